Source: an optimization exercise on an open RTL-to-GDS flow (aim: small area and a short achievable clock period). Production flows keep margins and buffers that such runs may drop. Where RTL was checked, it was by simulation tests only, not by an equivalence proof against the original. Runs are listed by start time; runs that overlapped did not see each other's results, and the first one shown may already differ from the original design. Not every run is shown, and edits may drop behaviour that the tests do not exercise. Function not checked in runs 5 to 13, 16, 17, 24 to 27, 30, 31, 33, 34, 37, 44, 45, 48 to 50, 52 and 54: the RTL went through the layout flow alone. The clock cells of runs 11, 14, 16, 18 and 20 to 58 come from the design's own scripts or RTL, not from TritonCTS. The flow treats the clock pin as an ideal source. Dropping or thinning the clock tree relies on that and would not hold on a real chip. Power is estimated from default activity; no workload was simulated.

## run.sh

```bash
#!/bin/bash
# synth_recipe.tcl (not shown) runs the flow's synth.tcl, then flattens the netlist and writes it again
# the make line also repeats each setting of config.mk as NAME=value (left out here)
make -C /OpenROAD-flow-scripts/flow DESIGN_CONFIG=/design/flow/config.mk WORK_HOME=/design/flow/orfs CLKGATE_MAP_FILE= SYNTH_SCRIPT=/design/flow/synth_recipe.tcl finish
```

## config.mk

```make
export PLATFORM = sky130hd
export DESIGN_NAME = apb_top
export DESIGN_NICKNAME = apb_top
export VERILOG_FILES = /design/flow/design.v
export SDC_FILE = /design/flow/constraint.sdc
export NUM_CORES = 8
export LEC_CHECK = 0
export CAP_MARGIN = 40
export CORE_MARGIN = 2
export CORE_UTILIZATION = 30
export SETUP_SLACK_MARGIN = 0.5
export SLEW_MARGIN = 40
```

## constraint.sdc

```tcl
create_clock -name core_clock -period 7.0 [get_ports {PCLK}]
set_input_delay 1.4000 -clock core_clock [delete_from_list [all_inputs] [get_ports {PCLK}]]
set_output_delay 1.4000 -clock core_clock [all_outputs]
set_load 0.01 [all_outputs]
```

## design.v

```verilog
module apb_master (
  input PCLK,
  input PRESETn,
  input transfer,        
  input read_write,    
  input  [7:0] write_addr,
  input  [7:0] write_data,
  input  [7:0] read_addr,
  input  [7:0] PRDATA,
  input  PREADY,
  output reg PWRITE,
  output reg PSEL,
  output reg PENABLE,
  output reg [7:0] PADDR,
  output reg [7:0] PWDATA,
  output reg [7:0] read_data_out
);
   reg [1:0] state;
   parameter IDLE = 2'b00,
              SETUP = 2'b01,
              ENABLE = 2'b10;
    always @(posedge PCLK or negedge PRESETn) begin
        if (!PRESETn) begin
            state <= IDLE;
            PSEL <= 0;
            PENABLE <= 0;
        end
        else begin
        case (state)
      IDLE: begin
        if (transfer) begin
         PSEL <= 1;
         PENABLE <= 0;
         state <= SETUP;
        if (read_write) begin
         PWRITE <= 1;
         PADDR  <= write_addr;
         PWDATA <= write_data;
        end
        else begin
         PWRITE <= 0;
         PADDR  <= read_addr;
        end
        end
        end
      SETUP: begin
         PENABLE <= 1;
         state <= ENABLE;
         end
      ENABLE: begin
       if (PREADY) begin
       if (!PWRITE)
        read_data_out <= PRDATA;
        PSEL <= 0;
        PENABLE <= 0;
        state <= IDLE;
     end
     end
       endcase
     end
     end
endmodule
module apb_slave (
  input PCLK,
  input PRESETn,
  input [7:0] PADDR,
  input [7:0] PWDATA,
  input PWRITE,
  input PSEL,
  input PENABLE,
  output reg [7:0] PRDATA,
  output reg PREADY
);
  reg [7:0] mem [0:255];
  always @(posedge PCLK or negedge PRESETn) begin
   if (!PRESETn) begin
    PREADY <= 0;
   end
   else begin
   if (PSEL && PENABLE) begin
    PREADY <= 1;
   if (PWRITE)
    mem[PADDR] <= PWDATA;      
   else
    PRDATA <= mem[PADDR];     
   end
   else begin
    PREADY <= 0;
  end
  end
  end
endmodule
module apb_top (
 input PCLK,
 input PRESETn,
 input transfer,
 input read_write,
 input  [7:0] write_addr,
 input  [7:0] write_data,
 input  [7:0] read_addr,
 output [7:0] read_data_out
);
 wire [7:0] PADDR;
 wire [7:0] PWDATA;
 wire [7:0] PRDATA;
 wire PWRITE, PSEL, PENABLE, PREADY;
    apb_master master (
     PCLK, PRESETn, transfer, read_write,write_addr, write_data, read_addr,PRDATA, PREADY,PWRITE,PSEL, PENABLE,PADDR, PWDATA, read_data_out
    );
    apb_slave slave (
     PCLK, PRESETn,PADDR, PWDATA, PWRITE,PSEL, PENABLE,PRDATA, PREADY
    );
endmodule
```

==> results of run 1 <==
-- cell usage after synthesis (9+ instances only) --
library cell	number
a2111oi_0	17
a21oi_1	58
a221oi_1	50
a222oi_1	81
a22o_1	74
a22oi_1	544
a32o_1	11
a32oi_1	157
and3_1	60
buf_1	77
buf_2	81
buf_4	11
buf_6	20
clkbuf_1	147
edfxtp_1	2081
mux2_2	16
nand2_1	91
nand3_1	101
nand4_1	83
nand4bb_1	9
nor2_1	308
nor3_1	133
nor4_1	71
nor4bb_1	11
o211ai_1	14
o21ai_0	29
o22ai_1	154
or4_1	23
-- cells by family (layout without fill, tap and decap cells) --
family / count (synthesis) / after routing / share of synthesized area
flops: 2085 / 2085 / 0.792
compound gates: 1229 / 1229 / 0.120
simple gates: 967 / 967 / 0.0647
buf+inv: 341 / 949 / 0.0199
mux: 19 / 19 / 0.00268
fa+ha+maj: 3 / 3 / 0.000475
xor+xnor: 3 / 3 / 0.000333
other cells: 0 / 24 / 0
-- state kept, by name, summed over array words and instances (netlist names) --
name,cells
slave.PREADY,1
master.read_data_out,8
master.state,2
master.PWDATA,8
slave.mem,2048
slave.PRDATA,8
master.PADDR,8
master.PSEL,1
master.PWRITE,1
-- stage by stage --
stage	utilization	std cells	instance area, um^2	setup WS (ns)	hold slack (ns)
3_3_place_gp	0.333	8296	87300	0.587	0.411
2_1_floorplan	-	4647	79000	2.95	0.400
3_5_place_dp	0.337	8347	88500	1.16	0.411
5_1_grt	0.367	8772	96200	1.02	0.429
6_report	0.367	8794	96200	0.808	0.425
4_1_cts	0.365	8752	95800	1.09	0.427
-- critical path, stage by stage (launching register included) --
cell and delay [ns]:
edfxtp_1 0.74, buf_8 0.24, or4b_4 0.68, nor2_2 0.39, nor4_1 0.83, buf_4 0.25
nand4_1 0.28, or4_1 0.73, nor4_1 0.43, and4_1 0.85, mux2_2 0.42
-- area by class of cell --
type / instances / area share
Inverter: 5 / 0.000195
Tap cell: 3515 / 0.0457
Sequential cell: 2085 / 0.650
Multi-Input combinational cell: 2221 / 0.175
Clock inverter: 150 / 0.0182
Timing Repair Buffer: 539 / 0.0524
Clock buffer: 255 / 0.0577
Antenna cell: 24 / 0.000624
-- layer usage --
| layer | vias to the layer above | GRT usage | routed length [um] |
|---|---|---|---|
| met2 | 6485 | 0.458 | 182000 |
| li1 | 20600 | - | - |
| met3 | 1368 | 0.157 | 76200 |
| met5 | - | 0.00415 | 210 |
| met1 | 30300 | 0.416 | 160000 |
| met4 | 30 | 0.231 | 39500 |
-- path summary, 6_finish.rpt --
check                      slack (ns)                                 to
setup / recovery                 0.81          slave.PRDATA[0]$_DFFE_PP_
hold / removal                   0.42  master.read_data_out[6]$_DFFE_PP_
setup reg to reg                 0.81          slave.PRDATA[0]$_DFFE_PP_
hold reg to reg                  0.42  master.read_data_out[6]$_DFFE_PP_
max in group asynchronous        5.95             slave.PREADY$_DFF_PN0_
min in group asynchronous        0.76        master.state[0]$_DFFE_PN0P_
==> qor.yml, run 1 <==
finish:
  multi_input_area_um2: 16800
  seq_area_um2: 62600
  nNetsFinal: 5099
  final_cell_mix: "2,081 x edfxtp_1, 542 x a22oi_1, 406 x buf_4, 216 x clkbuf_16, 160 x nor2_1"
  fillers: 24300
  final_common_cell: "edfxtp_1"
  drive_above_1_share: 0.221
  area_growth_pct: 21.8
grt:
  grt_pass1_wl_um: 574000
  grt_max_degree: 160
  grt_pass1_vias: 52200
  antenna_found_initial: 56
  track_usage: 0.335
  grt_overflow: 0
routing:
  ant_nets: 0
  vias_per_cell: 6.68
  routed-via-count: 58800
  wl_um: 458000
  route.detailed.drc: 0
  wl_per_cell_um: 52.1
  drt_iter0_drc: 14100
  drtPass1Iterations: 8
flow_run:
  max-cap-violations: 0
logic_synthesis:
  yosysTopAreaCell: "edfxtp_1"
  async_reset_ff_frac: 0.00192
  synth_top_area_frac: 0.791
  synth_edf_count: 2081
  ys_types: 70
  synthTopCellsByArea: "edfxtp_1 79%, a22oi_1 5.2%, a32oi_1 1.7%"
  ys_seq_elements: 2085
  syn_area_per_cell_um2: 17.0
  ys_warn_count: 3
  synthCells: 4647
  ys_seq_area_frac: 0.792
  syn_area_um2: 79000
  ys.flop_type: "edfxtp_1"
clock_network:
  post_cts_buffers: 0
  cts_made_buffers: 216
  htree_levels: 4
  cts_root_buf: "clkbuf_16"
  cts.sink_count: 2085
  clk_latency_ns: 0.94
  clk_pin_slew_ns: 0.07
  cts-resized-gates: 0
  clockBufferDepth: 3
  cts_tree: "yes"
  hold_buffers: 0
critical_path:
  cp_max_fo: 28
  cp.required_ns: 7.64
  path_class: "register to register"
  r2r-start: "master.PADDR[1]$_DFFE_PP_"
  crit_path_start: "master.PADDR[1]$_DFFE_PP_"
  cp.arrival_ns: 6.83
  worst-r2r-cell-count: 10
  cp-start-kind: "register"
  endpoint_kind: "register"
timing:
  setup_tns_ns: 0
  slew_viol_final: 0
  rsz0062_at_grt: "no"
  max_freq_mhz: 161
  max_slew_margin: 0.312
  finalCritPeriodShare: 0.885
  fin_skew_ns: 0.105
  setup_viol: 0
  period_needed_ns: 6.19
  hold_viol: 0
  worstMarginPinSlew_ns: 1.03
worst_hold_path:
  whs_path_depth: 0
  hp-start: "slave.PRDATA[6]$_DFFE_PP_"
  hold_class: "register to register"
die:
  pin_count: 36
  die_w_um: 517
  die_area_um2: 268000
  rows: 188
  start_util: 0.301
  die_h_um: 517
  core_area_um2: 262000
place:
  gp_congestion: 1.09
  port_buffers: 35
  dp_hpwl_um: 313000
outcome:
  status: "timing/DRC/antenna clean"
Power of run 1 is not shown: the default activity estimate is doubtful for this run.
==> run 2, diff against run 1 <==
==> design.v (replaced) <==
module apb_master (
  input PCLK,
  input PRESETn,
  input transfer,
  input read_write,
  input  [7:0] write_addr,
  input  [7:0] write_data,
  input  [7:0] read_addr,
  output reg [15:0] lo_n,    
  output reg [15:0] hi_n,    
  output reg [15:0] hw_n,    
  output reg [7:0]  wdata,
  input  [7:0] rdata,
  output reg [7:0] read_data_out
);
  reg st1, st2, st3;         
  reg rd1, rd2, rd3;         
  reg [7:0] m1, m2;          
  wire idle  = ~(st1 | st2 | st3);
  wire start = idle & transfer;
  wire [7:0] addr = read_write ? write_addr : read_addr;
  integer i;
  always @(posedge PCLK or negedge PRESETn) begin
    if (!PRESETn) begin
      st1 <= 1'b0; st2 <= 1'b0; st3 <= 1'b0;
      rd1 <= 1'b0; rd2 <= 1'b0; rd3 <= 1'b0;
      hw_n <= 16'hffff;
    end else begin
      st1 <= start;
      st2 <= st1;
      st3 <= st2;
      rd1 <= start & ~read_write;
      rd2 <= rd1;
      rd3 <= rd2;
      for (i = 0; i < 16; i = i + 1)
        hw_n[i] <= ~(start & read_write & (addr[7:4] == i));
    end
  end
  always @(posedge PCLK) begin
    for (i = 0; i < 16; i = i + 1) begin
      lo_n[i] <= ~(addr[3:0] == i);
      hi_n[i] <= ~(addr[7:4] == i);
    end
    wdata <= write_data;
    m1 <= rdata;
    m2 <= m1;
    if (rd3)
      read_data_out <= m2;
  end
endmodule
module apb_slave (
  input PCLK,
  input [15:0] lo_n,
  input [15:0] hi_n,
  input [15:0] hw_n,
  input [7:0]  wdata,
  output [7:0] rdata
);
  reg [2047:0] mem;
  genvar h, l;
  generate
    for (h = 0; h < 16; h = h + 1) begin : g_h
      for (l = 0; l < 16; l = l + 1) begin : g_l
        wire we = ~(hw_n[h] | lo_n[l]);
        always @(posedge PCLK)
          if (we)
            mem[(h*16+l)*8 +: 8] <= wdata;
      end
    end
  endgenerate
  reg [7:0] grp [0:15];
  reg [7:0] acc;
  integer gi, li;
  always @* begin
    for (gi = 0; gi < 16; gi = gi + 1) begin
      acc = 8'hff;
      for (li = 0; li < 16; li = li + 1)
        acc = acc & (mem[(gi*16+li)*8 +: 8] | {8{lo_n[li]}});
      grp[gi] = acc;
    end
  end
  reg [7:0] r;
  always @* begin
    r = 8'hff;
    for (gi = 0; gi < 16; gi = gi + 1)
      r = r & (grp[gi] | {8{hi_n[gi]}});
  end
  assign rdata = r;
endmodule
module apb_top (
 input PCLK,
 input PRESETn,
 input transfer,
 input read_write,
 input  [7:0] write_addr,
 input  [7:0] write_data,
 input  [7:0] read_addr,
 output [7:0] read_data_out
);
 wire [15:0] lo_n;
 wire [15:0] hi_n;
 wire [15:0] hw_n;
 wire [7:0]  wdata;
 wire [7:0]  rdata;
 wire        rd3;
    apb_master master (
     .PCLK(PCLK), .PRESETn(PRESETn), .transfer(transfer), .read_write(read_write),
     .write_addr(write_addr), .write_data(write_data), .read_addr(read_addr),
     .lo_n(lo_n), .hi_n(hi_n), .hw_n(hw_n), .wdata(wdata),
     .rdata(rdata), .read_data_out(read_data_out)
    );
    apb_slave slave (
     .PCLK(PCLK), .lo_n(lo_n), .hi_n(hi_n), .hw_n(hw_n), .wdata(wdata), .rdata(rdata)
    );
endmodule
==> run 2 against run 1 <==
Effect of this change: still clean on timing, DRC and antenna; register-to-register slack improved by 2.5 ns; fmax rose by 66%; setup slack improved by 2.5 ns; cell area fell by 10%; clock skew decreased by 0.029 ns; synthesized cell count down 6.1%; critical path depth fell by 4; worst hold slack got worse by 0.072 ns; core utilization fell by 2.3 points; area after synthesis is 4.4% lower; first-iteration DRC count is 69% lower; critical path type unchanged.
==> qor.yml, run 2 <==
routing:
  wl_met1_um: 76600  # was 160,000 um
  wl_met3_um: 12100  # was 76,200 um
  route.detailed.drc: 0  # unchanged
  ant_nets: 0  # unchanged
  drt_iter0_drc: 4387  # was 14.1k
  top_layer: "met4"  # was met5
  routed-via-count: 40600  # was 58.8k
  vias_per_cell: 5.14  # was 6.68
  drtPass1Iterations: 5  # was 8
  wl_met2_um: 90200  # was 182,000 um
critical_path:
  path_class: "register to register"  # unchanged
  critPathSlowestCell: "nor4_1"  # was and4_1
  worst-r2r-cell-count: 6  # was 10
  cp_cell_sequence: "buf_12 -> o22ai_1 -> nor4_1 -> a31oi_1 -> nor4_2 -> and4_1"  # was buf_8 -> or4b_4 -> nor2_2 -> nor4_1 -> buf_4 -> nand4_1 -> or4_1 -> nor4_1 -> and4_1 -> mux2_2
  cp_max_fo: 108  # was 28
  r2r-end: "master.m1[7]$_DFF_P_"  # was slave.PRDATA[0]$_DFFE_PP_
  r2r-start: "master.lo_n[3]$_DFF_P_"  # was master.PADDR[1]$_DFFE_PP_
  cp.required_ns: 7.78  # was 7.64 ns
worst_hold_path:
  hp-start: "master.m1[5]$_DFF_P_"  # was slave.PRDATA[6]$_DFFE_PP_
  whs_path_depth: 0  # unchanged
timing:
  rsz0062_at_grt: "no"  # unchanged
  hold_viol: 0  # unchanged
  finalCritPeriodShare: 0.533  # was 0.885
  worst_hold_slack_ns: 0.353  # was 0.425 ns
  setup_viol: 0  # unchanged
  worstMarginPinSlew_ns: 1.03  # about the same
  max_freq_mhz: 268  # was 161 MHz
  max_slew_margin: 0.313  # was 0.312
  setup_tns_ns: 0  # unchanged
  slew_viol_final: 0  # unchanged
clock_network:
  clockBufferDepth: 3  # unchanged
  cts-resized-gates: 0  # unchanged
  htree_levels: 4  # unchanged
  post_cts_buffers: 0  # unchanged
  cts.sink_count: 2134  # was 2,085
  clk_pin_slew_ns: 0.06  # was 0.07 ns
  cts_made_buffers: 201  # was 216
  hold_buffers: 0  # unchanged
  cts_tree: "yes"  # unchanged
die:
  core_area_um2: 251000  # was 262,000 um^2
  die_area_um2: 256000  # was 268,000 um^2
  die_h_um: 506  # was 517 um
  rows: 184  # was 188
  die_w_um: 506  # was 517 um
logic_synthesis:
  ys.flop_type: "edfxtp_1"  # unchanged
  ys_seq_area_frac: 0.840  # was 0.792
  synth_top_area_frac: 0.818  # was 0.791
  ys_seq_elements: 2134  # was 2,085
  synth_edf_count: 2056  # was 2,081
  syn_area_um2: 75500  # was 79,000 um^2
  synthTopCellsByArea: "edfxtp_1 82%, o22ai_1 8.5%, nor2_1 2.5%"  # was edfxtp_1 79%, a22oi_1 5.2%, a32oi_1 1.7%
  syn_area_per_cell_um2: 17.3  # was 17.0 um^2
  ys_types: 20  # was 70
  async_reset_ff_frac: 0.0103  # was 0.00192
grt:
  use_met2: 0.230  # was 0.458
  track_usage: 0.139  # was 0.335
  use_met3: 0.0215  # was 0.157
  grt_pass1_vias: 39600  # was 52.2k
  grt_busiest_layer: "met2"  # unchanged
  grt_overflow: 0  # unchanged
  grt_max_degree: 191  # was 160
finish:
  nNetsFinal: 4394  # was 5,099
  regMostFlops: "slave.mem"  # unchanged
  fillers: 23600  # was 24.3k
  area_growth_pct: 14.4  # was 21.8%
  multi_input_area_um2: 10800  # was 16,800 um^2
place:
  gp_congestion: 0.804  # was 1.09
  dp_hpwl_um: 106000  # was 313,000 um
  port_buffers: 35  # unchanged
outcome:
  status: "timing/DRC/antenna clean"  # unchanged
flow_run:
  max-cap-violations: 0  # unchanged
## run 2: cell count changes after synthesis, sizes merged, moves of 101 or more
| cell | delta |
|---|---|
| nor2 | +203 |
| nand3 | -101 |
| a22oi | -544 |
| a31oi | +120 |
| nor3 | -133 |
| a32oi | -157 |
| o22ai | +878 |
## run 2: worst max-delay path by stage
stage | startpoint | slack [ns] | endpoint
after floorplan | master.wdata[0]$_DFF_P_ | 2.77 | slave.mem[0]$_DFFE_PN_
after detailed placement | master.lo_n[9]$_DFF_P_ | 3.23 | master.m1[1]$_DFF_P_
after global placement | master.lo_n[9]$_DFF_P_ | 2.60 | master.m1[0]$_DFF_P_
after global routing | master.lo_n[9]$_DFF_P_ | 3.23 | master.m1[1]$_DFF_P_
final | master.lo_n[3]$_DFF_P_ | 3.27 | master.m1[7]$_DFF_P_
after CTS | master.lo_n[9]$_DFF_P_ | 3.20 | master.m1[1]$_DFF_P_
## run 2: cells by family after synthesis
logic type / count (synthesis) / synth area share
flip-flops: 2134 / 0.840
AND/OR/NAND/NOR: 747 / 0.0435
buffers and inverters: 314 / 0.0195
AO/OA/AOI/OAI: 1168 / 0.0970
## run 2: report_power, final
part | switching (mW) | internal [mW] | leakage, nW
clock network | 4.75 | 5.83 | 3.14
registers | 0.129 | 14.0 | 19.2
logic | 0.565 | 0.218 | 3.04
## run 2: layout make-up
type	instances	share of cell area
Timing Repair Buffer	106	0.0155
Tap cell	3348	0.0485
Inverter	8	0.000348
Clock inverter	115	0.0127
Multi-Input combinational cell	1915	0.125
Antenna cell	12	0.000348
Sequential cell	2134	0.735
Clock buffer	257	0.0620
## run 2: through the flow
step           instance area [um^2]   util  setup slack (ns)  instances
2_1_floorplan                 75500      -              2.77       4363
3_3_place_gp                  79300  0.316              2.60       7490
3_5_place_dp                  79600  0.317              3.23       7501
4_1_cts                       86000  0.343              3.20       7873
5_1_grt                       86400  0.344              3.23       7892
6_report                      86400  0.344              3.27       7895
## run 2: critical path: cells and delay by family (launching register included)
family                 cells  cell delay (ns)
flip-flops                 1             0.67
buffers and inverters      1             0.43
AO/OA/AOI/OAI              2             0.51
AND/OR/NAND/NOR            3             1.68
==> run 3, diff against run 2 <==
--- a/config.mk
+++ b/config.mk
@@ -8,5 +8,7 @@
 export CAP_MARGIN = 40
 export CORE_MARGIN = 2
-export CORE_UTILIZATION = 30
-export SETUP_SLACK_MARGIN = 0.5
+export CORE_UTILIZATION = 60
+export CTS_BUF_LIST = sky130_fd_sc_hd__clkbuf_4 sky130_fd_sc_hd__clkbuf_8
+export PLACE_DENSITY = 0.7
+export SETUP_SLACK_MARGIN = 4.5
 export SLEW_MARGIN = 40
==> run 3 against run 2 <==
Effect of this change: still clean on timing, DRC and antenna; flip-flop and latch count unchanged; worst hold slack gained 0.013 ns; final cell count shrank 18%; register-to-register slack improved by 1.1 ns; non-clock buffer count up 92; combinational power rose by about 30%; core utilization increased by 35 points; highest routed layer is now met5.
==> qor.yml, run 3 <==
outcome:
  status: "timing/DRC/antenna clean"  # unchanged
critical_path:
  slowest_delay_ns: 0.45  # was 0.71 ns
  cp.required_ns: 5.60  # was 7.78 ns
  cp_cell_sequence: "buf_2"  # was buf_12 -> o22ai_1 -> nor4_1 -> a31oi_1 -> nor4_2 -> and4_1
  cp.arrival_ns: 1.62  # was 4.52 ns
  r2r_slack_ns: 4.36  # was 3.27 ns
  r2r-end: "master.m1[7]$_DFF_P_"  # unchanged
  critPathSlowestCell: "edfxtp_1"  # was nor4_1
  worst-r2r-cell-count: 7  # was 6
  cp-start-kind: "register"  # unchanged
  path_buf_inv: 1  # unchanged
  path_class: "register to primary output"  # was register to register
  cp_max_fo: 1  # was 108
  r2r-start: "master.lo_n[2]$_DFF_P_"  # was master.lo_n[3]$_DFF_P_
timing:
  setup_viol: 0  # unchanged
  finalCritPeriodShare: 0.432  # was 0.533
  setup_tns_ns: 0  # unchanged
  rsz0062_at_grt: "yes"  # was no
  slew_viol_final: 0  # unchanged
  hold_viol: 0  # unchanged
  worst_hold_slack_ns: 0.366  # was 0.353 ns
  fin_skew_ns: 0.0622  # was 0.0759 ns
  worstMarginPinSlew_ns: 0.867  # was 1.03 ns
  max_slew_margin: 0.420  # was 0.313
  max_freq_mhz: 331  # was 268 MHz
routing:
  drt_iter0_drc: 7527  # was 4,387
  drtPass1Iterations: 6  # was 5
  wl_um: 213000  # was 184,000 um
  ant_nets: 0  # unchanged
  route.detailed.drc: 0  # unchanged
  vias_per_cell: 6.93  # was 5.14
die:
  die_w_um: 359  # was 506 um
  start_util: 0.603  # was 0.301
  die_h_um: 359  # was 506 um
  die_area_um2: 129000  # was 256,000 um^2
  pin_count: 36  # unchanged
  core_area_um2: 125000  # was 251,000 um^2
finish:
  final_cell_mix: "2,056 x edfxtp_1, 1,032 x o22ai_1, 486 x nor2_1, 355 x clkbuf_8, 112 x a31oi_1"  # was 2,056 x edfxtp_1, 1,032 x o22ai_1, 481 x nor2_1, 204 x clkbuf_16, 143 x nor4_1
  drive_above_1_share: 0.178  # was 0.0990
  nNetsFinal: 4625  # was 4,394
  regMostFlops: "slave.mem"  # unchanged
  largest_reg_flops: 2048  # unchanged
  final_common_cell: "edfxtp_1"  # unchanged
grt:
  grt_max_degree: 180  # was 191
  antenna_found_initial: 13  # was 7
  grt_pass1_wl_um: 290000  # was 269,000 um
  grt_overflow: 0  # unchanged
  grt_pass1_vias: 42200  # was 39.6k
worst_hold_path:
  holdPathEnd: "master.m2[3]$_DFF_P_"  # was master.m2[5]$_DFF_P_
  whs_path_depth: 0  # unchanged
  hold_class: "register to register"  # unchanged
logic_synthesis:
  synthTopCellsByArea: "edfxtp_1 82%, o22ai_1 8.5%, nor2_1 2.5%"  # unchanged
  ys_types: 20  # unchanged
  yosysTopAreaCell: "edfxtp_1"  # unchanged
  syn_area_um2: 75500  # unchanged
  ys.flop_type: "edfxtp_1"  # unchanged
  synthTopCellsByCount: "2,056 x edfxtp_1, 1,032 x o22ai_1, 512 x nor2_1"  # unchanged
  ys_warn_count: 3  # unchanged
  synth_edf_count: 2056  # unchanged
place:
  placed_area_um2: 77500  # was 79,600 um^2
  dp_slack_ns: 3.17  # was 3.23 ns
  post-place-cells: 5806  # was 7,501
  dp_hpwl_um: 102000  # was 106,000 um
clock_network:
  htree_levels: 5  # was 4
  cts_root_buf: "clkbuf_8"  # was clkbuf_16
  cts.sink_count: 2134  # unchanged
  clk_pin_slew_ns: 0.07  # was 0.06 ns
  cts_made_buffers: 340  # was 201
  cts_tree: "yes"  # unchanged
  hold_buffers: 0  # unchanged
flow_run:
  max-cap-violations: 0  # unchanged
==> run 3: cell counts after synthesis <==
Identical to the previous run, type by type.
==> run 3: layout make-up <==
cell class | count | area (um^2)
antenna | 5 | 12.5
clock buffer | 453 | 5620
clock inverter | 105 | 707
fill | 7641 | 38600
inverter | 8 | 30.0
multi-input combinational | 1915 | 11700
sequential | 2134 | 63500
tap | 1650 | 2060
timing repair buffer | 198 | 3050
==> run 3: report_power, final <==
part           switching [mW]  leakage [nW]  internal, mW
Combinational           0.714          4.24         0.301
Clock                    4.66          3.35          5.54
Sequential              0.101          19.2          14.0
Total                    5.47          26.8          19.9
==> run 3: kinds of logic (layout without fill, tap and decap cells) <==
| group | after synthesis | count (layout) | share of synthesized area |
|---|---|---|---|
| flip-flops | 2134 | 2134 | 0.840 |
| AO/OA/AOI/OAI | 1168 | 1168 | 0.0970 |
| buffers and inverters | 314 | 764 | 0.0195 |
| AND/OR/NAND/NOR | 747 | 747 | 0.0435 |
| other | 0 | 5 | 0 |
==> run 3: routing by layer <==
layer / up-vias / global-route usage / share of wire
li1: 18300 / - / -
met5: - / 0 / 0.00031
met4: 10 / 0.122 / 0.038
met2: 3575 / 0.473 / 0.46
met1: 22400 / 0.450 / 0.36
met3: 490 / 0.0852 / 0.14
==> run 3: repair_timing <==
action,4_1_cts,5_1_grt
pin swaps,15,23
setup buffers,53,19
resized for setup,169,71
setup endpoints to repair,56,148
gates cloned,14,11
==> run 3: how the worst max path moves through the flow <==
| stage | startpoint | endpoint | cells past startpoint |
|---|---|---|---|
| finish | master.read_data_out[3]$_DFFE_PP_ | read_data_out[3] | 1 |
| global route | master.read_data_out[3]$_DFFE_PP_ | read_data_out[3] | 1 |
| CTS | master.read_data_out[3]$_DFFE_PP_ | read_data_out[3] | 1 |
| detailed placement | master.lo_n[0]$_DFF_P_ | master.m1[2]$_DFF_P_ | 7 |
| global placement | master.lo_n[9]$_DFF_P_ | master.m1[4]$_DFF_P_ | 7 |
| floorplan | master.wdata[0]$_DFF_P_ | slave.mem[0]$_DFFE_PN_ | 0 |
==> run 4, diff against run 3 <==
--- a/config.mk
+++ b/config.mk
@@ -8,7 +8,5 @@
 export CAP_MARGIN = 40
 export CORE_MARGIN = 2
-export CORE_UTILIZATION = 60
-export CTS_BUF_LIST = sky130_fd_sc_hd__clkbuf_4 sky130_fd_sc_hd__clkbuf_8
-export PLACE_DENSITY = 0.7
+export CORE_UTILIZATION = 30
 export SETUP_SLACK_MARGIN = 4.5
 export SLEW_MARGIN = 40
==> run 4 against run 3 <==
Effect of this change: clock skew grew 0.012 ns; sequential share of layout area shrank 3.0 points; critical path depth is the same; cell area grew 4.3%; clock power grew 6%; routed wire length grew 3.1%; final cell count grew 24%; critical endpoint is now read_data_out[5]; non-clock buffer count grew 58; first-iteration DRC count shrank 18%; still clean on timing, DRC and antenna.
==> qor.yml, run 4 <==
timing:
  setup_tns_ns: 0  # unchanged
  rsz0062_at_grt: "yes"  # unchanged
  fin_skew_ns: 0.0742  # was 0.0622 ns
  finalCritPeriodShare: 0.429  # was 0.432
  slew_viol_final: 0  # unchanged
  hold_viol: 0  # unchanged
  worstMarginPinSlew_ns: 0.895  # was 0.867 ns
  setup_viol: 0  # unchanged
  period_needed_ns: 3.01  # was 3.02 ns
  max_slew_margin: 0.401  # was 0.420
routing:
  route.detailed.drc: 0  # unchanged
  ant_nets: 0  # unchanged
  drtPass1Iterations: 6  # unchanged
  vias_per_cell: 5.44  # was 6.93
  wl_per_cell_um: 27.3  # was 33.0 um
logic_synthesis:
  synth_top_area_frac: 0.818  # unchanged
  yosysMostFrequentCell: "edfxtp_1"  # unchanged
  synthTopCellsByArea: "edfxtp_1 82%, o22ai_1 8.5%, nor2_1 2.5%"  # unchanged
  synth_edf_count: 2056  # unchanged
  synth.area.mux_share: 0  # unchanged
  syn_area_um2: 75500  # unchanged
  synth_compound_area_frac: 0.0970  # unchanged
  ys_warn_count: 3  # unchanged
  ys.flop_type: "edfxtp_1"  # unchanged
  synth_xor_area_frac: 0  # unchanged
  yosys.area_share.simple: 0.0435  # unchanged
  syn_area_per_cell_um2: 17.3  # unchanged
  synth_fa_ha_area_frac: 0  # unchanged
  yosysTopAreaCell: "edfxtp_1"  # unchanged
  ys_seq_elements: 2134  # unchanged
  async_reset_ff_frac: 0.0103  # unchanged
die:
  die_w_um: 506  # was 359 um
  die_area_um2: 256000  # was 129,000 um^2
  die_h_um: 506  # was 359 um
  rows: 184  # was 130
  start_util: 0.301  # was 0.603
  pin_count: 36  # unchanged
critical_path:
  cp.required_ns: 5.60  # about the same
  cp-start-kind: "register"  # unchanged
  critPathSlowestCell: "edfxtp_1"  # unchanged
  path_buf_inv: 1  # unchanged
  crit_path_start: "master.read_data_out[5]$_DFFE_PP_"  # was master.read_data_out[3]$_DFFE_PP_
  r2r-end: "master.m1[1]$_DFF_P_"  # was master.m1[7]$_DFF_P_
  cp_cell_sequence: "buf_2"  # unchanged
  worst-r2r-cell-count: 8  # was 7
  endpoint_kind: "primary output"  # unchanged
  slowest_delay_ns: 0.54  # was 0.45 ns
  r2r-start: "master.lo_n[9]$_DFF_P_"  # was master.lo_n[2]$_DFF_P_
  r2r_slack_ns: 4.45  # was 4.36 ns
place:
  port_buffers: 35  # unchanged
clock_network:
  cts.sink_count: 2134  # unchanged
  cts_tree: "yes"  # unchanged
  clk_latency_ns: 0.88  # was 1.04 ns
  cts_root_buf: "clkbuf_16"  # was clkbuf_8
  cts_made_buffers: 202  # was 340
  clockBufferDepth: 3  # was 4
worst_hold_path:
  hp-start: "master.m1[1]$_DFF_P_"  # was master.m1[3]$_DFF_P_
  whs_path_depth: 0  # unchanged
finish:
  seq_area_um2: 63500  # about the same
  stdcell_area_um2: 90400  # was 86,700 um^2
  largest_reg_flops: 2048  # unchanged
  fillers: 23100  # was 7,641
  nNetsFinal: 4545  # was 4,625
  drive_above_1_share: 0.159  # was 0.178
grt:
  use_met3: 0.0272  # was 0.0852
  met1_usage: 0.219  # was 0.450
  use_met2: 0.255  # was 0.473
  grt_pass1_wl_um: 299000  # was 290,000 um
  antenna_found_initial: 9  # was 13
  grt_pass1_vias: 41000  # was 42.2k
outcome:
  status: "timing/DRC/antenna clean"  # unchanged
[run 4: cell counts after synthesis]
No cell type changed its count.
[run 4: routing by layer]
layer,share of wire,vias up
met5,0.000050,-
met4,0.029,2
met3,0.095,355
met2,0.48,2511
met1,0.40,22700
li1,-,18200
[run 4: cell families (layout without fill, tap and decap cells)]
logic type	after synthesis	in the layout
and+or+nand+nor	747	747
buffers and inverters	314	637
other	0	9
DFF	2134	2134
AOI/OAI and AO/OA	1168	1168
[run 4: worst max-delay path by stage]
stage	endpoint	slack [ns]	cells after the start
2_1_floorplan	slave.mem[0]$_DFFE_PN_	4.52	0
3_3_place_gp	master.m1[4]$_DFF_P_	2.63	6
3_5_place_dp	master.m1[6]$_DFF_P_	3.08	7
4_1_cts	read_data_out[5]	3.95	1
5_1_grt	read_data_out[5]	3.99	1
6_report	read_data_out[5]	3.99	1
[run 4: power breakdown]
part	leakage (nW)	total, mW	internal, mW	switching, mW
logic	4.92	1.08	0.345	0.736
clock network	3.17	10.8	6.00	4.76
registers	19.2	14.1	14.0	0.0977
[run 4: stage by stage]
step	instances	setup WS (ns)	utilization	hold slack, ns
6_report	8043	3.99	0.360	0.342
5_1_grt	8040	3.99	0.360	0.351
4_1_cts	7966	3.95	0.353	0.347
3_5_place_dp	7515	3.08	0.317	0.340
3_3_place_gp	7508	2.63	0.316	0.337
2_1_floorplan	4363	4.52	-	0.310
[run 4: area by class of cell]
class / count / area share
clock buffers: 256 / 0.0593
diodes: 9 / 0.000249
well taps: 3348 / 0.0463
clock inverters: 117 / 0.0126
multi-input cells: 1915 / 0.133
repair buffers: 256 / 0.0453
inverters: 8 / 0.000332
flip-flops and latches: 2134 / 0.703
[run 4: repair_timing]
item	in CTS	in global routing
endpoints found under the setup margin	277	19
buffers inserted	65	40
cloned	13	20
resized for setup	233	132
pin swaps	33	60
==> run 5, diff against run 4 <==
==> design.v (replaced) <==
module apb_master (
  input PCLK,
  input PRESETn,
  input transfer,
  input read_write,
  input  [7:0] write_addr,
  input  [7:0] write_data,
  input  [7:0] read_addr,
  output [15:0] wlo_n,       
  output [15:0] whi_n,       
  output reg [7:0] wdata,
  output reg [15:0] lo_n,    
  output reg [15:0] hi_n,    
  input  [7:0] rdata,
  output reg [7:0] read_data_out
);
  reg st1, st2, st3;         
  reg wr1;                   
  reg rd1, rd2;              
  reg [7:0] addr;
  reg [7:0] rhold;
  wire idle  = ~(st1 | st2 | st3);
  wire start = idle & transfer;
  always @(posedge PCLK or negedge PRESETn) begin
    if (!PRESETn) begin
      st1 <= 1'b0; st2 <= 1'b0; st3 <= 1'b0;
      wr1 <= 1'b0; rd1 <= 1'b0; rd2 <= 1'b0;
    end else begin
      st1 <= start;
      st2 <= st1;
      st3 <= st2;
      wr1 <= start & read_write;
      rd1 <= start & ~read_write;
      rd2 <= rd1;
    end
  end
  genvar i;
  generate
    for (i = 0; i < 16; i = i + 1) begin : g_dec
      assign wlo_n[i] = ~(addr[3:0] == i);
      assign whi_n[i] = ~(wr1 & (addr[7:4] == i));
    end
  endgenerate
  always @(posedge PCLK) begin
    addr  <= read_write ? write_addr : read_addr;
    wdata <= write_data;
    lo_n  <= wlo_n;
    hi_n  <= ~(16'h1 << addr[7:4]);
    if (rd2)
      rhold <= rdata;
    read_data_out <= rhold;
  end
endmodule
module apb_slave (
  input PCLK,
  input [15:0] wlo_n,
  input [15:0] whi_n,
  input [7:0]  wdata,
  input [15:0] lo_n,
  input [15:0] hi_n,
  output [7:0] rdata
);
  reg [2047:0] mem;
  genvar h, l;
  generate
    for (h = 0; h < 16; h = h + 1) begin : g_h
      for (l = 0; l < 16; l = l + 1) begin : g_l
        wire we = ~(whi_n[h] | wlo_n[l]);
        always @(posedge PCLK)
          if (we)
            mem[(h*16+l)*8 +: 8] <= wdata;
      end
    end
  endgenerate
  reg [7:0] grp [0:15];
  reg [7:0] acc;
  integer gi, li;
  always @* begin
    for (gi = 0; gi < 16; gi = gi + 1) begin
      acc = 8'hff;
      for (li = 0; li < 16; li = li + 1)
        acc = acc & (mem[(gi*16+li)*8 +: 8] | {8{lo_n[li]}});
      grp[gi] = acc;
    end
  end
  reg [7:0] r;
  always @* begin
    r = 8'hff;
    for (gi = 0; gi < 16; gi = gi + 1)
      r = r & (grp[gi] | {8{hi_n[gi]}});
  end
  assign rdata = r;
endmodule
module apb_top (
 input PCLK,
 input PRESETn,
 input transfer,
 input read_write,
 input  [7:0] write_addr,
 input  [7:0] write_data,
 input  [7:0] read_addr,
 output [7:0] read_data_out
);
 wire [15:0] lo_n;
 wire [15:0] hi_n;
 wire [15:0] wlo_n;
 wire [15:0] whi_n;
 wire [7:0]  wdata;
 wire [7:0]  rdata;
    apb_master master (
     .PCLK(PCLK), .PRESETn(PRESETn), .transfer(transfer), .read_write(read_write),
     .write_addr(write_addr), .write_data(write_data), .read_addr(read_addr),
     .wlo_n(wlo_n), .whi_n(whi_n), .wdata(wdata), .lo_n(lo_n), .hi_n(hi_n),
     .rdata(rdata), .read_data_out(read_data_out)
    );
    apb_slave slave (
     .PCLK(PCLK), .wlo_n(wlo_n), .whi_n(whi_n), .wdata(wdata),
     .lo_n(lo_n), .hi_n(hi_n), .rdata(rdata)
    );
endmodule
--- a/config.mk
+++ b/config.mk
@@ -8,5 +8,9 @@
 export CAP_MARGIN = 40
 export CORE_MARGIN = 2
-export CORE_UTILIZATION = 30
+export CORE_UTILIZATION = 60
+export CTS_BUF_LIST = sky130_fd_sc_hd__clkbuf_16
+export CTS_CLUSTER_DIAMETER = 100
+export CTS_CLUSTER_SIZE = 30
+export PLACE_DENSITY = 0.7
 export SETUP_SLACK_MARGIN = 4.5
 export SLEW_MARGIN = 40
==> run 5 against run 4 <==
Effect of this change: core utilization increased by 33 points; sequential power about the same; final cell count decreased by 24%; critical path type is now register to register; largest cell class unchanged.
==> qor.yml, run 5 <==
outcome:
  status: "timing/DRC/antenna clean"  # unchanged
critical_path:
  cp.required_ns: 7.38  # was 5.60 ns
  r2r_slack_ns: 4.29  # was 4.45 ns
  cp-endpoint: "slave.mem[907]$_DFFE_PN_"  # was read_data_out[5]
  r2r-end: "slave.mem[907]$_DFFE_PN_"  # was master.m1[1]$_DFF_P_
  cp_max_fo: 17  # was 2
  cp.arrival_ns: 3.09  # was 1.61 ns
  worst-r2r-cell-count: 3  # was 8
  crit_path_start: "master.addr[0]$_DFF_P_"  # was master.read_data_out[5]$_DFFE_PP_
finish:
  largest_reg_flops: 2048  # unchanged
  fillers: 7461  # was 23.1k
  regMostFlops: "slave.mem"  # unchanged
  reg_top3: "slave.mem: 2048 flops, master.hi_n: 16 flops, master.lo_n: 16 flops"
  multi_input_area_um2: 13600  # was 12,000 um^2
  nNetsFinal: 4444  # was 4,545
  final_common_cell: "edfxtp_1"  # unchanged
  seq_area_um2: 63100  # was 63,500 um^2
routing:
  ant_nets: 0  # unchanged
  route.detailed.drc: 0  # unchanged
  wl_per_cell_um: 38.3  # was 27.3 um
  wl_met3_um: 38200  # was 20,900 um
  drtPass1Iterations: 13  # was 6
  wl_um: 234000  # was 220,000 um
  drt_iter0_drc: 8592  # was 6,173
  wl_met2_um: 104000  # was 105,000 um
  routed-via-count: 45300  # was 43.8k
  top_layer: "met5"  # unchanged
grt:
  grt_pass1_vias: 40700  # was 41.0k
  antenna_found_initial: 9  # unchanged
  grt_max_degree: 141  # was 181
  grt_pass1_wl_um: 301000  # was 299,000 um
  grt_overflow: 0  # unchanged
clock_network:
  clk_latency_ns: 0.74  # was 0.88 ns
  cts_tree: "yes"  # unchanged
  hold_buffers: 0  # unchanged
  cts_made_buffers: 80  # was 202
  clk_pin_slew_ns: 0.11  # was 0.07 ns
  cts_root_buf: "clkbuf_16"  # unchanged
  htree_levels: 3  # was 4
logic_synthesis:
  ys_warn_count: 3  # unchanged
  syn_area_um2: 75000  # was 75,500 um^2
  ys_seq_area_frac: 0.840  # about the same
  yosysTopAreaCell: "edfxtp_1"  # unchanged
  ys.flop_type: "edfxtp_1"  # unchanged
  synthTopCellsByCount: "2,056 x edfxtp_1, 1,024 x o22ai_1, 516 x nor2_1"  # was 2,056 x edfxtp_1, 1,032 x o22ai_1, 512 x nor2_1
  synth_edf_count: 2056  # unchanged
  ys_types: 21  # was 20
  synth_top_area_frac: 0.823  # was 0.818
  syn_area_per_cell_um2: 17.4  # was 17.3 um^2
worst_hold_path:
  hold_class: "register to register"  # unchanged
  whs_path_depth: 0  # unchanged
die:
  die_w_um: 358  # was 506 um
  start_util: 0.606  # was 0.301
  die_area_um2: 128000  # was 256,000 um^2
  pin_count: 36  # unchanged
  die_h_um: 358  # was 506 um
  rows: 129  # was 184
  core_area_um2: 124000  # was 251,000 um^2
place:
  dp_slack_ns: 2.85  # was 3.08 ns
  dp_hpwl_um: 115000  # was 112,000 um
  port_buffers: 35  # unchanged
timing:
  max_freq_mhz: 369  # was 333 MHz
  fin_skew_ns: 0.0459  # was 0.0742 ns
  max_slew_margin: 0.370  # was 0.401
  setup_tns_ns: 0  # unchanged
  hold_viol: 0  # unchanged
  final.setup.worst_slack_ns: 4.29  # was 3.99 ns
  worstMarginPinSlew_ns: 0.944  # was 0.895 ns
  setup_viol: 0  # unchanged
  period_needed_ns: 2.71  # was 3.01 ns
flow_run:
  max-cap-violations: 0  # unchanged
## run 5: layer usage
metal / vias up / track usage
met4: 10 / 0.130
met3: 712 / 0.0835
met5: - / 0
met1: 22600 / 0.481
met2: 4193 / 0.510
li1: 17800 / -
## run 5: worst min-delay path by stage
stage / start / to / slack [ns]
final: master.rd1$_DFF_PN0_ / master.rd2$_DFF_PN0_ / 0.37
after global routing: master.rd1$_DFF_PN0_ / master.rd2$_DFF_PN0_ / 0.39
after CTS: master.rd1$_DFF_PN0_ / master.rd2$_DFF_PN0_ / 0.36
after detailed placement: master.rd1$_DFF_PN0_ / master.rd2$_DFF_PN0_ / 0.34
after global placement: master.rd1$_DFF_PN0_ / master.rd2$_DFF_PN0_ / 0.33
after floorplan: master.rhold[0]$_DFFE_PP_ / master.read_data_out[0]$_DFF_P_ / 0.32
## run 5: through the flow
step / hold slack [ns] / instances / power (mW)
finish: 0.367 / 6123 / 21.3
global route: 0.386 / 6114 / 21.7
CTS: 0.362 / 6011 / 21.0
detailed placement: 0.336 / 5766 / 15.2
global placement: 0.333 / 5758 / 15.2
floorplan: 0.323 / 4310 / 14.8
## run 5: area by class of cell
cell class / count / area share
antenna: 10 / 0.000292
clock buffer: 86 / 0.0251
clock inverter: 56 / 0.00268
multi-input combinational: 1908 / 0.158
sequential: 2118 / 0.736
tap: 1637 / 0.0239
timing repair buffer: 308 / 0.0538
## run 5: repair_timing
| action | 4_1_cts | 5_1_grt |
|---|---|---|
| setup buffers | 88 | 74 |
| gates resized for setup | 425 | 335 |
| cloned | 15 | 28 |
| pin swaps | 33 | 79 |
| endpoints found under the setup margin | 2082 | 1770 |
## run 5: kinds of logic (layout without fill, tap and decap cells)
group	Yosys count	after routing	synth area share
buf+inv	284	450	0.0186
other cells	0	10	0
mux	8	8	0.00120
flops	2118	2118	0.840
simple gates	748	748	0.0441
compound gates	1152	1152	0.0961
## run 5: worst max-delay path, cell delays in order (launching register included)
cell     delay, ns
dfxtp_1       0.58
nor2b_2       0.50
nand2_4       0.61
nor2_2        0.65
## run 5: where the power goes
group	switching, mW	internal (mW)
Sequential	0.0889	13.9
Combinational	0.974	0.428
Clock	3.66	2.26
Total	4.72	16.6
==> run 6, diff against run 5 <==
--- a/config.mk
+++ b/config.mk
@@ -6,4 +6,5 @@
 export NUM_CORES = 8
 export LEC_CHECK = 0
+export ABC_CLOCK_PERIOD_IN_PS = 2000
 export CAP_MARGIN = 40
 export CORE_MARGIN = 2
==> run 6 against run 5 <==
Effect of this change: still clean on timing, DRC and antenna; total power unchanged; first-iteration DRC count stayed put; routed wire length unchanged; combinational power barely moved; clock skew unchanged; worst hold slack did not move; synthesized cell count stayed put; critical path type unchanged; critical endpoint unchanged; largest power group unchanged.
==> qor.yml, run 6 <==
place:
  port_buffers: 35  # unchanged
  dp_hpwl_um: 115000  # unchanged
  post-place-cells: 5766  # unchanged
  dp_slack_ns: 2.85  # unchanged
  gp_congestion: 0.894  # unchanged
  placed_area_um2: 77100  # unchanged
die:
  die_w_um: 358  # unchanged
  rows: 129  # unchanged
  start_util: 0.606  # unchanged
  pin_count: 36  # unchanged
  core_area_um2: 124000  # unchanged
  die_area_um2: 128000  # unchanged
  die_h_um: 358  # unchanged
critical_path:
  cp_cell_sequence: "nor2b_2 -> nand2_4 -> nor2_2"  # unchanged
  r2r-start: "master.addr[0]$_DFF_P_"  # unchanged
  slowest_delay_ns: 0.65  # about the same
  cp.arrival_ns: 3.09  # about the same
  cp_top_family: "simple AND/OR/NAND/NOR gates"  # unchanged
  cp_max_fo: 17  # unchanged
  r2r_slack_ns: 4.29  # about the same
  critPathSlowestCell: "nor2_2"  # unchanged
  path_buf_inv: 0  # unchanged
  cp.required_ns: 7.38  # about the same
  r2r-end: "slave.mem[907]$_DFFE_PN_"  # unchanged
  path_class: "register to register"  # unchanged
  crit_path_start: "master.addr[0]$_DFF_P_"  # unchanged
  cp-start-kind: "register"  # unchanged
  worst-r2r-cell-count: 3  # unchanged
  endpoint_kind: "register"  # unchanged
pwr:
  p_per_area_nw_per_um2: 249  # unchanged
  power.total_mw: 21.3  # unchanged
  p_leak_nw: 25.7  # unchanged
  ir_drop_uv: 224  # unchanged
routing:
  routed-via-count: 45300  # unchanged
  wl_um: 234000  # unchanged
  ant_nets: 0  # unchanged
  wl_per_cell_um: 38.3  # unchanged
  drtPass1Iterations: 13  # unchanged
  route.detailed.drc: 0  # unchanged
  vias_per_cell: 7.40  # unchanged
  drt_iter0_drc: 8592  # unchanged
logic_synthesis:
  synth_edf_count: 2056  # unchanged
  ys.flop_type: "edfxtp_1"  # unchanged
  synthTopCellsByCount: "2,056 x edfxtp_1, 1,024 x o22ai_1, 516 x nor2_1"  # unchanged
  synthTopCellsByArea: "edfxtp_1 82%, o22ai_1 8.5%, nor2_1 2.6%"  # unchanged
  ys_warn_count: 3  # unchanged
  syn_area_per_cell_um2: 17.4  # unchanged
  synthCells: 4310  # unchanged
  yosysMostFrequentCell: "edfxtp_1"  # unchanged
  synth_top_area_frac: 0.823  # unchanged
  ys_types: 21  # unchanged
  yosysTopAreaCell: "edfxtp_1"  # unchanged
  ys_seq_elements: 2118  # unchanged
  ys_seq_area_frac: 0.840  # unchanged
  async_reset_ff_frac: 0.00283  # unchanged
  syn_area_um2: 75000  # unchanged
finish:
  largest_reg_flops: 2048  # unchanged
  reg_top3: "slave.mem: 2048 flops, master.hi_n: 16 flops, master.lo_n: 16 flops"  # unchanged
  drive_above_1_share: 0.189  # unchanged
  regMostFlops: "slave.mem"  # unchanged
  area_growth_pct: 14.3  # unchanged
  final_common_cell: "edfxtp_1"  # unchanged
  fillers: 7461  # unchanged
  stdcell_area_um2: 85800  # unchanged
  finalNonFillerCells: 6123  # unchanged
  multi_input_area_um2: 13600  # unchanged
  seq_area_um2: 63100  # unchanged
  final_core_util: 0.693  # unchanged
  nNetsFinal: 4444  # unchanged
  final_cell_mix: "2,056 x edfxtp_1, 1,011 x o22ai_1, 261 x nor2_1, 169 x nor2_4, 110 x clkbuf_16"  # unchanged
grt:
  grt_pass1_wl_um: 301000  # unchanged
  grt_overflow: 0  # unchanged
  track_usage: 0.337  # unchanged
  grt_pass1_vias: 40700  # unchanged
  antenna_found_initial: 9  # unchanged
  grt_max_degree: 141  # unchanged
clock_network:
  cts_root_buf: "clkbuf_16"  # unchanged
  clk_latency_ns: 0.74  # about the same
  cts_tree: "yes"  # unchanged
  clockBufferDepth: 3  # unchanged
  clk_pin_slew_ns: 0.11  # about the same
  cts_made_buffers: 80  # unchanged
  htree_levels: 3  # unchanged
  cts.sink_count: 2118  # unchanged
worst_hold_path:
  whs_path_depth: 0  # unchanged
  holdPathEnd: "master.rd2$_DFF_PN0_"  # unchanged
  hold_class: "register to register"  # unchanged
  hp-start: "master.rd1$_DFF_PN0_"  # unchanged
timing:
  rsz0062_at_grt: "yes"  # unchanged
  setup_viol: 0  # unchanged
  hold_viol: 0  # unchanged
  finalCritPeriodShare: 0.387  # unchanged
  max_slew_margin: 0.370  # unchanged
  worst_hold_slack_ns: 0.367  # unchanged
  worstMarginPinSlew_ns: 0.944  # unchanged
  setup_tns_ns: 0  # unchanged
  slew_viol_final: 0  # unchanged
  max_freq_mhz: 369  # unchanged
  period_needed_ns: 2.71  # unchanged
  fin_skew_ns: 0.0459  # unchanged
  final.setup.worst_slack_ns: 4.29  # unchanged
outcome:
  status: "timing/DRC/antenna clean"  # unchanged
flow_run:
  max-cap-violations: 0  # unchanged
## run 6: cell counts after synthesis
No cell type changed its count.
## run 6: timing repair
action	in CTS	in global routing
buffers inserted	88	74
hold buffers	0	0
gates cloned	15	28
setup endpoints to repair	2082	1770
pin swaps	33	79
gates resized for setup	425	335
## run 6: per-layer routing
layer	global-route usage	vias to the layer above	wire (um)
met5	0	-	210
met4	0.130	10	12800
met3	0.0835	712	38200
met2	0.510	4193	104000
met1	0.481	22600	78700
li1	-	17800	-
## run 6: how the worst max path moves through the flow
stage	endpoint	cells after the start
finish	slave.mem[907]$_DFFE_PN_	3
global route	slave.mem[927]$_DFFE_PN_	3
CTS	slave.mem[23]$_DFFE_PN_	4
detailed placement	master.rhold[4]$_DFFE_PP_	7
global placement	master.rhold[0]$_DFFE_PP_	7
floorplan	slave.mem[0]$_DFFE_PN_	0
## run 6: logic make-up after synthesis
kind of cell / after synthesis / synth area share
flops: 2118 / 0.840
mux: 8 / 0.00120
simple gates: 748 / 0.0441
compound gates: 1152 / 0.0961
buf+inv: 284 / 0.0186
## run 6: power breakdown
part	switching, mW	leakage [nW]	total [mW]	internal, mW
sequential	0.0889	19.0	14.0	13.9
clock	3.66	1.36	5.92	2.26
combinational	0.974	5.32	1.40	0.428
## run 6: area by class of cell
| type | count | share of cell area |
|---|---|---|
| Clock inverter | 56 | 0.00268 |
| Multi-Input combinational cell | 1908 | 0.158 |
| Sequential cell | 2118 | 0.736 |
| Clock buffer | 86 | 0.0251 |
| Tap cell | 1637 | 0.0239 |
| Timing Repair Buffer | 308 | 0.0538 |
| Antenna cell | 10 | 0.000292 |
==> run 7, diff against run 6 <==
--- a/design.v
+++ b/design.v
@@ -7,6 +7,5 @@
   input  [7:0] write_data,
   input  [7:0] read_addr,
-  output [15:0] wlo_n,       
-  output [15:0] whi_n,       
+  output reg [15:0] whi_n,   
   output reg [7:0] wdata,
   output reg [15:0] lo_n,    
@@ -19,4 +18,5 @@
   reg rd1, rd2;              
   reg [7:0] addr;
+  reg [7:0] wdata0;
   reg [7:0] rhold;
   wire idle  = ~(st1 | st2 | st3);
@@ -35,16 +35,11 @@
     end
   end
-  genvar i;
-  generate
-    for (i = 0; i < 16; i = i + 1) begin : g_dec
-      assign wlo_n[i] = ~(addr[3:0] == i);
-      assign whi_n[i] = ~(wr1 & (addr[7:4] == i));
-    end
-  endgenerate
   always @(posedge PCLK) begin
     addr  <= read_write ? write_addr : read_addr;
-    wdata <= write_data;
-    lo_n  <= wlo_n;
+    wdata0 <= write_data;
+    wdata <= wdata0;
+    lo_n  <= ~(16'h1 << addr[3:0]);
     hi_n  <= ~(16'h1 << addr[7:4]);
+    whi_n <= ~({15'h0, wr1} << addr[7:4]);
     if (rd2)
       rhold <= rdata;
@@ -54,5 +49,4 @@
 module apb_slave (
   input PCLK,
-  input [15:0] wlo_n,
   input [15:0] whi_n,
   input [7:0]  wdata,
@@ -66,5 +60,5 @@
     for (h = 0; h < 16; h = h + 1) begin : g_h
       for (l = 0; l < 16; l = l + 1) begin : g_l
-        wire we = ~(whi_n[h] | wlo_n[l]);
+        wire we = ~(whi_n[h] | lo_n[l]);
         always @(posedge PCLK)
           if (we)
@@ -104,5 +98,4 @@
  wire [15:0] lo_n;
  wire [15:0] hi_n;
- wire [15:0] wlo_n;
  wire [15:0] whi_n;
  wire [7:0]  wdata;
@@ -111,9 +104,9 @@
      .PCLK(PCLK), .PRESETn(PRESETn), .transfer(transfer), .read_write(read_write),
      .write_addr(write_addr), .write_data(write_data), .read_addr(read_addr),
-     .wlo_n(wlo_n), .whi_n(whi_n), .wdata(wdata), .lo_n(lo_n), .hi_n(hi_n),
+     .whi_n(whi_n), .wdata(wdata), .lo_n(lo_n), .hi_n(hi_n),
      .rdata(rdata), .read_data_out(read_data_out)
     );
     apb_slave slave (
-     .PCLK(PCLK), .wlo_n(wlo_n), .whi_n(whi_n), .wdata(wdata),
+     .PCLK(PCLK), .whi_n(whi_n), .wdata(wdata),
      .lo_n(lo_n), .hi_n(hi_n), .rdata(rdata)
     );
--- a/config.mk
+++ b/config.mk
@@ -6,5 +6,4 @@
 export NUM_CORES = 8
 export LEC_CHECK = 0
-export ABC_CLOCK_PERIOD_IN_PS = 2000
 export CAP_MARGIN = 40
 export CORE_MARGIN = 2
==> run 7 against run 6 <==
Effect of this change: total power shrank 0.40%; still clean on timing, DRC and antenna; critical endpoint is now master.rhold[5]$_DFFE_PP_; highest routed layer unchanged; global-route usage fell by 3.6 points; clock-buffer cell count fell by 1.
==> qor.yml, run 7 <==
routing:
  wl_met3_um: 24200  # was 38,200 um
  ant_nets: 0  # unchanged
  drt_iter0_drc: 7716  # was 8,592
  top_layer: "met5"  # unchanged
  route.detailed.drc: 0  # unchanged
  wl_met2_um: 93500  # was 104,000 um
  drtPass1Iterations: 6  # was 13
  routed-via-count: 42500  # was 45.3k
  wl_per_cell_um: 33.1  # was 38.3 um
logic_synthesis:
  ys_warn_count: 3  # unchanged
  synth_top_area_frac: 0.817  # was 0.823
  synthTopCellsByArea: "edfxtp_1 82%, o22ai_1 8.5%, nor2_1 2.6%"  # unchanged
  synthTopCellsByCount: "2,056 x edfxtp_1, 1,024 x o22ai_1, 516 x nor2_1"  # unchanged
  ys_seq_elements: 2142  # was 2,118
  synth_edf_count: 2056  # unchanged
  ys_types: 21  # unchanged
  yosysTopAreaCell: "edfxtp_1"  # unchanged
  synthCells: 4358  # was 4,310
critical_path:
  cp-start-kind: "register"  # unchanged
  cp_cell_sequence: "buf_4 -> o22ai_1 -> nor4_2 -> a31oi_1 -> nor4_1 -> buf_4 -> and4_1"  # was nor2b_2 -> nand2_4 -> nor2_2
  r2r-start: "master.lo_n[2]$_DFF_P_"  # was master.addr[0]$_DFF_P_
  r2r-end: "master.rhold[5]$_DFFE_PP_"  # was slave.mem[907]$_DFFE_PN_
  cp.required_ns: 7.62  # was 7.38 ns
  slowest_delay_ns: 0.55  # was 0.65 ns
  endpoint_kind: "register"  # unchanged
  cp.arrival_ns: 3.29  # was 3.09 ns
  critPathSlowestCell: "nor4_2"  # was nor2_2
  r2r_slack_ns: 4.33  # was 4.29 ns
place:
  dp_hpwl_um: 104000  # was 115,000 um
  port_buffers: 35  # unchanged
clock_network:
  cts_root_buf: "clkbuf_16"  # unchanged
  cts_tree: "yes"  # unchanged
  clockBufferDepth: 3  # unchanged
  clk_pin_slew_ns: 0.12  # was 0.11 ns
  clk_latency_ns: 0.75  # was 0.74 ns
  cts_made_buffers: 83  # was 80
  cts.sink_count: 2142  # was 2,118
worst_hold_path:
  whs_path_depth: 0  # unchanged
  holdPathEnd: "master.wdata[2]$_DFF_P_"  # was master.rd2$_DFF_PN0_
  hold_class: "register to register"  # unchanged
  hp-start: "master.wdata0[2]$_DFF_P_"  # was master.rd1$_DFF_PN0_
pwr:
  p_seq_frac: 0.666  # was 0.657
  p_per_area_nw_per_um2: 258  # was 249 nW/um^2
  p_leak_nw: 24.5  # was 25.7 nW
  powerComb_mw: 1.11  # was 1.40 mW
  combinationalPowerShare: 0.052  # was 0.066
  p_clk_mw: 5.98  # was 5.92 mW
  p_sw_frac: 0.216  # was 0.222
  power-top-group: "sequential cells"  # unchanged
die:
  die_w_um: 359  # was 358 um
  core_area_um2: 125000  # was 124,000 um^2
  start_util: 0.603  # was 0.606
  die_area_um2: 129000  # was 128,000 um^2
grt:
  grt_max_degree: 189  # was 141
  track_usage: 0.301  # was 0.337
  use_met3: 0.0502  # was 0.0835
  antenna_found_initial: 7  # was 9
  grt_busiest_layer: "met2"  # unchanged
timing:
  worst_hold_slack_ns: 0.327  # was 0.367 ns
  finalCritPeriodShare: 0.381  # was 0.387
  max_freq_mhz: 375  # was 369 MHz
  rsz0062_at_grt: "yes"  # unchanged
  setup_tns_ns: 0  # unchanged
  worstMarginPinSlew_ns: 0.888  # was 0.944 ns
outcome:
  status: "timing/DRC/antenna clean"  # unchanged
finish:
  drive_above_1_share: 0.0909  # was 0.189
  regMostFlops: "slave.mem"  # unchanged
  final_cell_mix: "2,056 x edfxtp_1, 1,024 x o22ai_1, 486 x nor2_1, 116 x a31oi_1, 88 x clkbuf_16"  # was 2,056 x edfxtp_1, 1,011 x o22ai_1, 261 x nor2_1, 169 x nor2_4, 110 x clkbuf_16
  nNetsFinal: 4331  # was 4,444
  area_growth_pct: 8.73  # was 14.3%
flow_run:
  max-cap-violations: 0  # unchanged
==> run 7: cell count changes in the layout (fill, tap and decap cells not counted), sizes merged <==
cell	before	now
dfxtp	56	80
diode	10	1
bufbuf	2	7
clkinv	2	4
clkbuf	110	88
inv	54	49
buf	255	131
==> run 7: layout make-up <==
type	count	area, um^2
diodes	1	2.50
clock buffers	85	2130
clock inverters	53	310
fillers	8243	43100
multi-input cells	1908	11400
flip-flops and latches	2142	63600
well taps	1650	2060
repair buffers	168	2640
==> run 7: per-stage QoR <==
step / cells / util / cell area, um^2 / setup WS, ns / power [mW]
after global placement: 5783 / 0.615 / 77100 / 2.98 / 15.3
final: 6007 / 0.656 / 82200 / 4.33 / 21.2
after global routing: 6006 / 0.656 / 82200 / 4.32 / 21.7
after detailed placement: 5789 / 0.617 / 77300 / 3.33 / 15.3
after floorplan: 4358 / - / 75600 / 4.52 / 14.9
after CTS: 5990 / 0.650 / 81500 / 4.32 / 21.2
==> run 7: cell families (layout without fill, tap and decap cells) <==
kind of cell | Yosys count | in the layout | synth area share
AOI/OAI and AO/OA | 1152 | 1152 | 0.0954
buffers and inverters | 308 | 306 | 0.0196
DFF | 2142 | 2142 | 0.840
muxes | 8 | 8 | 0.00119
other | 0 | 1 | 0
and+or+nand+nor | 748 | 748 | 0.0437
==> run 7: worst max path at each step <==
stage	start	end	slack [ns]	cells after the start
6_report	master.lo_n[2]$_DFF_P_	master.rhold[5]$_DFFE_PP_	4.33	7
5_1_grt	master.read_data_out[1]$_DFF_P_	read_data_out[1]	4.32	1
4_1_cts	master.read_data_out[1]$_DFF_P_	read_data_out[1]	4.32	1
3_5_place_dp	master.lo_n[3]$_DFF_P_	master.rhold[1]$_DFFE_PP_	3.33	6
3_3_place_gp	master.lo_n[2]$_DFF_P_	master.rhold[7]$_DFFE_PP_	2.98	6
2_1_floorplan	master.wdata[0]$_DFF_P_	slave.mem[0]$_DFFE_PN_	4.52	0
==> run 7: what timing repair did <==
action                     in CTS  in global routing
pin swaps                      14                 18
cloned                          9                  3
gates resized for setup       170                 59
setup endpoints to repair      58                 30
setup buffers                  54                  9
==> run 8, diff against run 7 <==
--- a/config.mk
+++ b/config.mk
@@ -10,6 +10,6 @@
 export CORE_UTILIZATION = 60
 export CTS_BUF_LIST = sky130_fd_sc_hd__clkbuf_16
-export CTS_CLUSTER_DIAMETER = 100
-export CTS_CLUSTER_SIZE = 30
+export CTS_CLUSTER_DIAMETER = 80
+export CTS_CLUSTER_SIZE = 25
 export PLACE_DENSITY = 0.7
 export SETUP_SLACK_MARGIN = 4.5
==> run 8 against run 7 <==
Effect of this change: setup slack worse by 0.050 ns; combinational power grew 5%; clock-buffer cell count rose by 19; clock power up 12%; fmax decreased by 1.9%; sequential share of layout area decreased by 1.1 points; worst hold slack worse by 0.0022 ns; core utilization is 0.97 points higher.
==> qor.yml, run 8 <==
pwr:
  ir_drop_uv: 280  # was 188 uV
  p_per_area_nw_per_um2: 263  # was 258 nW/um^2
worst_hold_path:
  hold_class: "register to register"  # unchanged
  hp-start: "master.wdata0[5]$_DFF_P_"  # was master.wdata0[2]$_DFF_P_
clock_network:
  cts_made_buffers: 100  # was 83
  cts_root_buf: "clkbuf_16"  # unchanged
  clk_latency_ns: 0.78  # was 0.75 ns
  post_cts_buffers: 64  # was 54
  cts-resized-gates: 178  # was 170
  cts_tree: "yes"  # unchanged
  clockBufferDepth: 3  # unchanged
grt:
  grt_pass1_vias: 40200  # was 39.6k
  use_met2: 0.465  # was 0.470
  grt_busiest_layer: "met2"  # unchanged
  grt_max_degree: 189  # unchanged
  grt_pass1_wl_um: 285000  # was 281,000 um
  antenna_found_initial: 4  # was 7
  grt_overflow: 0  # unchanged
die:
  core_area_um2: 125000  # unchanged
  die_area_um2: 129000  # unchanged
  die_h_um: 359  # unchanged
  die_w_um: 359  # unchanged
  start_util: 0.603  # unchanged
routing:
  routed-via-count: 43000  # was 42.5k
  route.detailed.drc: 0  # unchanged
  vias_per_cell: 7.08  # about the same
  ant_nets: 0  # unchanged
  drtPass1Iterations: 6  # unchanged
  wl_per_cell_um: 33.5  # was 33.1 um
logic_synthesis:
  synth_top_area_frac: 0.817  # unchanged
  synth.area.mux_share: 0.00119  # unchanged
  syn_area_per_cell_um2: 17.3  # unchanged
  synth_compound_area_frac: 0.0954  # unchanged
  syn_area_um2: 75600  # unchanged
  synth_edf_count: 2056  # unchanged
  yosysMostFrequentCell: "edfxtp_1"  # unchanged
  yosys.area_share.simple: 0.0437  # unchanged
  synth_fa_ha_area_frac: 0  # unchanged
  synthTopCellsByCount: "2,056 x edfxtp_1, 1,024 x o22ai_1, 516 x nor2_1"  # unchanged
  async_reset_ff_frac: 0.00280  # unchanged
  synthCells: 4358  # unchanged
  synth_top_family_by_area: "compound AO/OA/AOI/OAI gates"  # unchanged
  synth_xor_area_frac: 0  # unchanged
  ys_seq_elements: 2142  # unchanged
timing:
  finalCritPeriodShare: 0.388  # was 0.381
  max_slew_margin: 0.401  # was 0.406
  worstMarginPinSlew_ns: 0.895  # was 0.888 ns
  fin_skew_ns: 0.0524  # was 0.0527 ns
outcome:
  status: "timing/DRC/antenna clean"  # unchanged
finish:
  multi_input_area_um2: 11500  # was 11,400 um^2
  largest_reg_flops: 2048  # unchanged
  final_common_cell: "edfxtp_1"  # unchanged
  regMostFlops: "slave.mem"  # unchanged
  drive_above_1_share: 0.102  # was 0.0909
  final_cell_mix: "2,056 x edfxtp_1, 1,024 x o22ai_1, 488 x nor2_1, 114 x a31oi_1, 110 x clkbuf_16"  # was 2,056 x edfxtp_1, 1,024 x o22ai_1, 486 x nor2_1, 116 x a31oi_1, 88 x clkbuf_16
  area_growth_pct: 10.3  # was 8.73%
flow_run:
  max-cap-violations: 0  # unchanged
critical_path:
  path_class: "register to register"  # unchanged
  critPathMostFrequentCell: "buf_12"  # was buf_4
  cp-endpoint: "master.rhold[1]$_DFFE_PP_"  # was master.rhold[5]$_DFFE_PP_
  crit_path_start: "master.lo_n[3]$_DFF_P_"  # was master.lo_n[2]$_DFF_P_
  cp.required_ns: 7.65  # was 7.62 ns
  cp.arrival_ns: 3.36  # was 3.29 ns
  cp_cell_sequence: "buf_12 -> buf_12 -> clkbuf_16 -> o22ai_1 -> nor4_2 -> a31oi_2 -> nor4_4 -> and4_1"  # was buf_4 -> o22ai_1 -> nor4_2 -> a31oi_1 -> nor4_1 -> buf_4 -> and4_1
  r2r-end: "master.rhold[1]$_DFFE_PP_"  # was master.rhold[5]$_DFFE_PP_
  cp-start-kind: "register"  # unchanged
  critPathSlowestCell: "nor4_4"  # was nor4_2
  cp_max_fo: 27  # was 12
  r2r_slack_ns: 4.28  # was 4.33 ns
  endpoint_kind: "register"  # unchanged
place:
  gp_congestion: 0.870  # unchanged
run 8: cell count changes in the layout (fill, tap and decap cells not counted), sizes merged:
cell,previous run,this run
buf,131,152
bufbuf,7,6
clkbuf,88,110
clkinv,4,12
diode,1,5
inv,49,64
run 8: worst min path at each step:
| stage | endpoint | slack, ns | cells after the start |
|---|---|---|---|
| after floorplan | master.wdata[0]$_DFF_P_ | 0.31 | 0 |
| after global placement | master.wdata[1]$_DFF_P_ | 0.31 | 0 |
| after detailed placement | master.wdata[1]$_DFF_P_ | 0.31 | 0 |
| after CTS | master.wdata[3]$_DFF_P_ | 0.33 | 0 |
| after global routing | master.wdata[1]$_DFF_P_ | 0.33 | 0 |
| final | master.wdata[5]$_DFF_P_ | 0.32 | 0 |
run 8: per-layer routing:
| layer | share of wire | vias to the layer above |
|---|---|---|
| met1 | 0.37 | 21700 |
| met4 | 0.037 | 2 |
| li1 | - | 17700 |
| met5 | 0.000064 | - |
| met2 | 0.47 | 3202 |
| met3 | 0.12 | 406 |
run 8: metrics by stage:
| step | hold WS [ns] | instance area (um^2) | power (mW) | worst slack, ns | cells |
|---|---|---|---|---|---|
| after detailed placement | 0.312 | 77300 | 15.3 | 3.33 | 5789 |
| after global placement | 0.310 | 77100 | 15.3 | 2.98 | 5783 |
| final | 0.325 | 83400 | 22.0 | 4.28 | 6076 |
| after global routing | 0.330 | 83400 | 22.4 | 4.26 | 6071 |
| after CTS | 0.327 | 82400 | 21.9 | 4.27 | 6043 |
| after floorplan | 0.310 | 75600 | 14.9 | 4.52 | 4358 |
run 8: cell type report:
cell class	count	share of cell area
clock inverter	76	0.00521
multi-input combinational	1908	0.138
tap	1650	0.0248
antenna	5	0.000150
sequential	2142	0.763
timing repair buffer	191	0.0376
clock buffer	104	0.0312
run 8: report_power, final:
part | internal, mW | switching, mW
clock network | 2.76 | 3.91
logic | 0.360 | 0.795
registers | 14.0 | 0.0965
run 8: critical path, delay by kind of cell (launching register included):
kind            cells  cell delay [ns]
simple gates        3             1.21
compound gates      2             0.40
flops               1             0.45
buf+inv             3             0.50
==> run 9, diff against run 8 <==
--- a/design.v
+++ b/design.v
@@ -10,5 +10,5 @@
   output reg [7:0] wdata,
   output reg [15:0] lo_n,    
-  output reg [15:0] hi_n,    
+  output reg [15:0] hi,      
   input  [7:0] rdata,
   output reg [7:0] read_data_out
@@ -40,5 +40,5 @@
     wdata <= wdata0;
     lo_n  <= ~(16'h1 << addr[3:0]);
-    hi_n  <= ~(16'h1 << addr[7:4]);
+    hi    <= 16'h1 << addr[7:4];
     whi_n <= ~({15'h0, wr1} << addr[7:4]);
     if (rd2)
@@ -52,13 +52,14 @@
   input [7:0]  wdata,
   input [15:0] lo_n,
-  input [15:0] hi_n,
+  input [15:0] hi,
   output [7:0] rdata
 );
   reg [2047:0] mem;
-  genvar h, l;
+  genvar h, l, b, k;
   generate
     for (h = 0; h < 16; h = h + 1) begin : g_h
       for (l = 0; l < 16; l = l + 1) begin : g_l
-        wire we = ~(whi_n[h] | lo_n[l]);
+        wire we;
+        rd_nor2 u_we (.a(whi_n[h]), .b(lo_n[l]), .y(we));
         always @(posedge PCLK)
           if (we)
@@ -66,23 +67,41 @@
       end
     end
+    for (b = 0; b < 8; b = b + 1) begin : g_b
+      wire [15:0] z;
+      for (h = 0; h < 16; h = h + 1) begin : g_grp
+        wire [7:0] t;
+        wire [3:0] u;
+        for (k = 0; k < 8; k = k + 1) begin : g_t
+          rd_oai22 u_t (.a1(mem[(h*16+2*k)*8+b]), .a2(lo_n[2*k]),
+                        .b1(mem[(h*16+2*k+1)*8+b]), .b2(lo_n[2*k+1]), .y(t[k]));
+        end
+        for (k = 0; k < 4; k = k + 1) begin : g_u
+          rd_nor2 u_u (.a(t[2*k]), .b(t[2*k+1]), .y(u[k]));
+        end
+        rd_nand4 u_z (.a(u[0]), .b(u[1]), .c(u[2]), .d(u[3]), .y(z[h]));
+      end
+      wire [7:0] v;
+      wire [1:0] w;
+      for (k = 0; k < 8; k = k + 1) begin : g_v
+        rd_aoi22 u_v (.a1(z[2*k]), .a2(hi[2*k]), .b1(z[2*k+1]), .b2(hi[2*k+1]), .y(v[k]));
+      end
+      for (k = 0; k < 2; k = k + 1) begin : g_w
+        rd_nand4 u_w (.a(v[4*k]), .b(v[4*k+1]), .c(v[4*k+2]), .d(v[4*k+3]), .y(w[k]));
+      end
+      rd_nor2 u_r (.a(w[0]), .b(w[1]), .y(rdata[b]));
+    end
   endgenerate
-  reg [7:0] grp [0:15];
-  reg [7:0] acc;
-  integer gi, li;
-  always @* begin
-    for (gi = 0; gi < 16; gi = gi + 1) begin
-      acc = 8'hff;
-      for (li = 0; li < 16; li = li + 1)
-        acc = acc & (mem[(gi*16+li)*8 +: 8] | {8{lo_n[li]}});
-      grp[gi] = acc;
-    end
-  end
-  reg [7:0] r;
-  always @* begin
-    r = 8'hff;
-    for (gi = 0; gi < 16; gi = gi + 1)
-      r = r & (grp[gi] | {8{hi_n[gi]}});
-  end
-  assign rdata = r;
+endmodule
+module rd_nor2 (input a, input b, output y);
+  assign y = ~(a | b);
+endmodule
+module rd_nand4 (input a, input b, input c, input d, output y);
+  assign y = ~(a & b & c & d);
+endmodule
+module rd_oai22 (input a1, input a2, input b1, input b2, output y);
+  assign y = ~((a1 | a2) & (b1 | b2));
+endmodule
+module rd_aoi22 (input a1, input a2, input b1, input b2, output y);
+  assign y = ~((a1 & a2) | (b1 & b2));
 endmodule
 module apb_top (
@@ -97,5 +116,5 @@
 );
  wire [15:0] lo_n;
- wire [15:0] hi_n;
+ wire [15:0] hi;
  wire [15:0] whi_n;
  wire [7:0]  wdata;
@@ -104,10 +123,10 @@
      .PCLK(PCLK), .PRESETn(PRESETn), .transfer(transfer), .read_write(read_write),
      .write_addr(write_addr), .write_data(write_data), .read_addr(read_addr),
-     .whi_n(whi_n), .wdata(wdata), .lo_n(lo_n), .hi_n(hi_n),
+     .whi_n(whi_n), .wdata(wdata), .lo_n(lo_n), .hi(hi),
      .rdata(rdata), .read_data_out(read_data_out)
     );
     apb_slave slave (
      .PCLK(PCLK), .whi_n(whi_n), .wdata(wdata),
-     .lo_n(lo_n), .hi_n(hi_n), .rdata(rdata)
+     .lo_n(lo_n), .hi(hi), .rdata(rdata)
     );
 endmodule
--- a/config.mk
+++ b/config.mk
@@ -10,7 +10,8 @@
 export CORE_UTILIZATION = 60
 export CTS_BUF_LIST = sky130_fd_sc_hd__clkbuf_16
-export CTS_CLUSTER_DIAMETER = 80
-export CTS_CLUSTER_SIZE = 25
+export CTS_CLUSTER_DIAMETER = 100
+export CTS_CLUSTER_SIZE = 30
 export PLACE_DENSITY = 0.7
-export SETUP_SLACK_MARGIN = 4.5
+export SETUP_SLACK_MARGIN = 4.7
 export SLEW_MARGIN = 40
+export SYNTH_HIERARCHICAL = 1
==> run 9 against run 8 <==
Effect of this change: still clean; die area down 0.75%; setup slack worse by 0.0079 ns; worst hold slack improved by 0.0050 ns; critical endpoint is now master.rhold[6]$_DFFE_PP_; largest power group unchanged.
==> qor.yml, run 9 <==
critical_path:
  r2r-start: "master.lo_n[1]$_DFF_P_"  # was master.lo_n[3]$_DFF_P_
  cp_max_fo: 6  # was 27
  worst-r2r-cell-count: 11  # was 8
  cp.arrival_ns: 3.30  # was 3.36 ns
  endpoint_kind: "register"  # unchanged
  path_class: "register to register"  # unchanged
  crit_path_start: "master.lo_n[1]$_DFF_P_"  # was master.lo_n[3]$_DFF_P_
  r2r-end: "master.rhold[6]$_DFFE_PP_"  # was master.rhold[1]$_DFFE_PP_
  cp.required_ns: 7.57  # was 7.65 ns
  cp-endpoint: "master.rhold[6]$_DFFE_PP_"  # was master.rhold[1]$_DFFE_PP_
  cp-start-kind: "register"  # unchanged
pwr:
  p_leak_nw: 26.7  # was 25.2 nW
  ir_drop_uv: 200  # was 280 uV
  power.total_mw: 21.7  # was 22.0 mW
finish:
  finalNonFillerCells: 6322  # was 6,076
  largest_reg_flops: 2048  # unchanged
  final_cell_mix: "2,056 x edfxtp_1, 989 x o22ai_1, 707 x nor2_1, 145 x nand4_1, 108 x clkbuf_16"  # was 2,056 x edfxtp_1, 1,024 x o22ai_1, 488 x nor2_1, 114 x a31oi_1, 110 x clkbuf_16
  final_core_util: 0.691  # was 0.666
  fillers: 7609  # was 8,028
  final_common_cell: "edfxtp_1"  # unchanged
  seq_area_um2: 63600  # about the same
place:
  dp_slack_ns: 3.57  # was 3.33 ns
  placed_area_um2: 78100  # was 77,300 um^2
  dp_hpwl_um: 105000  # was 104,000 um
clock_network:
  clk_latency_ns: 0.73  # was 0.78 ns
  clockBufferDepth: 3  # unchanged
  cts_tree: "yes"  # unchanged
  cts_made_buffers: 81  # was 100
  cts.sink_count: 2142  # unchanged
  htree_levels: 3  # unchanged
grt:
  grt_overflow: 0  # unchanged
  track_usage: 0.341  # was 0.304
timing:
  period_needed_ns: 2.73  # was 2.72 ns
  max_slew_margin: 0.372  # was 0.401
  setup_viol: 0  # unchanged
  finalCritPeriodShare: 0.389  # was 0.388
  slew_viol_final: 0  # unchanged
  hold_viol: 0  # unchanged
  rsz0062_at_grt: "yes"  # unchanged
  max_freq_mhz: 367  # was 368 MHz
  final.setup.worst_slack_ns: 4.27  # was 4.28 ns
logic_synthesis:
  synth_compound_area_frac: 0.0961  # was 0.0954
  yosys.area_share.simple: 0.0557  # was 0.0437
  syn_area_um2: 75000  # was 75,600 um^2
  synth_xor_area_frac: 0  # unchanged
  ys_types: 22  # was 21
  ys_warn_count: 8  # was 3
  synth.area.mux_share: 0.00120  # was 0.00119
  synthTopCellsByCount: "2,056 x edfxtp_1, 1,024 x o22ai_1, 788 x nor2_1"  # was 2,056 x edfxtp_1, 1,024 x o22ai_1, 516 x nor2_1
  yosysMostFrequentCell: "edfxtp_1"  # unchanged
  synthCells: 4233  # was 4,358
  ys_seq_elements: 2142  # unchanged
  syn_area_per_cell_um2: 17.7  # was 17.3 um^2
  synth_edf_count: 2056  # unchanged
die:
  core_area_um2: 124000  # was 125,000 um^2
  pin_count: 36  # unchanged
  start_util: 0.606  # was 0.603
  die_area_um2: 128000  # was 129,000 um^2
routing:
  routed-via-count: 46100  # was 43.0k
  drtPass1Iterations: 6  # unchanged
  drt_iter0_drc: 9336  # was 7,586
  ant_nets: 0  # unchanged
  route.detailed.drc: 0  # unchanged
  wl_per_cell_um: 36.3  # was 33.5 um
  vias_per_cell: 7.29  # was 7.08
worst_hold_path:
  holdPathEnd: "master.wdata[0]$_DFF_P_"  # was master.wdata[5]$_DFF_P_
  whs_path_depth: 0  # unchanged
  hp-start: "master.wdata0[0]$_DFF_P_"  # was master.wdata0[5]$_DFF_P_
  hold_class: "register to register"  # unchanged
flow_run:
  max-cap-violations: 0  # unchanged
outcome:
  status: "timing/DRC/antenna clean"  # unchanged
[run 9: changes by cell type after synthesis, moves of 8 or more]
| cell | delta |
|---|---|
| a22oi_2 | +64 |
| nand2_1 | -14 |
| buf_2 | -144 |
| nor4_1 | -159 |
| buf_4 | -17 |
| clkbuf_1 | -107 |
| nand4_1 | +144 |
| buf_6 | -9 |
| nor2_1 | +272 |
| and4_1 | -8 |
| buf_1 | -26 |
| a31oi_1 | -128 |
[run 9: where the power goes]
| part | switching (mW) | internal [mW] | leakage [nW] |
|---|---|---|---|
| combinational | 1.02 | 0.486 | 6.12 |
| sequential | 0.101 | 14.1 | 19.2 |
| clock | 3.71 | 2.29 | 1.41 |
[run 9: worst max-delay path, stage by stage (launching register included)]
cell	delay (ns)
dfxtp_4	0.41
buf_12	0.11
buf_16	0.16
buf_16	0.20
buf_12	0.13
buf_6	0.09
o22ai_4	0.06
nor2_4	0.17
nand4_1	0.16
a22oi_2	0.52
nand4_1	0.33
nor2_1	0.21
[run 9: cells by family after synthesis]
| logic type | after synthesis |
|---|---|
| compound gates | 1088 |
| buf+inv | 5 |
| flops | 2142 |
| mux | 8 |
| simple gates | 990 |
[run 9: modules after synthesis (local to each module, per instance), a selection]
module      flip-flops and latches  cells  area, um^2  copies in the design
rd_nand4                         0      1        6.26                   144
rd_nor2                          0      1        3.75                   776
rd_aoi22                         0      1        12.5                    64
rd_oai22                         0      1        6.26                  1024
apb_master                      94    177        2480                     1
apb_slave                     2048   2048       61500                     1
[run 9: layout make-up]
| class | count | area share |
|---|---|---|
| Antenna cell | 1 | 0.0000292 |
| Multi-Input combinational cell | 2086 | 0.141 |
| Clock inverter | 63 | 0.00303 |
| Sequential cell | 2142 | 0.743 |
| Tap cell | 1637 | 0.0239 |
| Clock buffer | 87 | 0.0254 |
| Timing Repair Buffer | 306 | 0.0636 |
[run 9: layer usage]
layer  part of all wire  wire length, um  track usage
met1               0.34            79000        0.499
met2               0.45           103000        0.506
met3               0.16            36100       0.0810
met4              0.048            10900        0.131
met5            0.00019               43            0
[run 9: timing repair]
item | in CTS | in global routing
pin swaps | 122 | 97
resized for setup | 251 | 81
setup endpoints to repair | 138 | 16
buffers inserted | 105 | 38
gates cloned | 53 | 22
==> run 10, diff against run 9 <==
--- a/config.mk
+++ b/config.mk
@@ -13,5 +13,5 @@
 export CTS_CLUSTER_SIZE = 30
 export PLACE_DENSITY = 0.7
-export SETUP_SLACK_MARGIN = 4.7
+export SETUP_SLACK_MARGIN = 4.5
 export SLEW_MARGIN = 40
 export SYNTH_HIERARCHICAL = 1
==> run 10 against run 9 <==
Effect of this change: sequential share of layout area is 3.3 points higher; critical path depth is 4 lower; register-to-register slack better by 0.15 ns; die area stayed put; global-route usage down 4.9 points; fmax up 5.8%; combinational power decreased by 21%; clock-buffer cell count fell by 3; critical path type unchanged; critical endpoint is now master.rhold[7]$_DFFE_PP_.
==> qor.yml, run 10 <==
timing:
  worstMarginPinSlew_ns: 0.874  # was 0.938 ns
  setup_tns_ns: 0  # unchanged
  finalCritPeriodShare: 0.368  # was 0.389
  hold_viol: 0  # unchanged
  setup_viol: 0  # unchanged
  period_needed_ns: 2.58  # was 2.73 ns
  max_slew_margin: 0.415  # was 0.372
  max_freq_mhz: 388  # was 367 MHz
  fin_skew_ns: 0.0479  # was 0.0394 ns
grt:
  grt_pass1_vias: 39600  # was 41.8k
  grt_max_degree: 193  # unchanged
  grt_pass1_wl_um: 270000  # was 307,000 um
finish:
  multi_input_area_um2: 11500  # was 12,100 um^2
  final-nonclk-buf-share: 0.0295  # was 0.0636
  nNetsFinal: 4493  # was 4,645
  fillers: 8079  # was 7,609
  seq_area_um2: 63600  # about the same
  largest_reg_flops: 2048  # unchanged
  clkCellAreaFrac: 0.0288  # was 0.0285
  final_common_cell: "edfxtp_1"  # unchanged
  area_growth_pct: 9.27  # was 14.1%
  regMostFlops: "slave.mem"  # unchanged
  stdcell_area_um2: 82000  # was 85,600 um^2
  final_cell_mix: "2,056 x edfxtp_1, 1,024 x o22ai_1, 765 x nor2_1, 145 x nand4_1, 88 x clkbuf_16"  # was 2,056 x edfxtp_1, 989 x o22ai_1, 707 x nor2_1, 145 x nand4_1, 108 x clkbuf_16
  seq_area_frac: 0.776  # was 0.743
  seq_cells: 2142  # unchanged
  buffers: 154  # was 306
  multi_input_area_share: 0.141  # about the same
  layout.comb_gates.multi_input: 2086  # unchanged
  largest_class: "flip-flops and latches"  # unchanged
logic_synthesis:
  synth_top_area_frac: 0.823  # unchanged
  syn_area_per_cell_um2: 17.7  # unchanged
  synthTopCellsByArea: "edfxtp_1 82%, o22ai_1 8.5%, nor2_1 3.9%"  # unchanged
  async_reset_ff_frac: 0.00280  # unchanged
  ys_seq_elements: 2142  # unchanged
  ys_seq_area_frac: 0.847  # unchanged
  yosysMostFrequentCell: "edfxtp_1"  # unchanged
  ys_types: 22  # unchanged
  ys.flop_type: "edfxtp_1"  # unchanged
  synthCells: 4233  # unchanged
  synthTopCellsByCount: "2,056 x edfxtp_1, 1,024 x o22ai_1, 788 x nor2_1"  # unchanged
  synth_edf_count: 2056  # unchanged
  ys_warn_count: 8  # unchanged
die:
  die_w_um: 358  # unchanged
  die_area_um2: 128000  # unchanged
  die_h_um: 358  # unchanged
  start_util: 0.606  # unchanged
  rows: 129  # unchanged
clock_network:
  clk_latency_ns: 0.73  # about the same
  cts_made_buffers: 81  # unchanged
  cts_tree: "yes"  # unchanged
  cts_root_buf: "clkbuf_16"  # unchanged
  cts.sink_count: 2142  # unchanged
critical_path:
  cp_cell_sequence: "buf_12 -> o22ai_1 -> nor2_1 -> nand4_1 -> a22oi_2 -> nand4_1 -> nor2_1"  # was buf_12 -> buf_16 -> buf_16 -> buf_12 -> buf_6 -> o22ai_4 -> nor2_4 -> nand4_1 -> a22oi_2 -> nand4_1 -> nor2_1
  cp.required_ns: 7.57  # about the same
  critPathSlowestCell: "dfxtp_4"  # was a22oi_2
  cp_max_fo: 74  # was 6
  endpoint_kind: "register"  # unchanged
  path_buf_inv: 1  # was 5
routing:
  routed-via-count: 42500  # was 46.1k
  drtPass1Iterations: 5  # was 6
  ant_nets: 0  # unchanged
  vias_per_cell: 6.89  # was 7.29
place:
  port_buffers: 35  # unchanged
  placed_area_um2: 78200  # was 78,100 um^2
  dp_hpwl_um: 105000  # about the same
pwr:
  p_per_area_nw_per_um2: 258  # was 253 nW/um^2
  ir_drop_uv: 226  # was 200 uV
worst_hold_path:
  hold_class: "register to register"  # unchanged
flow_run:
  max-cap-violations: 0  # unchanged
outcome:
  status: "timing/DRC/antenna clean"  # unchanged
## run 10: stage by stage
| step | setup slack, ns | utilization | hold WS (ns) | cells | total power [mW] |
|---|---|---|---|---|---|
| after floorplan | 4.50 | - | 0.310 | 4233 | 15.0 |
| after global placement | 3.64 | 0.629 | 0.312 | 5941 | 15.4 |
| after detailed placement | 3.80 | 0.631 | 0.312 | 5953 | 15.5 |
| after CTS | 4.38 | 0.659 | 0.331 | 6145 | 21.1 |
| after global routing | 4.41 | 0.662 | 0.337 | 6162 | 21.7 |
| final | 4.42 | 0.662 | 0.331 | 6162 | 21.2 |
## run 10: path summary, 6_finish.rpt
kind,start,end,cells after the start
hold reg to reg,master.wdata0[4]$_DFF_P_,master.wdata[4]$_DFF_P_,0
max in group asynchronous,PRESETn,master.st2$_DFF_PN0_,1
min in group asynchronous,PRESETn,master.st3$_DFF_PN0_,1
setup / recovery,master.lo_n[1]$_DFF_P_,master.rhold[7]$_DFFE_PP_,7
hold / removal,master.wdata0[4]$_DFF_P_,master.wdata[4]$_DFF_P_,0
setup reg to reg,master.lo_n[1]$_DFF_P_,master.rhold[7]$_DFFE_PP_,7
## run 10: what timing repair did
item	in CTS	in global routing
endpoints found under the setup margin	16	15
hold buffers	0	0
gates resized for setup	98	19
gates cloned	4	4
pin swaps	3	5
setup buffers	45	8
## run 10: power by group
part           internal [mW]  switching [mW]  total [mW]
clock network           2.22            3.61        5.83
logic                  0.344           0.838        1.18
registers               14.0          0.0920        14.1
## run 10: per-layer routing
metal / global-route usage / wire length, um / share of wire / up-vias
li1: - / - / - / 17900
met5: 0 / 25 / 0.00013 / -
met4: 0.0695 / 4250 / 0.022 / 4
met2: 0.452 / 89400 / 0.47 / 2495
met3: 0.0639 / 22300 / 0.12 / 233
met1: 0.434 / 74100 / 0.39 / 21800
## run 10: cells by family (layout without fill, tap and decap cells)
family,count (synthesis),in the layout,synth area share
DFF,2142,2142,0.847
AOI/OAI and AO/OA,1088,1088,0.0961
and+or+nand+nor,990,990,0.0557
muxes,8,8,0.00120
buffers and inverters,5,297,0.000400
==> run 11, diff against run 10 <==
==> flow/run.sh (new file) <==
#!/bin/bash
# The standard layout (standard.sh), with the clock tree built by
# flow/clock_tree.tcl in place of TritonCTS: the CTS step sources it as its
# PRE_CTS_TCL hook. The make output goes to standard.log here; ORFS keeps
# each step's own log under orfs/logs/.
set -euo pipefail
export PRE_CTS_TCL="$PWD/flow/clock_tree.tcl"
bash standard.sh > standard.log 2>&1
==> flow/clock_tree.tcl (new file) <==
# Builds a two-level clock tree in place of TritonCTS: the clock port drives
# four root buffers, each root drives the leaf buffers of one quadrant, and
# each leaf buffer drives one cluster of about CLK_LEAF_SIZE flip-flops.
# Sourced as PRE_CTS_TCL; it then turns clock_tree_synthesis into a no-op so
# the rest of the standard CTS step (legalisation, repair) runs unchanged.

set ::ctree_leaf_cell [expr {[info exists ::env(CLK_LEAF_CELL)] ? $::env(CLK_LEAF_CELL) : "sky130_fd_sc_hd__clkbuf_16"}]
set ::ctree_root_cell [expr {[info exists ::env(CLK_ROOT_CELL)] ? $::env(CLK_ROOT_CELL) : "sky130_fd_sc_hd__clkbuf_16"}]
set ::ctree_leaf_size [expr {[info exists ::env(CLK_LEAF_SIZE)] ? $::env(CLK_LEAF_SIZE) : 30}]

proc ctree_build {} {
  global ctree_leaf_cell ctree_root_cell ctree_leaf_size
  set block [ord::get_db_block]
  set clk_port_net [$block findNet PCLK]
  set db [ord::get_db]
  set rmaster [$db findMaster $ctree_root_cell]
  set lmaster [$db findMaster $ctree_leaf_cell]
  set sinks {}
  foreach it [$clk_port_net getITerms] {
    set inst [$it getInst]
    set bb [$inst getBBox]
    set x [expr {([$bb xMin] + [$bb xMax]) / 2}]
    set y [expr {([$bb yMin] + [$bb yMax]) / 2}]
    lappend sinks [list [$inst getName] [[$it getMTerm] getName] $x $y]
  }
  set n [llength $sinks]
  set nleaf [expr {max(4, int(round(double($n) / $ctree_leaf_size)))}]
  # columns x rows close to square, with an even number of each
  set cols [expr {max(2, 2 * int(round(sqrt($nleaf) / 2.0)))}]
  set rows [expr {max(2, 2 * int(round(double($nleaf) / $cols / 2.0)))}]
  puts "ctree: $n sinks, $cols x $rows leaf clusters"

  # split into columns of equal count by x, then each column into rows by y
  set byx [lsort -integer -index 2 $sinks]
  set leaves {}
  for {set c 0} {$c < $cols} {incr c} {
    set lo [expr {$c * $n / $cols}]
    set hi [expr {($c + 1) * $n / $cols - 1}]
    set col [lsort -integer -index 3 [lrange $byx $lo $hi]]
    set m [llength $col]
    for {set r 0} {$r < $rows} {incr r} {
      set l2 [expr {$r * $m / $rows}]
      set h2 [expr {($r + 1) * $m / $rows - 1}]
      lappend leaves [list $c $r [lrange $col $l2 $h2]]
    }
  }

  # quadrants: left/right half of the columns, lower/upper half of the rows
  set leaf_idx 0
  foreach q {0 1 2 3} {
    set qc [expr {$q % 2}]
    set qr [expr {$q / 2}]
    set rname "ctree_root_$q"
    set rnet "ctree_rnet_$q"
    set rinst [odb::dbInst_create $block $rmaster $rname]
    set rn [odb::dbNet_create $block $rnet]
    $rn setSigType CLOCK
    [$rinst findITerm X] connect $rn
    [$rinst findITerm A] connect $clk_port_net
    set sx 0; set sy 0; set k 0
    foreach leaf $leaves {
      lassign $leaf c r members
      if {($c >= $cols / 2) != $qc || ($r >= $rows / 2) != $qr} { continue }
      set lname "ctree_leaf_$leaf_idx"
      set lnet "ctree_lnet_$leaf_idx"
      incr leaf_idx
      set linst [odb::dbInst_create $block $lmaster $lname]
      set ln [odb::dbNet_create $block $lnet]
      $ln setSigType CLOCK
      [$linst findITerm X] connect $ln
      [$linst findITerm A] connect $rn
      set lx 0; set ly 0
      foreach s $members {
        lassign $s iname pname x y
        set it [[$block findInst $iname] findITerm $pname]
        $it disconnect
        $it connect $ln
        incr lx $x; incr ly $y
      }
      set lx [expr {$lx / [llength $members]}]
      set ly [expr {$ly / [llength $members]}]
      ctree_place $lname $lx $ly
      incr sx $lx; incr sy $ly; incr k
    }
    ctree_place $rname [expr {$sx / $k}] [expr {$sy / $k}]
  }
  puts "ctree: $leaf_idx leaf buffers, 4 root buffers"
}

proc ctree_place {name x y} {
  set block [ord::get_db_block]
  set inst [$block findInst $name]
  set m [$inst getMaster]
  set x [expr {$x - [$m getWidth] / 2}]
  set y [expr {$y - [$m getHeight] / 2}]
  $inst setLocation $x $y
  $inst setPlacementStatus PLACED
}

ctree_build
set_propagated_clock [all_clocks]
rename ::clock_tree_synthesis ctree_unused_cts
proc ::clock_tree_synthesis {args} { puts "ctree: clock tree already built" }
==> standard.sh (new file) <==
#!/bin/bash
# synth_recipe.tcl (not shown) runs the flow's synth.tcl, then flattens the netlist and writes it again
# the make line also repeats each setting of config.mk as NAME=value (left out here)
make -C /OpenROAD-flow-scripts/flow DESIGN_CONFIG=/design/flow/config.mk WORK_HOME=/design/flow/orfs CLKGATE_MAP_FILE= SYNTH_SCRIPT=/design/flow/synth_recipe.tcl "${@:-finish}"
--- a/config.mk
+++ b/config.mk
@@ -9,7 +9,4 @@
 export CORE_MARGIN = 2
 export CORE_UTILIZATION = 60
-export CTS_BUF_LIST = sky130_fd_sc_hd__clkbuf_16
-export CTS_CLUSTER_DIAMETER = 100
-export CTS_CLUSTER_SIZE = 30
 export PLACE_DENSITY = 0.7
 export SETUP_SLACK_MARGIN = 4.5
removed: run.sh
==> run 11 against run 10 <==
Effect of this change: critical endpoint unchanged; synthesized cell count did not move; fmax fell by 1.6%; flip-flop and latch count did not move; global-route usage is 0.54 points lower; combinational power hardly changed; cell area down 0.88%; still clean; clock skew fell by 0.014 ns; final cell count down 1.2%.
==> qor.yml, run 11 <==
outcome:
  status: "timing/DRC/antenna clean"  # unchanged
routing:
  wl_um: 188000  # was 190,000 um
  wl_per_cell_um: 30.9  # was 30.8 um
  route.detailed.drc: 0  # unchanged
  drtPass1Iterations: 5  # unchanged
  drt_iter0_drc: 6361  # was 6,458
  routed-via-count: 42300  # was 42.5k
  ant_nets: 0  # unchanged
finish:
  largest_reg_flops: 2048  # unchanged
  finalNonFillerCells: 6087  # was 6,162
  drive_above_1_share: 0.0730  # was 0.0760
  stdcell_area_um2: 81200  # was 82,000 um^2
  final_cell_mix: "2,056 x edfxtp_1, 1,024 x o22ai_1, 764 x nor2_1, 145 x nand4_1, 71 x clkbuf_16"  # was 2,056 x edfxtp_1, 1,024 x o22ai_1, 765 x nor2_1, 145 x nand4_1, 88 x clkbuf_16
  regMostFlops: "slave.mem"  # unchanged
  area_growth_pct: 8.31  # was 9.27%
  final_core_util: 0.656  # was 0.662
timing:
  worst_hold_slack_ns: 0.333  # was 0.331 ns
  max_freq_mhz: 382  # was 388 MHz
  max_slew_margin: 0.371  # was 0.415
  worstMarginPinSlew_ns: 0.940  # was 0.874 ns
  final.setup.worst_slack_ns: 4.38  # was 4.42 ns
  rsz0062_at_grt: "yes"  # unchanged
  setup_viol: 0  # unchanged
  finalCritPeriodShare: 0.374  # was 0.368
  period_needed_ns: 2.62  # was 2.58 ns
  fin_skew_ns: 0.0336  # was 0.0479 ns
  slew_viol_final: 0  # unchanged
  setup_tns_ns: 0  # unchanged
place:
  gp_congestion: 0.894  # unchanged
  dp_slack_ns: 3.80  # unchanged
  port_buffers: 35  # unchanged
  dp_hpwl_um: 105000  # unchanged
  placed_area_um2: 78200  # unchanged
pwr:
  clockPowerShare: 0.250  # was 0.276
  p_sw_frac: 0.209  # was 0.214
  p_leak_nw: 24.4  # was 25.0 nW
  p_per_area_nw_per_um2: 251  # was 258 nW/um^2
  p_seq_frac: 0.693  # was 0.668
  switchingPower_mw: 4.26  # was 4.54 mW
grt:
  grt_pass1_vias: 39400  # was 39.6k
  grt_overflow: 0  # unchanged
  track_usage: 0.287  # was 0.292
  antenna_found_initial: 4  # was 6
logic_synthesis:
  ys_types: 22  # unchanged
  yosysTopAreaCell: "edfxtp_1"  # unchanged
  async_reset_ff_frac: 0.00280  # unchanged
  syn_area_um2: 75000  # unchanged
  ys_seq_area_frac: 0.847  # unchanged
  synthCells: 4233  # unchanged
  ys_warn_count: 8  # unchanged
  yosysMostFrequentCell: "edfxtp_1"  # unchanged
  synth_edf_count: 2056  # unchanged
  syn_area_per_cell_um2: 17.7  # unchanged
  synthTopCellsByArea: "edfxtp_1 82%, o22ai_1 8.5%, nor2_1 3.9%"  # unchanged
  ys_seq_elements: 2142  # unchanged
flow_run:
  max-cap-violations: 0  # unchanged
critical_path:
  cp_max_fo: 74  # unchanged
  cp.arrival_ns: 2.99  # was 3.15 ns
  cp_cell_sequence: "buf_12 -> o22ai_1 -> nor2_1 -> nand4_1 -> a22oi_2 -> nand4_1 -> nor2_1"  # unchanged
  endpoint_kind: "register"  # unchanged
  cp.required_ns: 7.37  # was 7.57 ns
  slowest_delay_ns: 0.46  # was 0.47 ns
  cp-start-kind: "register"  # unchanged
clock_network:
  clk_latency_ns: 0.54  # was 0.73 ns
die:
  rows: 129  # unchanged
  die_w_um: 358  # unchanged
  start_util: 0.606  # unchanged
  pin_count: 36  # unchanged
  die_h_um: 358  # unchanged
  core_area_um2: 124000  # unchanged
worst_hold_path:
  hold_class: "register to register"  # unchanged
run 11: cell families after synthesis:
group,synth area share
DFF,0.847
AOI/OAI and AO/OA,0.0961
and+or+nand+nor,0.0557
muxes,0.00120
buffers and inverters,0.000400
run 11: power by group through the flow:
stage / sequential, mW / clock, mW / combinational [mW]
after floorplan: 14.6 / 0 / 0.396
after global placement: 14.5 / 0 / 0.936
after detailed placement: 14.5 / 0 / 1.01
after CTS: 14.1 / 5.10 / 1.13
after global routing: 14.1 / 5.48 / 1.23
final: 14.1 / 5.09 / 1.17
run 11: critical path, delay by kind of cell (launching register included):
| family | cells | cell delay, ns |
|---|---|---|
| and+or+nand+nor | 4 | 0.95 |
| AOI/OAI and AO/OA | 2 | 0.58 |
| buffers and inverters | 1 | 0.30 |
| DFF | 1 | 0.46 |
run 11: final timing paths:
kind	start	end	slack, ns	depth (start not counted)
setup / recovery	master.lo_n[1]$_DFF_P_	master.rhold[7]$_DFFE_PP_	4.38	7
hold / removal	master.wdata0[4]$_DFF_P_	master.wdata[4]$_DFF_P_	0.33	0
setup reg to reg	master.lo_n[1]$_DFF_P_	master.rhold[7]$_DFFE_PP_	4.38	7
hold reg to reg	master.wdata0[4]$_DFF_P_	master.wdata[4]$_DFF_P_	0.33	0
max in group asynchronous	PRESETn	master.wr1$_DFF_PN0_	5.55	1
min in group asynchronous	PRESETn	master.st3$_DFF_PN0_	1.15	1
run 11: routing by layer:
metal,global-route usage,wire length [um],vias to the layer above
li1,-,-,17800
met1,0.431,73900,21700
met2,0.456,88700,2537
met3,0.0515,21600,224
met4,0.0482,3900,4
met5,0,22,-
run 11: final cells by class:
| class | count | area (um^2) |
|---|---|---|
| Sequential cell | 2142 | 63600 |
| Fill cell | 8183 | 42600 |
| Multi-Input combinational cell | 2086 | 11500 |
| Timing Repair Buffer | 154 | 2350 |
| Tap cell | 1637 | 2050 |
| Buffer | 68 | 1700 |
run 11: repair_timing:
action                                  4_1_cts  5_1_grt
gates resized for setup                      85       25
gates cloned                                  4        3
endpoints found under the setup margin       16       13
pin swaps                                     3        6
buffers inserted                             44        9
==> run 12, diff against run 11 <==
--- a/design.v
+++ b/design.v
@@ -9,5 +9,5 @@
   output reg [15:0] whi_n,   
   output reg [7:0] wdata,
-  output reg [15:0] lo_n,    
+  output [63:0] lo_n,        
   output reg [15:0] hi,      
   input  [7:0] rdata,
@@ -35,9 +35,15 @@
     end
   end
+  wire [15:0] lo_dec_n = ~(16'h1 << addr[3:0]);
+  genvar c;
+  generate
+    for (c = 0; c < 4; c = c + 1) begin : g_lo
+      apb_lo_reg u_lo (.PCLK(PCLK), .d(lo_dec_n), .q_n(lo_n[16*c +: 16]));
+    end
+  endgenerate
   always @(posedge PCLK) begin
     addr  <= read_write ? write_addr : read_addr;
     wdata0 <= write_data;
     wdata <= wdata0;
-    lo_n  <= ~(16'h1 << addr[3:0]);
     hi    <= 16'h1 << addr[7:4];
     whi_n <= ~({15'h0, wr1} << addr[7:4]);
@@ -47,9 +53,17 @@
   end
 endmodule
+module apb_lo_reg (
+  input PCLK,
+  input [15:0] d,
+  output reg [15:0] q_n
+);
+  always @(posedge PCLK)
+    q_n <= d;
+endmodule
 module apb_slave (
   input PCLK,
   input [15:0] whi_n,
   input [7:0]  wdata,
-  input [15:0] lo_n,
+  input [63:0] lo_n,        
   input [15:0] hi,
   output [7:0] rdata
@@ -61,5 +75,5 @@
       for (l = 0; l < 16; l = l + 1) begin : g_l
         wire we;
-        rd_nor2 u_we (.a(whi_n[h]), .b(lo_n[l]), .y(we));
+        rd_nor2 u_we (.a(whi_n[h]), .b(lo_n[16*(h/4)+l]), .y(we));
         always @(posedge PCLK)
           if (we)
@@ -73,6 +87,6 @@
         wire [3:0] u;
         for (k = 0; k < 8; k = k + 1) begin : g_t
-          rd_oai22 u_t (.a1(mem[(h*16+2*k)*8+b]), .a2(lo_n[2*k]),
-                        .b1(mem[(h*16+2*k+1)*8+b]), .b2(lo_n[2*k+1]), .y(t[k]));
+          rd_oai22 u_t (.a1(mem[(h*16+2*k)*8+b]), .a2(lo_n[16*(h/4)+2*k]),
+                        .b1(mem[(h*16+2*k+1)*8+b]), .b2(lo_n[16*(h/4)+2*k+1]), .y(t[k]));
         end
         for (k = 0; k < 4; k = k + 1) begin : g_u
@@ -115,5 +129,5 @@
  output [7:0] read_data_out
 );
- wire [15:0] lo_n;
+ wire [63:0] lo_n;
  wire [15:0] hi;
  wire [15:0] whi_n;
==> run.sh (new file) <==
#!/bin/bash
# synth_recipe.tcl (not shown) runs the flow's synth.tcl, then flattens the netlist and writes it again
# the make line also repeats each setting of config.mk as NAME=value (left out here)
make -C /OpenROAD-flow-scripts/flow DESIGN_CONFIG=/design/flow/config.mk WORK_HOME=/design/flow/orfs CLKGATE_MAP_FILE= SYNTH_SCRIPT=/design/flow/synth_recipe.tcl finish
--- a/config.mk
+++ b/config.mk
@@ -9,4 +9,7 @@
 export CORE_MARGIN = 2
 export CORE_UTILIZATION = 60
+export CTS_BUF_LIST = sky130_fd_sc_hd__clkbuf_16
+export CTS_CLUSTER_DIAMETER = 100
+export CTS_CLUSTER_SIZE = 30
 export PLACE_DENSITY = 0.7
 export SETUP_SLACK_MARGIN = 4.5
removed: flow/run.sh
removed: flow/clock_tree.tcl
removed: standard.sh
==> run 12 against run 11 <==
Effect of this change: routed wire length down 7.4%; global-route usage shrank 2.3 points; clock power up 18%; final cell count up 1.9%; flip-flop and latch count is 48 higher; die area increased by 1.3%; combinational power is 9% lower; critical path type is now register to primary output.
==> qor.yml, run 12 <==
logic_synthesis:
  synthTopCellsByArea: "edfxtp_1 81%, o22ai_1 8.4%, nor2_1 3.9%"  # was edfxtp_1 82%, o22ai_1 8.5%, nor2_1 3.9%
  ys_types: 22  # unchanged
  syn_area_per_cell_um2: 17.7  # about the same
  synth_edf_count: 2056  # unchanged
  syn_area_um2: 76000  # was 75,000 um^2
  yosysTopAreaCell: "edfxtp_1"  # unchanged
  ys_seq_elements: 2190  # was 2,142
  ys_seq_area_frac: 0.849  # was 0.847
  async_reset_ff_frac: 0.00274  # was 0.00280
  ys_warn_count: 9  # was 8
  synthCells: 4281  # was 4,233
  synthTopCellsByCount: "2,056 x edfxtp_1, 1,024 x o22ai_1, 788 x nor2_1"  # unchanged
  synth_top_area_frac: 0.813  # was 0.823
critical_path:
  cp-start-kind: "register"  # unchanged
  cp.arrival_ns: 1.16  # was 2.99 ns
  cp_top_family: "flip-flops"  # was simple AND/OR/NAND/NOR gates
  critPathSlowestCell: "dfxtp_2"  # was dfxtp_4
  path_class: "register to primary output"  # was register to register
  cp.required_ns: 5.60  # was 7.37 ns
  cp_cell_sequence: "buf_6"  # was buf_12 -> o22ai_1 -> nor2_1 -> nand4_1 -> a22oi_2 -> nand4_1 -> nor2_1
finish:
  multi_input_area_um2: 11500  # about the same
  finalNonFillerCells: 6203  # was 6,087
  regMostFlops: "slave.mem"  # unchanged
  nNetsFinal: 4512  # was 4,480
  fillers: 8519  # was 8,183
  reg_top3: "slave.mem: 2048 flops, master.g_lo.u_lo.q_n: 64 flops"
  area_growth_pct: 7.71  # was 8.31%
  stdcell_area_um2: 81800  # was 81,200 um^2
  seq_area_um2: 64500  # was 63,600 um^2
  drive_above_1_share: 0.0628  # was 0.0730
pwr:
  p_int_mw: 17.0  # was 16.1 mW
  powerSeq_mw: 14.4  # was 14.1 mW
  switchingPower_mw: 4.54  # was 4.26 mW
  p_clk_mw: 6.00  # was 5.09 mW
  clockPowerShare: 0.279  # was 0.250
  p_leak_nw: 24.8  # was 24.4 nW
  power-top-group: "sequential cells"  # unchanged
  ir_drop_uv: 232  # was 227 uV
  powerComb_mw: 1.07  # was 1.17 mW
  combinationalPowerShare: 0.050  # was 0.057
routing:
  vias_per_cell: 6.65  # was 6.95
  routed-via-count: 41200  # was 42.3k
  drt_iter0_drc: 5862  # was 6,361
  route.detailed.drc: 0  # unchanged
  drtPass1Iterations: 5  # unchanged
place:
  placed_area_um2: 79100  # was 78,200 um^2
  post-place-cells: 6045  # was 5,953
  dp_slack_ns: 3.97  # was 3.80 ns
grt:
  antenna_found_initial: 6  # was 4
  grt_max_degree: 183  # was 193
  grt_overflow: 0  # unchanged
  track_usage: 0.264  # was 0.287
die:
  rows: 130  # was 129
  die_area_um2: 129000  # was 128,000 um^2
  start_util: 0.605  # was 0.606
  die_w_um: 360  # was 358 um
  die_h_um: 360  # was 358 um
timing:
  setup_viol: 0  # unchanged
  setup_tns_ns: 0  # unchanged
  fin_skew_ns: 0.0392  # was 0.0336 ns
  finalCritPeriodShare: 0.366  # was 0.374
  period_needed_ns: 2.56  # was 2.62 ns
  final.setup.worst_slack_ns: 4.44  # was 4.38 ns
  slew_viol_final: 0  # unchanged
  hold_viol: 0  # unchanged
clock_network:
  cts_root_buf: "clkbuf_16"
  cts_tree: "yes"
  post_cts_buffers: 0  # was 44
  clk_latency_ns: 0.71  # was 0.54 ns
flow_run:
  max-cap-violations: 0  # unchanged
outcome:
  status: "timing/DRC/antenna clean"  # unchanged
[run 12: metal layers]
| layer | global-route usage | part of all wire |
|---|---|---|
| met5 | 0 | 0.000063 |
| met1 | 0.400 | 0.41 |
| met3 | 0.0408 | 0.090 |
| met4 | 0.0551 | 0.018 |
| met2 | 0.415 | 0.48 |
[run 12: cells by family (layout without fill, tap and decap cells)]
family / count (synthesis) / count (layout) / synth area share
flip-flops: 2190 / 2190 / 0.849
buffers and inverters: 5 / 275 / 0.000395
AND/OR/NAND/NOR: 990 / 990 / 0.0550
multiplexers: 8 / 8 / 0.00119
AO/OA/AOI/OAI: 1088 / 1088 / 0.0949
other: 0 / 2 / 0
[run 12: path summary, 6_finish.rpt]
check / from / to / slack (ns) / depth (start not counted)
setup / recovery: master.read_data_out[6]$_DFF_P_ / read_data_out[6] / 4.44 / 1
hold / removal: master.wdata0[0]$_DFF_P_ / master.wdata[0]$_DFF_P_ / 0.33 / 0
setup reg to reg: master.g_lo[0].u_lo.q_n[0]$_DFF_P_ / master.rhold[6]$_DFFE_PP_ / 4.52 / 7
hold reg to reg: master.wdata0[0]$_DFF_P_ / master.wdata[0]$_DFF_P_ / 0.33 / 0
max in group asynchronous: PRESETn / master.st3$_DFF_PN0_ / 5.86 / 1
min in group asynchronous: PRESETn / master.st1$_DFF_PN0_ / 0.92 / 1
[run 12: per-module statistics from Yosys, one instance, submodules excluded, excerpt]
| module | flops+latches | cells | times used |
|---|---|---|---|
| rd_aoi22 | 0 | 1 | 64 |
| apb_lo_reg | 16 | 16 | 4 |
| rd_oai22 | 0 | 1 | 1024 |
| apb_master | 78 | 161 | 1 |
| apb_slave | 2048 | 2048 | 1 |
| rd_nand4 | 0 | 1 | 144 |
| rd_nor2 | 0 | 1 | 776 |
[run 12: cell type report]
class	instances	area share
timing repair buffer	123	0.0155
antenna	2	0.0000612
clock inverter	63	0.00326
multi-input combinational	2086	0.140
sequential	2190	0.788
tap	1650	0.0252
clock buffer	89	0.0272
[run 12: worst register-to-register path, stage by stage, from the launching register on]
cell and delay [ns]:
dfxtp_1 0.34, buf_6 0.28, o22ai_1 0.21, nor2_1 0.27, nand4_1 0.27, a22oi_2 0.51
nand4_1 0.30, nor2_1 0.17
==> run 13, diff against run 12 <==
--- a/design.v
+++ b/design.v
@@ -7,5 +7,5 @@
   input  [7:0] write_data,
   input  [7:0] read_addr,
-  output reg [15:0] whi_n,   
+  output [63:0] ins,         
   output reg [7:0] wdata,
   output [63:0] lo_n,        
@@ -15,8 +15,9 @@
 );
   reg st1, st2, st3;         
-  reg wr1;                   
+  reg wr1, wr2, wr3;         
+  reg wr4;                   
   reg rd1, rd2;              
+  reg [1:0] phase;           
   reg [7:0] addr;
-  reg [7:0] wdata0;
   reg [7:0] rhold;
   wire idle  = ~(st1 | st2 | st3);
@@ -25,5 +26,6 @@
     if (!PRESETn) begin
       st1 <= 1'b0; st2 <= 1'b0; st3 <= 1'b0;
-      wr1 <= 1'b0; rd1 <= 1'b0; rd2 <= 1'b0;
+      wr1 <= 1'b0; wr2 <= 1'b0; wr3 <= 1'b0;
+      rd1 <= 1'b0; rd2 <= 1'b0;
     end else begin
       st1 <= start;
@@ -31,10 +33,21 @@
       st3 <= st2;
       wr1 <= start & read_write;
+      wr2 <= wr1;
+      wr3 <= wr2;
       rd1 <= start & ~read_write;
       rd2 <= rd1;
     end
   end
-  wire [15:0] lo_dec_n = ~(16'h1 << addr[3:0]);
-  genvar c;
+  wire wnow = (wr1 | wr2 | wr3 | wr4) & (addr[1:0] == ~phase);
+  wire [15:0] ins_hi = {15'h0, wnow} << addr[7:4];
+  wire [3:0]  ins_lo = 4'h1 << addr[3:2];
+  genvar c, g;
+  generate
+    for (g = 0; g < 64; g = g + 1) begin : g_ins
+      assign ins[g] = ins_hi[g / 4] & ins_lo[g % 4];
+    end
+  endgenerate
+  wire [1:0]  place    = addr[1:0] + phase + 2'd1;
+  wire [15:0] lo_dec_n = ~(16'h1 << {addr[3:2], place});
   generate
     for (c = 0; c < 4; c = c + 1) begin : g_lo
@@ -43,9 +56,11 @@
   endgenerate
   always @(posedge PCLK) begin
-    addr  <= read_write ? write_addr : read_addr;
-    wdata0 <= write_data;
-    wdata <= wdata0;
+    phase <= phase + 2'd1;
+    wr4   <= wr3;
+    if (idle) begin
+      addr  <= read_write ? write_addr : read_addr;
+      wdata <= write_data;
+    end
     hi    <= 16'h1 << addr[7:4];
-    whi_n <= ~({15'h0, wr1} << addr[7:4]);
     if (rd2)
       rhold <= rdata;
@@ -63,20 +78,19 @@
 module apb_slave (
   input PCLK,
-  input [15:0] whi_n,
+  input [63:0] ins,
   input [7:0]  wdata,
-  input [63:0] lo_n,        
+  input [63:0] lo_n,         
   input [15:0] hi,
   output [7:0] rdata
 );
   reg [2047:0] mem;
-  genvar h, l, b, k;
+  genvar h, b, k, p;
   generate
-    for (h = 0; h < 16; h = h + 1) begin : g_h
-      for (l = 0; l < 16; l = l + 1) begin : g_l
-        wire we;
-        rd_nor2 u_we (.a(whi_n[h]), .b(lo_n[16*(h/4)+l]), .y(we));
-        always @(posedge PCLK)
-          if (we)
-            mem[(h*16+l)*8 +: 8] <= wdata;
+    for (k = 0; k < 64; k = k + 1) begin : g_ring
+      always @(posedge PCLK) begin
+        mem[(4*k+0)*8 +: 8] <= ins[k] ? wdata : mem[(4*k+3)*8 +: 8];
+        mem[(4*k+1)*8 +: 8] <= mem[(4*k+0)*8 +: 8];
+        mem[(4*k+2)*8 +: 8] <= mem[(4*k+1)*8 +: 8];
+        mem[(4*k+3)*8 +: 8] <= mem[(4*k+2)*8 +: 8];
       end
     end
@@ -129,18 +143,17 @@
  output [7:0] read_data_out
 );
+ wire [63:0] ins;
+ wire [7:0]  wdata;
  wire [63:0] lo_n;
  wire [15:0] hi;
- wire [15:0] whi_n;
- wire [7:0]  wdata;
  wire [7:0]  rdata;
     apb_master master (
      .PCLK(PCLK), .PRESETn(PRESETn), .transfer(transfer), .read_write(read_write),
      .write_addr(write_addr), .write_data(write_data), .read_addr(read_addr),
-     .whi_n(whi_n), .wdata(wdata), .lo_n(lo_n), .hi(hi),
+     .ins(ins), .wdata(wdata), .lo_n(lo_n), .hi(hi),
      .rdata(rdata), .read_data_out(read_data_out)
     );
     apb_slave slave (
-     .PCLK(PCLK), .whi_n(whi_n), .wdata(wdata),
-     .lo_n(lo_n), .hi(hi), .rdata(rdata)
+     .PCLK(PCLK), .ins(ins), .wdata(wdata), .lo_n(lo_n), .hi(hi), .rdata(rdata)
     );
 endmodule
==> run 13 against run 12 <==
Effect of this change: routed wire length decreased by 8.5%; via count down 5.2%; clock-buffer cell count is the same; register-to-register slack worse by 0.03 ns; die area is 16% lower; cell area shrank 16%; first-iteration DRC count fell by 31%; area after synthesis fell by 16%; worst hold slack improved by 0.0068 ns; largest cell class unchanged.
==> qor.yml, run 13 <==
flow_run:
  max-cap-violations: 0  # unchanged
logic_synthesis:
  synth_fa_ha_area_frac: 0.000197  # was 0
  yosysTopAreaCell: "dfxtp_1"  # was edfxtp_1
  ys.flop_type: "dfxtp_1"  # was edfxtp_1
  ys_warn_count: 9  # unchanged
  yosys.area_share.simple: 0.0581  # was 0.0550
  ys_types: 39  # was 22
  syn_area_per_cell_um2: 13.5  # was 17.7 um^2
  yosysMostFrequentCell: "dfxtp_1"  # was edfxtp_1
  synth_edf_count: 24  # was 2,056
  synth_top_family_by_area: "multiplexers"  # was compound AO/OA/AOI/OAI gates
  ys_seq_area_frac: 0.687  # was 0.849
  syn_area_um2: 63700  # was 76,000 um^2
pwr:
  p_per_area_nw_per_um2: 330  # was 263 nW/um^2
  combinationalPowerShare: 0.151  # was 0.050
  switchingPower_mw: 6.33  # was 4.54 mW
  p_leak_nw: 27.4  # was 24.8 nW
  p_int_mw: 16.4  # was 17.0 mW
  p_seq_frac: 0.590  # was 0.671
  ir_drop_uv: 302  # was 232 uV
clock_network:
  clockBufferDepth: 3  # unchanged
  cts.sink_count: 2171  # was 2,190
  clk_pin_slew_ns: 0.11  # about the same
  cts_made_buffers: 82  # was 83
  cts_root_buf: "clkbuf_16"  # unchanged
finish:
  finalNonFillerCells: 6271  # was 6,203
  fillers: 7672  # was 8,519
  largest_reg_flops: 2048  # unchanged
  stdcell_area_um2: 69000  # was 81,800 um^2
  final_core_util: 0.655  # was 0.652
  final_common_cell: "dfxtp_1"  # was edfxtp_1
  regMostFlops: "slave.mem"  # unchanged
  drive_above_1_share: 0.198  # was 0.0628
critical_path:
  cp_top_family: "flip-flops"  # unchanged
  slowest_delay_ns: 0.37  # was 0.34 ns
  r2r-start: "master.g_lo[0].u_lo.q_n[13]$_DFF_P_"  # was master.g_lo[0].u_lo.q_n[0]$_DFF_P_
  cp_cell_sequence: "buf_6"  # unchanged
  worst-r2r-cell-count: 7  # unchanged
  cp.arrival_ns: 1.17  # was 1.16 ns
  r2r_slack_ns: 4.49  # was 4.52 ns
  cp_max_fo: 1  # unchanged
  crit_cells: 1  # unchanged
  path_buf_inv: 1  # unchanged
  critPathSlowestCell: "dfxtp_2"  # unchanged
timing:
  worst_hold_slack_ns: 0.339  # was 0.332 ns
  max_freq_mhz: 389  # was 390 MHz
  final.setup.worst_slack_ns: 4.43  # was 4.44 ns
  setup_tns_ns: 0  # unchanged
  period_needed_ns: 2.57  # was 2.56 ns
  setup_viol: 0  # unchanged
  rsz0062_at_grt: "yes"  # unchanged
worst_hold_path:
  hp-start: "slave.mem[1204]$_DFF_P_"  # was master.wdata0[0]$_DFF_P_
  whs_path_depth: 0  # unchanged
place:
  dp_slack_ns: 3.89  # was 3.97 ns
  placed_area_um2: 66000  # was 79,100 um^2
routing:
  routed-via-count: 39100  # was 41.2k
  wl_per_cell_um: 25.4  # was 28.1 um
  ant_nets: 0  # unchanged
grt:
  antenna_found_initial: 6  # unchanged
  use_met2: 0.438  # was 0.415
  grt_overflow: 0  # unchanged
  grt_pass1_wl_um: 238000  # was 254,000 um
  grt_max_degree: 51  # was 183
  grt_busiest_layer: "met2"  # unchanged
  met1_usage: 0.423  # was 0.400
  track_usage: 0.287  # was 0.264
outcome:
  status: "timing/DRC/antenna clean"  # unchanged
die:
  pin_count: 36  # unchanged
  core_area_um2: 105000  # was 126,000 um^2
  start_util: 0.605  # about the same
  die_w_um: 330  # was 360 um
## run 13: changes by cell type after synthesis, sizes merged, moves of 6 or more
cell     change
buf        +119
clkbuf      +23
dfxtp     +2011
edfxtp    -2032
inv         +10
mux2       +512
nand2       -22
nand3        -6
nand3b       +6
nand4b       +6
nand4bb      +6
nor2       -264
nor4        +65
or4b         +8
## run 13: timing repair
item / in CTS / in global routing
hold buffers: 0 / 0
pin swaps: 12 / 10
buffers inserted: 31 / 10
setup endpoints to repair: 517 / 131
resized for setup: 80 / 19
## run 13: Yosys stat by module (local to each module, per instance), a selection
module	flops+latches	cells inside	copies in the design
rd_nand4	0	1	144
apb_slave	2048	2680	1
rd_nor2	0	1	520
rd_oai22	0	1	1024
rd_aoi22	0	1	64
apb_master	59	231	1
apb_lo_reg	16	16	4
## run 13: worst max path at each step
stage	from	end	slack, ns
after floorplan	master.phase[0]$_DFF_P_	slave.mem[1280]$_DFF_P_	4.69
after global placement	master.phase[0]$_DFF_P_	slave.mem[37]$_DFF_P_	3.80
after detailed placement	read_write	master.addr[2]$_DFFE_PN_	3.89
after CTS	master.read_data_out[5]$_DFF_P_	read_data_out[5]	4.40
after global routing	master.read_data_out[5]$_DFF_P_	read_data_out[5]	4.40
final	master.read_data_out[5]$_DFF_P_	read_data_out[5]	4.43
## run 13: final cells by class
class | count | area [um^2] | area share
multi-input combinational | 2399 | 19300 | 0.279
clock inverter | 17 | 81.3 | 0.00118
inverter | 10 | 37.5 | 0.000544
tap | 1391 | 1740 | 0.0252
antenna | 2 | 5.00 | 0.0000725
timing repair buffer | 192 | 1760 | 0.0256
clock buffer | 89 | 2230 | 0.0323
sequential | 2171 | 43900 | 0.636
## run 13: layer usage
layer / part of all wire / up-vias
met5: 0.00029 / -
met4: 0.030 / 8
met3: 0.070 / 247
met2: 0.44 / 1487
met1: 0.46 / 19600
li1: - / 17700
## run 13: power by group through the flow
stage	Clock, mW	Sequential (mW)	Combinational (mW)
floorplan	0	13.5	2.07
global placement	0	13.7	3.15
detailed placement	0	13.7	3.22
CTS	5.98	13.4	3.35
global route	6.39	13.5	3.61
finish	5.89	13.4	3.45
--- run 14: outline of the changes from run 13 ---
design.v: 159 -> 163 lines; modules unchanged: 5
  apb_master: edited, 69 -> 74 lines, shown in part
  apb_slave: edited, 45 -> 41 lines, not shown
  rd_and4: new, 3 lines
  apb_top: edited, 25 -> 25 lines, not shown
==> module apb_master, changes in run 14, first 12 of 60 lines <==
@@ -9,6 +9,6 @@
   output [63:0] ins,         
   output reg [7:0] wdata,
-  output [63:0] lo_n,        
-  output reg [15:0] hi,      
+  output [31:0] lo_n,        
+  output reg [7:0] hi,       
   input  [7:0] rdata,
   output reg [7:0] read_data_out
@@ -17,7 +17,8 @@
   reg wr1, wr2, wr3;         
   reg wr4;                   
==> module rd_and4 as of run 14 <==
module rd_and4 (input a, input b, input c, input d, output y);
  assign y = a & b & c & d;
endmodule
removed: run.sh
==> flow/run.sh (new file) <==
#!/bin/bash
# The standard layout (standard.sh), with the clock tree built by
# flow/clock_tree.tcl in place of TritonCTS: the CTS step sources it as its
# PRE_CTS_TCL hook. The make output goes to standard.log here; ORFS keeps
# each step's own log under orfs/logs/.
set -euo pipefail
export PRE_CTS_TCL="$PWD/flow/clock_tree.tcl"
bash standard.sh > standard.log 2>&1
==> flow/clock_tree.tcl: back to that of run 11 <==
==> standard.sh (new file) <==
#!/bin/bash
# synth_recipe.tcl (not shown) runs the flow's synth.tcl, then flattens the netlist and writes it again
# the make line also repeats each setting of config.mk as NAME=value (left out here)
make -C /OpenROAD-flow-scripts/flow DESIGN_CONFIG=/design/flow/config.mk WORK_HOME=/design/flow/orfs CLKGATE_MAP_FILE= SYNTH_SCRIPT=/design/flow/synth_recipe.tcl "${@:-finish}"
--- a/config.mk
+++ b/config.mk
@@ -9,7 +9,4 @@
 export CORE_MARGIN = 2
 export CORE_UTILIZATION = 60
-export CTS_BUF_LIST = sky130_fd_sc_hd__clkbuf_16
-export CTS_CLUSTER_DIAMETER = 100
-export CTS_CLUSTER_SIZE = 30
 export PLACE_DENSITY = 0.7
 export SETUP_SLACK_MARGIN = 4.5
==> run 14 against run 13 <==
Effect of this change: synthesized cell count fell by 20%; first-iteration DRC count shrank 46%; critical path depth grew 6; global-route usage decreased by 4.6 points; clock skew is 0.012 ns lower; core utilization shrank 0.57 points; sequential power down 4%; cell area fell by 10%; largest cell class unchanged; largest power group unchanged.
==> qor.yml, run 14 <==
critical_path:
  slowest_delay_ns: 0.42  # was 0.37 ns
  cp_cell_sequence: "buf_6 -> o22ai_1 -> nor2_1 -> nand4_1 -> a22oi_2 -> and4_1 -> mux2_2"  # was buf_6
  crit_cells: 7  # was 1
  r2r-start: "master.g_lo[0].u_lo.q_n[7]$_DFF_P_"  # was master.g_lo[0].u_lo.q_n[13]$_DFF_P_
  endpoint_kind: "register"  # was primary output
  path_class: "register to register"  # was register to primary output
  cp.arrival_ns: 2.96  # was 1.17 ns
  cp.required_ns: 7.43  # was 5.60 ns
routing:
  wl_um: 123000  # was 159,000 um
  drt_iter0_drc: 2207  # was 4,065
  top_layer: "met5"  # unchanged
  wl_met2_um: 51100  # was 70,800 um
  wl_met3_um: 7080  # was 11,100 um
  wl_per_cell_um: 24.1  # was 25.4 um
grt:
  use_met3: 0.0429  # was 0.0414
  grt_busiest_layer: "met1"  # was met2
  met1_usage: 0.375  # was 0.423
  use_met2: 0.349  # was 0.438
  antenna_found_initial: 6  # unchanged
  track_usage: 0.241  # was 0.287
  grt_pass1_wl_um: 181000  # was 238,000 um
  grt_overflow: 0  # unchanged
  grt_max_degree: 58  # was 51
  grt_pass1_vias: 28200  # was 37.4k
pwr:
  p_leak_nw: 24.4  # was 27.4 nW
  p_clk_mw: 5.01  # was 5.89 mW
  power-top-group: "sequential cells"  # unchanged
  p_per_area_nw_per_um2: 328  # was 330 nW/um^2
  combinationalPowerShare: 0.117  # was 0.151
  p_sw_frac: 0.254  # was 0.278
  ir_drop_uv: 212  # was 302 uV
finish:
  final_cell_mix: "2,092 x dfxtp_1, 512 x o22ai_1, 480 x mux2_4, 253 x nor2_1, 68 x clkbuf_16"  # was 2,096 x dfxtp_1, 1,024 x o22ai_1, 524 x nor2_1, 480 x mux2_4, 145 x nand4_1
  regMostFlops: "slave.mem"  # unchanged
  reg_top3: "slave.mem: 2048 flops, master.g_lo.u_lo.q_n: 32 flops"  # was slave.mem: 2048 flops, master.g_lo.u_lo.q_n: 64 flops, master.hi: 16 flops
  finalNonFillerCells: 5122  # was 6,271
  drive_above_1_share: 0.213  # was 0.198
  final_core_util: 0.650  # was 0.655
  nNetsFinal: 3888  # was 4,885
outcome:
  status: "timing/DRC/antenna clean"  # unchanged
worst_hold_path:
  hp-start: "slave.mem[2030]$_DFF_P_"  # was slave.mem[1204]$_DFF_P_
  whs_path_depth: 0  # unchanged
logic_synthesis:
  ys_warn_count: 9  # unchanged
  ys_types: 35  # was 39
  synthCells: 3793  # was 4,727
  synth_xor_area_frac: 0.000867  # was 0.00102
  synth_top_area_frac: 0.728  # was 0.673
  ys.flop_type: "dfxtp_1"  # unchanged
  yosysMostFrequentCell: "dfxtp_1"  # unchanged
  ys_seq_area_frac: 0.745  # was 0.687
  synth_top_family_by_area: "multiplexers"  # unchanged
  ys_seq_elements: 2133  # was 2,171
  synthTopCellsByArea: "dfxtp_1 73%, mux2_4 12%, o22ai_1 5.5%"  # was dfxtp_1 67%, mux2_4 11%, o22ai_1 10%
  synth.area.mux_share: 0.134  # was 0.120
  syn_area_per_cell_um2: 15.2  # was 13.5 um^2
  yosys.area_share.simple: 0.0369  # was 0.0581
  synth_compound_area_frac: 0.0625  # was 0.113
timing:
  max_freq_mhz: 395  # was 389 MHz
  fin_skew_ns: 0.0212  # was 0.0337 ns
  setup_tns_ns: 0  # unchanged
  slew_viol_final: 0  # unchanged
  worstMarginPinSlew_ns: 0.902  # was 0.890 ns
  hold_viol: 0  # unchanged
die:
  core_area_um2: 95200  # was 105,000 um^2
  die_w_um: 314  # was 330 um
  die_h_um: 314  # was 330 um
clock_network:
  hold_buffers: 0  # unchanged
  post_cts_buffers: 4  # was 31
  clk_pin_slew_ns: 0.12  # was 0.11 ns
  clk_latency_ns: 0.51  # was 0.71 ns
place:
  gp_congestion: 0.819  # was 0.830
  post-place-cells: 5010  # was 6,122
==> run 14: cell count changes in the layout (fill, tap and decap cells not counted), moves of 14 or more <==
cell / before / now
nor4_4: 19 / 0
dfxtp_4: 31 / 7
nor2_1: 524 / 253
clkbuf_16: 89 / 68
buf_12: 7 / 30
inv_1: 25 / 2
buf_6: 22 / 8
nor4_2: 46 / 0
nand4_1: 145 / 64
a22oi_2: 64 / 32
nor2_4: 0 / 59
buf_4: 126 / 49
o22ai_1: 1024 / 512
==> run 14: final cells by class <==
cell class,instances,area share
buffer,68,0.0275
inverter,2,0.000121
sequential,2133,0.696
timing repair buffer,123,0.0228
tap,1265,0.0256
multi-input combinational,1531,0.228
==> run 14: per-module statistics from Yosys (local to each module, per instance), excerpt <==
| module | times used | cells | flops+latches | area (um^2) |
|---|---|---|---|---|
| rd_nor2 | 256 | 1 | 0 | 3.75 |
| apb_lo_reg | 2 | 16 | 16 | 320 |
| rd_oai22 | 512 | 1 | 0 | 6.26 |
| rd_nand4 | 64 | 1 | 0 | 6.26 |
| rd_aoi22 | 32 | 1 | 0 | 12.5 |
| apb_slave | 1 | 2680 | 2048 | 49700 |
| rd_and4 | 8 | 1 | 0 | 8.76 |
| apb_master | 1 | 209 | 53 | 2350 |
==> run 14: final timing paths <==
kind / end / slack [ns]
max: master.read_data_out[0]$_DFF_P_ / 4.47
min: slave.mem[2038]$_DFF_P_ / 0.33
max reg2reg: master.read_data_out[0]$_DFF_P_ / 4.47
min reg2reg: slave.mem[2038]$_DFF_P_ / 0.33
max in group asynchronous: master.wr1$_DFF_PN0_ / 5.46
min in group asynchronous: master.wr2$_DFF_PN0_ / 1.21
==> run 14: stage by stage <==
| stage | area [um^2] | power [mW] | setup WS (ns) | hold slack [ns] |
|---|---|---|---|---|
| 6_report | 61800 | 20.3 | 4.47 | 0.330 |
| 5_1_grt | 61800 | 20.9 | 4.44 | 0.334 |
| 4_1_cts | 61100 | 20.2 | 4.31 | 0.333 |
| 3_5_place_dp | 59000 | 15.4 | 3.92 | 0.312 |
| 3_3_place_gp | 58800 | 15.4 | 3.86 | 0.310 |
| 2_1_floorplan | 57700 | 14.5 | 4.68 | 0.310 |
==> run 15, diff against run 14 <==
==> run.sh (new file) <==
#!/bin/bash
# synth_recipe.tcl (not shown) runs the flow's synth.tcl, then flattens the netlist and writes it again
# the make line also repeats each setting of config.mk as NAME=value (left out here)
make -C /OpenROAD-flow-scripts/flow DESIGN_CONFIG=/design/flow/config.mk WORK_HOME=/design/flow/orfs CLKGATE_MAP_FILE= SYNTH_SCRIPT=/design/flow/synth_recipe.tcl finish
--- a/config.mk
+++ b/config.mk
@@ -9,4 +9,7 @@
 export CORE_MARGIN = 2
 export CORE_UTILIZATION = 60
+export CTS_BUF_LIST = sky130_fd_sc_hd__clkbuf_16
+export CTS_CLUSTER_DIAMETER = 100
+export CTS_CLUSTER_SIZE = 30
 export PLACE_DENSITY = 0.7
 export SETUP_SLACK_MARGIN = 4.5
removed: flow/run.sh
removed: flow/clock_tree.tcl
removed: standard.sh
==> run 15 against run 14 <==
Effect of this change: sequential share of layout area decreased by 0.67 points; largest cell class unchanged; flip-flop and latch count unchanged; highest routed layer unchanged; die area unchanged; via count increased by 1.2%; critical endpoint is now read_data_out[2]; global-route usage increased by 0.75 points.
==> qor.yml, run 15 <==
critical_path:
  cp.required_ns: 5.60  # was 7.43 ns
  cp-start-kind: "register"  # unchanged
  path_buf_inv: 1  # unchanged
  cp.arrival_ns: 1.13  # was 2.96 ns
  slowest_delay_ns: 0.34  # was 0.42 ns
  endpoint_kind: "primary output"  # was register
  cp_cell_sequence: "buf_6"  # was buf_6 -> o22ai_1 -> nor2_1 -> nand4_1 -> a22oi_2 -> and4_1 -> mux2_2
  critPathSlowestCell: "dfxtp_2"  # was nor2_1
  cp_max_fo: 1  # was 32
timing:
  rsz0062_at_grt: "yes"  # unchanged
  hold_viol: 0  # unchanged
  max_freq_mhz: 396  # was 395 MHz
  finalCritPeriodShare: 0.361  # was 0.362
  setup_viol: 0  # unchanged
  max_slew_margin: 0.405  # was 0.399
  slew_viol_final: 0  # unchanged
  final.setup.worst_slack_ns: 4.47  # about the same
  fin_skew_ns: 0.0314  # was 0.0212 ns
  period_needed_ns: 2.53  # about the same
  setup_tns_ns: 0  # unchanged
  worstMarginPinSlew_ns: 0.893  # was 0.902 ns
finish:
  final_cell_mix: "2,090 x dfxtp_1, 512 x o22ai_1, 480 x mux2_4, 252 x nor2_1, 85 x clkbuf_16"  # was 2,092 x dfxtp_1, 512 x o22ai_1, 480 x mux2_4, 253 x nor2_1, 68 x clkbuf_16
  finalNonFillerCells: 5152  # was 5,122
  drive_above_1_share: 0.217  # was 0.213
  stdcell_area_um2: 62400  # was 61,800 um^2
  largest_reg_flops: 2048  # unchanged
  nNetsFinal: 3900  # was 3,888
  final_common_cell: "dfxtp_1"  # unchanged
  regMostFlops: "slave.mem"  # unchanged
  reg_top3: "slave.mem: 2048 flops, master.g_lo.u_lo.q_n: 32 flops"  # unchanged
  final_core_util: 0.656  # was 0.650
  antenna_cells: 0  # unchanged
clock_network:
  hold_buffers: 0  # unchanged
  clk_pin_slew_ns: 0.11  # was 0.12 ns
  cts-resized-gates: 109  # was 92
  htree_levels: 3
  cts_tree: "yes"
  clk_latency_ns: 0.68  # was 0.51 ns
logic_synthesis:
  syn_area_per_cell_um2: 15.2  # unchanged
  ys_seq_elements: 2133  # unchanged
  async_reset_ff_frac: 0.00422  # unchanged
  synth_top_area_frac: 0.728  # unchanged
  ys_warn_count: 9  # unchanged
  yosysMostFrequentCell: "dfxtp_1"  # unchanged
  syn_area_um2: 57700  # unchanged
  ys_types: 35  # unchanged
  ys.flop_type: "dfxtp_1"  # unchanged
  ys_seq_area_frac: 0.745  # unchanged
die:
  pin_count: 36  # unchanged
  die_h_um: 314  # unchanged
  start_util: 0.607  # unchanged
  die_w_um: 314  # unchanged
  core_area_um2: 95200  # unchanged
routing:
  drtPass1Iterations: 5  # unchanged
  route.detailed.drc: 0  # unchanged
  vias_per_cell: 5.60  # was 5.56
  wl_per_cell_um: 24.2  # was 24.1 um
  ant_nets: 0  # unchanged
pwr:
  p_leak_nw: 24.7  # was 24.4 nW
  ir_drop_uv: 268  # was 212 uV
  power.total_mw: 21.0  # was 20.3 mW
grt:
  grt_pass1_wl_um: 184000  # was 181,000 um
  grt_overflow: 0  # unchanged
  track_usage: 0.249  # was 0.241
worst_hold_path:
  hold_class: "register to register"  # unchanged
place:
  placed_area_um2: 59000  # unchanged
  dp_slack_ns: 3.92  # unchanged
  post-place-cells: 5010  # unchanged
  dp_hpwl_um: 74300  # unchanged
flow_run:
  max-cap-violations: 0  # unchanged
outcome:
  status: "timing/DRC/antenna clean"  # unchanged
[run 15: modules after synthesis (local to each module, per instance), a selection]
| module | flip-flops and latches | copies in the design |
|---|---|---|
| apb_lo_reg | 16 | 2 |
| rd_oai22 | 0 | 512 |
| apb_master | 53 | 1 |
| rd_nand4 | 0 | 64 |
| apb_slave | 2048 | 1 |
| rd_nor2 | 0 | 256 |
| rd_aoi22 | 0 | 32 |
| rd_and4 | 0 | 8 |
[run 15: path summary, 6_finish.rpt]
kind	slack (ns)	end	depth (start not counted)	startpoint
max	4.47	read_data_out[2]	1	master.read_data_out[2]$_DFF_P_
min	0.30	slave.mem[1680]$_DFF_P_	0	slave.mem[1672]$_DFF_P_
max reg2reg	4.48	master.read_data_out[6]$_DFF_P_	6	master.g_lo[0].u_lo.q_n[6]$_DFF_P_
min reg2reg	0.30	slave.mem[1680]$_DFF_P_	0	slave.mem[1672]$_DFF_P_
max in group asynchronous	5.62	master.wr1$_DFF_PN0_	1	PRESETn
min in group asynchronous	1.04	master.rd2$_DFF_PN0_	1	PRESETn
[run 15: cell type report]
cell class / instances / area (um^2)
multi-input cells: 1531 / 14100
repair buffers: 122 / 1490
clock buffers: 85 / 2130
clock inverters: 14 / 88.8
well taps: 1265 / 1580
flip-flops and latches: 2133 / 43000
inverters: 2 / 7.51
fillers: 6712 / 32700
[run 15: power breakdown]
part	internal (mW)	total (mW)	switching [mW]
Combinational	0.759	2.38	1.62
Clock	2.21	5.68	3.47
Sequential	12.6	12.9	0.282
[run 15: cells by family (layout without fill, tap and decap cells)]
group	after synthesis	after routing	synth area share
AO/OA/AOI/OAI	545	545	0.0625
XOR/XNOR	4	4	0.000867
adder cells (fa/ha/maj)	1	1	0.000217
buffers and inverters	129	223	0.0207
flip-flops	2133	2133	0.745
multiplexers	528	528	0.134
AND/OR/NAND/NOR	453	453	0.0369
[run 15: routing by layer]
layer	vias up	track usage	routed length [um]
met1	14600	0.377	61700
met5	-	0	109
met2	725	0.359	51900
met3	154	0.0538	8140
li1	13400	-	-
met4	8	0.0663	2830
==> run 16: too many edits to list; what changed since run 15 <==
design.v: 163 -> 170 lines; modules unchanged: 6
  apb_master: edited, 74 -> 81 lines, shown in part
  apb_slave: edited, 41 -> 41 lines, not shown
  apb_top: edited, 25 -> 25 lines
==> module apb_master, changes in run 16, first 12 of 81 lines <==
@@ -9,5 +9,5 @@
   output [63:0] ins,         
   output reg [7:0] wdata,
-  output [31:0] lo_n,        
+  output [63:0] lo_n,        
   output reg [7:0] hi,       
   input  [7:0] rdata,
@@ -16,5 +16,6 @@
   reg st1, st2, st3;         
   reg wr1, wr2, wr3;         
-  reg wr4;                   
+  reg wm;                    
==> module apb_top, changes in run 16 <==
@@ -11,5 +11,5 @@
  wire [63:0] ins;
  wire [7:0]  wdata;
- wire [31:0] lo_n;
+ wire [63:0] lo_n;
  wire [7:0]  hi;
  wire [7:0]  rdata;
new, not shown: flow/clock_tree.tcl
removed: run.sh
==> flow/run.sh (new file) <==
#!/bin/bash
# The standard layout (standard.sh), with the clock tree built by
# flow/clock_tree.tcl in place of TritonCTS: the CTS step sources it as its
# PRE_CTS_TCL hook. The make output goes to standard.log here; ORFS keeps
# each step's own log under orfs/logs/.
set -euo pipefail
export PRE_CTS_TCL="$PWD/flow/clock_tree.tcl"
bash standard.sh > standard.log 2>&1
==> standard.sh (new file) <==
#!/bin/bash
# synth_recipe.tcl (not shown) runs the flow's synth.tcl, then flattens the netlist and writes it again
# the make line also repeats each setting of config.mk as NAME=value (left out here)
make -C /OpenROAD-flow-scripts/flow DESIGN_CONFIG=/design/flow/config.mk WORK_HOME=/design/flow/orfs CLKGATE_MAP_FILE= SYNTH_SCRIPT=/design/flow/synth_recipe.tcl "${@:-finish}"
--- a/config.mk
+++ b/config.mk
@@ -9,7 +9,4 @@
 export CORE_MARGIN = 2
 export CORE_UTILIZATION = 60
-export CTS_BUF_LIST = sky130_fd_sc_hd__clkbuf_16
-export CTS_CLUSTER_DIAMETER = 100
-export CTS_CLUSTER_SIZE = 30
 export PLACE_DENSITY = 0.7
 export SETUP_SLACK_MARGIN = 4.5
==> run 16 against run 15 <==
Effect of this change: sequential share of layout area grew 1.3 points; die area rose by 1.2%; global-route usage is 0.27 points lower; synthesized cell count is 1.7% higher; setup slack got worse by 0.12 ns; clock skew decreased by 0.020 ns; flip-flop and latch count up 33; core utilization shrank 1.1 points; area after synthesis up 1.2%; combinational power rose by 66%; worst hold slack better by 0.031 ns.
==> qor.yml, run 16 <==
routing:
  wl_per_cell_um: 24.5  # was 24.2 um
  routed-via-count: 28900  # was 28.8k
  drt_iter0_drc: 2268  # was 1,984
  ant_nets: 0  # unchanged
  vias_per_cell: 5.59  # was 5.60
pwr:
  power-top-group: "sequential cells"  # unchanged
  ir_drop_uv: 280  # was 268 uV
  p_int_mw: 16.9  # was 15.6 mW
  p_sw_frac: 0.288  # was 0.256
  combinationalPowerShare: 0.166  # was 0.113
  p_clk_mw: 5.48  # was 5.68 mW
  powerSeq_mw: 14.3  # was 12.9 mW
  p_per_area_nw_per_um2: 381  # was 336 nW/um^2
  switchingPower_mw: 6.83  # was 5.37 mW
  p_leak_nw: 24.5  # was 24.7 nW
critical_path:
  path_class: "register to register"  # was register to primary output
  critPathSlowestCell: "nor2_2"  # was dfxtp_2
  slowest_delay_ns: 0.62  # was 0.34 ns
  cp.required_ns: 7.43  # was 5.60 ns
  cp_max_fo: 8  # was 1
  cp_cell_sequence: "inv_1 -> nor3_2 -> nand3_1 -> nor2_2 -> mux2_4"  # was buf_6
place:
  gp_congestion: 0.801  # was 0.819
  dp_hpwl_um: 78600  # was 74,300 um
  placed_area_um2: 59600  # was 59,000 um^2
  post-place-cells: 5065  # was 5,010
  dp_slack_ns: 3.07  # was 3.92 ns
finish:
  final_core_util: 0.645  # was 0.656
  final_common_cell: "dfxtp_1"  # unchanged
  finalNonFillerCells: 5162  # was 5,152
  multi_input_area_um2: 14100  # unchanged
  nNetsFinal: 3916  # was 3,900
  drive_above_1_share: 0.213  # was 0.217
  fillers: 6893  # was 6,712
  reg_top3: "slave.mem: 2048 flops, master.g_lo.u_lo.q_n: 64 flops"  # was slave.mem: 2048 flops, master.g_lo.u_lo.q_n: 32 flops
  stdcell_area_um2: 62200  # was 62,400 um^2
grt:
  track_usage: 0.246  # was 0.249
  antenna_found_initial: 3  # was 5
  grt_overflow: 0  # unchanged
  grt_pass1_wl_um: 186000  # was 184,000 um
logic_synthesis:
  ys_types: 36  # was 35
  yosysTopAreaCell: "dfxtp_1"  # unchanged
  syn_area_per_cell_um2: 15.1  # was 15.2 um^2
  ys_seq_elements: 2166  # was 2,133
  ys_warn_count: 9  # unchanged
  synth_top_area_frac: 0.731  # was 0.728
  synth_compound_area_frac: 0.0633  # was 0.0625
  ys.flop_type: "dfxtp_1"  # unchanged
  synthTopCellsByArea: "dfxtp_1 73%, mux2_4 12%, o22ai_1 5.5%"  # unchanged
  synth.area.mux_share: 0.133  # was 0.134
  ys_seq_area_frac: 0.747  # was 0.745
  synthTopCellsByCount: "2,132 x dfxtp_1, 512 x o22ai_1, 480 x mux2_4"  # was 2,100 x dfxtp_1, 512 x o22ai_1, 480 x mux2_4
  synthCells: 3859  # was 3,793
  synth_top_family_by_area: "multiplexers"  # unchanged
timing:
  hold_viol: 0  # unchanged
  max_slew_margin: 0.406  # was 0.405
  fin_skew_ns: 0.0118  # was 0.0314 ns
  final.setup.worst_slack_ns: 4.36  # was 4.47 ns
  finalCritPeriodShare: 0.378  # was 0.361
  setup_viol: 0  # unchanged
  worstMarginPinSlew_ns: 0.890  # was 0.893 ns
  slew_viol_final: 0  # unchanged
  worst_hold_slack_ns: 0.327  # was 0.296 ns
  period_needed_ns: 2.64  # was 2.53 ns
die:
  die_w_um: 316  # was 314 um
  core_area_um2: 96600  # was 95,200 um^2
  die_h_um: 316  # was 314 um
clock_network:
  clk_latency_ns: 0.54  # was 0.68 ns
  clk_pin_slew_ns: 0.10  # was 0.11 ns
outcome:
  status: "timing/DRC/antenna clean"  # unchanged
worst_hold_path:
  hold_class: "register to register"  # unchanged
flow_run:
  max-cap-violations: 0  # unchanged
## run 16: cell types whose count changed in the layout (fill, tap and decap cells not counted), moves of 11 or more
cell     before  now
dfxtp_2       3   45
buf_12       38    4
nor2_4       59   40
nor2_1      252  270
buf_4        40   26
nor2_2       11   23
mux2_2       48   37
## run 16: final cells by class
cell class | instances | share of cell area
antenna | 1 | 0.0000402
tap | 1276 | 0.0256
inverter | 7 | 0.000422
buffer | 84 | 0.0338
multi-input combinational | 1556 | 0.227
timing repair buffer | 72 | 0.0112
sequential | 2166 | 0.702
## run 16: per-module statistics from Yosys, one instance, submodules excluded, a selection
module / cells inside / flip-flops and latches / cell area (um^2)
apb_lo_reg: 16 / 16 / 320
apb_slave: 2680 / 2048 / 49700
rd_nor2: 1 / 0 / 3.75
rd_nand4: 1 / 0 / 6.26
rd_aoi22: 1 / 0 / 12.5
rd_oai22: 1 / 0 / 6.26
rd_and4: 1 / 0 / 8.76
apb_master: 243 / 54 / 2390
## run 16: path summary, 6_finish.rpt
kind | end | from | cells past startpoint
setup / recovery | slave.mem[1701]$_DFF_P_ | master.addr[6]$_DFF_P_ | 5
hold / removal | slave.mem[592]$_DFF_P_ | slave.mem[584]$_DFF_P_ | 0
setup reg to reg | slave.mem[1701]$_DFF_P_ | master.addr[6]$_DFF_P_ | 5
hold reg to reg | slave.mem[592]$_DFF_P_ | slave.mem[584]$_DFF_P_ | 0
max in group asynchronous | master.st2$_DFF_PN0_ | PRESETn | 1
min in group asynchronous | master.rd1$_DFF_PN0_ | PRESETn | 1
## run 16: layer usage
layer,track usage,wire (um),up-vias,part of all wire
met3,0.0223,5390,142,0.043
met4,0.0434,2240,4,0.018
met1,0.382,63500,14600,0.50
met5,0,32,-,0.00025
met2,0.379,55400,645,0.44
li1,-,-,13500,-
## run 16: critical path: cells and delay by family (launching register included)
| family | cells | cell delay, ns |
|---|---|---|
| buf+inv | 1 | 0.10 |
| flops | 1 | 0.39 |
| simple gates | 3 | 1.69 |
| mux | 1 | 0.35 |
## run 16: repair_timing
item	in CTS	in global routing
pin swaps	4	3
setup endpoints to repair	399	446
gates resized for setup	84	68
buffers inserted	7	4
hold buffers	0	0
cloned	0	1
==> run 17, diff against run 16 <==
==> run.sh (new file) <==
#!/bin/bash
# synth_recipe.tcl (not shown) runs the flow's synth.tcl, then flattens the netlist and writes it again
# the make line also repeats each setting of config.mk as NAME=value (left out here)
make -C /OpenROAD-flow-scripts/flow DESIGN_CONFIG=/design/flow/config.mk WORK_HOME=/design/flow/orfs CLKGATE_MAP_FILE= SYNTH_SCRIPT=/design/flow/synth_recipe.tcl finish
--- a/config.mk
+++ b/config.mk
@@ -9,4 +9,7 @@
 export CORE_MARGIN = 2
 export CORE_UTILIZATION = 60
+export CTS_BUF_LIST = sky130_fd_sc_hd__clkbuf_16
+export CTS_CLUSTER_DIAMETER = 100
+export CTS_CLUSTER_SIZE = 30
 export PLACE_DENSITY = 0.7
 export SETUP_SLACK_MARGIN = 4.5
removed: flow/run.sh
removed: flow/clock_tree.tcl
removed: standard.sh
==> run 17 against run 16 <==
Effect of this change: global-route usage increased by 0.46 points; die area did not move; core utilization fell by 0.078 points; still clean; largest power group unchanged; highest routed layer unchanged; critical endpoint is now read_data_out[1]; routed wire length grew 0.55%.
==> qor.yml, run 17 <==
timing:
  slew_viol_final: 0  # unchanged
  rsz0062_at_grt: "yes"  # unchanged
  worstMarginPinSlew_ns: 0.889  # was 0.890 ns
  period_needed_ns: 2.79  # was 2.64 ns
  setup_viol: 0  # unchanged
  fin_skew_ns: 0.0413  # was 0.0118 ns
  finalCritPeriodShare: 0.399  # was 0.378
  max_slew_margin: 0.407  # was 0.406
  setup_tns_ns: 0  # unchanged
logic_synthesis:
  synth_edf_count: 24  # unchanged
  syn_area_um2: 58400  # unchanged
  ys_warn_count: 9  # unchanged
  syn_area_per_cell_um2: 15.1  # unchanged
  yosysTopAreaCell: "dfxtp_1"  # unchanged
  synthTopCellsByArea: "dfxtp_1 73%, mux2_4 12%, o22ai_1 5.5%"  # unchanged
  synth_top_area_frac: 0.731  # unchanged
  ys.flop_type: "dfxtp_1"  # unchanged
  synthCells: 3859  # unchanged
  yosysMostFrequentCell: "dfxtp_1"  # unchanged
  async_reset_ff_frac: 0.00462  # unchanged
  ys_seq_elements: 2166  # unchanged
  ys_seq_area_frac: 0.747  # unchanged
  synthTopCellsByCount: "2,132 x dfxtp_1, 512 x o22ai_1, 480 x mux2_4"  # unchanged
finish:
  finalNonFillerCells: 5176  # was 5,162
  final_cell_mix: "2,084 x dfxtp_1, 512 x o22ai_1, 480 x mux2_4, 272 x nor2_1, 83 x clkbuf_16"  # was 2,087 x dfxtp_1, 512 x o22ai_1, 481 x mux2_4, 270 x nor2_1, 85 x clkbuf_16
  drive_above_1_share: 0.211  # was 0.213
  reg_top3: "slave.mem: 2048 flops, master.g_lo.u_lo.q_n: 64 flops"  # unchanged
  largest_reg_flops: 2048  # unchanged
  area_growth_pct: 6.43  # was 6.55%
  nNetsFinal: 3912  # was 3,916
  regMostFlops: "slave.mem"  # unchanged
  fillers: 6920  # was 6,893
critical_path:
  cp.arrival_ns: 1.39  # was 3.07 ns
  critPathSlowestCell: "edfxtp_1"  # was nor2_2
  cp_top_family: "flip-flops"  # was simple AND/OR/NAND/NOR gates
  endpoint_kind: "primary output"  # was register
  cp_max_fo: 1  # was 8
  cp-start-kind: "register"  # unchanged
  path_class: "register to primary output"  # was register to register
  slowest_delay_ns: 0.51  # was 0.62 ns
  cp_cell_sequence: "buf_6"  # was inv_1 -> nor3_2 -> nand3_1 -> nor2_2 -> mux2_4
grt:
  track_usage: 0.250  # was 0.246
  grt_pass1_wl_um: 187000  # was 186,000 um
  antenna_found_initial: 2  # was 3
  grt_pass1_vias: 28500  # about the same
place:
  port_buffers: 35  # unchanged
  placed_area_um2: 59600  # unchanged
  post-place-cells: 5065  # unchanged
  gp_congestion: 0.801  # unchanged
  dp_hpwl_um: 78600  # unchanged
routing:
  ant_nets: 0  # unchanged
  wl_um: 127000  # about the same
  drt_iter0_drc: 2366  # was 2,268
  vias_per_cell: 5.59  # about the same
  routed-via-count: 28900  # about the same
  route.detailed.drc: 0  # unchanged
die:
  die_area_um2: 99900  # unchanged
  start_util: 0.605  # unchanged
  pin_count: 36  # unchanged
  die_h_um: 316  # unchanged
  rows: 114  # unchanged
  core_area_um2: 96600  # unchanged
pwr:
  ir_drop_uv: 241  # was 280 uV
  p_per_area_nw_per_um2: 385  # was 381 nW/um^2
clock_network:
  clockBufferDepth: 3
  clk_pin_slew_ns: 0.11  # was 0.10 ns
  cts_root_buf: "clkbuf_16"
  cts_made_buffers: 82
  hold_buffers: 0  # unchanged
outcome:
  status: "timing/DRC/antenna clean"  # unchanged
worst_hold_path:
  hold_class: "register to register"  # unchanged
-- run 17: worst paths after layout --
check                                       startpoint                      to  slack (ns)  cells past startpoint
max                        master.rshadow[1]$_DFFE_PP_        read_data_out[1]        4.21                      1
min                              slave.mem[75]$_DFF_P_   slave.mem[83]$_DFF_P_        0.32                      0
max reg2reg                     master.addr[3]$_DFF_P_  slave.mem[320]$_DFF_P_        4.54                      4
min reg2reg                      slave.mem[75]$_DFF_P_   slave.mem[83]$_DFF_P_        0.32                      0
max in group asynchronous                      PRESETn    master.st2$_DFF_PN0_        5.66                      1
min in group asynchronous                      PRESETn    master.rd2$_DFF_PN0_        1.01                      1
-- run 17: logic make-up after synthesis --
family,count (synthesis),share of synthesized area
xor+xnor,6,0.00141
mux,527,0.133
flops,2166,0.747
simple gates,463,0.0343
compound gates,559,0.0633
buf+inv,137,0.0209
fa+ha+maj,1,0.000214
-- run 17: modules after synthesis (local to each module, per instance), excerpt --
module,copies in the design,flops+latches,cells inside,cell area (um^2)
rd_nand4,64,0,1,6.26
apb_lo_reg,4,16,16,320
rd_nor2,256,0,1,3.75
rd_aoi22,32,0,1,12.5
rd_oai22,512,0,1,6.26
apb_master,1,54,243,2390
apb_slave,1,2048,2680,49700
rd_and4,8,0,1,8.76
-- run 17: power breakdown --
group	switching [mW]	total, mW	internal [mW]
logic	2.47	3.87	1.40
clock network	3.54	5.72	2.18
registers	0.975	14.3	13.3
-- run 17: what timing repair did --
action,CTS,global route
pin swaps,0,4
setup buffers,0,10
gates resized for setup,66,49
setup endpoints to repair,397,386
-- run 17: layout make-up --
cell class,instances,area [um^2],area share
clock buffers,83,2080,0.0334
flip-flops and latches,2166,43700,0.703
repair buffers,70,644,0.0104
well taps,1276,1600,0.0257
multi-input cells,1556,14000,0.225
diodes,1,2.50,0.0000403
clock inverters,17,130,0.00209
inverters,7,26.3,0.000423
-- run 17: layer usage --
layer / global-route usage / vias to the layer above / wire length [um]
li1: - / 13500 / -
met1: 0.385 / 14600 / 63500
met2: 0.375 / 672 / 54800
met3: 0.0332 / 163 / 5800
met4: 0.0618 / 4 / 3050
met5: 0 / - / 27
==> run 18, diff against run 17 <==
==> design.v: back to that of run 14 <==
==> flow/run.sh (new file) <==
#!/bin/bash
# The standard layout (standard.sh) with two hooks into its steps:
#   flow/downsize.tcl (POST_FLOORPLAN_TCL) sets logic cells to their
#     smallest size before placement; the repair steps size up what timing
#     needs.
#   flow/clock_tree.tcl (PRE_CTS_TCL) builds a two-level clock tree in place
#     of TritonCTS.
# The make output goes to standard.log here; ORFS keeps each step's own log
# under orfs/logs/.
set -euo pipefail
export POST_FLOORPLAN_TCL="$PWD/flow/downsize.tcl"
export PRE_CTS_TCL="$PWD/flow/clock_tree.tcl"
bash standard.sh > standard.log 2>&1
==> flow/clock_tree.tcl: back to that of run 16 <==
==> flow/downsize.tcl (new file) <==
# Sourced as POST_FLOORPLAN_TCL. Synthesis maps some cells at a larger drive
# than their loads need; this sets every logic cell (not buffers, clock
# cells, taps or ties) to the smallest size of its family, and leaves the
# later repair steps to size up the cells that timing needs.
proc ds_run {} {
  set db [ord::get_db]
  set block [ord::get_db_block]
  array set best {}
  array set best_area {}
  foreach lib [$db getLibs] {
    foreach m [$lib getMasters] {
      set n [$m getName]
      if {![regexp {^(sky130_fd_sc_hd__[a-z0-9]+)_([0-9]+)$} $n -> base drive]} { continue }
      set a [expr {[$m getWidth] * [$m getHeight]}]
      if {![info exists best($base)] || $a < $best_area($base)} {
        set best($base) $n
        set best_area($base) $a
      }
    }
  }
  set skip {^sky130_fd_sc_hd__(buf|bufbuf|bufinv|clkbuf|clkdlybuf4s[0-9]+|clkinv|clkinvlp|dlygate4sd[0-9]+|dlymetal6s[0-9]+s|dlyb|tapvpwrvgnd|tap|fill|decap|diode|conb)$}
  set count 0
  foreach inst [$block getInsts] {
    set n [[$inst getMaster] getName]
    if {![regexp {^(sky130_fd_sc_hd__[a-z0-9]+)_([0-9]+)$} $n -> base drive]} { continue }
    if {[regexp $skip $base]} { continue }
    if {![info exists best($base)] || $best($base) eq $n} { continue }
    replace_cell [$inst getName] $best($base)
    incr count
  }
  puts "downsize: $count cells set to their smallest size"
}
ds_run
==> standard.sh (new file) <==
#!/bin/bash
# synth_recipe.tcl (not shown) runs the flow's synth.tcl, then flattens the netlist and writes it again
# the make line also repeats each setting of config.mk as NAME=value (left out here)
make -C /OpenROAD-flow-scripts/flow DESIGN_CONFIG=/design/flow/config.mk WORK_HOME=/design/flow/orfs CLKGATE_MAP_FILE= SYNTH_SCRIPT=/design/flow/synth_recipe.tcl "${@:-finish}"
--- a/config.mk
+++ b/config.mk
@@ -9,7 +9,4 @@
 export CORE_MARGIN = 2
 export CORE_UTILIZATION = 60
-export CTS_BUF_LIST = sky130_fd_sc_hd__clkbuf_16
-export CTS_CLUSTER_DIAMETER = 100
-export CTS_CLUSTER_SIZE = 30
 export PLACE_DENSITY = 0.7
 export SETUP_SLACK_MARGIN = 4.5
removed: run.sh
==> run 18 against run 17 <==
Effect of this change: still clean on timing, DRC and antenna; fmax up 6.8%; first-iteration DRC count grew 3.8%; setup slack improved by 0.18 ns; cell area down 4.0%; via count down 0.15%; routed wire length fell by 3.7%; clock power shrank 5.1%; critical path depth up 5; final cell count decreased by 1.1%; register-to-register slack worse by 0.16 ns; flip-flop and latch count is 33 lower; synthesized cell count shrank 1.7%; critical endpoint is now master.read_data_out[4]$_DFF_P_; highest routed layer is now met4.
==> qor.yml, run 18 <==
logic_synthesis:
  synth_top_family_by_area: "multiplexers"  # unchanged
  synth_xor_area_frac: 0.000867  # was 0.00141
  yosys.area_share.simple: 0.0369  # was 0.0343
  synth.area.mux_share: 0.134  # was 0.133
  ys_types: 35  # was 36
  synth_top_area_frac: 0.728  # was 0.731
  synthTopCellsByCount: "2,100 x dfxtp_1, 512 x o22ai_1, 480 x mux2_4"  # was 2,132 x dfxtp_1, 512 x o22ai_1, 480 x mux2_4
  yosysMostFrequentCell: "dfxtp_1"  # unchanged
  async_reset_ff_frac: 0.00422  # was 0.00462
  synth_fa_ha_area_frac: 0.000217  # was 0.000214
  ys.flop_type: "dfxtp_1"  # unchanged
  ys_seq_area_frac: 0.745  # was 0.747
  syn_area_um2: 57700  # was 58,400 um^2
finish:
  final_common_cell: "dfxtp_1"  # unchanged
  reg_top3: "slave.mem: 2048 flops, master.g_lo.u_lo.q_n: 32 flops"  # was slave.mem: 2048 flops, master.g_lo.u_lo.q_n: 64 flops
  largest_reg_flops: 2048  # unchanged
  final_core_util: 0.627  # was 0.644
  seq_area_um2: 43000  # was 43,700 um^2
  stdcell_area_um2: 59700  # was 62,200 um^2
  area_growth_pct: 3.35  # was 6.43%
  nNetsFinal: 3876  # was 3,912
routing:
  wl_um: 122000  # was 127,000 um
  drtPass1Iterations: 5  # unchanged
  routed-via-count: 28900  # about the same
  wl_met1_um: 59900  # was 63,500 um
  wl_per_cell_um: 23.9  # was 24.6 um
  wl_met3_um: 7640  # was 5800 um
  route.detailed.drc: 0  # unchanged
  wl_met2_um: 52400  # was 54,800 um
timing:
  rsz0062_at_grt: "yes"  # unchanged
  period_needed_ns: 2.62  # was 2.79 ns
  worstMarginPinSlew_ns: 0.847  # was 0.889 ns
  setup_viol: 0  # unchanged
  worst_hold_slack_ns: 0.323  # was 0.321 ns
  finalCritPeriodShare: 0.374  # was 0.399
  slew_viol_final: 0  # unchanged
  setup_tns_ns: 0  # unchanged
  final.setup.worst_slack_ns: 4.38  # was 4.21 ns
  fin_skew_ns: 0.0177  # was 0.0413 ns
die:
  start_util: 0.607  # was 0.605
  core_area_um2: 95200  # was 96,600 um^2
  die_area_um2: 98700  # was 99,900 um^2
  die_w_um: 314  # was 316 um
  rows: 113  # was 114
critical_path:
  path_class: "register to register"  # was register to primary output
  r2r_slack_ns: 4.38  # was 4.54 ns
  cp.arrival_ns: 3.05  # was 1.39 ns
  cp-start-kind: "register"  # unchanged
  r2r-start: "master.g_lo[1].u_lo.q_n[8]$_DFF_P_"  # was master.addr[3]$_DFF_P_
  cp_cell_sequence: "o22ai_1 -> nor2_1 -> nand4_1 -> a22oi_1 -> and4_1 -> mux2_1"  # was buf_6
  slowest_delay_ns: 0.70  # was 0.51 ns
  r2r-end: "master.read_data_out[4]$_DFF_P_"  # was slave.mem[320]$_DFF_P_
clock_network:
  clk_pin_slew_ns: 0.10  # was 0.11 ns
  clk_latency_ns: 0.54  # was 0.70 ns
  hold_buffers: 0  # unchanged
grt:
  use_met3: 0.0236  # was 0.0332
  met1_usage: 0.382  # was 0.385
  grt_overflow: 0  # unchanged
  track_usage: 0.243  # was 0.250
  use_met2: 0.369  # was 0.375
  grt_pass1_vias: 28000  # was 28.5k
  grt_max_degree: 65  # was 54
  grt_pass1_wl_um: 182000  # was 187,000 um
place:
  gp_congestion: 0.818  # was 0.801
  post-place-cells: 5003  # was 5,065
  dp_slack_ns: 3.84  # was 3.07 ns
pwr:
  p_per_area_nw_per_um2: 345  # was 385 nW/um^2
  ir_drop_uv: 262  # was 241 uV
worst_hold_path:
  whs_path_depth: 0  # unchanged
  hold_class: "register to register"  # unchanged
outcome:
  status: "timing/DRC/antenna clean"  # unchanged
[run 18: final cells by class]
class,instances,share of cell area
Timing Repair Buffer,95,0.0162
Multi-Input combinational cell,1531,0.201
Inverter,2,0.000126
Antenna cell,7,0.000294
Buffer,84,0.0352
Sequential cell,2133,0.721
Tap cell,1265,0.0265
[run 18: repair_timing]
item	CTS	global route
endpoints found under the setup margin	514	374
cloned	0	0
gates resized for setup	141	33
pin swaps	8	2
buffers inserted	18	4
[run 18: worst max path at each step]
stage	start	end	slack [ns]	cells past startpoint
finish	master.g_lo[1].u_lo.q_n[8]$_DFF_P_	master.read_data_out[4]$_DFF_P_	4.38	6
global route	master.addr[4]$_DFFE_PN_	slave.mem[1090]$_DFF_P_	4.39	4
CTS	master.addr[1]$_DFFE_PN_	slave.mem[1250]$_DFF_P_	4.35	4
detailed placement	master.addr[1]$_DFFE_PN_	slave.mem[130]$_DFF_P_	3.84	4
global placement	master.addr[1]$_DFFE_PN_	slave.mem[1382]$_DFF_P_	3.55	4
floorplan	read_write	master.addr[0]$_DFFE_PN_	4.68	2
[run 18: report_power, final]
part           total, mW  switching [mW]  internal, mW
sequential          12.9           0.292          12.6
combinational       2.21            1.56         0.652
clock               5.43            3.31          2.12
total               20.6            5.16          15.4
[run 18: critical path, delay by kind of cell (launching register included)]
kind	cells	cell delay, ns
muxes	1	0.29
DFF	1	0.70
AOI/OAI and AO/OA	2	0.65
and+or+nand+nor	3	0.84
[run 18: kinds of logic (layout without fill, tap and decap cells)]
group | count (synthesis) | in the layout
XOR/XNOR | 4 | 4
buffers and inverters | 129 | 181
AND/OR/NAND/NOR | 453 | 453
adder cells (fa/ha/maj) | 1 | 1
flip-flops | 2133 | 2133
multiplexers | 528 | 528
AO/OA/AOI/OAI | 545 | 545
other | 0 | 7
[run 18: modules after synthesis (local to each module, per instance), excerpt]
module / flip-flops and latches / cells
rd_and4: 0 / 1
rd_oai22: 0 / 1
rd_nor2: 0 / 1
apb_slave: 2048 / 2680
apb_master: 53 / 209
rd_nand4: 0 / 1
rd_aoi22: 0 / 1
apb_lo_reg: 16 / 16
==> run 19, diff against run 18 <==
--- a/design.v
+++ b/design.v
@@ -9,5 +9,5 @@
   output [63:0] ins,         
   output reg [7:0] wdata,
-  output [31:0] lo_n,        
+  output [63:0] lo_n,        
   output reg [7:0] hi,       
   input  [7:0] rdata,
@@ -16,5 +16,8 @@
   reg st1, st2, st3;         
   reg wr1, wr2, wr3;         
-  reg wr4;                   
+  reg wm;                    
+  reg wm4;                   
+  reg [15:0] ins_h;          
+  reg [3:0]  ins_l_n;        
   reg rd1, rd2, rd3;         
   reg [1:0] phase;           
@@ -24,8 +27,11 @@
   wire idle  = ~(st1 | st2 | st3);
   wire start = idle & transfer;
+  wire [7:0] addr_d  = idle ? (read_write ? write_addr : read_addr) : addr;
+  wire [1:0] phase_d = phase + 2'd1;
   always @(posedge PCLK or negedge PRESETn) begin
     if (!PRESETn) begin
       st1 <= 1'b0; st2 <= 1'b0; st3 <= 1'b0;
       wr1 <= 1'b0; wr2 <= 1'b0; wr3 <= 1'b0;
+      wm  <= 1'b0;
       rd1 <= 1'b0; rd2 <= 1'b0; rd3 <= 1'b0;
     end else begin
@@ -36,4 +42,5 @@
       wr2 <= wr1;
       wr3 <= wr2;
+      wm  <= ((start & read_write) | wr1 | wr2) & (addr_d[1:0] == ~phase_d);
       rd1 <= start & ~read_write;
       rd2 <= rd1;
@@ -41,11 +48,10 @@
     end
   end
-  wire wnow = (wr1 | wr2 | wr3 | wr4) & (addr[1:0] == ~phase);
-  wire [15:0] ins_hi = {15'h0, wnow} << addr[7:4];
-  wire [3:0]  ins_lo = 4'h1 << addr[3:2];
+  wire wnow = wm | wm4;
+  wire [15:0] ins_h_n = ~({16{wnow}} & ins_h);
   genvar c, g;
   generate
     for (g = 0; g < 64; g = g + 1) begin : g_ins
-      assign ins[g] = ins_hi[g / 4] & ins_lo[g % 4];
+      assign ins[g] = ~(ins_h_n[g / 4] | ins_l_n[g % 4]);
     end
   endgenerate
@@ -53,5 +59,5 @@
   wire [15:0] lo_dec_n = ~(16'h1 << {addr[4:2], place[1]});
   generate
-    for (c = 0; c < 2; c = c + 1) begin : g_lo
+    for (c = 0; c < 4; c = c + 1) begin : g_lo
       apb_lo_reg u_lo (.PCLK(PCLK), .d(lo_dec_n), .q_n(lo_n[16*c +: 16]));
     end
@@ -61,9 +67,10 @@
   always @(posedge PCLK) begin
     phase <= phase + 2'd1;
-    wr4   <= wr3;
-    if (idle) begin
-      addr  <= read_write ? write_addr : read_addr;
+    wm4   <= wr3 & (addr[1:0] == ~phase_d);
+    ins_h <= 16'h1 << addr_d[7:4];
+    ins_l_n <= ~(4'h1 << addr_d[3:2]);
+    addr  <= addr_d;
+    if (idle)
       wdata <= write_data;
-    end
     hi    <= 8'h1 << addr[7:5];
     vis   <= ~place[0];
@@ -85,5 +92,5 @@
   input [63:0] ins,
   input [7:0]  wdata,
-  input [31:0] lo_n,         
+  input [63:0] lo_n,         
   input [7:0]  hi,
   output [7:0] rdata
@@ -106,6 +113,6 @@
         wire [3:0] u;
         for (i = 0; i < 8; i = i + 1) begin : g_t
-          rd_oai22 u_t (.a1(mem[(4*(8*h+i)+0)*8+b]), .a2(lo_n[16*(h/4)+2*i]),
-                        .b1(mem[(4*(8*h+i)+2)*8+b]), .b2(lo_n[16*(h/4)+2*i+1]), .y(t[i]));
+          rd_oai22 u_t (.a1(mem[(4*(8*h+i)+0)*8+b]), .a2(lo_n[16*(h/2)+2*i]),
+                        .b1(mem[(4*(8*h+i)+2)*8+b]), .b2(lo_n[16*(h/2)+2*i+1]), .y(t[i]));
         end
         for (i = 0; i < 4; i = i + 1) begin : g_u
@@ -149,5 +156,5 @@
  wire [63:0] ins;
  wire [7:0]  wdata;
- wire [31:0] lo_n;
+ wire [63:0] lo_n;
  wire [7:0]  hi;
  wire [7:0]  rdata;
==> run.sh (new file) <==
#!/bin/bash
# synth_recipe.tcl (not shown) runs the flow's synth.tcl, then flattens the netlist and writes it again
# the make line also repeats each setting of config.mk as NAME=value (left out here)
make -C /OpenROAD-flow-scripts/flow DESIGN_CONFIG=/design/flow/config.mk WORK_HOME=/design/flow/orfs CLKGATE_MAP_FILE= SYNTH_SCRIPT=/design/flow/synth_recipe.tcl finish
--- a/config.mk
+++ b/config.mk
@@ -9,4 +9,7 @@
 export CORE_MARGIN = 2
 export CORE_UTILIZATION = 60
+export CTS_BUF_LIST = sky130_fd_sc_hd__clkbuf_16
+export CTS_CLUSTER_DIAMETER = 100
+export CTS_CLUSTER_SIZE = 30
 export PLACE_DENSITY = 0.7
 export SETUP_SLACK_MARGIN = 4.5
removed: flow/run.sh
removed: flow/clock_tree.tcl
removed: flow/downsize.tcl
removed: standard.sh
==> run 19 against run 18 <==
Effect of this change: still clean; worst hold slack worse by 0.010 ns; final cell count up 1.7%; register-to-register slack improved by 0.13 ns; total power up 12%; setup slack better by 0.090 ns; highest routed layer is now met5; sequential power is 5% higher; sequential share of layout area is 1.4 points lower; cell area grew 4.4%; clock skew up 0.015 ns; first-iteration DRC count rose by 4.2%; flip-flop and latch count up 53; largest power group unchanged.
==> qor.yml, run 19 <==
routing:
  route.detailed.drc: 0  # unchanged
  ant_nets: 0  # unchanged
  routed-via-count: 28800  # was 28.9k
  drtPass1Iterations: 6  # was 5
  wl_met2_um: 53800  # was 52,400 um
  wl_um: 126000  # was 122,000 um
  top_layer: "met5"  # was met4
  wl_met3_um: 6720  # was 7640 um
logic_synthesis:
  synthTopCellsByCount: "2,160 x dfxtp_1, 512 x o22ai_1, 481 x mux2_4"  # was 2,100 x dfxtp_1, 512 x o22ai_1, 480 x mux2_4
  synth_fa_ha_area_frac: 0.000212  # was 0.000217
  yosysMostFrequentCell: "dfxtp_1"  # unchanged
  ys_warn_count: 9  # unchanged
  ys.flop_type: "dfxtp_1"  # unchanged
  synth_compound_area_frac: 0.0635  # was 0.0625
  synthTopCellsByArea: "dfxtp_1 73%, mux2_4 12%, o22ai_1 5.4%"  # was dfxtp_1 73%, mux2_4 12%, o22ai_1 5.5%
  syn_area_um2: 59100  # was 57,700 um^2
  ys_seq_elements: 2186  # was 2,133
  ys_types: 50  # was 35
  yosysTopAreaCell: "dfxtp_1"  # unchanged
grt:
  grt_overflow: 0  # unchanged
  grt_pass1_vias: 28900  # was 28.0k
  antenna_found_initial: 13  # was 4
clock_network:
  clockBufferDepth: 3
  clk_latency_ns: 0.71  # was 0.54 ns
  cts_root_buf: "clkbuf_16"
  cts_made_buffers: 82
die:
  core_area_um2: 98000  # was 95,200 um^2
  die_area_um2: 101000  # was 98,700 um^2
  start_util: 0.603  # was 0.607
  die_h_um: 318  # was 314 um
  rows: 115  # was 113
timing:
  finalCritPeriodShare: 0.361  # was 0.374
  hold_viol: 0  # unchanged
  max_freq_mhz: 396  # was 382 MHz
  worstMarginPinSlew_ns: 0.829  # was 0.847 ns
  period_needed_ns: 2.53  # was 2.62 ns
  setup_viol: 0  # unchanged
  rsz0062_at_grt: "yes"  # unchanged
  worst_hold_slack_ns: 0.313  # was 0.323 ns
  max_slew_margin: 0.447  # was 0.435
  final.setup.worst_slack_ns: 4.47  # was 4.38 ns
  setup_tns_ns: 0  # unchanged
critical_path:
  cp-start-kind: "register"  # unchanged
  cp.arrival_ns: 1.13  # was 3.05 ns
  path_buf_inv: 1  # was 0
  endpoint_kind: "primary output"  # was register
  path_class: "register to primary output"  # was register to register
  cp.required_ns: 5.60  # was 7.44 ns
  critPathSlowestCell: "dfxtp_2"  # was dfxtp_4
  cp_top_family: "flip-flops"  # was simple AND/OR/NAND/NOR gates
  crit_cells: 1  # was 6
worst_hold_path:
  hold_class: "register to register"  # unchanged
  whs_path_depth: 0  # unchanged
place:
  dp_slack_ns: 4.20  # was 3.84 ns
  gp_congestion: 0.804  # was 0.818
  placed_area_um2: 60000  # was 56,800 um^2
  post-place-cells: 5105  # was 5,003
finish:
  largest_reg_flops: 2048  # unchanged
  final_common_cell: "dfxtp_1"  # unchanged
  fillers: 7168  # was 7,091
  reg_top3: "slave.mem: 2048 flops, master.g_lo.u_lo.q_n: 64 flops, master.ins_h: 16 flops"  # was slave.mem: 2048 flops, master.g_lo.u_lo.q_n: 32 flops
  stdcell_area_um2: 62300  # was 59,700 um^2
  nNetsFinal: 3931  # was 3,876
  final_core_util: 0.636  # was 0.627
  area_growth_pct: 5.40  # was 3.35%
  finalNonFillerCells: 5204  # was 5,117
pwr:
  ir_drop_uv: 258  # was 262 uV
  p_leak_nw: 24.8  # was 24.5 nW
  p_per_area_nw_per_um2: 371  # was 345 nW/um^2
flow_run:
  max-cap-violations: 0  # unchanged
outcome:
  status: "timing/DRC/antenna clean"  # unchanged
==> run 19: cell count changes in the layout (fill, tap and decap cells not counted), sizes merged, moves of 6 or more <==
cell    previous run  this run
inv                2        17
diode              7         1
edfxtp            24        16
buf               66        31
mux2i              0        10
nor2             322       286
and2               5        68
dfxtp           2100      2160
==> run 19: worst paths after layout <==
path                                                       from                 endpoint  slack, ns
worst max register to register              master.wm$_DFF_PN0_  slave.mem[1254]$_DFF_P_       4.51
worst max-delay path            master.read_data_out[4]$_DFF_P_         read_data_out[4]       4.47
max in group asynchronous                               PRESETn      master.wm$_DFF_PN0_       5.66
worst min register to register           slave.mem[463]$_DFF_P_   slave.mem[471]$_DFF_P_       0.31
worst min-delay path                     slave.mem[463]$_DFF_P_   slave.mem[471]$_DFF_P_       0.31
min in group asynchronous                               PRESETn     master.rd3$_DFF_PN0_       1.01
==> run 19: area by class of cell <==
cell class	instances	area, um^2	area share
diodes	1	2.50	0.0000402
clock buffers	83	2080	0.0334
clock inverters	15	128	0.00205
inverters	6	35.0	0.000563
multi-input cells	1569	13900	0.223
flip-flops and latches	2186	44000	0.707
well taps	1287	1610	0.0259
repair buffers	57	539	0.00866
==> run 19: per-module statistics from Yosys (local to each module, per instance), excerpt <==
module | cells | cell area, um^2 | flops+latches
apb_master | 278 | 3060 | 74
apb_lo_reg | 16 | 320 | 16
rd_and4 | 1 | 8.76 | 0
rd_nand4 | 1 | 6.26 | 0
rd_oai22 | 1 | 6.26 | 0
rd_nor2 | 1 | 3.75 | 0
==> run 19: logic make-up (layout without fill, tap and decap cells) <==
family / Yosys count / count (layout)
buffers and inverters: 139 / 161
and+or+nand+nor: 470 / 470
xor gates and xnor gates: 6 / 6
DFF: 2186 / 2186
adders and majority gates: 1 / 1
AOI/OAI and AO/OA: 559 / 559
other: 0 / 1
muxes: 533 / 533
==> run 19: metal layers <==
layer / global-route usage / vias up
met3: 0.0366 / 148
li1: - / 13500
met4: 0.0592 / 4
met1: 0.380 / 14500
met2: 0.363 / 687
met5: 0 / -
==> run 19: report_power, final <==
group,internal (mW),leakage (nW),switching (mW)
combinational,1.24,6.00,2.50
clock,2.21,1.11,3.54
sequential,12.9,17.7,0.768
==> run 20, diff against run 19 <==
==> flow/run.sh (new file) <==
#!/bin/bash
# The standard layout (standard.sh) with hooks into its steps:
#   flow/downsize.tcl (POST_FLOORPLAN_TCL) sets logic cells to their
#     smallest size before placement; the repair steps size up what timing
#     needs.
#   flow/clock_tree.tcl (PRE_CTS_TCL) builds a two-level clock tree in place
#     of TritonCTS.
#   The port buffers are buf_2 cells (BUFFER_PORTS_ARGS).
# The make output goes to standard.log here; ORFS keeps each step's own log
# under orfs/logs/.
set -euo pipefail
export POST_FLOORPLAN_TCL="$PWD/flow/downsize.tcl"
export PRE_CTS_TCL="$PWD/flow/clock_tree.tcl"
export BUFFER_PORTS_ARGS="-buffer_cell sky130_fd_sc_hd__buf_2"
bash standard.sh > standard.log 2>&1
==> flow/clock_tree.tcl: back to that of run 16 <==
==> flow/downsize.tcl (new file) <==
# Sourced as POST_FLOORPLAN_TCL. Synthesis maps some cells at a larger drive
# than their loads need; this sets every logic cell (not buffers, clock
# cells, taps or ties) to the smallest size of its family, and leaves the
# later repair steps to size up the cells that timing needs.
proc ds_run {} {
  set db [ord::get_db]
  set block [ord::get_db_block]
  array set best {}
  array set best_area {}
  foreach lib [$db getLibs] {
    foreach m [$lib getMasters] {
      set n [$m getName]
      if {![regexp {^(sky130_fd_sc_hd__[a-z0-9]+)_([0-9]+)$} $n -> base drive]} { continue }
      set a [expr {[$m getWidth] * [$m getHeight]}]
      if {![info exists best($base)] || $a < $best_area($base)} {
        set best($base) $n
        set best_area($base) $a
      }
    }
  }
  set skip {^sky130_fd_sc_hd__(buf|bufbuf|bufinv|clkbuf|clkdlybuf4s[0-9]+|clkinv|clkinvlp|dlygate4sd[0-9]+|dlymetal6s[0-9]+s|dlyb|tapvpwrvgnd|tap|fill|decap|diode|conb)$}
  set count 0
  foreach inst [$block getInsts] {
    set n [[$inst getMaster] getName]
    if {![regexp {^(sky130_fd_sc_hd__[a-z0-9]+)_([0-9]+)$} $n -> base drive]} { continue }
    if {[regexp $skip $base]} { continue }
    if {![info exists best($base)] || $best($base) eq $n} { continue }
    replace_cell [$inst getName] $best($base)
    incr count
  }
  puts "downsize: $count cells set to their smallest size"
}
ds_run
==> standard.sh (new file) <==
#!/bin/bash
# synth_recipe.tcl (not shown) runs the flow's synth.tcl, then flattens the netlist and writes it again
# the make line also repeats each setting of config.mk as NAME=value (left out here)
make -C /OpenROAD-flow-scripts/flow DESIGN_CONFIG=/design/flow/config.mk WORK_HOME=/design/flow/orfs CLKGATE_MAP_FILE= SYNTH_SCRIPT=/design/flow/synth_recipe.tcl "${@:-finish}"
--- a/config.mk
+++ b/config.mk
@@ -9,7 +9,4 @@
 export CORE_MARGIN = 2
 export CORE_UTILIZATION = 60
-export CTS_BUF_LIST = sky130_fd_sc_hd__clkbuf_16
-export CTS_CLUSTER_DIAMETER = 100
-export CTS_CLUSTER_SIZE = 30
 export PLACE_DENSITY = 0.7
 export SETUP_SLACK_MARGIN = 4.5
removed: run.sh
==> run 20 against run 19 <==
Effect of this change: sequential power hardly changed; largest cell class unchanged; still clean; area after synthesis stayed put; total power is 2.3% lower; sequential share of layout area is 2.7 points higher.
==> qor.yml, run 20 <==
place:
  gp_congestion: 0.837  # was 0.804
  dp_slack_ns: 4.22  # was 4.20 ns
  port_buffers: 35  # unchanged
  dp_hpwl_um: 78200  # was 79,600 um
logic_synthesis:
  ys_seq_area_frac: 0.744  # unchanged
  synth_top_family_by_area: "multiplexers"  # unchanged
  synthTopCellsByArea: "dfxtp_1 73%, mux2_4 12%, o22ai_1 5.4%"  # unchanged
  synth_top_area_frac: 0.732  # unchanged
  ys_types: 50  # unchanged
  synth_compound_area_frac: 0.0635  # unchanged
  ys_seq_elements: 2186  # unchanged
  syn_area_um2: 59100  # unchanged
  syn_area_per_cell_um2: 15.2  # unchanged
  async_reset_ff_frac: 0.00457  # unchanged
  ys_warn_count: 9  # unchanged
  synthTopCellsByCount: "2,160 x dfxtp_1, 512 x o22ai_1, 481 x mux2_4"  # unchanged
  synth.area.mux_share: 0.132  # unchanged
  yosysTopAreaCell: "dfxtp_1"  # unchanged
  synthCells: 3894  # unchanged
critical_path:
  cp.arrival_ns: 3.08  # was 1.13 ns
  slowest_delay_ns: 0.77  # was 0.33 ns
  cp_max_fo: 16  # was 1
  path_class: "register to register"  # was register to primary output
  cp_cell_sequence: "o22ai_1 -> nor2_1 -> nand4_1 -> a22oi_1 -> and4_1 -> mux2_1"  # was buf_6
  cp-start-kind: "register"  # unchanged
  endpoint_kind: "register"  # was primary output
  cp_top_family: "simple AND/OR/NAND/NOR gates"  # was flip-flops
timing:
  max_slew_margin: 0.428  # was 0.447
  max_freq_mhz: 385  # was 396 MHz
  final.setup.worst_slack_ns: 4.40  # was 4.47 ns
  period_needed_ns: 2.60  # was 2.53 ns
  setup_viol: 0  # unchanged
  slew_viol_final: 0  # unchanged
  fin_skew_ns: 0.0162  # was 0.0327 ns
  hold_viol: 0  # unchanged
  rsz0062_at_grt: "yes"  # unchanged
  setup_tns_ns: 0  # unchanged
clock_network:
  clk_pin_slew_ns: 0.10  # about the same
  clk_latency_ns: 0.54  # was 0.71 ns
  post_cts_buffers: 0  # unchanged
  hold_buffers: 0  # unchanged
finish:
  final_cell_mix: "2,134 x dfxtp_1, 523 x mux2_1, 512 x o22ai_1, 281 x nor2_1, 84 x clkbuf_16"  # was 2,137 x dfxtp_1, 512 x o22ai_1, 481 x mux2_4, 280 x nor2_1, 83 x clkbuf_16
  area_growth_pct: 1.62  # was 5.40%
  nNetsFinal: 3931  # unchanged
  drive_above_1_share: 0.0449  # was 0.185
  fillers: 7470  # was 7,168
  multi_input_area_um2: 11900  # was 13,900 um^2
  seq_area_um2: 44000  # about the same
  regMostFlops: "slave.mem"  # unchanged
  largest_reg_flops: 2048  # unchanged
  reg_top3: "slave.mem: 2048 flops, master.g_lo.u_lo.q_n: 64 flops, master.ins_h: 16 flops"  # unchanged
die:
  core_area_um2: 98000  # unchanged
  pin_count: 36  # unchanged
  rows: 115  # unchanged
  die_h_um: 318  # unchanged
  die_area_um2: 101000  # unchanged
grt:
  grt_pass1_wl_um: 180000  # was 188,000 um
  grt_overflow: 0  # unchanged
  grt_max_degree: 65  # was 40
  grt_pass1_vias: 28200  # was 28.9k
  track_usage: 0.233  # was 0.246
pwr:
  p_per_area_nw_per_um2: 376  # was 371 nW/um^2
routing:
  drtPass1Iterations: 6  # unchanged
  wl_per_cell_um: 23.5  # was 24.2 um
  drt_iter0_drc: 2303  # was 2,560
  vias_per_cell: 5.54  # about the same
  wl_um: 122000  # was 126,000 um
  route.detailed.drc: 0  # unchanged
outcome:
  status: "timing/DRC/antenna clean"  # unchanged
worst_hold_path:
  hold_class: "register to register"  # unchanged
flow_run:
  max-cap-violations: 0  # unchanged
-- run 20: final timing paths --
| kind | start | to | slack, ns | cells past startpoint |
|---|---|---|---|---|
| worst max-delay path | master.g_lo[1].u_lo.q_n[7]$_DFF_P_ | master.read_data_out[5]$_DFF_P_ | 4.40 | 6 |
| worst min-delay path | slave.mem[202]$_DFF_P_ | slave.mem[210]$_DFF_P_ | 0.32 | 0 |
| worst max register to register | master.g_lo[1].u_lo.q_n[7]$_DFF_P_ | master.read_data_out[5]$_DFF_P_ | 4.40 | 6 |
| worst min register to register | slave.mem[202]$_DFF_P_ | slave.mem[210]$_DFF_P_ | 0.32 | 0 |
| max in group asynchronous | PRESETn | master.rd3$_DFF_PN0_ | 6.12 | 1 |
| min in group asynchronous | PRESETn | master.wm$_DFF_PN0_ | 0.69 | 1 |
-- run 20: repair_timing --
action / 4_1_cts / 5_1_grt
endpoints found under the setup margin: 9 / 144
gates resized for setup: 15 / 21
pin swaps: 0 / 0
-- run 20: power breakdown --
part           leakage (nW)  internal (mW)  switching (mW)
combinational          6.11           1.12            2.40
sequential             17.7           12.9           0.701
clock                  1.04           2.13            3.36
-- run 20: per-stage QoR --
step / hold WS, ns / utilization / instance area, um^2 / std cells / power [mW]
floorplan: 0.310 / - / 59100 / 3894 / 15.7
global placement: 0.310 / 0.589 / 57700 / 5096 / 17.2
detailed placement: 0.312 / 0.590 / 57800 / 5103 / 17.2
CTS: 0.320 / 0.612 / 60000 / 5187 / 22.5
global route: 0.331 / 0.613 / 60000 / 5188 / 23.3
finish: 0.324 / 0.613 / 60000 / 5197 / 22.6
-- run 20: area by class of cell --
type	count	share of cell area
Multi-Input combinational cell	1569	0.198
Sequential cell	2186	0.733
Tap cell	1287	0.0268
Antenna cell	10	0.000417
Buffer	84	0.0350
Timing Repair Buffer	55	0.00661
Inverter	6	0.000583
-- run 20: cell families after synthesis --
kind of cell | Yosys count
compound gates | 559
xor+xnor | 6
fa+ha+maj | 1
buf+inv | 139
flops | 2186
mux | 533
simple gates | 470
-- run 20: per-layer routing --
metal  vias up  routed length, um  track usage
li1      13600                  -            -
met4         8               3380       0.0598
met1     14300              59600        0.354
met2       748              50700        0.343
met5         -                 50            0
met3       188               8240       0.0444
==> run 21, diff against run 20 <==
==> flow/run.sh (replaced) <==
#!/bin/bash
# The standard layout (standard.sh) with hooks into its steps:
#   flow/downsize.tcl (PRE_FLOORPLAN_TCL) sets logic cells to their
#     smallest size; the floorplan's repair_timing and the later repair
#     steps size up what timing needs.
#   flow/clock_tree.tcl (PRE_CTS_TCL) builds a two-level clock tree in place
#     of TritonCTS.
#   The port buffers are buf_2 cells (BUFFER_PORTS_ARGS).
# The make output goes to standard.log here; ORFS keeps each step's own log
# under orfs/logs/.
set -euo pipefail
export PRE_FLOORPLAN_TCL="$PWD/flow/downsize.tcl"
export PRE_CTS_TCL="$PWD/flow/clock_tree.tcl"
export BUFFER_PORTS_ARGS="-buffer_cell sky130_fd_sc_hd__buf_2"
bash standard.sh > standard.log 2>&1
--- a/flow/downsize.tcl
+++ b/flow/downsize.tcl
@@ -1,3 +1,3 @@
-# Sourced as POST_FLOORPLAN_TCL. Synthesis maps some cells at a larger drive
+# Sourced as PRE_FLOORPLAN_TCL. Synthesis maps some cells at a larger drive
 # than their loads need; this sets every logic cell (not buffers, clock
 # cells, taps or ties) to the smallest size of its family, and leaves the
@@ -8,4 +8,5 @@
   array set best {}
   array set best_area {}
+  array set best_drive {}
   foreach lib [$db getLibs] {
     foreach m [$lib getMasters] {
@@ -13,7 +14,9 @@
       if {![regexp {^(sky130_fd_sc_hd__[a-z0-9]+)_([0-9]+)$} $n -> base drive]} { continue }
       set a [expr {[$m getWidth] * [$m getHeight]}]
-      if {![info exists best($base)] || $a < $best_area($base)} {
+      if {![info exists best($base)] || $a < $best_area($base)
+          || ($a == $best_area($base) && $drive > $best_drive($base))} {
         set best($base) $n
         set best_area($base) $a
+        set best_drive($base) $drive
       }
     }
==> run 21 against run 20 <==
Effect of this change: core utilization up 2.1 points; setup slack better by 0.13 ns; die area down 3.4%; critical path type unchanged; highest routed layer unchanged.
==> qor.yml, run 21 <==
die:
  die_h_um: 312  # was 318 um
  die_area_um2: 97600  # was 101,000 um^2
  pin_count: 36  # unchanged
  rows: 113  # was 115
  die_w_um: 312  # was 318 um
  start_util: 0.603  # about the same
  core_area_um2: 94600  # was 98,000 um^2
grt:
  grt_max_degree: 57  # was 65
  grt_pass1_vias: 27800  # was 28.2k
  track_usage: 0.245  # was 0.233
  antenna_found_initial: 15  # was 16
  grt_overflow: 0  # unchanged
  grt_pass1_wl_um: 181000  # was 180,000 um
critical_path:
  worst-r2r-cell-count: 6  # unchanged
  slowest_delay_ns: 0.78  # was 0.77 ns
  cp-start-kind: "register"  # unchanged
  cp.arrival_ns: 2.94  # was 3.08 ns
  cp.required_ns: 7.47  # was 7.49 ns
  path_buf_inv: 0  # unchanged
  cp_cell_sequence: "o22ai_1 -> nor2_1 -> nand4_1 -> a22oi_1 -> and4_1 -> mux2_2"  # was o22ai_1 -> nor2_1 -> nand4_1 -> a22oi_1 -> and4_1 -> mux2_1
  endpoint_kind: "register"  # unchanged
  critPathSlowestCell: "dfxtp_1"  # unchanged
  r2r-end: "master.read_data_out[1]$_DFF_P_"  # was master.read_data_out[5]$_DFF_P_
  r2r_slack_ns: 4.53  # was 4.40 ns
  path_class: "register to register"  # unchanged
  r2r-start: "master.g_lo[2].u_lo.q_n[12]$_DFF_P_"  # was master.g_lo[1].u_lo.q_n[7]$_DFF_P_
  cp_max_fo: 16  # unchanged
  cp_top_family: "flip-flops"  # was simple AND/OR/NAND/NOR gates
place:
  post-place-cells: 5077  # was 5,103
  dp_hpwl_um: 77400  # was 78,200 um
  port_buffers: 35  # unchanged
  gp_congestion: 0.822  # was 0.837
  placed_area_um2: 57800  # about the same
routing:
  vias_per_cell: 5.56  # was 5.54
  drtPass1Iterations: 7  # was 6
  wl_um: 124000  # was 122,000 um
  drt_iter0_drc: 2228  # was 2,303
  route.detailed.drc: 0  # unchanged
  wl_per_cell_um: 24.0  # was 23.5 um
  routed-via-count: 28700  # was 28.8k
  ant_nets: 0  # unchanged
worst_hold_path:
  hp-start: "slave.mem[970]$_DFF_P_"  # was slave.mem[202]$_DFF_P_
  whs_path_depth: 0  # unchanged
  hold_class: "register to register"  # unchanged
  holdPathEnd: "slave.mem[978]$_DFF_P_"  # was slave.mem[210]$_DFF_P_
timing:
  hold_viol: 0  # unchanged
  rsz0062_at_grt: "yes"  # unchanged
  fin_skew_ns: 0.0159  # was 0.0162 ns
  setup_tns_ns: 0  # unchanged
  worstMarginPinSlew_ns: 0.940  # was 0.858 ns
  finalCritPeriodShare: 0.352  # was 0.371
  max_freq_mhz: 405  # was 385 MHz
  slew_viol_final: 0  # unchanged
  period_needed_ns: 2.47  # was 2.60 ns
  max_slew_margin: 0.372  # was 0.428
  setup_viol: 0  # unchanged
outcome:
  status: "timing/DRC/antenna clean"  # unchanged
clock_network:
  clk_latency_ns: 0.55  # was 0.54 ns
  clk_pin_slew_ns: 0.10  # about the same
  hold_buffers: 0  # unchanged
finish:
  regMostFlops: "slave.mem"  # unchanged
  final_common_cell: "dfxtp_1"  # unchanged
  drive_above_1_share: 0.182  # was 0.0449
  largest_reg_flops: 2048  # unchanged
  final_cell_mix: "2,124 x dfxtp_1, 523 x mux2_2, 512 x o22ai_1, 281 x nor2_1, 84 x clkbuf_16"  # was 2,134 x dfxtp_1, 523 x mux2_1, 512 x o22ai_1, 281 x nor2_1, 84 x clkbuf_16
  finalNonFillerCells: 5162  # was 5,197
  reg_top3: "slave.mem: 2048 flops, master.g_lo.u_lo.q_n: 64 flops, master.ins_h: 16 flops"  # unchanged
  nNetsFinal: 3927  # was 3,931
  stdcell_area_um2: 60000  # about the same
logic_synthesis:
  ys_warn_count: 9  # unchanged
  synthCells: 3894  # unchanged
pwr:
  p_per_area_nw_per_um2: 377  # was 376 nW/um^2
  ir_drop_uv: 265  # was 246 uV
  p_leak_nw: 24.2  # was 24.8 nW
flow_run:
  max-cap-violations: 0  # unchanged
run 21: final cells by class:
| cell class | count | area [um^2] |
|---|---|---|
| antenna | 1 | 2.50 |
| sequential | 2186 | 44000 |
| fill | 6994 | 34600 |
| buffer | 84 | 2100 |
| inverter | 6 | 35.0 |
| timing repair buffer | 51 | 358 |
| multi-input combinational | 1569 | 11900 |
| tap | 1265 | 1580 |
run 21: worst max-delay path by stage:
stage	slack, ns	from	depth (start not counted)	endpoint
3_3_place_gp	3.98	read_write	5	master.wm$_DFF_PN0_
6_report	4.53	master.g_lo[2].u_lo.q_n[12]$_DFF_P_	6	master.read_data_out[1]$_DFF_P_
2_1_floorplan	4.57	read_write	5	master.ins_h[13]$_SDFF_PN0_
4_1_cts	4.50	master.g_lo[0].u_lo.q_n[13]$_DFF_P_	6	master.read_data_out[2]$_DFF_P_
3_5_place_dp	3.98	read_write	5	master.wm$_DFF_PN0_
5_1_grt	4.48	master.g_lo[1].u_lo.q_n[6]$_DFF_P_	6	master.read_data_out[7]$_DFF_P_
run 21: power breakdown:
group | internal, mW | leakage, nW | total [mW] | switching (mW)
logic | 1.13 | 5.48 | 3.51 | 2.38
clock network | 2.13 | 1.04 | 5.50 | 3.37
registers | 12.9 | 17.7 | 13.6 | 0.725
run 21: what timing repair did:
action	4_1_cts	5_1_grt
setup buffers	0	0
endpoints found under the hold margin	0	0
resized for setup	14	28
endpoints found under the setup margin	10	13
run 21: metrics by stage:
step	hold slack (ns)	utilization	total power, mW	setup slack [ns]
2_1_floorplan	0.310	-	15.5	4.57
3_3_place_gp	0.310	0.610	17.2	3.98
3_5_place_dp	0.312	0.611	17.3	3.98
4_1_cts	0.329	0.633	22.6	4.50
5_1_grt	0.333	0.634	23.3	4.48
6_report	0.325	0.634	22.6	4.53
run 21: metal layers:
metal	vias up	part of all wire	GRT usage	routed length [um]
met1	14200	0.48	0.375	59800
met5	-	0.00046	0	57
li1	13500	-	-	-
met4	8	0.026	0.0549	3250
met2	776	0.43	0.368	52900
met3	171	0.062	0.0371	7640
==> run 22, diff against run 21 <==
--- a/flow/run.sh
+++ b/flow/run.sh
@@ -12,4 +12,5 @@
 export PRE_FLOORPLAN_TCL="$PWD/flow/downsize.tcl"
 export PRE_CTS_TCL="$PWD/flow/clock_tree.tcl"
+export POST_CTS_TCL="$PWD/flow/post_cts.tcl"
 export BUFFER_PORTS_ARGS="-buffer_cell sky130_fd_sc_hd__buf_2"
 bash standard.sh > standard.log 2>&1
==> flow/post_cts.tcl (new file) <==
# Sourced as POST_CTS_TCL: one more setup repair pass after the CTS step's
# own, then legalise again.
repair_timing -setup -setup_margin [expr {$::env(SETUP_SLACK_MARGIN) + 0.1}] -verbose
detailed_placement
check_placement -verbose
==> run 22 against run 21 <==
Effect of this change: cell area is essentially flat; flip-flop and latch count stayed put; via count down 0.39%; combinational power barely moved; first-iteration DRC count is 2.6% lower; critical path depth is 5 lower; global-route usage is essentially flat; sequential power is essentially flat; still clean; clock power barely moved; sequential share of layout area is essentially flat; clock skew about the same.
==> qor.yml, run 22 <==
finish:
  reg_top3: "slave.mem: 2048 flops, master.g_lo.u_lo.q_n: 64 flops, master.ins_h: 16 flops"  # unchanged
  final_common_cell: "dfxtp_1"  # unchanged
  nNetsFinal: 3927  # unchanged
  final_core_util: 0.634  # about the same
  regMostFlops: "slave.mem"  # unchanged
  fillers: 6983  # was 6,994
  largest_reg_flops: 2048  # unchanged
  final_cell_mix: "2,116 x dfxtp_1, 523 x mux2_2, 512 x o22ai_1, 281 x nor2_1, 84 x clkbuf_16"  # was 2,124 x dfxtp_1, 523 x mux2_2, 512 x o22ai_1, 281 x nor2_1, 84 x clkbuf_16
  finalNonFillerCells: 5163  # was 5,162
  drive_above_1_share: 0.184  # was 0.182
critical_path:
  path_class: "register to primary output"  # was register to register
  cp_top_family: "flip-flops"  # unchanged
  slowest_delay_ns: 0.40  # was 0.78 ns
  critPathSlowestCell: "dfxtp_4"  # was dfxtp_1
  endpoint_kind: "primary output"  # was register
  cp.arrival_ns: 1.04  # was 2.94 ns
  path_buf_inv: 1  # was 0
  cp-start-kind: "register"  # unchanged
  cp_max_fo: 1  # was 16
  cp.required_ns: 5.60  # was 7.47 ns
  cp_cell_sequence: "buf_6"  # was o22ai_1 -> nor2_1 -> nand4_1 -> a22oi_1 -> and4_1 -> mux2_2
clock_network:
  clk_latency_ns: 0.54  # was 0.55 ns
  clk_pin_slew_ns: 0.10  # about the same
place:
  port_buffers: 35  # unchanged
  post-place-cells: 5077  # unchanged
  gp_congestion: 0.822  # unchanged
  dp_hpwl_um: 77400  # unchanged
routing:
  wl_per_cell_um: 23.9  # was 24.0 um
  drt_iter0_drc: 2170  # was 2,228
  ant_nets: 0  # unchanged
  routed-via-count: 28600  # was 28.7k
  route.detailed.drc: 0  # unchanged
  wl_um: 123000  # was 124,000 um
  vias_per_cell: 5.54  # was 5.56
  drtPass1Iterations: 5  # was 7
outcome:
  status: "timing/DRC/antenna clean"  # unchanged
timing:
  setup_viol: 0  # unchanged
  slew_viol_final: 0  # unchanged
  max_slew_margin: 0.379  # was 0.372
  period_needed_ns: 2.44  # was 2.47 ns
  finalCritPeriodShare: 0.349  # was 0.352
  worstMarginPinSlew_ns: 0.932  # was 0.940 ns
  rsz0062_at_grt: "no"  # was yes
  max_freq_mhz: 409  # was 405 MHz
  setup_tns_ns: 0  # unchanged
  hold_viol: 0  # unchanged
  fin_skew_ns: 0.0159  # about the same
grt:
  use_met3: 0.0372  # was 0.0371
  grt_pass1_wl_um: 181000  # about the same
  antenna_found_initial: 16  # was 15
  grt_max_degree: 57  # unchanged
  met1_usage: 0.375  # about the same
  grt_busiest_layer: "met1"  # unchanged
  use_met2: 0.368  # about the same
  grt_pass1_vias: 27800  # unchanged
  grt_overflow: 0  # unchanged
  track_usage: 0.245  # about the same
flow_run:
  max-cap-violations: 0  # unchanged
pwr:
  p_per_area_nw_per_um2: 377  # about the same
  ir_drop_uv: 268  # was 265 uV
  p_leak_nw: 24.2  # about the same
die:
  start_util: 0.603  # unchanged
  rows: 113  # unchanged
  core_area_um2: 94600  # unchanged
  die_area_um2: 97600  # unchanged
  die_h_um: 312  # unchanged
  die_w_um: 312  # unchanged
  pin_count: 36  # unchanged
logic_synthesis:
  synthCells: 3894  # unchanged
  ys_warn_count: 9  # unchanged
worst_hold_path:
  hold_class: "register to register"  # unchanged
-- run 22: final timing paths --
| kind | start | to | depth (start not counted) | slack [ns] |
|---|---|---|---|---|
| worst max-delay path | master.read_data_out[3]$_DFF_P_ | read_data_out[3] | 1 | 4.56 |
| worst min-delay path | slave.mem[1673]$_DFF_P_ | slave.mem[1681]$_DFF_P_ | 0 | 0.32 |
| worst max register to register | master.g_lo[3].u_lo.q_n[9]$_DFF_P_ | master.read_data_out[3]$_DFF_P_ | 6 | 4.59 |
| worst min register to register | slave.mem[1673]$_DFF_P_ | slave.mem[1681]$_DFF_P_ | 0 | 0.32 |
| max in group asynchronous | PRESETn | master.wm$_DFF_PN0_ | 1 | 6.09 |
| min in group asynchronous | PRESETn | master.rd1$_DFF_PN0_ | 1 | 0.71 |
-- run 22: report_power, final --
group | total (mW) | switching (mW) | internal, mW
logic | 3.52 | 2.37 | 1.15
registers | 13.6 | 0.726 | 12.9
clock network | 5.49 | 3.36 | 2.13
-- run 22: final cells by class --
type,instances,area (um^2),area share
flip-flops and latches,2186,44000,0.734
multi-input cells,1569,11900,0.198
diodes,2,5.00,0.0000834
repair buffers,51,389,0.00648
well taps,1265,1580,0.0264
inverters,6,35.0,0.000584
plain buffers,84,2100,0.0350
-- run 22: layer usage --
layer / routed length, um / up-vias
li1: - / 13500
met2: 52800 / 732
met1: 59300 / 14100
met5: 57 / -
met3: 7870 / 180
met4: 3320 / 8
-- run 22: metrics by stage --
step	total power [mW]	setup WS, ns	instance area, um^2	hold WS, ns
after floorplan	15.5	4.57	57000	0.310
after global placement	17.2	3.98	57700	0.310
after detailed placement	17.3	3.98	57800	0.312
after global routing	23.3	4.51	60000	0.333
final	22.6	4.56	60000	0.323
-- run 22: worst register-to-register path, stage by stage, from the launching register on --
cell and delay, ns:
dfxtp_1 0.75, o22ai_1 0.24, nor2_1 0.32, nand4_1 0.18
a22oi_1 0.39, and4_1 0.27, mux2_2 0.19
==> run 23, diff against run 22 <==
--- a/flow/run.sh
+++ b/flow/run.sh
@@ -12,5 +12,4 @@
 export PRE_FLOORPLAN_TCL="$PWD/flow/downsize.tcl"
 export PRE_CTS_TCL="$PWD/flow/clock_tree.tcl"
-export POST_CTS_TCL="$PWD/flow/post_cts.tcl"
 export BUFFER_PORTS_ARGS="-buffer_cell sky130_fd_sc_hd__buf_2"
 bash standard.sh > standard.log 2>&1
--- a/config.mk
+++ b/config.mk
@@ -10,5 +10,5 @@
 export CORE_UTILIZATION = 60
 export PLACE_DENSITY = 0.7
-export SETUP_SLACK_MARGIN = 4.5
+export SETUP_SLACK_MARGIN = 4.6
 export SLEW_MARGIN = 40
 export SYNTH_HIERARCHICAL = 1
removed: flow/post_cts.tcl
==> run 23 against run 22 <==
Effect of this change: still clean; first-iteration DRC count is 6.4% higher; combinational power is 2% lower; fmax is 1.2% lower; cell area is 0.13% higher; critical path depth stayed put; sequential power hardly changed; critical path type unchanged; setup slack worse by 0.029 ns; total power hardly changed; flip-flop and latch count stayed put; clock power hardly changed; core utilization is 0.085 points higher.
==> qor.yml, run 23 <==
grt:
  grt_pass1_wl_um: 183000  # was 181,000 um
  track_usage: 0.245  # about the same
  grt_max_degree: 65  # was 57
  antenna_found_initial: 14  # was 16
  grt_pass1_vias: 28000  # was 27.8k
  grt_overflow: 0  # unchanged
finish:
  fillers: 6971  # was 6,983
  final_common_cell: "dfxtp_1"  # unchanged
  final_core_util: 0.635  # was 0.634
  largest_reg_flops: 2048  # unchanged
  drive_above_1_share: 0.187  # was 0.184
  reg_top3: "slave.mem: 2048 flops, master.g_lo.u_lo.q_n: 64 flops, master.ins_h: 16 flops"  # unchanged
  final_cell_mix: "2,102 x dfxtp_1, 523 x mux2_2, 512 x o22ai_1, 282 x nor2_1, 84 x clkbuf_16"  # was 2,116 x dfxtp_1, 523 x mux2_2, 512 x o22ai_1, 281 x nor2_1, 84 x clkbuf_16
  regMostFlops: "slave.mem"  # unchanged
  nNetsFinal: 3926  # was 3,927
  stdcell_area_um2: 60100  # was 60,000 um^2
clock_network:
  post_cts_buffers: 0
  clk_pin_slew_ns: 0.10  # about the same
  clk_latency_ns: 0.54  # about the same
timing:
  period_needed_ns: 2.47  # was 2.44 ns
  setup_tns_ns: 0  # unchanged
  finalCritPeriodShare: 0.353  # was 0.349
  max_slew_margin: 0.389  # was 0.379
  slew_viol_final: 0  # unchanged
  rsz0062_at_grt: "yes"  # was no
  max_freq_mhz: 404  # was 409 MHz
  setup_viol: 0  # unchanged
  worstMarginPinSlew_ns: 0.916  # was 0.932 ns
  fin_skew_ns: 0.0186  # was 0.0159 ns
  hold_viol: 0  # unchanged
critical_path:
  path_buf_inv: 1  # unchanged
  crit_path_start: "master.read_data_out[2]$_DFF_P_"  # was master.read_data_out[3]$_DFF_P_
  cp-start-kind: "register"  # unchanged
  cp_max_fo: 1  # unchanged
  endpoint_kind: "primary output"  # unchanged
  path_class: "register to primary output"  # unchanged
  slowest_delay_ns: 0.42  # was 0.40 ns
  cp_cell_sequence: "buf_6"  # unchanged
  cp.required_ns: 5.60  # about the same
  r2r-start: "master.g_lo[0].u_lo.q_n[3]$_DFF_P_"  # was master.g_lo[3].u_lo.q_n[9]$_DFF_P_
  critPathSlowestCell: "dfxtp_4"  # unchanged
  worst-r2r-cell-count: 6  # unchanged
  crit_cells: 1  # unchanged
  cp.arrival_ns: 1.07  # was 1.04 ns
  cp_top_family: "flip-flops"  # unchanged
routing:
  wl_um: 123000  # about the same
  route.detailed.drc: 0  # unchanged
  drtPass1Iterations: 6  # was 5
  vias_per_cell: 5.60  # was 5.54
  drt_iter0_drc: 2308  # was 2,170
  wl_per_cell_um: 23.9  # about the same
  routed-via-count: 28900  # was 28.6k
  ant_nets: 0  # unchanged
place:
  gp_congestion: 0.840  # was 0.822
  placed_area_um2: 57800  # about the same
  port_buffers: 35  # unchanged
  dp_hpwl_um: 77900  # was 77,400 um
logic_synthesis:
  ys_warn_count: 9  # unchanged
  synthCells: 3894  # unchanged
worst_hold_path:
  hold_class: "register to register"  # unchanged
  whs_path_depth: 0  # unchanged
  hp-start: "slave.mem[1579]$_DFF_P_"  # was slave.mem[1673]$_DFF_P_
die:
  die_w_um: 312  # unchanged
  die_h_um: 312  # unchanged
  start_util: 0.603  # unchanged
  pin_count: 36  # unchanged
  core_area_um2: 94600  # unchanged
  rows: 113  # unchanged
  die_area_um2: 97600  # unchanged
outcome:
  status: "timing/DRC/antenna clean"  # unchanged
pwr:
  p_per_area_nw_per_um2: 376  # was 377 nW/um^2
  ir_drop_uv: 268  # about the same
  p_leak_nw: 24.2  # about the same
flow_run:
  max-cap-violations: 0  # unchanged
[run 23: power by group]
part / switching [mW] / internal [mW]
sequential: 0.725 / 12.9
clock: 3.39 / 2.13
combinational: 2.31 / 1.15
total: 6.42 / 16.2
[run 23: final cells by class]
cell class                 count  area [um^2]  area share
antenna                        6         15.0    0.000250
sequential                  2186        44100       0.733
inverter                       6         35.0    0.000583
timing repair buffer          50          435     0.00725
multi-input combinational   1569        11900       0.197
tap                         1265         1580      0.0263
buffer                        84         2100      0.0350
[run 23: repair_timing]
action | in CTS | in global routing
hold buffers | 0 | 0
resized for setup | 49 | 27
setup endpoints to repair | 12 | 19
[run 23: worst paths after layout]
check / end / slack [ns]
max: read_data_out[2] / 4.53
max reg2reg: master.read_data_out[4]$_DFF_P_ / 4.60
min: slave.mem[1587]$_DFF_P_ / 0.32
min in group asynchronous: master.st3$_DFF_PN0_ / 0.70
max in group asynchronous: master.wr3$_DFF_PN0_ / 6.10
min reg2reg: slave.mem[1587]$_DFF_P_ / 0.32
[run 23: per-layer routing]
| layer | GRT usage | vias up | part of all wire | routed length (um) |
|---|---|---|---|---|
| met5 | 0 | - | 0.00026 | 32 |
| met3 | 0.0295 | 125 | 0.057 | 7030 |
| met1 | 0.382 | 14500 | 0.49 | 60200 |
| li1 | - | 13600 | - | - |
| met2 | 0.376 | 724 | 0.44 | 54000 |
| met4 | 0.0327 | 6 | 0.016 | 1990 |
[run 23: metrics by stage]
step | setup slack (ns) | std cells | hold slack, ns | total power [mW]
5_1_grt | 4.50 | 5160 | 0.327 | 23.3
3_3_place_gp | 4.33 | 5071 | 0.310 | 17.1
4_1_cts | 4.52 | 5160 | 0.327 | 22.5
6_report | 4.53 | 5166 | 0.322 | 22.6
2_1_floorplan | 4.60 | 3894 | 0.310 | 15.5
3_5_place_dp | 4.25 | 5076 | 0.312 | 17.2
==> run 24, diff against run 23 <==
--- a/design.v
+++ b/design.v
@@ -20,9 +20,10 @@
   reg [15:0] ins_h;          
   reg [3:0]  ins_l_n;        
-  reg rd1, rd2, rd3;         
+  reg rd1, rd2;              
   reg [1:0] phase;           
   reg [7:0] addr;
   reg vis;                   
   reg [7:0] rhold;
+  reg [7:0] rshadow;
   wire idle  = ~(st1 | st2 | st3);
   wire start = idle & transfer;
@@ -34,5 +35,5 @@
       wr1 <= 1'b0; wr2 <= 1'b0; wr3 <= 1'b0;
       wm  <= 1'b0;
-      rd1 <= 1'b0; rd2 <= 1'b0; rd3 <= 1'b0;
+      rd1 <= 1'b0; rd2 <= 1'b0;
     end else begin
       st1 <= start;
@@ -45,5 +46,4 @@
       rd1 <= start & ~read_write;
       rd2 <= rd1;
-      rd3 <= rd2;
     end
   end
@@ -56,6 +56,7 @@
     end
   endgenerate
-  wire [1:0]  place    = addr[1:0] + phase + 2'd1;
-  wire [15:0] lo_dec_n = ~(16'h1 << {addr[4:2], place[1]});
+  wire [7:0]  raddr_d  = idle ? read_addr : addr;
+  wire [1:0]  place    = raddr_d[1:0] + phase_d;
+  wire [15:0] lo_dec_n = ~(16'h1 << {raddr_d[4:2], place[1]});
   generate
     for (c = 0; c < 4; c = c + 1) begin : g_lo
@@ -63,6 +64,6 @@
     end
   endgenerate
+  wire take1 = rd1 & vis;    
   wire take2 = rd2 & vis;    
-  wire take3 = rd3 & vis;    
   always @(posedge PCLK) begin
     phase <= phase + 2'd1;
@@ -73,9 +74,10 @@
     if (idle)
       wdata <= write_data;
-    hi    <= 8'h1 << addr[7:5];
+    hi    <= 8'h1 << raddr_d[7:5];
     vis   <= ~place[0];
-    if (take2 | take3)
+    if (take1 | take2)
       rhold <= rdata;
-    read_data_out <= take3 ? rdata : rhold;
+    rshadow <= rhold;
+    read_data_out <= rd2 ? rshadow : rhold;
   end
 endmodule
==> run 24 against run 23 <==
Effect of this change: core utilization rose by 0.45 points; sequential power barely moved; first-iteration DRC count fell by 1.1%; synthesized cell count rose by 0.85%; final cell count rose by 1.1%; flip-flop and latch count rose by 7; critical path depth rose by 8; largest cell class unchanged; register-to-register slack got worse by 0.06 ns; combinational power fell by about 10%; critical path type is now input port to register; clock skew rose by 0.0016 ns; critical endpoint is now master.g_lo[3].u_lo.q_n[2]$_DFF_P_; cell area rose by 1.0%; worst hold slack barely moved.
==> qor.yml, run 24 <==
pwr:
  p_seq_frac: 0.611  # was 0.602
  combinationalPowerShare: 0.140  # was 0.153
  p_int_mw: 16.1  # was 16.2 mW
  p_sw_frac: 0.273  # was 0.284
  clockPowerShare: 0.249  # was 0.244
  p_leak_nw: 24.5  # was 24.2 nW
  power.total_mw: 22.2  # was 22.6 mW
  switchingPower_mw: 6.06  # was 6.42 mW
  p_per_area_nw_per_um2: 365  # was 376 nW/um^2
  ir_drop_uv: 253  # was 268 uV
timing:
  slew_viol_final: 0  # unchanged
  period_needed_ns: 2.48  # was 2.47 ns
  hold_viol: 0  # unchanged
  fin_skew_ns: 0.0202  # was 0.0186 ns
  setup_viol: 0  # unchanged
  max_slew_margin: 0.388  # was 0.389
  max_freq_mhz: 403  # was 404 MHz
  final.setup.worst_slack_ns: 4.52  # was 4.53 ns
  setup_tns_ns: 0  # unchanged
  finalCritPeriodShare: 0.355  # was 0.353
  rsz0062_at_grt: "yes"  # unchanged
  worstMarginPinSlew_ns: 0.910  # was 0.916 ns
critical_path:
  critPathMostFrequentCell: "nand2_2"
  cp.required_ns: 7.38  # was 5.60 ns
  slowest_delay_ns: 0.33  # was 0.42 ns
  endpoint_kind: "register"  # was primary output
  cp_max_fo: 4  # was 1
  cp.arrival_ns: 2.86  # was 1.07 ns
  cp_cell_sequence: "buf_12 -> nand2_4 -> nand2_2 -> ha_2 -> xnor3_2 -> buf_6 -> xnor2_4 -> o32ai_4 -> nand2_2"  # was buf_6
  critPathSlowestCell: "xnor3_2"  # was dfxtp_4
  cp-start-kind: "input port"  # was register
  path_class: "input port to register"  # was register to primary output
routing:
  route.detailed.drc: 0  # unchanged
  vias_per_cell: 5.60  # about the same
  ant_nets: 0  # unchanged
  wl_um: 126000  # was 123,000 um
  drtPass1Iterations: 6  # unchanged
  drt_iter0_drc: 2283  # was 2,308
  routed-via-count: 29300  # was 28.9k
  wl_per_cell_um: 24.1  # was 23.9 um
grt:
  track_usage: 0.251  # was 0.245
  grt_pass1_wl_um: 188000  # was 183,000 um
  antenna_found_initial: 24  # was 14
  grt_pass1_vias: 29100  # was 28.0k
  grt_max_degree: 65  # unchanged
  grt_overflow: 0  # unchanged
die:
  die_w_um: 313  # was 312 um
  die_area_um2: 98000  # was 97,600 um^2
  rows: 113  # unchanged
  die_h_um: 313  # was 312 um
  core_area_um2: 94900  # was 94,600 um^2
  start_util: 0.604  # was 0.603
  pin_count: 36  # unchanged
clock_network:
  clk_latency_ns: 0.54  # about the same
  clk_pin_slew_ns: 0.10  # about the same
  hold_buffers: 0  # unchanged
logic_synthesis:
  ys_warn_count: 9  # unchanged
  synthCells: 3927  # was 3,894
finish:
  drive_above_1_share: 0.198  # was 0.187
  finalNonFillerCells: 5225  # was 5,166
  seq_area_um2: 44200  # was 44,100 um^2
  regMostFlops: "slave.mem"  # unchanged
  largest_reg_flops: 2048  # unchanged
  final_cell_mix: "2,121 x dfxtp_1, 523 x mux2_2, 512 x o22ai_1, 283 x nor2_1, 84 x clkbuf_16"  # was 2,102 x dfxtp_1, 523 x mux2_2, 512 x o22ai_1, 282 x nor2_1, 84 x clkbuf_16
  reg_top3: "slave.mem: 2048 flops, master.g_lo.u_lo.q_n: 64 flops, master.ins_h: 16 flops"  # unchanged
  multi_input_area_um2: 12200  # was 11,900 um^2
  nNetsFinal: 3985  # was 3,926
  fillers: 7112  # was 6,971
  final_common_cell: "dfxtp_1"  # unchanged
place:
  post-place-cells: 5123  # was 5,076
  dp_slack_ns: 3.60  # was 4.25 ns
  dp_hpwl_um: 80200  # was 77,900 um
  port_buffers: 35  # unchanged
  gp_congestion: 0.823  # was 0.840
worst_hold_path:
  hold_class: "register to register"  # unchanged
flow_run:
  max-cap-violations: 0  # unchanged
outcome:
  status: "timing/DRC/antenna clean"  # unchanged
==> run 24: final timing paths <==
check                                        startpoint  cells past startpoint                                 end  slack, ns
worst max-delay path                       read_addr[0]                      9  master.g_lo[3].u_lo.q_n[2]$_DFF_P_       4.52
worst min-delay path            slave.mem[1449]$_DFF_P_                      0             slave.mem[1457]$_DFF_P_       0.32
worst max register to register     master.st2$_DFF_PN0_                      9  master.g_lo[3].u_lo.q_n[2]$_DFF_P_       4.54
worst min register to register  slave.mem[1449]$_DFF_P_                      0             slave.mem[1457]$_DFF_P_       0.32
max in group asynchronous                       PRESETn                      1                master.st2$_DFF_PN0_       6.10
min in group asynchronous                       PRESETn                      1                master.wr2$_DFF_PN0_       0.69
==> run 24: repair_timing <==
item | in CTS | in global routing
resized for setup | 60 | 22
buffers inserted | 6 | 4
setup endpoints to repair | 135 | 77
gates cloned | 2 | 0
pin swaps | 4 | 7
==> run 24: power by group through the flow <==
stage               clock (mW)  sequential, mW  combinational, mW
finish                    5.51            13.5               3.11
global route              6.02            13.6               3.28
CTS                       5.57            13.5               3.02
detailed placement           0            13.8               2.95
global placement             0            13.8               2.92
floorplan                    0            13.5               1.79
==> run 24: per-layer routing <==
metal	vias up	track usage	wire (um)
met1	14700	0.371	60300
met4	22	0.0440	2410
li1	13700	-	-
met5	-	0	139
met3	178	0.0341	6280
met2	601	0.401	56900
==> run 24: through the flow <==
step | utilization | hold WS [ns] | instance area [um^2]
final | 0.640 | 0.322 | 60700
after global routing | 0.640 | 0.328 | 60700
after CTS | 0.638 | 0.322 | 60500
after detailed placement | 0.614 | 0.312 | 58200
after global placement | 0.613 | 0.310 | 58100
after floorplan | - | 0.310 | 57400
==> run 24: critical path, delay by kind of cell <==
family,cells,cell delay [ns]
xor gates and xnor gates,2,0.49
buffers and inverters,2,0.30
and+or+nand+nor,3,0.24
AOI/OAI and AO/OA,1,0.23
adders and majority gates,1,0.19
==> run 24: area by class of cell <==
cell class,count,area share
flip-flops and latches,2193,0.728
multi-input cells,1591,0.201
plain buffers,84,0.0346
well taps,1265,0.0261
repair buffers,76,0.00919
inverters,9,0.000763
diodes,6,0.000247
repair inverters,1,0.000144
==> run 25, diff against run 24 <==
--- a/config.mk
+++ b/config.mk
@@ -8,6 +8,6 @@
 export CAP_MARGIN = 40
 export CORE_MARGIN = 2
-export CORE_UTILIZATION = 60
-export PLACE_DENSITY = 0.7
+export CORE_UTILIZATION = 75
+export PLACE_DENSITY = 0.8
 export SETUP_SLACK_MARGIN = 4.6
 export SLEW_MARGIN = 40
==> run 25 against run 24 <==
Effect of this change: still clean on timing, DRC and antenna; combinational power is essentially flat; final cell count shrank 5.8%; register-to-register slack lost 0.13 ns; global-route usage grew 7.6 points; sequential share of layout area grew 0.55 points; flip-flop and latch count is the same; worst hold slack lost 0.0011 ns; die area shrank 20%; sequential power is essentially flat; cell area shrank 0.74%; clock power shrank 0.9%.
==> qor.yml, run 25 <==
clock_network:
  hold_buffers: 0  # unchanged
  cts-resized-gates: 34  # was 60
  clk_pin_slew_ns: 0.10  # about the same
  post_cts_buffers: 4  # was 6
  clk_latency_ns: 0.54  # about the same
critical_path:
  cp_max_fo: 4  # unchanged
  slowest_delay_ns: 0.41  # was 0.33 ns
  critPathSlowestCell: "o32ai_4"  # was xnor3_2
  cp.required_ns: 7.36  # was 7.38 ns
  cp_top_family: "XOR/XNOR gates"  # unchanged
  critPathMostFrequentCell: "nand2_4"  # was nand2_2
  cp-start-kind: "input port"  # unchanged
  endpoint_kind: "register"  # unchanged
  cp.arrival_ns: 2.96  # was 2.86 ns
  cp_cell_sequence: "buf_2 -> nand2_4 -> nand2_4 -> ha_4 -> xnor3_2 -> xor2_4 -> o32ai_4 -> nand2_2"  # was buf_12 -> nand2_4 -> nand2_2 -> ha_2 -> xnor3_2 -> buf_6 -> xnor2_4 -> o32ai_4 -> nand2_2
  path_class: "input port to register"  # unchanged
  path_buf_inv: 1  # was 2
die:
  core_area_um2: 75800  # was 94,900 um^2
  pin_count: 36  # unchanged
  start_util: 0.756  # was 0.604
  die_h_um: 280  # was 313 um
  die_w_um: 280  # was 313 um
  rows: 101  # was 113
  die_area_um2: 78600  # was 98,000 um^2
finish:
  regMostFlops: "slave.mem"  # unchanged
  nNetsFinal: 3970  # was 3,985
  drive_above_1_share: 0.194  # was 0.198
  final_cell_mix: "2,118 x dfxtp_1, 523 x mux2_2, 512 x o22ai_1, 285 x nor2_1, 84 x clkbuf_16"  # was 2,121 x dfxtp_1, 523 x mux2_2, 512 x o22ai_1, 283 x nor2_1, 84 x clkbuf_16
  multi_input_area_um2: 12200  # about the same
  largest_reg_flops: 2048  # unchanged
  reg_top3: "slave.mem: 2048 flops, master.g_lo.u_lo.q_n: 64 flops, master.ins_h: 16 flops"  # unchanged
  seq_area_um2: 44200  # about the same
  final_core_util: 0.795  # was 0.640
  final_common_cell: "dfxtp_1"  # unchanged
  fillers: 4248  # was 7,112
routing:
  route.detailed.drc: 0  # unchanged
  wl_um: 131000  # was 126,000 um
  ant_nets: 0  # unchanged
  routed-via-count: 30300  # was 29.3k
  wl_per_cell_um: 26.6  # was 24.1 um
  drt_iter0_drc: 2294  # was 2,283
  drtPass1Iterations: 5  # was 6
  vias_per_cell: 6.16  # was 5.60
worst_hold_path:
  hold_class: "register to register"  # unchanged
place:
  dp_hpwl_um: 84000  # was 80,200 um
  gp_congestion: 0.897  # was 0.823
  port_buffers: 35  # unchanged
flow_run:
  max-cap-violations: 0  # unchanged
pwr:
  switchingPower_mw: 6.09  # was 6.06 mW
  ir_drop_uv: 292  # was 253 uV
  p_seq_frac: 0.613  # was 0.611
  p_per_area_nw_per_um2: 368  # was 365 nW/um^2
  p_leak_nw: 24.4  # was 24.5 nW
  combinationalPowerShare: 0.141  # was 0.140
  clockPowerShare: 0.246  # was 0.249
  p_sw_frac: 0.274  # was 0.273
  power.total_mw: 22.2  # about the same
  p_int_mw: 16.1  # about the same
timing:
  max_freq_mhz: 385  # was 403 MHz
  period_needed_ns: 2.60  # was 2.48 ns
  hold_viol: 0  # unchanged
  setup_viol: 0  # unchanged
  setup_tns_ns: 0  # unchanged
  max_slew_margin: 0.302  # was 0.388
  finalCritPeriodShare: 0.371  # was 0.355
  slew_viol_final: 0  # unchanged
  rsz0062_at_grt: "yes"  # unchanged
  worstMarginPinSlew_ns: 1.04  # was 0.910 ns
  fin_skew_ns: 0.0226  # was 0.0202 ns
grt:
  track_usage: 0.327  # was 0.251
  grt_overflow: 0  # unchanged
  grt_max_degree: 65  # unchanged
  grt_pass1_wl_um: 193000  # was 188,000 um
  antenna_found_initial: 18  # was 24
  grt_pass1_vias: 30800  # was 29.1k
logic_synthesis:
  ys_warn_count: 9  # unchanged
  synthCells: 3927  # unchanged
outcome:
  status: "timing/DRC/antenna clean"  # unchanged
-- run 25: power groups by stage --
stage	Clock (mW)	Combinational (mW)	Sequential (mW)
floorplan	0	1.79	13.5
global placement	0	2.85	13.8
detailed placement	0	2.92	13.9
CTS	5.47	3.01	13.6
global route	5.90	3.21	13.6
finish	5.46	3.12	13.6
-- run 25: routing by layer --
metal | global-route usage | routed length, um | vias up | part of all wire
met5 | 0 | 87 | - | 0.00067
met4 | 0.135 | 6330 | 14 | 0.048
met3 | 0.0386 | 8500 | 285 | 0.065
met2 | 0.545 | 61800 | 1018 | 0.47
met1 | 0.439 | 54100 | 15300 | 0.41
li1 | - | - | 13700 | -
-- run 25: path summary, 6_finish.rpt --
check	startpoint	to	slack, ns	cells after the start
max	read_addr[0]	master.g_lo[2].u_lo.q_n[1]$_DFF_P_	4.40	8
min	slave.mem[73]$_DFF_P_	slave.mem[81]$_DFF_P_	0.32	0
max reg2reg	master.st2$_DFF_PN0_	master.g_lo[2].u_lo.q_n[1]$_DFF_P_	4.41	10
min reg2reg	slave.mem[73]$_DFF_P_	slave.mem[81]$_DFF_P_	0.32	0
max in group asynchronous	PRESETn	master.wm$_DFF_PN0_	6.12	1
min in group asynchronous	PRESETn	master.rd1$_DFF_PN0_	0.70	1
-- run 25: final cells by class --
class                      instances  area share
sequential                      2193       0.733
multi-input combinational       1590       0.202
buffer                            84      0.0349
tap                              978      0.0203
timing repair buffer              62     0.00837
inverter                           9    0.000831
antenna                            7    0.000291
timing repair inverter             1    0.000145
-- run 25: per-stage QoR --
| stage | setup slack [ns] | cell area, um^2 | instances | hold WS, ns |
|---|---|---|---|---|
| 2_1_floorplan | 4.34 | 57400 | 3927 | 0.310 |
| 3_3_place_gp | 3.84 | 57600 | 4819 | 0.310 |
| 3_5_place_dp | 3.76 | 57800 | 4823 | 0.312 |
| 4_1_cts | 4.45 | 60100 | 4913 | 0.333 |
| 5_1_grt | 4.36 | 60200 | 4917 | 0.333 |
| 6_report | 4.40 | 60200 | 4924 | 0.321 |
==> run 26, diff against run 25 <==
--- a/design.v
+++ b/design.v
@@ -21,5 +21,5 @@
   reg [3:0]  ins_l_n;        
   reg rd1, rd2;              
-  reg [1:0] phase;           
+  reg [1:0] cnt;             
   reg [7:0] addr;
   reg vis;                   
@@ -29,5 +29,4 @@
   wire start = idle & transfer;
   wire [7:0] addr_d  = idle ? (read_write ? write_addr : read_addr) : addr;
-  wire [1:0] phase_d = phase + 2'd1;
   always @(posedge PCLK or negedge PRESETn) begin
     if (!PRESETn) begin
@@ -43,5 +42,5 @@
       wr2 <= wr1;
       wr3 <= wr2;
-      wm  <= ((start & read_write) | wr1 | wr2) & (addr_d[1:0] == ~phase_d);
+      wm  <= ((start & read_write) | wr1 | wr2) & (addr_d[1:0] == ~cnt);
       rd1 <= start & ~read_write;
       rd2 <= rd1;
@@ -56,7 +55,8 @@
     end
   endgenerate
-  wire [7:0]  raddr_d  = idle ? read_addr : addr;
-  wire [1:0]  place    = raddr_d[1:0] + phase_d;
-  wire [15:0] lo_dec_n = ~(16'h1 << {raddr_d[4:2], place[1]});
+  wire [7:0]  raddr_d = idle ? read_addr : addr;
+  wire [15:0] lo_dec_n;
+  wire        vis_d;
+  apb_rdec u_rdec (.a(raddr_d[4:0]), .cnt(cnt), .lo_n(lo_dec_n), .vis(vis_d));
   generate
     for (c = 0; c < 4; c = c + 1) begin : g_lo
@@ -67,6 +67,6 @@
   wire take2 = rd2 & vis;    
   always @(posedge PCLK) begin
-    phase <= phase + 2'd1;
-    wm4   <= wr3 & (addr[1:0] == ~phase_d);
+    cnt   <= cnt + 2'd1;
+    wm4   <= wr3 & (addr[1:0] == ~cnt);
     ins_h <= 16'h1 << addr_d[7:4];
     ins_l_n <= ~(4'h1 << addr_d[3:2]);
@@ -75,5 +75,5 @@
       wdata <= write_data;
     hi    <= 8'h1 << raddr_d[7:5];
-    vis   <= ~place[0];
+    vis   <= vis_d;
     if (take1 | take2)
       rhold <= rdata;
@@ -89,4 +89,14 @@
   always @(posedge PCLK)
     q_n <= d;
+endmodule
+module apb_rdec (
+  input  [4:0]  a,
+  input  [1:0]  cnt,
+  output [15:0] lo_n,
+  output        vis
+);
+  wire p1 = a[1] ^ cnt[1] ^ (a[0] & cnt[0]);
+  assign vis  = ~(a[0] ^ cnt[0]);
+  assign lo_n = ~(16'h1 << {a[4:2], p1});
 endmodule
 module apb_slave (
--- a/flow/clock_tree.tcl
+++ b/flow/clock_tree.tcl
@@ -6,5 +6,5 @@
 
 set ::ctree_leaf_cell [expr {[info exists ::env(CLK_LEAF_CELL)] ? $::env(CLK_LEAF_CELL) : "sky130_fd_sc_hd__clkbuf_16"}]
-set ::ctree_root_cell [expr {[info exists ::env(CLK_ROOT_CELL)] ? $::env(CLK_ROOT_CELL) : "sky130_fd_sc_hd__clkbuf_16"}]
+set ::ctree_root_cell [expr {[info exists ::env(CLK_ROOT_CELL)] ? $::env(CLK_ROOT_CELL) : "sky130_fd_sc_hd__buf_16"}]
 set ::ctree_leaf_size [expr {[info exists ::env(CLK_LEAF_SIZE)] ? $::env(CLK_LEAF_SIZE) : 26}]
 
--- a/config.mk
+++ b/config.mk
@@ -8,7 +8,7 @@
 export CAP_MARGIN = 40
 export CORE_MARGIN = 2
-export CORE_UTILIZATION = 75
-export PLACE_DENSITY = 0.8
-export SETUP_SLACK_MARGIN = 4.6
+export CORE_UTILIZATION = 60
+export PLACE_DENSITY = 0.7
+export SETUP_SLACK_MARGIN = 4.5
 export SLEW_MARGIN = 40
 export SYNTH_HIERARCHICAL = 1
==> run 26 against run 25 <==
Effect of this change: still clean; global-route usage decreased by 8.2 points; flip-flop and latch count unchanged; worst hold slack improved by 0.0080 ns; via count decreased by 5.1%; combinational power increased by 14%; final cell count increased by 5.6%; highest routed layer unchanged.
==> qor.yml, run 26 <==
timing:
  setup_viol: 0  # unchanged
  setup_tns_ns: 0  # unchanged
  period_needed_ns: 2.48  # was 2.60 ns
  hold_viol: 0  # unchanged
  finalCritPeriodShare: 0.354  # was 0.371
  worstMarginPinSlew_ns: 0.878  # was 1.04 ns
  rsz0062_at_grt: "yes"  # unchanged
  max_freq_mhz: 403  # was 385 MHz
  max_slew_margin: 0.414  # was 0.302
  fin_skew_ns: 0.0147  # was 0.0226 ns
  slew_viol_final: 0  # unchanged
routing:
  routed-via-count: 28800  # was 30.3k
  wl_per_cell_um: 23.7  # was 26.6 um
  wl_um: 123000  # was 131,000 um
  vias_per_cell: 5.54  # was 6.16
  drt_iter0_drc: 2151  # was 2,294
  route.detailed.drc: 0  # unchanged
  ant_nets: 0  # unchanged
  drtPass1Iterations: 5  # unchanged
die:
  rows: 113  # was 101
  die_w_um: 313  # was 280 um
  core_area_um2: 94900  # was 75,800 um^2
  pin_count: 36  # unchanged
  start_util: 0.604  # was 0.756
  die_area_um2: 98000  # was 78,600 um^2
  die_h_um: 313  # was 280 um
pwr:
  power.total_mw: 23.4  # was 22.2 mW
  clockPowerShare: 0.236  # was 0.246
  p_sw_frac: 0.283  # was 0.274
  p_seq_frac: 0.611  # was 0.613
  p_per_area_nw_per_um2: 388  # was 368 nW/um^2
  p_int_mw: 16.8  # was 16.1 mW
  combinationalPowerShare: 0.153  # was 0.141
  switchingPower_mw: 6.62  # was 6.09 mW
  ir_drop_uv: 263  # was 292 uV
  p_leak_nw: 24.4  # about the same
critical_path:
  crit_path_start: "master.g_lo[2].u_lo.q_n[0]$_DFF_P_"  # was read_addr[0]
  cp.arrival_ns: 2.86  # was 2.96 ns
  path_buf_inv: 0  # was 1
  r2r-start: "master.g_lo[2].u_lo.q_n[0]$_DFF_P_"  # was master.st2$_DFF_PN0_
  cp-start-kind: "register"  # was input port
  critPathSlowestCell: "dfxtp_1"  # was o32ai_4
  slowest_delay_ns: 0.82  # was 0.41 ns
  path_class: "register to register"  # was input port to register
  cp_max_fo: 16  # was 4
  cp.required_ns: 7.38  # was 7.36 ns
  cp_top_family: "flip-flops"  # was XOR/XNOR gates
  endpoint_kind: "register"  # unchanged
  cp_cell_sequence: "o22ai_1 -> nor2_1 -> nand4_1 -> a22oi_1 -> and4_1"  # was buf_2 -> nand2_4 -> nand2_4 -> ha_4 -> xnor3_2 -> xor2_4 -> o32ai_4 -> nand2_2
place:
  port_buffers: 35  # unchanged
  dp_hpwl_um: 77400  # was 84,000 um
  gp_congestion: 0.803  # was 0.897
logic_synthesis:
  ys_warn_count: 9  # unchanged
  synthCells: 3925  # was 3,927
grt:
  track_usage: 0.245  # was 0.327
  grt_max_degree: 65  # unchanged
  antenna_found_initial: 12  # was 18
  grt_pass1_vias: 28400  # was 30.8k
  grt_overflow: 0  # unchanged
  grt_pass1_wl_um: 182000  # was 193,000 um
clock_network:
  clk_latency_ns: 0.52  # was 0.54 ns
  hold_buffers: 0  # unchanged
  clk_pin_slew_ns: 0.11  # was 0.10 ns
finish:
  final_common_cell: "dfxtp_1"  # unchanged
  final_cell_mix: "2,122 x dfxtp_1, 523 x mux2_2, 512 x o22ai_1, 283 x nor2_1, 80 x clkbuf_16"  # was 2,118 x dfxtp_1, 523 x mux2_2, 512 x o22ai_1, 285 x nor2_1, 84 x clkbuf_16
  nNetsFinal: 3965  # was 3,970
  regMostFlops: "slave.mem"  # unchanged
  largest_reg_flops: 2048  # unchanged
  reg_top3: "slave.mem: 2048 flops, master.g_lo.u_lo.q_n: 64 flops, master.ins_h: 16 flops"  # unchanged
  drive_above_1_share: 0.187  # was 0.194
outcome:
  status: "timing/DRC/antenna clean"  # unchanged
worst_hold_path:
  hold_class: "register to register"  # unchanged
  hp-start: "slave.mem[335]$_DFF_P_"  # was slave.mem[73]$_DFF_P_
flow_run:
  max-cap-violations: 0  # unchanged
-- run 26: final timing paths --
check,end,slack [ns],depth (start not counted)
max in group asynchronous,master.rd1$_DFF_PN0_,6.12,1
hold / removal,slave.mem[343]$_DFF_P_,0.33,0
setup reg to reg,master.rhold[7]$_DFFE_PP_,4.52,5
min in group asynchronous,master.wr2$_DFF_PN0_,0.71,1
hold reg to reg,slave.mem[343]$_DFF_P_,0.33,0
setup / recovery,master.rhold[7]$_DFFE_PP_,4.52,5
-- run 26: metrics by stage --
| step | util | instances | hold slack [ns] | instance area (um^2) | setup WS [ns] |
|---|---|---|---|---|---|
| floorplan | - | 3925 | 0.310 | 57300 | 4.50 |
| global placement | 0.611 | 5104 | 0.310 | 58000 | 3.85 |
| detailed placement | 0.612 | 5110 | 0.312 | 58100 | 3.83 |
| CTS | 0.635 | 5194 | 0.330 | 60200 | 4.50 |
| global route | 0.636 | 5199 | 0.326 | 60300 | 4.48 |
| finish | 0.636 | 5202 | 0.329 | 60300 | 4.52 |
-- run 26: what timing repair did --
| action | 4_1_cts | 5_1_grt |
|---|---|---|
| gates resized for setup | 12 | 26 |
| pin swaps | 0 | 2 |
| buffers inserted | 0 | 4 |
| setup endpoints to repair | 45 | 44 |
| cloned | 0 | 0 |
-- run 26: power groups by stage --
| stage | registers (mW) | logic [mW] | clock network [mW] |
|---|---|---|---|
| after global placement | 14.5 | 3.42 | 0 |
| final | 14.3 | 3.57 | 5.54 |
| after floorplan | 14.1 | 2.17 | 0 |
| after detailed placement | 14.6 | 3.48 | 0 |
| after global routing | 14.4 | 3.77 | 6.05 |
| after CTS | 14.3 | 3.50 | 5.61 |
-- run 26: layout make-up --
cell class	instances	area, um^2
plain buffers	84	2110
well taps	1265	1580
inverters	9	46.3
fillers	7006	34500
flip-flops and latches	2193	44200
repair buffers	60	455
multi-input cells	1588	12000
diodes	3	7.51
-- run 26: layer usage --
layer | up-vias | part of all wire | track usage
li1 | 13700 | - | -
met1 | 14300 | 0.48 | 0.367
met2 | 607 | 0.43 | 0.372
met3 | 192 | 0.057 | 0.0369
met4 | 10 | 0.031 | 0.0669
met5 | - | 0.00051 | 0
==> run 27, diff against run 26 <==
--- a/config.mk
+++ b/config.mk
@@ -10,5 +10,5 @@
 export CORE_UTILIZATION = 60
 export PLACE_DENSITY = 0.7
-export SETUP_SLACK_MARGIN = 4.5
+export SETUP_SLACK_MARGIN = 4.6
 export SLEW_MARGIN = 40
 export SYNTH_HIERARCHICAL = 1
==> run 27 against run 26 <==
Effect of this change: setup slack better by 0.032 ns; total power is 0.13% lower; combinational power is essentially flat; worst hold slack lost 0.0035 ns; flip-flop and latch count unchanged; die area stayed put; first-iteration DRC count rose by 8.2%; synthesized cell count stayed put; global-route usage rose by 0.35 points; clock skew up 0.0047 ns; critical path type unchanged; critical endpoint unchanged; largest cell class unchanged; largest power group unchanged.
==> qor.yml, run 27 <==
outcome:
  status: "timing/DRC/antenna clean"  # unchanged
routing:
  wl_um: 125000  # was 123,000 um
  vias_per_cell: 5.60  # was 5.54
  top_layer: "met5"  # unchanged
  routed-via-count: 29100  # was 28.8k
  route.detailed.drc: 0  # unchanged
  wl_per_cell_um: 24.1  # was 23.7 um
  ant_nets: 0  # unchanged
  drtPass1Iterations: 5  # unchanged
  drt_iter0_drc: 2327  # was 2,151
  wl_met3_um: 5860  # was 7070 um
  wl_met1_um: 60500  # was 58,900 um
  wl_met2_um: 55000  # was 53,500 um
critical_path:
  cp_cell_sequence: "o22ai_1 -> nor2_1 -> nand4_1 -> a22oi_1 -> and4_1"  # unchanged
  cp_max_fo: 16  # unchanged
  r2r-end: "master.rhold[7]$_DFFE_PP_"  # unchanged
  r2r_slack_ns: 4.55  # was 4.52 ns
  slowest_delay_ns: 0.65  # was 0.82 ns
  endpoint_kind: "register"  # unchanged
  cp.arrival_ns: 2.83  # was 2.86 ns
  r2r-start: "master.g_lo[1].u_lo.q_n[12]$_DFF_P_"  # was master.g_lo[2].u_lo.q_n[0]$_DFF_P_
  cp.required_ns: 7.38  # about the same
  path_class: "register to register"  # unchanged
  crit_path_start: "master.g_lo[1].u_lo.q_n[12]$_DFF_P_"  # was master.g_lo[2].u_lo.q_n[0]$_DFF_P_
  critPathSlowestCell: "a22oi_1"  # was dfxtp_1
  cp-start-kind: "register"  # unchanged
  worst-r2r-cell-count: 5  # unchanged
finish:
  drive_above_1_share: 0.190  # was 0.187
  final_cell_mix: "2,122 x dfxtp_1, 523 x mux2_2, 512 x o22ai_1, 283 x nor2_1, 80 x clkbuf_16"  # unchanged
  regMostFlops: "slave.mem"  # unchanged
  nNetsFinal: 3967  # was 3,965
  finalNonFillerCells: 5205  # was 5,202
  largest_reg_flops: 2048  # unchanged
  final_common_cell: "dfxtp_1"  # unchanged
  reg_top3: "slave.mem: 2048 flops, master.g_lo.u_lo.q_n: 64 flops, master.ins_h: 16 flops"  # unchanged
grt:
  grt_busiest_layer: "met2"  # unchanged
  met1_usage: 0.377  # was 0.367
  grt_pass1_wl_um: 185000  # was 182,000 um
  grt_max_degree: 65  # unchanged
  antenna_found_initial: 18  # was 12
  grt_pass1_vias: 28300  # was 28.4k
  grt_overflow: 0  # unchanged
  use_met3: 0.0228  # was 0.0369
  use_met2: 0.385  # was 0.372
  track_usage: 0.248  # was 0.245
timing:
  hold_viol: 0  # unchanged
  slew_viol_final: 0  # unchanged
  setup_viol: 0  # unchanged
  worstMarginPinSlew_ns: 0.846  # was 0.878 ns
  setup_tns_ns: 0  # unchanged
  period_needed_ns: 2.45  # was 2.48 ns
  rsz0062_at_grt: "yes"  # unchanged
  max_slew_margin: 0.435  # was 0.414
  max_freq_mhz: 409  # was 403 MHz
  fin_skew_ns: 0.0194  # was 0.0147 ns
  finalCritPeriodShare: 0.350  # was 0.354
logic_synthesis:
  synthCells: 3925  # unchanged
  ys_warn_count: 9  # unchanged
die:
  rows: 113  # unchanged
  die_area_um2: 98000  # unchanged
  die_h_um: 313  # unchanged
  core_area_um2: 94900  # unchanged
  die_w_um: 313  # unchanged
  start_util: 0.604  # unchanged
  pin_count: 36  # unchanged
worst_hold_path:
  whs_path_depth: 0  # unchanged
  holdPathEnd: "slave.mem[1526]$_DFF_P_"  # was slave.mem[343]$_DFF_P_
  hp-start: "slave.mem[1518]$_DFF_P_"  # was slave.mem[335]$_DFF_P_
  hold_class: "register to register"  # unchanged
place:
  port_buffers: 35  # unchanged
  dp_hpwl_um: 79600  # was 77,400 um
  post-place-cells: 5110  # unchanged
  gp_congestion: 0.836  # was 0.803
pwr:
  p_per_area_nw_per_um2: 387  # was 388 nW/um^2
  power.total_mw: 23.4  # about the same
  p_leak_nw: 24.4  # about the same
  ir_drop_uv: 258  # was 263 uV
flow_run:
  max-cap-violations: 0  # unchanged
clock_network:
  clk_latency_ns: 0.52  # about the same
  clk_pin_slew_ns: 0.10  # was 0.11 ns
## run 27: repair_timing
action	4_1_cts	5_1_grt
setup buffers	4	0
pin swaps	0	1
hold buffers	0	0
resized for setup	34	10
gates cloned	0	2
endpoints found under the setup margin	71	28
## run 27: worst max path at each step
| stage | end | slack [ns] | depth (start not counted) |
|---|---|---|---|
| finish | master.rhold[7]$_DFFE_PP_ | 4.55 | 5 |
| global route | read_data_out[6] | 4.59 | 1 |
| CTS | read_data_out[5] | 4.60 | 1 |
| detailed placement | master.g_lo[2].u_lo.q_n[14]$_DFF_P_ | 3.98 | 6 |
| global placement | master.g_lo[2].u_lo.q_n[15]$_DFF_P_ | 3.93 | 6 |
| floorplan | master.g_lo[0].u_lo.q_n[10]$_DFF_P_ | 4.55 | 5 |
## run 27: metrics by stage
| step | util | hold WS, ns | area, um^2 | setup slack [ns] |
|---|---|---|---|---|
| 2_1_floorplan | - | 0.310 | 57400 | 4.55 |
| 4_1_cts | 0.636 | 0.328 | 60300 | 4.60 |
| 3_3_place_gp | 0.612 | 0.310 | 58000 | 3.93 |
| 3_5_place_dp | 0.613 | 0.312 | 58100 | 3.98 |
| 5_1_grt | 0.637 | 0.332 | 60400 | 4.59 |
| 6_report | 0.637 | 0.325 | 60400 | 4.55 |
## run 27: area by class of cell
class | count | area, um^2
fillers | 7007 | 34400
inverters | 9 | 46.3
repair inverters | 1 | 8.76
plain buffers | 84 | 2110
flip-flops and latches | 2193 | 44200
diodes | 4 | 10.0
well taps | 1265 | 1580
repair buffers | 60 | 430
multi-input cells | 1589 | 12100
## run 27: critical path, delay by kind of cell (launching register included)
kind | cells | cell delay, ns
AO/OA/AOI/OAI | 2 | 0.83
flip-flops | 1 | 0.63
AND/OR/NAND/NOR | 3 | 0.85
## run 27: report_power, final
group	internal, mW	switching, mW	total [mW]
sequential	13.4	0.896	14.3
combinational	1.28	2.31	3.59
clock	2.15	3.38	5.53
total	16.8	6.59	23.4
==> run 28, diff against run 27 <==
--- a/design.v
+++ b/design.v
@@ -8,5 +8,5 @@
   input  [7:0] read_addr,
   output [63:0] ins,         
-  output reg [7:0] wdata,
+  output [7:0] wdata,        
   output [63:0] lo_n,        
   output reg [7:0] hi,       
@@ -21,8 +21,11 @@
   reg [3:0]  ins_l_n;        
   reg rd1, rd2;              
-  reg [1:0] cnt;             
+  reg [2:0] cnt;             
   reg [7:0] addr;
   reg vis;                   
-  reg [7:0] rhold;
+  reg [7:0] wbyte;
+  reg wpol;                  
+  reg [7:0] rhold;           
+  reg rpol;                  
   reg [7:0] rshadow;
   wire idle  = ~(st1 | st2 | st3);
@@ -42,5 +45,5 @@
       wr2 <= wr1;
       wr3 <= wr2;
-      wm  <= ((start & read_write) | wr1 | wr2) & (addr_d[1:0] == ~cnt);
+      wm  <= ((start & read_write) | wr1 | wr2) & (addr_d[1:0] == ~cnt[1:0]);
       rd1 <= start & ~read_write;
       rd2 <= rd1;
@@ -58,5 +61,9 @@
   wire [15:0] lo_dec_n;
   wire        vis_d;
-  apb_rdec u_rdec (.a(raddr_d[4:0]), .cnt(cnt), .lo_n(lo_dec_n), .vis(vis_d));
+  apb_rdec u_rdec (.a(raddr_d[4:0]), .cnt(cnt[1:0]), .lo_n(lo_dec_n), .vis(vis_d));
+  wire [2:0] x_now  = {1'b0, addr[1:0]} + cnt + 3'd7;
+  wire [2:0] x_next = {1'b0, addr_d[1:0]} + cnt;
+  assign wdata = wbyte ^ {8{wpol}};
+  wire [7:0] rbyte = rhold ^ {8{rpol}};
   generate
     for (c = 0; c < 4; c = c + 1) begin : g_lo
@@ -67,17 +74,20 @@
   wire take2 = rd2 & vis;    
   always @(posedge PCLK) begin
-    cnt   <= cnt + 2'd1;
-    wm4   <= wr3 & (addr[1:0] == ~cnt);
+    cnt   <= cnt + 3'd1;
+    wm4   <= wr3 & (addr[1:0] == ~cnt[1:0]);
+    wpol  <= x_next[2];
     ins_h <= 16'h1 << addr_d[7:4];
     ins_l_n <= ~(4'h1 << addr_d[3:2]);
     addr  <= addr_d;
     if (idle)
-      wdata <= write_data;
+      wbyte <= write_data;
     hi    <= 8'h1 << raddr_d[7:5];
     vis   <= vis_d;
-    if (take1 | take2)
+    if (take1 | take2) begin
       rhold <= rdata;
-    rshadow <= rhold;
-    read_data_out <= rd2 ? rshadow : rhold;
+      rpol  <= x_now[2];
+    end
+    rshadow <= rbyte;
+    read_data_out <= rd2 ? rshadow : rbyte;
   end
 endmodule
@@ -112,6 +122,10 @@
   generate
     for (k = 0; k < 64; k = k + 1) begin : g_ring
+      wire [7:0] d0;
+      for (b = 0; b < 8; b = b + 1) begin : g_in
+        rd_mux2i u_in (.a0(mem[(4*k+3)*8+b]), .a1(wdata[b]), .s(ins[k]), .y(d0[b]));
+      end
       always @(posedge PCLK) begin
-        mem[(4*k+0)*8 +: 8] <= ins[k] ? wdata : mem[(4*k+3)*8 +: 8];
+        mem[(4*k+0)*8 +: 8] <= d0;
         mem[(4*k+1)*8 +: 8] <= mem[(4*k+0)*8 +: 8];
         mem[(4*k+2)*8 +: 8] <= mem[(4*k+1)*8 +: 8];
@@ -140,4 +154,7 @@
     end
   endgenerate
+endmodule
+module rd_mux2i (input a0, input a1, input s, output y);
+  assign y = ~(s ? a1 : a0);
 endmodule
 module rd_nor2 (input a, input b, output y);
==> run 28 against run 27 <==
Effect of this change: worst hold slack worse by 0.0048 ns; total power down 5.3%; synthesized cell count down 1.6%; via count up 2.3%; critical path depth unchanged; routed wire length up 2.1%; final cell count up 0.79%; clock power about the same; clock skew up 0.00064 ns; cell area about the same; global-route usage up 1.3 points; setup slack better by 0.024 ns.
==> qor.yml, run 28 <==
outcome:
  status: "timing/DRC/antenna clean"  # unchanged
critical_path:
  critPathSlowestCell: "dfxtp_1"  # was a22oi_1
  r2r-end: "master.rhold[4]$_DFFE_PP_"  # was master.rhold[7]$_DFFE_PP_
  worst-r2r-cell-count: 5  # unchanged
  path_buf_inv: 0  # unchanged
  slowest_delay_ns: 0.89  # was 0.65 ns
  r2r_slack_ns: 4.58  # was 4.55 ns
  cp.required_ns: 7.39  # was 7.38 ns
  cp_top_family: "flip-flops"  # was simple AND/OR/NAND/NOR gates
  cp_max_fo: 16  # unchanged
  cp.arrival_ns: 2.82  # was 2.83 ns
  endpoint_kind: "register"  # unchanged
logic_synthesis:
  synthTopCellsByArea: "dfxtp_1 77%, mux2i_1 9.3%, o22ai_1 5.7%"
  ys.flop_type: "dfxtp_1"
  ys_warn_count: 9  # unchanged
  synthTopCellsByCount: "2,170 x dfxtp_1, 521 x mux2i_1, 512 x o22ai_1"
  synth_top_family_by_area: "multiplexers"
  async_reset_ff_frac: 0.00410
  synth.area.mux_share: 0.0951
  yosysTopAreaCell: "dfxtp_1"
  yosysMostFrequentCell: "dfxtp_1"
  synth_edf_count: 17
  ys_seq_elements: 2196
  synth_fa_ha_area_frac: 0.00156
  yosys.area_share.simple: 0.0412
  ys_types: 43
die:
  die_area_um2: 95800  # was 98,000 um^2
  pin_count: 36  # unchanged
  rows: 112  # was 113
routing:
  routed-via-count: 29800  # was 29.1k
  ant_nets: 0  # unchanged
  wl_per_cell_um: 24.4  # was 24.1 um
  drt_iter0_drc: 2825  # was 2,327
  wl_met2_um: 56000  # was 55,000 um
  wl_met3_um: 7000  # was 5860 um
  vias_per_cell: 5.68  # was 5.60
place:
  port_buffers: 35  # unchanged
  placed_area_um2: 58100  # about the same
  dp_hpwl_um: 81100  # was 79,600 um
grt:
  track_usage: 0.261  # was 0.248
  antenna_found_initial: 16  # was 18
  grt_max_degree: 51  # was 65
  grt_pass1_vias: 28300  # about the same
timing:
  fin_skew_ns: 0.0200  # was 0.0194 ns
  setup_viol: 0  # unchanged
  setup_tns_ns: 0  # unchanged
  slew_viol_final: 0  # unchanged
  finalCritPeriodShare: 0.346  # was 0.350
  hold_viol: 0  # unchanged
  worstMarginPinSlew_ns: 0.909  # was 0.846 ns
  rsz0062_at_grt: "no"  # was yes
  period_needed_ns: 2.42  # was 2.45 ns
  max_slew_margin: 0.392  # was 0.435
  max_freq_mhz: 413  # was 409 MHz
flow_run:
  max-cap-violations: 0  # unchanged
worst_hold_path:
  holdPathEnd: "slave.mem[791]$_DFF_P_"  # was slave.mem[1526]$_DFF_P_
  hp-start: "slave.mem[783]$_DFF_P_"  # was slave.mem[1518]$_DFF_P_
finish:
  regMostFlops: "slave.mem"  # unchanged
  nNetsFinal: 4024  # was 3,967
  largest_reg_flops: 2048  # unchanged
  seq_area_um2: 44300  # was 44,200 um^2
  final_core_util: 0.650  # was 0.637
  drive_above_1_share: 0.0647  # was 0.190
  stdcell_area_um2: 60400  # about the same
  final_cell_mix: "2,108 x dfxtp_1, 521 x mux2i_1, 512 x o22ai_1, 274 x nor2_1, 80 x clkbuf_16"  # was 2,122 x dfxtp_1, 523 x mux2_2, 512 x o22ai_1, 283 x nor2_1, 80 x clkbuf_16
  multi_input_area_um2: 12000  # was 12,100 um^2
  reg_top3: "slave.mem: 2048 flops, master.g_lo.u_lo.q_n: 64 flops, master.ins_h: 16 flops"  # unchanged
clock_network:
  clk_pin_slew_ns: 0.10  # about the same
  hold_buffers: 0  # unchanged
  clk_latency_ns: 0.52  # about the same
pwr:
  ir_drop_uv: 251  # was 258 uV
[run 28: area by class of cell]
| cell class | count | area share |
|---|---|---|
| flip-flops and latches | 2196 | 0.733 |
| multi-input cells | 1639 | 0.198 |
| plain buffers | 84 | 0.0350 |
| well taps | 1254 | 0.0260 |
| repair buffers | 58 | 0.00704 |
| inverters | 10 | 0.000746 |
| diodes | 5 | 0.000207 |
[run 28: what timing repair did]
| item | in CTS | in global routing |
|---|---|---|
| buffers inserted | 0 | 3 |
| pin swaps | 1 | 1 |
| endpoints found under the setup margin | 172 | 22 |
| cloned | 2 | 0 |
| endpoints found under the hold margin | 0 | 0 |
| gates resized for setup | 37 | 12 |
[run 28: stage by stage]
stage | setup WS [ns] | total power, mW | std cells | hold slack (ns)
finish | 4.58 | 22.2 | 5246 | 0.321
CTS | 4.61 | 22.1 | 5238 | 0.328
floorplan | 3.78 | 15.3 | 3863 | 0.310
global placement | 4.00 | 16.7 | 5146 | 0.310
global route | 4.60 | 22.8 | 5243 | 0.334
detailed placement | 3.99 | 16.8 | 5152 | 0.312
[run 28: worst max path at each step]
stage               depth (start not counted)                            endpoint                           startpoint
floorplan                                   3                slave.mem[0]$_DFF_P_                  master.wpol$_DFF_P_
global placement                            5  master.g_lo[0].u_lo.q_n[0]$_DFF_P_                         read_addr[4]
detailed placement                          4  master.g_lo[3].u_lo.q_n[8]$_DFF_P_                         read_addr[4]
CTS                                         5           master.rhold[5]$_DFFE_PP_   master.g_lo[1].u_lo.q_n[2]$_DFF_P_
global route                                1                    read_data_out[2]      master.read_data_out[2]$_DFF_P_
finish                                      5           master.rhold[4]$_DFFE_PP_  master.g_lo[2].u_lo.q_n[13]$_DFF_P_
[run 28: report_power, final]
part / internal, mW / total (mW) / switching (mW)
registers: 13.3 / 14.2 / 0.890
logic: 0.793 / 2.44 / 1.65
clock network: 2.15 / 5.55 / 3.39
[run 28: routing by layer]
| metal | GRT usage | vias to the layer above |
|---|---|---|
| met5 | 0 | - |
| met4 | 0.0496 | 18 |
| met3 | 0.0275 | 172 |
| met2 | 0.403 | 764 |
| met1 | 0.401 | 14900 |
| li1 | - | 13900 |
==> run 29, diff against run 28 <==
--- a/config.mk
+++ b/config.mk
@@ -11,4 +11,4 @@
 export PLACE_DENSITY = 0.7
 export SETUP_SLACK_MARGIN = 4.6
-export SLEW_MARGIN = 40
+export SLEW_MARGIN = 85
 export SYNTH_HIERARCHICAL = 1
==> run 29 against run 28 <==
Effect of this change: still clean on timing, DRC and antenna; critical path depth grew 3; clock power is essentially flat; global-route usage grew 1.1 points; die area is the same; routed wire length grew 4.5%; fmax grew 2.5%; sequential share of layout area shrank 4.8 points; synthesized cell count is the same; core utilization grew 4.9 points; clock skew shrank 0.0024 ns; flip-flop and latch count is the same; worst hold slack gained 0.00074 ns; critical path type unchanged; critical endpoint is now master.rhold[7]$_DFFE_PP_.
==> qor.yml, run 29 <==
critical_path:
  endpoint_kind: "register"  # unchanged
  slowest_delay_ns: 0.52  # was 0.89 ns
  critPathMostFrequentCell: "buf_4"
  cp.arrival_ns: 2.75  # was 2.82 ns
  cp-start-kind: "register"  # unchanged
  cp_cell_sequence: "buf_4 -> buf_4 -> o22ai_1 -> nor2_1 -> nand4_1 -> a22oi_2 -> clkdlybuf4s50_1 -> and4_1"  # was o22ai_1 -> nor2_1 -> nand4_1 -> a22oi_1 -> and4_1
  path_class: "register to register"  # unchanged
  cp_max_fo: 7  # was 16
  critPathSlowestCell: "clkdlybuf4s50_1"  # was dfxtp_1
routing:
  drt_iter0_drc: 2878  # was 2,825
  wl_met2_um: 59900  # was 56,000 um
  vias_per_cell: 5.62  # was 5.68
  wl_um: 134000  # was 128,000 um
  routed-via-count: 30900  # was 29.8k
  wl_met1_um: 62500  # was 61,900 um
  top_layer: "met5"  # unchanged
  ant_nets: 0  # unchanged
  drtPass1Iterations: 7  # was 8
timing:
  finalCritPeriodShare: 0.338  # was 0.346
  setup_viol: 0  # unchanged
  final.setup.worst_slack_ns: 4.64  # was 4.58 ns
  max_slew_margin: 0.810  # was 0.392
  setup_tns_ns: 0  # unchanged
  max_freq_mhz: 423  # was 413 MHz
  period_needed_ns: 2.36  # was 2.42 ns
  worstMarginPinSlew_ns: 0.285  # was 0.909 ns
  hold_viol: 0  # unchanged
  rsz0062_at_grt: "no"  # unchanged
clock_network:
  clk_latency_ns: 0.52  # about the same
finish:
  nNetsFinal: 4281  # was 4,024
  seq_area_um2: 44500  # was 44,300 um^2
  drive_above_1_share: 0.215  # was 0.0647
  multi_input_area_share: 0.216  # was 0.198
  antenna_cells: 7  # was 5
  largest_class: "flip-flops and latches"  # unchanged
  regMostFlops: "slave.mem"  # unchanged
  reg_top3: "slave.mem: 2048 flops, master.g_lo.u_lo.q_n: 64 flops, master.ins_h: 16 flops"  # unchanged
  largest_reg_flops: 2048  # unchanged
  final_common_cell: "dfxtp_1"  # unchanged
grt:
  track_usage: 0.272  # was 0.261
die:
  core_area_um2: 92900  # unchanged
  die_area_um2: 95800  # unchanged
  n_tap_cell: 1254  # unchanged
  die_h_um: 310  # unchanged
place:
  dp_hpwl_um: 94300  # was 81,100 um
  gp_congestion: 0.835  # unchanged
  port_buffers: 35  # unchanged
logic_synthesis:
  ys_types: 43  # unchanged
  synth.area.mux_share: 0.0951  # unchanged
  yosys.area_share.simple: 0.0412  # unchanged
  ys.flop_type: "dfxtp_1"  # unchanged
  synth_fa_ha_area_frac: 0.00156  # unchanged
  synth_edf_count: 17  # unchanged
  ys_seq_area_frac: 0.786  # unchanged
  synthTopCellsByCount: "2,170 x dfxtp_1, 521 x mux2i_1, 512 x o22ai_1"  # unchanged
  yosysMostFrequentCell: "dfxtp_1"  # unchanged
  yosysTopAreaCell: "dfxtp_1"  # unchanged
  synthTopCellsByArea: "dfxtp_1 77%, mux2i_1 9.3%, o22ai_1 5.7%"  # unchanged
  ys_warn_count: 9  # unchanged
  ys_seq_elements: 2196  # unchanged
pwr:
  combinationalPowerShare: 0.166  # was 0.110
  power.total_mw: 23.3  # was 22.2 mW
  clockPowerShare: 0.239  # was 0.250
  p_sw_frac: 0.275  # was 0.268
  p_seq_frac: 0.595  # was 0.639
  p_per_area_nw_per_um2: 359  # was 367 nW/um^2
  p_int_mw: 16.9  # was 16.2 mW
  switchingPower_mw: 6.43  # was 5.93 mW
  p_clk_mw: 5.58  # was 5.55 mW
outcome:
  status: "timing/DRC/antenna clean"  # unchanged
worst_hold_path:
  hold_class: "register to register"  # unchanged
## run 29: timing repair
action / 4_1_cts / 5_1_grt
hold buffers: 0 / 0
buffers inserted: 2 / 3
pin swaps: 3 / 2
gates resized for setup: 6 / 13
gates cloned: 0 / 1
setup endpoints to repair: 32 / 49
## run 29: through the flow
step                      utilization  cells  cell area, um^2  hold WS [ns]
after global placement          0.624   5146            58000         0.310
final                           0.699   5505            64900         0.321
after floorplan                     -   3863            56100         0.310
after CTS                       0.694   5481            64500         0.328
after global routing            0.699   5500            64900         0.334
after detailed placement        0.671   5395            62300         0.312
## run 29: worst paths after layout
path | startpoint | to | slack, ns
worst max-delay path | master.g_lo[1].u_lo.q_n[11]$_DFF_P_ | master.rhold[7]$_DFFE_PP_ | 4.64
worst min-delay path | slave.mem[783]$_DFF_P_ | slave.mem[791]$_DFF_P_ | 0.32
worst max register to register | master.g_lo[1].u_lo.q_n[11]$_DFF_P_ | master.rhold[7]$_DFFE_PP_ | 4.64
worst min register to register | slave.mem[783]$_DFF_P_ | slave.mem[791]$_DFF_P_ | 0.32
max in group asynchronous | PRESETn | master.rd2$_DFF_PN0_ | 6.13
min in group asynchronous | PRESETn | master.rd1$_DFF_PN0_ | 0.70
## run 29: critical path, delay by kind of cell (launching register included)
family | cells | cell delay (ns)
buffers and inverters | 3 | 0.89
AND/OR/NAND/NOR | 3 | 0.60
AO/OA/AOI/OAI | 2 | 0.31
flip-flops | 1 | 0.43
## run 29: Yosys stat by module (local to each module, per instance), excerpt
module	flops+latches	cells	times used	area, um^2
rd_nor2	0	1	256	3.75
apb_master	84	337	1	3540
rd_nand4	0	1	64	6.26
apb_lo_reg	16	16	4	320
apb_slave	2048	2048	1	41000
rd_aoi22	0	1	32	12.5
apb_rdec	0	30	1	201
rd_oai22	0	1	512	6.26
rd_and4	0	1	8	8.76
## run 29: per-layer routing
metal / up-vias / GRT usage
met3: 205 / 0.0250
li1: 14400 / -
met1: 15400 / 0.407
met5: - / 0
met4: 10 / 0.0611
met2: 884 / 0.431
==> run 30, diff against run 29 <==
--- a/design.v
+++ b/design.v
@@ -15,4 +15,5 @@
 );
   reg st1, st2, st3;         
+  reg idle;                  
   reg wr1, wr2, wr3;         
   reg wm;                    
@@ -29,5 +30,4 @@
   reg rpol;                  
   reg [7:0] rshadow;
-  wire idle  = ~(st1 | st2 | st3);
   wire start = idle & transfer;
   wire [7:0] addr_d  = idle ? (read_write ? write_addr : read_addr) : addr;
@@ -35,4 +35,5 @@
     if (!PRESETn) begin
       st1 <= 1'b0; st2 <= 1'b0; st3 <= 1'b0;
+      idle <= 1'b1;
       wr1 <= 1'b0; wr2 <= 1'b0; wr3 <= 1'b0;
       wm  <= 1'b0;
@@ -42,4 +43,5 @@
       st2 <= st1;
       st3 <= st2;
+      idle <= ~(start | st1 | st2);
       wr1 <= start & read_write;
       wr2 <= wr1;
@@ -58,8 +60,11 @@
     end
   endgenerate
-  wire [7:0]  raddr_d = idle ? read_addr : addr;
-  wire [15:0] lo_dec_n;
-  wire        vis_d;
-  apb_rdec u_rdec (.a(raddr_d[4:0]), .cnt(cnt[1:0]), .lo_n(lo_dec_n), .vis(vis_d));
+  wire [15:0] lo_in_n, lo_held_n;
+  wire        vis_in, vis_held;
+  apb_rdec u_rdec_in (.a(read_addr[4:0]), .cnt(cnt[1:0]), .lo_n(lo_in_n), .vis(vis_in));
+  apb_rdec u_rdec_held (.a(addr[4:0]), .cnt(cnt[1:0]), .lo_n(lo_held_n), .vis(vis_held));
+  wire [15:0] lo_dec_n = idle ? lo_in_n : lo_held_n;
+  wire        vis_d    = idle ? vis_in : vis_held;
+  wire [2:0]  hi_a     = idle ? read_addr[7:5] : addr[7:5];
   wire [2:0] x_now  = {1'b0, addr[1:0]} + cnt + 3'd7;
   wire [2:0] x_next = {1'b0, addr_d[1:0]} + cnt;
@@ -82,5 +87,5 @@
     if (idle)
       wbyte <= write_data;
-    hi    <= 8'h1 << raddr_d[7:5];
+    hi    <= 8'h1 << hi_a;
     vis   <= vis_d;
     if (take1 | take2) begin
--- a/config.mk
+++ b/config.mk
@@ -11,4 +11,4 @@
 export PLACE_DENSITY = 0.7
 export SETUP_SLACK_MARGIN = 4.6
-export SLEW_MARGIN = 85
+export SLEW_MARGIN = 60
 export SYNTH_HIERARCHICAL = 1
==> run 30 against run 29 <==
Effect of this change: register-to-register slack is essentially flat; sequential power grew 5%; die area is 0.15% higher; largest cell class unchanged; first-iteration DRC count shrank 18%; largest power group unchanged; fmax is 0.13% lower; total power fell by 2.7%; combinational power shrank 34%; worst hold slack got worse by 0.0067 ns; core utilization down 4.8 points.
==> qor.yml, run 30 <==
pwr:
  switchingPower_mw: 6.02  # was 6.43 mW
  p_seq_frac: 0.642  # was 0.595
  clockPowerShare: 0.245  # was 0.239
  p_clk_mw: 5.56  # was 5.58 mW
  combinationalPowerShare: 0.113  # was 0.166
  ir_drop_uv: 263  # was 285 uV
  powerComb_mw: 2.57  # was 3.88 mW
  p_int_mw: 16.7  # was 16.9 mW
  power.total_mw: 22.7  # was 23.3 mW
  power-top-group: "sequential cells"  # unchanged
  p_per_area_nw_per_um2: 375  # was 359 nW/um^2
grt:
  use_met3: 0.0286  # was 0.0250
  met1_usage: 0.392  # was 0.407
  grt_pass1_vias: 28800  # was 30.5k
  grt_busiest_layer: "met2"  # unchanged
  use_met2: 0.402  # was 0.431
timing:
  setup_viol: 0  # unchanged
  rsz0062_at_grt: "no"  # unchanged
  hold_viol: 0  # unchanged
  max_freq_mhz: 422  # was 423 MHz
  slew_viol_final: 0  # unchanged
  worstMarginPinSlew_ns: 0.591  # was 0.285 ns
  final.setup.worst_slack_ns: 4.63  # was 4.64 ns
  worst_hold_slack_ns: 0.315  # was 0.321 ns
routing:
  drt_iter0_drc: 2374  # was 2,878
  wl_met3_um: 6480  # was 7550 um
  drtPass1Iterations: 5  # was 7
  routed-via-count: 29500  # was 30.9k
  wl_met2_um: 56000  # was 59,900 um
  wl_met1_um: 62000  # was 62,500 um
  vias_per_cell: 5.63  # was 5.62
  top_layer: "met5"  # unchanged
  wl_um: 127000  # was 134,000 um
  wl_per_cell_um: 24.2  # was 24.3 um
logic_synthesis:
  ys_seq_area_frac: 0.785  # was 0.786
  ys.flop_type: "dfxtp_1"  # unchanged
  synthCells: 3857  # was 3,863
  async_reset_ff_frac: 0.00410  # unchanged
  synth_top_area_frac: 0.772  # was 0.773
  synthTopCellsByArea: "dfxtp_1 77%, mux2i_1 9.2%, o22ai_1 5.7%"  # was dfxtp_1 77%, mux2i_1 9.3%, o22ai_1 5.7%
  synthTopCellsByCount: "2,170 x dfxtp_1, 520 x mux2i_1, 512 x o22ai_1"  # was 2,170 x dfxtp_1, 521 x mux2i_1, 512 x o22ai_1
critical_path:
  slowest_delay_ns: 0.38  # was 0.52 ns
  cp_max_fo: 8  # was 7
  critPathSlowestCell: "or3_1"  # was clkdlybuf4s50_1
  path_buf_inv: 1  # was 3
  endpoint_kind: "register"  # unchanged
  cp.arrival_ns: 2.77  # was 2.75 ns
  cp-start-kind: "input port"  # was register
  cp.required_ns: 7.40  # was 7.39 ns
  cp_top_family: "simple AND/OR/NAND/NOR gates"  # was buffers and inverters
die:
  die_w_um: 310  # about the same
  core_area_um2: 93000  # was 92,900 um^2
  die_area_um2: 96000  # was 95,800 um^2
  die_h_um: 310  # about the same
  pin_count: 36  # unchanged
clock_network:
  hold_buffers: 0  # unchanged
  post_cts_buffers: 0  # was 2
place:
  post-place-cells: 5160  # was 5,395
  port_buffers: 35  # unchanged
  gp_congestion: 0.816  # was 0.835
  dp_slack_ns: 4.13  # was 3.75 ns
  dp_hpwl_um: 80800  # was 94,300 um
finish:
  regMostFlops: "slave.mem"  # unchanged
  multi_input_area_um2: 12000  # was 14,000 um^2
  reg_top3: "slave.mem: 2048 flops, master.g_lo.u_lo.q_n: 64 flops, master.ins_h: 16 flops"  # unchanged
  final_cell_mix: "2,104 x dfxtp_1, 520 x mux2i_1, 512 x o22ai_1, 276 x nor2_1, 80 x clkbuf_16"  # was 2,079 x dfxtp_1, 514 x mux2i_1, 422 x o22ai_1, 139 x nor2_1, 113 x nor2_2
  final_core_util: 0.651  # was 0.699
  fillers: 6851  # was 6,174
  final_common_cell: "dfxtp_1"  # unchanged
worst_hold_path:
  hold_class: "register to register"  # unchanged
outcome:
  status: "timing/DRC/antenna clean"  # unchanged
-- run 30: cell families after synthesis --
logic type | Yosys count | share of synthesized area
flip-flops | 2196 | 0.785
AO/OA/AOI/OAI | 561 | 0.0661
multiplexers | 545 | 0.0975
AND/OR/NAND/NOR | 489 | 0.0417
buffers and inverters | 35 | 0.00325
XOR/XNOR | 24 | 0.00485
adder cells (fa/ha/maj) | 7 | 0.00156
-- run 30: what timing repair did --
action,in CTS,in global routing
cloned,0,0
setup endpoints to repair,1,14
resized for setup,3,13
-- run 30: cell type report --
cell class | count | area share
Sequential cell | 2196 | 0.730
Tap cell | 1254 | 0.0259
Inverter | 12 | 0.000743
Multi-Input combinational cell | 1626 | 0.198
Antenna cell | 3 | 0.000124
Timing Repair Buffer | 76 | 0.00974
Buffer | 84 | 0.0348
-- run 30: path summary, 6_finish.rpt --
kind | startpoint | to | cells past startpoint
worst min register to register | slave.mem[1615]$_DFF_P_ | slave.mem[1623]$_DFF_P_ | 0
max in group asynchronous | PRESETn | master.idle$_DFF_PN1_ | 1
worst max-delay path | read_addr[0] | master.g_lo[3].u_lo.q_n[4]$_DFF_P_ | 5
worst min-delay path | slave.mem[1615]$_DFF_P_ | slave.mem[1623]$_DFF_P_ | 0
min in group asynchronous | PRESETn | master.wr1$_DFF_PN0_ | 1
worst max register to register | master.g_lo[2].u_lo.q_n[10]$_DFF_P_ | master.rhold[4]$_DFFE_PP_ | 5
-- run 30: per-module statistics from Yosys, one instance, submodules excluded, excerpt --
| module | flip-flops and latches | cells | times used | cell area [um^2] |
|---|---|---|---|---|
| apb_rdec | 0 | 30 | 2 | 201 |
| rd_mux2i | 0 | 1 | 512 | 10.0 |
| rd_nor2 | 0 | 1 | 256 | 3.75 |
| rd_and4 | 0 | 1 | 8 | 8.76 |
| apb_lo_reg | 16 | 16 | 4 | 320 |
| rd_oai22 | 0 | 1 | 512 | 6.26 |
| apb_master | 84 | 301 | 1 | 3430 |
| rd_aoi22 | 0 | 1 | 32 | 12.5 |
| rd_nand4 | 0 | 1 | 64 | 6.26 |
| apb_slave | 2048 | 2048 | 1 | 41000 |
==> run 31, diff against run 30 <==
--- a/config.mk
+++ b/config.mk
@@ -11,4 +11,4 @@
 export PLACE_DENSITY = 0.7
 export SETUP_SLACK_MARGIN = 4.6
-export SLEW_MARGIN = 60
+export SLEW_MARGIN = 70
 export SYNTH_HIERARCHICAL = 1
==> run 31 against run 30 <==
Effect of this change: still clean; combinational power up 3%; synthesized cell count unchanged; global-route usage up 0.056 points; total power up 0.36%; highest routed layer unchanged; routed wire length down 0.19%; critical path type is now register to primary output; critical endpoint is now read_data_out[0]; sequential share of layout area down 0.27 points; first-iteration DRC count down 0.93%; setup slack better by 0.0077 ns; via count up 0.25%; final cell count up 0.15%.
==> qor.yml, run 31 <==
critical_path:
  cp_cell_sequence: "buf_6"  # was buf_2 -> ha_4 -> xor3_2 -> or3_1 -> mux2_4
  path_buf_inv: 1  # unchanged
  critPathSlowestCell: "dfxtp_2"  # was or3_1
  r2r-end: "master.rhold[6]$_DFFE_PP_"  # was master.rhold[4]$_DFFE_PP_
  cp-endpoint: "read_data_out[0]"  # was master.g_lo[3].u_lo.q_n[4]$_DFF_P_
  slowest_delay_ns: 0.33  # was 0.38 ns
  crit_path_start: "master.read_data_out[0]$_DFF_P_"  # was read_addr[0]
  r2r-start: "master.g_lo[2].u_lo.q_n[8]$_DFF_P_"  # was master.g_lo[2].u_lo.q_n[10]$_DFF_P_
  endpoint_kind: "primary output"  # was register
  r2r_slack_ns: 4.76  # was 4.64 ns
  cp.arrival_ns: 0.96  # was 2.77 ns
  crit_cells: 1  # was 5
die:
  rows: 112  # unchanged
  pin_count: 36  # unchanged
  die_area_um2: 96000  # unchanged
  core_area_um2: 93000  # unchanged
  start_util: 0.603  # unchanged
pwr:
  combinationalPowerShare: 0.116  # was 0.113
  power.total_mw: 22.8  # was 22.7 mW
  p_seq_frac: 0.640  # was 0.642
  ir_drop_uv: 251  # was 263 uV
  switchingPower_mw: 6.05  # was 6.02 mW
  p_leak_nw: 22.5  # was 22.4 nW
  clockPowerShare: 0.244  # was 0.245
  p_per_area_nw_per_um2: 374  # was 375 nW/um^2
grt:
  grt_max_degree: 43  # was 53
  grt_overflow: 0  # unchanged
  grt_pass1_vias: 28800  # about the same
  track_usage: 0.258  # about the same
  grt_pass1_wl_um: 187000  # about the same
finish:
  drive_above_1_share: 0.0930  # was 0.0816
  final_common_cell: "dfxtp_1"  # unchanged
  regMostFlops: "slave.mem"  # unchanged
  finalNonFillerCells: 5259  # was 5,251
  final_cell_mix: "2,098 x dfxtp_1, 520 x mux2i_1, 512 x o22ai_1, 276 x nor2_1, 80 x clkbuf_16"  # was 2,104 x dfxtp_1, 520 x mux2i_1, 512 x o22ai_1, 276 x nor2_1, 80 x clkbuf_16
  stdcell_area_um2: 61000  # was 60,600 um^2
logic_synthesis:
  synthTopCellsByCount: "2,170 x dfxtp_1, 520 x mux2i_1, 512 x o22ai_1"  # unchanged
  ys_types: 45  # unchanged
  async_reset_ff_frac: 0.00410  # unchanged
  yosysTopAreaCell: "dfxtp_1"  # unchanged
  synthTopCellsByArea: "dfxtp_1 77%, mux2i_1 9.2%, o22ai_1 5.7%"  # unchanged
  synth_edf_count: 17  # unchanged
  yosysMostFrequentCell: "dfxtp_1"  # unchanged
  ys_warn_count: 9  # unchanged
  ys_seq_elements: 2196  # unchanged
timing:
  setup_viol: 0  # unchanged
  max_freq_mhz: 424  # was 422 MHz
  rsz0062_at_grt: "yes"  # was no
  hold_viol: 0  # unchanged
  finalCritPeriodShare: 0.337  # was 0.338
  worstMarginPinSlew_ns: 0.457  # was 0.591 ns
  setup_tns_ns: 0  # unchanged
place:
  placed_area_um2: 58700  # was 58,400 um^2
  post-place-cells: 5168  # was 5,160
routing:
  drtPass1Iterations: 6  # was 5
  routed-via-count: 29600  # was 29.5k
  wl_per_cell_um: 24.1  # was 24.2 um
  top_layer: "met5"  # unchanged
  wl_met3_um: 6370  # was 6480 um
  wl_met1_um: 62100  # was 62,000 um
  wl_met2_um: 56000  # about the same
  drt_iter0_drc: 2352  # was 2,374
  ant_nets: 0  # unchanged
flow_run:
  max-cap-violations: 0  # unchanged
clock_network:
  clk_pin_slew_ns: 0.10  # about the same
  post_cts_buffers: 0  # unchanged
  hold_buffers: 0  # unchanged
worst_hold_path:
  hold_class: "register to register"  # unchanged
  hp-start: "slave.mem[1165]$_DFF_P_"  # was slave.mem[1615]$_DFF_P_
  whs_path_depth: 0  # unchanged
outcome:
  status: "timing/DRC/antenna clean"  # unchanged
-- run 31: changes by cell type in the layout (fill, tap and decap cells not counted), sizes merged --
cell	previous run	this run
clkbuf	81	83
clkdlybuf4s15	0	4
diode	3	5
-- run 31: Yosys stat by module, one instance, submodules excluded, a selection --
| module | cells inside | area (um^2) |
|---|---|---|
| rd_aoi22 | 1 | 12.5 |
| rd_mux2i | 1 | 10.0 |
| apb_slave | 2048 | 41000 |
| rd_nor2 | 1 | 3.75 |
| apb_master | 301 | 3430 |
| rd_oai22 | 1 | 6.26 |
-- run 31: layer usage --
layer / vias to the layer above / global-route usage
li1: 13900 / -
met1: 14800 / 0.396
met2: 681 / 0.402
met3: 158 / 0.0280
met4: 10 / 0.0449
met5: - / 0
-- run 31: timing repair --
action	CTS	global route
cloned	0	0
endpoints found under the setup margin	1	17
pin swaps	0	0
gates resized for setup	1	15
-- run 31: power by group through the flow --
stage	logic (mW)	registers [mW]	clock network, mW
after floorplan	1.41	14.4	0
after global placement	2.44	14.8	0
after detailed placement	2.58	14.8	0
after CTS	2.59	14.6	5.60
after global routing	2.77	14.7	6.03
final	2.64	14.6	5.55
-- run 31: cell type report --
cell class	count	area, um^2	area share
tap	1254	1570	0.0257
sequential	2196	44400	0.728
buffer	84	2110	0.0346
antenna	5	12.5	0.000205
inverter	12	45.0	0.000739
multi-input combinational	1626	12100	0.199
timing repair buffer	82	751	0.0123
-- run 31: stage by stage --
stage,util,setup WS (ns),hold slack (ns)
CTS,0.654,4.60,0.328
floorplan,-,3.78,0.310
detailed placement,0.631,4.12,0.312
global route,0.655,4.60,0.331
global placement,0.624,4.12,0.310
finish,0.655,4.64,0.328
-- run 31: logic make-up (layout without fill, tap and decap cells) --
family | count (synthesis) | after routing | share of synthesized area
flip-flops | 2196 | 2196 | 0.785
AO/OA/AOI/OAI | 561 | 561 | 0.0661
multiplexers | 545 | 545 | 0.0975
AND/OR/NAND/NOR | 489 | 489 | 0.0417
buffers and inverters | 35 | 178 | 0.00325
XOR/XNOR | 24 | 24 | 0.00485
adder cells (fa/ha/maj) | 7 | 7 | 0.00156
other | 0 | 5 | 0
==> run 32, diff against run 31 <==
--- a/design.v
+++ b/design.v
@@ -15,5 +15,4 @@
 );
   reg st1, st2, st3;         
-  reg idle;                  
   reg wr1, wr2, wr3;         
   reg wm;                    
@@ -30,4 +29,5 @@
   reg rpol;                  
   reg [7:0] rshadow;
+  wire idle  = ~(st1 | st2 | st3);
   wire start = idle & transfer;
   wire [7:0] addr_d  = idle ? (read_write ? write_addr : read_addr) : addr;
@@ -35,5 +35,4 @@
     if (!PRESETn) begin
       st1 <= 1'b0; st2 <= 1'b0; st3 <= 1'b0;
-      idle <= 1'b1;
       wr1 <= 1'b0; wr2 <= 1'b0; wr3 <= 1'b0;
       wm  <= 1'b0;
@@ -43,5 +42,4 @@
       st2 <= st1;
       st3 <= st2;
-      idle <= ~(start | st1 | st2);
       wr1 <= start & read_write;
       wr2 <= wr1;
@@ -60,11 +58,8 @@
     end
   endgenerate
-  wire [15:0] lo_in_n, lo_held_n;
-  wire        vis_in, vis_held;
-  apb_rdec u_rdec_in (.a(read_addr[4:0]), .cnt(cnt[1:0]), .lo_n(lo_in_n), .vis(vis_in));
-  apb_rdec u_rdec_held (.a(addr[4:0]), .cnt(cnt[1:0]), .lo_n(lo_held_n), .vis(vis_held));
-  wire [15:0] lo_dec_n = idle ? lo_in_n : lo_held_n;
-  wire        vis_d    = idle ? vis_in : vis_held;
-  wire [2:0]  hi_a     = idle ? read_addr[7:5] : addr[7:5];
+  wire [7:0]  raddr_d = idle ? read_addr : addr;
+  wire [15:0] lo_dec_n;
+  wire        vis_d;
+  apb_rdec u_rdec (.a(raddr_d[4:0]), .cnt(cnt[1:0]), .lo_n(lo_dec_n), .vis(vis_d));
   wire [2:0] x_now  = {1'b0, addr[1:0]} + cnt + 3'd7;
   wire [2:0] x_next = {1'b0, addr_d[1:0]} + cnt;
@@ -87,5 +82,5 @@
     if (idle)
       wbyte <= write_data;
-    hi    <= 8'h1 << hi_a;
+    hi    <= 8'h1 << raddr_d[7:5];
     vis   <= vis_d;
     if (take1 | take2) begin
==> run 32 against run 31 <==
Effect of this change: setup slack improved by 0.0099 ns; cell area rose by 0.23%; fmax rose by 0.42%; sequential share of layout area fell by 0.11 points; global-route usage rose by 0.23 points; routed wire length rose by 0.90%; via count rose by 0.38%; first-iteration DRC count rose by 22%; core utilization rose by 0.25 points; synthesized cell count rose by 0.16%; clock skew rose by 0.0092 ns.
==> qor.yml, run 32 <==
outcome:
  status: "timing/DRC/antenna clean"  # unchanged
logic_synthesis:
  yosysTopAreaCell: "dfxtp_1"  # unchanged
  synth_compound_area_frac: 0.0694  # was 0.0661
  ys_warn_count: 9  # unchanged
  async_reset_ff_frac: 0.00410  # unchanged
  synth_top_area_frac: 0.773  # was 0.772
  synthCells: 3863  # was 3,857
  synthTopCellsByArea: "dfxtp_1 77%, mux2i_1 9.3%, o22ai_1 5.7%"  # was dfxtp_1 77%, mux2i_1 9.2%, o22ai_1 5.7%
  ys_seq_area_frac: 0.786  # was 0.785
  synth_edf_count: 17  # unchanged
  yosysMostFrequentCell: "dfxtp_1"  # unchanged
  synth_xor_area_frac: 0.00399  # was 0.00485
  synthTopCellsByCount: "2,170 x dfxtp_1, 521 x mux2i_1, 512 x o22ai_1"  # was 2,170 x dfxtp_1, 520 x mux2i_1, 512 x o22ai_1
timing:
  max_freq_mhz: 426  # was 424 MHz
  setup_tns_ns: 0  # unchanged
  max_slew_margin: 0.692  # was 0.694
  finalCritPeriodShare: 0.336  # was 0.337
  setup_viol: 0  # unchanged
  final.setup.worst_slack_ns: 4.65  # was 4.64 ns
  worstMarginPinSlew_ns: 0.462  # was 0.457 ns
  period_needed_ns: 2.35  # was 2.36 ns
finish:
  largest_reg_flops: 2048  # unchanged
  reg_top3: "slave.mem: 2048 flops, master.g_lo.u_lo.q_n: 64 flops, master.ins_h: 16 flops"  # unchanged
  regMostFlops: "slave.mem"  # unchanged
  nNetsFinal: 4061  # was 4,037
  multi_input_area_um2: 12100  # unchanged
pwr:
  powerSeq_mw: 14.2  # was 14.6 mW
  combinationalPowerShare: 0.115  # was 0.116
  power.total_mw: 22.3  # was 22.8 mW
  ir_drop_uv: 286  # was 251 uV
  powerComb_mw: 2.56  # was 2.64 mW
  p_per_area_nw_per_um2: 365  # was 374 nW/um^2
  switchingPower_mw: 5.95  # was 6.05 mW
  p_seq_frac: 0.637  # was 0.640
  p_int_mw: 16.3  # was 16.7 mW
  p_leak_nw: 22.5  # about the same
  power-top-group: "sequential cells"  # unchanged
clock_network:
  cts-resized-gates: 1  # unchanged
  clk_latency_ns: 0.53  # was 0.52 ns
  post_cts_buffers: 0  # unchanged
place:
  port_buffers: 35  # unchanged
  dp_hpwl_um: 84000  # was 82,100 um
  placed_area_um2: 58900  # was 58,700 um^2
  gp_congestion: 0.835  # was 0.816
  dp_slack_ns: 4.22  # was 4.12 ns
  post-place-cells: 5191  # was 5,168
grt:
  grt_overflow: 0  # unchanged
  use_met3: 0.0312  # was 0.0280
  grt_max_degree: 43  # unchanged
  grt_pass1_wl_um: 188000  # was 187,000 um
  use_met2: 0.403  # was 0.402
critical_path:
  path_buf_inv: 1  # unchanged
  cp.arrival_ns: 0.95  # was 0.96 ns
  cp.required_ns: 5.60  # about the same
  cp_top_family: "flip-flops"  # unchanged
  worst-r2r-cell-count: 7  # was 5
  slowest_delay_ns: 0.32  # was 0.33 ns
  cp_max_fo: 1  # unchanged
  crit_cells: 1  # unchanged
routing:
  top_layer: "met5"  # unchanged
  wl_met2_um: 56300  # was 56,000 um
  route.detailed.drc: 0  # unchanged
  vias_per_cell: 5.63  # about the same
  wl_met3_um: 7020  # was 6370 um
  wl_um: 128000  # was 127,000 um
die:
  start_util: 0.603  # about the same
  rows: 112  # unchanged
  die_area_um2: 95800  # was 96,000 um^2
  pin_count: 36  # unchanged
worst_hold_path:
  hold_class: "register to register"  # unchanged
  whs_path_depth: 0  # unchanged
==> run 32: per-module statistics from Yosys (local to each module, per instance), a selection <==
| module | times used | cells inside | flip-flops and latches | cell area [um^2] |
|---|---|---|---|---|
| apb_slave | 1 | 2048 | 2048 | 41000 |
| apb_lo_reg | 4 | 16 | 16 | 320 |
| apb_rdec | 1 | 30 | 0 | 201 |
| rd_aoi22 | 32 | 1 | 0 | 12.5 |
| rd_mux2i | 512 | 1 | 0 | 10.0 |
| rd_and4 | 8 | 1 | 0 | 8.76 |
| rd_nand4 | 64 | 1 | 0 | 6.26 |
| rd_oai22 | 512 | 1 | 0 | 6.26 |
| rd_nor2 | 256 | 1 | 0 | 3.75 |
==> run 32: worst paths after layout <==
check                                                start                            endpoint  slack [ns]
max                        master.read_data_out[5]$_DFF_P_                    read_data_out[5]        4.65
min                                 slave.mem[783]$_DFF_P_              slave.mem[791]$_DFF_P_        0.32
max reg2reg                           master.st2$_DFF_PN0_  master.g_lo[3].u_lo.q_n[2]$_DFF_P_        4.68
min reg2reg                         slave.mem[783]$_DFF_P_              slave.mem[791]$_DFF_P_        0.32
max in group asynchronous                          PRESETn                master.wr2$_DFF_PN0_        6.07
min in group asynchronous                          PRESETn                master.rd2$_DFF_PN0_        0.72
==> run 32: worst register-to-register path, cell delays in order, from the launching register on <==
cell	delay [ns]
dfrtp_1	0.41
or3_4	0.47
inv_4	0.25
nand2_4	0.08
nand2_2	0.09
ha_4	0.14
xor3_2	0.34
or3_4	0.42
==> run 32: cells by family (layout without fill, tap and decap cells) <==
kind of cell,after synthesis,after routing
AO/OA/AOI/OAI,586,586
XOR/XNOR,22,22
adder cells (fa/ha/maj),7,7
buffers and inverters,30,191
flip-flops,2196,2196
multiplexers,532,532
other,0,3
AND/OR/NAND/NOR,490,490
==> run 32: cell type report <==
class / instances / share of cell area
repair buffers: 97 / 0.0142
inverters: 10 / 0.000655
plain buffers: 84 / 0.0346
multi-input cells: 1637 / 0.198
well taps: 1254 / 0.0257
diodes: 3 / 0.000123
flip-flops and latches: 2196 / 0.727
==> run 33, diff against run 32 <==
--- a/design.v
+++ b/design.v
@@ -9,5 +9,5 @@
   output [63:0] ins,         
   output [7:0] wdata,        
-  output [63:0] lo_n,        
+  output [31:0] lo_n,        
   output reg [7:0] hi,       
   input  [7:0] rdata,
@@ -15,9 +15,8 @@
 );
   reg st1, st2, st3;         
+  reg idle;                  
   reg wr1, wr2, wr3;         
   reg wm;                    
   reg wm4;                   
-  reg [15:0] ins_h;          
-  reg [3:0]  ins_l_n;        
   reg rd1, rd2;              
   reg [2:0] cnt;             
@@ -29,5 +28,4 @@
   reg rpol;                  
   reg [7:0] rshadow;
-  wire idle  = ~(st1 | st2 | st3);
   wire start = idle & transfer;
   wire [7:0] addr_d  = idle ? (read_write ? write_addr : read_addr) : addr;
@@ -35,4 +33,5 @@
     if (!PRESETn) begin
       st1 <= 1'b0; st2 <= 1'b0; st3 <= 1'b0;
+      idle <= 1'b1;
       wr1 <= 1'b0; wr2 <= 1'b0; wr3 <= 1'b0;
       wm  <= 1'b0;
@@ -42,4 +41,5 @@
       st2 <= st1;
       st3 <= st2;
+      idle <= ~(start | st1 | st2);
       wr1 <= start & read_write;
       wr2 <= wr1;
@@ -51,5 +51,6 @@
   end
   wire wnow = wm | wm4;
-  wire [15:0] ins_h_n = ~({16{wnow}} & ins_h);
+  wire [15:0] ins_h_n = ~({15'h0, wnow} << addr[7:4]);
+  wire [3:0]  ins_l_n = ~(4'h1 << addr[3:2]);
   genvar c, g;
   generate
@@ -58,8 +59,11 @@
     end
   endgenerate
-  wire [7:0]  raddr_d = idle ? read_addr : addr;
-  wire [15:0] lo_dec_n;
-  wire        vis_d;
-  apb_rdec u_rdec (.a(raddr_d[4:0]), .cnt(cnt[1:0]), .lo_n(lo_dec_n), .vis(vis_d));
+  wire [15:0] lo_in_n, lo_held_n;
+  wire        vis_in, vis_held;
+  apb_rdec u_rdec_in (.a(read_addr[4:0]), .cnt(cnt[1:0]), .lo_n(lo_in_n), .vis(vis_in));
+  apb_rdec u_rdec_held (.a(addr[4:0]), .cnt(cnt[1:0]), .lo_n(lo_held_n), .vis(vis_held));
+  wire [15:0] lo_dec_n = idle ? lo_in_n : lo_held_n;
+  wire        vis_d    = idle ? vis_in : vis_held;
+  wire [2:0]  hi_a     = idle ? read_addr[7:5] : addr[7:5];
   wire [2:0] x_now  = {1'b0, addr[1:0]} + cnt + 3'd7;
   wire [2:0] x_next = {1'b0, addr_d[1:0]} + cnt;
@@ -67,5 +71,5 @@
   wire [7:0] rbyte = rhold ^ {8{rpol}};
   generate
-    for (c = 0; c < 4; c = c + 1) begin : g_lo
+    for (c = 0; c < 2; c = c + 1) begin : g_lo
       apb_lo_reg u_lo (.PCLK(PCLK), .d(lo_dec_n), .q_n(lo_n[16*c +: 16]));
     end
@@ -77,10 +81,8 @@
     wm4   <= wr3 & (addr[1:0] == ~cnt[1:0]);
     wpol  <= x_next[2];
-    ins_h <= 16'h1 << addr_d[7:4];
-    ins_l_n <= ~(4'h1 << addr_d[3:2]);
     addr  <= addr_d;
     if (idle)
       wbyte <= write_data;
-    hi    <= 8'h1 << raddr_d[7:5];
+    hi    <= 8'h1 << hi_a;
     vis   <= vis_d;
     if (take1 | take2) begin
@@ -114,5 +116,5 @@
   input [63:0] ins,
   input [7:0]  wdata,
-  input [63:0] lo_n,         
+  input [31:0] lo_n,         
   input [7:0]  hi,
   output [7:0] rdata
@@ -139,6 +141,6 @@
         wire [3:0] u;
         for (i = 0; i < 8; i = i + 1) begin : g_t
-          rd_oai22 u_t (.a1(mem[(4*(8*h+i)+0)*8+b]), .a2(lo_n[16*(h/2)+2*i]),
-                        .b1(mem[(4*(8*h+i)+2)*8+b]), .b2(lo_n[16*(h/2)+2*i+1]), .y(t[i]));
+          rd_oai22 u_t (.a1(mem[(4*(8*h+i)+0)*8+b]), .a2(lo_n[16*(h/4)+2*i]),
+                        .b1(mem[(4*(8*h+i)+2)*8+b]), .b2(lo_n[16*(h/4)+2*i+1]), .y(t[i]));
         end
         for (i = 0; i < 4; i = i + 1) begin : g_u
@@ -185,5 +187,5 @@
  wire [63:0] ins;
  wire [7:0]  wdata;
- wire [63:0] lo_n;
+ wire [31:0] lo_n;
  wire [7:0]  hi;
  wire [7:0]  rdata;
==> run 33 against run 32 <==
Effect of this change: still clean; setup slack got worse by 0.0012 ns; register-to-register slack got worse by 0.02 ns; fmax barely moved; worst hold slack improved by 0.0054 ns; die area fell by 1.7%; first-iteration DRC count fell by 4.8%; cell area up 1.1%; combinational power about the same; final cell count shrank 0.83%; flip-flop and latch count is 52 lower; critical path depth is the same; clock skew fell by 0.0013 ns; critical path type unchanged.
==> qor.yml, run 33 <==
place:
  port_buffers: 35  # unchanged
  placed_area_um2: 59500  # was 58,900 um^2
  gp_congestion: 0.840  # was 0.835
grt:
  use_met3: 0.0509  # was 0.0312
  grt_busiest_layer: "met1"  # was met2
  grt_pass1_wl_um: 186000  # was 188,000 um
  met1_usage: 0.415  # was 0.398
  grt_max_degree: 35  # was 43
  grt_overflow: 0  # unchanged
  use_met2: 0.366  # was 0.403
finish:
  regMostFlops: "slave.mem"  # unchanged
  final_core_util: 0.677  # was 0.658
  largest_reg_flops: 2048  # unchanged
  stdcell_area_um2: 61700  # was 61,100 um^2
  final_cell_mix: "2,081 x dfxtp_1, 515 x mux2i_1, 512 x o22ai_1, 250 x nor2_1, 80 x clkbuf_16"  # was 2,104 x dfxtp_1, 520 x mux2i_1, 512 x o22ai_1, 272 x nor2_1, 80 x clkbuf_16
  finalNonFillerCells: 5237  # was 5,281
  reg_top3: "slave.mem: 2048 flops, master.g_lo.u_lo.q_n: 32 flops"  # was slave.mem: 2048 flops, master.g_lo.u_lo.q_n: 64 flops, master.ins_h: 16 flops
  drive_above_1_share: 0.113  # was 0.0932
critical_path:
  path_buf_inv: 1  # unchanged
  endpoint_kind: "primary output"  # unchanged
  path_class: "register to primary output"  # unchanged
  cp_top_family: "flip-flops"  # unchanged
  cp-start-kind: "register"  # unchanged
  slowest_delay_ns: 0.33  # was 0.32 ns
  critPathSlowestCell: "dfxtp_2"  # unchanged
  cp.arrival_ns: 0.95  # about the same
  cp_cell_sequence: "buf_6"  # was buf_2
  cp.required_ns: 5.60  # about the same
die:
  die_h_um: 307  # was 310 um
  rows: 111  # was 112
  die_area_um2: 94200  # was 95,800 um^2
  pin_count: 36  # unchanged
  start_util: 0.604  # was 0.603
  die_w_um: 307  # was 310 um
pwr:
  clockPowerShare: 0.256  # was 0.249
  p_per_area_nw_per_um2: 347  # was 365 nW/um^2
  p_sw_frac: 0.255  # was 0.267
  p_leak_nw: 22.9  # was 22.5 nW
  combinationalPowerShare: 0.119  # was 0.115
  p_int_mw: 15.9  # was 16.3 mW
  switchingPower_mw: 5.46  # was 5.95 mW
  ir_drop_uv: 334  # was 286 uV
timing:
  worstMarginPinSlew_ns: 0.494  # was 0.462 ns
  setup_tns_ns: 0  # unchanged
  slew_viol_final: 0  # unchanged
  max_slew_margin: 0.669  # was 0.692
  worst_hold_slack_ns: 0.327  # was 0.322 ns
  final.setup.worst_slack_ns: 4.65  # about the same
  setup_viol: 0  # unchanged
  hold_viol: 0  # unchanged
  fin_skew_ns: 0.0256  # was 0.0268 ns
  rsz0062_at_grt: "yes"  # was no
logic_synthesis:
  synth_edf_count: 23  # was 17
  synthTopCellsByCount: "2,112 x dfxtp_1, 515 x mux2i_1, 512 x o22ai_1"  # was 2,170 x dfxtp_1, 521 x mux2i_1, 512 x o22ai_1
  synthCells: 3791  # was 3,863
  yosysMostFrequentCell: "dfxtp_1"  # unchanged
  synth_top_area_frac: 0.764  # was 0.773
  yosysTopAreaCell: "dfxtp_1"  # unchanged
  ys_seq_area_frac: 0.781  # was 0.786
clock_network:
  hold_buffers: 0  # unchanged
  clk_pin_slew_ns: 0.10  # about the same
routing:
  top_layer: "met4"  # was met5
  vias_per_cell: 5.73  # was 5.63
  ant_nets: 0  # unchanged
  wl_met3_um: 9330  # was 7020 um
  wl_um: 125000  # was 128,000 um
  wl_per_cell_um: 23.9  # was 24.3 um
  route.detailed.drc: 0  # unchanged
  wl_met2_um: 50700  # was 56,300 um
  wl_met1_um: 62700  # was 61,900 um
outcome:
  status: "timing/DRC/antenna clean"  # unchanged
==> run 33: cell types whose count changed after synthesis, sizes merged, moves of 16 or more <==
| cell | change |
|---|---|
| nor3 | +17 |
| o31ai | -16 |
| nor4 | +48 |
| mux2 | +21 |
| and2 | -64 |
| dfxtp | -58 |
| buf | +18 |
| nand2 | -16 |
| nor2 | -16 |
==> run 33: power by group through the flow <==
stage | clock (mW) | sequential, mW | combinational (mW)
after floorplan | 0 | 13.5 | 1.08
after global placement | 0 | 13.8 | 1.97
after detailed placement | 0 | 13.6 | 2.45
after CTS | 5.54 | 13.4 | 2.47
after global routing | 5.99 | 13.4 | 2.66
final | 5.48 | 13.4 | 2.56
==> run 33: final timing paths <==
kind | from | cells after the start | slack [ns] | endpoint
max | master.read_data_out[5]$_DFF_P_ | 1 | 4.65 | read_data_out[5]
max reg2reg | master.g_lo[0].u_lo.q_n[7]$_DFF_P_ | 8 | 4.66 | master.rhold[1]$_DFFE_PP_
max in group asynchronous | PRESETn | 1 | 6.02 | master.idle$_DFF_PN1_
min reg2reg | slave.mem[202]$_DFF_P_ | 0 | 0.33 | slave.mem[210]$_DFF_P_
min in group asynchronous | PRESETn | 1 | 0.72 | master.st2$_DFF_PN0_
min | slave.mem[202]$_DFF_P_ | 0 | 0.33 | slave.mem[210]$_DFF_P_
==> run 33: layout make-up <==
type | instances | area [um^2] | area share
Antenna cell | 1 | 2.50 | 0.0000405
Buffer | 84 | 2110 | 0.0342
Inverter | 6 | 22.5 | 0.000365
Multi-Input combinational cell | 1602 | 12400 | 0.201
Sequential cell | 2144 | 43300 | 0.701
Tap cell | 1186 | 1480 | 0.0240
Timing Repair Buffer | 214 | 2410 | 0.0391
==> run 33: kinds of logic after synthesis <==
logic type	synth area share
AO/OA/AOI/OAI	0.0666
XOR/XNOR	0.00493
multiplexers	0.0997
adder cells (fa/ha/maj)	0.00158
AND/OR/NAND/NOR	0.0419
buffers and inverters	0.00446
flip-flops	0.781
==> run 33: timing repair <==
item,in CTS,in global routing
pin swaps,0,2
gates resized for setup,2,3
hold endpoints to repair,0,0
buffers inserted,5,2
endpoints found under the setup margin,16,11
==> run 34, diff against run 33 <==
--- a/design.v
+++ b/design.v
@@ -9,5 +9,5 @@
   output [63:0] ins,         
   output [7:0] wdata,        
-  output [31:0] lo_n,        
+  output [63:0] lo_n,        
   output reg [7:0] hi,       
   input  [7:0] rdata,
@@ -71,5 +71,5 @@
   wire [7:0] rbyte = rhold ^ {8{rpol}};
   generate
-    for (c = 0; c < 2; c = c + 1) begin : g_lo
+    for (c = 0; c < 4; c = c + 1) begin : g_lo
       apb_lo_reg u_lo (.PCLK(PCLK), .d(lo_dec_n), .q_n(lo_n[16*c +: 16]));
     end
@@ -116,5 +116,5 @@
   input [63:0] ins,
   input [7:0]  wdata,
-  input [31:0] lo_n,         
+  input [63:0] lo_n,         
   input [7:0]  hi,
   output [7:0] rdata
@@ -141,6 +141,6 @@
         wire [3:0] u;
         for (i = 0; i < 8; i = i + 1) begin : g_t
-          rd_oai22 u_t (.a1(mem[(4*(8*h+i)+0)*8+b]), .a2(lo_n[16*(h/4)+2*i]),
-                        .b1(mem[(4*(8*h+i)+2)*8+b]), .b2(lo_n[16*(h/4)+2*i+1]), .y(t[i]));
+          rd_oai22 u_t (.a1(mem[(4*(8*h+i)+0)*8+b]), .a2(lo_n[16*(h/2)+2*i]),
+                        .b1(mem[(4*(8*h+i)+2)*8+b]), .b2(lo_n[16*(h/2)+2*i+1]), .y(t[i]));
         end
         for (i = 0; i < 4; i = i + 1) begin : g_u
@@ -187,5 +187,5 @@
  wire [63:0] ins;
  wire [7:0]  wdata;
- wire [31:0] lo_n;
+ wire [63:0] lo_n;
  wire [7:0]  hi;
  wire [7:0]  rdata;
==> run 34 against run 33 <==
Effect of this change: clock skew barely moved; register-to-register slack improved by 0.04 ns; global-route usage rose by 0.39 points; die area rose by 1.1%; total power rose by 0.10%; combinational power fell by 16%; critical path type unchanged; highest routed layer is now met5.
==> qor.yml, run 34 <==
critical_path:
  path_buf_inv: 1  # unchanged
  r2r_slack_ns: 4.70  # was 4.66 ns
  cp_cell_sequence: "buf_6"  # unchanged
  endpoint_kind: "primary output"  # unchanged
  worst-r2r-cell-count: 7  # was 8
  cp.arrival_ns: 0.95  # about the same
  path_class: "register to primary output"  # unchanged
  cp-endpoint: "read_data_out[2]"  # was read_data_out[5]
  crit_path_start: "master.read_data_out[2]$_DFF_P_"  # was master.read_data_out[5]$_DFF_P_
  r2r-end: "master.rhold[3]$_DFFE_PP_"  # was master.rhold[1]$_DFFE_PP_
  r2r-start: "master.g_lo[0].u_lo.q_n[14]$_DFF_P_"  # was master.g_lo[0].u_lo.q_n[7]$_DFF_P_
  cp_max_fo: 1  # unchanged
timing:
  max_slew_margin: 0.697  # was 0.669
  worstMarginPinSlew_ns: 0.454  # was 0.494 ns
  hold_viol: 0  # unchanged
  worst_hold_slack_ns: 0.328  # was 0.327 ns
  fin_skew_ns: 0.0254  # was 0.0256 ns
  setup_tns_ns: 0  # unchanged
  max_freq_mhz: 425  # about the same
  setup_viol: 0  # unchanged
  finalCritPeriodShare: 0.336  # about the same
  final.setup.worst_slack_ns: 4.65  # about the same
  period_needed_ns: 2.35  # about the same
  rsz0062_at_grt: "yes"  # unchanged
finish:
  regMostFlops: "slave.mem"  # unchanged
  largest_reg_flops: 2048  # unchanged
  final_common_cell: "dfxtp_1"  # unchanged
  stdcell_area_um2: 61400  # was 61,700 um^2
  drive_above_1_share: 0.111  # was 0.113
  final_core_util: 0.669  # was 0.677
grt:
  grt_pass1_vias: 29300  # was 29.2k
  track_usage: 0.264  # was 0.260
  grt_overflow: 0  # unchanged
  antenna_found_initial: 11  # was 4
  grt_max_degree: 39  # was 35
  grt_pass1_wl_um: 190000  # was 186,000 um
routing:
  drtPass1Iterations: 5  # unchanged
  ant_nets: 0  # unchanged
  wl_per_cell_um: 24.3  # was 23.9 um
  wl_um: 129000  # was 125,000 um
  drt_iter0_drc: 2360  # was 2,727
  vias_per_cell: 5.62  # was 5.73
die:
  core_area_um2: 91800  # was 91,200 um^2
  rows: 111  # unchanged
  die_area_um2: 95300  # was 94,200 um^2
  die_w_um: 309  # was 307 um
  pin_count: 36  # unchanged
  start_util: 0.607  # was 0.604
logic_synthesis:
  synth_top_area_frac: 0.767  # was 0.764
  ys_seq_elements: 2176  # was 2,144
  synth_edf_count: 23  # unchanged
  ys.flop_type: "dfxtp_1"  # unchanged
  synthTopCellsByCount: "2,144 x dfxtp_1, 515 x mux2i_1, 512 x o22ai_1"  # was 2,112 x dfxtp_1, 515 x mux2i_1, 512 x o22ai_1
  yosysMostFrequentCell: "dfxtp_1"  # unchanged
  synthTopCellsByArea: "dfxtp_1 77%, mux2i_1 9.2%, o22ai_1 5.7%"  # was dfxtp_1 76%, mux2i_1 9.3%, o22ai_1 5.8%
  async_reset_ff_frac: 0.00414  # was 0.00420
place:
  port_buffers: 35  # unchanged
  placed_area_um2: 59200  # was 59,500 um^2
  post-place-cells: 5193  # was 5,140
  dp_slack_ns: 4.17  # was 4.19 ns
pwr:
  p_leak_nw: 22.6  # was 22.9 nW
  p_per_area_nw_per_um2: 349  # was 347 nW/um^2
  ir_drop_uv: 271  # was 334 uV
  power.total_mw: 21.4  # about the same
worst_hold_path:
  hold_class: "register to register"  # unchanged
  whs_path_depth: 0  # unchanged
clock_network:
  hold_buffers: 0  # unchanged
  clk_latency_ns: 0.53  # was 0.52 ns
  clk_pin_slew_ns: 0.10  # about the same
flow_run:
  max-cap-violations: 0  # unchanged
outcome:
  status: "timing/DRC/antenna clean"  # unchanged
==> run 34: cell types whose count changed after synthesis, sizes merged <==
cell   previous run  this run
dfxtp          2112      2144
==> run 34: timing repair <==
item | CTS | global route
setup endpoints to repair | 3 | 10
gates resized for setup | 1 | 5
gates cloned | 0 | 0
pin swaps | 0 | 1
setup buffers | 2 | 3
==> run 34: layer usage <==
metal | vias to the layer above | share of wire | GRT usage
li1 | 14000 | - | -
met3 | 147 | 0.049 | 0.0274
met1 | 14900 | 0.49 | 0.402
met4 | 4 | 0.021 | 0.0543
met2 | 708 | 0.44 | 0.411
met5 | - | 0.00021 | 0
==> run 34: cell families after synthesis <==
| group | Yosys count | synth area share |
|---|---|---|
| xor+xnor | 24 | 0.00487 |
| simple gates | 466 | 0.0414 |
| mux | 547 | 0.0986 |
| buf+inv | 45 | 0.00440 |
| flops | 2176 | 0.783 |
| fa+ha+maj | 7 | 0.00156 |
| compound gates | 558 | 0.0658 |
==> run 34: per-module statistics from Yosys (local to each module, per instance), excerpt <==
| module | copies in the design | cells inside | cell area, um^2 | flip-flops and latches |
|---|---|---|---|---|
| apb_lo_reg | 4 | 16 | 320 | 16 |
| apb_master | 1 | 267 | 3120 | 64 |
| apb_rdec | 2 | 30 | 201 | 0 |
| apb_slave | 1 | 2048 | 41000 | 2048 |
| rd_and4 | 8 | 1 | 8.76 | 0 |
| rd_aoi22 | 32 | 1 | 12.5 | 0 |
| rd_mux2i | 512 | 1 | 10.0 | 0 |
| rd_nand4 | 64 | 1 | 6.26 | 0 |
| rd_nor2 | 256 | 1 | 3.75 | 0 |
| rd_oai22 | 512 | 1 | 6.26 | 0 |
==> run 34: cell type report <==
cell class | instances | area, um^2
Inverter | 6 | 22.5
Multi-Input combinational cell | 1602 | 12300
Timing Repair Buffer | 176 | 1400
Sequential cell | 2176 | 44000
Tap cell | 1243 | 1560
Fill cell | 6491 | 30400
Antenna cell | 6 | 15.0
Buffer | 84 | 2110
==> run 34: report_power, final <==
part | switching, mW | internal (mW)
sequential | 0.610 | 13.1
combinational | 1.43 | 0.712
clock | 3.37 | 2.15
total | 5.41 | 16.0
==> run 35, diff against run 34 <==
--- a/design.v
+++ b/design.v
@@ -15,8 +15,9 @@
 );
   reg st1, st2, st3;         
-  reg idle;                  
   reg wr1, wr2, wr3;         
   reg wm;                    
   reg wm4;                   
+  reg [15:0] ins_h;          
+  reg [3:0]  ins_l_n;        
   reg rd1, rd2;              
   reg [2:0] cnt;             
@@ -28,4 +29,5 @@
   reg rpol;                  
   reg [7:0] rshadow;
+  wire idle  = ~(st1 | st2 | st3);
   wire start = idle & transfer;
   wire [7:0] addr_d  = idle ? (read_write ? write_addr : read_addr) : addr;
@@ -33,5 +35,4 @@
     if (!PRESETn) begin
       st1 <= 1'b0; st2 <= 1'b0; st3 <= 1'b0;
-      idle <= 1'b1;
       wr1 <= 1'b0; wr2 <= 1'b0; wr3 <= 1'b0;
       wm  <= 1'b0;
@@ -41,5 +42,4 @@
       st2 <= st1;
       st3 <= st2;
-      idle <= ~(start | st1 | st2);
       wr1 <= start & read_write;
       wr2 <= wr1;
@@ -51,6 +51,5 @@
   end
   wire wnow = wm | wm4;
-  wire [15:0] ins_h_n = ~({15'h0, wnow} << addr[7:4]);
-  wire [3:0]  ins_l_n = ~(4'h1 << addr[3:2]);
+  wire [15:0] ins_h_n = ~({16{wnow}} & ins_h);
   genvar c, g;
   generate
@@ -59,11 +58,8 @@
     end
   endgenerate
-  wire [15:0] lo_in_n, lo_held_n;
-  wire        vis_in, vis_held;
-  apb_rdec u_rdec_in (.a(read_addr[4:0]), .cnt(cnt[1:0]), .lo_n(lo_in_n), .vis(vis_in));
-  apb_rdec u_rdec_held (.a(addr[4:0]), .cnt(cnt[1:0]), .lo_n(lo_held_n), .vis(vis_held));
-  wire [15:0] lo_dec_n = idle ? lo_in_n : lo_held_n;
-  wire        vis_d    = idle ? vis_in : vis_held;
-  wire [2:0]  hi_a     = idle ? read_addr[7:5] : addr[7:5];
+  wire [7:0]  raddr_d = idle ? read_addr : addr;
+  wire [15:0] lo_dec_n;
+  wire        vis_d;
+  apb_rdec u_rdec (.a(raddr_d[4:0]), .cnt(cnt[1:0]), .lo_n(lo_dec_n), .vis(vis_d));
   wire [2:0] x_now  = {1'b0, addr[1:0]} + cnt + 3'd7;
   wire [2:0] x_next = {1'b0, addr_d[1:0]} + cnt;
@@ -81,8 +77,10 @@
     wm4   <= wr3 & (addr[1:0] == ~cnt[1:0]);
     wpol  <= x_next[2];
+    ins_h <= 16'h1 << addr_d[7:4];
+    ins_l_n <= ~(4'h1 << addr_d[3:2]);
     addr  <= addr_d;
     if (idle)
       wbyte <= write_data;
-    hi    <= 8'h1 << hi_a;
+    hi    <= 8'h1 << raddr_d[7:5];
     vis   <= vis_d;
     if (take1 | take2) begin
--- a/flow/clock_tree.tcl
+++ b/flow/clock_tree.tcl
@@ -56,5 +56,5 @@
     set rn [odb::dbNet_create $block $rnet]
     $rn setSigType CLOCK
-    [$rinst findITerm X] connect $rn
+    [$rinst findITerm [ctree_out $rmaster]] connect $rn
     [$rinst findITerm A] connect $clk_port_net
     set sx 0; set sy 0; set k 0
@@ -68,5 +68,5 @@
       set ln [odb::dbNet_create $block $lnet]
       $ln setSigType CLOCK
-      [$linst findITerm X] connect $ln
+      [$linst findITerm [ctree_out $lmaster]] connect $ln
       [$linst findITerm A] connect $rn
       set lx 0; set ly 0
@@ -88,4 +88,12 @@
 }
 
+# name of a buffer's or inverter's output pin
+proc ctree_out {master} {
+  foreach mt [$master getMTerms] {
+    if {[$mt getIoType] eq "OUTPUT" && [$mt getSigType] eq "SIGNAL"} { return [$mt getName] }
+  }
+  error "ctree: no output pin on [$master getName]"
+}
+
 proc ctree_place {name x y} {
   set block [ord::get_db_block]
--- a/config.mk
+++ b/config.mk
@@ -10,5 +10,5 @@
 export CORE_UTILIZATION = 60
 export PLACE_DENSITY = 0.7
-export SETUP_SLACK_MARGIN = 4.6
-export SLEW_MARGIN = 70
+export SETUP_SLACK_MARGIN = 4.7
+export SLEW_MARGIN = 65
 export SYNTH_HIERARCHICAL = 1
==> run 35 against run 34 <==
Effect of this change: largest power group unchanged; highest routed layer unchanged; clock skew rose by 0.0019 ns; critical path depth did not move; fmax down 0.22%; routed wire length is 0.88% lower; core utilization shrank 1.3 points; critical path type unchanged; sequential power rose by 3%; cell area decreased by 0.79%.
==> qor.yml, run 35 <==
outcome:
  status: "timing/DRC/antenna clean"  # unchanged
timing:
  max_slew_margin: 0.649  # was 0.697
  period_needed_ns: 2.36  # was 2.35 ns
  setup_viol: 0  # unchanged
  worstMarginPinSlew_ns: 0.512  # was 0.454 ns
  max_freq_mhz: 424  # was 425 MHz
  setup_tns_ns: 0  # unchanged
  worst_hold_slack_ns: 0.324  # was 0.328 ns
  finalCritPeriodShare: 0.337  # was 0.336
  fin_skew_ns: 0.0273  # was 0.0254 ns
place:
  gp_congestion: 0.844  # was 0.851
  port_buffers: 35  # unchanged
  dp_slack_ns: 3.99  # was 4.17 ns
  placed_area_um2: 58600  # was 59,200 um^2
critical_path:
  cp_max_fo: 1  # unchanged
  critPathSlowestCell: "dfxtp_1"  # was dfxtp_2
  cp_cell_sequence: "buf_2"  # was buf_6
  cp_top_family: "flip-flops"  # unchanged
  endpoint_kind: "primary output"  # unchanged
  path_buf_inv: 1  # unchanged
  cp-start-kind: "register"  # unchanged
  r2r_slack_ns: 4.72  # was 4.70 ns
  path_class: "register to primary output"  # unchanged
  slowest_delay_ns: 0.32  # was 0.33 ns
routing:
  wl_per_cell_um: 24.1  # was 24.3 um
  drt_iter0_drc: 2496  # was 2,360
  route.detailed.drc: 0  # unchanged
  drtPass1Iterations: 5  # unchanged
  vias_per_cell: 5.60  # was 5.62
  wl_um: 127000  # was 129,000 um
  routed-via-count: 29600  # was 29.8k
die:
  pin_count: 36  # unchanged
  core_area_um2: 92900  # was 91,800 um^2
  die_area_um2: 95800  # was 95,300 um^2
  die_w_um: 310  # was 309 um
grt:
  grt_overflow: 0  # unchanged
  grt_max_degree: 49  # was 39
  grt_pass1_wl_um: 187000  # was 190,000 um
  track_usage: 0.259  # was 0.264
  grt_pass1_vias: 28800  # was 29.3k
logic_synthesis:
  yosys.area_share.simple: 0.0412  # was 0.0414
  synth_edf_count: 17  # was 23
  synthTopCellsByCount: "2,170 x dfxtp_1, 521 x mux2i_1, 512 x o22ai_1"  # was 2,144 x dfxtp_1, 515 x mux2i_1, 512 x o22ai_1
  synth_top_family_by_area: "multiplexers"  # unchanged
  synth_fa_ha_area_frac: 0.00156  # was 0.00157
  ys_warn_count: 9  # unchanged
  synthCells: 3863  # was 3,823
  synth.area.mux_share: 0.0951  # was 0.0986
  ys_types: 43  # was 40
  synth_compound_area_frac: 0.0694  # was 0.0658
  yosysMostFrequentCell: "dfxtp_1"  # unchanged
  async_reset_ff_frac: 0.00410  # was 0.00414
  synthTopCellsByArea: "dfxtp_1 77%, mux2i_1 9.3%, o22ai_1 5.7%"  # was dfxtp_1 77%, mux2i_1 9.2%, o22ai_1 5.7%
  synth_top_area_frac: 0.773  # was 0.767
pwr:
  p_per_area_nw_per_um2: 366  # was 349 nW/um^2
  p_int_mw: 16.3  # was 16.0 mW
  p_seq_frac: 0.635  # was 0.642
  p_sw_frac: 0.268  # was 0.252
  p_leak_nw: 22.5  # was 22.6 nW
  switchingPower_mw: 5.98  # was 5.41 mW
  clockPowerShare: 0.249  # was 0.258
finish:
  finalNonFillerCells: 5281  # was 5,293
  largest_reg_flops: 2048  # unchanged
  nNetsFinal: 4056  # was 4,081
  final_common_cell: "dfxtp_1"  # unchanged
  regMostFlops: "slave.mem"  # unchanged
  stdcell_area_um2: 61000  # was 61,400 um^2
  final_cell_mix: "2,103 x dfxtp_1, 519 x mux2i_1, 512 x o22ai_1, 273 x nor2_1, 80 x clkbuf_16"  # was 2,079 x dfxtp_1, 515 x mux2i_1, 511 x o22ai_1, 261 x nor2_1
  final_core_util: 0.656  # was 0.669
clock_network:
  clk_latency_ns: 0.52  # was 0.53 ns
worst_hold_path:
  hold_class: "register to register"  # unchanged
## run 35: per-module statistics from Yosys, one instance, submodules excluded, excerpt
module | cells inside | area (um^2) | copies in the design | flops+latches
apb_lo_reg | 16 | 320 | 4 | 16
apb_slave | 2048 | 41000 | 1 | 2048
rd_nor2 | 1 | 3.75 | 256 | 0
rd_aoi22 | 1 | 12.5 | 32 | 0
apb_master | 337 | 3540 | 1 | 84
rd_and4 | 1 | 8.76 | 8 | 0
rd_nand4 | 1 | 6.26 | 64 | 0
rd_mux2i | 1 | 10.0 | 512 | 0
rd_oai22 | 1 | 6.26 | 512 | 0
## run 35: power by group through the flow
stage	registers (mW)	logic [mW]	clock network, mW
2_1_floorplan	14.0	1.30	0
3_3_place_gp	14.4	2.30	0
3_5_place_dp	14.4	2.44	0
4_1_cts	14.2	2.51	5.61
5_1_grt	14.3	2.70	6.03
6_report	14.2	2.58	5.56
## run 35: what timing repair did
item / in CTS / in global routing
pin swaps: 2 / 3
buffers inserted: 2 / 1
gates resized for setup: 10 / 11
hold endpoints to repair: 0 / 0
cloned: 3 / 0
endpoints found under the setup margin: 73 / 25
## run 35: routing by layer
layer,GRT usage,wire (um),up-vias
met5,0,23,-
met4,0.0404,2180,6
met3,0.0252,6830,136
met2,0.405,56300,723
met1,0.399,62100,14800
li1,-,-,14000
## run 35: path summary, 6_finish.rpt
path | startpoint | end | depth (start not counted)
hold / removal | slave.mem[1354]$_DFF_P_ | slave.mem[1362]$_DFF_P_ | 0
hold reg to reg | slave.mem[1354]$_DFF_P_ | slave.mem[1362]$_DFF_P_ | 0
min in group asynchronous | PRESETn | master.rd1$_DFF_PN0_ | 1
setup / recovery | master.read_data_out[3]$_DFF_P_ | read_data_out[3] | 1
max in group asynchronous | PRESETn | master.rd2$_DFF_PN0_ | 1
setup reg to reg | master.g_lo[0].u_lo.q_n[15]$_DFF_P_ | master.rhold[0]$_DFFE_PP_ | 5
## run 35: final cells by class
type                    instances  area [um^2]
diodes                          8         20.0
plain buffers                  84         2110
fillers                      6796        31900
inverters                      10         63.8
multi-input cells            1637        12100
flip-flops and latches       2196        44300
well taps                    1254         1570
repair buffers                 91          817
repair inverters                1         8.76
==> run 36, diff against run 35 <==
--- a/config.mk
+++ b/config.mk
@@ -8,7 +8,7 @@
 export CAP_MARGIN = 40
 export CORE_MARGIN = 2
-export CORE_UTILIZATION = 60
-export PLACE_DENSITY = 0.7
-export SETUP_SLACK_MARGIN = 4.7
-export SLEW_MARGIN = 65
+export CORE_UTILIZATION = 66
+export PLACE_DENSITY = 0.75
+export SETUP_SLACK_MARGIN = 4.6
+export SLEW_MARGIN = 70
 export SYNTH_HIERARCHICAL = 1
==> run 36 against run 35 <==
Effect of this change: still clean on timing, DRC and antenna; combinational power decreased by 3%; cell area shrank 0.17%; fmax shrank 0.50%; synthesized cell count did not move; sequential share of layout area increased by 0.28 points; clock power about the same; routed wire length decreased by 1.9%.
==> qor.yml, run 36 <==
finish:
  drive_above_1_share: 0.0903  # unchanged
  final_core_util: 0.726  # was 0.656
  reg_top3: "slave.mem: 2048 flops, master.g_lo.u_lo.q_n: 64 flops, master.ins_h: 16 flops"  # unchanged
  nNetsFinal: 4056  # unchanged
  largest_reg_flops: 2048  # unchanged
  finalNonFillerCells: 5164  # was 5,281
  stdcell_area_um2: 60900  # was 61,000 um^2
routing:
  wl_per_cell_um: 24.2  # was 24.1 um
  wl_met2_um: 53700  # was 56,300 um
  wl_met1_um: 59300  # was 62,100 um
  routed-via-count: 29900  # was 29.6k
  vias_per_cell: 5.78  # was 5.60
  route.detailed.drc: 0  # unchanged
  top_layer: "met5"  # unchanged
  drt_iter0_drc: 2591  # was 2,496
  ant_nets: 0  # unchanged
logic_synthesis:
  ys_seq_area_frac: 0.786  # unchanged
  synthTopCellsByArea: "dfxtp_1 77%, mux2i_1 9.3%, o22ai_1 5.7%"  # unchanged
  synth_edf_count: 17  # unchanged
  ys.flop_type: "dfxtp_1"  # unchanged
  synth_top_area_frac: 0.773  # unchanged
  yosysMostFrequentCell: "dfxtp_1"  # unchanged
  async_reset_ff_frac: 0.00410  # unchanged
clock_network:
  clk_latency_ns: 0.52  # about the same
critical_path:
  r2r_slack_ns: 4.72  # about the same
  worst-r2r-cell-count: 6  # was 5
  critPathSlowestCell: "dfxtp_2"  # was dfxtp_1
  r2r-end: "master.g_lo[2].u_lo.q_n[2]$_DFF_P_"  # was master.rhold[0]$_DFFE_PP_
  cp_top_family: "flip-flops"  # unchanged
  crit_cells: 1  # unchanged
  cp_max_fo: 1  # unchanged
  r2r-start: "master.st1$_DFF_PN0_"  # was master.g_lo[0].u_lo.q_n[15]$_DFF_P_
  cp-start-kind: "register"  # unchanged
grt:
  use_met3: 0.0459  # was 0.0252
  grt_pass1_wl_um: 185000  # was 187,000 um
  antenna_found_initial: 17  # was 11
  grt_max_degree: 39  # was 49
  grt_overflow: 0  # unchanged
  met1_usage: 0.425  # was 0.399
  grt_busiest_layer: "met2"  # unchanged
  grt_pass1_vias: 29100  # was 28.8k
  use_met2: 0.426  # was 0.405
  track_usage: 0.280  # was 0.259
timing:
  setup_viol: 0  # unchanged
  setup_tns_ns: 0  # unchanged
  period_needed_ns: 2.37  # was 2.36 ns
  slew_viol_final: 0  # unchanged
  hold_viol: 0  # unchanged
  finalCritPeriodShare: 0.338  # was 0.337
  worst_hold_slack_ns: 0.324  # about the same
  max_slew_margin: 0.611  # was 0.649
  fin_skew_ns: 0.0162  # was 0.0273 ns
  worstMarginPinSlew_ns: 0.583  # was 0.512 ns
  final.setup.worst_slack_ns: 4.63  # was 4.64 ns
die:
  rows: 106  # was 112
  pin_count: 36  # unchanged
  die_h_um: 295  # was 310 um
  die_area_um2: 87200  # was 95,800 um^2
  start_util: 0.668  # was 0.603
  die_w_um: 295  # was 310 um
worst_hold_path:
  hold_class: "register to register"  # unchanged
place:
  dp_slack_ns: 4.19  # was 3.99 ns
  port_buffers: 35  # unchanged
  gp_congestion: 0.837  # was 0.844
  post-place-cells: 5063  # was 5,180
  placed_area_um2: 58600  # about the same
pwr:
  ir_drop_uv: 237  # was 303 uV
  p_per_area_nw_per_um2: 365  # was 366 nW/um^2
  p_leak_nw: 22.5  # about the same
flow_run:
  max-cap-violations: 0  # unchanged
outcome:
  status: "timing/DRC/antenna clean"  # unchanged
[run 36: where the power goes]
| group | internal, mW | switching, mW | total [mW] |
|---|---|---|---|
| Combinational | 0.870 | 1.63 | 2.50 |
| Sequential | 13.3 | 0.914 | 14.2 |
| Clock | 2.16 | 3.38 | 5.53 |
[run 36: cell families after synthesis]
logic type,after synthesis,synth area share
mux,532,0.0951
xor+xnor,22,0.00399
buf+inv,30,0.00249
flops,2196,0.786
compound gates,586,0.0694
fa+ha+maj,7,0.00156
simple gates,490,0.0412
[run 36: repair_timing]
item / CTS / global route
hold buffers: 0 / 0
setup endpoints to repair: 4 / 25
pin swaps: 0 / 1
gates resized for setup: 1 / 2
gates cloned: 0 / 1
setup buffers: 0 / 2
[run 36: worst reg2reg max path, cell delays in order, from the launching register on]
cell     delay, ns
dfrtp_1       0.45
or3_4         0.48
buf_4         0.17
nand2_1       0.09
nand2_2       0.08
xor3_2        0.47
or3_4         0.42
[run 36: worst max-delay path by stage]
stage	from	endpoint	slack, ns
floorplan	master.wpol$_DFF_P_	slave.mem[0]$_DFF_P_	3.78
global placement	master.st2$_DFF_PN0_	master.g_lo[1].u_lo.q_n[2]$_DFF_P_	4.01
detailed placement	read_write	master.wpol$_DFF_P_	4.19
CTS	master.read_data_out[3]$_DFF_P_	read_data_out[3]	4.62
global route	master.read_data_out[5]$_DFF_P_	read_data_out[5]	4.60
finish	master.read_data_out[3]$_DFF_P_	read_data_out[3]	4.63
[run 36: area by class of cell]
class	instances	area (um^2)
antenna	11	27.5
buffer	84	2110
fill	5538	23000
inverter	10	45.0
multi-input combinational	1638	12100
sequential	2196	44400
tap	1134	1420
timing repair buffer	91	788
[run 36: Yosys stat by module (local to each module, per instance), a selection]
module,cells,area (um^2),flops+latches,times used
rd_aoi22,1,12.5,0,32
rd_oai22,1,6.26,0,512
rd_mux2i,1,10.0,0,512
rd_nand4,1,6.26,0,64
apb_lo_reg,16,320,16,4
apb_slave,2048,41000,2048,1
apb_rdec,30,201,0,1
rd_and4,1,8.76,0,8
rd_nor2,1,3.75,0,256
apb_master,337,3540,84,1
==> run 37, diff against run 36 <==
--- a/design.v
+++ b/design.v
@@ -7,5 +7,6 @@
   input  [7:0] write_data,
   input  [7:0] read_addr,
-  output [63:0] ins,         
+  output [15:0] ins_h_n,     
+  output [3:0]  ins_l_n,     
   output [7:0] wdata,        
   output [63:0] lo_n,        
@@ -19,5 +20,5 @@
   reg wm4;                   
   reg [15:0] ins_h;          
-  reg [3:0]  ins_l_n;        
+  reg [3:0]  ins_l;          
   reg rd1, rd2;              
   reg [2:0] cnt;             
@@ -51,11 +52,7 @@
   end
   wire wnow = wm | wm4;
-  wire [15:0] ins_h_n = ~({16{wnow}} & ins_h);
-  genvar c, g;
-  generate
-    for (g = 0; g < 64; g = g + 1) begin : g_ins
-      assign ins[g] = ~(ins_h_n[g / 4] | ins_l_n[g % 4]);
-    end
-  endgenerate
+  assign ins_h_n = ~({16{wnow}} & ins_h);
+  assign ins_l_n = ins_l;
+  genvar c;
   wire [7:0]  raddr_d = idle ? read_addr : addr;
   wire [15:0] lo_dec_n;
@@ -78,5 +75,5 @@
     wpol  <= x_next[2];
     ins_h <= 16'h1 << addr_d[7:4];
-    ins_l_n <= ~(4'h1 << addr_d[3:2]);
+    ins_l <= ~(4'h1 << addr_d[3:2]);
     addr  <= addr_d;
     if (idle)
@@ -112,5 +109,6 @@
 module apb_slave (
   input PCLK,
-  input [63:0] ins,
+  input [15:0] ins_h_n,
+  input [3:0]  ins_l_n,
   input [7:0]  wdata,
   input [63:0] lo_n,         
@@ -123,6 +121,8 @@
     for (k = 0; k < 64; k = k + 1) begin : g_ring
       wire [7:0] d0;
+      wire ins;
+      rd_nor2 u_ins (.a(ins_h_n[k/4]), .b(ins_l_n[k%4]), .y(ins));
       for (b = 0; b < 8; b = b + 1) begin : g_in
-        rd_mux2i u_in (.a0(mem[(4*k+3)*8+b]), .a1(wdata[b]), .s(ins[k]), .y(d0[b]));
+        rd_mux2i u_in (.a0(mem[(4*k+3)*8+b]), .a1(wdata[b]), .s(ins), .y(d0[b]));
       end
       always @(posedge PCLK) begin
@@ -183,5 +183,6 @@
  output [7:0] read_data_out
 );
- wire [63:0] ins;
+ wire [15:0] ins_h_n;
+ wire [3:0]  ins_l_n;
  wire [7:0]  wdata;
  wire [63:0] lo_n;
@@ -191,9 +192,9 @@
      .PCLK(PCLK), .PRESETn(PRESETn), .transfer(transfer), .read_write(read_write),
      .write_addr(write_addr), .write_data(write_data), .read_addr(read_addr),
-     .ins(ins), .wdata(wdata), .lo_n(lo_n), .hi(hi),
+     .ins_h_n(ins_h_n), .ins_l_n(ins_l_n), .wdata(wdata), .lo_n(lo_n), .hi(hi),
      .rdata(rdata), .read_data_out(read_data_out)
     );
     apb_slave slave (
-     .PCLK(PCLK), .ins(ins), .wdata(wdata), .lo_n(lo_n), .hi(hi), .rdata(rdata)
+     .PCLK(PCLK), .ins_h_n(ins_h_n), .ins_l_n(ins_l_n), .wdata(wdata), .lo_n(lo_n), .hi(hi), .rdata(rdata)
     );
 endmodule
--- a/config.mk
+++ b/config.mk
@@ -8,6 +8,6 @@
 export CAP_MARGIN = 40
 export CORE_MARGIN = 2
-export CORE_UTILIZATION = 66
-export PLACE_DENSITY = 0.75
+export CORE_UTILIZATION = 60
+export PLACE_DENSITY = 0.7
 export SETUP_SLACK_MARGIN = 4.6
 export SLEW_MARGIN = 70
==> run 37 against run 36 <==
Effect of this change: critical path type unchanged; largest cell class unchanged; sequential power is essentially flat; still clean; core utilization fell by 5.8 points; register-to-register slack better by 0.05 ns; via count fell by 1.2%; synthesized cell count is 0.80% lower; critical path depth did not move; clock power about the same; cell area grew 0.85%.
==> qor.yml, run 37 <==
logic_synthesis:
  ys.flop_type: "dfxtp_1"  # unchanged
  async_reset_ff_frac: 0.00410  # unchanged
  synthCells: 3832  # was 3,863
  synth_top_area_frac: 0.777  # was 0.773
  synth_edf_count: 17  # unchanged
  ys_seq_elements: 2196  # unchanged
  ys_warn_count: 9  # unchanged
  yosysTopAreaCell: "dfxtp_1"  # unchanged
  synthTopCellsByCount: "2,170 x dfxtp_1, 521 x mux2i_1, 512 x o22ai_1"  # unchanged
  ys_seq_area_frac: 0.790  # was 0.786
  ys_types: 44  # was 43
  synthTopCellsByArea: "dfxtp_1 78%, mux2i_1 9.3%, o22ai_1 5.7%"  # was dfxtp_1 77%, mux2i_1 9.3%, o22ai_1 5.7%
routing:
  wl_met2_um: 54300  # was 53,700 um
  wl_met1_um: 59900  # was 59,300 um
  route.detailed.drc: 0  # unchanged
  wl_met3_um: 8720  # was 8890 um
  vias_per_cell: 5.63  # was 5.78
  wl_per_cell_um: 24.2  # about the same
  ant_nets: 0  # unchanged
  wl_um: 127000  # was 125,000 um
  drt_iter0_drc: 2224  # was 2,591
pwr:
  ir_drop_uv: 262  # was 237 uV
  clockPowerShare: 0.243  # was 0.249
  p_sw_frac: 0.274  # was 0.266
  p_leak_nw: 22.4  # was 22.5 nW
  p_int_mw: 16.5  # was 16.3 mW
  p_per_area_nw_per_um2: 371  # was 365 nW/um^2
  switchingPower_mw: 6.25  # was 5.92 mW
  power.total_mw: 22.8  # was 22.2 mW
die:
  start_util: 0.607  # was 0.668
  pin_count: 36  # unchanged
  rows: 111  # was 106
  die_area_um2: 95300  # was 87,200 um^2
critical_path:
  cp.arrival_ns: 0.96  # was 0.97 ns
  slowest_delay_ns: 0.32  # was 0.33 ns
  r2r-end: "master.g_lo[1].u_lo.q_n[2]$_DFF_P_"  # was master.g_lo[2].u_lo.q_n[2]$_DFF_P_
  critPathSlowestCell: "dfxtp_1"  # was dfxtp_2
  worst-r2r-cell-count: 7  # was 6
  cp_top_family: "flip-flops"  # unchanged
  cp.required_ns: 5.60  # about the same
  cp_max_fo: 1  # unchanged
  endpoint_kind: "primary output"  # unchanged
timing:
  setup_viol: 0  # unchanged
  rsz0062_at_grt: "no"  # unchanged
  hold_viol: 0  # unchanged
  fin_skew_ns: 0.0196  # was 0.0162 ns
  period_needed_ns: 2.36  # was 2.37 ns
  finalCritPeriodShare: 0.337  # was 0.338
clock_network:
  clk_latency_ns: 0.52  # about the same
  clk_pin_slew_ns: 0.10  # about the same
grt:
  grt_busiest_layer: "met2"  # unchanged
  track_usage: 0.259  # was 0.280
  met1_usage: 0.381  # was 0.425
  use_met2: 0.391  # was 0.426
  antenna_found_initial: 8  # was 17
  use_met3: 0.0525  # was 0.0459
  grt_overflow: 0  # unchanged
worst_hold_path:
  hp-start: "slave.mem[1898]$_DFF_P_"  # was slave.mem[975]$_DFF_P_
outcome:
  status: "timing/DRC/antenna clean"  # unchanged
flow_run:
  max-cap-violations: 0  # unchanged
finish:
  multi_input_area_um2: 12300  # was 12,100 um^2
  antenna_cells: 0  # was 11
  seq_area_um2: 44400  # about the same
  finalNonFillerCells: 5240  # was 5,164
  fillers: 6547  # was 5,538
  nNetsFinal: 4034  # was 4,056
  reg_top3: "slave.mem: 2048 flops, master.g_lo.u_lo.q_n: 64 flops, master.ins_h: 16 flops"  # unchanged
  final_common_cell: "dfxtp_1"  # unchanged
place:
  gp_congestion: 0.816  # was 0.837
  placed_area_um2: 59100  # was 58,600 um^2
  dp_slack_ns: 4.13  # was 4.19 ns
-- run 37: cell types whose count changed in the layout (fill, tap and decap cells not counted), sizes merged, moves of 4 or more --
| cell | before | now |
|---|---|---|
| and2 | 65 | 1 |
| buf | 88 | 92 |
| nand2 | 24 | 33 |
| o31ai | 16 | 2 |
| nand4 | 72 | 66 |
| nor2 | 278 | 332 |
| nand3 | 17 | 7 |
| a32oi | 4 | 0 |
| a211oi | 0 | 12 |
| diode | 11 | 0 |
-- run 37: worst max-delay path by stage --
stage | end | startpoint | depth (start not counted) | slack (ns)
2_1_floorplan | slave.mem[0]$_DFF_P_ | master.wpol$_DFF_P_ | 3 | 3.78
3_3_place_gp | master.g_lo[0].u_lo.q_n[2]$_DFF_P_ | master.st2$_DFF_PN0_ | 7 | 4.09
3_5_place_dp | master.ins_h[4]$_SDFF_PP0_ | read_write | 5 | 4.13
4_1_cts | master.g_lo[1].u_lo.q_n[2]$_DFF_P_ | master.st2$_DFF_PN0_ | 7 | 4.61
5_1_grt | read_data_out[3] | master.read_data_out[3]$_DFF_P_ | 1 | 4.60
6_report | read_data_out[3] | master.read_data_out[3]$_DFF_P_ | 1 | 4.64
-- run 37: cell type report --
class,count,area share
tap,1243,0.0253
buffer,84,0.0344
timing repair buffer,93,0.0153
sequential,2196,0.723
multi-input combinational,1615,0.201
inverter,9,0.000754
-- run 37: power by group through the flow --
stage               Clock [mW]  Combinational, mW  Sequential, mW
global placement             0               2.36            14.6
detailed placement           0               2.77            14.6
floorplan                    0               1.34            14.1
global route              6.02               3.00            14.5
finish                    5.55               2.87            14.4
CTS                       5.61               2.79            14.4
-- run 37: timing repair --
item,CTS,global route
buffers inserted,0,4
pin swaps,0,1
hold endpoints to repair,0,0
gates cloned,0,0
hold buffers,0,0
gates resized for setup,3,1
endpoints found under the setup margin,74,26
-- run 37: cell families (layout without fill, tap and decap cells) --
family,count (synthesis),count (layout),share of synthesized area
xor gates and xnor gates,22,22,0.00401
AOI/OAI and AO/OA,570,570,0.0678
muxes,537,537,0.0968
and+or+nand+nor,479,479,0.0376
buffers and inverters,21,186,0.00175
adders and majority gates,7,7,0.00157
DFF,2196,2196,0.790
==> run 38, diff against run 37 <==
--- a/design.v
+++ b/design.v
@@ -10,5 +10,5 @@
   output [3:0]  ins_l_n,     
   output [7:0] wdata,        
-  output [63:0] lo_n,        
+  output [31:0] lo_n,        
   output reg [7:0] hi,       
   input  [7:0] rdata,
@@ -64,5 +64,5 @@
   wire [7:0] rbyte = rhold ^ {8{rpol}};
   generate
-    for (c = 0; c < 4; c = c + 1) begin : g_lo
+    for (c = 0; c < 2; c = c + 1) begin : g_lo
       apb_lo_reg u_lo (.PCLK(PCLK), .d(lo_dec_n), .q_n(lo_n[16*c +: 16]));
     end
@@ -112,5 +112,5 @@
   input [3:0]  ins_l_n,
   input [7:0]  wdata,
-  input [63:0] lo_n,         
+  input [31:0] lo_n,         
   input [7:0]  hi,
   output [7:0] rdata
@@ -139,6 +139,6 @@
         wire [3:0] u;
         for (i = 0; i < 8; i = i + 1) begin : g_t
-          rd_oai22 u_t (.a1(mem[(4*(8*h+i)+0)*8+b]), .a2(lo_n[16*(h/2)+2*i]),
-                        .b1(mem[(4*(8*h+i)+2)*8+b]), .b2(lo_n[16*(h/2)+2*i+1]), .y(t[i]));
+          rd_oai22 u_t (.a1(mem[(4*(8*h+i)+0)*8+b]), .a2(lo_n[16*(h/4)+2*i]),
+                        .b1(mem[(4*(8*h+i)+2)*8+b]), .b2(lo_n[16*(h/4)+2*i+1]), .y(t[i]));
         end
         for (i = 0; i < 4; i = i + 1) begin : g_u
@@ -186,5 +186,5 @@
  wire [3:0]  ins_l_n;
  wire [7:0]  wdata;
- wire [63:0] lo_n;
+ wire [31:0] lo_n;
  wire [7:0]  hi;
  wire [7:0]  rdata;
==> run 38 against run 37 <==
Effect of this change: still clean on timing, DRC and antenna; flip-flop and latch count shrank 32; cell area shrank 0.67%; first-iteration DRC count is 0.99% lower; critical path type unchanged; largest power group unchanged; highest routed layer is now met4.
==> qor.yml, run 38 <==
place:
  dp_hpwl_um: 81100  # was 81,900 um
  post-place-cells: 5095  # was 5,148
  gp_congestion: 0.808  # was 0.816
  dp_slack_ns: 4.11  # was 4.13 ns
  port_buffers: 35  # unchanged
finish:
  stdcell_area_um2: 61000  # was 61,400 um^2
  regMostFlops: "slave.mem"  # unchanged
  multi_input_area_um2: 12300  # about the same
  largest_reg_flops: 2048  # unchanged
  fillers: 6464  # was 6,547
  final_core_util: 0.668  # was 0.669
  drive_above_1_share: 0.0967  # was 0.101
  final_common_cell: "dfxtp_1"  # unchanged
critical_path:
  path_class: "register to primary output"  # unchanged
  cp-start-kind: "register"  # unchanged
  endpoint_kind: "primary output"  # unchanged
  path_buf_inv: 1  # unchanged
  cp.arrival_ns: 0.96  # about the same
  critPathSlowestCell: "dfxtp_1"  # unchanged
  cp_max_fo: 1  # unchanged
  cp_cell_sequence: "buf_2"  # unchanged
timing:
  max_freq_mhz: 423  # was 424 MHz
  max_slew_margin: 0.679  # was 0.691
  period_needed_ns: 2.36  # about the same
  worst_hold_slack_ns: 0.327  # was 0.329 ns
  hold_viol: 0  # unchanged
  rsz0062_at_grt: "no"  # unchanged
  fin_skew_ns: 0.0139  # was 0.0196 ns
  worstMarginPinSlew_ns: 0.472  # was 0.461 ns
  final.setup.worst_slack_ns: 4.64  # about the same
  finalCritPeriodShare: 0.338  # was 0.337
grt:
  grt_pass1_wl_um: 188000  # was 185,000 um
  track_usage: 0.265  # was 0.259
pwr:
  power-top-group: "sequential cells"  # unchanged
  power.total_mw: 22.7  # was 22.8 mW
  p_int_mw: 16.4  # was 16.5 mW
  clockPowerShare: 0.244  # was 0.243
  powerSeq_mw: 13.6  # was 14.4 mW
  switchingPower_mw: 6.28  # was 6.25 mW
  p_per_area_nw_per_um2: 372  # was 371 nW/um^2
  powerComb_mw: 3.50  # was 2.87 mW
  ir_drop_uv: 224  # was 262 uV
  p_sw_frac: 0.277  # was 0.274
  combinationalPowerShare: 0.155  # was 0.126
routing:
  wl_um: 128000  # was 127,000 um
  drtPass1Iterations: 7  # was 5
  vias_per_cell: 5.73  # was 5.63
  routed-via-count: 29800  # was 29.5k
  wl_per_cell_um: 24.7  # was 24.2 um
logic_synthesis:
  yosysMostFrequentCell: "dfxtp_1"  # unchanged
  synthCells: 3800  # was 3,832
  synthTopCellsByCount: "2,138 x dfxtp_1, 521 x mux2i_1, 512 x o22ai_1"  # was 2,170 x dfxtp_1, 521 x mux2i_1, 512 x o22ai_1
  ys_seq_elements: 2164  # was 2,196
  synth_top_area_frac: 0.775  # was 0.777
  yosys.area_share.simple: 0.0380  # was 0.0376
  synth_fa_ha_area_frac: 0.00159  # was 0.00157
  ys_seq_area_frac: 0.788  # was 0.790
  synth_compound_area_frac: 0.0686  # was 0.0678
  async_reset_ff_frac: 0.00416  # was 0.00410
  synth.area.mux_share: 0.0980  # was 0.0968
  synth_top_family_by_area: "multiplexers"  # unchanged
  synth_xor_area_frac: 0.00405  # was 0.00401
  yosysTopAreaCell: "dfxtp_1"  # unchanged
worst_hold_path:
  hold_class: "register to register"  # unchanged
clock_network:
  hold_buffers: 0  # unchanged
  clk_latency_ns: 0.52  # about the same
  clk_pin_slew_ns: 0.10  # about the same
flow_run:
  max-cap-violations: 0  # unchanged
outcome:
  status: "timing/DRC/antenna clean"  # unchanged
die:
  core_area_um2: 91200  # was 91,800 um^2
  die_area_um2: 94200  # was 95,300 um^2
-- run 38: cell count changes after synthesis, sizes merged --
cell   before   now
dfxtp    2170  2138
-- run 38: area by class of cell --
type	instances	share of cell area
timing repair buffer	132	0.0238
sequential	2164	0.715
inverter	9	0.000759
tap	1186	0.0243
buffer	84	0.0346
multi-input combinational	1615	0.201
antenna	2	0.0000821
-- run 38: path summary, 6_finish.rpt --
path / start / endpoint / slack (ns) / cells after the start
max: master.read_data_out[5]$_DFF_P_ / read_data_out[5] / 4.64 / 1
min: slave.mem[815]$_DFF_P_ / slave.mem[823]$_DFF_P_ / 0.33 / 0
max reg2reg: master.st3$_DFF_PN0_ / master.g_lo[0].u_lo.q_n[4]$_DFF_P_ / 4.73 / 6
min reg2reg: slave.mem[815]$_DFF_P_ / slave.mem[823]$_DFF_P_ / 0.33 / 0
max in group asynchronous: PRESETn / master.rd2$_DFF_PN0_ / 6.04 / 1
min in group asynchronous: PRESETn / master.wm$_DFF_PN0_ / 0.73 / 1
-- run 38: cells by family (layout without fill, tap and decap cells) --
kind of cell	count (synthesis)	after routing
other	0	2
xor gates and xnor gates	22	22
and+or+nand+nor	479	479
muxes	537	537
DFF	2164	2164
AOI/OAI and AO/OA	570	570
adders and majority gates	7	7
buffers and inverters	21	225
-- run 38: worst register-to-register path, delay by kind of cell, from the launching register on --
family,cells,cell delay [ns]
DFF,1,0.45
and+or+nand+nor,4,1.06
xor gates and xnor gates,1,0.47
buffers and inverters,1,0.17
-- run 38: routing by layer --
metal,share of wire,vias to the layer above,global-route usage,wire (um)
met3,0.048,125,0.0221,6180
li1,-,13900,-,-
met2,0.44,723,0.412,56100
met5,0,-,0,0
met1,0.50,15100,0.416,63600
met4,0.017,0,0.0389,2190
-- run 38: per-module statistics from Yosys, one instance, submodules excluded, excerpt --
module      area, um^2  flip-flops and latches  cells inside
apb_slave        41000                    2048          2048
apb_master        3010                      84           242
apb_lo_reg         320                      16            16
apb_rdec           201                       0            30
rd_aoi22          12.5                       0             1
rd_mux2i          10.0                       0             1
rd_and4           8.76                       0             1
rd_nand4          6.26                       0             1
rd_oai22          6.26                       0             1
rd_nor2           3.75                       0             1
==> run 39, diff against run 38 <==
==> flow/clock_tree.tcl (replaced) <==
# Builds a two-level clock tree in place of TritonCTS: the clock port drives
# four root buffers, each root drives a quarter of the leaf buffers, and each
# leaf buffer drives one cluster of about CLK_LEAF_SIZE flip-flops.
# Sourced as PRE_CTS_TCL; it then turns clock_tree_synthesis into a no-op so
# the rest of the standard CTS step (legalisation, repair) runs unchanged.

set ::ctree_leaf_cell [expr {[info exists ::env(CLK_LEAF_CELL)] ? $::env(CLK_LEAF_CELL) : "sky130_fd_sc_hd__clkbuf_16"}]
set ::ctree_root_cell [expr {[info exists ::env(CLK_ROOT_CELL)] ? $::env(CLK_ROOT_CELL) : "sky130_fd_sc_hd__buf_16"}]
set ::ctree_leaf_size [expr {[info exists ::env(CLK_LEAF_SIZE)] ? $::env(CLK_LEAF_SIZE) : 30}]

# split items (lists whose element idx is a coordinate) into parts of equal
# count along that coordinate
proc ctree_split {items idx parts} {
  set sorted [lsort -integer -index $idx $items]
  set n [llength $sorted]
  set out {}
  for {set p 0} {$p < $parts} {incr p} {
    lappend out [lrange $sorted [expr {$p * $n / $parts}] [expr {($p + 1) * $n / $parts - 1}]]
  }
  return $out
}

proc ctree_build {} {
  global ctree_leaf_cell ctree_root_cell ctree_leaf_size
  set block [ord::get_db_block]
  set clk_port_net [$block findNet PCLK]
  set db [ord::get_db]
  set rmaster [$db findMaster $ctree_root_cell]
  set lmaster [$db findMaster $ctree_leaf_cell]
  set sinks {}
  foreach it [$clk_port_net getITerms] {
    set inst [$it getInst]
    set bb [$inst getBBox]
    set x [expr {([$bb xMin] + [$bb xMax]) / 2}]
    set y [expr {([$bb yMin] + [$bb yMax]) / 2}]
    lappend sinks [list [$inst getName] [[$it getMTerm] getName] $x $y]
  }
  set n [llength $sinks]
  set nleaf [expr {max(4, int(round(double($n) / $ctree_leaf_size)))}]
  # a grid of cols x rows clusters, close to square, each of equal count
  set cols [expr {max(2, int(round(sqrt($nleaf))))}]
  set rows [expr {max(2, int(round(double($nleaf) / $cols)))}]
  puts "ctree: $n sinks, $cols x $rows leaf clusters"
  set clusters {}
  foreach col [ctree_split $sinks 2 $cols] {
    foreach cl [ctree_split $col 3 $rows] {
      set sx 0; set sy 0
      foreach s $cl { incr sx [lindex $s 2]; incr sy [lindex $s 3] }
      set k [llength $cl]
      lappend clusters [list $cl [expr {$sx / $k}] [expr {$sy / $k}]]
    }
  }

  # four groups of leaves of equal count: halves by x, then halves by y
  set leaf_idx 0
  set q 0
  foreach half [ctree_split $clusters 1 2] {
    foreach group [ctree_split $half 2 2] {
      set rname "ctree_root_$q"
      set rinst [odb::dbInst_create $block $rmaster $rname]
      set rn [odb::dbNet_create $block "ctree_rnet_$q"]
      $rn setSigType CLOCK
      [$rinst findITerm [ctree_out $rmaster]] connect $rn
      [$rinst findITerm A] connect $clk_port_net
      incr q
      set gx 0; set gy 0
      foreach cluster $group {
        lassign $cluster members lx ly
        set lname "ctree_leaf_$leaf_idx"
        set linst [odb::dbInst_create $block $lmaster $lname]
        set ln [odb::dbNet_create $block "ctree_lnet_$leaf_idx"]
        incr leaf_idx
        $ln setSigType CLOCK
        [$linst findITerm [ctree_out $lmaster]] connect $ln
        [$linst findITerm A] connect $rn
        foreach s $members {
          lassign $s iname pname
          set it [[$block findInst $iname] findITerm $pname]
          $it disconnect
          $it connect $ln
        }
        ctree_place $lname $lx $ly
        incr gx $lx; incr gy $ly
      }
      set k [llength $group]
      ctree_place $rname [expr {$gx / $k}] [expr {$gy / $k}]
    }
  }
  puts "ctree: $leaf_idx leaf buffers, 4 root buffers"
}

# name of a buffer's or inverter's output pin
proc ctree_out {master} {
  foreach mt [$master getMTerms] {
    if {[$mt getIoType] eq "OUTPUT" && [$mt getSigType] eq "SIGNAL"} { return [$mt getName] }
  }
  error "ctree: no output pin on [$master getName]"
}

proc ctree_place {name x y} {
  set block [ord::get_db_block]
  set inst [$block findInst $name]
  set m [$inst getMaster]
  set x [expr {$x - [$m getWidth] / 2}]
  set y [expr {$y - [$m getHeight] / 2}]
  $inst setLocation $x $y
  $inst setPlacementStatus PLACED
}

ctree_build
set_propagated_clock [all_clocks]
rename ::clock_tree_synthesis ctree_unused_cts
proc ::clock_tree_synthesis {args} { puts "ctree: clock tree already built" }
==> run 39 against run 38 <==
Effect of this change: cell area shrank 0.29%; highest routed layer unchanged; final cell count about the same; clock power down 4.5%; combinational power is essentially flat.
==> qor.yml, run 39 <==
logic_synthesis:
  synth_top_area_frac: 0.775  # unchanged
  yosysTopAreaCell: "dfxtp_1"  # unchanged
  ys_types: 44  # unchanged
  synthCells: 3800  # unchanged
  synthTopCellsByArea: "dfxtp_1 77%, mux2i_1 9.4%, o22ai_1 5.8%"  # unchanged
  ys_warn_count: 9  # unchanged
  ys_seq_area_frac: 0.788  # unchanged
  ys_seq_elements: 2164  # unchanged
  async_reset_ff_frac: 0.00416  # unchanged
  synthTopCellsByCount: "2,138 x dfxtp_1, 521 x mux2i_1, 512 x o22ai_1"  # unchanged
routing:
  ant_nets: 0  # unchanged
  route.detailed.drc: 0  # unchanged
  drtPass1Iterations: 5  # was 7
  wl_um: 128000  # about the same
  routed-via-count: 29700  # was 29.8k
grt:
  grt_max_degree: 43  # unchanged
  track_usage: 0.264  # was 0.265
  antenna_found_initial: 4  # unchanged
  grt_overflow: 0  # unchanged
critical_path:
  cp_top_family: "flip-flops"  # unchanged
  cp_cell_sequence: "buf_2"  # unchanged
  r2r-start: "master.g_lo[1].u_lo.q_n[3]$_DFF_P_"  # was master.st3$_DFF_PN0_
  crit_path_start: "master.read_data_out[5]$_DFF_P_"  # unchanged
  slowest_delay_ns: 0.32  # about the same
  endpoint_kind: "primary output"  # unchanged
  critPathSlowestCell: "dfxtp_1"  # unchanged
  path_class: "register to primary output"  # unchanged
  cp.required_ns: 5.60  # about the same
  cp.arrival_ns: 0.93  # was 0.96 ns
  path_buf_inv: 1  # unchanged
  cp-start-kind: "register"  # unchanged
place:
  dp_hpwl_um: 81100  # unchanged
  gp_congestion: 0.808  # unchanged
pwr:
  powerComb_mw: 3.51  # was 3.50 mW
  p_seq_frac: 0.608  # was 0.602
  power-top-group: "sequential cells"  # unchanged
  clockPowerShare: 0.236  # was 0.244
  p_leak_nw: 22.3  # was 22.4 nW
  p_clk_mw: 5.28  # was 5.53 mW
  switchingPower_mw: 6.22  # was 6.28 mW
  combinationalPowerShare: 0.156  # was 0.155
  p_int_mw: 16.2  # was 16.4 mW
  ir_drop_uv: 263  # was 224 uV
die:
  pin_count: 36  # unchanged
  core_area_um2: 91200  # unchanged
  die_w_um: 307  # unchanged
  rows: 111  # unchanged
  die_h_um: 307  # unchanged
  start_util: 0.603  # unchanged
  die_area_um2: 94200  # unchanged
finish:
  fillers: 6490  # was 6,464
  drive_above_1_share: 0.0960  # was 0.0967
  seq_area_um2: 43600  # unchanged
  final_common_cell: "dfxtp_1"  # unchanged
  finalNonFillerCells: 5189  # was 5,192
  reg_top3: "slave.mem: 2048 flops, master.g_lo.u_lo.q_n: 32 flops, master.ins_h: 16 flops"  # unchanged
  nNetsFinal: 4037  # was 4,041
clock_network:
  hold_buffers: 0  # unchanged
  clk_pin_slew_ns: 0.11  # was 0.10 ns
  clk_latency_ns: 0.50  # was 0.52 ns
timing:
  worstMarginPinSlew_ns: 0.443  # was 0.472 ns
  setup_tns_ns: 0  # unchanged
  max_slew_margin: 0.699  # was 0.679
  hold_viol: 0  # unchanged
  slew_viol_final: 0  # unchanged
  setup_viol: 0  # unchanged
  rsz0062_at_grt: "no"  # unchanged
outcome:
  status: "timing/DRC/antenna clean"  # unchanged
flow_run:
  max-cap-violations: 0  # unchanged
worst_hold_path:
  hold_class: "register to register"  # unchanged
  hp-start: "slave.mem[238]$_DFF_P_"  # was slave.mem[815]$_DFF_P_
-- run 39: area by class of cell --
type                       count  share of cell area
timing repair buffer         136              0.0242
antenna                        3            0.000124
sequential                  2164               0.717
buffer                        76              0.0315
tap                         1186              0.0244
inverter                       9            0.000762
multi-input combinational   1615               0.202
-- run 39: cells by family (layout without fill, tap and decap cells) --
group	Yosys count	after routing	share of synthesized area
flops	2164	2164	0.788
compound gates	570	570	0.0686
mux	537	537	0.0980
simple gates	479	479	0.0380
xor+xnor	22	22	0.00405
buf+inv	21	221	0.00177
fa+ha+maj	7	7	0.00159
other cells	0	3	0
-- run 39: final timing paths --
path | endpoint | slack, ns | cells after the start
min in group asynchronous | master.rd2$_DFF_PN0_ | 0.75 | 1
max in group asynchronous | master.rd2$_DFF_PN0_ | 6.03 | 1
max | read_data_out[5] | 4.67 | 1
min | slave.mem[246]$_DFF_P_ | 0.33 | 0
min reg2reg | slave.mem[246]$_DFF_P_ | 0.33 | 0
max reg2reg | master.rhold[0]$_DFFE_PP_ | 4.74 | 7
-- run 39: layer usage --
layer / track usage / up-vias / share of wire
li1: - / 13900 / -
met1: 0.415 / 15000 / 0.49
met2: 0.406 / 745 / 0.44
met3: 0.0199 / 126 / 0.050
met4: 0.0451 / 0 / 0.020
met5: 0 / - / 0
-- run 39: Yosys stat by module (local to each module, per instance), a selection --
module	cell area, um^2	times used
apb_slave	41000	1
apb_master	3010	1
apb_lo_reg	320	2
apb_rdec	201	1
rd_aoi22	12.5	32
rd_mux2i	10.0	512
rd_and4	8.76	8
rd_nand4	6.26	64
rd_oai22	6.26	512
rd_nor2	3.75	320
-- run 39: what timing repair did --
action / in CTS / in global routing
setup endpoints to repair: 39 / 18
gates resized for setup: 3 / 1
pin swaps: 0 / 1
buffers inserted: 0 / 7
-- run 39: per-stage QoR --
| step | setup slack, ns | area [um^2] | hold slack [ns] |
|---|---|---|---|
| 2_1_floorplan | 3.78 | 55200 | 0.310 |
| 3_3_place_gp | 4.12 | 57300 | 0.310 |
| 3_5_place_dp | 4.11 | 58700 | 0.312 |
| 4_1_cts | 4.62 | 60600 | 0.330 |
| 5_1_grt | 4.63 | 60800 | 0.335 |
| 6_report | 4.67 | 60800 | 0.326 |
==> run 40, diff against run 39 <==
--- a/config.mk
+++ b/config.mk
@@ -11,4 +11,4 @@
 export PLACE_DENSITY = 0.7
 export SETUP_SLACK_MARGIN = 4.6
-export SLEW_MARGIN = 70
+export SLEW_MARGIN = 60
 export SYNTH_HIERARCHICAL = 1
==> run 40 against run 39 <==
Effect of this change: sequential share of layout area increased by 0.61 points; routed wire length decreased by 0.68%; core utilization decreased by 0.57 points; register-to-register slack got worse by 0.19 ns; flip-flop and latch count unchanged; worst hold slack got worse by 0.011 ns; setup slack got worse by 0.11 ns; critical path type is now register to register; highest routed layer is now met5.
==> qor.yml, run 40 <==
clock_network:
  hold_buffers: 0  # unchanged
  post_cts_buffers: 0  # unchanged
  clk_latency_ns: 0.51  # was 0.50 ns
  cts-resized-gates: 4  # was 3
grt:
  grt_max_degree: 49  # was 43
  antenna_found_initial: 5  # was 4
  grt_overflow: 0  # unchanged
  track_usage: 0.262  # was 0.264
  grt_pass1_wl_um: 186000  # was 187,000 um
finish:
  drive_above_1_share: 0.0854  # was 0.0960
  final_common_cell: "dfxtp_1"  # unchanged
  final_cell_mix: "2,120 x dfxtp_1, 517 x mux2i_1, 512 x o22ai_1, 272 x nor2_1, 72 x clkbuf_16"  # was 2,116 x dfxtp_1, 517 x mux2i_1, 512 x o22ai_1, 270 x nor2_1, 72 x clkbuf_16
  largest_reg_flops: 2048  # unchanged
  reg_top3: "slave.mem: 2048 flops, master.g_lo.u_lo.q_n: 32 flops, master.ins_h: 16 flops"  # unchanged
  nNetsFinal: 4019  # was 4,037
logic_synthesis:
  synthTopCellsByCount: "2,138 x dfxtp_1, 521 x mux2i_1, 512 x o22ai_1"  # unchanged
  synth_fa_ha_area_frac: 0.00159  # unchanged
  ys.flop_type: "dfxtp_1"  # unchanged
  synthTopCellsByArea: "dfxtp_1 77%, mux2i_1 9.4%, o22ai_1 5.8%"  # unchanged
  ys_warn_count: 9  # unchanged
  yosys.area_share.simple: 0.0380  # unchanged
  synth_top_family_by_area: "multiplexers"  # unchanged
  synth_compound_area_frac: 0.0686  # unchanged
  async_reset_ff_frac: 0.00416  # unchanged
  yosysMostFrequentCell: "dfxtp_1"  # unchanged
  synth.area.mux_share: 0.0980  # unchanged
  synthCells: 3800  # unchanged
  synth_top_area_frac: 0.775  # unchanged
timing:
  setup_viol: 0  # unchanged
  max_slew_margin: 0.609  # was 0.699
  rsz0062_at_grt: "no"  # unchanged
  fin_skew_ns: 0.0232  # was 0.0222 ns
  hold_viol: 0  # unchanged
  slew_viol_final: 0  # unchanged
  finalCritPeriodShare: 0.350  # was 0.333
  worstMarginPinSlew_ns: 0.585  # was 0.443 ns
pwr:
  p_seq_frac: 0.614  # was 0.608
  p_leak_nw: 22.1  # was 22.3 nW
  p_int_mw: 16.1  # was 16.2 mW
  power.total_mw: 22.3  # was 22.4 mW
  p_sw_frac: 0.277  # about the same
  combinationalPowerShare: 0.149  # was 0.156
  p_per_area_nw_per_um2: 369  # about the same
  ir_drop_uv: 262  # was 263 uV
  clockPowerShare: 0.237  # was 0.236
outcome:
  status: "timing/DRC/antenna clean"  # unchanged
critical_path:
  cp.arrival_ns: 2.82  # was 0.93 ns
  critPathSlowestCell: "nor2_1"  # was dfxtp_1
  slowest_delay_ns: 0.48  # was 0.32 ns
  path_class: "register to register"  # was register to primary output
  endpoint_kind: "register"  # was primary output
  cp_cell_sequence: "buf_4 -> o22ai_1 -> nor2_1 -> nand4_1 -> a22oi_1 -> buf_2 -> and4_1"  # was buf_2
  cp-start-kind: "register"  # unchanged
  cp_top_family: "simple AND/OR/NAND/NOR gates"  # was flip-flops
  path_buf_inv: 2  # was 1
  cp_max_fo: 32  # was 1
routing:
  wl_um: 127000  # was 128,000 um
  vias_per_cell: 5.73  # was 5.72
  route.detailed.drc: 0  # unchanged
  drt_iter0_drc: 2450  # was 2,353
  routed-via-count: 29600  # was 29.7k
  wl_per_cell_um: 24.5  # was 24.6 um
  drtPass1Iterations: 7  # was 5
die:
  die_w_um: 307  # unchanged
  pin_count: 36  # unchanged
  die_h_um: 307  # unchanged
  start_util: 0.603  # unchanged
  rows: 111  # unchanged
  die_area_um2: 94200  # unchanged
place:
  gp_congestion: 0.808  # unchanged
  port_buffers: 35  # unchanged
-- run 40: power groups by stage --
stage                     clock, mW  combinational (mW)  sequential [mW]
after floorplan                   0                1.33             13.9
after global placement            0                2.89             13.9
after detailed placement          0                3.21             13.9
after CTS                      5.33                3.22             13.7
after global routing           5.73                3.45             13.7
final                          5.28                3.31             13.7
-- run 40: cells by family (layout without fill, tap and decap cells) --
logic type,after synthesis,count (layout)
buffers and inverters,21,203
muxes,537,537
AOI/OAI and AO/OA,570,570
xor gates and xnor gates,22,22
adders and majority gates,7,7
and+or+nand+nor,479,479
DFF,2164,2164
-- run 40: path summary, 6_finish.rpt --
path | from | endpoint | slack (ns) | cells past startpoint
worst max-delay path | master.g_lo[1].u_lo.q_n[9]$_DFF_P_ | master.rhold[6]$_DFFE_PP_ | 4.55 | 7
worst min-delay path | slave.mem[238]$_DFF_P_ | slave.mem[246]$_DFF_P_ | 0.31 | 0
worst max register to register | master.g_lo[1].u_lo.q_n[9]$_DFF_P_ | master.rhold[6]$_DFFE_PP_ | 4.55 | 7
worst min register to register | slave.mem[238]$_DFF_P_ | slave.mem[246]$_DFF_P_ | 0.31 | 0
max in group asynchronous | PRESETn | master.st3$_DFF_PN0_ | 6.00 | 1
min in group asynchronous | PRESETn | master.rd2$_DFF_PN0_ | 0.76 | 1
-- run 40: per-stage QoR --
step           hold slack [ns]   util  std cells  instance area [um^2]  worst slack, ns
3_3_place_gp             0.310  0.628       5056                 57300             4.12
3_5_place_dp             0.312  0.638       5087                 58200             4.11
4_1_cts                  0.318  0.659       5163                 60100             4.62
5_1_grt                  0.331  0.661       5168                 60300             4.61
2_1_floorplan            0.310      -       3800                 55200             3.78
6_report                 0.314  0.661       5168                 60300             4.55
-- run 40: cell type report --
class	count	area (um^2)
fillers	6551	31000
well taps	1186	1480
plain buffers	76	1910
repair buffers	118	1060
multi-input cells	1615	12200
flip-flops and latches	2164	43600
inverters	9	46.3
-- run 40: per-layer routing --
layer,up-vias,GRT usage,share of wire
met5,-,0,0.000095
met3,137,0.0173,0.048
met4,2,0.0442,0.019
li1,13800,-,-
met1,14900,0.415,0.50
met2,747,0.403,0.44
==> run 41, diff against run 40 <==
--- a/config.mk
+++ b/config.mk
@@ -10,5 +10,5 @@
 export CORE_UTILIZATION = 60
 export PLACE_DENSITY = 0.7
-export SETUP_SLACK_MARGIN = 4.6
-export SLEW_MARGIN = 60
+export SETUP_SLACK_MARGIN = 4.7
+export SLEW_MARGIN = 70
 export SYNTH_HIERARCHICAL = 1
==> run 41 against run 40 <==
Effect of this change: via count fell by 0.44%; core utilization grew 1.0 points; sequential share of layout area shrank 1.0 points; total power is 1.1% higher; clock skew fell by 0.0089 ns; still clean; sequential power about the same; global-route usage down 0.61 points; die area unchanged.
==> qor.yml, run 41 <==
critical_path:
  cp_top_family: "flip-flops"  # was simple AND/OR/NAND/NOR gates
  endpoint_kind: "primary output"  # was register
  path_buf_inv: 1  # was 2
  crit_cells: 1  # was 7
  r2r_slack_ns: 4.75  # was 4.55 ns
  slowest_delay_ns: 0.32  # was 0.48 ns
  path_class: "register to primary output"  # was register to register
  critPathSlowestCell: "dfxtp_1"  # was nor2_1
  cp.required_ns: 5.60  # was 7.38 ns
  cp.arrival_ns: 0.94  # was 2.82 ns
  r2r-start: "master.g_lo[0].u_lo.q_n[12]$_DFF_P_"  # was master.g_lo[1].u_lo.q_n[9]$_DFF_P_
logic_synthesis:
  synth_top_area_frac: 0.775  # unchanged
  async_reset_ff_frac: 0.00416  # unchanged
  ys_seq_elements: 2164  # unchanged
  synth_edf_count: 17  # unchanged
  yosysMostFrequentCell: "dfxtp_1"  # unchanged
  synthCells: 3800  # unchanged
  yosysTopAreaCell: "dfxtp_1"  # unchanged
  ys_types: 44  # unchanged
  ys.flop_type: "dfxtp_1"  # unchanged
worst_hold_path:
  whs_path_depth: 0  # unchanged
  hold_class: "register to register"  # unchanged
  holdPathEnd: "slave.mem[690]$_DFF_P_"  # was slave.mem[246]$_DFF_P_
  hp-start: "slave.mem[682]$_DFF_P_"  # was slave.mem[238]$_DFF_P_
clock_network:
  cts-resized-gates: 4  # unchanged
  post_cts_buffers: 3  # was 0
  hold_buffers: 0  # unchanged
  clk_latency_ns: 0.50  # was 0.51 ns
die:
  pin_count: 36  # unchanged
  rows: 111  # unchanged
  start_util: 0.603  # unchanged
  core_area_um2: 91200  # unchanged
  die_h_um: 307  # unchanged
  die_area_um2: 94200  # unchanged
routing:
  wl_met3_um: 6960  # was 6040 um
  vias_per_cell: 5.67  # was 5.73
  wl_met1_um: 61900  # was 63,000 um
  routed-via-count: 29500  # was 29.6k
  ant_nets: 0  # unchanged
  wl_met2_um: 52000  # was 55,200 um
  route.detailed.drc: 0  # unchanged
  drtPass1Iterations: 8  # was 7
  wl_per_cell_um: 23.8  # was 24.5 um
  wl_um: 124000  # was 127,000 um
grt:
  grt_max_degree: 47  # was 49
  met1_usage: 0.407  # was 0.415
  track_usage: 0.256  # was 0.262
  grt_pass1_vias: 28900  # was 28.5k
  grt_overflow: 0  # unchanged
timing:
  max_slew_margin: 0.695  # was 0.609
  period_needed_ns: 2.34  # was 2.45 ns
  hold_viol: 0  # unchanged
  setup_tns_ns: 0  # unchanged
  fin_skew_ns: 0.0144  # was 0.0232 ns
  rsz0062_at_grt: "yes"  # was no
  finalCritPeriodShare: 0.334  # was 0.350
  setup_viol: 0  # unchanged
  worstMarginPinSlew_ns: 0.449  # was 0.585 ns
place:
  gp_congestion: 0.871  # was 0.808
  post-place-cells: 5105  # was 5,087
outcome:
  status: "timing/DRC/antenna clean"  # unchanged
pwr:
  clockPowerShare: 0.235  # was 0.237
  switchingPower_mw: 6.21  # was 6.16 mW
  ir_drop_uv: 312  # was 262 uV
  p_int_mw: 16.3  # was 16.1 mW
  p_per_area_nw_per_um2: 368  # was 369 nW/um^2
finish:
  nNetsFinal: 4042  # was 4,019
  drive_above_1_share: 0.0961  # was 0.0854
  final_common_cell: "dfxtp_1"  # unchanged
  reg_top3: "slave.mem: 2048 flops, master.g_lo.u_lo.q_n: 32 flops, master.ins_h: 16 flops"  # unchanged
flow_run:
  max-cap-violations: 0  # unchanged
[run 41: cell counts after synthesis]
No cell type changed its count.
[run 41: how the worst max path moves through the flow]
stage | startpoint | to | slack (ns)
after floorplan | master.wpol$_DFF_P_ | slave.mem[0]$_DFF_P_ | 4.37
after global placement | master.wpol$_DFF_P_ | slave.mem[1862]$_DFF_P_ | 4.12
after detailed placement | read_write | master.ins_h[4]$_SDFF_PP0_ | 4.18
after CTS | master.read_data_out[2]$_DFF_P_ | read_data_out[2] | 4.63
after global routing | master.read_data_out[4]$_DFF_P_ | read_data_out[4] | 4.62
final | master.read_data_out[6]$_DFF_P_ | read_data_out[6] | 4.66
[run 41: logic make-up (layout without fill, tap and decap cells)]
group / count (synthesis) / in the layout / synth area share
AO/OA/AOI/OAI: 570 / 570 / 0.0686
multiplexers: 537 / 537 / 0.0980
buffers and inverters: 21 / 226 / 0.00177
adder cells (fa/ha/maj): 7 / 7 / 0.00159
flip-flops: 2164 / 2164 / 0.788
XOR/XNOR: 22 / 22 / 0.00405
other: 0 / 2 / 0
AND/OR/NAND/NOR: 479 / 479 / 0.0380
[run 41: per-stage QoR]
step                worst slack, ns  area [um^2]  hold slack, ns  total power, mW
floorplan                      4.37        55300           0.310             15.2
finish                         4.66        61200           0.330             22.5
CTS                            4.63        61000           0.335             22.4
detailed placement             4.18        59100           0.312             17.3
global route                   4.62        61200           0.331             23.2
global placement               4.12        57300           0.310             16.8
[run 41: power groups by stage]
stage / clock network (mW) / registers (mW) / logic, mW
after global placement: 0 / 14.0 / 2.78
after CTS: 5.33 / 13.6 / 3.49
after global routing: 5.76 / 13.7 / 3.74
final: 5.28 / 13.6 / 3.61
after detailed placement: 0 / 13.9 / 3.46
after floorplan: 0 / 13.9 / 1.34
[run 41: cell type report]
type / instances / area [um^2]
antenna: 2 / 5.00
buffer: 76 / 1910
fill: 6464 / 30100
inverter: 9 / 48.8
multi-input combinational: 1615 / 12300
sequential: 2164 / 43600
tap: 1186 / 1480
timing repair buffer: 140 / 1810
timing repair inverter: 1 / 8.76
==> run 42, diff against run 41 <==
--- a/config.mk
+++ b/config.mk
@@ -10,5 +10,5 @@
 export CORE_UTILIZATION = 60
 export PLACE_DENSITY = 0.7
-export SETUP_SLACK_MARGIN = 4.7
-export SLEW_MARGIN = 70
+export SETUP_SLACK_MARGIN = 4.6
+export SLEW_MARGIN = 75
 export SYNTH_HIERARCHICAL = 1
==> run 42 against run 41 <==
Effect of this change: still clean on timing, DRC and antenna; combinational power about the same; final cell count increased by 1.1%; flip-flop and latch count unchanged; clock power barely moved; critical path type unchanged; largest power group unchanged.
==> qor.yml, run 42 <==
pwr:
  p_sw_frac: 0.278  # was 0.276
  ir_drop_uv: 284  # was 312 uV
  switchingPower_mw: 6.28  # was 6.21 mW
  p_int_mw: 16.3  # about the same
  p_leak_nw: 22.8  # was 22.5 nW
  powerSeq_mw: 13.6  # about the same
  power-top-group: "sequential cells"  # unchanged
  p_seq_frac: 0.603  # was 0.605
  p_per_area_nw_per_um2: 367  # was 368 nW/um^2
  p_clk_mw: 5.30  # was 5.28 mW
grt:
  grt_pass1_vias: 28900  # about the same
  use_met2: 0.405  # was 0.381
  grt_busiest_layer: "met2"  # was met1
  use_met3: 0.0320  # was 0.0276
  antenna_found_initial: 9  # was 1
  grt_pass1_wl_um: 187000  # was 184,000 um
  met1_usage: 0.403  # was 0.407
  grt_overflow: 0  # unchanged
logic_synthesis:
  synth_top_area_frac: 0.775  # unchanged
  synthTopCellsByCount: "2,138 x dfxtp_1, 521 x mux2i_1, 512 x o22ai_1"  # unchanged
  ys_types: 44  # unchanged
  ys.flop_type: "dfxtp_1"  # unchanged
  ys_warn_count: 9  # unchanged
  ys_seq_elements: 2164  # unchanged
  synthTopCellsByArea: "dfxtp_1 77%, mux2i_1 9.4%, o22ai_1 5.8%"  # unchanged
flow_run:
  max-cap-violations: 0  # unchanged
finish:
  stdcell_area_um2: 61500  # was 61,200 um^2
  largest_reg_flops: 2048  # unchanged
  nNetsFinal: 4100  # was 4,042
  fillers: 6382  # was 6,464
  regMostFlops: "slave.mem"  # unchanged
  final_core_util: 0.674  # was 0.670
  finalNonFillerCells: 5252  # was 5,193
die:
  die_w_um: 307  # unchanged
  start_util: 0.603  # unchanged
  die_h_um: 307  # unchanged
  core_area_um2: 91200  # unchanged
  pin_count: 36  # unchanged
place:
  port_buffers: 35  # unchanged
  dp_slack_ns: 4.08  # was 4.18 ns
  placed_area_um2: 59400  # was 59,100 um^2
  post-place-cells: 5164  # was 5,105
  dp_hpwl_um: 83100  # was 78,700 um
timing:
  fin_skew_ns: 0.0250  # was 0.0144 ns
  setup_tns_ns: 0  # unchanged
  setup_viol: 0  # unchanged
  hold_viol: 0  # unchanged
  slew_viol_final: 0  # unchanged
  period_needed_ns: 2.33  # was 2.34 ns
  worst_hold_slack_ns: 0.321  # was 0.330 ns
  rsz0062_at_grt: "no"  # was yes
  worstMarginPinSlew_ns: 0.402  # was 0.449 ns
clock_network:
  hold_buffers: 0  # unchanged
  clk_latency_ns: 0.51  # was 0.50 ns
  post_cts_buffers: 0  # was 3
  clk_pin_slew_ns: 0.11  # about the same
critical_path:
  cp.required_ns: 5.60  # about the same
  endpoint_kind: "primary output"  # unchanged
  critPathSlowestCell: "dfxtp_1"  # unchanged
  cp-start-kind: "register"  # unchanged
  slowest_delay_ns: 0.32  # about the same
  cp_top_family: "flip-flops"  # unchanged
  path_buf_inv: 1  # unchanged
routing:
  drt_iter0_drc: 2330  # was 2,342
  drtPass1Iterations: 5  # was 8
  wl_um: 128000  # was 124,000 um
  routed-via-count: 29700  # was 29.5k
  wl_per_cell_um: 24.3  # was 23.8 um
  ant_nets: 0  # unchanged
  route.detailed.drc: 0  # unchanged
outcome:
  status: "timing/DRC/antenna clean"  # unchanged
-- run 42: cell families (layout without fill, tap and decap cells) --
family / count (synthesis) / in the layout / synth area share
xor gates and xnor gates: 22 / 22 / 0.00405
adders and majority gates: 7 / 7 / 0.00159
other: 0 / 3 / 0
muxes: 537 / 537 / 0.0980
DFF: 2164 / 2164 / 0.788
AOI/OAI and AO/OA: 570 / 570 / 0.0686
and+or+nand+nor: 479 / 479 / 0.0380
buffers and inverters: 21 / 284 / 0.00177
-- run 42: Yosys stat by module, one instance, submodules excluded, a selection --
module / copies in the design / flops+latches / cells / area (um^2)
apb_master: 1 / 84 / 242 / 3010
apb_rdec: 1 / 0 / 30 / 201
rd_aoi22: 32 / 0 / 1 / 12.5
rd_mux2i: 512 / 0 / 1 / 10.0
rd_and4: 8 / 0 / 1 / 8.76
rd_oai22: 512 / 0 / 1 / 6.26
rd_nor2: 320 / 0 / 1 / 3.75
-- run 42: metal layers --
metal,wire [um],vias to the layer above
li1,-,14000
met1,62100,14800
met2,55400,795
met3,7260,155
met4,3050,4
met5,31,-
-- run 42: layout make-up --
| class | count | area, um^2 | area share |
|---|---|---|---|
| Antenna cell | 3 | 7.51 | 0.000122 |
| Buffer | 76 | 1910 | 0.0311 |
| Inverter | 9 | 46.3 | 0.000753 |
| Multi-Input combinational cell | 1615 | 12400 | 0.202 |
| Sequential cell | 2164 | 43600 | 0.709 |
| Tap cell | 1186 | 1480 | 0.0241 |
| Timing Repair Buffer | 199 | 2020 | 0.0328 |
-- run 42: final timing paths --
check	depth (start not counted)	start	to	slack, ns
min reg2reg	0	slave.mem[141]$_DFF_P_	slave.mem[149]$_DFF_P_	0.32
max reg2reg	6	master.st3$_DFF_PN0_	master.g_lo[0].u_lo.q_n[4]$_DFF_P_	4.67
min in group asynchronous	1	PRESETn	master.rd1$_DFF_PN0_	0.76
max	1	master.read_data_out[2]$_DFF_P_	read_data_out[2]	4.67
min	0	slave.mem[141]$_DFF_P_	slave.mem[149]$_DFF_P_	0.32
max in group asynchronous	1	PRESETn	master.rd2$_DFF_PN0_	6.00
==> run 43, diff against run 42 <==
--- a/config.mk
+++ b/config.mk
@@ -6,9 +6,9 @@
 export NUM_CORES = 8
 export LEC_CHECK = 0
-export CAP_MARGIN = 40
+export CAP_MARGIN = 60
 export CORE_MARGIN = 2
 export CORE_UTILIZATION = 60
 export PLACE_DENSITY = 0.7
 export SETUP_SLACK_MARGIN = 4.6
-export SLEW_MARGIN = 75
+export SLEW_MARGIN = 70
 export SYNTH_HIERARCHICAL = 1
==> run 43 against run 42 <==
Effect of this change: still clean; total power fell by 0.38%; largest power group unchanged; combinational power fell by 3%; clock skew grew 0.0061 ns; sequential share of layout area rose by 0.80 points; via count down 0.78%; worst hold slack about the same; critical path type unchanged; clock power hardly changed; core utilization is 0.76 points lower; routed wire length grew 0.21%; setup slack better by 0.0092 ns.
==> qor.yml, run 43 <==
outcome:
  status: "timing/DRC/antenna clean"  # unchanged
finish:
  regMostFlops: "slave.mem"  # unchanged
  fillers: 6505  # was 6,382
  reg_top3: "slave.mem: 2048 flops, master.g_lo.u_lo.q_n: 32 flops, master.ins_h: 16 flops"  # unchanged
  final_cell_mix: "2,116 x dfxtp_1, 517 x mux2i_1, 511 x o22ai_1, 271 x nor2_1, 72 x clkbuf_16"  # was 2,114 x dfxtp_1, 517 x mux2i_1, 509 x o22ai_1, 266 x nor2_1, 72 x clkbuf_16
  final_core_util: 0.666  # was 0.674
  stdcell_area_um2: 60800  # was 61,500 um^2
  nNetsFinal: 4031  # was 4,100
  final_common_cell: "dfxtp_1"  # unchanged
place:
  placed_area_um2: 58700  # was 59,400 um^2
  dp_hpwl_um: 81100  # was 83,100 um
  dp_slack_ns: 4.13  # was 4.08 ns
  gp_congestion: 0.808  # unchanged
  post-place-cells: 5095  # was 5,164
timing:
  max_slew_margin: 0.661  # was 0.731
  setup_viol: 0  # unchanged
  max_freq_mhz: 430  # was 428 MHz
  rsz0062_at_grt: "no"  # unchanged
  period_needed_ns: 2.32  # was 2.33 ns
  fin_skew_ns: 0.0312  # was 0.0250 ns
  slew_viol_final: 0  # unchanged
  hold_viol: 0  # unchanged
  final.setup.worst_slack_ns: 4.68  # was 4.67 ns
grt:
  use_met3: 0.0326  # was 0.0320
  met1_usage: 0.410  # was 0.403
  grt_max_degree: 43  # was 39
  grt_busiest_layer: "met1"  # was met2
  antenna_found_initial: 6  # was 9
  use_met2: 0.397  # was 0.405
  grt_overflow: 0  # unchanged
critical_path:
  cp-start-kind: "register"  # unchanged
  cp_top_family: "flip-flops"  # unchanged
  path_class: "register to primary output"  # unchanged
  cp.arrival_ns: 0.92  # was 0.93 ns
  cp_cell_sequence: "buf_2"  # unchanged
  critPathSlowestCell: "dfxtp_1"  # unchanged
  endpoint_kind: "primary output"  # unchanged
  cp_max_fo: 1  # unchanged
die:
  start_util: 0.603  # unchanged
  pin_count: 36  # unchanged
  rows: 111  # unchanged
  die_h_um: 307  # unchanged
  core_area_um2: 91200  # unchanged
  die_area_um2: 94200  # unchanged
logic_synthesis:
  synthCells: 3800  # unchanged
  ys.flop_type: "dfxtp_1"  # unchanged
  yosysTopAreaCell: "dfxtp_1"  # unchanged
  ys_seq_area_frac: 0.788  # unchanged
  async_reset_ff_frac: 0.00416  # unchanged
  synth_top_area_frac: 0.775  # unchanged
  yosysMostFrequentCell: "dfxtp_1"  # unchanged
  ys_types: 44  # unchanged
routing:
  drt_iter0_drc: 2356  # was 2,330
  ant_nets: 0  # unchanged
  route.detailed.drc: 0  # unchanged
  wl_per_cell_um: 24.7  # was 24.3 um
  routed-via-count: 29500  # was 29.7k
  wl_um: 128000  # about the same
  drtPass1Iterations: 4  # was 5
pwr:
  power.total_mw: 22.5  # about the same
  switchingPower_mw: 6.25  # was 6.28 mW
  p_int_mw: 16.2  # was 16.3 mW
  ir_drop_uv: 255  # was 284 uV
  p_sw_frac: 0.278  # about the same
  p_seq_frac: 0.608  # was 0.603
  p_per_area_nw_per_um2: 369  # was 367 nW/um^2
  clockPowerShare: 0.236  # was 0.235
clock_network:
  clk_latency_ns: 0.51  # about the same
  hold_buffers: 0  # unchanged
worst_hold_path:
  hold_class: "register to register"  # unchanged
flow_run:
  max-cap-violations: 0  # unchanged
-- run 43: path summary, 6_finish.rpt --
kind / endpoint / start / slack (ns) / depth (start not counted)
min in group asynchronous: master.rd1$_DFF_PN0_ / PRESETn / 0.75 / 1
max reg2reg: master.rhold[3]$_DFFE_PP_ / master.g_lo[1].u_lo.q_n[8]$_DFF_P_ / 4.71 / 6
max: read_data_out[2] / master.read_data_out[2]$_DFF_P_ / 4.68 / 1
min reg2reg: slave.mem[149]$_DFF_P_ / slave.mem[141]$_DFF_P_ / 0.32 / 0
min: slave.mem[149]$_DFF_P_ / slave.mem[141]$_DFF_P_ / 0.32 / 0
max in group asynchronous: master.rd2$_DFF_PN0_ / PRESETn / 6.02 / 1
-- run 43: repair_timing --
action	in CTS	in global routing
endpoints found under the setup margin	34	18
buffers inserted	0	6
pin swaps	0	1
gates resized for setup	3	1
-- run 43: cells by family after synthesis --
family | after synthesis | synth area share
adder cells (fa/ha/maj) | 7 | 0.00159
buffers and inverters | 21 | 0.00177
XOR/XNOR | 22 | 0.00405
AND/OR/NAND/NOR | 479 | 0.0380
AO/OA/AOI/OAI | 570 | 0.0686
multiplexers | 537 | 0.0980
flip-flops | 2164 | 0.788
-- run 43: routing by layer --
| layer | wire (um) | up-vias |
|---|---|---|
| li1 | - | 13800 |
| met1 | 62400 | 14800 |
| met2 | 55000 | 766 |
| met3 | 7260 | 160 |
| met4 | 3490 | 4 |
| met5 | 26 | - |
-- run 43: power groups by stage --
stage | Sequential [mW] | Combinational [mW] | Clock, mW
2_1_floorplan | 13.9 | 1.33 | 0
3_3_place_gp | 13.9 | 2.89 | 0
3_5_place_dp | 13.9 | 3.40 | 0
4_1_cts | 13.6 | 3.41 | 5.33
5_1_grt | 13.7 | 3.66 | 5.74
6_report | 13.6 | 3.52 | 5.29
-- run 43: final cells by class --
type / instances / area [um^2] / share of cell area
diodes: 8 / 20.0 / 0.000329
plain buffers: 76 / 1910 / 0.0315
inverters: 9 / 46.3 / 0.000762
multi-input cells: 1615 / 12300 / 0.203
flip-flops and latches: 2164 / 43600 / 0.717
well taps: 1186 / 1480 / 0.0244
repair buffers: 130 / 1420 / 0.0234
==> run 44, diff against run 43 <==
--- a/design.v
+++ b/design.v
@@ -7,6 +7,6 @@
   input  [7:0] write_data,
   input  [7:0] read_addr,
-  output [15:0] ins_h_n,     
-  output [3:0]  ins_l_n,     
+  output [7:0] ins_h_n,      
+  output [7:0] ins_l_n,      
   output [7:0] wdata,        
   output [31:0] lo_n,        
@@ -19,6 +19,5 @@
   reg wm;                    
   reg wm4;                   
-  reg [15:0] ins_h;          
-  reg [3:0]  ins_l;          
+  reg [7:0] mid_n;           
   reg rd1, rd2;              
   reg [2:0] cnt;             
@@ -52,6 +51,6 @@
   end
   wire wnow = wm | wm4;
-  assign ins_h_n = ~({16{wnow}} & ins_h);
-  assign ins_l_n = ins_l;
+  assign ins_h_n = ~({8{wnow}} & hi);
+  assign ins_l_n = mid_n;
   genvar c;
   wire [7:0]  raddr_d = idle ? read_addr : addr;
@@ -74,10 +73,9 @@
     wm4   <= wr3 & (addr[1:0] == ~cnt[1:0]);
     wpol  <= x_next[2];
-    ins_h <= 16'h1 << addr_d[7:4];
-    ins_l <= ~(4'h1 << addr_d[3:2]);
+    mid_n <= ~(8'h1 << addr_d[4:2]);
     addr  <= addr_d;
     if (idle)
       wbyte <= write_data;
-    hi    <= 8'h1 << raddr_d[7:5];
+    hi    <= 8'h1 << addr_d[7:5];
     vis   <= vis_d;
     if (take1 | take2) begin
@@ -109,6 +107,6 @@
 module apb_slave (
   input PCLK,
-  input [15:0] ins_h_n,
-  input [3:0]  ins_l_n,
+  input [7:0]  ins_h_n,
+  input [7:0]  ins_l_n,
   input [7:0]  wdata,
   input [31:0] lo_n,         
@@ -122,5 +120,5 @@
       wire [7:0] d0;
       wire ins;
-      rd_nor2 u_ins (.a(ins_h_n[k/4]), .b(ins_l_n[k%4]), .y(ins));
+      rd_nor2 u_ins (.a(ins_h_n[k/8]), .b(ins_l_n[k%8]), .y(ins));
       for (b = 0; b < 8; b = b + 1) begin : g_in
         rd_mux2i u_in (.a0(mem[(4*k+3)*8+b]), .a1(wdata[b]), .s(ins), .y(d0[b]));
@@ -183,6 +181,6 @@
  output [7:0] read_data_out
 );
- wire [15:0] ins_h_n;
- wire [3:0]  ins_l_n;
+ wire [7:0]  ins_h_n;
+ wire [7:0]  ins_l_n;
  wire [7:0]  wdata;
  wire [31:0] lo_n;
--- a/config.mk
+++ b/config.mk
@@ -6,5 +6,5 @@
 export NUM_CORES = 8
 export LEC_CHECK = 0
-export CAP_MARGIN = 60
+export CAP_MARGIN = 40
 export CORE_MARGIN = 2
 export CORE_UTILIZATION = 60
==> run 44 against run 43 <==
Effect of this change: first-iteration DRC count rose by 17%; synthesized cell count is 1.4% lower; critical endpoint is now master.rhold[7]$_DFFE_PP_; die area is 0.89% lower; critical path depth is 5 higher; register-to-register slack got worse by 0.11 ns; sequential power is essentially flat; combinational power shrank 8.2%; setup slack lost 0.079 ns; final cell count decreased by 1.4%; worst hold slack better by 0.0058 ns; largest power group unchanged.
==> qor.yml, run 44 <==
critical_path:
  cp_top_family: "simple AND/OR/NAND/NOR gates"  # was flip-flops
  path_buf_inv: 1  # unchanged
  path_class: "register to register"  # was register to primary output
  slowest_delay_ns: 0.54  # was 0.32 ns
  cp.required_ns: 7.38  # was 5.60 ns
  cp.arrival_ns: 2.79  # was 0.92 ns
  cp_cell_sequence: "buf_6 -> o22ai_1 -> nor2_1 -> nand4_1 -> a22oi_1 -> and4_1"  # was buf_2
logic_synthesis:
  synth_xor_area_frac: 0.00409  # was 0.00405
  synth_edf_count: 17  # unchanged
  synth.area.mux_share: 0.0976  # was 0.0980
  synthTopCellsByArea: "dfxtp_1 78%, mux2i_1 9.5%, o22ai_1 5.9%"  # was dfxtp_1 77%, mux2i_1 9.4%, o22ai_1 5.8%
  synth_top_area_frac: 0.777  # was 0.775
  ys_types: 41  # was 44
  yosysTopAreaCell: "dfxtp_1"  # unchanged
  ys_warn_count: 9  # unchanged
  ys.flop_type: "dfxtp_1"  # unchanged
  synthTopCellsByCount: "2,126 x dfxtp_1, 517 x mux2i_1, 512 x o22ai_1"  # was 2,138 x dfxtp_1, 521 x mux2i_1, 512 x o22ai_1
  yosys.area_share.simple: 0.0365  # was 0.0380
  synth_compound_area_frac: 0.0674  # was 0.0686
  yosysMostFrequentCell: "dfxtp_1"  # unchanged
  synthCells: 3746  # was 3,800
  synth_fa_ha_area_frac: 0.00160  # was 0.00159
timing:
  rsz0062_at_grt: "no"  # unchanged
  worstMarginPinSlew_ns: 0.559  # was 0.508 ns
  max_freq_mhz: 416  # was 430 MHz
  fin_skew_ns: 0.0229  # was 0.0312 ns
  setup_viol: 0  # unchanged
  slew_viol_final: 0  # unchanged
  worst_hold_slack_ns: 0.327  # was 0.321 ns
  period_needed_ns: 2.40  # was 2.32 ns
  hold_viol: 0  # unchanged
  setup_tns_ns: 0  # unchanged
place:
  post-place-cells: 5031  # was 5,095
  dp_slack_ns: 4.30  # was 4.13 ns
  gp_congestion: 0.795  # was 0.808
  port_buffers: 35  # unchanged
  placed_area_um2: 58000  # was 58,700 um^2
grt:
  grt_pass1_wl_um: 187000  # about the same
  grt_max_degree: 37  # was 43
  grt_pass1_vias: 28700  # was 28.8k
  track_usage: 0.264  # was 0.265
  grt_overflow: 0  # unchanged
die:
  start_util: 0.606  # was 0.603
  pin_count: 36  # unchanged
  die_area_um2: 93400  # was 94,200 um^2
  die_w_um: 306  # was 307 um
  rows: 110  # was 111
  die_h_um: 306  # was 307 um
  core_area_um2: 90000  # was 91,200 um^2
flow_run:
  max-cap-violations: 0  # unchanged
finish:
  final_core_util: 0.667  # was 0.666
  drive_above_1_share: 0.0879  # was 0.0946
  final_cell_mix: "2,100 x dfxtp_1, 517 x mux2i_1, 512 x o22ai_1, 259 x nor2_1, 72 x clkbuf_16"  # was 2,116 x dfxtp_1, 517 x mux2i_1, 511 x o22ai_1, 271 x nor2_1, 72 x clkbuf_16
  stdcell_area_um2: 60000  # was 60,800 um^2
  largest_reg_flops: 2048  # unchanged
  nNetsFinal: 3974  # was 4,031
  reg_top3: "slave.mem: 2048 flops, master.g_lo.u_lo.q_n: 32 flops"  # was slave.mem: 2048 flops, master.g_lo.u_lo.q_n: 32 flops, master.ins_h: 16 flops
  final_common_cell: "dfxtp_1"  # unchanged
  finalNonFillerCells: 5117  # was 5,188
clock_network:
  clk_latency_ns: 0.51  # about the same
  clk_pin_slew_ns: 0.11  # about the same
pwr:
  power.total_mw: 22.2  # was 22.5 mW
  ir_drop_uv: 227  # was 255 uV
  p_leak_nw: 22.1  # was 22.3 nW
routing:
  drt_iter0_drc: 2767  # was 2,356
  routed-via-count: 29200  # was 29.5k
  ant_nets: 0  # unchanged
  drtPass1Iterations: 5  # was 4
  wl_per_cell_um: 24.6  # was 24.7 um
  wl_um: 126000  # was 128,000 um
outcome:
  status: "timing/DRC/antenna clean"  # unchanged
## run 44: changes by cell type after synthesis, moves of 4 or more
cell / previous run / this run
dfxtp_1: 2138 / 2126
nor3_1: 5 / 9
nor2b_1: 7 / 3
mux2i_1: 521 / 517
nor2_1: 332 / 322
a211oi_1: 12 / 0
nand2_1: 33 / 23
## run 44: path summary, 6_finish.rpt
| check | from | to | slack [ns] | depth (start not counted) |
|---|---|---|---|---|
| max | master.g_lo[1].u_lo.q_n[0]$_DFF_P_ | master.rhold[7]$_DFFE_PP_ | 4.60 | 6 |
| min | slave.mem[303]$_DFF_P_ | slave.mem[311]$_DFF_P_ | 0.33 | 0 |
| max reg2reg | master.g_lo[1].u_lo.q_n[0]$_DFF_P_ | master.rhold[7]$_DFFE_PP_ | 4.60 | 6 |
| min reg2reg | slave.mem[303]$_DFF_P_ | slave.mem[311]$_DFF_P_ | 0.33 | 0 |
| max in group asynchronous | PRESETn | master.rd2$_DFF_PN0_ | 6.05 | 1 |
| min in group asynchronous | PRESETn | master.rd1$_DFF_PN0_ | 0.74 | 1 |
## run 44: metal layers
layer	vias to the layer above	wire, um	part of all wire	global-route usage
li1	13600	-	-	-
met5	-	16	0.00013	0
met4	2	3000	0.024	0.0528
met1	14600	62900	0.50	0.420
met2	770	52900	0.42	0.389
met3	150	7280	0.058	0.0286
## run 44: repair_timing
| item | in CTS | in global routing |
|---|---|---|
| resized for setup | 3 | 3 |
| buffers inserted | 0 | 0 |
| pin swaps | 0 | 0 |
| hold buffers | 0 | 0 |
| endpoints found under the setup margin | 14 | 4 |
## run 44: layout make-up
type	count	area (um^2)
Buffer	76	1910
Tap cell	1176	1470
Fill cell	6453	30000
Timing Repair Buffer	125	1330
Sequential cell	2152	43400
Multi-Input combinational cell	1573	11900
Inverter	11	57.6
Antenna cell	4	10.0
## run 44: worst reg2reg max path: stages (launching register included)
cell and delay, ns:
dfxtp_1 0.35, buf_6 0.37, o22ai_1 0.19, nor2_1 0.29, nand4_1 0.29, a22oi_1 0.54
and4_1 0.26
## run 44: power breakdown
part	switching, mW	internal (mW)	leakage, nW
combinational	2.24	0.988	3.15
clock	3.31	1.97	0.938
sequential	0.603	13.1	18.0
==> run 45, diff against run 44 <==
--- a/flow/downsize.tcl
+++ b/flow/downsize.tcl
@@ -1,6 +1,10 @@
 # Sourced as PRE_FLOORPLAN_TCL. Synthesis maps some cells at a larger drive
 # than their loads need; this sets every logic cell (not buffers, clock
-# cells, taps or ties) to the smallest size of its family, and leaves the
-# later repair steps to size up the cells that timing needs.
+# cells, taps or ties) to the smallest size of its family (the strongest of
+# those when several share the smallest area), and leaves the floorplan's
+# repair_timing and the later repair steps to size up what timing needs.
+# The exception is the read select's combining gates, which drive long wires
+# across the memory: a NAND4 that drives an AOI22, and an AOI22 that drives
+# an AND4, start at size 2.
 proc ds_run {} {
   set db [ord::get_db]
@@ -33,4 +37,27 @@
   }
   puts "downsize: $count cells set to their smallest size"
+
+  set up 0
+  foreach inst [$block getInsts] {
+    set n [[$inst getMaster] getName]
+    if {$n eq "sky130_fd_sc_hd__nand4_1"} {
+      set load "sky130_fd_sc_hd__a22oi_"; set to "sky130_fd_sc_hd__nand4_2"
+    } elseif {$n eq "sky130_fd_sc_hd__a22oi_1"} {
+      set load "sky130_fd_sc_hd__and4_"; set to "sky130_fd_sc_hd__a22oi_2"
+    } else {
+      continue
+    }
+    set out [$inst findITerm Y]
+    set net [$out getNet]
+    if {$net eq "NULL"} { continue }
+    foreach it [$net getITerms] {
+      if {[string match "${load}*" [[[$it getInst] getMaster] getName]]} {
+        replace_cell [$inst getName] $to
+        incr up
+        break
+      }
+    }
+  }
+  puts "downsize: $up read select gates set to size 2"
 }
 ds_run
==> run 45 against run 44 <==
Effect of this change: combinational power is 7.1% higher; total power up 2.0%; register-to-register slack improved by 0.09 ns; core utilization increased by 0.16 points; first-iteration DRC count decreased by 20%; sequential share of layout area decreased by 1.1 points; clock power is essentially flat; cell area is 1.8% higher; final cell count down 0.29%; global-route usage shrank 0.69 points; die area up 1.0%; critical endpoint is now read_data_out[0]; largest cell class unchanged; largest power group unchanged; highest routed layer unchanged.
==> qor.yml, run 45 <==
outcome:
  status: "timing/DRC/antenna clean"  # unchanged
worst_hold_path:
  hold_class: "register to register"  # unchanged
critical_path:
  critPathSlowestCell: "dfxtp_1"  # was a22oi_1
  cp_max_fo: 1  # was 32
  endpoint_kind: "primary output"  # was register
  slowest_delay_ns: 0.33  # was 0.54 ns
  cp.required_ns: 5.60  # was 7.38 ns
  path_buf_inv: 1  # unchanged
  cp_cell_sequence: "buf_2"  # was buf_6 -> o22ai_1 -> nor2_1 -> nand4_1 -> a22oi_1 -> and4_1
  path_class: "register to primary output"  # was register to register
routing:
  wl_met1_um: 63500  # was 62,900 um
  wl_met3_um: 8750  # was 7280 um
  ant_nets: 0  # unchanged
  route.detailed.drc: 0  # unchanged
  wl_um: 124000  # was 126,000 um
  top_layer: "met5"  # unchanged
  drt_iter0_drc: 2203  # was 2,767
  vias_per_cell: 5.65  # was 5.70
  wl_per_cell_um: 24.2  # was 24.6 um
timing:
  finalCritPeriodShare: 0.335  # was 0.343
  setup_tns_ns: 0  # unchanged
  setup_viol: 0  # unchanged
  worstMarginPinSlew_ns: 0.491  # was 0.559 ns
  max_freq_mhz: 427  # was 416 MHz
  max_slew_margin: 0.672  # was 0.627
  worst_hold_slack_ns: 0.330  # was 0.327 ns
  period_needed_ns: 2.34  # was 2.40 ns
  fin_skew_ns: 0.0247  # was 0.0229 ns
  final.setup.worst_slack_ns: 4.66  # was 4.60 ns
logic_synthesis:
  synthTopCellsByArea: "dfxtp_1 78%, mux2i_1 9.5%, o22ai_1 5.9%"  # unchanged
  ys.flop_type: "dfxtp_1"  # unchanged
  synthTopCellsByCount: "2,126 x dfxtp_1, 517 x mux2i_1, 512 x o22ai_1"  # unchanged
  yosysTopAreaCell: "dfxtp_1"  # unchanged
  ys_warn_count: 9  # unchanged
  ys_seq_elements: 2152  # unchanged
  ys_types: 41  # unchanged
  ys_seq_area_frac: 0.791  # unchanged
die:
  pin_count: 36  # unchanged
  die_h_um: 307  # was 306 um
  core_area_um2: 91400  # was 90,000 um^2
  rows: 111  # was 110
  start_util: 0.603  # was 0.606
finish:
  nNetsFinal: 3951  # was 3,974
  regMostFlops: "slave.mem"  # unchanged
  finalNonFillerCells: 5102  # was 5,117
  final_common_cell: "dfxtp_1"  # unchanged
  drive_above_1_share: 0.118  # was 0.0879
  reg_top3: "slave.mem: 2048 flops, master.g_lo.u_lo.q_n: 32 flops"  # unchanged
clock_network:
  clk_pin_slew_ns: 0.11  # about the same
  hold_buffers: 0  # unchanged
  post_cts_buffers: 0  # unchanged
  clk_latency_ns: 0.51  # about the same
place:
  gp_congestion: 0.955  # was 0.795
  port_buffers: 35  # unchanged
  placed_area_um2: 59100  # was 58,000 um^2
  dp_slack_ns: 4.21  # was 4.30 ns
pwr:
  combinationalPowerShare: 0.153  # was 0.145
  switchingPower_mw: 6.34  # was 6.15 mW
  p_seq_frac: 0.614  # was 0.617
  power.total_mw: 22.7  # was 22.2 mW
  ir_drop_uv: 192  # was 227 uV
  p_per_area_nw_per_um2: 371  # was 370 nW/um^2
  p_sw_frac: 0.280  # was 0.277
grt:
  grt_pass1_vias: 28000  # was 28.7k
  antenna_found_initial: 6  # was 8
  track_usage: 0.257  # was 0.264
  grt_pass1_wl_um: 184000  # was 187,000 um
  grt_overflow: 0  # unchanged
  grt_busiest_layer: "met1"  # unchanged
  grt_max_degree: 35  # was 37
flow_run:
  max-cap-violations: 0  # unchanged
==> run 45: cell types whose count changed in the layout (fill, tap and decap cells not counted), moves of 21 or more <==
| cell | previous run | this run |
|---|---|---|
| nand4_1 | 66 | 2 |
| nand4_2 | 0 | 64 |
| buf_16 | 13 | 42 |
| a22oi_1 | 28 | 0 |
| a22oi_2 | 4 | 32 |
| buf_6 | 33 | 7 |
| dfxtp_4 | 13 | 38 |
| dfxtp_1 | 2100 | 2079 |
==> run 45: cell families after synthesis <==
| group | count (synthesis) | synth area share |
|---|---|---|
| buf+inv | 21 | 0.00192 |
| simple gates | 458 | 0.0365 |
| flops | 2152 | 0.791 |
| fa+ha+maj | 7 | 0.00160 |
| compound gates | 555 | 0.0674 |
| mux | 531 | 0.0976 |
| xor+xnor | 22 | 0.00409 |
==> run 45: power by group through the flow <==
stage               combinational, mW  sequential [mW]  clock [mW]
global route                     3.60             14.0        5.75
global placement                 2.66             14.3           0
finish                           3.46             13.9        5.29
CTS                              3.36             13.9        5.32
detailed placement               3.35             14.2           0
floorplan                        1.58             13.9           0
==> run 45: area by class of cell <==
cell class                      count  area, um^2  share of cell area
Antenna cell                        2        5.00           0.0000819
Buffer                             76        1910              0.0313
Inverter                           11        48.8            0.000799
Multi-Input combinational cell   1573       12600               0.206
Sequential cell                  2152       43500               0.711
Tap cell                         1186        1480              0.0243
Timing Repair Buffer              102        1610              0.0263
==> run 45: path summary, 6_finish.rpt <==
path / from / end / slack [ns] / depth (start not counted)
setup / recovery: master.read_data_out[0]$_DFF_P_ / read_data_out[0] / 4.66 / 1
hold / removal: slave.mem[780]$_DFF_P_ / slave.mem[788]$_DFF_P_ / 0.33 / 0
setup reg to reg: master.st2$_DFF_PN0_ / master.g_lo[1].u_lo.q_n[5]$_DFF_P_ / 4.69 / 7
hold reg to reg: slave.mem[780]$_DFF_P_ / slave.mem[788]$_DFF_P_ / 0.33 / 0
max in group asynchronous: PRESETn / master.rd2$_DFF_PN0_ / 6.06 / 1
min in group asynchronous: PRESETn / master.rd1$_DFF_PN0_ / 0.73 / 1
==> run 46, diff against run 45 <==
--- a/design.v
+++ b/design.v
@@ -7,6 +7,6 @@
   input  [7:0] write_data,
   input  [7:0] read_addr,
-  output [7:0] ins_h_n,      
-  output [7:0] ins_l_n,      
+  output [15:0] ins_h_n,     
+  output [3:0]  ins_l_n,     
   output [7:0] wdata,        
   output [31:0] lo_n,        
@@ -19,5 +19,6 @@
   reg wm;                    
   reg wm4;                   
-  reg [7:0] mid_n;           
+  reg [15:0] ins_h;          
+  reg [3:0]  ins_l;          
   reg rd1, rd2;              
   reg [2:0] cnt;             
@@ -51,6 +52,6 @@
   end
   wire wnow = wm | wm4;
-  assign ins_h_n = ~({8{wnow}} & hi);
-  assign ins_l_n = mid_n;
+  assign ins_h_n = ~({16{wnow}} & ins_h);
+  assign ins_l_n = ins_l;
   genvar c;
   wire [7:0]  raddr_d = idle ? read_addr : addr;
@@ -73,9 +74,10 @@
     wm4   <= wr3 & (addr[1:0] == ~cnt[1:0]);
     wpol  <= x_next[2];
-    mid_n <= ~(8'h1 << addr_d[4:2]);
+    ins_h <= 16'h1 << addr_d[7:4];
+    ins_l <= ~(4'h1 << addr_d[3:2]);
     addr  <= addr_d;
     if (idle)
       wbyte <= write_data;
-    hi    <= 8'h1 << addr_d[7:5];
+    hi    <= 8'h1 << raddr_d[7:5];
     vis   <= vis_d;
     if (take1 | take2) begin
@@ -107,6 +109,6 @@
 module apb_slave (
   input PCLK,
-  input [7:0]  ins_h_n,
-  input [7:0]  ins_l_n,
+  input [15:0] ins_h_n,
+  input [3:0]  ins_l_n,
   input [7:0]  wdata,
   input [31:0] lo_n,         
@@ -120,5 +122,5 @@
       wire [7:0] d0;
       wire ins;
-      rd_nor2 u_ins (.a(ins_h_n[k/8]), .b(ins_l_n[k%8]), .y(ins));
+      rd_nor2 u_ins (.a(ins_h_n[k/4]), .b(ins_l_n[k%4]), .y(ins));
       for (b = 0; b < 8; b = b + 1) begin : g_in
         rd_mux2i u_in (.a0(mem[(4*k+3)*8+b]), .a1(wdata[b]), .s(ins), .y(d0[b]));
@@ -181,6 +183,6 @@
  output [7:0] read_data_out
 );
- wire [7:0]  ins_h_n;
- wire [7:0]  ins_l_n;
+ wire [15:0] ins_h_n;
+ wire [3:0]  ins_l_n;
  wire [7:0]  wdata;
  wire [31:0] lo_n;
==> run 46 against run 45 <==
Effect of this change: combinational power is 11% higher; clock power about the same; register-to-register slack got worse by 0.04 ns; fmax is 2.6% lower; setup slack worse by 0.062 ns; largest cell class unchanged; still clean on timing, DRC and antenna.
==> qor.yml, run 46 <==
timing:
  hold_viol: 0  # unchanged
  fin_skew_ns: 0.0272  # was 0.0247 ns
  period_needed_ns: 2.41  # was 2.34 ns
  slew_viol_final: 0  # unchanged
  worstMarginPinSlew_ns: 0.491  # about the same
  setup_viol: 0  # unchanged
  max_freq_mhz: 416  # was 427 MHz
  finalCritPeriodShare: 0.344  # was 0.335
  rsz0062_at_grt: "yes"  # was no
  max_slew_margin: 0.671  # was 0.672
critical_path:
  cp-start-kind: "register"  # unchanged
  cp_cell_sequence: "buf_6"  # was buf_2
  path_class: "register to primary output"  # unchanged
  slowest_delay_ns: 0.38  # was 0.33 ns
  cp.required_ns: 5.60  # about the same
  critPathSlowestCell: "dfxtp_4"  # was dfxtp_1
  cp_top_family: "flip-flops"  # unchanged
  cp.arrival_ns: 1.01  # was 0.94 ns
  cp_max_fo: 1  # unchanged
  r2r_slack_ns: 4.65  # was 4.69 ns
  path_buf_inv: 1  # unchanged
logic_synthesis:
  ys_seq_area_frac: 0.788  # was 0.791
  ys_seq_elements: 2164  # was 2,152
  synth_top_area_frac: 0.775  # was 0.777
  synthCells: 3800  # was 3,746
  async_reset_ff_frac: 0.00416  # was 0.00418
  synthTopCellsByArea: "dfxtp_1 77%, mux2i_1 9.4%, o22ai_1 5.8%"  # was dfxtp_1 78%, mux2i_1 9.5%, o22ai_1 5.9%
  ys.flop_type: "dfxtp_1"  # unchanged
  yosysTopAreaCell: "dfxtp_1"  # unchanged
  synthTopCellsByCount: "2,138 x dfxtp_1, 521 x mux2i_1, 512 x o22ai_1"  # was 2,126 x dfxtp_1, 517 x mux2i_1, 512 x o22ai_1
  yosysMostFrequentCell: "dfxtp_1"  # unchanged
  ys_types: 44  # was 41
  synth_edf_count: 17  # unchanged
finish:
  drive_above_1_share: 0.123  # was 0.118
  nNetsFinal: 4022  # was 3,951
  final_cell_mix: "2,102 x dfxtp_1, 518 x mux2i_1, 512 x o22ai_1, 246 x nor2_1, 72 x clkbuf_16"  # was 2,079 x dfxtp_1, 517 x mux2i_1, 512 x o22ai_1, 245 x nor2_1, 72 x clkbuf_16
  final_common_cell: "dfxtp_1"  # unchanged
  regMostFlops: "slave.mem"  # unchanged
  reg_top3: "slave.mem: 2048 flops, master.g_lo.u_lo.q_n: 32 flops, master.ins_h: 16 flops"  # was slave.mem: 2048 flops, master.g_lo.u_lo.q_n: 32 flops
  antenna_cells: 0  # was 2
grt:
  grt_pass1_wl_um: 183000  # was 184,000 um
  grt_max_degree: 37  # was 35
  antenna_found_initial: 3  # was 6
  track_usage: 0.255  # was 0.257
routing:
  route.detailed.drc: 0  # unchanged
  drt_iter0_drc: 2857  # was 2,203
  wl_um: 124000  # about the same
  routed-via-count: 29400  # was 28.8k
  vias_per_cell: 5.62  # was 5.65
  ant_nets: 0  # unchanged
  drtPass1Iterations: 5  # unchanged
clock_network:
  clk_pin_slew_ns: 0.12  # was 0.11 ns
  hold_buffers: 0  # unchanged
  post_cts_buffers: 0  # unchanged
  clk_latency_ns: 0.51  # about the same
die:
  die_h_um: 308  # was 307 um
  pin_count: 36  # unchanged
  start_util: 0.606  # was 0.603
  rows: 111  # unchanged
  die_w_um: 308  # was 307 um
place:
  dp_slack_ns: 4.07  # was 4.21 ns
  gp_congestion: 0.830  # was 0.955
  port_buffers: 35  # unchanged
  dp_hpwl_um: 81500  # about the same
flow_run:
  max-cap-violations: 0  # unchanged
pwr:
  p_leak_nw: 22.5  # was 22.3 nW
  p_per_area_nw_per_um2: 370  # was 371 nW/um^2
  ir_drop_uv: 242  # was 192 uV
  power.total_mw: 22.8  # was 22.7 mW
worst_hold_path:
  hold_class: "register to register"  # unchanged
outcome:
  status: "timing/DRC/antenna clean"  # unchanged
-- run 46: final timing paths --
check	startpoint	to	depth (start not counted)
max in group asynchronous	PRESETn	master.rd2$_DFF_PN0_	1
min reg2reg	slave.mem[1771]$_DFF_P_	slave.mem[1779]$_DFF_P_	0
min in group asynchronous	PRESETn	master.st1$_DFF_PN0_	1
max	master.read_data_out[3]$_DFF_P_	read_data_out[3]	1
max reg2reg	master.st2$_DFF_PN0_	master.g_lo[1].u_lo.q_n[4]$_DFF_P_	7
min	slave.mem[1771]$_DFF_P_	slave.mem[1779]$_DFF_P_	0
-- run 46: routing by layer --
metal | vias up | GRT usage | wire length [um] | part of all wire
met3 | 136 | 0.0269 | 6440 | 0.052
met4 | 4 | 0.0472 | 2610 | 0.021
met5 | - | 0 | 34 | 0.00027
met1 | 14800 | 0.429 | 66000 | 0.53
li1 | 13800 | - | - | -
met2 | 643 | 0.352 | 49200 | 0.40
-- run 46: final cells by class --
class	count	area [um^2]
buffer	76	1910
fill	6363	30000
inverter	9	50.0
multi-input combinational	1616	12900
sequential	2164	43600
tap	1243	1560
timing repair buffer	120	1770
-- run 46: Yosys stat by module, one instance, submodules excluded, excerpt --
module / cell area, um^2 / cells inside
rd_and4: 8.76 / 1
apb_master: 3010 / 242
apb_lo_reg: 320 / 16
rd_mux2i: 10.0 / 1
rd_nor2: 3.75 / 1
rd_nand4: 6.26 / 1
apb_rdec: 201 / 30
apb_slave: 41000 / 2048
rd_aoi22: 12.5 / 1
-- run 46: stage by stage --
step	hold WS (ns)	cells	area [um^2]
2_1_floorplan	0.310	3800	55800
3_3_place_gp	0.309	5092	57800
3_5_place_dp	0.312	5140	59700
4_1_cts	0.328	5216	61700
5_1_grt	0.333	5228	61800
6_report	0.322	5228	61800
-- run 46: power breakdown --
part | internal, mW | total, mW | switching (mW)
clock network | 1.97 | 5.27 | 3.31
logic | 1.35 | 3.85 | 2.51
registers | 13.2 | 13.7 | 0.563
-- run 46: cells by family after synthesis --
group           count (synthesis)  synth area share
compound gates                570            0.0686
simple gates                  479            0.0380
buf+inv                        21           0.00177
xor+xnor                       22           0.00405
fa+ha+maj                       7           0.00159
mux                           537            0.0980
flops                        2164             0.788
==> run 47, diff against run 46 <==
--- a/flow/run.sh
+++ b/flow/run.sh
@@ -13,3 +13,4 @@
 export PRE_CTS_TCL="$PWD/flow/clock_tree.tcl"
 export BUFFER_PORTS_ARGS="-buffer_cell sky130_fd_sc_hd__buf_2"
+export REMOVE_ABC_BUFFERS=1
 bash standard.sh > standard.log 2>&1
==> flow/downsize.tcl (replaced) <==
# Sourced as PRE_FLOORPLAN_TCL. Synthesis maps some cells at a larger drive
# than their loads need; this sets every logic cell (not buffers, clock
# cells, taps or ties) to the smallest size of its family, and leaves the
# later repair steps to size up the cells that timing needs.
proc ds_run {} {
  set db [ord::get_db]
  set block [ord::get_db_block]
  array set best {}
  array set best_area {}
  array set best_drive {}
  foreach lib [$db getLibs] {
    foreach m [$lib getMasters] {
      set n [$m getName]
      if {![regexp {^(sky130_fd_sc_hd__[a-z0-9]+)_([0-9]+)$} $n -> base drive]} { continue }
      set a [expr {[$m getWidth] * [$m getHeight]}]
      if {![info exists best($base)] || $a < $best_area($base)
          || ($a == $best_area($base) && $drive > $best_drive($base))} {
        set best($base) $n
        set best_area($base) $a
        set best_drive($base) $drive
      }
    }
  }
  set skip {^sky130_fd_sc_hd__(buf|bufbuf|bufinv|clkbuf|clkdlybuf4s[0-9]+|clkinv|clkinvlp|dlygate4sd[0-9]+|dlymetal6s[0-9]+s|dlyb|tapvpwrvgnd|tap|fill|decap|diode|conb)$}
  set count 0
  foreach inst [$block getInsts] {
    set n [[$inst getMaster] getName]
    if {![regexp {^(sky130_fd_sc_hd__[a-z0-9]+)_([0-9]+)$} $n -> base drive]} { continue }
    if {[regexp $skip $base]} { continue }
    if {![info exists best($base)] || $best($base) eq $n} { continue }
    replace_cell [$inst getName] $best($base)
    incr count
  }
  puts "downsize: $count cells set to their smallest size"
}
ds_run
==> run 47 against run 46 <==
Effect of this change: still clean on timing, DRC and antenna; register-to-register slack improved by 0.02 ns; sequential power barely moved; clock skew fell by 0.0024 ns; global-route usage increased by 0.089 points; via count is essentially flat; first-iteration DRC count shrank 15%; synthesized cell count is the same; cell area shrank 1.8%; core utilization down 0.84 points; fmax is 2.7% higher; largest power group unchanged.
==> qor.yml, run 47 <==
critical_path:
  path_class: "input port to register"  # was register to primary output
  cp-start-kind: "input port"  # was register
  r2r_slack_ns: 4.67  # was 4.65 ns
  worst-r2r-cell-count: 7  # unchanged
  cp_max_fo: 7  # was 1
  critPathSlowestCell: "xor3_2"  # was dfxtp_4
  crit_cells: 6  # was 1
  r2r-start: "master.st3$_DFF_PN0_"  # was master.st2$_DFF_PN0_
  r2r-end: "master.g_lo[0].u_lo.q_n[4]$_DFF_P_"  # was master.g_lo[1].u_lo.q_n[4]$_DFF_P_
routing:
  route.detailed.drc: 0  # unchanged
  wl_per_cell_um: 23.9  # was 23.8 um
  vias_per_cell: 5.66  # was 5.62
  top_layer: "met4"  # was met5
  drt_iter0_drc: 2426  # was 2,857
  drtPass1Iterations: 5  # unchanged
  wl_um: 124000  # about the same
  wl_met1_um: 61100  # was 66,000 um
grt:
  grt_pass1_wl_um: 183000  # about the same
  grt_overflow: 0  # unchanged
  use_met2: 0.378  # was 0.352
  met1_usage: 0.401  # was 0.429
  grt_pass1_vias: 28700  # was 28.3k
  grt_max_degree: 43  # was 37
  use_met3: 0.0324  # was 0.0269
timing:
  fin_skew_ns: 0.0248  # was 0.0272 ns
  setup_tns_ns: 0  # unchanged
  max_slew_margin: 0.673  # was 0.671
  setup_viol: 0  # unchanged
  period_needed_ns: 2.34  # was 2.41 ns
  max_freq_mhz: 427  # was 416 MHz
  hold_viol: 0  # unchanged
  rsz0062_at_grt: "no"  # was yes
  worstMarginPinSlew_ns: 0.480  # was 0.491 ns
pwr:
  powerSeq_mw: 13.6  # was 13.7 mW
  ir_drop_uv: 239  # was 242 uV
  p_seq_frac: 0.609  # was 0.601
  p_int_mw: 16.2  # was 16.5 mW
  clockPowerShare: 0.236  # was 0.231
  combinationalPowerShare: 0.155  # was 0.169
  power-top-group: "sequential cells"  # unchanged
  switchingPower_mw: 6.13  # was 6.37 mW
finish:
  seq_cells: 2164  # unchanged
  largest_reg_flops: 2048  # unchanged
  final_common_cell: "dfxtp_1"  # unchanged
  seq_area_frac: 0.718  # was 0.706
  regMostFlops: "slave.mem"  # unchanged
  drive_above_1_share: 0.0903  # was 0.123
  antenna_cells: 2  # was 0
  inverters: 9  # unchanged
  reg_top3: "slave.mem: 2048 flops, master.g_lo.u_lo.q_n: 32 flops, master.ins_h: 16 flops"  # unchanged
  multi_input_area_um2: 12100  # was 12,900 um^2
clock_network:
  hold_buffers: 0  # unchanged
  clk_latency_ns: 0.50  # was 0.51 ns
  clk_pin_slew_ns: 0.11  # was 0.12 ns
logic_synthesis:
  synthCells: 3800  # unchanged
  yosysTopAreaCell: "dfxtp_1"  # unchanged
  ys_seq_elements: 2164  # unchanged
  ys_types: 44  # unchanged
  synthTopCellsByCount: "2,138 x dfxtp_1, 521 x mux2i_1, 512 x o22ai_1"  # unchanged
die:
  die_h_um: 307  # was 308 um
  core_area_um2: 91200  # was 91,800 um^2
  n_tap_cell: 1186  # was 1,243
  start_util: 0.603  # was 0.606
  die_area_um2: 94200  # was 95,100 um^2
  rows: 111  # unchanged
place:
  dp_hpwl_um: 76500  # was 81,500 um
  gp_congestion: 0.823  # was 0.830
  port_buffers: 35  # unchanged
outcome:
  status: "timing/DRC/antenna clean"  # unchanged
flow_run:
  max-cap-violations: 0  # unchanged
worst_hold_path:
  hold_class: "register to register"  # unchanged
==> run 47: cell counts after synthesis <==
No cell type changed its count.
==> run 47: repair_timing <==
item,in CTS,in global routing
buffers inserted,3,6
setup endpoints to repair,12,18
resized for setup,3,8
pin swaps,1,3
cloned,0,0
==> run 47: Yosys stat by module (local to each module, per instance), excerpt <==
module      cells inside  area [um^2]  flip-flops and latches  copies in the design
rd_mux2i               1         10.0                       0                   512
rd_aoi22               1         12.5                       0                    32
apb_master           242         3010                      84                     1
rd_nand4               1         6.26                       0                    64
rd_and4                1         8.76                       0                     8
rd_nor2                1         3.75                       0                   320
apb_rdec              30          201                       0                     1
rd_oai22               1         6.26                       0                   512
apb_slave           2048        41000                    2048                     1
apb_lo_reg            16          320                      16                     2
==> run 47: per-stage QoR <==
stage | hold WS (ns) | setup WS, ns | util | cell area (um^2) | std cells
3_3_place_gp | 0.310 | 3.84 | 0.627 | 57200 | 5058
5_1_grt | 0.334 | 4.61 | 0.665 | 60700 | 5186
2_1_floorplan | 0.310 | 3.91 | - | 55000 | 3788
6_report | 0.322 | 4.66 | 0.665 | 60700 | 5187
3_5_place_dp | 0.312 | 4.10 | 0.642 | 58500 | 5094
4_1_cts | 0.327 | 4.62 | 0.663 | 60500 | 5173
==> run 47: worst min path at each step <==
stage / from / endpoint / slack, ns / depth (start not counted)
after global routing: slave.mem[364]$_DFF_P_ / slave.mem[372]$_DFF_P_ / 0.33 / 0
after global placement: slave.mem[1288]$_DFF_P_ / slave.mem[1296]$_DFF_P_ / 0.31 / 0
after floorplan: slave.mem[1000]$_DFF_P_ / slave.mem[1008]$_DFF_P_ / 0.31 / 0
final: slave.mem[237]$_DFF_P_ / slave.mem[245]$_DFF_P_ / 0.32 / 0
after detailed placement: slave.mem[1514]$_DFF_P_ / slave.mem[1522]$_DFF_P_ / 0.31 / 0
after CTS: slave.mem[237]$_DFF_P_ / slave.mem[245]$_DFF_P_ / 0.33 / 0
==> run 47: cell families after synthesis <==
family | count (synthesis) | synth area share
flops | 2164 | 0.788
compound gates | 570 | 0.0686
mux | 537 | 0.0980
simple gates | 479 | 0.0380
xor+xnor | 22 | 0.00405
buf+inv | 21 | 0.00177
fa+ha+maj | 7 | 0.00159
==> run 48, diff against run 47 <==
--- a/design.v
+++ b/design.v
@@ -121,8 +121,9 @@
     for (k = 0; k < 64; k = k + 1) begin : g_ring
       wire [7:0] d0;
-      wire ins;
+      wire ins, hold;
       rd_nor2 u_ins (.a(ins_h_n[k/4]), .b(ins_l_n[k%4]), .y(ins));
+      rd_or2 u_hold (.a(ins_h_n[k/4]), .b(ins_l_n[k%4]), .y(hold));
       for (b = 0; b < 8; b = b + 1) begin : g_in
-        rd_mux2i u_in (.a0(mem[(4*k+3)*8+b]), .a1(wdata[b]), .s(ins), .y(d0[b]));
+        rd_aoi22 u_in (.a1(ins), .a2(wdata[b]), .b1(hold), .b2(mem[(4*k+3)*8+b]), .y(d0[b]));
       end
       always @(posedge PCLK) begin
@@ -155,6 +156,6 @@
   endgenerate
 endmodule
-module rd_mux2i (input a0, input a1, input s, output y);
-  assign y = ~(s ? a1 : a0);
+module rd_or2 (input a, input b, output y);
+  assign y = a | b;
 endmodule
 module rd_nor2 (input a, input b, output y);
--- a/flow/run.sh
+++ b/flow/run.sh
@@ -13,4 +13,3 @@
 export PRE_CTS_TCL="$PWD/flow/clock_tree.tcl"
 export BUFFER_PORTS_ARGS="-buffer_cell sky130_fd_sc_hd__buf_2"
-export REMOVE_ABC_BUFFERS=1
 bash standard.sh > standard.log 2>&1
==> run 48 against run 47 <==
Effect of this change: combinational power down 1%; largest power group unchanged; setup slack got worse by 0.067 ns; final cell count increased by 0.37%; total power up 2.0%; routed wire length up 3.8%; fmax is 2.8% lower; still clean on timing, DRC and antenna; clock power is essentially flat.
==> qor.yml, run 48 <==
pwr:
  power.total_mw: 22.8  # was 22.3 mW
  p_seq_frac: 0.617  # was 0.609
  switchingPower_mw: 6.30  # was 6.13 mW
  p_sw_frac: 0.277  # was 0.275
  combinationalPowerShare: 0.150  # was 0.155
  p_int_mw: 16.5  # was 16.2 mW
  p_per_area_nw_per_um2: 384  # was 368 nW/um^2
  ir_drop_uv: 307  # was 239 uV
  p_leak_nw: 22.2  # was 22.3 nW
  clockPowerShare: 0.232  # was 0.236
routing:
  wl_per_cell_um: 24.7  # was 23.9 um
  routed-via-count: 31400  # was 29.4k
  drtPass1Iterations: 6  # was 5
  vias_per_cell: 6.04  # was 5.66
  drt_iter0_drc: 3027  # was 2,426
  route.detailed.drc: 0  # unchanged
  ant_nets: 0  # unchanged
  wl_um: 129000  # was 124,000 um
clock_network:
  clk_latency_ns: 0.51  # was 0.50 ns
  clk_pin_slew_ns: 0.11  # about the same
  hold_buffers: 0  # unchanged
grt:
  grt_max_degree: 39  # was 43
  antenna_found_initial: 6  # unchanged
  grt_pass1_wl_um: 191000  # was 183,000 um
  grt_overflow: 0  # unchanged
  track_usage: 0.268  # was 0.256
  grt_pass1_vias: 30000  # was 28.7k
timing:
  rsz0062_at_grt: "yes"  # was no
  worstMarginPinSlew_ns: 0.479  # was 0.480 ns
  slew_viol_final: 0  # unchanged
  setup_tns_ns: 0  # unchanged
  worst_hold_slack_ns: 0.319  # was 0.322 ns
  max_freq_mhz: 415  # was 427 MHz
  fin_skew_ns: 0.0330  # was 0.0248 ns
  period_needed_ns: 2.41  # was 2.34 ns
  hold_viol: 0  # unchanged
  finalCritPeriodShare: 0.344  # was 0.335
  max_slew_margin: 0.679  # was 0.673
  setup_viol: 0  # unchanged
  final.setup.worst_slack_ns: 4.59  # was 4.66 ns
logic_synthesis:
  ys_warn_count: 9  # unchanged
  synthCells: 3864  # was 3,800
finish:
  nNetsFinal: 4067  # was 4,036
  finalNonFillerCells: 5206  # was 5,187
  largest_reg_flops: 2048  # unchanged
  final_common_cell: "dfxtp_1"  # unchanged
  fillers: 6541  # was 6,426
  antenna_cells: 0  # was 2
  reg_top3: "slave.mem: 2048 flops, master.g_lo.u_lo.q_n: 32 flops, master.ins_h: 16 flops"  # unchanged
  final_cell_mix: "2,118 x dfxtp_1, 538 x a22oi_1, 512 x o22ai_1, 264 x nor2_1, 72 x clkbuf_16"  # was 2,115 x dfxtp_1, 517 x mux2i_1, 512 x o22ai_1, 274 x nor2_1, 72 x clkbuf_16
  stdcell_area_um2: 59300  # was 60,700 um^2
  regMostFlops: "slave.mem"  # unchanged
  drive_above_1_share: 0.100  # was 0.0903
  final_core_util: 0.661  # was 0.665
critical_path:
  path_buf_inv: 1  # unchanged
  path_class: "register to primary output"  # was input port to register
  critPathSlowestCell: "dfxtp_4"  # was xor3_2
  endpoint_kind: "primary output"  # was register
  cp.arrival_ns: 1.01  # was 2.72 ns
  cp-start-kind: "register"  # was input port
  cp_cell_sequence: "buf_6"  # was buf_2 -> nand2_1 -> nand2_1 -> ha_2 -> xor3_2 -> or3_1
  cp_max_fo: 1  # was 7
  cp.required_ns: 5.60  # was 7.38 ns
  cp_top_family: "flip-flops"  # was simple AND/OR/NAND/NOR gates
  slowest_delay_ns: 0.40  # was 0.45 ns
place:
  placed_area_um2: 57100  # was 58,500 um^2
  port_buffers: 35  # unchanged
  gp_congestion: 0.923  # was 0.823
  dp_slack_ns: 4.05  # was 4.10 ns
  post-place-cells: 5122  # was 5,094
  dp_hpwl_um: 81700  # was 76,500 um
flow_run:
  max-cap-violations: 0  # unchanged
outcome:
  status: "timing/DRC/antenna clean"  # unchanged
die:
  start_util: 0.604  # was 0.603
  core_area_um2: 89700  # was 91,200 um^2
  rows: 110  # was 111
  die_h_um: 304  # was 307 um
  die_w_um: 304  # was 307 um
  die_area_um2: 92700  # was 94,200 um^2
  pin_count: 36  # unchanged
worst_hold_path:
  hold_class: "register to register"  # unchanged
==> run 48: path summary, 6_finish.rpt <==
check	start	end	slack, ns	cells after the start
min in group asynchronous	PRESETn	master.wr3$_DFF_PN0_	0.73	1
max	master.read_data_out[7]$_DFF_P_	read_data_out[7]	4.59	1
max in group asynchronous	PRESETn	master.rd2$_DFF_PN0_	6.06	1
min	slave.mem[1966]$_DFF_P_	slave.mem[1974]$_DFF_P_	0.32	0
min reg2reg	slave.mem[1966]$_DFF_P_	slave.mem[1974]$_DFF_P_	0.32	0
max reg2reg	master.g_lo[1].u_lo.q_n[5]$_DFF_P_	master.rhold[7]$_DFFE_PP_	4.67	6
==> run 48: final cells by class <==
cell class | count | area, um^2 | share of cell area
flip-flops and latches | 2164 | 43600 | 0.735
inverters | 9 | 46.3 | 0.000781
well taps | 1176 | 1470 | 0.0248
multi-input cells | 1679 | 11100 | 0.187
repair buffers | 102 | 1170 | 0.0197
plain buffers | 76 | 1910 | 0.0323
==> run 48: per-layer routing <==
layer  GRT usage  vias to the layer above  wire length [um]
li1            -                    14400                 -
met1       0.440                    15800             63500
met2       0.385                     1036             53700
met3      0.0218                      157              8360
met4      0.0568                        2              3170
met5           0                        -                14
==> run 48: worst register-to-register path: cells and delay by family, from the launching register on <==
kind	cells	cell delay, ns
AND/OR/NAND/NOR	3	0.63
AO/OA/AOI/OAI	2	0.62
flip-flops	1	0.53
buffers and inverters	1	0.41
==> run 48: repair_timing <==
| item | in CTS | in global routing |
|---|---|---|
| pin swaps | 0 | 1 |
| setup buffers | 0 | 6 |
| endpoints found under the hold margin | 0 | 0 |
| endpoints found under the setup margin | 39 | 17 |
| gates resized for setup | 16 | 1 |
==> run 48: power groups by stage <==
| stage | Combinational, mW | Clock (mW) | Sequential (mW) |
|---|---|---|---|
| CTS | 3.29 | 5.32 | 14.0 |
| global placement | 2.88 | 0 | 14.4 |
| finish | 3.42 | 5.29 | 14.1 |
| global route | 3.56 | 5.74 | 14.2 |
| floorplan | 1.37 | 0 | 14.3 |
| detailed placement | 3.26 | 0 | 14.3 |
==> run 49, diff against run 48 <==
--- a/flow/run.sh
+++ b/flow/run.sh
@@ -4,4 +4,6 @@
 #     smallest size; the floorplan's repair_timing and the later repair
 #     steps size up what timing needs.
+#   flow/place_out.tcl (POST_GLOBAL_PLACE_TCL) puts each output register
+#     next to its port buffer.
 #   flow/clock_tree.tcl (PRE_CTS_TCL) builds a two-level clock tree in place
 #     of TritonCTS.
@@ -12,4 +14,5 @@
 export PRE_FLOORPLAN_TCL="$PWD/flow/downsize.tcl"
 export PRE_CTS_TCL="$PWD/flow/clock_tree.tcl"
+export POST_GLOBAL_PLACE_TCL="$PWD/flow/place_out.tcl"
 export BUFFER_PORTS_ARGS="-buffer_cell sky130_fd_sc_hd__buf_2"
 bash standard.sh > standard.log 2>&1
==> flow/place_out.tcl (new file) <==
# Sourced as POST_GLOBAL_PLACE_TCL: puts each register that drives an output
# port's buffer next to that buffer, by the pin, so the clock-to-output path
# has no long wire (its input path from the design has the slack for it).
# Detailed placement legalises the moved cells.
proc po_driver {net} {
  foreach it [$net getITerms] {
    if {[$it isOutputSignal]} { return $it }
  }
  return ""
}

proc po_run {} {
  set block [ord::get_db_block]
  set moved 0
  foreach bt [$block getBTerms] {
    if {[$bt getIoType] ne "OUTPUT"} { continue }
    set drv [po_driver [$bt getNet]]
    if {$drv eq ""} { continue }
    set buf [$drv getInst]
    set in ""
    foreach it [$buf getITerms] {
      if {[$it isInputSignal]} { set in $it }
    }
    if {$in eq "" || [$in getNet] eq "NULL"} { continue }
    set rdrv [po_driver [$in getNet]]
    if {$rdrv eq ""} { continue }
    set reg [$rdrv getInst]
    if {![string match "*df*" [[$reg getMaster] getName]]} { continue }
    lassign [$buf getLocation] x y
    $reg setLocation $x $y
    incr moved
  }
  puts "place_out: moved $moved output registers next to their port buffers"
}
po_run
==> run 49 against run 48 <==
Effect of this change: highest routed layer unchanged; global-route usage hardly changed; sequential share of layout area hardly changed; register-to-register slack worse by 0.02 ns; fmax is 2.6% higher.
==> qor.yml, run 49 <==
routing:
  routed-via-count: 31300  # was 31.4k
  drt_iter0_drc: 3435  # was 3,027
  vias_per_cell: 6.01  # was 6.04
  drtPass1Iterations: 10  # was 6
  wl_per_cell_um: 24.8  # was 24.7 um
  ant_nets: 0  # unchanged
  route.detailed.drc: 0  # unchanged
  wl_um: 129000  # about the same
pwr:
  p_per_area_nw_per_um2: 384  # about the same
  power.total_mw: 22.8  # about the same
  ir_drop_uv: 257  # was 307 uV
  p_leak_nw: 22.2  # about the same
clock_network:
  clk_latency_ns: 0.51  # about the same
  clk_pin_slew_ns: 0.11  # about the same
critical_path:
  cp.arrival_ns: 2.72  # was 1.01 ns
  crit_path_start: "master.g_lo[1].u_lo.q_n[5]$_DFF_P_"  # was master.read_data_out[7]$_DFF_P_
  r2r-start: "master.g_lo[1].u_lo.q_n[5]$_DFF_P_"  # unchanged
  critPathSlowestCell: "dfxtp_2"  # was dfxtp_4
  endpoint_kind: "register"  # was primary output
  cp_max_fo: 24  # was 1
  cp_cell_sequence: "buf_4 -> o22ai_1 -> nor2_1 -> nand4_1 -> a22oi_1 -> and4_1"  # was buf_6
  cp.required_ns: 7.37  # was 5.60 ns
  path_class: "register to register"  # was register to primary output
  slowest_delay_ns: 0.54  # was 0.40 ns
  cp-start-kind: "register"  # unchanged
finish:
  fillers: 6559  # was 6,541
  final_cell_mix: "2,122 x dfxtp_1, 538 x a22oi_1, 512 x o22ai_1, 264 x nor2_1, 72 x clkbuf_16"  # was 2,118 x dfxtp_1, 538 x a22oi_1, 512 x o22ai_1, 264 x nor2_1, 72 x clkbuf_16
  reg_top3: "slave.mem: 2048 flops, master.g_lo.u_lo.q_n: 32 flops, master.ins_h: 16 flops"  # unchanged
  drive_above_1_share: 0.0995  # was 0.100
  regMostFlops: "slave.mem"  # unchanged
  final_common_cell: "dfxtp_1"  # unchanged
  nNetsFinal: 4069  # was 4,067
  largest_reg_flops: 2048  # unchanged
grt:
  grt_overflow: 0  # unchanged
  track_usage: 0.268  # about the same
  grt_pass1_vias: 30100  # was 30.0k
  antenna_found_initial: 9  # was 6
  grt_pass1_wl_um: 191000  # about the same
  grt_max_degree: 39  # unchanged
timing:
  setup_viol: 0  # unchanged
  hold_viol: 0  # unchanged
  slew_viol_final: 0  # unchanged
  setup_tns_ns: 0  # unchanged
  max_freq_mhz: 426  # was 415 MHz
  fin_skew_ns: 0.0197  # was 0.0330 ns
  worstMarginPinSlew_ns: 0.480  # was 0.479 ns
  period_needed_ns: 2.35  # was 2.41 ns
  rsz0062_at_grt: "no"  # was yes
  finalCritPeriodShare: 0.336  # was 0.344
  max_slew_margin: 0.679  # about the same
outcome:
  status: "timing/DRC/antenna clean"  # unchanged
die:
  rows: 110  # unchanged
  die_h_um: 304  # unchanged
  pin_count: 36  # unchanged
  start_util: 0.604  # unchanged
  die_w_um: 304  # unchanged
  core_area_um2: 89700  # unchanged
  die_area_um2: 92700  # unchanged
worst_hold_path:
  hp-start: "slave.mem[110]$_DFF_P_"  # was slave.mem[1966]$_DFF_P_
  hold_class: "register to register"  # unchanged
flow_run:
  max-cap-violations: 0  # unchanged
logic_synthesis:
  synthCells: 3864  # unchanged
  ys_warn_count: 9  # unchanged
place:
  port_buffers: 35  # unchanged
  dp_hpwl_um: 81600  # was 81,700 um
[run 49: stage by stage]
| step | std cells | area [um^2] | worst slack, ns | utilization | hold slack (ns) |
|---|---|---|---|---|---|
| finish | 5211 | 59300 | 4.65 | 0.661 | 0.327 |
| floorplan | 3864 | 54400 | 4.26 | - | 0.310 |
| detailed placement | 5122 | 57100 | 4.08 | 0.637 | 0.312 |
| global route | 5208 | 59300 | 4.60 | 0.661 | 0.336 |
| CTS | 5198 | 59100 | 4.62 | 0.658 | 0.324 |
| global placement | 5108 | 56400 | 4.13 | 0.628 | 0.310 |
[run 49: worst paths after layout]
kind,end,slack [ns],cells past startpoint
worst max-delay path,master.rhold[7]$_DFFE_PP_,4.65,6
worst min-delay path,slave.mem[118]$_DFF_P_,0.33,0
worst max register to register,master.rhold[7]$_DFFE_PP_,4.65,6
worst min register to register,slave.mem[118]$_DFF_P_,0.33,0
max in group asynchronous,master.rd2$_DFF_PN0_,6.04,1
min in group asynchronous,master.st2$_DFF_PN0_,0.74,1
[run 49: report_power, final]
group	switching [mW]	total [mW]	leakage, nW	internal, mW
logic	2.38	3.45	3.11	1.07
registers	0.603	14.0	18.1	13.4
clock network	3.32	5.29	0.938	1.97
[run 49: final cells by class]
class                           instances  area, um^2  share of cell area
Antenna cell                            3        7.51            0.000127
Multi-Input combinational cell       1679       11100               0.187
Timing Repair Buffer                  104        1180              0.0200
Inverter                                9        46.3            0.000781
Sequential cell                      2164       43600               0.735
Buffer                                 76        1910              0.0322
Tap cell                             1176        1470              0.0248
[run 49: timing repair]
action,in CTS,in global routing
buffers inserted,0,5
hold buffers,0,0
setup endpoints to repair,34,20
pin swaps,0,1
gates resized for setup,3,2
[run 49: critical path, delay by kind of cell (launching register included)]
family	cells	cell delay [ns]
AO/OA/AOI/OAI	2	0.59
buffers and inverters	1	0.41
flip-flops	1	0.54
AND/OR/NAND/NOR	3	0.64
[run 49: routing by layer]
| layer | vias to the layer above | track usage | wire, um |
|---|---|---|---|
| met1 | 15600 | 0.442 | 63500 |
| met4 | 2 | 0.0623 | 3320 |
| met3 | 160 | 0.0181 | 8150 |
| met2 | 1062 | 0.384 | 54000 |
| li1 | 14500 | - | - |
| met5 | - | 0 | 13 |
==> run 50, diff against run 49 <==
--- a/flow/downsize.tcl
+++ b/flow/downsize.tcl
@@ -1,6 +1,10 @@
 # Sourced as PRE_FLOORPLAN_TCL. Synthesis maps some cells at a larger drive
 # than their loads need; this sets every logic cell (not buffers, clock
-# cells, taps or ties) to the smallest size of its family, and leaves the
-# later repair steps to size up the cells that timing needs.
+# cells, taps or ties) to the smallest size of its family (the strongest of
+# those when several share the smallest area), and leaves the floorplan's
+# repair_timing and the later repair steps to size up what timing needs.
+# The exceptions drive long wires across the memory: the read select's
+# second-level AOI22s (those that drive an AND4) start at size 2, and the
+# registered low predecode (master.g_lo*) at size 4.
 proc ds_run {} {
   set db [ord::get_db]
@@ -33,4 +37,29 @@
   }
   puts "downsize: $count cells set to their smallest size"
+
+  set up 0
+  foreach inst [$block getInsts] {
+    set n [[$inst getMaster] getName]
+    if {$n eq "sky130_fd_sc_hd__dfxtp_1" && [string match "master.g_lo*" [$inst getName]]} {
+      replace_cell [$inst getName] sky130_fd_sc_hd__dfxtp_4
+      incr up
+      continue
+    } elseif {$n eq "sky130_fd_sc_hd__a22oi_1"} {
+      set load "sky130_fd_sc_hd__and4_"; set to "sky130_fd_sc_hd__a22oi_2"
+    } else {
+      continue
+    }
+    set out [$inst findITerm Y]
+    set net [$out getNet]
+    if {$net eq "NULL"} { continue }
+    foreach it [$net getITerms] {
+      if {[string match "${load}*" [[[$it getInst] getMaster] getName]]} {
+        replace_cell [$inst getName] $to
+        incr up
+        break
+      }
+    }
+  }
+  puts "downsize: $up read select cells sized up"
 }
 ds_run
==> run 50 against run 49 <==
Effect of this change: final cell count increased by 0.27%; combinational power grew 4%; worst hold slack got worse by 0.014 ns; total power rose by 1.4%; largest power group unchanged; flip-flop and latch count is the same; clock power hardly changed; sequential power hardly changed; routed wire length down 0.65%; critical path type is now register to primary output; global-route usage decreased by 0.15 points; cell area rose by 1.6%; clock skew grew 0.0076 ns; largest cell class unchanged.
==> qor.yml, run 50 <==
critical_path:
  slowest_delay_ns: 0.34  # was 0.54 ns
  cp_top_family: "flip-flops"  # was simple AND/OR/NAND/NOR gates
  cp.arrival_ns: 0.96  # was 2.72 ns
  endpoint_kind: "primary output"  # was register
  path_buf_inv: 1  # unchanged
  r2r-end: "master.g_lo[0].u_lo.q_n[3]$_DFF_P_"  # was master.rhold[7]$_DFFE_PP_
  cp_max_fo: 1  # was 24
  worst-r2r-cell-count: 7  # was 6
  cp-start-kind: "register"  # unchanged
  r2r_slack_ns: 4.68  # was 4.65 ns
  r2r-start: "master.st1$_DFF_PN0_"  # was master.g_lo[1].u_lo.q_n[5]$_DFF_P_
  path_class: "register to primary output"  # was register to register
  critPathSlowestCell: "dfxtp_1"  # was dfxtp_2
  cp_cell_sequence: "buf_2"  # was buf_4 -> o22ai_1 -> nor2_1 -> nand4_1 -> a22oi_1 -> and4_1
  cp.required_ns: 5.60  # was 7.37 ns
pwr:
  switchingPower_mw: 6.44  # was 6.31 mW
  p_sw_frac: 0.279  # was 0.277
  p_per_area_nw_per_um2: 383  # was 384 nW/um^2
  power.total_mw: 23.1  # was 22.8 mW
  p_int_mw: 16.6  # was 16.4 mW
  ir_drop_uv: 215  # was 257 uV
  clockPowerShare: 0.229  # was 0.233
  combinationalPowerShare: 0.155  # was 0.152
  p_leak_nw: 22.5  # was 22.2 nW
  p_seq_frac: 0.616  # about the same
grt:
  grt_overflow: 0  # unchanged
  track_usage: 0.266  # was 0.268
  grt_max_degree: 35  # was 39
  grt_pass1_vias: 30300  # was 30.1k
  grt_pass1_wl_um: 191000  # about the same
  antenna_found_initial: 8  # was 9
finish:
  nNetsFinal: 4083  # was 4,069
  reg_top3: "slave.mem: 2048 flops, master.g_lo.u_lo.q_n: 32 flops, master.ins_h: 16 flops"  # unchanged
  finalNonFillerCells: 5225  # was 5,211
  drive_above_1_share: 0.116  # was 0.0995
  final_core_util: 0.669  # was 0.661
  final_cell_mix: "2,095 x dfxtp_1, 512 x o22ai_1, 512 x a22oi_1, 268 x nor2_1, 72 x clkbuf_16"  # was 2,122 x dfxtp_1, 538 x a22oi_1, 512 x o22ai_1, 264 x nor2_1, 72 x clkbuf_16
  regMostFlops: "slave.mem"  # unchanged
  final_common_cell: "dfxtp_1"  # unchanged
  largest_reg_flops: 2048  # unchanged
  stdcell_area_um2: 60200  # was 59,300 um^2
timing:
  finalCritPeriodShare: 0.337  # was 0.336
  rsz0062_at_grt: "no"  # unchanged
  fin_skew_ns: 0.0273  # was 0.0197 ns
  final.setup.worst_slack_ns: 4.64  # was 4.65 ns
  hold_viol: 0  # unchanged
  worstMarginPinSlew_ns: 0.461  # was 0.480 ns
  max_slew_margin: 0.692  # was 0.679
  setup_tns_ns: 0  # unchanged
  slew_viol_final: 0  # unchanged
  period_needed_ns: 2.36  # was 2.35 ns
  worst_hold_slack_ns: 0.313  # was 0.327 ns
  max_freq_mhz: 423  # was 426 MHz
  setup_viol: 0  # unchanged
die:
  pin_count: 36  # unchanged
  start_util: 0.605  # was 0.604
  core_area_um2: 90000  # was 89,700 um^2
  die_h_um: 305  # was 304 um
  die_w_um: 305  # was 304 um
  die_area_um2: 93200  # was 92,700 um^2
  rows: 110  # unchanged
routing:
  route.detailed.drc: 0  # unchanged
  routed-via-count: 31300  # about the same
  drtPass1Iterations: 5  # was 10
  wl_met2_um: 55200  # was 54,000 um
  wl_met3_um: 8120  # was 8150 um
  drt_iter0_drc: 3216  # was 3,435
  wl_um: 128000  # was 129,000 um
  ant_nets: 0  # unchanged
  top_layer: "met5"  # unchanged
  wl_per_cell_um: 24.5  # was 24.8 um
  vias_per_cell: 5.98  # was 6.01
  wl_met1_um: 61500  # was 63,500 um
clock_network:
  clk_pin_slew_ns: 0.10  # was 0.11 ns
  clk_latency_ns: 0.50  # was 0.51 ns
  hold_buffers: 0  # unchanged
place:
  placed_area_um2: 58200  # was 57,100 um^2
  dp_slack_ns: 4.09  # was 4.08 ns
  dp_hpwl_um: 83600  # was 81,600 um
  post-place-cells: 5142  # was 5,122
  port_buffers: 35  # unchanged
worst_hold_path:
  holdPathEnd: "slave.mem[722]$_DFF_P_"  # was slave.mem[118]$_DFF_P_
  whs_path_depth: 0  # unchanged
  hp-start: "slave.mem[714]$_DFF_P_"  # was slave.mem[110]$_DFF_P_
  hold_class: "register to register"  # unchanged
outcome:
  status: "timing/DRC/antenna clean"  # unchanged
logic_synthesis:
  synthCells: 3864  # unchanged
  ys_warn_count: 9  # unchanged
flow_run:
  max-cap-violations: 0  # unchanged
run 50: final cells by class:
cell class                      count  area (um^2)
Antenna cell                        3         7.51
Buffer                             76         1910
Fill cell                        6526        29800
Inverter                            9         41.3
Multi-Input combinational cell   1679        11300
Sequential cell                  2164        43700
Tap cell                         1176         1470
Timing Repair Buffer              118         1870
run 50: timing repair:
action,4_1_cts,5_1_grt
endpoints found under the setup margin,53,37
cloned,0,0
setup buffers,0,3
pin swaps,0,1
gates resized for setup,4,4
run 50: worst max path at each step:
stage | from | endpoint | cells past startpoint
floorplan | master.wpol$_DFF_P_ | slave.mem[0]$_DFF_P_ | 3
global placement | read_write | master.ins_h[7]$_SDFF_PP0_ | 5
detailed placement | read_write | master.ins_h[4]$_SDFF_PP0_ | 5
CTS | master.st2$_DFF_PN0_ | master.g_lo[0].u_lo.q_n[3]$_DFF_P_ | 7
global route | master.st1$_DFF_PN0_ | master.g_lo[0].u_lo.q_n[3]$_DFF_P_ | 7
finish | master.read_data_out[5]$_DFF_P_ | read_data_out[5] | 1
run 50: power by group through the flow:
stage	sequential, mW	combinational [mW]	clock, mW
final	14.2	3.58	5.29
after global placement	14.8	2.54	0
after detailed placement	14.5	3.47	0
after CTS	14.2	3.49	5.33
after global routing	14.3	3.73	5.77
after floorplan	14.3	1.46	0
run 50: metal layers:
layer / GRT usage / up-vias
li1: - / 14500
met1: 0.420 / 15600
met2: 0.399 / 955
met3: 0.0259 / 165
met4: 0.0581 / 8
met5: 0 / -
==> run 51, diff against run 50 <==
--- a/design.v
+++ b/design.v
@@ -7,6 +7,6 @@
   input  [7:0] write_data,
   input  [7:0] read_addr,
-  output [15:0] ins_h_n,     
-  output [3:0]  ins_l_n,     
+  output [7:0] ins_h_n,      
+  output [7:0] ins_l_n,      
   output [7:0] wdata,        
   output [31:0] lo_n,        
@@ -19,6 +19,5 @@
   reg wm;                    
   reg wm4;                   
-  reg [15:0] ins_h;          
-  reg [3:0]  ins_l;          
+  reg [7:0] mid_n;           
   reg rd1, rd2;              
   reg [2:0] cnt;             
@@ -52,6 +51,6 @@
   end
   wire wnow = wm | wm4;
-  assign ins_h_n = ~({16{wnow}} & ins_h);
-  assign ins_l_n = ins_l;
+  assign ins_h_n = ~({8{wnow}} & hi);
+  assign ins_l_n = mid_n;
   genvar c;
   wire [7:0]  raddr_d = idle ? read_addr : addr;
@@ -74,10 +73,9 @@
     wm4   <= wr3 & (addr[1:0] == ~cnt[1:0]);
     wpol  <= x_next[2];
-    ins_h <= 16'h1 << addr_d[7:4];
-    ins_l <= ~(4'h1 << addr_d[3:2]);
+    mid_n <= ~(8'h1 << addr_d[4:2]);
     addr  <= addr_d;
     if (idle)
       wbyte <= write_data;
-    hi    <= 8'h1 << raddr_d[7:5];
+    hi    <= 8'h1 << addr_d[7:5];
     vis   <= vis_d;
     if (take1 | take2) begin
@@ -109,6 +107,6 @@
 module apb_slave (
   input PCLK,
-  input [15:0] ins_h_n,
-  input [3:0]  ins_l_n,
+  input [7:0]  ins_h_n,
+  input [7:0]  ins_l_n,
   input [7:0]  wdata,
   input [31:0] lo_n,         
@@ -122,6 +120,6 @@
       wire [7:0] d0;
       wire ins, hold;
-      rd_nor2 u_ins (.a(ins_h_n[k/4]), .b(ins_l_n[k%4]), .y(ins));
-      rd_or2 u_hold (.a(ins_h_n[k/4]), .b(ins_l_n[k%4]), .y(hold));
+      rd_nor2 u_ins (.a(ins_h_n[k/8]), .b(ins_l_n[k%8]), .y(ins));
+      rd_or2 u_hold (.a(ins_h_n[k/8]), .b(ins_l_n[k%8]), .y(hold));
       for (b = 0; b < 8; b = b + 1) begin : g_in
         rd_aoi22 u_in (.a1(ins), .a2(wdata[b]), .b1(hold), .b2(mem[(4*k+3)*8+b]), .y(d0[b]));
@@ -184,6 +182,6 @@
  output [7:0] read_data_out
 );
- wire [15:0] ins_h_n;
- wire [3:0]  ins_l_n;
+ wire [7:0]  ins_h_n;
+ wire [7:0]  ins_l_n;
  wire [7:0]  wdata;
  wire [31:0] lo_n;
==> run 51 against run 50 <==
Effect of this change: register-to-register slack better by 0.05 ns; synthesized cell count is 1.4% lower; core utilization is 0.20 points higher; first-iteration DRC count is 3.1% lower; largest power group unchanged; fmax is 0.55% higher; combinational power hardly changed; setup slack better by 0.013 ns; highest routed layer is now met4; critical path depth stayed put; die area is 0.90% lower.
==> qor.yml, run 51 <==
pwr:
  p_leak_nw: 22.3  # was 22.5 nW
  p_per_area_nw_per_um2: 386  # was 383 nW/um^2
  switchingPower_mw: 6.45  # was 6.44 mW
  p_int_mw: 16.6  # about the same
  ir_drop_uv: 281  # was 215 uV
  combinationalPowerShare: 0.156  # was 0.155
  power.total_mw: 23.0  # was 23.1 mW
  p_seq_frac: 0.616  # about the same
  p_sw_frac: 0.280  # was 0.279
  clockPowerShare: 0.228  # was 0.229
critical_path:
  slowest_delay_ns: 0.33  # was 0.34 ns
  path_buf_inv: 1  # unchanged
  critPathSlowestCell: "dfxtp_1"  # unchanged
  cp.required_ns: 5.60  # about the same
  cp-start-kind: "register"  # unchanged
  cp_max_fo: 1  # unchanged
  cp.arrival_ns: 0.95  # was 0.96 ns
  cp_top_family: "flip-flops"  # unchanged
  cp_cell_sequence: "buf_2"  # unchanged
  crit_path_start: "master.read_data_out[5]$_DFF_P_"  # unchanged
  endpoint_kind: "primary output"  # unchanged
  path_class: "register to primary output"  # unchanged
  r2r-start: "master.g_lo[0].u_lo.q_n[7]$_DFF_P_"  # was master.st1$_DFF_PN0_
routing:
  routed-via-count: 31000  # was 31.3k
  drt_iter0_drc: 3116  # was 3,216
  wl_per_cell_um: 24.5  # about the same
  vias_per_cell: 6.01  # was 5.98
  ant_nets: 0  # unchanged
  wl_um: 126000  # was 128,000 um
  route.detailed.drc: 0  # unchanged
  drtPass1Iterations: 5  # unchanged
die:
  start_util: 0.608  # was 0.605
  die_w_um: 304  # was 305 um
  rows: 109  # was 110
  die_h_um: 304  # was 305 um
  pin_count: 36  # unchanged
  die_area_um2: 92300  # was 93,200 um^2
  core_area_um2: 88800  # was 90,000 um^2
clock_network:
  clk_pin_slew_ns: 0.11  # was 0.10 ns
  clk_latency_ns: 0.50  # about the same
grt:
  grt_max_degree: 38  # was 35
  grt_overflow: 0  # unchanged
  grt_pass1_vias: 29800  # was 30.3k
  grt_pass1_wl_um: 188000  # was 191,000 um
  antenna_found_initial: 4  # was 8
  track_usage: 0.263  # was 0.266
worst_hold_path:
  hp-start: "slave.mem[1199]$_DFF_P_"  # was slave.mem[714]$_DFF_P_
  hold_class: "register to register"  # unchanged
finish:
  regMostFlops: "slave.mem"  # unchanged
  final_cell_mix: "2,083 x dfxtp_1, 512 x o22ai_1, 512 x a22oi_1, 258 x nor2_1, 72 x clkbuf_16"  # was 2,095 x dfxtp_1, 512 x o22ai_1, 512 x a22oi_1, 268 x nor2_1, 72 x clkbuf_16
  final_common_cell: "dfxtp_1"  # unchanged
  nNetsFinal: 4031  # was 4,083
  largest_reg_flops: 2048  # unchanged
  final_core_util: 0.671  # was 0.669
  fillers: 6300  # was 6,526
  reg_top3: "slave.mem: 2048 flops, master.g_lo.u_lo.q_n: 32 flops"  # was slave.mem: 2048 flops, master.g_lo.u_lo.q_n: 32 flops, master.ins_h: 16 flops
  drive_above_1_share: 0.113  # was 0.116
timing:
  max_slew_margin: 0.692  # about the same
  fin_skew_ns: 0.0157  # was 0.0273 ns
  worst_hold_slack_ns: 0.330  # was 0.313 ns
  rsz0062_at_grt: "no"  # unchanged
  finalCritPeriodShare: 0.336  # was 0.337
  hold_viol: 0  # unchanged
  worstMarginPinSlew_ns: 0.462  # was 0.461 ns
  setup_tns_ns: 0  # unchanged
  setup_viol: 0  # unchanged
  period_needed_ns: 2.35  # was 2.36 ns
  max_freq_mhz: 426  # was 423 MHz
  slew_viol_final: 0  # unchanged
place:
  port_buffers: 35  # unchanged
  dp_hpwl_um: 82600  # was 83,600 um
logic_synthesis:
  synthCells: 3810  # was 3,864
  ys_warn_count: 9  # unchanged
flow_run:
  max-cap-violations: 0  # unchanged
outcome:
  status: "timing/DRC/antenna clean"  # unchanged
==> run 51: repair_timing <==
item | 4_1_cts | 5_1_grt
gates resized for setup | 1 | 2
setup buffers | 3 | 0
hold buffers | 0 | 0
setup endpoints to repair | 12 | 4
==> run 51: metrics by stage <==
stage	cells	cell area, um^2	setup WS (ns)
detailed placement	5079	57500	4.26
global route	5159	59600	4.60
floorplan	3810	54100	4.26
global placement	5022	55900	4.28
CTS	5158	59500	4.63
finish	5161	59600	4.65
==> run 51: per-layer routing <==
metal,wire (um),global-route usage,up-vias,part of all wire
met2,54100,0.398,922,0.43
met5,0,0,-,0
met4,3340,0.0580,0,0.026
met1,61800,0.412,15600,0.49
met3,6980,0.0224,166,0.055
li1,-,-,14300,-
==> run 51: final timing paths <==
| kind | end | slack [ns] | depth (start not counted) |
|---|---|---|---|
| hold / removal | slave.mem[1207]$_DFF_P_ | 0.33 | 0 |
| min in group asynchronous | master.wr3$_DFF_PN0_ | 0.75 | 1 |
| hold reg to reg | slave.mem[1207]$_DFF_P_ | 0.33 | 0 |
| setup reg to reg | master.rhold[5]$_DFFE_PP_ | 4.73 | 7 |
| setup / recovery | read_data_out[5] | 4.65 | 1 |
| max in group asynchronous | master.rd2$_DFF_PN0_ | 6.04 | 1 |
==> run 51: area by class of cell <==
type,instances,area (um^2),area share
Inverter,11,46.3,0.000777
Tap cell,1165,1460,0.0245
Timing Repair Buffer,118,1810,0.0304
Antenna cell,2,5.00,0.0000840
Multi-Input combinational cell,1637,10900,0.183
Buffer,76,1910,0.0321
Sequential cell,2152,43400,0.729
==> run 51: power groups by stage <==
| stage | Sequential, mW | Combinational (mW) | Clock [mW] |
|---|---|---|---|
| after global placement | 14.7 | 2.63 | 0 |
| after CTS | 14.2 | 3.46 | 5.30 |
| after detailed placement | 14.4 | 3.44 | 0 |
| after global routing | 14.3 | 3.72 | 5.70 |
| final | 14.2 | 3.58 | 5.26 |
| after floorplan | 14.3 | 1.43 | 0 |
==> run 52, diff against run 51 <==
--- a/design.v
+++ b/design.v
@@ -9,5 +9,5 @@
   output [7:0] ins_h_n,      
   output [7:0] ins_l_n,      
-  output [7:0] wdata,        
+  output reg [7:0] wdata,    
   output [31:0] lo_n,        
   output reg [7:0] hi,       
@@ -24,6 +24,4 @@
   reg [7:0] addr;
   reg vis;                   
-  reg [7:0] wbyte;
-  reg wpol;                  
   reg [7:0] rhold;           
   reg rpol;                  
@@ -59,6 +57,5 @@
   apb_rdec u_rdec (.a(raddr_d[4:0]), .cnt(cnt[1:0]), .lo_n(lo_dec_n), .vis(vis_d));
   wire [2:0] x_now  = {1'b0, addr[1:0]} + cnt + 3'd7;
-  wire [2:0] x_next = {1'b0, addr_d[1:0]} + cnt;
-  assign wdata = wbyte ^ {8{wpol}};
+  wire [2:0] x_next = {1'b0, write_addr[1:0]} + cnt;
   wire [7:0] rbyte = rhold ^ {8{rpol}};
   generate
@@ -72,9 +69,8 @@
     cnt   <= cnt + 3'd1;
     wm4   <= wr3 & (addr[1:0] == ~cnt[1:0]);
-    wpol  <= x_next[2];
     mid_n <= ~(8'h1 << addr_d[4:2]);
     addr  <= addr_d;
     if (idle)
-      wbyte <= write_data;
+      wdata <= write_data ^ {8{x_next[2]}};
     hi    <= 8'h1 << addr_d[7:5];
     vis   <= vis_d;
==> run 52 against run 51 <==
Effect of this change: still clean; die area barely moved; critical path depth unchanged; via count is 0.48% higher; largest cell class unchanged; largest power group unchanged; highest routed layer unchanged; flip-flop and latch count fell by 1; final cell count is essentially flat; critical endpoint is now read_data_out[7]; core utilization shrank 0.25 points.
==> qor.yml, run 52 <==
finish:
  final_common_cell: "dfxtp_1"  # unchanged
  drive_above_1_share: 0.111  # was 0.113
  finalNonFillerCells: 5162  # was 5,161
  final_core_util: 0.669  # was 0.671
  stdcell_area_um2: 59400  # was 59,600 um^2
  seq_area_um2: 43400  # about the same
  regMostFlops: "slave.mem"  # unchanged
  multi_input_area_um2: 10800  # was 10,900 um^2
  reg_top3: "slave.mem: 2048 flops, master.g_lo.u_lo.q_n: 32 flops"  # unchanged
  fillers: 6262  # was 6,300
  antenna_cells: 0  # was 2
  nNetsFinal: 4032  # was 4,031
  largest_reg_flops: 2048  # unchanged
  final_cell_mix: "2,082 x dfxtp_1, 512 x o22ai_1, 512 x a22oi_1, 268 x nor2_1, 72 x clkbuf_16"  # was 2,083 x dfxtp_1, 512 x o22ai_1, 512 x a22oi_1, 258 x nor2_1, 72 x clkbuf_16
die:
  die_w_um: 304  # about the same
  core_area_um2: 88800  # unchanged
  die_area_um2: 92300  # about the same
  pin_count: 36  # unchanged
  start_util: 0.608  # about the same
  die_h_um: 304  # about the same
  rows: 109  # unchanged
outcome:
  status: "timing/DRC/antenna clean"  # unchanged
pwr:
  ir_drop_uv: 290  # was 281 uV
  power.total_mw: 23.3  # was 23.0 mW
  p_leak_nw: 22.3  # about the same
  p_per_area_nw_per_um2: 393  # was 386 nW/um^2
critical_path:
  cp.arrival_ns: 0.95  # about the same
  r2r_slack_ns: 4.75  # was 4.73 ns
  cp_cell_sequence: "buf_2"  # unchanged
  r2r-end: "master.rhold[1]$_DFFE_PP_"  # was master.rhold[5]$_DFFE_PP_
  slowest_delay_ns: 0.32  # was 0.33 ns
  r2r-start: "master.g_lo[1].u_lo.q_n[10]$_DFF_P_"  # was master.g_lo[0].u_lo.q_n[7]$_DFF_P_
  path_buf_inv: 1  # unchanged
  crit_cells: 1  # unchanged
  cp.required_ns: 5.60  # about the same
  worst-r2r-cell-count: 7  # unchanged
  cp_top_family: "flip-flops"  # unchanged
  cp-start-kind: "register"  # unchanged
  endpoint_kind: "primary output"  # unchanged
  path_class: "register to primary output"  # unchanged
  cp_max_fo: 1  # unchanged
  crit_path_start: "master.read_data_out[7]$_DFF_P_"  # was master.read_data_out[5]$_DFF_P_
  critPathSlowestCell: "dfxtp_2"  # was dfxtp_1
place:
  port_buffers: 35  # unchanged
  placed_area_um2: 57300  # was 57,500 um^2
  dp_slack_ns: 4.16  # was 4.26 ns
  dp_hpwl_um: 82400  # was 82,600 um
  post-place-cells: 5084  # was 5,079
worst_hold_path:
  hp-start: "slave.mem[1197]$_DFF_P_"  # was slave.mem[1199]$_DFF_P_
  whs_path_depth: 0  # unchanged
  hold_class: "register to register"  # unchanged
  holdPathEnd: "slave.mem[1205]$_DFF_P_"  # was slave.mem[1207]$_DFF_P_
routing:
  ant_nets: 0  # unchanged
  route.detailed.drc: 0  # unchanged
  routed-via-count: 31200  # was 31.0k
  wl_um: 128000  # was 126,000 um
  wl_per_cell_um: 24.8  # was 24.5 um
  drtPass1Iterations: 6  # was 5
  drt_iter0_drc: 3372  # was 3,116
  vias_per_cell: 6.04  # was 6.01
grt:
  grt_overflow: 0  # unchanged
  grt_max_degree: 38  # unchanged
  grt_pass1_wl_um: 190000  # was 188,000 um
  grt_pass1_vias: 29900  # was 29.8k
  track_usage: 0.267  # was 0.263
  antenna_found_initial: 3  # was 4
clock_network:
  hold_buffers: 0  # unchanged
  clk_latency_ns: 0.51  # was 0.50 ns
  clk_pin_slew_ns: 0.11  # about the same
timing:
  max_slew_margin: 0.689  # was 0.692
  setup_viol: 0  # unchanged
  worst_hold_slack_ns: 0.328  # was 0.330 ns
  finalCritPeriodShare: 0.336  # about the same
  hold_viol: 0  # unchanged
  slew_viol_final: 0  # unchanged
  worstMarginPinSlew_ns: 0.466  # was 0.462 ns
  rsz0062_at_grt: "no"  # unchanged
  period_needed_ns: 2.35  # about the same
  final.setup.worst_slack_ns: 4.65  # about the same
  setup_tns_ns: 0  # unchanged
  fin_skew_ns: 0.0217  # was 0.0157 ns
  max_freq_mhz: 425  # was 426 MHz
logic_synthesis:
  ys_warn_count: 9  # unchanged
  synthCells: 3817  # was 3,810
flow_run:
  max-cap-violations: 0  # unchanged
==> run 52: what timing repair did <==
item,CTS,global route
setup buffers,0,0
gates resized for setup,0,2
endpoints found under the setup margin,0,13
==> run 52: layer usage <==
metal | global-route usage | routed length, um
met5 | 0 | 0
met4 | 0.0683 | 3720
met3 | 0.0222 | 7710
met2 | 0.390 | 54000
met1 | 0.427 | 62400
==> run 52: where the power goes <==
part / switching (mW) / leakage (nW) / internal (mW)
registers: 0.821 / 18.0 / 13.6
logic: 2.47 / 3.34 / 1.21
clock network: 3.30 / 0.938 / 1.97
total: 6.59 / 22.3 / 16.7
==> run 52: worst max-delay path by stage <==
stage | endpoint | slack [ns]
3_5_place_dp | master.hi[3]$_SDFF_PP0_ | 4.16
6_report | read_data_out[7] | 4.65
4_1_cts | read_data_out[2] | 4.62
5_1_grt | read_data_out[7] | 4.60
2_1_floorplan | master.wdata[0]$_DFFE_PN_ | 4.55
3_3_place_gp | master.hi[3]$_SDFF_PP0_ | 4.20
==> run 52: cell type report <==
cell class | count | share of cell area
Multi-Input combinational cell | 1645 | 0.182
Timing Repair Buffer | 112 | 0.0292
Inverter | 12 | 0.000843
Sequential cell | 2151 | 0.731
Buffer | 76 | 0.0322
Timing Repair inverter | 1 | 0.0000843
Tap cell | 1165 | 0.0245
==> run 53, diff against run 52 <==
--- a/design.v
+++ b/design.v
@@ -16,4 +16,5 @@
 );
   reg st1, st2, st3;         
+  reg idle;                  
   reg wr1, wr2, wr3;         
   reg wm;                    
@@ -27,5 +28,4 @@
   reg rpol;                  
   reg [7:0] rshadow;
-  wire idle  = ~(st1 | st2 | st3);
   wire start = idle & transfer;
   wire [7:0] addr_d  = idle ? (read_write ? write_addr : read_addr) : addr;
@@ -33,4 +33,5 @@
     if (!PRESETn) begin
       st1 <= 1'b0; st2 <= 1'b0; st3 <= 1'b0;
+      idle <= 1'b1;
       wr1 <= 1'b0; wr2 <= 1'b0; wr3 <= 1'b0;
       wm  <= 1'b0;
@@ -40,8 +41,10 @@
       st2 <= st1;
       st3 <= st2;
+      idle <= ~(start | st1 | st2);
       wr1 <= start & read_write;
       wr2 <= wr1;
       wr3 <= wr2;
-      wm  <= ((start & read_write) | wr1 | wr2) & (addr_d[1:0] == ~cnt[1:0]);
+      wm  <= (start & read_write & (write_addr[1:0] == ~cnt[1:0]))
+           | ((wr1 | wr2) & (addr[1:0] == ~cnt[1:0]));
       rd1 <= start & ~read_write;
       rd2 <= rd1;
@@ -69,9 +72,10 @@
     cnt   <= cnt + 3'd1;
     wm4   <= wr3 & (addr[1:0] == ~cnt[1:0]);
-    mid_n <= ~(8'h1 << addr_d[4:2]);
+    mid_n <= idle ? ~(8'h1 << write_addr[4:2]) : ~(8'h1 << addr[4:2]);
     addr  <= addr_d;
     if (idle)
       wdata <= write_data ^ {8{x_next[2]}};
-    hi    <= 8'h1 << addr_d[7:5];
+    hi    <= idle ? (read_write ? 8'h1 << write_addr[7:5] : 8'h1 << read_addr[7:5])
+                  : 8'h1 << addr[7:5];
     vis   <= vis_d;
     if (take1 | take2) begin
==> run 53 against run 52 <==
Effect of this change: routed wire length is 0.71% lower; worst hold slack is essentially flat; setup slack improved by 0.014 ns; global-route usage fell by 0.16 points; clock skew hardly changed; flip-flop and latch count did not move; first-iteration DRC count down 13%; final cell count barely moved; critical path type unchanged.
==> qor.yml, run 53 <==
outcome:
  status: "timing/DRC/antenna clean"  # unchanged
routing:
  wl_um: 127000  # was 128,000 um
  routed-via-count: 30900  # was 31.2k
  wl_per_cell_um: 24.6  # was 24.8 um
  route.detailed.drc: 0  # unchanged
  ant_nets: 0  # unchanged
  vias_per_cell: 6.00  # was 6.04
  drt_iter0_drc: 2932  # was 3,372
  drtPass1Iterations: 6  # unchanged
timing:
  finalCritPeriodShare: 0.334  # was 0.336
  fin_skew_ns: 0.0217  # about the same
  slew_viol_final: 0  # unchanged
  worstMarginPinSlew_ns: 0.459  # was 0.466 ns
  setup_viol: 0  # unchanged
  hold_viol: 0  # unchanged
  max_slew_margin: 0.693  # was 0.689
  setup_tns_ns: 0  # unchanged
  max_freq_mhz: 428  # was 425 MHz
  period_needed_ns: 2.34  # was 2.35 ns
  rsz0062_at_grt: "no"  # unchanged
finish:
  nNetsFinal: 4018  # was 4,032
  fillers: 6406  # was 6,262
  reg_top3: "slave.mem: 2048 flops, master.g_lo.u_lo.q_n: 32 flops"  # unchanged
  seq_area_um2: 43500  # was 43,400 um^2
  multi_input_area_um2: 10800  # about the same
  regMostFlops: "slave.mem"  # unchanged
  final_common_cell: "dfxtp_1"  # unchanged
  final_core_util: 0.664  # was 0.669
  largest_reg_flops: 2048  # unchanged
  final_cell_mix: "2,072 x dfxtp_1, 514 x a22oi_1, 512 x o22ai_1, 261 x nor2_1, 72 x clkbuf_16"  # was 2,082 x dfxtp_1, 512 x o22ai_1, 512 x a22oi_1, 268 x nor2_1, 72 x clkbuf_16
  drive_above_1_share: 0.110  # was 0.111
worst_hold_path:
  hp-start: "slave.mem[1097]$_DFF_P_"  # was slave.mem[1197]$_DFF_P_
  hold_class: "register to register"  # unchanged
  whs_path_depth: 0  # unchanged
  holdPathEnd: "slave.mem[1105]$_DFF_P_"  # was slave.mem[1205]$_DFF_P_
place:
  port_buffers: 35  # unchanged
  dp_hpwl_um: 82400  # about the same
die:
  rows: 110  # was 109
  core_area_um2: 89600  # was 88,800 um^2
  pin_count: 36  # unchanged
  die_area_um2: 92500  # was 92,300 um^2
  start_util: 0.603  # was 0.608
  die_w_um: 304  # about the same
  die_h_um: 304  # about the same
critical_path:
  slowest_delay_ns: 0.33  # was 0.32 ns
  cp_cell_sequence: "buf_2"  # unchanged
  cp-start-kind: "register"  # unchanged
  crit_cells: 1  # unchanged
  r2r-end: "master.rhold[5]$_DFFE_PP_"  # was master.rhold[1]$_DFFE_PP_
  r2r-start: "master.g_lo[1].u_lo.q_n[1]$_DFF_P_"  # was master.g_lo[1].u_lo.q_n[10]$_DFF_P_
  worst-r2r-cell-count: 7  # unchanged
  cp_top_family: "flip-flops"  # unchanged
  path_class: "register to primary output"  # unchanged
  path_buf_inv: 1  # unchanged
  endpoint_kind: "primary output"  # unchanged
  r2r_slack_ns: 4.76  # was 4.75 ns
  cp_max_fo: 1  # unchanged
  cp.arrival_ns: 0.94  # was 0.95 ns
  cp.required_ns: 5.60  # about the same
  critPathSlowestCell: "dfxtp_1"  # was dfxtp_2
clock_network:
  clk_pin_slew_ns: 0.11  # about the same
  hold_buffers: 0  # unchanged
  post_cts_buffers: 0  # unchanged
  clk_latency_ns: 0.50  # was 0.51 ns
  cts-resized-gates: 0  # unchanged
flow_run:
  max-cap-violations: 0  # unchanged
pwr:
  p_per_area_nw_per_um2: 364  # was 393 nW/um^2
  p_leak_nw: 22.2  # was 22.3 nW
  power.total_mw: 21.6  # was 23.3 mW
  ir_drop_uv: 262  # was 290 uV
grt:
  grt_max_degree: 39  # was 38
  antenna_found_initial: 6  # was 3
  grt_pass1_vias: 30100  # was 29.9k
  grt_pass1_wl_um: 188000  # was 190,000 um
  grt_overflow: 0  # unchanged
  track_usage: 0.265  # was 0.267
logic_synthesis:
  ys_warn_count: 9  # unchanged
  synthCells: 3806  # was 3,817
[run 53: metal layers]
layer | wire (um) | GRT usage | up-vias
li1 | - | - | 14300
met5 | 0 | 0 | -
met1 | 61300 | 0.417 | 15400
met3 | 8060 | 0.0289 | 180
met2 | 54000 | 0.392 | 1032
met4 | 3580 | 0.0648 | 0
[run 53: layout make-up]
cell class | count | share of cell area
Antenna cell | 2 | 0.0000842
Inverter | 7 | 0.000442
Sequential cell | 2151 | 0.732
Multi-Input combinational cell | 1639 | 0.182
Buffer | 76 | 0.0321
Tap cell | 1176 | 0.0247
Timing Repair Buffer | 109 | 0.0294
[run 53: worst max path at each step]
stage,from,end,slack (ns)
floorplan,read_addr[0],master.g_lo[0].u_lo.q_n[4]$_DFF_P_,4.54
global placement,read_addr[0],master.g_lo[0].u_lo.q_n[4]$_DFF_P_,4.24
detailed placement,write_addr[1],master.wdata[6]$_DFFE_PP_,4.24
CTS,master.read_data_out[3]$_DFF_P_,read_data_out[3],4.64
global route,master.read_data_out[6]$_DFF_P_,read_data_out[6],4.60
finish,master.read_data_out[6]$_DFF_P_,read_data_out[6],4.66
[run 53: stage by stage]
| stage | cell area [um^2] | instances | setup slack [ns] | hold WS, ns |
|---|---|---|---|---|
| 2_1_floorplan | 54100 | 3806 | 4.54 | 0.310 |
| 3_3_place_gp | 55900 | 5029 | 4.24 | 0.310 |
| 3_5_place_dp | 57400 | 5077 | 4.24 | 0.312 |
| 4_1_cts | 59300 | 5153 | 4.64 | 0.333 |
| 5_1_grt | 59500 | 5159 | 4.60 | 0.337 |
| 6_report | 59500 | 5160 | 4.66 | 0.328 |
[run 53: where the power goes]
group	leakage, nW	internal (mW)	switching (mW)
combinational	3.28	0.909	1.81
clock	0.938	1.97	3.27
sequential	18.0	13.1	0.585
==> run 54, diff against run 53 <==
--- a/design.v
+++ b/design.v
@@ -10,5 +10,5 @@
   output [7:0] ins_l_n,      
   output reg [7:0] wdata,    
-  output [31:0] lo_n,        
+  output [63:0] lo_n,        
   output reg [7:0] hi,       
   input  [7:0] rdata,
@@ -63,5 +63,5 @@
   wire [7:0] rbyte = rhold ^ {8{rpol}};
   generate
-    for (c = 0; c < 2; c = c + 1) begin : g_lo
+    for (c = 0; c < 4; c = c + 1) begin : g_lo
       apb_lo_reg u_lo (.PCLK(PCLK), .d(lo_dec_n), .q_n(lo_n[16*c +: 16]));
     end
@@ -110,5 +110,5 @@
   input [7:0]  ins_l_n,
   input [7:0]  wdata,
-  input [31:0] lo_n,         
+  input [63:0] lo_n,         
   input [7:0]  hi,
   output [7:0] rdata
@@ -138,6 +138,6 @@
         wire [3:0] u;
         for (i = 0; i < 8; i = i + 1) begin : g_t
-          rd_oai22 u_t (.a1(mem[(4*(8*h+i)+0)*8+b]), .a2(lo_n[16*(h/4)+2*i]),
-                        .b1(mem[(4*(8*h+i)+2)*8+b]), .b2(lo_n[16*(h/4)+2*i+1]), .y(t[i]));
+          rd_oai22 u_t (.a1(mem[(4*(8*h+i)+0)*8+b]), .a2(lo_n[16*(h/2)+2*i]),
+                        .b1(mem[(4*(8*h+i)+2)*8+b]), .b2(lo_n[16*(h/2)+2*i+1]), .y(t[i]));
         end
         for (i = 0; i < 4; i = i + 1) begin : g_u
@@ -185,5 +185,5 @@
  wire [7:0]  ins_l_n;
  wire [7:0]  wdata;
- wire [31:0] lo_n;
+ wire [63:0] lo_n;
  wire [7:0]  hi;
  wire [7:0]  rdata;
==> run 54 against run 53 <==
Effect of this change: still clean; final cell count increased by 0.14%; setup slack got worse by 0.020 ns; clock skew is 0.0018 ns lower; fmax down 0.83%; register-to-register slack is essentially flat; flip-flop and latch count is 32 higher; critical endpoint is now read_data_out[4].
==> qor.yml, run 54 <==
critical_path:
  critPathSlowestCell: "dfxtp_2"  # was dfxtp_1
  worst-r2r-cell-count: 5  # was 7
  slowest_delay_ns: 0.32  # was 0.33 ns
  cp-start-kind: "register"  # unchanged
  endpoint_kind: "primary output"  # unchanged
  cp.required_ns: 5.60  # about the same
  r2r_slack_ns: 4.77  # was 4.76 ns
  cp_top_family: "flip-flops"  # unchanged
  cp.arrival_ns: 0.96  # was 0.94 ns
  r2r-start: "master.g_lo[0].u_lo.q_n[12]$_DFF_P_"  # was master.g_lo[1].u_lo.q_n[1]$_DFF_P_
  cp_cell_sequence: "buf_2"  # unchanged
  cp_max_fo: 1  # unchanged
  path_buf_inv: 1  # unchanged
  r2r-end: "master.rhold[2]$_DFFE_PP_"  # was master.rhold[5]$_DFFE_PP_
  path_class: "register to primary output"  # unchanged
pwr:
  p_sw_frac: 0.262  # about the same
  switchingPower_mw: 5.70  # was 5.67 mW
  p_per_area_nw_per_um2: 367  # was 364 nW/um^2
  power.total_mw: 21.7  # was 21.6 mW
  p_int_mw: 16.0  # about the same
  combinationalPowerShare: 0.104  # was 0.126
  p_leak_nw: 22.0  # was 22.2 nW
  p_seq_frac: 0.652  # was 0.632
  clockPowerShare: 0.244  # was 0.242
  ir_drop_uv: 271  # was 262 uV
die:
  die_area_um2: 93800  # was 92,500 um^2
  start_util: 0.607  # was 0.603
  die_h_um: 306  # was 304 um
  rows: 110  # unchanged
  core_area_um2: 90300  # was 89,600 um^2
  die_w_um: 306  # was 304 um
  pin_count: 36  # unchanged
timing:
  final.setup.worst_slack_ns: 4.64  # was 4.66 ns
  max_slew_margin: 0.696  # was 0.693
  max_freq_mhz: 424  # was 428 MHz
  hold_viol: 0  # unchanged
  worst_hold_slack_ns: 0.324  # was 0.328 ns
  setup_tns_ns: 0  # unchanged
  fin_skew_ns: 0.0199  # was 0.0217 ns
  worstMarginPinSlew_ns: 0.455  # was 0.459 ns
  finalCritPeriodShare: 0.337  # was 0.334
  period_needed_ns: 2.36  # was 2.34 ns
  setup_viol: 0  # unchanged
  slew_viol_final: 0  # unchanged
  rsz0062_at_grt: "no"  # unchanged
place:
  dp_slack_ns: 4.14  # was 4.24 ns
  port_buffers: 35  # unchanged
  placed_area_um2: 57200  # was 57,400 um^2
  dp_hpwl_um: 84100  # was 82,400 um
routing:
  drt_iter0_drc: 3462  # was 2,932
  vias_per_cell: 5.99  # was 6.00
  drtPass1Iterations: 7  # was 6
  wl_per_cell_um: 25.2  # was 24.6 um
  ant_nets: 0  # unchanged
  wl_um: 130000  # was 127,000 um
  route.detailed.drc: 0  # unchanged
  routed-via-count: 31000  # was 30.9k
grt:
  antenna_found_initial: 10  # was 6
  grt_pass1_vias: 29800  # was 30.1k
  grt_max_degree: 36  # was 39
  grt_overflow: 0  # unchanged
  grt_pass1_wl_um: 193000  # was 188,000 um
  track_usage: 0.270  # was 0.265
finish:
  final_common_cell: "dfxtp_1"  # unchanged
  nNetsFinal: 4023  # was 4,018
  fillers: 6638  # was 6,406
  regMostFlops: "slave.mem"  # unchanged
  reg_top3: "slave.mem: 2048 flops, master.g_lo.u_lo.q_n: 64 flops"  # was slave.mem: 2048 flops, master.g_lo.u_lo.q_n: 32 flops
  stdcell_area_um2: 59300  # was 59,500 um^2
  drive_above_1_share: 0.113  # was 0.110
  final_cell_mix: "2,070 x dfxtp_1, 514 x a22oi_1, 512 x o22ai_1, 261 x nor2_1, 72 x clkbuf_16"  # was 2,072 x dfxtp_1, 514 x a22oi_1, 512 x o22ai_1, 261 x nor2_1, 72 x clkbuf_16
  largest_reg_flops: 2048  # unchanged
clock_network:
  clk_pin_slew_ns: 0.11  # about the same
  post_cts_buffers: 0  # unchanged
  clk_latency_ns: 0.51  # was 0.50 ns
worst_hold_path:
  hp-start: "slave.mem[1966]$_DFF_P_"  # was slave.mem[1097]$_DFF_P_
  hold_class: "register to register"  # unchanged
  holdPathEnd: "slave.mem[1974]$_DFF_P_"  # was slave.mem[1105]$_DFF_P_
  whs_path_depth: 0  # unchanged
logic_synthesis:
  synthCells: 3838  # was 3,806
  ys_warn_count: 9  # unchanged
outcome:
  status: "timing/DRC/antenna clean"  # unchanged
flow_run:
  max-cap-violations: 0  # unchanged
[run 54: worst max-delay path by stage]
| stage | start | to | cells past startpoint |
|---|---|---|---|
| 2_1_floorplan | read_addr[0] | master.g_lo[0].u_lo.q_n[4]$_DFF_P_ | 5 |
| 3_5_place_dp | read_addr[0] | master.g_lo[3].u_lo.q_n[10]$_DFF_P_ | 6 |
| 6_report | master.read_data_out[4]$_DFF_P_ | read_data_out[4] | 1 |
| 4_1_cts | master.read_data_out[4]$_DFF_P_ | read_data_out[4] | 1 |
| 3_3_place_gp | read_addr[0] | master.g_lo[2].u_lo.q_n[4]$_DFF_P_ | 6 |
| 5_1_grt | master.read_data_out[4]$_DFF_P_ | read_data_out[4] | 1 |
[run 54: area by class of cell]
type                       count  area (um^2)  area share
sequential                  2183        44300       0.747
timing repair buffer          82          737      0.0124
multi-input combinational   1639        10800       0.183
antenna                        4         10.0    0.000169
inverter                       7         26.3    0.000443
buffer                        76         1910      0.0323
tap                         1176         1470      0.0248
[run 54: repair_timing]
action                                  4_1_cts  5_1_grt
hold buffers                                  0        0
resized for setup                             0        2
endpoints found under the setup margin        0        2
[run 54: metrics by stage]
| step | utilization | instances |
|---|---|---|
| after global routing | 0.656 | 5163 |
| final | 0.656 | 5167 |
| after detailed placement | 0.634 | 5080 |
| after CTS | 0.655 | 5156 |
| after floorplan | - | 3838 |
| after global placement | 0.627 | 5059 |
[run 54: power groups by stage]
stage | Sequential (mW) | Combinational, mW | Clock [mW]
finish | 14.2 | 2.26 | 5.30
CTS | 14.2 | 2.18 | 5.37
global route | 14.3 | 2.34 | 5.81
global placement | 14.4 | 2.02 | 0
detailed placement | 14.4 | 2.18 | 0
floorplan | 14.1 | 1.01 | 0
[run 54: metal layers]
metal | GRT usage | up-vias | routed length, um
met5 | 0 | - | 49
met2 | 0.412 | 979 | 57500
met3 | 0.0335 | 159 | 8660
met1 | 0.419 | 15500 | 61500
li1 | - | 14300 | -
met4 | 0.0455 | 8 | 2560
==> run 55, diff against run 54 <==
--- a/design.v
+++ b/design.v
@@ -10,5 +10,5 @@
   output [7:0] ins_l_n,      
   output reg [7:0] wdata,    
-  output [63:0] lo_n,        
+  output [31:0] lo_n,        
   output reg [7:0] hi,       
   input  [7:0] rdata,
@@ -63,5 +63,5 @@
   wire [7:0] rbyte = rhold ^ {8{rpol}};
   generate
-    for (c = 0; c < 4; c = c + 1) begin : g_lo
+    for (c = 0; c < 2; c = c + 1) begin : g_lo
       apb_lo_reg u_lo (.PCLK(PCLK), .d(lo_dec_n), .q_n(lo_n[16*c +: 16]));
     end
@@ -110,5 +110,5 @@
   input [7:0]  ins_l_n,
   input [7:0]  wdata,
-  input [63:0] lo_n,         
+  input [31:0] lo_n,         
   input [7:0]  hi,
   output [7:0] rdata
@@ -123,5 +123,5 @@
       rd_or2 u_hold (.a(ins_h_n[k/8]), .b(ins_l_n[k%8]), .y(hold));
       for (b = 0; b < 8; b = b + 1) begin : g_in
-        rd_aoi22 u_in (.a1(ins), .a2(wdata[b]), .b1(hold), .b2(mem[(4*k+3)*8+b]), .y(d0[b]));
+        rd_oai22 u_in (.a1(mem[(4*k+3)*8+b]), .a2(ins), .b1(wdata[b]), .b2(hold), .y(d0[b]));
       end
       always @(posedge PCLK) begin
@@ -138,6 +138,6 @@
         wire [3:0] u;
         for (i = 0; i < 8; i = i + 1) begin : g_t
-          rd_oai22 u_t (.a1(mem[(4*(8*h+i)+0)*8+b]), .a2(lo_n[16*(h/2)+2*i]),
-                        .b1(mem[(4*(8*h+i)+2)*8+b]), .b2(lo_n[16*(h/2)+2*i+1]), .y(t[i]));
+          rd_oai22 u_t (.a1(mem[(4*(8*h+i)+0)*8+b]), .a2(lo_n[16*(h/4)+2*i]),
+                        .b1(mem[(4*(8*h+i)+2)*8+b]), .b2(lo_n[16*(h/4)+2*i+1]), .y(t[i]));
         end
         for (i = 0; i < 4; i = i + 1) begin : g_u
@@ -185,5 +185,5 @@
  wire [7:0]  ins_l_n;
  wire [7:0]  wdata;
- wire [63:0] lo_n;
+ wire [31:0] lo_n;
  wire [7:0]  hi;
  wire [7:0]  rdata;
==> run 55 against run 54 <==
Effect of this change: critical path depth unchanged; worst hold slack better by 0.0058 ns; clock power decreased by 1%; via count fell by 0.65%; final cell count shrank 0.43%; routed wire length down 4.2%; highest routed layer is now met4.
==> qor.yml, run 55 <==
logic_synthesis:
  synth_compound_area_frac: 0.129
  syn_area_per_cell_um2: 14.0
  ys_seq_area_frac: 0.813
  ys_seq_elements: 2151
  synth_fa_ha_area_frac: 0.00141
  yosysMostFrequentCell: "dfxtp_1"
  synth_top_family_by_area: "compound AO/OA/AOI/OAI gates"
  syn_area_um2: 53400
  synth.area.mux_share: 0.00535
  synth_xor_area_frac: 0.00434
  yosys.area_share.simple: 0.0448
  synthTopCellsByArea: "dfxtp_1 79%, o22ai_1 12%, nor2_1 2.3%"
  yosysTopAreaCell: "dfxtp_1"
  ys_warn_count: 9  # unchanged
  synth_edf_count: 25
  ys_types: 47
  synthTopCellsByCount: "2,117 x dfxtp_1, 1,024 x o22ai_1, 325 x nor2_1"
  ys_area_um2: 53300
  synth_top_area_frac: 0.795
  synthCells: 3806  # was 3,838
  ys.flop_type: "dfxtp_1"
  async_reset_ff_frac: 0.00418
finish:
  finalNonFillerCells: 5145  # was 5,167
  area_growth_pct: 9.83
  drive_above_1_share: 0.109  # was 0.113
  fillers: 6271  # was 6,638
  reg_top3: "slave.mem: 2048 flops, master.g_lo.u_lo.q_n: 32 flops"  # was slave.mem: 2048 flops, master.g_lo.u_lo.q_n: 64 flops
  final_cell_mix: "2,073 x dfxtp_1, 1,023 x o22ai_1, 261 x nor2_1, 72 x clkbuf_16, 66 x nand4_1"  # was 2,070 x dfxtp_1, 514 x a22oi_1, 512 x o22ai_1, 261 x nor2_1, 72 x clkbuf_16
  regMostFlops: "slave.mem"  # unchanged
  nNetsFinal: 4013  # was 4,023
  final_common_cell: "dfxtp_1"  # unchanged
  largest_reg_flops: 2048  # unchanged
critical_path:
  slowest_delay_ns: 0.34  # was 0.32 ns
  cp_cell_sequence: "buf_2"  # unchanged
  cp_top_family: "flip-flops"  # unchanged
  cp-start-kind: "register"  # unchanged
  path_class: "register to primary output"  # unchanged
  cp.arrival_ns: 0.96  # about the same
  endpoint_kind: "primary output"  # unchanged
  critPathSlowestCell: "dfxtp_1"  # was dfxtp_2
  cp_max_fo: 1  # unchanged
  cp.required_ns: 5.60  # about the same
  path_buf_inv: 1  # unchanged
grt:
  grt_pass1_vias: 29400  # was 29.8k
  grt_pass1_wl_um: 185000  # was 193,000 um
  grt_overflow: 0  # unchanged
  antenna_found_initial: 4  # was 10
  grt_max_degree: 39  # was 36
  track_usage: 0.265  # was 0.270
timing:
  setup_viol: 0  # unchanged
  hold_viol: 0  # unchanged
  rsz0062_at_grt: "no"  # unchanged
  setup_tns_ns: 0  # unchanged
  max_freq_mhz: 425  # was 424 MHz
  finalCritPeriodShare: 0.336  # was 0.337
  max_slew_margin: 0.687  # was 0.696
  final.setup.worst_slack_ns: 4.64  # about the same
  period_needed_ns: 2.36  # about the same
  fin_skew_ns: 0.0173  # was 0.0199 ns
  worstMarginPinSlew_ns: 0.470  # was 0.455 ns
  worst_hold_slack_ns: 0.330  # was 0.324 ns
  slew_viol_final: 0  # unchanged
place:
  dp_hpwl_um: 79400  # was 84,100 um
  post-place-cells: 5064  # was 5,080
  port_buffers: 35  # unchanged
  dp_slack_ns: 4.19  # was 4.14 ns
routing:
  wl_um: 125000  # was 130,000 um
  drt_iter0_drc: 2830  # was 3,462
  route.detailed.drc: 0  # unchanged
  vias_per_cell: 5.98  # was 5.99
  wl_per_cell_um: 24.3  # was 25.2 um
  drtPass1Iterations: 5  # was 7
  routed-via-count: 30800  # was 31.0k
  ant_nets: 0  # unchanged
clock_network:
  hold_buffers: 0  # unchanged
  cts-resized-gates: 0  # unchanged
  post_cts_buffers: 0  # unchanged
  clk_pin_slew_ns: 0.11  # about the same
  clk_latency_ns: 0.50  # was 0.51 ns
die:
  die_h_um: 302  # was 306 um
  core_area_um2: 88200  # was 90,300 um^2
  die_area_um2: 91400  # was 93,800 um^2
  start_util: 0.605  # was 0.607
  die_w_um: 302  # was 306 um
  rows: 109  # was 110
  pin_count: 36  # unchanged
outcome:
  status: "timing/DRC/antenna clean"  # unchanged
pwr:
  p_leak_nw: 22.2  # was 22.0 nW
  ir_drop_uv: 263  # was 271 uV
  p_per_area_nw_per_um2: 369  # was 367 nW/um^2
worst_hold_path:
  hold_class: "register to register"  # unchanged
flow_run:
  max-cap-violations: 0  # unchanged
[run 55: per-layer routing]
layer	vias to the layer above	GRT usage	wire, um
met5	-	0	0
met3	160	0.0259	7690
li1	14300	-	-
met2	988	0.388	52900
met4	0	0.0711	3710
met1	15300	0.422	60600
[run 55: path summary, 6_finish.rpt]
check,start,end,slack (ns),cells after the start
worst max-delay path,master.read_data_out[5]$_DFF_P_,read_data_out[5],4.64,1
worst min-delay path,slave.mem[1999]$_DFF_P_,slave.mem[2007]$_DFF_P_,0.33,0
worst max register to register,master.g_lo[1].u_lo.q_n[3]$_DFF_P_,master.rhold[3]$_DFFE_PP_,4.77,6
worst min register to register,slave.mem[1999]$_DFF_P_,slave.mem[2007]$_DFF_P_,0.33,0
max in group asynchronous,PRESETn,master.idle$_DFF_PN1_,5.97,1
min in group asynchronous,PRESETn,master.wr2$_DFF_PN0_,0.77,1
[run 55: kinds of logic after synthesis]
group                    count (synthesis)
XOR/XNOR                                22
multiplexers                            24
AO/OA/AOI/OAI                         1070
buffers and inverters                   16
flip-flops                            2151
AND/OR/NAND/NOR                        517
adder cells (fa/ha/maj)                  6
[run 55: stage by stage]
step / utilization / power [mW] / instance area (um^2)
after floorplan: - / 14.9 / 53500
after global placement: 0.626 / 16.2 / 55200
after detailed placement: 0.642 / 16.6 / 56700
after CTS: 0.664 / 21.6 / 58600
after global routing: 0.665 / 22.3 / 58700
final: 0.665 / 21.6 / 58700
[run 55: report_power, final]
part           total [mW]  leakage, nW  switching, mW  internal (mW)
Clock                5.24        0.938           3.27           1.97
Sequential           13.7         18.0          0.566           13.1
Combinational        2.74         3.25           1.81          0.930
Total                21.6         22.2           5.65           16.0
[run 55: cell type report]
type	instances	area [um^2]	share of cell area
antenna	3	7.51	0.000128
buffer	76	1910	0.0326
inverter	7	26.3	0.000448
multi-input combinational	1639	10100	0.173
sequential	2151	43500	0.742
tap	1165	1460	0.0248
timing repair buffer	104	1620	0.0275
==> run 56, diff against run 55 <==
--- a/flow/downsize.tcl
+++ b/flow/downsize.tcl
@@ -4,7 +4,6 @@
 # those when several share the smallest area), and leaves the floorplan's
 # repair_timing and the later repair steps to size up what timing needs.
-# The exceptions drive long wires across the memory: the read select's
-# second-level AOI22s (those that drive an AND4) start at size 2, and the
-# registered low predecode (master.g_lo*) at size 4.
+# The exception drives long wires across the memory: the read select's
+# second-level AOI22s (those that drive an AND4) start at size 2.
 proc ds_run {} {
   set db [ord::get_db]
@@ -41,9 +40,5 @@
   foreach inst [$block getInsts] {
     set n [[$inst getMaster] getName]
-    if {$n eq "sky130_fd_sc_hd__dfxtp_1" && [string match "master.g_lo*" [$inst getName]]} {
-      replace_cell [$inst getName] sky130_fd_sc_hd__dfxtp_4
-      incr up
-      continue
-    } elseif {$n eq "sky130_fd_sc_hd__a22oi_1"} {
+    if {$n eq "sky130_fd_sc_hd__a22oi_1"} {
       set load "sky130_fd_sc_hd__and4_"; set to "sky130_fd_sc_hd__a22oi_2"
     } else {
==> run 56 against run 55 <==
Effect of this change: global-route usage shrank 0.22 points; area after synthesis shrank 0.22%; flip-flop and latch count is the same; worst hold slack gained 0.00059 ns; die area shrank 0.22%; cell area shrank 0.25%; routed wire length shrank 1.1%; fmax grew 0.70%; combinational power shrank 1%; sequential share of layout area grew 0.14 points; clock skew is essentially flat; total power shrank 0.37%; largest cell class unchanged; largest power group unchanged.
==> qor.yml, run 56 <==
critical_path:
  cp_top_family: "flip-flops"  # unchanged
  cp_max_fo: 1  # unchanged
  cp-start-kind: "register"  # unchanged
  slowest_delay_ns: 0.33  # was 0.34 ns
  endpoint_kind: "primary output"  # unchanged
  cp_cell_sequence: "buf_2"  # unchanged
  cp.arrival_ns: 0.94  # was 0.96 ns
  path_buf_inv: 1  # unchanged
  r2r_slack_ns: 4.81  # was 4.77 ns
die:
  die_h_um: 302  # about the same
  core_area_um2: 88200  # unchanged
  start_util: 0.604  # was 0.605
  die_w_um: 302  # about the same
  rows: 109  # unchanged
  pin_count: 36  # unchanged
routing:
  wl_met1_um: 60400  # was 60,600 um
  top_layer: "met4"  # unchanged
  wl_per_cell_um: 24.0  # was 24.3 um
  wl_um: 123000  # was 125,000 um
  routed-via-count: 30700  # was 30.8k
  wl_met3_um: 7470  # was 7690 um
  ant_nets: 0  # unchanged
  route.detailed.drc: 0  # unchanged
worst_hold_path:
  hold_class: "register to register"  # unchanged
grt:
  grt_max_degree: 39  # unchanged
  grt_pass1_wl_um: 183000  # was 185,000 um
  grt_busiest_layer: "met1"  # unchanged
  track_usage: 0.263  # was 0.265
  met1_usage: 0.413  # was 0.422
  antenna_found_initial: 7  # was 4
  grt_overflow: 0  # unchanged
  use_met2: 0.390  # was 0.388
logic_synthesis:
  ys_seq_area_frac: 0.813  # unchanged
  yosysTopAreaCell: "dfxtp_1"  # unchanged
  async_reset_ff_frac: 0.00418  # unchanged
  synthTopCellsByArea: "dfxtp_1 79%, o22ai_1 12%, nor2_1 2.3%"  # unchanged
  synth_edf_count: 25  # unchanged
  synthTopCellsByCount: "2,117 x dfxtp_1, 1,024 x o22ai_1, 325 x nor2_1"  # unchanged
  ys_seq_elements: 2151  # unchanged
  yosysMostFrequentCell: "dfxtp_1"  # unchanged
  synth_top_area_frac: 0.795  # unchanged
  ys_types: 47  # unchanged
finish:
  final_common_cell: "dfxtp_1"  # unchanged
  largest_reg_flops: 2048  # unchanged
  area_growth_pct: 9.81  # was 9.83%
  drive_above_1_share: 0.108  # was 0.109
  finalNonFillerCells: 5145  # unchanged
  final_cell_mix: "2,076 x dfxtp_1, 1,024 x o22ai_1, 261 x nor2_1, 72 x clkbuf_16, 66 x nand4_1"  # was 2,073 x dfxtp_1, 1,023 x o22ai_1, 261 x nor2_1, 72 x clkbuf_16, 66 x nand4_1
  reg_top3: "slave.mem: 2048 flops, master.g_lo.u_lo.q_n: 32 flops"  # unchanged
  regMostFlops: "slave.mem"  # unchanged
  nNetsFinal: 4012  # was 4,013
clock_network:
  clk_pin_slew_ns: 0.10  # was 0.11 ns
  hold_buffers: 0  # unchanged
  cts-resized-gates: 0  # unchanged
  clk_latency_ns: 0.50  # about the same
timing:
  slew_viol_final: 0  # unchanged
  period_needed_ns: 2.34  # was 2.36 ns
  setup_viol: 0  # unchanged
  worst_hold_slack_ns: 0.331  # was 0.330 ns
  worstMarginPinSlew_ns: 0.465  # was 0.470 ns
  setup_tns_ns: 0  # unchanged
  finalCritPeriodShare: 0.334  # was 0.336
  max_freq_mhz: 428  # was 425 MHz
pwr:
  p_leak_nw: 22.1  # was 22.2 nW
  ir_drop_uv: 278  # was 263 uV
  p_per_area_nw_per_um2: 369  # about the same
place:
  post-place-cells: 5060  # was 5,064
  dp_hpwl_um: 78300  # was 79,400 um
  port_buffers: 35  # unchanged
outcome:
  status: "timing/DRC/antenna clean"  # unchanged
flow_run:
  max-cap-violations: 0  # unchanged
run 56: cell counts after synthesis:
No cell type changed its count.
run 56: area by class of cell:
type                    instances  area, um^2
multi-input cells            1639       10200
fillers                      6348       29700
diodes                          4        10.0
repair buffers                103        1450
flip-flops and latches       2151       43500
inverters                       7        26.3
well taps                    1165        1460
plain buffers                  76        1910
run 56: logic make-up after synthesis:
kind of cell             Yosys count  share of synthesized area
AO/OA/AOI/OAI                   1070                      0.129
adder cells (fa/ha/maj)            6                    0.00141
XOR/XNOR                          22                    0.00434
multiplexers                      24                    0.00535
buffers and inverters             16                    0.00138
AND/OR/NAND/NOR                  517                     0.0448
flip-flops                      2151                      0.813
run 56: Yosys stat by module, one instance, submodules excluded, excerpt:
module / area [um^2] / flip-flops and latches
apb_slave: 41000 / 2048
apb_master: 2600 / 71
apb_lo_reg: 320 / 16
apb_rdec: 201 / 0
rd_aoi22: 12.5 / 0
rd_and4: 8.76 / 0
rd_nand4: 6.26 / 0
rd_oai22: 6.26 / 0
rd_or2: 6.26 / 0
rd_nor2: 3.75 / 0
run 56: final timing paths:
check,startpoint,to,cells after the start
worst min-delay path,slave.mem[13]$_DFF_P_,slave.mem[21]$_DFF_P_,0
max in group asynchronous,PRESETn,master.idle$_DFF_PN1_,1
worst max-delay path,master.read_data_out[6]$_DFF_P_,read_data_out[6],1
worst max register to register,master.g_lo[1].u_lo.q_n[0]$_DFF_P_,master.rhold[6]$_DFFE_PP_,6
worst min register to register,slave.mem[13]$_DFF_P_,slave.mem[21]$_DFF_P_,0
min in group asynchronous,PRESETn,master.st1$_DFF_PN0_,1
run 56: where the power goes:
group	internal [mW]	switching, mW
Sequential	13.1	0.536
Combinational	0.897	1.80
Clock	1.97	3.27
Total	16.0	5.61
run 56: per-stage QoR:
step	setup slack, ns	util	power [mW]	instance area (um^2)
floorplan	4.53	-	14.9	53300
global placement	4.26	0.626	16.2	55200
detailed placement	4.25	0.639	16.5	56400
CTS	4.63	0.661	21.5	58300
global route	4.61	0.663	22.2	58500
finish	4.66	0.663	21.6	58500
==> run 57, diff against run 56 <==
--- a/flow/clock_tree.tcl
+++ b/flow/clock_tree.tcl
@@ -1,5 +1,8 @@
 # Builds a two-level clock tree in place of TritonCTS: the clock port drives
 # four root buffers, each root drives a quarter of the leaf buffers, and each
-# leaf buffer drives one cluster of about CLK_LEAF_SIZE flip-flops.
+# leaf buffer drives one cluster of about CLK_LEAF_SIZE flip-flops. A leaf
+# buffer sits CLK_LEAF_PULL of the way from its cluster's centre towards its
+# root: that moves wire from the four root nets to the many leaf nets, which
+# share the load, and lowers the clock's latency.
 # Sourced as PRE_CTS_TCL; it then turns clock_tree_synthesis into a no-op so
 # the rest of the standard CTS step (legalisation, repair) runs unchanged.
@@ -8,4 +11,5 @@
 set ::ctree_root_cell [expr {[info exists ::env(CLK_ROOT_CELL)] ? $::env(CLK_ROOT_CELL) : "sky130_fd_sc_hd__buf_16"}]
 set ::ctree_leaf_size [expr {[info exists ::env(CLK_LEAF_SIZE)] ? $::env(CLK_LEAF_SIZE) : 30}]
+set ::ctree_leaf_pull [expr {[info exists ::env(CLK_LEAF_PULL)] ? $::env(CLK_LEAF_PULL) : 0.8}]
 
 # split items (lists whose element idx is a coordinate) into parts of equal
@@ -22,5 +26,5 @@
 
 proc ctree_build {} {
-  global ctree_leaf_cell ctree_root_cell ctree_leaf_size
+  global ctree_leaf_cell ctree_root_cell ctree_leaf_size ctree_leaf_pull
   set block [ord::get_db_block]
   set clk_port_net [$block findNet PCLK]
@@ -66,4 +70,11 @@
       set gx 0; set gy 0
       foreach cluster $group {
+        incr gx [lindex $cluster 1]; incr gy [lindex $cluster 2]
+      }
+      set k [llength $group]
+      set rx [expr {$gx / $k}]
+      set ry [expr {$gy / $k}]
+      ctree_place $rname $rx $ry
+      foreach cluster $group {
         lassign $cluster members lx ly
         set lname "ctree_leaf_$leaf_idx"
@@ -80,9 +91,7 @@
           $it connect $ln
         }
-        ctree_place $lname $lx $ly
-        incr gx $lx; incr gy $ly
+        ctree_place $lname [expr {int($lx + $ctree_leaf_pull * ($rx - $lx))}] \
+          [expr {int($ly + $ctree_leaf_pull * ($ry - $ly))}]
       }
-      set k [llength $group]
-      ctree_place $rname [expr {$gx / $k}] [expr {$gy / $k}]
     }
   }
==> run 57 against run 56 <==
Effect of this change: clock power up 2%; routed wire length up 2.4%; sequential share of layout area up 0.070 points; global-route usage is 0.52 points higher; worst hold slack got worse by 0.0031 ns; fmax grew 2.0%; area after synthesis did not move; cell area hardly changed; register-to-register slack is essentially flat; critical path depth did not move; flip-flop and latch count stayed put.
==> qor.yml, run 57 <==
critical_path:
  crit_path_start: "master.read_data_out[6]$_DFF_P_"  # unchanged
  cp.arrival_ns: 0.89  # was 0.94 ns
  path_class: "register to primary output"  # unchanged
  worst-r2r-cell-count: 6  # unchanged
  cp-start-kind: "register"  # unchanged
  crit_cells: 1  # unchanged
  slowest_delay_ns: 0.33  # about the same
  r2r_slack_ns: 4.80  # was 4.81 ns
  cp_top_family: "flip-flops"  # unchanged
  cp_max_fo: 1  # unchanged
  critPathSlowestCell: "dfxtp_1"  # unchanged
  r2r-start: "master.g_lo[1].u_lo.q_n[3]$_DFF_P_"  # was master.g_lo[1].u_lo.q_n[0]$_DFF_P_
logic_synthesis:
  syn_area_per_cell_um2: 14.0  # unchanged
  ys_warn_count: 9  # unchanged
  synth_top_area_frac: 0.795  # unchanged
  ys_types: 47  # unchanged
  ys_seq_elements: 2151  # unchanged
  synthTopCellsByArea: "dfxtp_1 79%, o22ai_1 12%, nor2_1 2.3%"  # unchanged
  ys_seq_area_frac: 0.813  # unchanged
  yosysMostFrequentCell: "dfxtp_1"  # unchanged
  syn_area_um2: 53300  # unchanged
  synthTopCellsByCount: "2,117 x dfxtp_1, 1,024 x o22ai_1, 325 x nor2_1"  # unchanged
  synth_edf_count: 25  # unchanged
grt:
  grt_max_degree: 39  # unchanged
  grt_pass1_vias: 30100  # was 29.7k
  grt_pass1_wl_um: 187000  # was 183,000 um
  antenna_found_initial: 6  # was 7
  track_usage: 0.268  # was 0.263
routing:
  ant_nets: 0  # unchanged
  vias_per_cell: 6.00  # was 5.96
  wl_per_cell_um: 24.6  # was 24.0 um
timing:
  setup_viol: 0  # unchanged
  worst_hold_slack_ns: 0.328  # was 0.331 ns
  max_freq_mhz: 436  # was 428 MHz
  fin_skew_ns: 0.0254  # was 0.0177 ns
  max_slew_margin: 0.699  # was 0.690
  rsz0062_at_grt: "no"  # unchanged
  worstMarginPinSlew_ns: 0.451  # was 0.465 ns
  hold_viol: 0  # unchanged
clock_network:
  hold_buffers: 0  # unchanged
  clk_latency_ns: 0.44  # was 0.50 ns
  clk_pin_slew_ns: 0.11  # was 0.10 ns
pwr:
  p_int_mw: 16.0  # about the same
  ir_drop_uv: 318  # was 278 uV
  p_leak_nw: 22.1  # about the same
  p_sw_frac: 0.263  # was 0.260
  combinationalPowerShare: 0.124  # was 0.125
  clockPowerShare: 0.246  # was 0.243
die:
  core_area_um2: 88200  # unchanged
  n_tap_cell: 1165  # unchanged
  rows: 109  # unchanged
  pin_count: 36  # unchanged
  die_h_um: 302  # unchanged
  die_w_um: 302  # unchanged
finish:
  final_core_util: 0.663  # about the same
  finalNonFillerCells: 5143  # was 5,145
  drive_above_1_share: 0.107  # was 0.108
  seq_cells: 2151  # unchanged
  layout.comb_gates.multi_input: 1639  # unchanged
  final_cell_mix: "2,076 x dfxtp_1, 1,024 x o22ai_1, 261 x nor2_1, 72 x clkbuf_16, 66 x nand4_1"  # unchanged
  multi_input_area_um2: 10200  # about the same
  area_growth_pct: 9.70  # was 9.81%
  reg_top3: "slave.mem: 2048 flops, master.g_lo.u_lo.q_n: 32 flops"  # unchanged
  stdcell_area_um2: 58500  # about the same
  seq_area_frac: 0.744  # was 0.743
  largest_class: "flip-flops and latches"  # unchanged
  multi_input_area_share: 0.174  # about the same
worst_hold_path:
  whs_path_depth: 0  # unchanged
  hold_class: "register to register"  # unchanged
place:
  dp_slack_ns: 4.25  # unchanged
outcome:
  status: "timing/DRC/antenna clean"  # unchanged
==> run 57: cell counts after synthesis <==
No cell type changed its count.
==> run 57: Yosys stat by module, one instance, submodules excluded, a selection <==
module | flip-flops and latches | cell area (um^2) | times used | cells inside
rd_and4 | 0 | 8.76 | 8 | 1
apb_rdec | 0 | 201 | 1 | 30
rd_or2 | 0 | 6.26 | 64 | 1
apb_master | 71 | 2600 | 1 | 184
apb_lo_reg | 16 | 320 | 2 | 16
rd_nor2 | 0 | 3.75 | 320 | 1
apb_slave | 2048 | 41000 | 1 | 2048
==> run 57: cells by family (layout without fill, tap and decap cells) <==
family                   after synthesis  in the layout  synth area share
multiplexers                          24             24           0.00535
AND/OR/NAND/NOR                      517            517            0.0448
AO/OA/AOI/OAI                       1070           1070             0.129
buffers and inverters                 16            184           0.00138
flip-flops                          2151           2151             0.813
XOR/XNOR                              22             22           0.00434
other                                  0              4                 0
adder cells (fa/ha/maj)                6              6           0.00141
==> run 57: how the worst min path moves through the flow <==
stage	slack, ns	start	endpoint
after floorplan	0.31	slave.mem[1000]$_DFF_P_	slave.mem[1008]$_DFF_P_
after global placement	0.31	slave.mem[1642]$_DFF_P_	slave.mem[1650]$_DFF_P_
after detailed placement	0.31	slave.mem[1097]$_DFF_P_	slave.mem[1105]$_DFF_P_
after CTS	0.33	slave.mem[712]$_DFF_P_	slave.mem[720]$_DFF_P_
after global routing	0.33	slave.mem[813]$_DFF_P_	slave.mem[821]$_DFF_P_
final	0.33	slave.mem[813]$_DFF_P_	slave.mem[821]$_DFF_P_
==> run 57: power by group through the flow <==
stage | Combinational, mW | Clock, mW | Sequential (mW)
detailed placement | 2.55 | 0 | 13.9
floorplan | 1.05 | 0 | 13.9
CTS | 2.56 | 5.32 | 13.6
global placement | 2.17 | 0 | 14.0
global route | 2.79 | 5.74 | 13.7
finish | 2.69 | 5.33 | 13.6
==> run 57: routing by layer <==
metal	up-vias	track usage
met5	-	0
met4	0	0.0529
met3	103	0.0319
met2	1019	0.407
met1	15500	0.419
li1	14300	-
==> run 58, diff against run 57 <==
--- a/flow/clock_tree.tcl
+++ b/flow/clock_tree.tcl
@@ -11,5 +11,5 @@
 set ::ctree_root_cell [expr {[info exists ::env(CLK_ROOT_CELL)] ? $::env(CLK_ROOT_CELL) : "sky130_fd_sc_hd__buf_16"}]
 set ::ctree_leaf_size [expr {[info exists ::env(CLK_LEAF_SIZE)] ? $::env(CLK_LEAF_SIZE) : 30}]
-set ::ctree_leaf_pull [expr {[info exists ::env(CLK_LEAF_PULL)] ? $::env(CLK_LEAF_PULL) : 0.8}]
+set ::ctree_leaf_pull [expr {[info exists ::env(CLK_LEAF_PULL)] ? $::env(CLK_LEAF_PULL) : 0.6}]
 
 # split items (lists whose element idx is a coordinate) into parts of equal
==> run 58 against run 57 <==
Effect of this change: largest power group unchanged; routed wire length decreased by 1.3%; die area unchanged; flip-flop and latch count stayed put; clock skew is 0.0044 ns lower; register-to-register slack barely moved; setup slack hardly changed; largest cell class unchanged.
==> qor.yml, run 58 <==
outcome:
  status: "timing/DRC/antenna clean"  # unchanged
finish:
  nNetsFinal: 4011  # was 4,010
  fillers: 6311  # was 6,281
  final_common_cell: "dfxtp_1"  # unchanged
  finalNonFillerCells: 5143  # unchanged
  largest_reg_flops: 2048  # unchanged
  regMostFlops: "slave.mem"  # unchanged
die:
  die_area_um2: 91200  # unchanged
  core_area_um2: 88200  # unchanged
  rows: 109  # unchanged
  start_util: 0.604  # unchanged
  die_h_um: 302  # unchanged
timing:
  slew_viol_final: 0  # unchanged
  max_freq_mhz: 436  # about the same
  worst_hold_slack_ns: 0.326  # was 0.328 ns
  max_slew_margin: 0.698  # was 0.699
  setup_viol: 0  # unchanged
  rsz0062_at_grt: "no"  # unchanged
  fin_skew_ns: 0.0210  # was 0.0254 ns
  setup_tns_ns: 0  # unchanged
  finalCritPeriodShare: 0.328  # about the same
pwr:
  p_sw_frac: 0.261  # was 0.263
  ir_drop_uv: 287  # was 318 uV
  p_leak_nw: 22.1  # about the same
  p_seq_frac: 0.630  # about the same
  p_int_mw: 16.0  # unchanged
  switchingPower_mw: 5.65  # was 5.69 mW
  clockPowerShare: 0.245  # was 0.246
  p_per_area_nw_per_um2: 370  # was 371 nW/um^2
  combinationalPowerShare: 0.125  # was 0.124
logic_synthesis:
  synthCells: 3806  # unchanged
  yosysTopAreaCell: "dfxtp_1"  # unchanged
  synth_top_area_frac: 0.795  # unchanged
  ys_types: 47  # unchanged
  synth_edf_count: 25  # unchanged
  ys_seq_area_frac: 0.813  # unchanged
  ys_seq_elements: 2151  # unchanged
  ys_warn_count: 9  # unchanged
  syn_area_per_cell_um2: 14.0  # unchanged
  synthTopCellsByArea: "dfxtp_1 79%, o22ai_1 12%, nor2_1 2.3%"  # unchanged
flow_run:
  max-cap-violations: 0  # unchanged
routing:
  routed-via-count: 30700  # was 30.8k
  drt_iter0_drc: 2903  # was 2,996
  vias_per_cell: 5.97  # was 6.00
  drtPass1Iterations: 5  # unchanged
  wl_per_cell_um: 24.3  # was 24.6 um
  route.detailed.drc: 0  # unchanged
critical_path:
  cp-endpoint: "read_data_out[6]"  # unchanged
  path_class: "register to primary output"  # unchanged
  cp.required_ns: 5.60  # about the same
  worst-r2r-cell-count: 6  # unchanged
  cp.arrival_ns: 0.89  # about the same
  r2r_slack_ns: 4.80  # about the same
  cp_top_family: "flip-flops"  # unchanged
  r2r-start: "master.g_lo[1].u_lo.q_n[3]$_DFF_P_"  # unchanged
  cp-start-kind: "register"  # unchanged
  cp_max_fo: 1  # unchanged
  endpoint_kind: "primary output"  # unchanged
clock_network:
  clk_latency_ns: 0.45  # was 0.44 ns
  cts-resized-gates: 0  # unchanged
  clk_pin_slew_ns: 0.11  # about the same
  hold_buffers: 0  # unchanged
worst_hold_path:
  holdPathEnd: "slave.mem[337]$_DFF_P_"  # was slave.mem[821]$_DFF_P_
  whs_path_depth: 0  # unchanged
  hold_class: "register to register"  # unchanged
grt:
  antenna_found_initial: 4  # was 6
  grt_pass1_vias: 30000  # was 30.1k
  grt_overflow: 0  # unchanged
  track_usage: 0.265  # was 0.268
place:
  port_buffers: 35  # unchanged
  placed_area_um2: 56400  # unchanged
-- run 58: stage by stage --
step / power (mW) / utilization / setup slack [ns]
2_1_floorplan: 14.9 / - / 4.53
3_3_place_gp: 16.2 / 0.626 / 4.26
3_5_place_dp: 16.5 / 0.639 / 4.25
4_1_cts: 21.5 / 0.661 / 4.69
5_1_grt: 22.2 / 0.663 / 4.66
6_report: 21.6 / 0.663 / 4.71
-- run 58: power groups by stage --
stage	Combinational, mW	Clock [mW]	Sequential (mW)
6_report	2.70	5.29	13.6
5_1_grt	2.80	5.70	13.7
4_1_cts	2.56	5.28	13.6
3_5_place_dp	2.55	0	13.9
3_3_place_gp	2.17	0	14.0
2_1_floorplan	1.05	0	13.9
-- run 58: kinds of logic after synthesis --
logic type	synth area share
AND/OR/NAND/NOR	0.0448
XOR/XNOR	0.00434
buffers and inverters	0.00138
AO/OA/AOI/OAI	0.129
adder cells (fa/ha/maj)	0.00141
flip-flops	0.813
multiplexers	0.00535
-- run 58: layout make-up --
type	count	area (um^2)	area share
buffer	76	1910	0.0327
timing repair buffer	102	1430	0.0244
antenna	3	7.51	0.000128
tap	1165	1460	0.0249
multi-input combinational	1639	10200	0.174
inverter	7	26.3	0.000449
sequential	2151	43500	0.743
-- run 58: modules after synthesis, one instance, submodules excluded, a selection --
module      flops+latches  cell area (um^2)  times used  cells inside
rd_nor2                 0              3.75         320             1
rd_aoi22                0              12.5          32             1
apb_slave            2048             41000           1          2048
apb_lo_reg             16               320           2            16
rd_oai22                0              6.26        1024             1
apb_rdec                0               201           1            30
rd_or2                  0              6.26          64             1
apb_master             71              2600           1           184
rd_nand4                0              6.26          64             1
rd_and4                 0              8.76           8             1
-- run 58: layer usage --
layer,share of wire,track usage
met1,0.49,0.417
met2,0.43,0.402
met4,0.018,0.0490
met3,0.058,0.0279
met5,0,0

[separate check: timing with driven ports]
The results above use ideal ports. As a check the final layouts listed here were re-extracted and re-timed, cells and wires unchanged. Step 1 (the two cells are an assumption about what drives the block):
set clk [get_ports {PCLK}]
set_driving_cell -lib_cell sky130_fd_sc_hd__clkbuf_16 $clk
set_driving_cell -lib_cell sky130_fd_sc_hd__buf_2 [delete_from_list [all_inputs] $clk]
Step 2 moves the port delays by t, midway between the first and last clock arrival at a register: inputs arrive t later, outputs are due t later. That takes back most of the time a late clock gives input paths. Slacks: ideal ports / drivers / drivers and shift; pairs: ideal ports / drivers.
run | shift t [ns] | setup WS [ns] | latest minus earliest clock arrival (ns) | worst data-port slew with drivers (ns) | cell pins on the clock port's net
run 1 | 0.994 | 0.808 / 0.808 / 0.808 | 0.128 / 0.128 | 0.04 | 1
run 2 | 0.925 | 3.267 / 3.267 / 3.267 | 0.077 / 0.076 | 0.31 | 1
run 3 | 1.077 | 3.979 / 3.909 / 3.700 | 0.075 / 0.075 | 0.16 | 1
run 4 | 0.934 | 3.995 / 3.905 / 3.623 | 0.076 / 0.076 | 0.31 | 1
run 5 | 0.802 | 4.292 / 4.292 / 4.279 | 0.054 / 0.054 | 0.04 | 1
run 6 | 0.802 | 4.292 / 4.292 / 4.279 | 0.054 / 0.054 | 0.04 | 1
run 7 | 0.798 | 4.332 / 4.276 / 3.927 | 0.056 / 0.056 | 0.04 | 1
run 8 | 0.824 | 4.282 / 4.223 / 3.951 | 0.054 / 0.054 | 0.04 | 1
run 9 | 0.798 | 4.274 / 4.274 / 4.274 | 0.041 / 0.042 | 0.04 | 1
run 10 | 0.786 | 4.424 / 4.350 / 4.193 | 0.050 / 0.050 | 0.04 | 1
run 11 | 0.690 | 4.381 / 4.381 / 4.183 | 0.036 / 0.036 | 0.04 | 4
run 12 | 0.769 | 4.436 / 4.359 / 4.519 | 0.042 / 0.042 | 0.31 | 1
run 13 | 0.773 | 4.427 / 4.346 / 3.779 | 0.034 / 0.034 | 0.12 | 1
run 14 | 0.652 | 4.467 / 4.393 / 4.095 | 0.022 / 0.022 | 0.17 | 4
run 15 | 0.738 | 4.473 / 4.403 / 4.095 | 0.037 / 0.037 | 0.15 | 1
run 16 | 0.684 | 4.357 / 4.211 / 3.814 | 0.018 / 0.017 | 0.20 | 4
run 17 | 0.754 | 4.206 / 4.136 / 3.783 | 0.045 / 0.046 | 0.14 | 1
run 18 | 0.680 | 4.384 / 4.384 / 4.162 | 0.019 / 0.020 | 0.15 | 4
run 19 | 0.758 | 4.475 / 4.403 / 4.173 | 0.039 / 0.040 | 0.06 | 1
run 20 | 0.686 | 4.405 / 4.374 / 4.133 | 0.021 / 0.021 | 0.14 | 4
run 21 | 0.681 | 4.534 / 4.388 / 4.002 | 0.021 / 0.021 | 0.15 | 4
run 22 | 0.679 | 4.557 / 4.411 / 4.014 | 0.020 / 0.020 | 0.15 | 4
run 23 | 0.682 | 4.527 / 4.379 / 4.199 | 0.020 / 0.019 | 0.15 | 4
run 24 | 0.681 | 4.516 / 4.477 / 3.934 | 0.021 / 0.021 | 0.18 | 4
run 25 | 0.676 | 4.405 / 4.410 / 3.800 | 0.026 / 0.027 | 0.18 | 4
run 26 | 0.675 | 4.521 / 4.467 / 4.046 | 0.019 / 0.019 | 0.17 | 4
run 27 | 0.673 | 4.553 / 4.479 / 4.126 | 0.021 / 0.021 | 0.14 | 4
run 28 | 0.677 | 4.577 / 4.472 / 4.135 | 0.023 / 0.021 | 0.17 | 4
run 29 | 0.678 | 4.635 / 4.480 / 4.051 | 0.024 / 0.025 | 0.16 | 4
run 30 | 0.674 | 4.632 / 4.476 / 4.074 | 0.027 / 0.027 | 0.17 | 4
run 31 | 0.678 | 4.640 / 4.475 / 4.092 | 0.018 / 0.018 | 0.16 | 4
run 32 | 0.676 | 4.650 / 4.486 / 4.156 | 0.031 / 0.031 | 0.16 | 4
run 33 | 0.672 | 4.649 / 4.487 / 4.134 | 0.027 / 0.026 | 0.13 | 4
run 34 | 0.678 | 4.649 / 4.485 / 4.056 | 0.025 / 0.025 | 0.14 | 4
run 35 | 0.669 | 4.644 / 4.480 / 4.127 | 0.028 / 0.028 | 0.27 | 4
run 36 | 0.672 | 4.632 / 4.469 / 4.195 | 0.019 / 0.020 | 0.17 | 4
run 37 | 0.671 | 4.642 / 4.484 / 4.244 | 0.021 / 0.021 | 0.24 | 4
run 38 | 0.678 | 4.636 / 4.473 / 4.240 | 0.015 / 0.016 | 0.12 | 4
run 39 | 0.654 | 4.667 / 4.503 / 4.240 | 0.025 / 0.024 | 0.12 | 4
run 40 | 0.655 | 4.552 / 4.510 / 4.223 | 0.027 / 0.027 | 0.14 | 4
run 41 | 0.651 | 4.664 / 4.504 / 4.276 | 0.019 / 0.018 | 0.11 | 4
run 42 | 0.654 | 4.666 / 4.507 / 4.159 | 0.030 / 0.030 | 0.12 | 4
run 43 | 0.655 | 4.675 / 4.516 / 4.265 | 0.033 / 0.033 | 0.14 | 4
run 44 | 0.661 | 4.596 / 4.485 / 4.234 | 0.026 / 0.027 | 0.12 | 4
run 45 | 0.656 | 4.656 / 4.499 / 4.182 | 0.025 / 0.026 | 0.15 | 4
run 46 | 0.657 | 4.594 / 4.432 / 4.241 | 0.027 / 0.027 | 0.10 | 4
run 47 | 0.651 | 4.657 / 4.503 / 4.140 | 0.027 / 0.027 | 0.14 | 4
run 48 | 0.665 | 4.591 / 4.421 / 4.147 | 0.034 / 0.033 | 0.11 | 4
run 49 | 0.661 | 4.651 / 4.499 / 4.122 | 0.024 / 0.023 | 0.10 | 4
run 50 | 0.649 | 4.638 / 4.480 / 3.995 | 0.034 / 0.033 | 0.18 | 4
run 51 | 0.655 | 4.651 / 4.487 / 4.251 | 0.022 / 0.021 | 0.14 | 4
run 52 | 0.658 | 4.647 / 4.486 / 4.133 | 0.028 / 0.028 | 0.04 | 4
run 53 | 0.658 | 4.661 / 4.495 / 4.182 | 0.023 / 0.022 | 0.12 | 4
run 54 | 0.661 | 4.642 / 4.481 / 4.127 | 0.024 / 0.023 | 0.18 | 4
run 55 | 0.643 | 4.645 / 4.490 / 4.224 | 0.021 / 0.021 | 0.14 | 4
run 56 | 0.650 | 4.661 / 4.501 / 4.181 | 0.022 / 0.022 | 0.16 | 4
run 57 | 0.592 | 4.707 / 4.544 / 4.188 | 0.026 / 0.026 | 0.14 | 4
run 58 | 0.599 | 4.707 / 4.549 / 4.197 | 0.024 / 0.024 | 0.14 | 4
After both steps every run listed still meets setup and hold. For run 13, which loses most, drivers alone change the setup slack by -0.081 ns; drivers and shift together by -0.648 ns.
